Source: an optimization exercise on an open RTL-to-GDS flow (aim: small area and a short achievable clock period). Production flows keep margins and buffers that such runs may drop. At most, simulation tests tie the RTL to the original design; equivalence was not proved. Runs are listed by start time; runs that overlapped did not see each other's results, and the first one shown may already differ from the original design. Not every run is shown, and edits may drop behaviour that the tests do not exercise. For runs 1, 16 and 20, only the layout was checked, not whether the RTL still works.

$ cat flow/config.mk
export PLATFORM = sky130hd
export DESIGN_NAME = intt4point
export DESIGN_NICKNAME = intt4point
export VERILOG_FILES = /design/flow/design.v
export SDC_FILE = /design/flow/constraint.sdc
export NUM_CORES = 4
export LEC_CHECK = 0
export CAP_MARGIN = 20
export CORE_MARGIN = 2
export CORE_UTILIZATION = 40
export SLEW_MARGIN = 20
$ cat flow/constraint.sdc
create_clock -name core_clock -period 95.0 [get_ports {clk}]
set_input_delay 19.0000 -clock core_clock [delete_from_list [all_inputs] [get_ports {clk}]]
set_output_delay 19.0000 -clock core_clock [all_outputs]
set_load 0.01 [all_outputs]
$ cat flow/design.v
module intt4point(
    input clk, rst,
    input [15:0] in0, in1, in2, in3,
    output reg [15:0] out0, out1, out2, out3
);
    wire [15:0] q_val = 16'd7681;
    wire [15:0] phim1 = 16'd1213;
    wire [15:0] phim2 = 16'd4298;
    wire [15:0] phim3 = 16'd5756;
    wire [15:0] temp0, temp1, temp2, temp3;
    wire [15:0] y0, y1, y2, y3;
    gsbf u0(.in_up(in0), .in_down(in2), .twf(phim1), .q(q_val), .out_up(temp0), .out_down(temp1)); 
    gsbf u1(.in_up(in1), .in_down(in3), .twf(phim3), .q(q_val), .out_up(temp2), .out_down(temp3)); 
    gsbf u2(.in_up(temp0), .in_down(temp2), .twf(phim2), .q(q_val), .out_up(y0), .out_down(y2));
    gsbf u3(.in_up(temp1), .in_down(temp3), .twf(phim2), .q(q_val), .out_up(y1), .out_down(y3));
    wire [15:0] n_inv = 16'd5761;
    wire [15:0] z0, z1, z2, z3;
    modmul s0(.a(y0), .b(n_inv), .q(q_val), .y(z0));
    modmul s1(.a(y1), .b(n_inv), .q(q_val), .y(z1));
    modmul s2(.a(y2), .b(n_inv), .q(q_val), .y(z2));
    modmul s3(.a(y3), .b(n_inv), .q(q_val), .y(z3));
    always @(posedge clk) begin
      if (rst) begin
        out0 <= 0;
        out1 <= 0;
        out2 <= 0;
        out3 <= 0;
      end else begin
        out0 <= z0;  
        out1 <= z1;
        out2 <= z2;
        out3 <= z3;
      end
    end
endmodule
module gsbf(
  input [15:0] in_up, in_down, twf, q,
  output [15:0] out_up, out_down
);
  wire [15:0] temp;
  modadd ma(.a(in_up), .b(in_down), .q(q), .y(out_up));
  modsub ms(.a(in_up), .b(in_down), .q(q), .y(temp));
  modmul mm(.a(temp), .b(twf), .q(q), .y(out_down));
endmodule
module modadd(
    input [15:0] a, b, q,
    output [15:0] y
);
    wire [16:0] sum;
    assign sum = a + b;
    assign y = (sum >= q) ? sum - q : sum;
endmodule
module modsub(
    input [15:0] a, b, q,
    output [15:0] y
);
    wire [16:0] qplusa;
    assign qplusa = q + a;
    assign y = (a >= b) ? (a - b) : (qplusa - b);
endmodule
module modmul(
    input [15:0] a, b, q,
    output [15:0] y
);
    wire [31:0] result;
    assign result = a * b;
    assign y = result % q;
endmodule
$ cat flow/run.sh
#!/bin/bash
# synth_recipe.tcl (not shown) runs the flow's synth.tcl, then flattens the netlist and writes it again
# the make line also repeats each setting of config.mk as NAME=value (left out here)
make -C /OpenROAD-flow-scripts/flow DESIGN_CONFIG=/design/flow/config.mk WORK_HOME=/design/flow/orfs CLKGATE_MAP_FILE= SYNTH_SCRIPT=/design/flow/synth_recipe.tcl finish
==> results.sh, run 1 <==
export IMPL_run_status="complete, no violations"
export IMPL_die_span_y_um=511
export IMPL_drt_first_iter_violations=7350
export IMPL_cts_made_buffers=9
export IMPL_cts_root_buf="sky130_fd_sc_hd__clkbuf_16"
export IMPL_setup_worst_path_class="primary input to flop"
export IMPL_grt_met2_usage_pct=38.5
export IMPL_detailed_place_hpwl_um=265000
export IMPL_final_cell_area_sq_um=122000
export IMPL_ys_top_cells_by_count="sky130_fd_sc_hd__nor2_1, sky130_fd_sc_hd__inv_1, sky130_fd_sc_hd__xnor2_1"
export IMPL_syn_avg_cell_area_sq_um=7.55
export IMPL_crit_path_max_fanout=9
export IMPL_grt_busiest_layer="met2"
export IMPL_maximum_number_of_pins_on_one_net_before_global_route_repair=65
export IMPL_io_buffer_count=129
export IMPL_worst_path_max_delay_cell="sky130_fd_sc_hd__or4_4"
export IMPL_cell_mode_on_critical_path="sky130_fd_sc_hd__buf_4"
export IMPL_cts_clk_slew_worst_paths_ns=0.11
export IMPL_syn_cell_area_sq_um=103000
export IMPL_fp_dieW_um=511
export IMPL_slew_limit_headroom_pct=19.9
export IMPL_yosys_most_used_dff="sky130_fd_sc_hd__dfxtp_1"
export IMPL_synth_sequential_area_ratio_pct=1.25
export IMPL_grt_antenna_before_repair=3
export IMPL_grtUsageMet3_pct=1.34
export IMPL_tritoncts="yes"
export IMPL_detail_route_wirelength_um=319000
export IMPL_post_place_cell_area_sq_um=114000
export IMPL_cts_sink_cnt=64
export IMPL_tightestPinTransition_ns=1.19
export IMPL_final_setup_viol_count=0
export IMPL_worstPathBufferInverterCount=52
export IMPL_post_synth_top_area_fraction_pct=11.3
export IMPL_critical_path_top_delay_family="compound AO/OA/AOI/OAI gates"
export IMPL_dr_total_vias=105000
export IMPL_drc_errors=0
export IMPL_fp_dieArea_sq_um=261000
export IMPL_first_global_vias=97000
export IMPL_timing_critical_path_required_ns=95.23
export IMPL_arrival_ns=92.92
export IMPL_detail_route_first_pass_iterations=6
export IMPL_critical_path_max_stage_delay_ns=0.63
export IMPL_cap_viol_max_count=0
export IMPL_groute_layer_met1_usage_pct=32.0
export IMPL_start_kind="primary input"
export IMPL_floorplan_io_pins=130
export IMPL_clock_tree_htree_level_count=3
export IMPL_layout_cells_sized_above_1_pct=25.1
export IMPL_synthesis_instances=13600
export IMPL_grt_usage_pct=22.7
export IMPL_floorplan_rows=186
export IMPL_yosysMostFrequentCell="sky130_fd_sc_hd__nor2_1"
export IMPL_syn2layout_area_growth_pct=18.8
export IMPL_fillers=25400
export IMPL_final_period_minus_worst_setup_slack_ns=92.69
export IMPL_design_core_area_sq_um=256000
export IMPL_post_route_worst_setup_slack_ns=2.31
export IMPL_max_clock_freq_ghz=0.0108
export IMPL_place_worst_setup_slack_ns=-1.26
export IMPL_post_route_period_util_pct=97.6
export IMPL_route_detailed_vias_per_inst=5.75
export IMPL_slew_violations=0
export IMPL_synthesis_yosys_warnings=1
export IMPL_min_delay_path_class="primary input to flop"
export IMPL_initial_utilization_pct=40.1
export IMPL_end_kind="flop"
export IMPL_grt_first_pass_wirelength_um=509000
export IMPL_ys_top_cells_by_area="sky130_fd_sc_hd__ha_1, sky130_fd_sc_hd__xnor2_1, sky130_fd_sc_hd__fa_1"
export IMPL_synth_cell_type_count=237
export IMPL_num_nets_final=16200
export IMPL_synth_edff_count=0
export IMPL_wirelength_per_cell_um=17.5
export IMPL_grt_remaining_overflow=0
export IMPL_ctsLongestPathBuffers=2
export IMPL_yosys_register_bits=64
export IMPL_synth_largest_area_cell="sky130_fd_sc_hd__ha_1"
export IMPL_cts_hold_fix_buffers=0
export IMPL_async_reset_ff_share_pct=0
export IMPL_ant_nets=0
export IMPL_final_hold_viol_count=0
export IMPL_gpl_final_weighted_congestion=0.950
-- final timing paths --
path	start	end	depth (start not counted)
max	in1[2]	out3[15]	352
min	rst	out3[1]	3
-- flip-flops by register name, summed over array words and instances, names as in the netlist --
signal and count:
out3 16, out0 16, out2 16, out1 16
-- timing repair --
action                                  in CTS  in global routing
cloned                                       0                 10
endpoints found under the setup margin      16                 32
pin swaps                                   24                506
gates resized for setup                     55                950
setup buffers                               22                314
-- per-stage QoR --
stage	setup TNS, ns	std cells	hold WS, ns	utilization, %
after floorplan	0	13600	19.22	-
after global placement	-8.78	17800	19.67	44.5
after detailed placement	-19.11	17800	19.68	44.5
after CTS	0	17900	19.23	44.8
after global routing	-18.90	18200	19.29	47.7
final	0	18200	19.23	47.7
-- layer usage --
layer	part of all wire [%]	vias to the layer above	wire [um]
li1	-	51700	-
met1	47	49900	151000
met2	47	2650	150000
met3	4.2	353	13200
met4	1.6	0	4990
met5	0	-	0
-- logic make-up after synthesis --
group / after synthesis / synth area share (%)
simple gates: 5148 / 27.4
buf+inv: 1604 / 7.66
compound gates: 3580 / 27.5
fa+ha+maj: 1339 / 18.9
flops: 64 / 1.25
xor+xnor: 1646 / 14.8
mux: 239 / 2.55
-- cell usage in the layout, fill, tap and decap left out, types with 115 or more instances in the layout --
cell / instances
sky130_fd_sc_hd__a21oi_2: 128
sky130_fd_sc_hd__o21ai_0: 435
sky130_fd_sc_hd__xnor2_1: 1030
sky130_fd_sc_hd__fa_1: 362
sky130_fd_sc_hd__nand3_1: 385
sky130_fd_sc_hd__and3_1: 115
sky130_fd_sc_hd__ha_1: 889
sky130_fd_sc_hd__inv_1: 1210
sky130_fd_sc_hd__nor3_1: 410
sky130_fd_sc_hd__nor2_1: 1258
sky130_fd_sc_hd__and2_1: 121
sky130_fd_sc_hd__o21ai_1: 127
sky130_fd_sc_hd__mux2i_1: 129
sky130_fd_sc_hd__or2_2: 122
sky130_fd_sc_hd__o21bai_1: 122
sky130_fd_sc_hd__o211ai_1: 136
sky130_fd_sc_hd__nand4_1: 160
sky130_fd_sc_hd__nand2_1: 956
sky130_fd_sc_hd__a21oi_1: 570
sky130_fd_sc_hd__o21a_1: 116
sky130_fd_sc_hd__xor2_1: 427
sky130_fd_sc_hd__buf_4: 1318
sky130_fd_sc_hd__nand2b_1: 147
sky130_fd_sc_hd__a31oi_1: 142
-- cell type report --
type / count / area [sq um] / area share, %
Timing Repair Buffer: 1520 / 12200 / 10.0
Clock buffer: 11 / 253 / 0.207
Sequential cell: 64 / 1280 / 1.05
Antenna cell: 1 / 2.50 / 0.00205
Multi-Input combinational cell: 12000 / 99400 / 81.4
Inverter: 1242 / 4710 / 3.85
Clock inverter: 4 / 53.8 / 0.0440
Tap cell: 3384 / 4230 / 3.47
-- worst min-delay path, stage by stage --
cell	delay, ns
sky130_fd_sc_hd__buf_2	0.09
sky130_fd_sc_hd__buf_4	0.34
sky130_fd_sc_hd__nor2b_1	0.18
Power of run 1 is not shown: default switching activity piles up to over one toggle a cycle in this logic, so the estimate is an artifact.
==> inputs of run 2 (changes only) <==
==> flow/design.v (replaced) <==
module intt4point(
    input clk, rst,
    input [15:0] in0, in1, in2, in3,
    output reg [15:0] out0, out1, out2, out3
);
  wire s1 = in0[0] ^ in2[0];
  wire c2 = in0[0] & in2[0];
  wire s3 = in0[1] ^ in2[1] ^ c2;
  wire c4 = (in0[1] & in2[1]) | (in0[1] & c2) | (in2[1] & c2);
  wire s5 = in0[2] ^ in2[2] ^ c4;
  wire c6 = (in0[2] & in2[2]) | (in0[2] & c4) | (in2[2] & c4);
  wire s7 = in0[3] ^ in2[3] ^ c6;
  wire c8 = (in0[3] & in2[3]) | (in0[3] & c6) | (in2[3] & c6);
  wire s9 = in0[4] ^ in2[4] ^ c8;
  wire c10 = (in0[4] & in2[4]) | (in0[4] & c8) | (in2[4] & c8);
  wire s11 = in0[5] ^ in2[5] ^ c10;
  wire c12 = (in0[5] & in2[5]) | (in0[5] & c10) | (in2[5] & c10);
  wire s13 = in0[6] ^ in2[6] ^ c12;
  wire c14 = (in0[6] & in2[6]) | (in0[6] & c12) | (in2[6] & c12);
  wire s15 = in0[7] ^ in2[7] ^ c14;
  wire c16 = (in0[7] & in2[7]) | (in0[7] & c14) | (in2[7] & c14);
  wire s17 = in0[8] ^ in2[8] ^ c16;
  wire c18 = (in0[8] & in2[8]) | (in0[8] & c16) | (in2[8] & c16);
  wire s19 = in0[9] ^ in2[9] ^ c18;
  wire c20 = (in0[9] & in2[9]) | (in0[9] & c18) | (in2[9] & c18);
  wire s21 = in0[10] ^ in2[10] ^ c20;
  wire c22 = (in0[10] & in2[10]) | (in0[10] & c20) | (in2[10] & c20);
  wire s23 = in0[11] ^ in2[11] ^ c22;
  wire c24 = (in0[11] & in2[11]) | (in0[11] & c22) | (in2[11] & c22);
  wire s25 = in0[12] ^ in2[12] ^ c24;
  wire c26 = (in0[12] & in2[12]) | (in0[12] & c24) | (in2[12] & c24);
  wire s27 = in1[0] ^ in3[0];
  wire c28 = in1[0] & in3[0];
  wire s29 = in1[1] ^ in3[1] ^ c28;
  wire c30 = (in1[1] & in3[1]) | (in1[1] & c28) | (in3[1] & c28);
  wire s31 = in1[2] ^ in3[2] ^ c30;
  wire c32 = (in1[2] & in3[2]) | (in1[2] & c30) | (in3[2] & c30);
  wire s33 = in1[3] ^ in3[3] ^ c32;
  wire c34 = (in1[3] & in3[3]) | (in1[3] & c32) | (in3[3] & c32);
  wire s35 = in1[4] ^ in3[4] ^ c34;
  wire c36 = (in1[4] & in3[4]) | (in1[4] & c34) | (in3[4] & c34);
  wire s37 = in1[5] ^ in3[5] ^ c36;
  wire c38 = (in1[5] & in3[5]) | (in1[5] & c36) | (in3[5] & c36);
  wire s39 = in1[6] ^ in3[6] ^ c38;
  wire c40 = (in1[6] & in3[6]) | (in1[6] & c38) | (in3[6] & c38);
  wire s41 = in1[7] ^ in3[7] ^ c40;
  wire c42 = (in1[7] & in3[7]) | (in1[7] & c40) | (in3[7] & c40);
  wire s43 = in1[8] ^ in3[8] ^ c42;
  wire c44 = (in1[8] & in3[8]) | (in1[8] & c42) | (in3[8] & c42);
  wire s45 = in1[9] ^ in3[9] ^ c44;
  wire c46 = (in1[9] & in3[9]) | (in1[9] & c44) | (in3[9] & c44);
  wire s47 = in1[10] ^ in3[10] ^ c46;
  wire c48 = (in1[10] & in3[10]) | (in1[10] & c46) | (in3[10] & c46);
  wire s49 = in1[11] ^ in3[11] ^ c48;
  wire c50 = (in1[11] & in3[11]) | (in1[11] & c48) | (in3[11] & c48);
  wire s51 = in1[12] ^ in3[12] ^ c50;
  wire c52 = (in1[12] & in3[12]) | (in1[12] & c50) | (in3[12] & c50);
  wire n53 = ~in2[0];
  wire n54 = ~in2[1];
  wire n55 = ~in2[2];
  wire n56 = ~in2[3];
  wire n57 = ~in2[4];
  wire n58 = ~in2[5];
  wire n59 = ~in2[6];
  wire n60 = ~in2[7];
  wire n61 = ~in2[8];
  wire n62 = ~in2[9];
  wire n63 = ~in2[10];
  wire n64 = ~in2[11];
  wire n65 = ~in2[12];
  wire s66 = in0[0] ^ n53 ^ 1'b1;
  wire c67 = (in0[0] & n53) | (in0[0] & 1'b1) | (n53 & 1'b1);
  wire s68 = in0[1] ^ n54 ^ c67;
  wire c69 = (in0[1] & n54) | (in0[1] & c67) | (n54 & c67);
  wire s70 = in0[2] ^ n55 ^ c69;
  wire c71 = (in0[2] & n55) | (in0[2] & c69) | (n55 & c69);
  wire s72 = in0[3] ^ n56 ^ c71;
  wire c73 = (in0[3] & n56) | (in0[3] & c71) | (n56 & c71);
  wire s74 = in0[4] ^ n57 ^ c73;
  wire c75 = (in0[4] & n57) | (in0[4] & c73) | (n57 & c73);
  wire s76 = in0[5] ^ n58 ^ c75;
  wire c77 = (in0[5] & n58) | (in0[5] & c75) | (n58 & c75);
  wire s78 = in0[6] ^ n59 ^ c77;
  wire c79 = (in0[6] & n59) | (in0[6] & c77) | (n59 & c77);
  wire s80 = in0[7] ^ n60 ^ c79;
  wire c81 = (in0[7] & n60) | (in0[7] & c79) | (n60 & c79);
  wire s82 = in0[8] ^ n61 ^ c81;
  wire c83 = (in0[8] & n61) | (in0[8] & c81) | (n61 & c81);
  wire s84 = in0[9] ^ n62 ^ c83;
  wire c85 = (in0[9] & n62) | (in0[9] & c83) | (n62 & c83);
  wire s86 = in0[10] ^ n63 ^ c85;
  wire c87 = (in0[10] & n63) | (in0[10] & c85) | (n63 & c85);
  wire s88 = in0[11] ^ n64 ^ c87;
  wire c89 = (in0[11] & n64) | (in0[11] & c87) | (n64 & c87);
  wire s90 = in0[12] ^ n65 ^ c89;
  wire c91 = (in0[12] & n65) | (in0[12] & c89) | (n65 & c89);
  wire n92 = ~c91;
  wire n93 = ~in3[0];
  wire n94 = ~in3[1];
  wire n95 = ~in3[2];
  wire n96 = ~in3[3];
  wire n97 = ~in3[4];
  wire n98 = ~in3[5];
  wire n99 = ~in3[6];
  wire n100 = ~in3[7];
  wire n101 = ~in3[8];
  wire n102 = ~in3[9];
  wire n103 = ~in3[10];
  wire n104 = ~in3[11];
  wire n105 = ~in3[12];
  wire s106 = in1[0] ^ n93 ^ 1'b1;
  wire c107 = (in1[0] & n93) | (in1[0] & 1'b1) | (n93 & 1'b1);
  wire s108 = in1[1] ^ n94 ^ c107;
  wire c109 = (in1[1] & n94) | (in1[1] & c107) | (n94 & c107);
  wire s110 = in1[2] ^ n95 ^ c109;
  wire c111 = (in1[2] & n95) | (in1[2] & c109) | (n95 & c109);
  wire s112 = in1[3] ^ n96 ^ c111;
  wire c113 = (in1[3] & n96) | (in1[3] & c111) | (n96 & c111);
  wire s114 = in1[4] ^ n97 ^ c113;
  wire c115 = (in1[4] & n97) | (in1[4] & c113) | (n97 & c113);
  wire s116 = in1[5] ^ n98 ^ c115;
  wire c117 = (in1[5] & n98) | (in1[5] & c115) | (n98 & c115);
  wire s118 = in1[6] ^ n99 ^ c117;
  wire c119 = (in1[6] & n99) | (in1[6] & c117) | (n99 & c117);
  wire s120 = in1[7] ^ n100 ^ c119;
  wire c121 = (in1[7] & n100) | (in1[7] & c119) | (n100 & c119);
  wire s122 = in1[8] ^ n101 ^ c121;
  wire c123 = (in1[8] & n101) | (in1[8] & c121) | (n101 & c121);
  wire s124 = in1[9] ^ n102 ^ c123;
  wire c125 = (in1[9] & n102) | (in1[9] & c123) | (n102 & c123);
  wire s126 = in1[10] ^ n103 ^ c125;
  wire c127 = (in1[10] & n103) | (in1[10] & c125) | (n103 & c125);
  wire s128 = in1[11] ^ n104 ^ c127;
  wire c129 = (in1[11] & n104) | (in1[11] & c127) | (n104 & c127);
  wire s130 = in1[12] ^ n105 ^ c129;
  wire c131 = (in1[12] & n105) | (in1[12] & c129) | (n105 & c129);
  wire n132 = ~c131;
  wire n133 = ~s27;
  wire n134 = ~s29;
  wire n135 = ~s31;
  wire n136 = ~s33;
  wire n137 = ~s35;
  wire n138 = ~s37;
  wire n139 = ~s39;
  wire n140 = ~s41;
  wire n141 = ~s43;
  wire n142 = ~s45;
  wire n143 = ~s47;
  wire n144 = ~s49;
  wire n145 = ~s51;
  wire n146 = ~c52;
  wire s147 = s1 ^ n133 ^ 1'b1;
  wire c148 = (s1 & n133) | (s1 & 1'b1) | (n133 & 1'b1);
  wire s149 = s3 ^ n134 ^ c148;
  wire c150 = (s3 & n134) | (s3 & c148) | (n134 & c148);
  wire s151 = s5 ^ n135 ^ c150;
  wire c152 = (s5 & n135) | (s5 & c150) | (n135 & c150);
  wire s153 = s7 ^ n136 ^ c152;
  wire c154 = (s7 & n136) | (s7 & c152) | (n136 & c152);
  wire s155 = s9 ^ n137 ^ c154;
  wire c156 = (s9 & n137) | (s9 & c154) | (n137 & c154);
  wire s157 = s11 ^ n138 ^ c156;
  wire c158 = (s11 & n138) | (s11 & c156) | (n138 & c156);
  wire s159 = s13 ^ n139 ^ c158;
  wire c160 = (s13 & n139) | (s13 & c158) | (n139 & c158);
  wire s161 = s15 ^ n140 ^ c160;
  wire c162 = (s15 & n140) | (s15 & c160) | (n140 & c160);
  wire s163 = s17 ^ n141 ^ c162;
  wire c164 = (s17 & n141) | (s17 & c162) | (n141 & c162);
  wire s165 = s19 ^ n142 ^ c164;
  wire c166 = (s19 & n142) | (s19 & c164) | (n142 & c164);
  wire s167 = s21 ^ n143 ^ c166;
  wire c168 = (s21 & n143) | (s21 & c166) | (n143 & c166);
  wire s169 = s23 ^ n144 ^ c168;
  wire c170 = (s23 & n144) | (s23 & c168) | (n144 & c168);
  wire s171 = s25 ^ n145 ^ c170;
  wire c172 = (s25 & n145) | (s25 & c170) | (n145 & c170);
  wire s173 = c26 ^ n146 ^ c172;
  wire c174 = (c26 & n146) | (c26 & c172) | (n146 & c172);
  wire n175 = ~c174;
  wire n176 = ~s1;
  wire n177 = ~s3;
  wire n178 = ~s27;
  wire n179 = ~s29;
  wire s180 = 1'b1 ^ s5 ^ s31;
  wire c181 = (1'b1 & s5) | (1'b1 & s31) | (s5 & s31);
  wire s182 = 1'b1 ^ s7 ^ s33;
  wire c183 = (1'b1 & s7) | (1'b1 & s33) | (s7 & s33);
  wire s184 = 1'b1 ^ s9 ^ s35;
  wire c185 = (1'b1 & s9) | (1'b1 & s35) | (s9 & s35);
  wire s186 = 1'b1 ^ s11 ^ s37;
  wire c187 = (1'b1 & s11) | (1'b1 & s37) | (s11 & s37);
  wire s188 = 1'b1 ^ s13 ^ s39;
  wire c189 = (1'b1 & s13) | (1'b1 & s39) | (s13 & s39);
  wire s190 = 1'b1 ^ s15 ^ s41;
  wire c191 = (1'b1 & s15) | (1'b1 & s41) | (s15 & s41);
  wire s192 = 1'b1 ^ s17 ^ s43;
  wire c193 = (1'b1 & s17) | (1'b1 & s43) | (s17 & s43);
  wire s194 = 1'b1 ^ s1 ^ s27;
  wire c195 = (1'b1 & s1) | (1'b1 & s27) | (s1 & s27);
  wire s196 = s194 ^ s19 ^ s45;
  wire c197 = (s194 & s19) | (s194 & s45) | (s19 & s45);
  wire s198 = 1'b1 ^ s3 ^ s29;
  wire c199 = (1'b1 & s3) | (1'b1 & s29) | (s3 & s29);
  wire s200 = c195 ^ s198 ^ s21;
  wire c201 = (c195 & s198) | (c195 & s21) | (s198 & s21);
  wire s202 = s47 ^ c197 ^ s200;
  wire c203 = (s47 & c197) | (s47 & s200) | (c197 & s200);
  wire s204 = 1'b1 ^ c199 ^ s23;
  wire c205 = (1'b1 & c199) | (1'b1 & s23) | (c199 & s23);
  wire s206 = s49 ^ c201 ^ c203;
  wire c207 = (s49 & c201) | (s49 & c203) | (c201 & c203);
  wire s208 = s25 ^ s51 ^ c205;
  wire c209 = (s25 & s51) | (s25 & c205) | (s51 & c205);
  wire s210 = 1'b1 ^ n176 ^ n178;
  wire c211 = (1'b1 & n176) | (1'b1 & n178) | (n176 & n178);
  wire s212 = s210 ^ c26 ^ c52;
  wire c213 = (s210 & c26) | (s210 & c52) | (c26 & c52);
  wire s214 = n177 ^ n179 ^ c211;
  wire c215 = (n177 & n179) | (n177 & c211) | (n179 & c211);
  wire n216 = ~c215;
  wire s217 = s214 ^ c213;
  wire c218 = s214 & c213;
  wire n219 = ~c218;
  wire s220 = n216 ^ s180 ^ n219;
  wire c221 = (n216 & s180) | (n216 & n219) | (s180 & n219);
  wire s222 = c181 ^ s182 ^ c221;
  wire c223 = (c181 & s182) | (c181 & c221) | (s182 & c221);
  wire s224 = c183 ^ s184 ^ c223;
  wire c225 = (c183 & s184) | (c183 & c223) | (s184 & c223);
  wire s226 = c185 ^ s186 ^ c225;
  wire c227 = (c185 & s186) | (c185 & c225) | (s186 & c225);
  wire s228 = c187 ^ s188 ^ c227;
  wire c229 = (c187 & s188) | (c187 & c227) | (s188 & c227);
  wire s230 = c189 ^ s190 ^ c229;
  wire c231 = (c189 & s190) | (c189 & c229) | (s190 & c229);
  wire s232 = c191 ^ s192 ^ c231;
  wire c233 = (c191 & s192) | (c191 & c231) | (s192 & c231);
  wire s234 = c193 ^ s196 ^ c233;
  wire c235 = (c193 & s196) | (c193 & c233) | (s196 & c233);
  wire s236 = c215 ^ s204 ^ s206;
  wire c237 = (c215 & s204) | (c215 & s206) | (s204 & s206);
  wire s238 = c207 ^ s208 ^ c237;
  wire c239 = (c207 & s208) | (c207 & c237) | (s208 & c237);
  wire s240 = c209 ^ s212 ^ c239;
  wire c241 = (c209 & s212) | (c209 & c239) | (s212 & c239);
  wire s242 = s217 ^ c241;
  wire c243 = s217 & c241;
  wire n244 = ~c243;
  wire s245 = c218 ^ s236 ^ c243;
  wire c246 = (c218 & s236) | (c218 & c243) | (s236 & c243);
  wire s247 = s220 ^ n244;
  wire c248 = s220 & n244;
  wire s249 = s222 ^ 1'b0 ^ c248;
  wire c250 = (s222 & 1'b0) | (s222 & c248) | (1'b0 & c248);
  wire s251 = s224 ^ 1'b0 ^ c250;
  wire c252 = (s224 & 1'b0) | (s224 & c250) | (1'b0 & c250);
  wire s253 = s226 ^ 1'b0 ^ c252;
  wire c254 = (s226 & 1'b0) | (s226 & c252) | (1'b0 & c252);
  wire s255 = s228 ^ 1'b0 ^ c254;
  wire c256 = (s228 & 1'b0) | (s228 & c254) | (1'b0 & c254);
  wire s257 = s230 ^ 1'b0 ^ c256;
  wire c258 = (s230 & 1'b0) | (s230 & c256) | (1'b0 & c256);
  wire s259 = s232 ^ 1'b0 ^ c258;
  wire c260 = (s232 & 1'b0) | (s232 & c258) | (1'b0 & c258);
  wire s261 = s234 ^ 1'b0 ^ c260;
  wire c262 = (s234 & 1'b0) | (s234 & c260) | (1'b0 & c260);
  wire s263 = s202 ^ c235 ^ c262;
  wire c264 = (s202 & c235) | (s202 & c262) | (c235 & c262);
  wire s265 = s245 ^ 1'b0 ^ c264;
  wire c266 = (s245 & 1'b0) | (s245 & c264) | (1'b0 & c264);
  wire s267 = s238 ^ c246 ^ c266;
  wire c268 = (s238 & c246) | (s238 & c266) | (c246 & c266);
  wire s269 = s240 ^ 1'b0 ^ c268;
  wire c270 = (s240 & 1'b0) | (s240 & c268) | (1'b0 & c268);
  wire s271 = s242 ^ 1'b0 ^ c270;
  wire c272 = (s242 & 1'b0) | (s242 & c270) | (1'b0 & c270);
  wire [13:0] v0 = {c272, s271, s269, s267, s265, s263, s261, s259, s257, s255, s253, s251, s249, s247};
  wire [14:0] v0m = {1'b0, v0} - 15'd7681;
  wire [12:0] z0 = v0m[14] ? v0[12:0] : v0m[12:0];
  wire n273 = ~s66;
  wire n274 = ~s66;
  wire n275 = ~s66;
  wire n276 = ~s66;
  wire n277 = ~s68;
  wire n278 = ~s68;
  wire n279 = ~s68;
  wire n280 = ~s68;
  wire n281 = ~s70;
  wire n282 = ~s70;
  wire n283 = ~s72;
  wire n284 = ~s72;
  wire n285 = ~s74;
  wire n286 = ~s74;
  wire n287 = ~s76;
  wire n288 = ~s76;
  wire n289 = ~s78;
  wire n290 = ~s78;
  wire n291 = ~s80;
  wire n292 = ~s80;
  wire n293 = ~s80;
  wire n294 = ~s82;
  wire n295 = ~s82;
  wire n296 = ~s82;
  wire n297 = ~s84;
  wire n298 = ~s84;
  wire n299 = ~s84;
  wire n300 = ~s86;
  wire n301 = ~s86;
  wire n302 = ~s86;
  wire n303 = ~s88;
  wire n304 = ~s88;
  wire n305 = ~s88;
  wire n306 = ~s88;
  wire n307 = ~s90;
  wire n308 = ~s90;
  wire n309 = ~s90;
  wire n310 = ~s90;
  wire n311 = ~s106;
  wire n312 = ~s106;
  wire n313 = ~s106;
  wire n314 = ~s108;
  wire n315 = ~s108;
  wire n316 = ~s108;
  wire n317 = ~s110;
  wire n318 = ~s110;
  wire n319 = ~s110;
  wire n320 = ~s112;
  wire n321 = ~s112;
  wire n322 = ~s112;
  wire n323 = ~s114;
  wire n324 = ~s114;
  wire n325 = ~s116;
  wire n326 = ~s116;
  wire n327 = ~s118;
  wire n328 = ~s118;
  wire n329 = ~s120;
  wire n330 = ~s120;
  wire n331 = ~s122;
  wire n332 = ~s122;
  wire n333 = ~s124;
  wire n334 = ~s124;
  wire n335 = ~s126;
  wire n336 = ~s126;
  wire n337 = ~s128;
  wire n338 = ~s128;
  wire n339 = ~s130;
  wire n340 = ~s130;
  wire n341 = ~n132;
  wire s342 = 1'b1 ^ n273 ^ n311;
  wire c343 = (1'b1 & n273) | (1'b1 & n311) | (n273 & n311);
  wire s344 = s342 ^ s70 ^ n317;
  wire c345 = (s342 & s70) | (s342 & n317) | (s70 & n317);
  wire s346 = n320 ^ s344 ^ s114;
  wire c347 = (n320 & s344) | (n320 & s114) | (s344 & s114);
  wire s348 = n287 ^ s346 ^ n291;
  wire c349 = (n287 & s346) | (n287 & n291) | (s346 & n291);
  wire s350 = s348 ^ n303 ^ n341;
  wire c351 = (s348 & n303) | (s348 & n341) | (n303 & n341);
  wire s352 = n277 ^ n314 ^ c343;
  wire c353 = (n277 & n314) | (n277 & c343) | (n314 & c343);
  wire s354 = s352 ^ c345 ^ s72;
  wire c355 = (s352 & c345) | (s352 & s72) | (c345 & s72);
  wire s356 = s354 ^ s116 ^ c347;
  wire c357 = (s354 & s116) | (s354 & c347) | (s116 & c347);
  wire s358 = n289 ^ s356 ^ n294;
  wire c359 = (n289 & s356) | (n289 & n294) | (s356 & n294);
  wire s360 = c349 ^ s358 ^ n307;
  wire c361 = (c349 & s358) | (c349 & n307) | (s358 & n307);
  wire s362 = 1'b1 ^ n281 ^ n318;
  wire c363 = (1'b1 & n281) | (1'b1 & n318) | (n281 & n318);
  wire s364 = c353 ^ s362 ^ s74;
  wire c365 = (c353 & s362) | (c353 & s74) | (s362 & s74);
  wire s366 = n323 ^ c355 ^ s364;
  wire c367 = (n323 & c355) | (n323 & s364) | (c355 & s364);
  wire s368 = s118 ^ c357 ^ s366;
  wire c369 = (s118 & c357) | (s118 & s366) | (c357 & s366);
  wire s370 = n292 ^ s368 ^ n297;
  wire c371 = (n292 & s368) | (n292 & n297) | (s368 & n297);
  wire s372 = c359 ^ s370 ^ n92;
  wire c373 = (c359 & s370) | (c359 & n92) | (s370 & n92);
  wire s374 = 1'b1 ^ c363 ^ n283;
  wire c375 = (1'b1 & c363) | (1'b1 & n283) | (c363 & n283);
  wire s376 = n321 ^ s374 ^ s76;
  wire c377 = (n321 & s374) | (n321 & s76) | (s374 & s76);
  wire s378 = n325 ^ c365 ^ c367;
  wire c379 = (n325 & c365) | (n325 & c367) | (c365 & c367);
  wire s380 = s376 ^ s120 ^ c369;
  wire c381 = (s376 & s120) | (s376 & c369) | (s120 & c369);
  wire s382 = s378 ^ n295 ^ s380;
  wire c383 = (s378 & n295) | (s378 & s380) | (n295 & s380);
  wire s384 = s382 ^ n300 ^ c371;
  wire c385 = (s382 & n300) | (s382 & c371) | (n300 & c371);
  wire s386 = n274 ^ n285 ^ n324;
  wire c387 = (n274 & n285) | (n274 & n324) | (n285 & n324);
  wire s388 = c375 ^ s386 ^ s78;
  wire c389 = (c375 & s386) | (c375 & s78) | (s386 & s78);
  wire s390 = n327 ^ c377 ^ c379;
  wire c391 = (n327 & c377) | (n327 & c379) | (c377 & c379);
  wire s392 = s388 ^ s122 ^ c381;
  wire c393 = (s388 & s122) | (s388 & c381) | (s122 & c381);
  wire s394 = s390 ^ n298 ^ s392;
  wire c395 = (s390 & n298) | (s390 & s392) | (n298 & s392);
  wire s396 = c383 ^ s394 ^ n304;
  wire c397 = (c383 & s394) | (c383 & n304) | (s394 & n304);
  wire s398 = s106 ^ n278 ^ n288;
  wire c399 = (s106 & n278) | (s106 & n288) | (n278 & n288);
  wire s400 = n326 ^ c387 ^ s398;
  wire c401 = (n326 & c387) | (n326 & s398) | (c387 & s398);
  wire s402 = s80 ^ n329 ^ c389;
  wire c403 = (s80 & n329) | (s80 & c389) | (n329 & c389);
  wire s404 = s400 ^ c391 ^ s402;
  wire c405 = (s400 & c391) | (s400 & s402) | (c391 & s402);
  wire s406 = s124 ^ c393 ^ s404;
  wire c407 = (s124 & c393) | (s124 & s404) | (c393 & s404);
  wire s408 = n301 ^ c395 ^ s406;
  wire c409 = (n301 & c395) | (n301 & s406) | (c395 & s406);
  wire s410 = s408 ^ n308 ^ c397;
  wire c411 = (s408 & n308) | (s408 & c397) | (n308 & c397);
  wire s412 = n275 ^ s108 ^ n282;
  wire c413 = (n275 & s108) | (n275 & n282) | (s108 & n282);
  wire s414 = s412 ^ n290 ^ n328;
  wire c415 = (s412 & n290) | (s412 & n328) | (n290 & n328);
  wire s416 = c399 ^ c401 ^ s414;
  wire c417 = (c399 & c401) | (c399 & s414) | (c401 & s414);
  wire s418 = s82 ^ n331 ^ c403;
  wire c419 = (s82 & n331) | (s82 & c403) | (n331 & c403);
  wire s420 = s416 ^ s418 ^ c405;
  wire c421 = (s416 & s418) | (s416 & c405) | (s418 & c405);
  wire s422 = s126 ^ c407 ^ s420;
  wire c423 = (s126 & c407) | (s126 & s420) | (c407 & s420);
  wire s424 = n305 ^ c409 ^ s422;
  wire c425 = (n305 & c409) | (n305 & s422) | (c409 & s422);
  wire s426 = n92 ^ s424 ^ c411;
  wire c427 = (n92 & s424) | (n92 & c411) | (s424 & c411);
  wire s428 = 1'b1 ^ n312 ^ n279;
  wire c429 = (1'b1 & n312) | (1'b1 & n279) | (n312 & n279);
  wire s430 = s110 ^ s428 ^ c413;
  wire c431 = (s110 & s428) | (s110 & c413) | (s428 & c413);
  wire s432 = n284 ^ s430 ^ n293;
  wire c433 = (n284 & s430) | (n284 & n293) | (s430 & n293);
  wire s434 = n330 ^ c415 ^ c417;
  wire c435 = (n330 & c415) | (n330 & c417) | (c415 & c417);
  wire s436 = s432 ^ s84 ^ n333;
  wire c437 = (s432 & s84) | (s432 & n333) | (s84 & n333);
  wire s438 = c419 ^ s434 ^ s436;
  wire c439 = (c419 & s434) | (c419 & s436) | (s434 & s436);
  wire s440 = c421 ^ s128 ^ s438;
  wire c441 = (c421 & s128) | (c421 & s438) | (s128 & s438);
  wire s442 = c423 ^ n309 ^ s440;
  wire c443 = (c423 & n309) | (c423 & s440) | (n309 & s440);
  wire s444 = c425 ^ s442 ^ c427;
  wire c445 = (c425 & s442) | (c425 & c427) | (s442 & c427);
  wire s446 = 1'b1 ^ n315 ^ s70;
  wire c447 = (1'b1 & n315) | (1'b1 & s70) | (n315 & s70);
  wire s448 = c429 ^ n322 ^ s446;
  wire c449 = (c429 & n322) | (c429 & s446) | (n322 & s446);
  wire s450 = c431 ^ n286 ^ s448;
  wire c451 = (c431 & n286) | (c431 & s448) | (n286 & s448);
  wire s452 = s450 ^ n296 ^ n332;
  wire c453 = (s450 & n296) | (s450 & n332) | (n296 & n332);
  wire s454 = c433 ^ s452 ^ c435;
  wire c455 = (c433 & s452) | (c433 & c435) | (s452 & c435);
  wire s456 = s86 ^ n335 ^ c437;
  wire c457 = (s86 & n335) | (s86 & c437) | (n335 & c437);
  wire s458 = s454 ^ c439 ^ s456;
  wire c459 = (s454 & c439) | (s454 & s456) | (c439 & s456);
  wire s460 = n92 ^ s130 ^ c441;
  wire c461 = (n92 & s130) | (n92 & c441) | (s130 & c441);
  wire s462 = s458 ^ c443 ^ s460;
  wire c463 = (s458 & c443) | (s458 & s460) | (c443 & s460);
  wire s464 = 1'b1 ^ s66 ^ n313;
  wire c465 = (1'b1 & s66) | (1'b1 & n313) | (s66 & n313);
  wire s466 = s464 ^ c447 ^ s72;
  wire c467 = (s464 & c447) | (s464 & s72) | (c447 & s72);
  wire s468 = c449 ^ s466 ^ c451;
  wire c469 = (c449 & s466) | (c449 & c451) | (s466 & c451);
  wire s470 = s468 ^ s80 ^ n299;
  wire c471 = (s468 & s80) | (s468 & n299) | (s80 & n299);
  wire s472 = n334 ^ c453 ^ s470;
  wire c473 = (n334 & c453) | (n334 & s470) | (c453 & s470);
  wire s474 = c455 ^ n337 ^ c457;
  wire c475 = (c455 & n337) | (c455 & c457) | (n337 & c457);
  wire s476 = s472 ^ c459 ^ s474;
  wire c477 = (s472 & c459) | (s472 & s474) | (c459 & s474);
  wire s478 = c461 ^ s476 ^ c463;
  wire c479 = (c461 & s476) | (c461 & c463) | (s476 & c463);
  wire s480 = 1'b1 ^ s68 ^ n316;
  wire c481 = (1'b1 & s68) | (1'b1 & n316) | (s68 & n316);
  wire s482 = c465 ^ s70 ^ s480;
  wire c483 = (c465 & s70) | (c465 & s480) | (s70 & s480);
  wire s484 = s482 ^ s74 ^ c467;
  wire c485 = (s482 & s74) | (s482 & c467) | (s74 & c467);
  wire s486 = s484 ^ c469 ^ s82;
  wire c487 = (s484 & c469) | (s484 & s82) | (c469 & s82);
  wire s488 = s486 ^ n302 ^ n336;
  wire c489 = (s486 & n302) | (s486 & n336) | (n302 & n336);
  wire s490 = c471 ^ n306 ^ s488;
  wire c491 = (c471 & n306) | (c471 & s488) | (n306 & s488);
  wire s492 = c473 ^ n339 ^ c475;
  wire c493 = (c473 & n339) | (c473 & c475) | (n339 & c475);
  wire s494 = s490 ^ c477 ^ s492;
  wire c495 = (s490 & c477) | (s490 & s492) | (c477 & s492);
  wire s496 = 1'b1 ^ n276 ^ s106;
  wire c497 = (1'b1 & n276) | (1'b1 & s106) | (n276 & s106);
  wire s498 = s496 ^ n319 ^ c481;
  wire c499 = (s496 & n319) | (s496 & c481) | (n319 & c481);
  wire s500 = s72 ^ s498 ^ c483;
  wire c501 = (s72 & s498) | (s72 & c483) | (s498 & c483);
  wire s502 = s500 ^ s76 ^ c485;
  wire c503 = (s500 & s76) | (s500 & c485) | (s76 & c485);
  wire s504 = s502 ^ s84 ^ c487;
  wire c505 = (s502 & s84) | (s502 & c487) | (s84 & c487);
  wire s506 = s504 ^ n338 ^ c489;
  wire c507 = (s504 & n338) | (s504 & c489) | (n338 & c489);
  wire s508 = n132 ^ n310 ^ c491;
  wire c509 = (n132 & n310) | (n132 & c491) | (n310 & c491);
  wire s510 = s506 ^ c493 ^ s508;
  wire c511 = (s506 & c493) | (s506 & s508) | (c493 & s508);
  wire s512 = n280 ^ s108 ^ c497;
  wire c513 = (n280 & s108) | (n280 & c497) | (s108 & c497);
  wire n514 = ~c513;
  wire s515 = s512 ^ c499 ^ s112;
  wire c516 = (s512 & c499) | (s512 & s112) | (c499 & s112);
  wire n517 = ~c516;
  wire s518 = s74 ^ c501 ^ s515;
  wire c519 = (s74 & c501) | (s74 & s515) | (c501 & s515);
  wire n520 = ~c519;
  wire s521 = s518 ^ s78 ^ c503;
  wire c522 = (s518 & s78) | (s518 & c503) | (s78 & c503);
  wire n523 = ~c522;
  wire s524 = s521 ^ s86 ^ c505;
  wire c525 = (s521 & s86) | (s521 & c505) | (s86 & c505);
  wire n526 = ~c525;
  wire s527 = s524 ^ n92 ^ n340;
  wire c528 = (s524 & n92) | (s524 & n340) | (n92 & n340);
  wire n529 = ~c528;
  wire s530 = c507 ^ c509 ^ s527;
  wire c531 = (c507 & c509) | (c507 & s527) | (c509 & s527);
  wire n532 = ~c531;
  wire s533 = c511 ^ s530;
  wire c534 = c511 & s530;
  wire n535 = ~c534;
  wire s536 = n514 ^ n517 ^ n520;
  wire c537 = (n514 & n517) | (n514 & n520) | (n517 & n520);
  wire s538 = s536 ^ n523 ^ n526;
  wire c539 = (s536 & n523) | (s536 & n526) | (n523 & n526);
  wire s540 = s538 ^ s350 ^ n529;
  wire c541 = (s538 & s350) | (s538 & n529) | (s350 & n529);
  wire s542 = n532 ^ s540 ^ n535;
  wire c543 = (n532 & s540) | (n532 & n535) | (s540 & n535);
  wire s544 = c537 ^ c539 ^ c351;
  wire c545 = (c537 & c539) | (c537 & c351) | (c539 & c351);
  wire s546 = s360 ^ c541 ^ s544;
  wire c547 = (s360 & c541) | (s360 & s544) | (c541 & s544);
  wire s548 = c361 ^ s372 ^ c545;
  wire c549 = (c361 & s372) | (c361 & c545) | (s372 & c545);
  wire s550 = s384 ^ c373 ^ c549;
  wire c551 = (s384 & c373) | (s384 & c549) | (c373 & c549);
  wire s552 = c385 ^ s396 ^ c551;
  wire c553 = (c385 & s396) | (c385 & c551) | (s396 & c551);
  wire s554 = c513 ^ c516 ^ c519;
  wire c555 = (c513 & c516) | (c513 & c519) | (c516 & c519);
  wire s556 = s554 ^ c522 ^ c525;
  wire c557 = (s554 & c522) | (s554 & c525) | (c522 & c525);
  wire s558 = s556 ^ c528 ^ c531;
  wire c559 = (s556 & c528) | (s556 & c531) | (c528 & c531);
  wire s560 = c534 ^ s558 ^ s478;
  wire c561 = (c534 & s558) | (c534 & s478) | (s558 & s478);
  wire s562 = c555 ^ c557 ^ s494;
  wire c563 = (c555 & c557) | (c555 & s494) | (c557 & s494);
  wire s564 = c559 ^ c479 ^ s562;
  wire c565 = (c559 & c479) | (c559 & s562) | (c479 & s562);
  wire s566 = c495 ^ s510 ^ c563;
  wire c567 = (c495 & s510) | (c495 & c563) | (s510 & c563);
  wire s568 = s533 ^ c567;
  wire c569 = s533 & c567;
  wire n570 = ~c569;
  wire s571 = s542 ^ n570;
  wire c572 = s542 & n570;
  wire s573 = c543 ^ s546 ^ c572;
  wire c574 = (c543 & s546) | (c543 & c572) | (s546 & c572);
  wire s575 = c547 ^ s548 ^ c574;
  wire c576 = (c547 & s548) | (c547 & c574) | (s548 & c574);
  wire s577 = s550 ^ 1'b0 ^ c576;
  wire c578 = (s550 & 1'b0) | (s550 & c576) | (1'b0 & c576);
  wire s579 = s552 ^ 1'b0 ^ c578;
  wire c580 = (s552 & 1'b0) | (s552 & c578) | (1'b0 & c578);
  wire s581 = s410 ^ c553 ^ c580;
  wire c582 = (s410 & c553) | (s410 & c580) | (c553 & c580);
  wire s583 = s426 ^ 1'b0 ^ c582;
  wire c584 = (s426 & 1'b0) | (s426 & c582) | (1'b0 & c582);
  wire s585 = s444 ^ 1'b0 ^ c584;
  wire c586 = (s444 & 1'b0) | (s444 & c584) | (1'b0 & c584);
  wire s587 = c445 ^ s462 ^ c586;
  wire c588 = (c445 & s462) | (c445 & c586) | (s462 & c586);
  wire s589 = s560 ^ c569 ^ c588;
  wire c590 = (s560 & c569) | (s560 & c588) | (c569 & c588);
  wire s591 = c561 ^ s564 ^ c590;
  wire c592 = (c561 & s564) | (c561 & c590) | (s564 & c590);
  wire s593 = c565 ^ s566 ^ c592;
  wire c594 = (c565 & s566) | (c565 & c592) | (s566 & c592);
  wire s595 = s568 ^ 1'b0 ^ c594;
  wire c596 = (s568 & 1'b0) | (s568 & c594) | (1'b0 & c594);
  wire [13:0] v1 = {c596, s595, s593, s591, s589, s587, s585, s583, s581, s579, s577, s575, s573, s571};
  wire [14:0] v1m = {1'b0, v1} - 15'd7681;
  wire [12:0] z1 = v1m[14] ? v1[12:0] : v1m[12:0];
  wire n597 = ~s147;
  wire n598 = ~s147;
  wire n599 = ~s149;
  wire n600 = ~s151;
  wire n601 = ~s153;
  wire n602 = ~s153;
  wire n603 = ~s155;
  wire n604 = ~s155;
  wire n605 = ~s157;
  wire n606 = ~s157;
  wire n607 = ~s159;
  wire n608 = ~s159;
  wire n609 = ~s159;
  wire n610 = ~s161;
  wire n611 = ~s161;
  wire n612 = ~s161;
  wire n613 = ~s163;
  wire n614 = ~s163;
  wire n615 = ~s163;
  wire n616 = ~s165;
  wire n617 = ~s165;
  wire n618 = ~s165;
  wire n619 = ~s167;
  wire n620 = ~s167;
  wire n621 = ~s169;
  wire n622 = ~s169;
  wire n623 = ~s171;
  wire n624 = ~s171;
  wire n625 = ~s173;
  wire n626 = ~s173;
  wire n627 = ~n175;
  wire s628 = s149 ^ n601 ^ n607;
  wire c629 = (s149 & n601) | (s149 & n607) | (n601 & n607);
  wire s630 = s628 ^ s167 ^ n623;
  wire c631 = (s628 & s167) | (s628 & n623) | (s167 & n623);
  wire s632 = s147 ^ s151 ^ n603;
  wire c633 = (s147 & s151) | (s147 & n603) | (s151 & n603);
  wire s634 = s632 ^ n610 ^ c629;
  wire c635 = (s632 & n610) | (s632 & c629) | (n610 & c629);
  wire s636 = s634 ^ s169 ^ n625;
  wire c637 = (s634 & s169) | (s634 & n625) | (s169 & n625);
  wire s638 = 1'b1 ^ s149 ^ s153;
  wire c639 = (1'b1 & s149) | (1'b1 & s153) | (s149 & s153);
  wire s640 = s638 ^ n605 ^ c633;
  wire c641 = (s638 & n605) | (s638 & c633) | (n605 & c633);
  wire s642 = s640 ^ n613 ^ c635;
  wire c643 = (s640 & n613) | (s640 & c635) | (n613 & c635);
  wire s644 = s642 ^ s171 ^ n175;
  wire c645 = (s642 & s171) | (s642 & n175) | (s171 & n175);
  wire s646 = 1'b1 ^ s151 ^ s155;
  wire c647 = (1'b1 & s151) | (1'b1 & s155) | (s151 & s155);
  wire s648 = c639 ^ s646 ^ n608;
  wire c649 = (c639 & s646) | (c639 & n608) | (s646 & n608);
  wire s650 = c641 ^ s648 ^ n616;
  wire c651 = (c641 & s648) | (c641 & n616) | (s648 & n616);
  wire s652 = c643 ^ s650 ^ s173;
  wire c653 = (c643 & s650) | (c643 & s173) | (s650 & s173);
  wire s654 = 1'b1 ^ n597 ^ s153;
  wire c655 = (1'b1 & n597) | (1'b1 & s153) | (n597 & s153);
  wire s656 = s654 ^ s157 ^ c647;
  wire c657 = (s654 & s157) | (s654 & c647) | (s157 & c647);
  wire s658 = s656 ^ n611 ^ c649;
  wire c659 = (s656 & n611) | (s656 & c649) | (n611 & c649);
  wire s660 = s658 ^ n619 ^ c651;
  wire c661 = (s658 & n619) | (s658 & c651) | (n619 & c651);
  wire s662 = s660 ^ n627 ^ c653;
  wire c663 = (s660 & n627) | (s660 & c653) | (n627 & c653);
  wire s664 = 1'b1 ^ n599 ^ s155;
  wire c665 = (1'b1 & n599) | (1'b1 & s155) | (n599 & s155);
  wire s666 = c655 ^ s664 ^ s159;
  wire c667 = (c655 & s664) | (c655 & s159) | (s664 & s159);
  wire s668 = c657 ^ s666 ^ n614;
  wire c669 = (c657 & s666) | (c657 & n614) | (s666 & n614);
  wire s670 = c659 ^ s668 ^ n621;
  wire c671 = (c659 & s668) | (c659 & n621) | (s668 & n621);
  wire s672 = c661 ^ s670 ^ c663;
  wire c673 = (c661 & s670) | (c661 & c663) | (s670 & c663);
  wire s674 = 1'b1 ^ s147 ^ n600;
  wire c675 = (1'b1 & s147) | (1'b1 & n600) | (s147 & n600);
  wire s676 = s674 ^ s157 ^ c665;
  wire c677 = (s674 & s157) | (s674 & c665) | (s157 & c665);
  wire s678 = s676 ^ s161 ^ c667;
  wire c679 = (s676 & s161) | (s676 & c667) | (s161 & c667);
  wire s680 = s678 ^ n617 ^ c669;
  wire c681 = (s678 & n617) | (s678 & c669) | (n617 & c669);
  wire s682 = s680 ^ n624 ^ c671;
  wire c683 = (s680 & n624) | (s680 & c671) | (n624 & c671);
  wire s684 = 1'b1 ^ s149 ^ n602;
  wire c685 = (1'b1 & s149) | (1'b1 & n602) | (s149 & n602);
  wire s686 = c675 ^ s684 ^ s159;
  wire c687 = (c675 & s684) | (c675 & s159) | (s684 & s159);
  wire s688 = c677 ^ s686 ^ s163;
  wire c689 = (c677 & s686) | (c677 & s163) | (s686 & s163);
  wire s690 = c679 ^ s688 ^ n620;
  wire c691 = (c679 & s688) | (c679 & n620) | (s688 & n620);
  wire s692 = c681 ^ s690 ^ n626;
  wire c693 = (c681 & s690) | (c681 & n626) | (s690 & n626);
  wire s694 = s147 ^ s151 ^ n604;
  wire c695 = (s147 & s151) | (s147 & n604) | (s151 & n604);
  wire s696 = c685 ^ s694 ^ s161;
  wire c697 = (c685 & s694) | (c685 & s161) | (s694 & s161);
  wire s698 = c687 ^ s696 ^ s165;
  wire c699 = (c687 & s696) | (c687 & s165) | (s696 & s165);
  wire s700 = c689 ^ s698 ^ n622;
  wire c701 = (c689 & s698) | (c689 & n622) | (s698 & n622);
  wire s702 = c691 ^ s700 ^ n175;
  wire c703 = (c691 & s700) | (c691 & n175) | (s700 & n175);
  wire s704 = 1'b1 ^ n606 ^ c695;
  wire c705 = (1'b1 & n606) | (1'b1 & c695) | (n606 & c695);
  wire s706 = n609 ^ s704 ^ s163;
  wire c707 = (n609 & s704) | (n609 & s163) | (s704 & s163);
  wire s708 = c697 ^ s706 ^ c699;
  wire c709 = (c697 & s706) | (c697 & c699) | (s706 & c699);
  wire s710 = s708 ^ c701 ^ c703;
  wire c711 = (s708 & c701) | (s708 & c703) | (c701 & c703);
  wire s712 = 1'b1 ^ s147 ^ s153;
  wire c713 = (1'b1 & s147) | (1'b1 & s153) | (s147 & s153);
  wire s714 = s712 ^ c705 ^ n612;
  wire c715 = (s712 & c705) | (s712 & n612) | (c705 & n612);
  wire s716 = s714 ^ s165 ^ c707;
  wire c717 = (s714 & s165) | (s714 & c707) | (s165 & c707);
  wire s718 = s716 ^ c709 ^ c711;
  wire c719 = (s716 & c709) | (s716 & c711) | (c709 & c711);
  wire s720 = s149 ^ s155 ^ c713;
  wire c721 = (s149 & s155) | (s149 & c713) | (s155 & c713);
  wire s722 = s720 ^ n615 ^ c715;
  wire c723 = (s720 & n615) | (s720 & c715) | (n615 & c715);
  wire s724 = s722 ^ s167 ^ c717;
  wire c725 = (s722 & s167) | (s722 & c717) | (s167 & c717);
  wire s726 = n598 ^ s151 ^ s157;
  wire c727 = (n598 & s151) | (n598 & s157) | (s151 & s157);
  wire n728 = ~c727;
  wire s729 = c721 ^ s726 ^ n618;
  wire c730 = (c721 & s726) | (c721 & n618) | (s726 & n618);
  wire n731 = ~c730;
  wire s732 = c723 ^ s729 ^ s169;
  wire c733 = (c723 & s729) | (c723 & s169) | (s729 & s169);
  wire n734 = ~c733;
  wire s735 = c725 ^ s732;
  wire c736 = c725 & s732;
  wire n737 = ~c736;
  wire s738 = n728 ^ n731 ^ n734;
  wire c739 = (n728 & n731) | (n728 & n734) | (n731 & n734);
  wire s740 = n737 ^ s630 ^ s738;
  wire c741 = (n737 & s630) | (n737 & s738) | (s630 & s738);
  wire s742 = c631 ^ c739 ^ s636;
  wire c743 = (c631 & c739) | (c631 & s636) | (c739 & s636);
  wire s744 = c637 ^ s644 ^ c743;
  wire c745 = (c637 & s644) | (c637 & c743) | (s644 & c743);
  wire s746 = c645 ^ s652 ^ c745;
  wire c747 = (c645 & s652) | (c645 & c745) | (s652 & c745);
  wire s748 = c727 ^ c730 ^ c733;
  wire c749 = (c727 & c730) | (c727 & c733) | (c730 & c733);
  wire s750 = c736 ^ s748 ^ s710;
  wire c751 = (c736 & s748) | (c736 & s710) | (s748 & s710);
  wire s752 = c749 ^ s718 ^ c751;
  wire c753 = (c749 & s718) | (c749 & c751) | (s718 & c751);
  wire s754 = s724 ^ c719 ^ c753;
  wire c755 = (s724 & c719) | (s724 & c753) | (c719 & c753);
  wire s756 = s735 ^ c755;
  wire c757 = s735 & c755;
  wire n758 = ~c757;
  wire s759 = s740 ^ n758;
  wire c760 = s740 & n758;
  wire s761 = c741 ^ s742 ^ c760;
  wire c762 = (c741 & s742) | (c741 & c760) | (s742 & c760);
  wire s763 = s744 ^ 1'b0 ^ c762;
  wire c764 = (s744 & 1'b0) | (s744 & c762) | (1'b0 & c762);
  wire s765 = s746 ^ 1'b0 ^ c764;
  wire c766 = (s746 & 1'b0) | (s746 & c764) | (1'b0 & c764);
  wire s767 = s662 ^ c747 ^ c766;
  wire c768 = (s662 & c747) | (s662 & c766) | (c747 & c766);
  wire s769 = s672 ^ 1'b0 ^ c768;
  wire c770 = (s672 & 1'b0) | (s672 & c768) | (1'b0 & c768);
  wire s771 = c673 ^ s682 ^ c770;
  wire c772 = (c673 & s682) | (c673 & c770) | (s682 & c770);
  wire s773 = c683 ^ s692 ^ c772;
  wire c774 = (c683 & s692) | (c683 & c772) | (s692 & c772);
  wire s775 = c693 ^ s702 ^ c774;
  wire c776 = (c693 & s702) | (c693 & c774) | (s702 & c774);
  wire s777 = s750 ^ c757 ^ c776;
  wire c778 = (s750 & c757) | (s750 & c776) | (c757 & c776);
  wire s779 = s752 ^ 1'b0 ^ c778;
  wire c780 = (s752 & 1'b0) | (s752 & c778) | (1'b0 & c778);
  wire s781 = s754 ^ 1'b0 ^ c780;
  wire c782 = (s754 & 1'b0) | (s754 & c780) | (1'b0 & c780);
  wire s783 = s756 ^ 1'b0 ^ c782;
  wire c784 = (s756 & 1'b0) | (s756 & c782) | (1'b0 & c782);
  wire [13:0] v2 = {c784, s783, s781, s779, s777, s775, s773, s771, s769, s767, s765, s763, s761, s759};
  wire [14:0] v2m = {1'b0, v2} - 15'd7681;
  wire [12:0] z2 = v2m[14] ? v2[12:0] : v2m[12:0];
  wire n785 = ~s66;
  wire n786 = ~s66;
  wire n787 = ~s66;
  wire n788 = ~s68;
  wire n789 = ~s68;
  wire n790 = ~s68;
  wire n791 = ~s70;
  wire n792 = ~s70;
  wire n793 = ~s70;
  wire n794 = ~s72;
  wire n795 = ~s72;
  wire n796 = ~s72;
  wire n797 = ~s74;
  wire n798 = ~s74;
  wire n799 = ~s76;
  wire n800 = ~s76;
  wire n801 = ~s78;
  wire n802 = ~s78;
  wire n803 = ~s80;
  wire n804 = ~s80;
  wire n805 = ~s82;
  wire n806 = ~s82;
  wire n807 = ~s84;
  wire n808 = ~s84;
  wire n809 = ~s86;
  wire n810 = ~s86;
  wire n811 = ~s88;
  wire n812 = ~s88;
  wire n813 = ~s90;
  wire n814 = ~s90;
  wire n815 = ~n92;
  wire n816 = ~s106;
  wire n817 = ~s106;
  wire n818 = ~s106;
  wire n819 = ~s106;
  wire n820 = ~s108;
  wire n821 = ~s108;
  wire n822 = ~s108;
  wire n823 = ~s108;
  wire n824 = ~s110;
  wire n825 = ~s110;
  wire n826 = ~s112;
  wire n827 = ~s112;
  wire n828 = ~s114;
  wire n829 = ~s114;
  wire n830 = ~s116;
  wire n831 = ~s116;
  wire n832 = ~s118;
  wire n833 = ~s118;
  wire n834 = ~s120;
  wire n835 = ~s120;
  wire n836 = ~s120;
  wire n837 = ~s122;
  wire n838 = ~s122;
  wire n839 = ~s122;
  wire n840 = ~s124;
  wire n841 = ~s124;
  wire n842 = ~s124;
  wire n843 = ~s126;
  wire n844 = ~s126;
  wire n845 = ~s126;
  wire n846 = ~s128;
  wire n847 = ~s128;
  wire n848 = ~s128;
  wire n849 = ~s128;
  wire n850 = ~s130;
  wire n851 = ~s130;
  wire n852 = ~s130;
  wire n853 = ~s130;
  wire s854 = 1'b1 ^ n785 ^ n816;
  wire c855 = (1'b1 & n785) | (1'b1 & n816) | (n785 & n816);
  wire s856 = s854 ^ n791 ^ s110;
  wire c857 = (s854 & n791) | (s854 & s110) | (n791 & s110);
  wire s858 = n794 ^ s856 ^ s74;
  wire c859 = (n794 & s856) | (n794 & s74) | (s856 & s74);
  wire s860 = n830 ^ s858 ^ n834;
  wire c861 = (n830 & s858) | (n830 & n834) | (s858 & n834);
  wire s862 = s860 ^ n846 ^ n815;
  wire c863 = (s860 & n846) | (s860 & n815) | (n846 & n815);
  wire s864 = n788 ^ n820 ^ c855;
  wire c865 = (n788 & n820) | (n788 & c855) | (n820 & c855);
  wire s866 = s864 ^ c857 ^ s112;
  wire c867 = (s864 & c857) | (s864 & s112) | (c857 & s112);
  wire s868 = s866 ^ s76 ^ c859;
  wire c869 = (s866 & s76) | (s866 & c859) | (s76 & c859);
  wire s870 = n832 ^ s868 ^ n837;
  wire c871 = (n832 & s868) | (n832 & n837) | (s868 & n837);
  wire s872 = c861 ^ s870 ^ n850;
  wire c873 = (c861 & s870) | (c861 & n850) | (s870 & n850);
  wire s874 = 1'b1 ^ n792 ^ n824;
  wire c875 = (1'b1 & n792) | (1'b1 & n824) | (n792 & n824);
  wire s876 = c865 ^ s874 ^ n797;
  wire c877 = (c865 & s874) | (c865 & n797) | (s874 & n797);
  wire s878 = s114 ^ c867 ^ s876;
  wire c879 = (s114 & c867) | (s114 & s876) | (c867 & s876);
  wire s880 = s78 ^ c869 ^ s878;
  wire c881 = (s78 & c869) | (s78 & s878) | (c869 & s878);
  wire s882 = n835 ^ s880 ^ n840;
  wire c883 = (n835 & s880) | (n835 & n840) | (s880 & n840);
  wire s884 = c871 ^ s882 ^ n132;
  wire c885 = (c871 & s882) | (c871 & n132) | (s882 & n132);
  wire s886 = 1'b1 ^ c875 ^ n795;
  wire c887 = (1'b1 & c875) | (1'b1 & n795) | (c875 & n795);
  wire s888 = n826 ^ s886 ^ n799;
  wire c889 = (n826 & s886) | (n826 & n799) | (s886 & n799);
  wire s890 = s116 ^ c877 ^ c879;
  wire c891 = (s116 & c877) | (s116 & c879) | (c877 & c879);
  wire s892 = s888 ^ s80 ^ c881;
  wire c893 = (s888 & s80) | (s888 & c881) | (s80 & c881);
  wire s894 = s890 ^ n838 ^ s892;
  wire c895 = (s890 & n838) | (s890 & s892) | (n838 & s892);
  wire s896 = s894 ^ n843 ^ c883;
  wire c897 = (s894 & n843) | (s894 & c883) | (n843 & c883);
  wire s898 = n817 ^ n798 ^ n828;
  wire c899 = (n817 & n798) | (n817 & n828) | (n798 & n828);
  wire s900 = c887 ^ s898 ^ n801;
  wire c901 = (c887 & s898) | (c887 & n801) | (s898 & n801);
  wire s902 = s118 ^ c889 ^ c891;
  wire c903 = (s118 & c889) | (s118 & c891) | (c889 & c891);
  wire s904 = s900 ^ s82 ^ c893;
  wire c905 = (s900 & s82) | (s900 & c893) | (s82 & c893);
  wire s906 = s902 ^ n841 ^ s904;
  wire c907 = (s902 & n841) | (s902 & s904) | (n841 & s904);
  wire s908 = c895 ^ s906 ^ n847;
  wire c909 = (c895 & s906) | (c895 & n847) | (s906 & n847);
  wire s910 = s66 ^ n821 ^ n800;
  wire c911 = (s66 & n821) | (s66 & n800) | (n821 & n800);
  wire s912 = n831 ^ c899 ^ s910;
  wire c913 = (n831 & c899) | (n831 & s910) | (c899 & s910);
  wire s914 = n803 ^ s120 ^ c901;
  wire c915 = (n803 & s120) | (n803 & c901) | (s120 & c901);
  wire s916 = s912 ^ c903 ^ s914;
  wire c917 = (s912 & c903) | (s912 & s914) | (c903 & s914);
  wire s918 = s84 ^ c905 ^ s916;
  wire c919 = (s84 & c905) | (s84 & s916) | (c905 & s916);
  wire s920 = n844 ^ c907 ^ s918;
  wire c921 = (n844 & c907) | (n844 & s918) | (c907 & s918);
  wire s922 = s920 ^ n851 ^ c909;
  wire c923 = (s920 & n851) | (s920 & c909) | (n851 & c909);
  wire s924 = n818 ^ s68 ^ n825;
  wire c925 = (n818 & s68) | (n818 & n825) | (s68 & n825);
  wire s926 = s924 ^ n802 ^ n833;
  wire c927 = (s924 & n802) | (s924 & n833) | (n802 & n833);
  wire s928 = c911 ^ c913 ^ s926;
  wire c929 = (c911 & c913) | (c911 & s926) | (c913 & s926);
  wire s930 = n805 ^ s122 ^ c915;
  wire c931 = (n805 & s122) | (n805 & c915) | (s122 & c915);
  wire s932 = s928 ^ s930 ^ c917;
  wire c933 = (s928 & s930) | (s928 & c917) | (s930 & c917);
  wire s934 = s86 ^ c919 ^ s932;
  wire c935 = (s86 & c919) | (s86 & s932) | (c919 & s932);
  wire s936 = n848 ^ c921 ^ s934;
  wire c937 = (n848 & c921) | (n848 & s934) | (c921 & s934);
  wire s938 = n132 ^ s936 ^ c923;
  wire c939 = (n132 & s936) | (n132 & c923) | (s936 & c923);
  wire s940 = 1'b1 ^ n786 ^ n822;
  wire c941 = (1'b1 & n786) | (1'b1 & n822) | (n786 & n822);
  wire s942 = s70 ^ s940 ^ c925;
  wire c943 = (s70 & s940) | (s70 & c925) | (s940 & c925);
  wire s944 = n827 ^ s942 ^ n804;
  wire c945 = (n827 & s942) | (n827 & n804) | (s942 & n804);
  wire s946 = n836 ^ c927 ^ c929;
  wire c947 = (n836 & c927) | (n836 & c929) | (c927 & c929);
  wire s948 = s944 ^ n807 ^ s124;
  wire c949 = (s944 & n807) | (s944 & s124) | (n807 & s124);
  wire s950 = c931 ^ s946 ^ s948;
  wire c951 = (c931 & s946) | (c931 & s948) | (s946 & s948);
  wire s952 = c933 ^ s88 ^ s950;
  wire c953 = (c933 & s88) | (c933 & s950) | (s88 & s950);
  wire s954 = c935 ^ n852 ^ s952;
  wire c955 = (c935 & n852) | (c935 & s952) | (n852 & s952);
  wire s956 = c937 ^ s954 ^ c939;
  wire c957 = (c937 & s954) | (c937 & c939) | (s954 & c939);
  wire s958 = 1'b1 ^ n789 ^ s110;
  wire c959 = (1'b1 & n789) | (1'b1 & s110) | (n789 & s110);
  wire s960 = c941 ^ n796 ^ s958;
  wire c961 = (c941 & n796) | (c941 & s958) | (n796 & s958);
  wire s962 = c943 ^ n829 ^ s960;
  wire c963 = (c943 & n829) | (c943 & s960) | (n829 & s960);
  wire s964 = s962 ^ n806 ^ n839;
  wire c965 = (s962 & n806) | (s962 & n839) | (n806 & n839);
  wire s966 = c945 ^ s964 ^ c947;
  wire c967 = (c945 & s964) | (c945 & c947) | (s964 & c947);
  wire s968 = n809 ^ s126 ^ c949;
  wire c969 = (n809 & s126) | (n809 & c949) | (s126 & c949);
  wire s970 = s966 ^ c951 ^ s968;
  wire c971 = (s966 & c951) | (s966 & s968) | (c951 & s968);
  wire s972 = n132 ^ s90 ^ c953;
  wire c973 = (n132 & s90) | (n132 & c953) | (s90 & c953);
  wire s974 = s970 ^ c955 ^ s972;
  wire c975 = (s970 & c955) | (s970 & s972) | (c955 & s972);
  wire s976 = 1'b1 ^ n787 ^ s106;
  wire c977 = (1'b1 & n787) | (1'b1 & s106) | (n787 & s106);
  wire s978 = s976 ^ c959 ^ s112;
  wire c979 = (s976 & c959) | (s976 & s112) | (c959 & s112);
  wire s980 = c961 ^ s978 ^ c963;
  wire c981 = (c961 & s978) | (c961 & c963) | (s978 & c963);
  wire s982 = s980 ^ s120 ^ n808;
  wire c983 = (s980 & s120) | (s980 & n808) | (s120 & n808);
  wire s984 = n842 ^ c965 ^ s982;
  wire c985 = (n842 & c965) | (n842 & s982) | (c965 & s982);
  wire s986 = c967 ^ n811 ^ c969;
  wire c987 = (c967 & n811) | (c967 & c969) | (n811 & c969);
  wire s988 = s984 ^ c971 ^ s986;
  wire c989 = (s984 & c971) | (s984 & s986) | (c971 & s986);
  wire s990 = c973 ^ s988 ^ c975;
  wire c991 = (c973 & s988) | (c973 & c975) | (s988 & c975);
  wire s992 = 1'b1 ^ n790 ^ s108;
  wire c993 = (1'b1 & n790) | (1'b1 & s108) | (n790 & s108);
  wire s994 = c977 ^ s110 ^ s992;
  wire c995 = (c977 & s110) | (c977 & s992) | (s110 & s992);
  wire s996 = s994 ^ s114 ^ c979;
  wire c997 = (s994 & s114) | (s994 & c979) | (s114 & c979);
  wire s998 = s996 ^ c981 ^ s122;
  wire c999 = (s996 & c981) | (s996 & s122) | (c981 & s122);
  wire s1000 = s998 ^ n810 ^ n845;
  wire c1001 = (s998 & n810) | (s998 & n845) | (n810 & n845);
  wire s1002 = c983 ^ n849 ^ s1000;
  wire c1003 = (c983 & n849) | (c983 & s1000) | (n849 & s1000);
  wire s1004 = c985 ^ n813 ^ c987;
  wire c1005 = (c985 & n813) | (c985 & c987) | (n813 & c987);
  wire s1006 = s1002 ^ c989 ^ s1004;
  wire c1007 = (s1002 & c989) | (s1002 & s1004) | (c989 & s1004);
  wire s1008 = 1'b1 ^ s66 ^ n819;
  wire c1009 = (1'b1 & s66) | (1'b1 & n819) | (s66 & n819);
  wire s1010 = s1008 ^ n793 ^ c993;
  wire c1011 = (s1008 & n793) | (s1008 & c993) | (n793 & c993);
  wire s1012 = s112 ^ s1010 ^ c995;
  wire c1013 = (s112 & s1010) | (s112 & c995) | (s1010 & c995);
  wire s1014 = s1012 ^ s116 ^ c997;
  wire c1015 = (s1012 & s116) | (s1012 & c997) | (s116 & c997);
  wire s1016 = s1014 ^ s124 ^ c999;
  wire c1017 = (s1014 & s124) | (s1014 & c999) | (s124 & c999);
  wire s1018 = s1016 ^ n812 ^ c1001;
  wire c1019 = (s1016 & n812) | (s1016 & c1001) | (n812 & c1001);
  wire s1020 = n92 ^ n853 ^ c1003;
  wire c1021 = (n92 & n853) | (n92 & c1003) | (n853 & c1003);
  wire s1022 = s1018 ^ c1005 ^ s1020;
  wire c1023 = (s1018 & c1005) | (s1018 & s1020) | (c1005 & s1020);
  wire s1024 = s68 ^ n823 ^ c1009;
  wire c1025 = (s68 & n823) | (s68 & c1009) | (n823 & c1009);
  wire n1026 = ~c1025;
  wire s1027 = s1024 ^ c1011 ^ s72;
  wire c1028 = (s1024 & c1011) | (s1024 & s72) | (c1011 & s72);
  wire n1029 = ~c1028;
  wire s1030 = s114 ^ c1013 ^ s1027;
  wire c1031 = (s114 & c1013) | (s114 & s1027) | (c1013 & s1027);
  wire n1032 = ~c1031;
  wire s1033 = s1030 ^ s118 ^ c1015;
  wire c1034 = (s1030 & s118) | (s1030 & c1015) | (s118 & c1015);
  wire n1035 = ~c1034;
  wire s1036 = s1033 ^ s126 ^ c1017;
  wire c1037 = (s1033 & s126) | (s1033 & c1017) | (s126 & c1017);
  wire n1038 = ~c1037;
  wire s1039 = s1036 ^ n132 ^ n814;
  wire c1040 = (s1036 & n132) | (s1036 & n814) | (n132 & n814);
  wire n1041 = ~c1040;
  wire s1042 = c1019 ^ c1021 ^ s1039;
  wire c1043 = (c1019 & c1021) | (c1019 & s1039) | (c1021 & s1039);
  wire n1044 = ~c1043;
  wire s1045 = c1023 ^ s1042;
  wire c1046 = c1023 & s1042;
  wire n1047 = ~c1046;
  wire s1048 = n1026 ^ n1029 ^ n1032;
  wire c1049 = (n1026 & n1029) | (n1026 & n1032) | (n1029 & n1032);
  wire s1050 = s1048 ^ n1035 ^ n1038;
  wire c1051 = (s1048 & n1035) | (s1048 & n1038) | (n1035 & n1038);
  wire s1052 = s1050 ^ s862 ^ n1041;
  wire c1053 = (s1050 & s862) | (s1050 & n1041) | (s862 & n1041);
  wire s1054 = n1044 ^ s1052 ^ n1047;
  wire c1055 = (n1044 & s1052) | (n1044 & n1047) | (s1052 & n1047);
  wire s1056 = c1049 ^ c1051 ^ c863;
  wire c1057 = (c1049 & c1051) | (c1049 & c863) | (c1051 & c863);
  wire s1058 = s872 ^ c1053 ^ s1056;
  wire c1059 = (s872 & c1053) | (s872 & s1056) | (c1053 & s1056);
  wire s1060 = c873 ^ s884 ^ c1057;
  wire c1061 = (c873 & s884) | (c873 & c1057) | (s884 & c1057);
  wire s1062 = s896 ^ c885 ^ c1061;
  wire c1063 = (s896 & c885) | (s896 & c1061) | (c885 & c1061);
  wire s1064 = c897 ^ s908 ^ c1063;
  wire c1065 = (c897 & s908) | (c897 & c1063) | (s908 & c1063);
  wire s1066 = c1025 ^ c1028 ^ c1031;
  wire c1067 = (c1025 & c1028) | (c1025 & c1031) | (c1028 & c1031);
  wire s1068 = s1066 ^ c1034 ^ c1037;
  wire c1069 = (s1066 & c1034) | (s1066 & c1037) | (c1034 & c1037);
  wire s1070 = s1068 ^ c1040 ^ c1043;
  wire c1071 = (s1068 & c1040) | (s1068 & c1043) | (c1040 & c1043);
  wire s1072 = c1046 ^ s1070 ^ s990;
  wire c1073 = (c1046 & s1070) | (c1046 & s990) | (s1070 & s990);
  wire s1074 = c1067 ^ c1069 ^ s1006;
  wire c1075 = (c1067 & c1069) | (c1067 & s1006) | (c1069 & s1006);
  wire s1076 = c1071 ^ c991 ^ s1074;
  wire c1077 = (c1071 & c991) | (c1071 & s1074) | (c991 & s1074);
  wire s1078 = c1007 ^ s1022 ^ c1075;
  wire c1079 = (c1007 & s1022) | (c1007 & c1075) | (s1022 & c1075);
  wire s1080 = s1045 ^ c1079;
  wire c1081 = s1045 & c1079;
  wire n1082 = ~c1081;
  wire s1083 = s1054 ^ n1082;
  wire c1084 = s1054 & n1082;
  wire s1085 = c1055 ^ s1058 ^ c1084;
  wire c1086 = (c1055 & s1058) | (c1055 & c1084) | (s1058 & c1084);
  wire s1087 = c1059 ^ s1060 ^ c1086;
  wire c1088 = (c1059 & s1060) | (c1059 & c1086) | (s1060 & c1086);
  wire s1089 = s1062 ^ 1'b0 ^ c1088;
  wire c1090 = (s1062 & 1'b0) | (s1062 & c1088) | (1'b0 & c1088);
  wire s1091 = s1064 ^ 1'b0 ^ c1090;
  wire c1092 = (s1064 & 1'b0) | (s1064 & c1090) | (1'b0 & c1090);
  wire s1093 = s922 ^ c1065 ^ c1092;
  wire c1094 = (s922 & c1065) | (s922 & c1092) | (c1065 & c1092);
  wire s1095 = s938 ^ 1'b0 ^ c1094;
  wire c1096 = (s938 & 1'b0) | (s938 & c1094) | (1'b0 & c1094);
  wire s1097 = s956 ^ 1'b0 ^ c1096;
  wire c1098 = (s956 & 1'b0) | (s956 & c1096) | (1'b0 & c1096);
  wire s1099 = c957 ^ s974 ^ c1098;
  wire c1100 = (c957 & s974) | (c957 & c1098) | (s974 & c1098);
  wire s1101 = s1072 ^ c1081 ^ c1100;
  wire c1102 = (s1072 & c1081) | (s1072 & c1100) | (c1081 & c1100);
  wire s1103 = c1073 ^ s1076 ^ c1102;
  wire c1104 = (c1073 & s1076) | (c1073 & c1102) | (s1076 & c1102);
  wire s1105 = c1077 ^ s1078 ^ c1104;
  wire c1106 = (c1077 & s1078) | (c1077 & c1104) | (s1078 & c1104);
  wire s1107 = s1080 ^ 1'b0 ^ c1106;
  wire c1108 = (s1080 & 1'b0) | (s1080 & c1106) | (1'b0 & c1106);
  wire [13:0] v3 = {c1108, s1107, s1105, s1103, s1101, s1099, s1097, s1095, s1093, s1091, s1089, s1087, s1085, s1083};
  wire [14:0] v3m = {1'b0, v3} - 15'd7681;
  wire [12:0] z3 = v3m[14] ? v3[12:0] : v3m[12:0];
  always @(posedge clk) begin
    if (rst) begin
      out0 <= 16'd0;
      out1 <= 16'd0;
      out2 <= 16'd0;
      out3 <= 16'd0;
    end else begin
      out0 <= {3'b000, z0};
      out1 <= {3'b000, z1};
      out2 <= {3'b000, z2};
      out3 <= {3'b000, z3};
    end
  end
endmodule
==> run 2 against run 1 <==
Core utilization is 1.8 points lower. Critical path depth is 306 lower. Setup slack better by 60 ns. Die area is 87% lower. Worst hold slack better by 0.14 ns. Highest routed layer unchanged. Synthesized area is 88% lower. Synthesized cell count is 91% lower. Critical path type unchanged.
==> results.sh, run 2 <==
export IMPL_timing_critical_path_required_ns=95.18
export IMPL_ant_nets=0
export IMPL_grt_remaining_overflow=0
export IMPL_slew_limit_headroom_pct=48.0
export IMPL_seqCellArea_sq_um=1040
export IMPL_clock_tree_htree_level_count=2
export IMPL_layout_cells_most_common="sky130_fd_sc_hd__inv_1"
export IMPL_cts_sink_cnt=52
export IMPL_drc_errors=0
export IMPL_tritoncts="yes"
export IMPL_antenna_cells_inserted=0
export IMPL_multi_input_comb_area_sq_um=9770
export IMPL_min_delay_path_class="primary input to flop"
export IMPL_first_global_vias=8413
export IMPL_detail_route_wirelength_um=27500
export IMPL_cts_clk_slew_worst_paths_ns=0.06
export IMPL_final_hold_viol_count=0
export IMPL_fp_dieW_um=181
export IMPL_async_reset_ff_share_pct=0
export IMPL_fp_dieArea_sq_um=32700
export IMPL_run_status="complete, no violations"
export IMPL_synth_cell_type_count=60
export IMPL_num_nets_final=1789
export IMPL_final_cell_mix="sky130_fd_sc_hd__inv_1, sky130_fd_sc_hd__fa_1, sky130_fd_sc_hd__clkdlybuf4s50_1"
export IMPL_initial_utilization_pct=40.8
export IMPL_cts_resized_gates=0
export IMPL_gpl_final_weighted_congestion=0.910
export IMPL_synth_edff_count=0
export IMPL_post_synth_top_area_fraction_pct=54.4
export IMPL_wirelength_per_cell_um=16.2
export IMPL_synthesis_yosys_warnings=1
export IMPL_ctsLongestPathBuffers=2
export IMPL_end_kind="flop"
export IMPL_floorplan_io_pins=130
export IMPL_grt_first_pass_wirelength_um=45300
export IMPL_final_setup_viol_count=0
export IMPL_ys_top_cells_by_count="sky130_fd_sc_hd__inv_1, sky130_fd_sc_hd__fa_1, sky130_fd_sc_hd__ha_1"
export IMPL_drt_first_iter_violations=421
export IMPL_final_period_minus_worst_setup_slack_ns=32.55
export IMPL_route_detailed_vias_per_inst=4.61
export IMPL_floorplan_rows=64
export IMPL_syn2layout_area_growth_pct=12.5
export IMPL_cts_made_buffers=5
export IMPL_io_buffer_count=105
export IMPL_cts_hold_fix_buffers=0
export IMPL_yosys_register_bits=52
export IMPL_crit_path_max_fanout=11
export IMPL_syn_avg_cell_area_sq_um=10.3
export IMPL_start_kind="primary input"
export IMPL_syn_cell_area_sq_um=12500
export IMPL_detailed_place_hpwl_um=25500
export IMPL_yosys_most_used_dff="sky130_fd_sc_hd__dfxtp_1"
export IMPL_detail_route_first_pass_iterations=4
export IMPL_ys_top_cells_by_area="sky130_fd_sc_hd__fa_1, sky130_fd_sc_hd__inv_1, sky130_fd_sc_hd__dfxtp_1"
export IMPL_dr_total_vias=7845
export IMPL_post_cts_setup_buffer_count=0
export IMPL_post_route_period_util_pct=34.3
export IMPL_arrival_ns=32.72
export IMPL_maximum_number_of_pins_on_one_net_before_global_route_repair=83
export IMPL_die_span_y_um=181
export IMPL_tns_ns=0
export IMPL_grt_setup_unrepaired="false"
export IMPL_critical_path_max_stage_delay_ns=0.66
export IMPL_cts_root_buf="sky130_fd_sc_hd__clkbuf_16"
export IMPL_layout_cells_sized_above_1_pct=3.52
export IMPL_synthesis_instances=1213
export IMPL_synth_sequential_area_ratio_pct=8.32
export IMPL_synth_largest_area_cell="sky130_fd_sc_hd__fa_1"
export IMPL_worst_path_max_delay_cell="sky130_fd_sc_hd__fa_1"
export IMPL_yosysMostFrequentCell="sky130_fd_sc_hd__inv_1"
export IMPL_setup_worst_path_class="primary input to flop"
export IMPL_fillers=2954
export IMPL_slew_violations=0
export IMPL_tightestPinTransition_ns=0.780
export IMPL_grt_usage_pct=17.5
export IMPL_cap_viol_max_count=0
export IMPL_cell_mode_on_critical_path="sky130_fd_sc_hd__fa_1"
export IMPL_grt_antenna_before_repair=0
export IMPL_design_core_area_sq_um=30700
export IMPL_max_clock_freq_ghz=0.0307
-- run 2: layout make-up --
type,instances,area share (%)
flip-flops and latches,52,7.39
multi-input cells,722,69.4
well taps,396,3.52
repair buffers,106,7.48
clock buffers,8,1.04
inverters,419,11.2
-- run 2: logic make-up after synthesis --
group	after synthesis	share of synthesized area, %
compound gates	91	4.84
simple gates	151	6.57
buf+inv	450	13.9
fa+ha+maj	421	62.4
other cells	1	0.0300
mux	32	2.86
xor+xnor	15	1.05
flops	52	8.32
-- run 2: per-stage QoR --
step,setup WS [ns],hold WS (ns),cell area (sq um),utilization [%],cells
finish,62.46,19.37,14100,45.9,1703
detailed placement,62.03,19.69,13900,45.4,1695
global placement,62.19,19.68,13900,45.4,1695
CTS,62.37,19.38,14100,45.9,1703
global route,61.71,19.43,14100,45.9,1703
floorplan,63.48,19.30,12600,-,1224
-- run 2: worst paths after layout --
kind                   start       end  depth (start not counted)
worst max-delay path  in0[0]   out3[5]                         46
worst min-delay path     rst  out1[12]                          3
-- run 2: routing by layer --
layer	part of all wire (%)	GRT usage (%)
met1	50	26.3
met2	45	27.8
met3	4.3	1.89
met4	1.2	3.16
met5	0	0
-- run 2: worst max-delay path, delay by kind of cell --
kind / cells / cell delay (ns)
adders and majority gates: 31 / 11.18
buffers and inverters: 11 / 1.22
AOI/OAI and AO/OA: 2 / 0.64
muxes: 1 / 0.39
and+or+nand+nor: 1 / 0.29
Power of run 2 is left out for the same reason.
==> inputs of run 3 (changes only) <==
==> flow/design.v (replaced) <==
module intt4point(
    input clk, rst,
    input [15:0] in0, in1, in2, in3,
    output [15:0] out0, out1, out2, out3
);
  wire s1 = in0[0] ^ in2[0];
  wire c2 = in0[0] & in2[0];
  wire s3 = in0[1] ^ in2[1] ^ c2;
  wire c4 = (in0[1] & in2[1]) | (in0[1] & c2) | (in2[1] & c2);
  wire s5 = in0[2] ^ in2[2] ^ c4;
  wire c6 = (in0[2] & in2[2]) | (in0[2] & c4) | (in2[2] & c4);
  wire s7 = in0[3] ^ in2[3] ^ c6;
  wire c8 = (in0[3] & in2[3]) | (in0[3] & c6) | (in2[3] & c6);
  wire s9 = in0[4] ^ in2[4] ^ c8;
  wire c10 = (in0[4] & in2[4]) | (in0[4] & c8) | (in2[4] & c8);
  wire s11 = in0[5] ^ in2[5] ^ c10;
  wire c12 = (in0[5] & in2[5]) | (in0[5] & c10) | (in2[5] & c10);
  wire s13 = in0[6] ^ in2[6] ^ c12;
  wire c14 = (in0[6] & in2[6]) | (in0[6] & c12) | (in2[6] & c12);
  wire s15 = in0[7] ^ in2[7] ^ c14;
  wire c16 = (in0[7] & in2[7]) | (in0[7] & c14) | (in2[7] & c14);
  wire s17 = in0[8] ^ in2[8] ^ c16;
  wire c18 = (in0[8] & in2[8]) | (in0[8] & c16) | (in2[8] & c16);
  wire s19 = in0[9] ^ in2[9] ^ c18;
  wire c20 = (in0[9] & in2[9]) | (in0[9] & c18) | (in2[9] & c18);
  wire s21 = in0[10] ^ in2[10] ^ c20;
  wire c22 = (in0[10] & in2[10]) | (in0[10] & c20) | (in2[10] & c20);
  wire s23 = in0[11] ^ in2[11] ^ c22;
  wire c24 = (in0[11] & in2[11]) | (in0[11] & c22) | (in2[11] & c22);
  wire s25 = in0[12] ^ in2[12] ^ c24;
  wire c26 = (in0[12] & in2[12]) | (in0[12] & c24) | (in2[12] & c24);
  wire s27 = in1[0] ^ in3[0];
  wire c28 = in1[0] & in3[0];
  wire s29 = in1[1] ^ in3[1] ^ c28;
  wire c30 = (in1[1] & in3[1]) | (in1[1] & c28) | (in3[1] & c28);
  wire s31 = in1[2] ^ in3[2] ^ c30;
  wire c32 = (in1[2] & in3[2]) | (in1[2] & c30) | (in3[2] & c30);
  wire s33 = in1[3] ^ in3[3] ^ c32;
  wire c34 = (in1[3] & in3[3]) | (in1[3] & c32) | (in3[3] & c32);
  wire s35 = in1[4] ^ in3[4] ^ c34;
  wire c36 = (in1[4] & in3[4]) | (in1[4] & c34) | (in3[4] & c34);
  wire s37 = in1[5] ^ in3[5] ^ c36;
  wire c38 = (in1[5] & in3[5]) | (in1[5] & c36) | (in3[5] & c36);
  wire s39 = in1[6] ^ in3[6] ^ c38;
  wire c40 = (in1[6] & in3[6]) | (in1[6] & c38) | (in3[6] & c38);
  wire s41 = in1[7] ^ in3[7] ^ c40;
  wire c42 = (in1[7] & in3[7]) | (in1[7] & c40) | (in3[7] & c40);
  wire s43 = in1[8] ^ in3[8] ^ c42;
  wire c44 = (in1[8] & in3[8]) | (in1[8] & c42) | (in3[8] & c42);
  wire s45 = in1[9] ^ in3[9] ^ c44;
  wire c46 = (in1[9] & in3[9]) | (in1[9] & c44) | (in3[9] & c44);
  wire s47 = in1[10] ^ in3[10] ^ c46;
  wire c48 = (in1[10] & in3[10]) | (in1[10] & c46) | (in3[10] & c46);
  wire s49 = in1[11] ^ in3[11] ^ c48;
  wire c50 = (in1[11] & in3[11]) | (in1[11] & c48) | (in3[11] & c48);
  wire s51 = in1[12] ^ in3[12] ^ c50;
  wire c52 = (in1[12] & in3[12]) | (in1[12] & c50) | (in3[12] & c50);
  wire n53 = ~in2[0];
  wire n54 = ~in2[1];
  wire n55 = ~in2[2];
  wire n56 = ~in2[3];
  wire n57 = ~in2[4];
  wire n58 = ~in2[5];
  wire n59 = ~in2[6];
  wire n60 = ~in2[7];
  wire n61 = ~in2[8];
  wire n62 = ~in2[9];
  wire n63 = ~in2[10];
  wire n64 = ~in2[11];
  wire n65 = ~in2[12];
  wire s66 = in0[0] ^ n53 ^ 1'b1;
  wire c67 = (in0[0] & n53) | (in0[0] & 1'b1) | (n53 & 1'b1);
  wire s68 = in0[1] ^ n54 ^ c67;
  wire c69 = (in0[1] & n54) | (in0[1] & c67) | (n54 & c67);
  wire s70 = in0[2] ^ n55 ^ c69;
  wire c71 = (in0[2] & n55) | (in0[2] & c69) | (n55 & c69);
  wire s72 = in0[3] ^ n56 ^ c71;
  wire c73 = (in0[3] & n56) | (in0[3] & c71) | (n56 & c71);
  wire s74 = in0[4] ^ n57 ^ c73;
  wire c75 = (in0[4] & n57) | (in0[4] & c73) | (n57 & c73);
  wire s76 = in0[5] ^ n58 ^ c75;
  wire c77 = (in0[5] & n58) | (in0[5] & c75) | (n58 & c75);
  wire s78 = in0[6] ^ n59 ^ c77;
  wire c79 = (in0[6] & n59) | (in0[6] & c77) | (n59 & c77);
  wire s80 = in0[7] ^ n60 ^ c79;
  wire c81 = (in0[7] & n60) | (in0[7] & c79) | (n60 & c79);
  wire s82 = in0[8] ^ n61 ^ c81;
  wire c83 = (in0[8] & n61) | (in0[8] & c81) | (n61 & c81);
  wire s84 = in0[9] ^ n62 ^ c83;
  wire c85 = (in0[9] & n62) | (in0[9] & c83) | (n62 & c83);
  wire s86 = in0[10] ^ n63 ^ c85;
  wire c87 = (in0[10] & n63) | (in0[10] & c85) | (n63 & c85);
  wire s88 = in0[11] ^ n64 ^ c87;
  wire c89 = (in0[11] & n64) | (in0[11] & c87) | (n64 & c87);
  wire s90 = in0[12] ^ n65 ^ c89;
  wire c91 = (in0[12] & n65) | (in0[12] & c89) | (n65 & c89);
  wire n92 = ~c91;
  wire n93 = ~in3[0];
  wire n94 = ~in3[1];
  wire n95 = ~in3[2];
  wire n96 = ~in3[3];
  wire n97 = ~in3[4];
  wire n98 = ~in3[5];
  wire n99 = ~in3[6];
  wire n100 = ~in3[7];
  wire n101 = ~in3[8];
  wire n102 = ~in3[9];
  wire n103 = ~in3[10];
  wire n104 = ~in3[11];
  wire n105 = ~in3[12];
  wire s106 = in1[0] ^ n93 ^ 1'b1;
  wire c107 = (in1[0] & n93) | (in1[0] & 1'b1) | (n93 & 1'b1);
  wire s108 = in1[1] ^ n94 ^ c107;
  wire c109 = (in1[1] & n94) | (in1[1] & c107) | (n94 & c107);
  wire s110 = in1[2] ^ n95 ^ c109;
  wire c111 = (in1[2] & n95) | (in1[2] & c109) | (n95 & c109);
  wire s112 = in1[3] ^ n96 ^ c111;
  wire c113 = (in1[3] & n96) | (in1[3] & c111) | (n96 & c111);
  wire s114 = in1[4] ^ n97 ^ c113;
  wire c115 = (in1[4] & n97) | (in1[4] & c113) | (n97 & c113);
  wire s116 = in1[5] ^ n98 ^ c115;
  wire c117 = (in1[5] & n98) | (in1[5] & c115) | (n98 & c115);
  wire s118 = in1[6] ^ n99 ^ c117;
  wire c119 = (in1[6] & n99) | (in1[6] & c117) | (n99 & c117);
  wire s120 = in1[7] ^ n100 ^ c119;
  wire c121 = (in1[7] & n100) | (in1[7] & c119) | (n100 & c119);
  wire s122 = in1[8] ^ n101 ^ c121;
  wire c123 = (in1[8] & n101) | (in1[8] & c121) | (n101 & c121);
  wire s124 = in1[9] ^ n102 ^ c123;
  wire c125 = (in1[9] & n102) | (in1[9] & c123) | (n102 & c123);
  wire s126 = in1[10] ^ n103 ^ c125;
  wire c127 = (in1[10] & n103) | (in1[10] & c125) | (n103 & c125);
  wire s128 = in1[11] ^ n104 ^ c127;
  wire c129 = (in1[11] & n104) | (in1[11] & c127) | (n104 & c127);
  wire s130 = in1[12] ^ n105 ^ c129;
  wire c131 = (in1[12] & n105) | (in1[12] & c129) | (n105 & c129);
  wire n132 = ~c131;
  wire n133 = ~s27;
  wire n134 = ~s29;
  wire n135 = ~s31;
  wire n136 = ~s33;
  wire n137 = ~s35;
  wire n138 = ~s37;
  wire n139 = ~s39;
  wire n140 = ~s41;
  wire n141 = ~s43;
  wire n142 = ~s45;
  wire n143 = ~s47;
  wire n144 = ~s49;
  wire n145 = ~s51;
  wire n146 = ~c52;
  wire s147 = s1 ^ n133 ^ 1'b1;
  wire c148 = (s1 & n133) | (s1 & 1'b1) | (n133 & 1'b1);
  wire s149 = s3 ^ n134 ^ c148;
  wire c150 = (s3 & n134) | (s3 & c148) | (n134 & c148);
  wire s151 = s5 ^ n135 ^ c150;
  wire c152 = (s5 & n135) | (s5 & c150) | (n135 & c150);
  wire s153 = s7 ^ n136 ^ c152;
  wire c154 = (s7 & n136) | (s7 & c152) | (n136 & c152);
  wire s155 = s9 ^ n137 ^ c154;
  wire c156 = (s9 & n137) | (s9 & c154) | (n137 & c154);
  wire s157 = s11 ^ n138 ^ c156;
  wire c158 = (s11 & n138) | (s11 & c156) | (n138 & c156);
  wire s159 = s13 ^ n139 ^ c158;
  wire c160 = (s13 & n139) | (s13 & c158) | (n139 & c158);
  wire s161 = s15 ^ n140 ^ c160;
  wire c162 = (s15 & n140) | (s15 & c160) | (n140 & c160);
  wire s163 = s17 ^ n141 ^ c162;
  wire c164 = (s17 & n141) | (s17 & c162) | (n141 & c162);
  wire s165 = s19 ^ n142 ^ c164;
  wire c166 = (s19 & n142) | (s19 & c164) | (n142 & c164);
  wire s167 = s21 ^ n143 ^ c166;
  wire c168 = (s21 & n143) | (s21 & c166) | (n143 & c166);
  wire s169 = s23 ^ n144 ^ c168;
  wire c170 = (s23 & n144) | (s23 & c168) | (n144 & c168);
  wire s171 = s25 ^ n145 ^ c170;
  wire c172 = (s25 & n145) | (s25 & c170) | (n145 & c170);
  wire s173 = c26 ^ n146 ^ c172;
  wire c174 = (c26 & n146) | (c26 & c172) | (n146 & c172);
  wire n175 = ~c174;
  wire s176 = s1 ^ s27;
  wire c177 = s1 & s27;
  wire s178 = s3 ^ s29 ^ c177;
  wire c179 = (s3 & s29) | (s3 & c177) | (s29 & c177);
  wire s180 = s5 ^ s31 ^ c179;
  wire c181 = (s5 & s31) | (s5 & c179) | (s31 & c179);
  wire s182 = s7 ^ s33 ^ c181;
  wire c183 = (s7 & s33) | (s7 & c181) | (s33 & c181);
  wire s184 = s9 ^ s35 ^ c183;
  wire c185 = (s9 & s35) | (s9 & c183) | (s35 & c183);
  wire s186 = s11 ^ s37 ^ c185;
  wire c187 = (s11 & s37) | (s11 & c185) | (s37 & c185);
  wire s188 = s13 ^ s39 ^ c187;
  wire c189 = (s13 & s39) | (s13 & c187) | (s39 & c187);
  wire s190 = s15 ^ s41 ^ c189;
  wire c191 = (s15 & s41) | (s15 & c189) | (s41 & c189);
  wire s192 = s17 ^ s43 ^ c191;
  wire c193 = (s17 & s43) | (s17 & c191) | (s43 & c191);
  wire s194 = s19 ^ s45 ^ c193;
  wire c195 = (s19 & s45) | (s19 & c193) | (s45 & c193);
  wire s196 = s21 ^ s47 ^ c195;
  wire c197 = (s21 & s47) | (s21 & c195) | (s47 & c195);
  wire s198 = s23 ^ s49 ^ c197;
  wire c199 = (s23 & s49) | (s23 & c197) | (s49 & c197);
  wire s200 = s25 ^ s51 ^ c199;
  wire c201 = (s25 & s51) | (s25 & c199) | (s51 & c199);
  wire s202 = c26 ^ c52 ^ c201;
  wire c203 = (c26 & c52) | (c26 & c201) | (c52 & c201);
  wire [13:0] ra_d = {n92, s90, s88, s86, s84, s82, s80, s78, s76, s74, s72, s70, s68, s66};
  reg [13:0] ra;
  wire [13:0] rb_d = {n132, s130, s128, s126, s124, s122, s120, s118, s116, s114, s112, s110, s108, s106};
  reg [13:0] rb;
  wire [14:0] rs_d = {c203, s202, s200, s198, s196, s194, s192, s190, s188, s186, s184, s182, s180, s178, s176};
  reg [14:0] rs;
  wire [14:0] rd_d = {n175, s173, s171, s169, s167, s165, s163, s161, s159, s157, s155, s153, s151, s149, s147};
  reg [14:0] rd;
  wire s204 = rs[0] ^ rs[9] ^ 1'b1;
  wire c205 = (rs[0] & rs[9]) | (rs[0] & 1'b1) | (rs[9] & 1'b1);
  wire s206 = rs[1] ^ rs[10] ^ 1'b1;
  wire c207 = (rs[1] & rs[10]) | (rs[1] & 1'b1) | (rs[10] & 1'b1);
  wire n208 = ~rs[1];
  wire s209 = n208 ^ rs[14];
  wire c210 = n208 & rs[14];
  wire n211 = ~c210;
  wire s212 = rs[2] ^ 1'b1 ^ n211;
  wire c213 = (rs[2] & 1'b1) | (rs[2] & n211) | (1'b1 & n211);
  wire s214 = rs[3] ^ 1'b1 ^ c213;
  wire c215 = (rs[3] & 1'b1) | (rs[3] & c213) | (1'b1 & c213);
  wire s216 = rs[4] ^ 1'b1 ^ c215;
  wire c217 = (rs[4] & 1'b1) | (rs[4] & c215) | (1'b1 & c215);
  wire s218 = rs[5] ^ 1'b1 ^ c217;
  wire c219 = (rs[5] & 1'b1) | (rs[5] & c217) | (1'b1 & c217);
  wire s220 = rs[6] ^ 1'b1 ^ c219;
  wire c221 = (rs[6] & 1'b1) | (rs[6] & c219) | (1'b1 & c219);
  wire s222 = rs[7] ^ 1'b1 ^ c221;
  wire c223 = (rs[7] & 1'b1) | (rs[7] & c221) | (1'b1 & c221);
  wire s224 = rs[8] ^ 1'b1 ^ c223;
  wire c225 = (rs[8] & 1'b1) | (rs[8] & c223) | (1'b1 & c223);
  wire s226 = rs[11] ^ c210 ^ c207;
  wire c227 = (rs[11] & c210) | (rs[11] & c207) | (c210 & c207);
  wire s228 = rs[12] ^ 1'b1 ^ c227;
  wire c229 = (rs[12] & 1'b1) | (rs[12] & c227) | (1'b1 & c227);
  wire n230 = ~rs[0];
  wire s231 = n230 ^ rs[13] ^ c229;
  wire c232 = (n230 & rs[13]) | (n230 & c229) | (rs[13] & c229);
  wire s233 = s209 ^ c232;
  wire c234 = s209 & c232;
  wire n235 = ~c234;
  wire [13:0] v0 = {1'b0, s233, s231, s228, s226, c205, s204, s224, s222, s220, s218, s216, s214, s212} + {1'b0, 1'b0, 1'b0, 1'b0, c234, s206, c225, 1'b0, 1'b0, 1'b0, 1'b0, 1'b0, 1'b0, n235};
  wire [14:0] v0m = {1'b0, v0} - 15'd7681;
  wire [12:0] z0 = v0m[14] ? v0[12:0] : v0m[12:0];
  wire n236 = ~ra[2];
  wire s237 = ra[0] ^ n236 ^ ra[5];
  wire c238 = (ra[0] & n236) | (ra[0] & ra[5]) | (n236 & ra[5]);
  wire s239 = ra[7] ^ ra[11] ^ rb[0];
  wire c240 = (ra[7] & ra[11]) | (ra[7] & rb[0]) | (ra[11] & rb[0]);
  wire n241 = ~rb[4];
  wire s242 = rb[2] ^ rb[3] ^ n241;
  wire c243 = (rb[2] & rb[3]) | (rb[2] & n241) | (rb[3] & n241);
  wire n244 = ~1'b1;
  wire s245 = rb[13] ^ n244 ^ s237;
  wire c246 = (rb[13] & n244) | (rb[13] & s237) | (n244 & s237);
  wire s247 = s239 ^ s242 ^ s245;
  wire c248 = (s239 & s242) | (s239 & s245) | (s242 & s245);
  wire n249 = ~ra[3];
  wire s250 = ra[1] ^ n249 ^ ra[6];
  wire c251 = (ra[1] & n249) | (ra[1] & ra[6]) | (n249 & ra[6]);
  wire s252 = ra[8] ^ ra[12] ^ rb[1];
  wire c253 = (ra[8] & ra[12]) | (ra[8] & rb[1]) | (ra[12] & rb[1]);
  wire n254 = ~rb[5];
  wire s255 = n254 ^ c238 ^ c240;
  wire c256 = (n254 & c238) | (n254 & c240) | (c238 & c240);
  wire s257 = c243 ^ s250 ^ s252;
  wire c258 = (c243 & s250) | (c243 & s252) | (s250 & s252);
  wire s259 = c246 ^ s255 ^ s257;
  wire c260 = (c246 & s255) | (c246 & s257) | (s255 & s257);
  wire n261 = ~ra[4];
  wire s262 = ra[2] ^ n261 ^ ra[7];
  wire c263 = (ra[2] & n261) | (ra[2] & ra[7]) | (n261 & ra[7]);
  wire n264 = ~ra[13];
  wire s265 = ra[9] ^ n264 ^ rb[2];
  wire c266 = (ra[9] & n264) | (ra[9] & rb[2]) | (n264 & rb[2]);
  wire s267 = n241 ^ rb[6] ^ 1'b1;
  wire c268 = (n241 & rb[6]) | (n241 & 1'b1) | (rb[6] & 1'b1);
  wire s269 = c251 ^ c253 ^ s262;
  wire c270 = (c251 & c253) | (c251 & s262) | (c253 & s262);
  wire n271 = ~s267;
  wire s272 = s265 ^ n271 ^ c256;
  wire c273 = (s265 & n271) | (s265 & c256) | (n271 & c256);
  wire s274 = c258 ^ s269 ^ s272;
  wire c275 = (c258 & s269) | (c258 & s272) | (s269 & s272);
  wire n276 = ~ra[5];
  wire s277 = ra[3] ^ n276 ^ ra[8];
  wire c278 = (ra[3] & n276) | (ra[3] & ra[8]) | (n276 & ra[8]);
  wire s279 = ra[10] ^ rb[3] ^ rb[5];
  wire c280 = (ra[10] & rb[3]) | (ra[10] & rb[5]) | (rb[3] & rb[5]);
  wire n281 = ~c263;
  wire s282 = rb[7] ^ 1'b1 ^ n281;
  wire c283 = (rb[7] & 1'b1) | (rb[7] & n281) | (1'b1 & n281);
  wire n284 = ~c268;
  wire s285 = c266 ^ n284 ^ s277;
  wire c286 = (c266 & n284) | (c266 & s277) | (n284 & s277);
  wire n287 = ~s282;
  wire s288 = s279 ^ c270 ^ n287;
  wire c289 = (s279 & c270) | (s279 & n287) | (c270 & n287);
  wire s290 = s285 ^ c273 ^ s288;
  wire c291 = (s285 & c273) | (s285 & s288) | (c273 & s288);
  wire n292 = ~ra[6];
  wire s293 = ra[0] ^ ra[4] ^ n292;
  wire c294 = (ra[0] & ra[4]) | (ra[0] & n292) | (ra[4] & n292);
  wire s295 = ra[9] ^ ra[11] ^ rb[4];
  wire c296 = (ra[9] & ra[11]) | (ra[9] & rb[4]) | (ra[11] & rb[4]);
  wire n297 = ~rb[8];
  wire s298 = rb[6] ^ n297 ^ c278;
  wire c299 = (rb[6] & n297) | (rb[6] & c278) | (n297 & c278);
  wire s300 = c280 ^ s293 ^ s295;
  wire c301 = (c280 & s293) | (c280 & s295) | (s293 & s295);
  wire n302 = ~c283;
  wire s303 = n302 ^ c286 ^ s298;
  wire c304 = (n302 & c286) | (n302 & s298) | (c286 & s298);
  wire s305 = s300 ^ c289 ^ s303;
  wire c306 = (s300 & c289) | (s300 & s303) | (c289 & s303);
  wire n307 = ~ra[7];
  wire s308 = ra[1] ^ ra[5] ^ n307;
  wire c309 = (ra[1] & ra[5]) | (ra[1] & n307) | (ra[5] & n307);
  wire n310 = ~rb[0];
  wire s311 = ra[10] ^ ra[12] ^ n310;
  wire c312 = (ra[10] & ra[12]) | (ra[10] & n310) | (ra[12] & n310);
  wire n313 = ~rb[9];
  wire s314 = rb[5] ^ rb[7] ^ n313;
  wire c315 = (rb[5] & rb[7]) | (rb[5] & n313) | (rb[7] & n313);
  wire s316 = c294 ^ c296 ^ s308;
  wire c317 = (c294 & c296) | (c294 & s308) | (c296 & s308);
  wire s318 = s311 ^ s314 ^ c299;
  wire c319 = (s311 & s314) | (s311 & c299) | (s314 & c299);
  wire s320 = c301 ^ s316 ^ c304;
  wire c321 = (c301 & s316) | (c301 & c304) | (s316 & c304);
  wire s322 = s318 ^ s320 ^ c306;
  wire c323 = (s318 & s320) | (s318 & c306) | (s320 & c306);
  wire s324 = ra[0] ^ ra[2] ^ ra[6];
  wire c325 = (ra[0] & ra[2]) | (ra[0] & ra[6]) | (ra[2] & ra[6]);
  wire n326 = ~ra[11];
  wire s327 = ra[8] ^ n326 ^ ra[13];
  wire c328 = (ra[8] & n326) | (ra[8] & ra[13]) | (n326 & ra[13]);
  wire n329 = ~rb[1];
  wire s330 = n329 ^ rb[6] ^ rb[8];
  wire c331 = (n329 & rb[6]) | (n329 & rb[8]) | (rb[6] & rb[8]);
  wire n332 = ~rb[10];
  wire s333 = n332 ^ c309 ^ c312;
  wire c334 = (n332 & c309) | (n332 & c312) | (c309 & c312);
  wire n335 = ~s327;
  wire s336 = c315 ^ s324 ^ n335;
  wire c337 = (c315 & s324) | (c315 & n335) | (s324 & n335);
  wire s338 = s330 ^ c317 ^ s333;
  wire c339 = (s330 & c317) | (s330 & s333) | (c317 & s333);
  wire s340 = s336 ^ c319 ^ s338;
  wire c341 = (s336 & c319) | (s336 & s338) | (c319 & s338);
  wire s342 = c321 ^ s340 ^ c323;
  wire c343 = (c321 & s340) | (c321 & c323) | (s340 & c323);
  wire s344 = ra[1] ^ ra[3] ^ ra[7];
  wire c345 = (ra[1] & ra[3]) | (ra[1] & ra[7]) | (ra[3] & ra[7]);
  wire n346 = ~ra[9];
  wire s347 = n346 ^ ra[12] ^ rb[0];
  wire c348 = (n346 & ra[12]) | (n346 & rb[0]) | (ra[12] & rb[0]);
  wire n349 = ~rb[2];
  wire s350 = n349 ^ rb[7] ^ rb[9];
  wire c351 = (n349 & rb[7]) | (n349 & rb[9]) | (rb[7] & rb[9]);
  wire n352 = ~c325;
  wire s353 = rb[11] ^ 1'b1 ^ n352;
  wire c354 = (rb[11] & 1'b1) | (rb[11] & n352) | (1'b1 & n352);
  wire n355 = ~c328;
  wire s356 = n355 ^ c331 ^ s344;
  wire c357 = (n355 & c331) | (n355 & s344) | (c331 & s344);
  wire s358 = s347 ^ s350 ^ c334;
  wire c359 = (s347 & s350) | (s347 & c334) | (s350 & c334);
  wire n360 = ~s353;
  wire s361 = c337 ^ n360 ^ s356;
  wire c362 = (c337 & n360) | (c337 & s356) | (n360 & s356);
  wire s363 = c339 ^ s358 ^ s361;
  wire c364 = (c339 & s358) | (c339 & s361) | (s358 & s361);
  wire s365 = c341 ^ s363 ^ c343;
  wire c366 = (c341 & s363) | (c341 & c343) | (s363 & c343);
  wire s367 = n236 ^ ra[4] ^ ra[8];
  wire c368 = (n236 & ra[4]) | (n236 & ra[8]) | (ra[4] & ra[8]);
  wire s369 = ra[10] ^ ra[13] ^ n329;
  wire c370 = (ra[10] & ra[13]) | (ra[10] & n329) | (ra[13] & n329);
  wire s371 = rb[3] ^ rb[8] ^ rb[10];
  wire c372 = (rb[3] & rb[8]) | (rb[3] & rb[10]) | (rb[8] & rb[10]);
  wire n373 = ~c345;
  wire s374 = rb[12] ^ 1'b1 ^ n373;
  wire c375 = (rb[12] & 1'b1) | (rb[12] & n373) | (1'b1 & n373);
  wire s376 = c348 ^ c351 ^ s367;
  wire c377 = (c348 & c351) | (c348 & s367) | (c351 & s367);
  wire n378 = ~s371;
  wire s379 = s369 ^ n378 ^ c354;
  wire c380 = (s369 & n378) | (s369 & c354) | (n378 & c354);
  wire n381 = ~s374;
  wire s382 = c357 ^ n381 ^ s376;
  wire c383 = (c357 & n381) | (c357 & s376) | (n381 & s376);
  wire n384 = ~s379;
  wire s385 = c359 ^ n384 ^ c362;
  wire c386 = (c359 & n384) | (c359 & c362) | (n384 & c362);
  wire s387 = s382 ^ c364 ^ s385;
  wire c388 = (s382 & c364) | (s382 & s385) | (c364 & s385);
  wire s389 = ra[0] ^ ra[3] ^ ra[7];
  wire c390 = (ra[0] & ra[3]) | (ra[0] & ra[7]) | (ra[3] & ra[7]);
  wire s391 = ra[9] ^ rb[0] ^ rb[9];
  wire c392 = (ra[9] & rb[0]) | (ra[9] & rb[9]) | (rb[0] & rb[9]);
  wire s393 = rb[11] ^ n244 ^ c368;
  wire c394 = (rb[11] & n244) | (rb[11] & c368) | (n244 & c368);
  wire n395 = ~c372;
  wire s396 = c370 ^ n395 ^ s389;
  wire c397 = (c370 & n395) | (c370 & s389) | (n395 & s389);
  wire n398 = ~c375;
  wire s399 = s391 ^ n398 ^ c377;
  wire c400 = (s391 & n398) | (s391 & c377) | (n398 & c377);
  wire n401 = ~s393;
  wire s402 = n401 ^ s396 ^ c380;
  wire c403 = (n401 & s396) | (n401 & c380) | (s396 & c380);
  wire n404 = ~s402;
  wire s405 = c383 ^ s399 ^ n404;
  wire c406 = (c383 & s399) | (c383 & n404) | (s399 & n404);
  wire s407 = c386 ^ s405 ^ c388;
  wire c408 = (c386 & s405) | (c386 & c388) | (s405 & c388);
  wire s409 = ra[1] ^ ra[2] ^ ra[4];
  wire c410 = (ra[1] & ra[2]) | (ra[1] & ra[4]) | (ra[2] & ra[4]);
  wire n411 = ~ra[8];
  wire s412 = n411 ^ ra[10] ^ ra[11];
  wire c413 = (n411 & ra[10]) | (n411 & ra[11]) | (ra[10] & ra[11]);
  wire s414 = rb[1] ^ rb[10] ^ rb[12];
  wire c415 = (rb[1] & rb[10]) | (rb[1] & rb[12]) | (rb[10] & rb[12]);
  wire n416 = ~c392;
  wire s417 = 1'b1 ^ c390 ^ n416;
  wire c418 = (1'b1 & c390) | (1'b1 & n416) | (c390 & n416);
  wire n419 = ~s409;
  wire s420 = n419 ^ s412 ^ s414;
  wire c421 = (n419 & s412) | (n419 & s414) | (s412 & s414);
  wire n422 = ~c394;
  wire s423 = n422 ^ c397 ^ s417;
  wire c424 = (n422 & c397) | (n422 & s417) | (c397 & s417);
  wire n425 = ~s423;
  wire s426 = s420 ^ c400 ^ n425;
  wire c427 = (s420 & c400) | (s420 & n425) | (c400 & n425);
  wire n428 = ~c403;
  wire s429 = n428 ^ s426 ^ c406;
  wire c430 = (n428 & s426) | (n428 & c406) | (s426 & c406);
  wire n431 = ~ra[0];
  wire s432 = n431 ^ ra[3] ^ ra[5];
  wire c433 = (n431 & ra[3]) | (n431 & ra[5]) | (ra[3] & ra[5]);
  wire n434 = ~ra[12];
  wire s435 = ra[9] ^ n434 ^ rb[0];
  wire c436 = (ra[9] & n434) | (ra[9] & rb[0]) | (n434 & rb[0]);
  wire n437 = ~rb[13];
  wire s438 = rb[2] ^ rb[11] ^ n437;
  wire c439 = (rb[2] & rb[11]) | (rb[2] & n437) | (rb[11] & n437);
  wire n440 = ~c413;
  wire s441 = 1'b1 ^ c410 ^ n440;
  wire c442 = (1'b1 & c410) | (1'b1 & n440) | (c410 & n440);
  wire n443 = ~c415;
  wire s444 = n443 ^ s432 ^ s435;
  wire c445 = (n443 & s432) | (n443 & s435) | (s432 & s435);
  wire n446 = ~c418;
  wire s447 = s438 ^ n446 ^ c421;
  wire c448 = (s438 & n446) | (s438 & c421) | (n446 & c421);
  wire s449 = s441 ^ s444 ^ c424;
  wire c450 = (s441 & s444) | (s441 & c424) | (s444 & c424);
  wire n451 = ~s449;
  wire s452 = s447 ^ n451 ^ c427;
  wire c453 = (s447 & n451) | (s447 & c427) | (n451 & c427);
  wire n454 = ~ra[1];
  wire s455 = n454 ^ ra[4] ^ ra[6];
  wire c456 = (n454 & ra[4]) | (n454 & ra[6]) | (ra[4] & ra[6]);
  wire s457 = ra[10] ^ ra[13] ^ rb[1];
  wire c458 = (ra[10] & ra[13]) | (ra[10] & rb[1]) | (ra[13] & rb[1]);
  wire n459 = ~rb[12];
  wire s460 = rb[3] ^ n459 ^ c433;
  wire c461 = (rb[3] & n459) | (rb[3] & c433) | (n459 & c433);
  wire n462 = ~c439;
  wire s463 = c436 ^ n462 ^ s455;
  wire c464 = (c436 & n462) | (c436 & s455) | (n462 & s455);
  wire s465 = s457 ^ c442 ^ c445;
  wire c466 = (s457 & c442) | (s457 & c445) | (c442 & c445);
  wire n467 = ~c448;
  wire s468 = s460 ^ s463 ^ n467;
  wire c469 = (s460 & s463) | (s460 & n467) | (s463 & n467);
  wire s470 = s465 ^ c450 ^ s468;
  wire c471 = (s465 & c450) | (s465 & s468) | (c450 & s468);
  wire n472 = ~c453;
  wire s473 = n472 ^ s470;
  wire c474 = n472 & s470;
  wire s475 = c456 ^ c458 ^ c461;
  wire c476 = (c456 & c458) | (c456 & c461) | (c458 & c461);
  wire s477 = c464 ^ c466 ^ s475;
  wire c478 = (c464 & c466) | (c464 & s475) | (c466 & s475);
  wire s479 = s247 ^ c469 ^ s477;
  wire c480 = (s247 & c469) | (s247 & s477) | (c469 & s477);
  wire s481 = c471 ^ s479 ^ c474;
  wire c482 = (c471 & s479) | (c471 & c474) | (s479 & c474);
  wire s483 = c476 ^ c248 ^ s259;
  wire c484 = (c476 & c248) | (c476 & s259) | (c248 & s259);
  wire s485 = c478 ^ s483 ^ c480;
  wire c486 = (c478 & s483) | (c478 & c480) | (s483 & c480);
  wire s487 = c260 ^ s274 ^ c484;
  wire c488 = (c260 & s274) | (c260 & c484) | (s274 & c484);
  wire s489 = c275 ^ s290 ^ c488;
  wire c490 = (c275 & s290) | (c275 & c488) | (s290 & c488);
  wire s491 = c291 ^ s305 ^ c490;
  wire c492 = (c291 & s305) | (c291 & c490) | (s305 & c490);
  wire s493 = c456 ^ c458 ^ c461;
  wire c494 = (c456 & c458) | (c456 & c461) | (c458 & c461);
  wire s495 = c464 ^ c466 ^ s493;
  wire c496 = (c464 & c466) | (c464 & s493) | (c466 & s493);
  wire s497 = c469 ^ s495 ^ c471;
  wire c498 = (c469 & s495) | (c469 & c471) | (s495 & c471);
  wire n499 = ~s407;
  wire s500 = c474 ^ s497 ^ n499;
  wire c501 = (c474 & s497) | (c474 & n499) | (s497 & n499);
  wire s502 = c494 ^ c496 ^ c498;
  wire c503 = (c494 & c496) | (c494 & c498) | (c496 & c498);
  wire n504 = ~s502;
  wire s505 = s429 ^ c408 ^ n504;
  wire c506 = (s429 & c408) | (s429 & n504) | (c408 & n504);
  wire n507 = ~c503;
  wire s508 = s452 ^ c430 ^ n507;
  wire c509 = (s452 & c430) | (s452 & n507) | (c430 & n507);
  wire n510 = ~c509;
  wire s511 = s473 ^ n510;
  wire c512 = s473 & n510;
  wire n513 = ~s481;
  wire n514 = ~c512;
  wire n515 = ~c482;
  wire n516 = ~s485;
  wire n517 = ~c486;
  wire n518 = ~s487;
  wire n519 = ~s489;
  wire n520 = ~s491;
  wire n521 = ~s322;
  wire n522 = ~c492;
  wire n523 = ~s342;
  wire n524 = ~s365;
  wire n525 = ~c366;
  wire n526 = ~s387;
  wire n527 = ~s505;
  wire n528 = ~c506;
  wire n529 = ~s508;
  wire [13:0] v1 = {1'b0, s511, n528, c501, s500, n525, n524, n523, n521, n520, n519, n517, n515, n513} + {1'b0, 1'b0, n529, n527, c512, n526, 1'b0, 1'b0, n522, 1'b0, 1'b0, n518, n516, n514};
  wire [14:0] v1m = {1'b0, v1} - 15'd7681;
  wire [12:0] z1 = v1m[14] ? v1[12:0] : v1m[12:0];
  wire n530 = ~rd[1];
  wire s531 = n530 ^ rd[3] ^ rd[6];
  wire c532 = (n530 & rd[3]) | (n530 & rd[6]) | (rd[3] & rd[6]);
  wire n533 = ~rd[10];
  wire s534 = n533 ^ rd[12] ^ s531;
  wire c535 = (n533 & rd[12]) | (n533 & s531) | (rd[12] & s531);
  wire n536 = ~rd[4];
  wire s537 = rd[0] ^ rd[2] ^ n536;
  wire c538 = (rd[0] & rd[2]) | (rd[0] & n536) | (rd[2] & n536);
  wire n539 = ~rd[11];
  wire s540 = rd[7] ^ n539 ^ rd[13];
  wire c541 = (rd[7] & n539) | (rd[7] & rd[13]) | (n539 & rd[13]);
  wire n542 = ~s537;
  wire s543 = c532 ^ n542 ^ s540;
  wire c544 = (c532 & n542) | (c532 & s540) | (n542 & s540);
  wire n545 = ~rd[5];
  wire s546 = rd[1] ^ rd[3] ^ n545;
  wire c547 = (rd[1] & rd[3]) | (rd[1] & n545) | (rd[3] & n545);
  wire n548 = ~rd[8];
  wire s549 = n548 ^ rd[12] ^ rd[14];
  wire c550 = (n548 & rd[12]) | (n548 & rd[14]) | (rd[12] & rd[14]);
  wire n551 = ~c541;
  wire s552 = 1'b1 ^ c538 ^ n551;
  wire c553 = (1'b1 & c538) | (1'b1 & n551) | (c538 & n551);
  wire n554 = ~c544;
  wire s555 = s546 ^ s549 ^ n554;
  wire c556 = (s546 & s549) | (s546 & n554) | (s549 & n554);
  wire n557 = ~rd[6];
  wire s558 = rd[2] ^ rd[4] ^ n557;
  wire c559 = (rd[2] & rd[4]) | (rd[2] & n557) | (rd[4] & n557);
  wire n560 = ~rd[9];
  wire s561 = n560 ^ rd[13] ^ 1'b1;
  wire c562 = (n560 & rd[13]) | (n560 & 1'b1) | (rd[13] & 1'b1);
  wire s563 = c547 ^ c550 ^ s558;
  wire c564 = (c547 & c550) | (c547 & s558) | (c550 & s558);
  wire s565 = s561 ^ c553 ^ s563;
  wire c566 = (s561 & c553) | (s561 & s563) | (c553 & s563);
  wire n567 = ~rd[0];
  wire s568 = n567 ^ rd[3] ^ rd[5];
  wire c569 = (n567 & rd[3]) | (n567 & rd[5]) | (rd[3] & rd[5]);
  wire s570 = rd[7] ^ rd[10] ^ rd[14];
  wire c571 = (rd[7] & rd[10]) | (rd[7] & rd[14]) | (rd[10] & rd[14]);
  wire s572 = 1'b1 ^ c559 ^ c562;
  wire c573 = (1'b1 & c559) | (1'b1 & c562) | (c559 & c562);
  wire n574 = ~s570;
  wire s575 = s568 ^ n574 ^ c564;
  wire c576 = (s568 & n574) | (s568 & c564) | (n574 & c564);
  wire s577 = s572 ^ c566 ^ s575;
  wire c578 = (s572 & c566) | (s572 & s575) | (c566 & s575);
  wire s579 = n530 ^ rd[4] ^ rd[6];
  wire c580 = (n530 & rd[4]) | (n530 & rd[6]) | (rd[4] & rd[6]);
  wire n581 = ~1'b1;
  wire s582 = rd[8] ^ rd[11] ^ n581;
  wire c583 = (rd[8] & rd[11]) | (rd[8] & n581) | (rd[11] & n581);
  wire n584 = ~c571;
  wire s585 = c569 ^ n584 ^ s579;
  wire c586 = (c569 & n584) | (c569 & s579) | (n584 & s579);
  wire n587 = ~s582;
  wire s588 = n587 ^ c573 ^ s585;
  wire c589 = (n587 & c573) | (n587 & s585) | (c573 & s585);
  wire s590 = c576 ^ s588 ^ c578;
  wire c591 = (c576 & s588) | (c576 & c578) | (s588 & c578);
  wire n592 = ~rd[2];
  wire s593 = rd[0] ^ n592 ^ rd[5];
  wire c594 = (rd[0] & n592) | (rd[0] & rd[5]) | (n592 & rd[5]);
  wire n595 = ~rd[7];
  wire s596 = n595 ^ rd[9] ^ rd[12];
  wire c597 = (n595 & rd[9]) | (n595 & rd[12]) | (rd[9] & rd[12]);
  wire n598 = ~c583;
  wire s599 = 1'b1 ^ c580 ^ n598;
  wire c600 = (1'b1 & c580) | (1'b1 & n598) | (c580 & n598);
  wire n601 = ~s596;
  wire s602 = s593 ^ n601 ^ c586;
  wire c603 = (s593 & n601) | (s593 & c586) | (n601 & c586);
  wire s604 = s599 ^ c589 ^ s602;
  wire c605 = (s599 & c589) | (s599 & s602) | (c589 & s602);
  wire n606 = ~rd[3];
  wire s607 = rd[1] ^ n606 ^ rd[6];
  wire c608 = (rd[1] & n606) | (rd[1] & rd[6]) | (n606 & rd[6]);
  wire s609 = n548 ^ rd[10] ^ rd[13];
  wire c610 = (n548 & rd[10]) | (n548 & rd[13]) | (rd[10] & rd[13]);
  wire n611 = ~c597;
  wire s612 = 1'b1 ^ c594 ^ n611;
  wire c613 = (1'b1 & c594) | (1'b1 & n611) | (c594 & n611);
  wire n614 = ~s609;
  wire s615 = s607 ^ n614 ^ c600;
  wire c616 = (s607 & n614) | (s607 & c600) | (n614 & c600);
  wire s617 = s612 ^ c603 ^ s615;
  wire c618 = (s612 & c603) | (s612 & s615) | (c603 & s615);
  wire s619 = rd[0] ^ rd[2] ^ n536;
  wire c620 = (rd[0] & rd[2]) | (rd[0] & n536) | (rd[2] & n536);
  wire s621 = rd[7] ^ rd[9] ^ n539;
  wire c622 = (rd[7] & rd[9]) | (rd[7] & n539) | (rd[9] & n539);
  wire n623 = ~c610;
  wire s624 = rd[14] ^ c608 ^ n623;
  wire c625 = (rd[14] & c608) | (rd[14] & n623) | (c608 & n623);
  wire s626 = s619 ^ s621 ^ c613;
  wire c627 = (s619 & s621) | (s619 & c613) | (s621 & c613);
  wire s628 = s624 ^ c616 ^ s626;
  wire c629 = (s624 & c616) | (s624 & s626) | (c616 & s626);
  wire s630 = rd[5] ^ rd[6] ^ n548;
  wire c631 = (rd[5] & rd[6]) | (rd[5] & n548) | (rd[6] & n548);
  wire s632 = 1'b1 ^ c620 ^ c622;
  wire c633 = (1'b1 & c620) | (1'b1 & c622) | (c620 & c622);
  wire n634 = ~s630;
  wire s635 = n634 ^ c625 ^ s632;
  wire c636 = (n634 & c625) | (n634 & s632) | (c625 & s632);
  wire s637 = c627 ^ s635 ^ c629;
  wire c638 = (c627 & s635) | (c627 & c629) | (s635 & c629);
  wire s639 = rd[0] ^ rd[3] ^ n595;
  wire c640 = (rd[0] & rd[3]) | (rd[0] & n595) | (rd[3] & n595);
  wire n641 = ~c631;
  wire s642 = rd[9] ^ 1'b1 ^ n641;
  wire c643 = (rd[9] & 1'b1) | (rd[9] & n641) | (1'b1 & n641);
  wire s644 = s639 ^ c633 ^ s642;
  wire c645 = (s639 & c633) | (s639 & s642) | (c633 & s642);
  wire s646 = c636 ^ s644 ^ c638;
  wire c647 = (c636 & s644) | (c636 & c638) | (s644 & c638);
  wire s648 = rd[1] ^ rd[4] ^ n548;
  wire c649 = (rd[1] & rd[4]) | (rd[1] & n548) | (rd[4] & n548);
  wire s650 = rd[10] ^ c640 ^ s648;
  wire c651 = (rd[10] & c640) | (rd[10] & s648) | (c640 & s648);
  wire s652 = c643 ^ s650 ^ c645;
  wire c653 = (c643 & s650) | (c643 & c645) | (s650 & c645);
  wire s654 = n567 ^ rd[2] ^ rd[5];
  wire c655 = (n567 & rd[2]) | (n567 & rd[5]) | (rd[2] & rd[5]);
  wire s656 = n560 ^ rd[11] ^ c649;
  wire c657 = (n560 & rd[11]) | (n560 & c649) | (rd[11] & c649);
  wire s658 = s654 ^ c651 ^ s656;
  wire c659 = (s654 & c651) | (s654 & s656) | (c651 & s656);
  wire s660 = s658 ^ c653;
  wire c661 = s658 & c653;
  wire s662 = c655 ^ c657 ^ s534;
  wire c663 = (c655 & c657) | (c655 & s534) | (c657 & s534);
  wire s664 = c659 ^ s662 ^ c661;
  wire c665 = (c659 & s662) | (c659 & c661) | (s662 & c661);
  wire s666 = c535 ^ s543 ^ c663;
  wire c667 = (c535 & s543) | (c535 & c663) | (s543 & c663);
  wire n668 = ~c667;
  wire s669 = s552 ^ s555 ^ n668;
  wire c670 = (s552 & s555) | (s552 & n668) | (s555 & n668);
  wire s671 = c556 ^ s565 ^ c670;
  wire c672 = (c556 & s565) | (c556 & c670) | (s565 & c670);
  wire s673 = c655 ^ c657 ^ c659;
  wire c674 = (c655 & c657) | (c655 & c659) | (c657 & c659);
  wire s675 = s673 ^ c661 ^ s637;
  wire c676 = (s673 & c661) | (s673 & s637) | (c661 & s637);
  wire s677 = c674 ^ s646 ^ c676;
  wire c678 = (c674 & s646) | (c674 & c676) | (s646 & c676);
  wire s679 = s652 ^ c647 ^ c678;
  wire c680 = (s652 & c647) | (s652 & c678) | (c647 & c678);
  wire s681 = s660 ^ c680;
  wire c682 = s660 & c680;
  wire n683 = ~s664;
  wire n684 = ~c682;
  wire n685 = ~c665;
  wire n686 = ~s666;
  wire [13:0] v2 = {1'b0, s681, s679, s677, s675, c618, c605, c591, s590, s577, s671, s669, n685, n683} + {1'b0, 1'b0, 1'b0, 1'b0, c682, s628, s617, s604, 1'b0, c672, 1'b0, 1'b0, n686, n684};
  wire [14:0] v2m = {1'b0, v2} - 15'd7681;
  wire [12:0] z2 = v2m[14] ? v2[12:0] : v2m[12:0];
  wire s687 = ra[0] ^ ra[2] ^ ra[3];
  wire c688 = (ra[0] & ra[2]) | (ra[0] & ra[3]) | (ra[2] & ra[3]);
  wire n689 = ~ra[4];
  wire s690 = n689 ^ ra[13] ^ rb[0];
  wire c691 = (n689 & ra[13]) | (n689 & rb[0]) | (ra[13] & rb[0]);
  wire n692 = ~rb[2];
  wire s693 = n692 ^ rb[5] ^ rb[7];
  wire c694 = (n692 & rb[5]) | (n692 & rb[7]) | (rb[5] & rb[7]);
  wire n695 = ~1'b1;
  wire s696 = rb[11] ^ n695 ^ s687;
  wire c697 = (rb[11] & n695) | (rb[11] & s687) | (n695 & s687);
  wire s698 = s690 ^ s693 ^ s696;
  wire c699 = (s690 & s693) | (s690 & s696) | (s693 & s696);
  wire n700 = ~ra[5];
  wire s701 = ra[1] ^ n700 ^ rb[1];
  wire c702 = (ra[1] & n700) | (ra[1] & rb[1]) | (n700 & rb[1]);
  wire n703 = ~rb[3];
  wire s704 = n703 ^ rb[6] ^ rb[8];
  wire c705 = (n703 & rb[6]) | (n703 & rb[8]) | (rb[6] & rb[8]);
  wire s706 = rb[12] ^ c688 ^ c691;
  wire c707 = (rb[12] & c688) | (rb[12] & c691) | (c688 & c691);
  wire s708 = c694 ^ s701 ^ s704;
  wire c709 = (c694 & s701) | (c694 & s704) | (s701 & s704);
  wire s710 = c697 ^ s706 ^ s708;
  wire c711 = (c697 & s706) | (c697 & s708) | (s706 & s708);
  wire n712 = ~ra[6];
  wire s713 = ra[2] ^ ra[4] ^ n712;
  wire c714 = (ra[2] & ra[4]) | (ra[2] & n712) | (ra[4] & n712);
  wire n715 = ~rb[4];
  wire s716 = rb[2] ^ n715 ^ rb[7];
  wire c717 = (rb[2] & n715) | (rb[2] & rb[7]) | (n715 & rb[7]);
  wire n718 = ~rb[9];
  wire s719 = n718 ^ rb[13] ^ 1'b1;
  wire c720 = (n718 & rb[13]) | (n718 & 1'b1) | (rb[13] & 1'b1);
  wire s721 = c702 ^ c705 ^ s713;
  wire c722 = (c702 & c705) | (c702 & s713) | (c705 & s713);
  wire n723 = ~s719;
  wire s724 = s716 ^ n723 ^ c707;
  wire c725 = (s716 & n723) | (s716 & c707) | (n723 & c707);
  wire s726 = c709 ^ s721 ^ s724;
  wire c727 = (c709 & s721) | (c709 & s724) | (s721 & s724);
  wire n728 = ~ra[7];
  wire s729 = ra[3] ^ ra[5] ^ n728;
  wire c730 = (ra[3] & ra[5]) | (ra[3] & n728) | (ra[5] & n728);
  wire n731 = ~rb[5];
  wire s732 = rb[3] ^ n731 ^ rb[8];
  wire c733 = (rb[3] & n731) | (rb[3] & rb[8]) | (n731 & rb[8]);
  wire s734 = rb[10] ^ n695 ^ c714;
  wire c735 = (rb[10] & n695) | (rb[10] & c714) | (n695 & c714);
  wire n736 = ~c720;
  wire s737 = c717 ^ n736 ^ s729;
  wire c738 = (c717 & n736) | (c717 & s729) | (n736 & s729);
  wire s739 = s732 ^ c722 ^ s734;
  wire c740 = (s732 & c722) | (s732 & s734) | (c722 & s734);
  wire s741 = s737 ^ c725 ^ s739;
  wire c742 = (s737 & c725) | (s737 & s739) | (c725 & s739);
  wire n743 = ~ra[8];
  wire s744 = ra[4] ^ ra[6] ^ n743;
  wire c745 = (ra[4] & ra[6]) | (ra[4] & n743) | (ra[6] & n743);
  wire n746 = ~rb[6];
  wire s747 = rb[0] ^ rb[4] ^ n746;
  wire c748 = (rb[0] & rb[4]) | (rb[0] & n746) | (rb[4] & n746);
  wire s749 = rb[9] ^ rb[11] ^ c730;
  wire c750 = (rb[9] & rb[11]) | (rb[9] & c730) | (rb[11] & c730);
  wire s751 = c733 ^ s744 ^ s747;
  wire c752 = (c733 & s744) | (c733 & s747) | (s744 & s747);
  wire s753 = c735 ^ c738 ^ s749;
  wire c754 = (c735 & c738) | (c735 & s749) | (c738 & s749);
  wire s755 = s751 ^ c740 ^ s753;
  wire c756 = (s751 & c740) | (s751 & s753) | (c740 & s753);
  wire n757 = ~ra[0];
  wire s758 = n757 ^ ra[5] ^ ra[7];
  wire c759 = (n757 & ra[5]) | (n757 & ra[7]) | (ra[5] & ra[7]);
  wire n760 = ~ra[9];
  wire s761 = n760 ^ rb[1] ^ rb[5];
  wire c762 = (n760 & rb[1]) | (n760 & rb[5]) | (rb[1] & rb[5]);
  wire n763 = ~rb[7];
  wire s764 = n763 ^ rb[10] ^ rb[12];
  wire c765 = (n763 & rb[10]) | (n763 & rb[12]) | (rb[10] & rb[12]);
  wire s766 = c745 ^ c748 ^ s758;
  wire c767 = (c745 & c748) | (c745 & s758) | (c748 & s758);
  wire s768 = s761 ^ s764 ^ c750;
  wire c769 = (s761 & s764) | (s761 & c750) | (s764 & c750);
  wire s770 = c752 ^ s766 ^ c754;
  wire c771 = (c752 & s766) | (c752 & c754) | (s766 & c754);
  wire s772 = s768 ^ s770 ^ c756;
  wire c773 = (s768 & s770) | (s768 & c756) | (s770 & c756);
  wire n774 = ~ra[1];
  wire s775 = n774 ^ ra[6] ^ ra[8];
  wire c776 = (n774 & ra[6]) | (n774 & ra[8]) | (ra[6] & ra[8]);
  wire n777 = ~ra[10];
  wire s778 = n777 ^ rb[0] ^ rb[2];
  wire c779 = (n777 & rb[0]) | (n777 & rb[2]) | (rb[0] & rb[2]);
  wire n780 = ~rb[8];
  wire s781 = rb[6] ^ n780 ^ rb[11];
  wire c782 = (rb[6] & n780) | (rb[6] & rb[11]) | (n780 & rb[11]);
  wire n783 = ~rb[13];
  wire s784 = n783 ^ c759 ^ c762;
  wire c785 = (n783 & c759) | (n783 & c762) | (c759 & c762);
  wire s786 = c765 ^ s775 ^ s778;
  wire c787 = (c765 & s775) | (c765 & s778) | (s775 & s778);
  wire s788 = s781 ^ c767 ^ s784;
  wire c789 = (s781 & c767) | (s781 & s784) | (c767 & s784);
  wire s790 = s786 ^ c769 ^ s788;
  wire c791 = (s786 & c769) | (s786 & s788) | (c769 & s788);
  wire s792 = c771 ^ s790 ^ c773;
  wire c793 = (c771 & s790) | (c771 & c773) | (s790 & c773);
  wire n794 = ~ra[2];
  wire s795 = ra[0] ^ n794 ^ ra[7];
  wire c796 = (ra[0] & n794) | (ra[0] & ra[7]) | (n794 & ra[7]);
  wire n797 = ~ra[11];
  wire s798 = ra[9] ^ n797 ^ rb[1];
  wire c799 = (ra[9] & n797) | (ra[9] & rb[1]) | (n797 & rb[1]);
  wire s800 = rb[3] ^ rb[7] ^ n718;
  wire c801 = (rb[3] & rb[7]) | (rb[3] & n718) | (rb[7] & n718);
  wire s802 = rb[12] ^ n695 ^ c776;
  wire c803 = (rb[12] & n695) | (rb[12] & c776) | (n695 & c776);
  wire s804 = c779 ^ c782 ^ s795;
  wire c805 = (c779 & c782) | (c779 & s795) | (c782 & s795);
  wire s806 = s798 ^ s800 ^ c785;
  wire c807 = (s798 & s800) | (s798 & c785) | (s800 & c785);
  wire s808 = c787 ^ s802 ^ s804;
  wire c809 = (c787 & s802) | (c787 & s804) | (s802 & s804);
  wire s810 = c789 ^ s806 ^ s808;
  wire c811 = (c789 & s806) | (c789 & s808) | (s806 & s808);
  wire s812 = c791 ^ s810 ^ c793;
  wire c813 = (c791 & s810) | (c791 & c793) | (s810 & c793);
  wire s814 = ra[1] ^ ra[3] ^ ra[8];
  wire c815 = (ra[1] & ra[3]) | (ra[1] & ra[8]) | (ra[3] & ra[8]);
  wire s816 = n777 ^ ra[12] ^ rb[2];
  wire c817 = (n777 & ra[12]) | (n777 & rb[2]) | (ra[12] & rb[2]);
  wire n818 = ~rb[10];
  wire s819 = rb[4] ^ rb[8] ^ n818;
  wire c820 = (rb[4] & rb[8]) | (rb[4] & n818) | (rb[8] & n818);
  wire n821 = ~c796;
  wire s822 = rb[13] ^ 1'b1 ^ n821;
  wire c823 = (rb[13] & 1'b1) | (rb[13] & n821) | (1'b1 & n821);
  wire s824 = c799 ^ c801 ^ s814;
  wire c825 = (c799 & c801) | (c799 & s814) | (c801 & s814);
  wire n826 = ~s816;
  wire s827 = n826 ^ s819 ^ c803;
  wire c828 = (n826 & s819) | (n826 & c803) | (s819 & c803);
  wire n829 = ~s822;
  wire s830 = c805 ^ n829 ^ s824;
  wire c831 = (c805 & n829) | (c805 & s824) | (n829 & s824);
  wire s832 = c807 ^ s827 ^ c809;
  wire c833 = (c807 & s827) | (c807 & c809) | (s827 & c809);
  wire s834 = s830 ^ c811 ^ s832;
  wire c835 = (s830 & c811) | (s830 & s832) | (c811 & s832);
  wire s836 = ra[0] ^ ra[9] ^ ra[11];
  wire c837 = (ra[0] & ra[9]) | (ra[0] & ra[11]) | (ra[9] & ra[11]);
  wire s838 = rb[0] ^ rb[3] ^ rb[7];
  wire c839 = (rb[0] & rb[3]) | (rb[0] & rb[7]) | (rb[3] & rb[7]);
  wire s840 = rb[9] ^ n695 ^ c815;
  wire c841 = (rb[9] & n695) | (rb[9] & c815) | (n695 & c815);
  wire n842 = ~c817;
  wire s843 = n842 ^ c820 ^ s836;
  wire c844 = (n842 & c820) | (n842 & s836) | (c820 & s836);
  wire n845 = ~c825;
  wire s846 = s838 ^ c823 ^ n845;
  wire c847 = (s838 & c823) | (s838 & n845) | (c823 & n845);
  wire s848 = s840 ^ s843 ^ c828;
  wire c849 = (s840 & s843) | (s840 & c828) | (s843 & c828);
  wire n850 = ~s846;
  wire s851 = c831 ^ n850 ^ s848;
  wire c852 = (c831 & n850) | (c831 & s848) | (n850 & s848);
  wire s853 = c833 ^ s851 ^ c835;
  wire c854 = (c833 & s851) | (c833 & c835) | (s851 & c835);
  wire s855 = ra[1] ^ ra[10] ^ ra[12];
  wire c856 = (ra[1] & ra[10]) | (ra[1] & ra[12]) | (ra[10] & ra[12]);
  wire s857 = rb[1] ^ rb[2] ^ rb[4];
  wire c858 = (rb[1] & rb[2]) | (rb[1] & rb[4]) | (rb[2] & rb[4]);
  wire s859 = n780 ^ rb[10] ^ rb[11];
  wire c860 = (n780 & rb[10]) | (n780 & rb[11]) | (rb[10] & rb[11]);
  wire n861 = ~c837;
  wire s862 = 1'b1 ^ n861 ^ c839;
  wire c863 = (1'b1 & n861) | (1'b1 & c839) | (n861 & c839);
  wire n864 = ~s857;
  wire s865 = s855 ^ n864 ^ s859;
  wire c866 = (s855 & n864) | (s855 & s859) | (n864 & s859);
  wire n867 = ~s862;
  wire s868 = c841 ^ c844 ^ n867;
  wire c869 = (c841 & c844) | (c841 & n867) | (c844 & n867);
  wire n870 = ~c847;
  wire s871 = s865 ^ n870 ^ s868;
  wire c872 = (s865 & n870) | (s865 & s868) | (n870 & s868);
  wire s873 = c849 ^ s871 ^ c852;
  wire c874 = (c849 & s871) | (c849 & c852) | (s871 & c852);
  wire s875 = n757 ^ ra[2] ^ ra[11];
  wire c876 = (n757 & ra[2]) | (n757 & ra[11]) | (ra[2] & ra[11]);
  wire n877 = ~rb[0];
  wire s878 = ra[13] ^ n877 ^ rb[3];
  wire c879 = (ra[13] & n877) | (ra[13] & rb[3]) | (n877 & rb[3]);
  wire n880 = ~rb[12];
  wire s881 = rb[5] ^ rb[9] ^ n880;
  wire c882 = (rb[5] & rb[9]) | (rb[5] & n880) | (rb[9] & n880);
  wire n883 = ~c856;
  wire s884 = 1'b1 ^ n883 ^ c858;
  wire c885 = (1'b1 & n883) | (1'b1 & c858) | (n883 & c858);
  wire n886 = ~s878;
  wire s887 = c860 ^ s875 ^ n886;
  wire c888 = (c860 & s875) | (c860 & n886) | (s875 & n886);
  wire n889 = ~c866;
  wire s890 = s881 ^ c863 ^ n889;
  wire c891 = (s881 & c863) | (s881 & n889) | (c863 & n889);
  wire n892 = ~s884;
  wire s893 = n892 ^ s887 ^ c869;
  wire c894 = (n892 & s887) | (n892 & c869) | (s887 & c869);
  wire n895 = ~s890;
  wire s896 = n895 ^ s893 ^ c872;
  wire c897 = (n895 & s893) | (n895 & c872) | (s893 & c872);
  wire n898 = ~ra[12];
  wire s899 = ra[1] ^ ra[3] ^ n898;
  wire c900 = (ra[1] & ra[3]) | (ra[1] & n898) | (ra[3] & n898);
  wire n901 = ~rb[1];
  wire s902 = n901 ^ rb[4] ^ rb[6];
  wire c903 = (n901 & rb[4]) | (n901 & rb[6]) | (rb[4] & rb[6]);
  wire n904 = ~c876;
  wire s905 = rb[10] ^ rb[13] ^ n904;
  wire c906 = (rb[10] & rb[13]) | (rb[10] & n904) | (rb[13] & n904);
  wire s907 = c879 ^ c882 ^ s899;
  wire c908 = (c879 & c882) | (c879 & s899) | (c882 & s899);
  wire n909 = ~c888;
  wire s910 = s902 ^ c885 ^ n909;
  wire c911 = (s902 & c885) | (s902 & n909) | (c885 & n909);
  wire s912 = s905 ^ s907 ^ c891;
  wire c913 = (s905 & s907) | (s905 & c891) | (s907 & c891);
  wire n914 = ~c894;
  wire s915 = s910 ^ n914 ^ s912;
  wire c916 = (s910 & n914) | (s910 & s912) | (n914 & s912);
  wire n917 = ~c897;
  wire s918 = n917 ^ s915;
  wire c919 = n917 & s915;
  wire s920 = c900 ^ c903 ^ c906;
  wire c921 = (c900 & c903) | (c900 & c906) | (c903 & c906);
  wire s922 = c908 ^ c911 ^ s920;
  wire c923 = (c908 & c911) | (c908 & s920) | (c911 & s920);
  wire s924 = s698 ^ c913 ^ s922;
  wire c925 = (s698 & c913) | (s698 & s922) | (c913 & s922);
  wire s926 = c916 ^ s924 ^ c919;
  wire c927 = (c916 & s924) | (c916 & c919) | (s924 & c919);
  wire s928 = c921 ^ c699 ^ s710;
  wire c929 = (c921 & c699) | (c921 & s710) | (c699 & s710);
  wire s930 = c923 ^ s928 ^ c925;
  wire c931 = (c923 & s928) | (c923 & c925) | (s928 & c925);
  wire s932 = c711 ^ s726 ^ c929;
  wire c933 = (c711 & s726) | (c711 & c929) | (s726 & c929);
  wire s934 = c727 ^ s741 ^ c933;
  wire c935 = (c727 & s741) | (c727 & c933) | (s741 & c933);
  wire s936 = c742 ^ s755 ^ c935;
  wire c937 = (c742 & s755) | (c742 & c935) | (s755 & c935);
  wire s938 = c900 ^ c903 ^ c906;
  wire c939 = (c900 & c903) | (c900 & c906) | (c903 & c906);
  wire s940 = c908 ^ c911 ^ s938;
  wire c941 = (c908 & c911) | (c908 & s938) | (c911 & s938);
  wire s942 = c913 ^ s940 ^ c916;
  wire c943 = (c913 & s940) | (c913 & c916) | (s940 & c916);
  wire n944 = ~s853;
  wire s945 = c919 ^ s942 ^ n944;
  wire c946 = (c919 & s942) | (c919 & n944) | (s942 & n944);
  wire s947 = c939 ^ c941 ^ c943;
  wire c948 = (c939 & c941) | (c939 & c943) | (c941 & c943);
  wire n949 = ~s947;
  wire s950 = s873 ^ c854 ^ n949;
  wire c951 = (s873 & c854) | (s873 & n949) | (c854 & n949);
  wire n952 = ~c948;
  wire s953 = s896 ^ c874 ^ n952;
  wire c954 = (s896 & c874) | (s896 & n952) | (c874 & n952);
  wire n955 = ~c954;
  wire s956 = s918 ^ n955;
  wire c957 = s918 & n955;
  wire n958 = ~s926;
  wire n959 = ~c957;
  wire n960 = ~c927;
  wire n961 = ~s930;
  wire n962 = ~c931;
  wire n963 = ~s932;
  wire n964 = ~s934;
  wire n965 = ~s936;
  wire n966 = ~s772;
  wire n967 = ~c937;
  wire n968 = ~s792;
  wire n969 = ~s812;
  wire n970 = ~c813;
  wire n971 = ~s834;
  wire n972 = ~s950;
  wire n973 = ~c951;
  wire n974 = ~s953;
  wire [13:0] v3 = {1'b0, s956, n973, c946, s945, n970, n969, n968, n966, n965, n964, n962, n960, n958} + {1'b0, 1'b0, n974, n972, c957, n971, 1'b0, 1'b0, n967, 1'b0, 1'b0, n963, n961, n959};
  wire [14:0] v3m = {1'b0, v3} - 15'd7681;
  wire [12:0] z3 = v3m[14] ? v3[12:0] : v3m[12:0];
  always @(posedge clk) begin
    if (rst) begin
      ra <= 14'd0;
      rb <= 14'd0;
      rs <= 15'd0;
      rd <= 15'd0;
    end else begin
      ra <= ra_d;
      rb <= rb_d;
      rs <= rs_d;
      rd <= rd_d;
    end
  end
  assign out0 = {3'b000, z0};
  assign out1 = {3'b000, z1};
  assign out2 = {3'b000, z2};
  assign out3 = {3'b000, z3};
endmodule
==> run 3 against run 2 <==
Still clean. Worst hold slack lost 0.031 ns. Die area grew 6.7%. Non-clock buffer count shrank 1. Cell area grew 7.5%. Core utilization grew 0.36 points. Global-route usage grew 0.63 points. Via count grew 17%. First-iteration DRC count shrank 14%. Fmax grew 17%. Wire length grew 9.3%. Count of clock-buffer cells in the layout grew 5.
==> results.sh, run 3 <==
export IMPL_cts_resized_gates=0
export IMPL_tightestPinTransition_ns=1.06
export IMPL_arrival_ns=8.90
export IMPL_synth_sequential_area_ratio_pct=8.54
export IMPL_critical_path_max_stage_delay_ns=0.84
export IMPL_whs_endpoint="rd[14]"
export IMPL_ys_top_cells_by_count="sky130_fd_sc_hd__inv_1, sky130_fd_sc_hd__fa_1, sky130_fd_sc_hd__nor2_1"
export IMPL_run_status="complete, no violations"
export IMPL_ant_nets=0
export IMPL_synth_top_family_by_area="adder cells"
export IMPL_route_detailed_vias_per_inst=4.71
export IMPL_maximum_number_of_pins_on_one_net_before_global_route_repair=60
export IMPL_number_of_instances_on_the_worst_hold_path=2
export IMPL_top_register="rd"
export IMPL_die_span_y_um=187
export IMPL_num_nets_final=1961
export IMPL_cts_sink_cnt=57
export IMPL_slew_violations=0
export IMPL_grtUsageMet3_pct=3.35
export IMPL_yosysMostFrequentCell="sky130_fd_sc_hd__inv_1"
export IMPL_grt_setup_unrepaired="false"
export IMPL_layout_cells_sized_above_1_pct=2.93
export IMPL_antenna_cells_inserted=0
export IMPL_design_core_area_sq_um=32700
export IMPL_worst_hold_startpoint="rst"
export IMPL_yosys_register_bits=57
export IMPL_yosys_area_share_adder_pct=54.3
export IMPL_cts_clk_slew_worst_paths_ns=0.05
export IMPL_end_kind="output port"
export IMPL_start_kind="flop"
export IMPL_grt_met2_usage_pct=31.4
export IMPL_grt_usage_pct=18.2
export IMPL_critical_path_top_delay_family="adder cells"
export IMPL_grt_remaining_overflow=0
export IMPL_cts_made_buffers=9
export IMPL_setup_worst_path_class="flop to output port"
export IMPL_final_period_minus_worst_setup_slack_ns=27.90
export IMPL_groute_layer_met1_usage_pct=24.1
export IMPL_max_ffs_per_register=15
export IMPL_dr_total_vias=9164
export IMPL_gpl_final_weighted_congestion=0.896
export IMPL_detailed_place_hpwl_um=26400
export IMPL_clock_tree_htree_level_count=3
export IMPL_tritoncts="yes"
export IMPL_drt_first_iter_violations=364
export IMPL_post_synth_top_area_fraction_pct=45.7
export IMPL_fp_dieW_um=187
export IMPL_final_hold_viol_count=0
export IMPL_synth_xor_area_share_pct=5.90
export IMPL_synth_cell_type_count=86
export IMPL_synthesis_yosys_warnings=1
export IMPL_cap_viol_max_count=0
export IMPL_min_delay_path_class="primary input to flop"
export IMPL_max_clock_freq_ghz=0.0358
export IMPL_io_buffer_count=105
export IMPL_wirelength_per_cell_um=15.5
export IMPL_synth_largest_area_cell="sky130_fd_sc_hd__fa_1"
export IMPL_detail_route_wirelength_um=30100
export IMPL_final_cell_mix="sky130_fd_sc_hd__inv_1, sky130_fd_sc_hd__fa_1, sky130_fd_sc_hd__clkdlybuf4s50_1"
export IMPL_cts_hold_fix_buffers=0
export IMPL_grt_busiest_layer="met2"
export IMPL_cell_mode_on_critical_path="sky130_fd_sc_hd__fa_1"
export IMPL_layout_cells_most_common="sky130_fd_sc_hd__inv_1"
export IMPL_post_synthesis_compound_gate_area_fraction_pct=7.64
export IMPL_slew_limit_headroom_pct=29.2
export IMPL_syn2layout_area_growth_pct=13.2
export IMPL_worstPathBufferInverterCount=8
export IMPL_cts_root_buf="sky130_fd_sc_hd__clkbuf_16"
export IMPL_synth_edff_count=0
export IMPL_grt_antenna_before_repair=0
export IMPL_grt_first_pass_wirelength_um=50200
export IMPL_synth_simple_area_share_pct=9.63
export IMPL_first_global_vias=9943
export IMPL_final_setup_viol_count=0
export IMPL_synthesis_instances=1397
export IMPL_detail_route_first_pass_iterations=5
export IMPL_fp_dieArea_sq_um=34900
export IMPL_crit_path_max_fanout=14
export IMPL_tns_ns=0
export IMPL_syn_avg_cell_area_sq_um=9.57
export IMPL_yosys_most_used_dff="sky130_fd_sc_hd__dfxtp_1"
export IMPL_initial_utilization_pct=40.9
export IMPL_post_route_period_util_pct=29.4
export IMPL_muxShareOfSynthArea_pct=0.814
export IMPL_async_reset_ff_share_pct=0
export IMPL_timing_critical_path_required_ns=76.00
export IMPL_floorplan_io_pins=130
export IMPL_post_cts_setup_buffer_count=0
export IMPL_ctsLongestPathBuffers=2
export IMPL_ys_top_cells_by_area="sky130_fd_sc_hd__fa_1, sky130_fd_sc_hd__inv_1, sky130_fd_sc_hd__dfxtp_1"
export IMPL_syn_cell_area_sq_um=13400
export IMPL_worst_path_max_delay_cell="sky130_fd_sc_hd__dfxtp_1"
export IMPL_floorplan_rows=66
export IMPL_drc_errors=0
==> run 3: changes by cell type after synthesis, sizes merged, moves of 26 or more <==
cell / delta
xnor2: +40
xor2: +35
fa: -35
nor2: +50
nand2: +31
mux2: -26
==> run 3: cell type report <==
cell class,instances,area [sq um]
clock buffers,13,270
clock inverters,2,12.5
fillers,3196,17600
inverters,426,1600
multi-input cells,900,10500
flip-flops and latches,57,1140
well taps,442,553
repair buffers,105,1050
==> run 3: worst max-delay path by stage <==
stage	from	to	slack (ns)	cells past startpoint
6_report	ra[1]	out3[11]	67.10	28
4_1_cts	ra[1]	out3[11]	67.05	28
3_5_place_dp	ra[0]	out3[11]	67.43	28
3_3_place_gp	ra[1]	out3[11]	67.53	28
2_1_floorplan	ra[1]	out3[5]	69.26	28
5_1_grt	ra[1]	out3[7]	66.55	28
==> run 3: per-layer routing <==
metal  share of wire, %  wire, um  vias up
li1                   -         -     4376
met1                 45     13500     4610
met2                 50     14900      151
met3                4.2      1250       27
met4                1.4       412        0
met5                  0         0        -
==> run 3: kinds of logic after synthesis <==
kind of cell,count (synthesis)
AOI/OAI and AO/OA,136
xor gates and xnor gates,90
adders and majority gates,397
buffers and inverters,451
DFF,57
muxes,10
other,1
and+or+nand+nor,255
==> run 3: per-stage QoR <==
| step | hold WS, ns | cells | cell area (sq um) | worst slack [ns] | util [%] |
|---|---|---|---|---|---|
| after detailed placement | 19.69 | 1930 | 14800 | 67.43 | 45.4 |
| after global routing | 19.39 | 1945 | 15100 | 66.55 | 46.3 |
| final | 19.34 | 1945 | 15100 | 67.10 | 46.3 |
| after floorplan | 19.20 | 1408 | 13400 | 69.26 | - |
| after global placement | 19.69 | 1930 | 14800 | 67.53 | 45.4 |
| after CTS | 19.35 | 1945 | 15100 | 67.05 | 46.3 |
Power of run 3 is left out for the same reason.
==> inputs of run 4 (changes only) <==
==> flow/flow/run.sh (new file) <==
#!/bin/bash
# Standard ORFS layout, with one extra step between synthesis and floorplan:
# flow/fixinv.py removes inverters between full adders by flipping the
# polarity of self-dual full-adder cells (registers and ports untouched).
set -euo pipefail
cd "$(dirname "$0")/.."
R=orfs/results/${FLOW_PLATFORM:-sky130hd}/intt4point/base
bash standard.sh synth > synth.log 2>&1
cp $R/1_2_yosys.v 1_2_yosys.orig.v
python3 flow/fixinv.py 1_2_yosys.orig.v $R/1_2_yosys.v > fixinv.log 2>&1
rm -f $R/1_synth.odb $R/1_synth.sdc
bash standard.sh > layout.log 2>&1
==> flow/flow/fixinv.py (new file) <==
#!/usr/bin/env python3
"""Remove inverters between full adders by flipping full-adder polarity.

A full adder is self-dual: FA(~a, ~b, ~c) = (~sum, ~cout). This pass
collapses inverter chains, chooses for every sky130 fa cell whether it
computes the true or the complemented function, and re-inserts only the
inverters the chosen polarities need. Registers, ports and all other cells
are left as they are. usage: fixinv.py IN.v OUT.v
"""
import re, sys
from collections import defaultdict

OUTPINS = {'X', 'Y', 'Q', 'Q_N', 'SUM', 'COUT', 'HI', 'LO'}
src = open(sys.argv[1]).read()
inst_re = re.compile(r'^  (sky130_fd_sc_hd__\w+) (\S+(?: )?) \(\n(.*?)\n  \);\n', re.S | re.M)
pin_re = re.compile(r'\.(\w+)\((.*?)\)(?:,)?$')

cells = []
first = None; last = None
for m in inst_re.finditer(src):
    if first is None: first = m.start()
    last = m.end()
    pins = []
    for line in m.group(3).split('\n'):
        pm = pin_re.match(line.strip())
        if not pm: raise SystemExit('cannot parse pin line: ' + line)
        pins.append([pm.group(1), pm.group(2)])
    cells.append({'type': m.group(1), 'name': m.group(2), 'pins': pins})
head = src[:first]; tail = src[last:]
if inst_re.sub('', src[first:last]).strip():
    raise SystemExit('unparsed text between instances')

ports = set()
for m in re.finditer(r'^\s*(input|output)\s+(?:\[(\d+):(\d+)\]\s+)?(\w+);', head, re.M):
    if m.group(2):
        for i in range(int(m.group(3)), int(m.group(2)) + 1): ports.add(f'{m.group(4)}[{i}]')
    else:
        ports.add(m.group(4))

def is_inv(c):
    return re.match(r'sky130_fd_sc_hd__(clk)?inv_\d+$', c['type']) is not None

driver = {}
for c in cells:
    for p, n in c['pins']:
        if p in OUTPINS: driver[n] = (c, p)

removable = []
for c in cells:
    if is_inv(c):
        pd = dict(c['pins'])
        if pd['Y'] not in ports and pd['A'] != 'clk':
            c['rm'] = True; removable.append(c)

def root(n):
    par = 0
    while n in driver and driver[n][0].get('rm'):
        n = dict(driver[n][0]['pins'])['A']; par ^= 1
    return n, par

fa = [c for c in cells if c['type'].startswith('sky130_fd_sc_hd__fa_')]
for c in fa:
    c['flip'] = 0
    c['can'] = all(n not in ports for p, n in c['pins'] if p in OUTPINS)

# loads: (cell, pin index, root, parity)
loads = defaultdict(list)
for c in cells:
    if c.get('rm'): continue
    for i, (p, n) in enumerate(c['pins']):
        if p in OUTPINS: continue
        r, par = root(n)
        loads[r].append((c, i, par))
# roots whose logical value is required at a port through a removed inverter chain cannot happen
# (inverters driving ports are kept).

def rootflip(r):
    d = driver.get(r)
    return d[0].get('flip', 0) if d else 0

def need(r):
    f = rootflip(r)
    return any((par ^ f ^ c.get('flip', 0)) for c, i, par in loads[r])

fa_roots = defaultdict(set)   # fa cell -> roots it touches
for r, ls in loads.items():
    for c, i, par in ls:
        if c in fa: fa_roots[id(c)].add(r)
for c in fa:
    for p, n in c['pins']:
        if p in OUTPINS: fa_roots[id(c)].add(n)

before = sum(1 for r in loads if need(r))
import random, math
rng = random.Random(1)
flippable = [c for c in fa if c['can']]
def total(): return sum(1 for r in loads if need(r))
def greedy():
    improved = True
    while improved:
        improved = False
        for c in flippable:
            rs = fa_roots[id(c)]
            old = sum(1 for r in rs if need(r))
            c['flip'] ^= 1
            new = sum(1 for r in rs if need(r))
            if new < old: improved = True
            else: c['flip'] ^= 1
greedy()
cur = total(); best = cur; bestf = [c['flip'] for c in flippable]
T = 2.0
steps = 400000 if flippable else 0
for it in range(steps):
    c = rng.choice(flippable)
    rs = fa_roots[id(c)]
    old = sum(1 for r in rs if need(r))
    c['flip'] ^= 1
    new = sum(1 for r in rs if need(r))
    dlt = new - old
    if dlt <= 0 or rng.random() < math.exp(-dlt / T):
        cur += dlt
        if cur < best:
            best = cur; bestf = [x['flip'] for x in flippable]
    else:
        c['flip'] ^= 1
    T = max(0.05, 2.0 * (1 - it / steps))
for c, f in zip(flippable, bestf): c['flip'] = f
greedy()
after = total()

newwires = []; newcells = []
invnet = {}
k = 0
for r, ls in loads.items():
    f = rootflip(r)
    for c, i, par in ls:
        if par ^ f ^ c.get('flip', 0):
            if r not in invnet:
                k += 1
                nn = f'_fixinv_n{k}_'
                invnet[r] = nn; newwires.append(nn)
                newcells.append({'type': 'sky130_fd_sc_hd__inv_1', 'name': f'_fixinv_c{k}_',
                                 'pins': [['A', r], ['Y', nn]]})
            c['pins'][i][1] = invnet[r]
        else:
            c['pins'][i][1] = r

def emit(c):
    body = ',\n'.join(f'    .{p}({n})' for p, n in c['pins'])
    return f'  {c["type"]} {c["name"]} (\n{body}\n  );\n'

out = head.rstrip('\n') + '\n' + ''.join(f'  wire {w};\n' for w in newwires)
out += ''.join(emit(c) for c in cells if not c.get('rm')) + ''.join(emit(c) for c in newcells) + tail
open(sys.argv[2], 'w').write(out)
print(f'fixinv: {len(removable)} inverters removed, {len(newcells)} added; '
      f'{sum(c["flip"] for c in fa)} of {len(fa)} full adders flipped; roots needing inverter {before} -> {after}',
      file=sys.stderr)
==> flow/standard.sh (new file) <==
#!/bin/bash
# synth_recipe.tcl (not shown) runs the flow's synth.tcl, then flattens the netlist and writes it again
# the make line also repeats each setting of config.mk as NAME=value (left out here)
make -C /OpenROAD-flow-scripts/flow DESIGN_CONFIG=/design/flow/config.mk WORK_HOME=/design/flow/orfs CLKGATE_MAP_FILE= SYNTH_SCRIPT=/design/flow/synth_recipe.tcl "${@:-finish}"
removed: flow/run.sh
==> run 4 against run 3 <==
Wire length is 4.3% lower. Global-route usage is 0.50 points higher. Critical path type unchanged. Worst hold slack better by 0.011 ns. Non-clock buffer count stayed put. Setup slack worse by 0.47 ns. Via count is 7.8% lower. Still clean on timing, DRC and antenna. Synthesized area is 6.2% lower. Flip-flop and latch count stayed put. First-iteration DRC count is 9.9% higher. Sequential share of layout area is 0.43 points higher.
==> results.sh, run 4 <==
export IMPL_timing_critical_path_required_ns=76.00
export IMPL_multi_input_comb_area_sq_um=10500
export IMPL_critical_path_startpoint="rb[1]"
export IMPL_tightestPinTransition_ns=1.06
export IMPL_final_hold_viol_count=0
export IMPL_seqCellArea_sq_um=1140
export IMPL_layout_cells_most_common="sky130_fd_sc_hd__fa_1"
export IMPL_floorplan_io_pins=130
export IMPL_gpl_final_weighted_congestion=0.892
export IMPL_cell_mode_on_critical_path="sky130_fd_sc_hd__fa_1"
export IMPL_grt_setup_unrepaired="false"
export IMPL_cts_resized_gates=0
export IMPL_run_status="complete, no violations"
export IMPL_route_detailed_vias_per_inst=5.03
export IMPL_cts_sink_cnt=57
export IMPL_slew_limit_headroom_pct=29.3
export IMPL_antenna_cells_inserted=0
export IMPL_grt_antenna_before_repair=0
export IMPL_post_route_period_util_pct=29.9
export IMPL_wirelength_per_cell_um=17.1
export IMPL_io_buffer_count=105
export IMPL_worstPathBufferInverterCount=5
export IMPL_cts_hold_fix_buffers=0
export IMPL_syn_avg_cell_area_sq_um=10.6
export IMPL_fp_dieW_um=181
export IMPL_synthesis_yosys_warnings=1
export IMPL_setup_worst_path_class="flop to output port"
export IMPL_cts_clk_slew_worst_paths_ns=0.05
export IMPL_worst_hold_startpoint="rst"
export IMPL_min_delay_path_class="primary input to flop"
export IMPL_critical_path_top_delay_family="adder cells"
export IMPL_critical_path_max_stage_delay_ns=0.80
export IMPL_crit_path_max_fanout=14
export IMPL_num_nets_final=1742
export IMPL_ctsLongestPathBuffers=2
export IMPL_post_cts_setup_buffer_count=0
export IMPL_cap_viol_max_count=0
export IMPL_cts_root_buf="sky130_fd_sc_hd__clkbuf_16"
export IMPL_syn2layout_area_growth_pct=14.1
export IMPL_grt_remaining_overflow=0
export IMPL_first_global_vias=9378
export IMPL_grt_first_pass_wirelength_um=48000
export IMPL_worst_path_max_delay_cell="sky130_fd_sc_hd__o31ai_2"
export IMPL_syn_cell_area_sq_um=12500
export IMPL_max_ffs_per_register=15
export IMPL_slew_violations=0
export IMPL_initial_utilization_pct=40.8
export IMPL_floorplan_rows=64
export IMPL_dr_total_vias=8451
export IMPL_die_span_y_um=181
export IMPL_final_cell_mix="sky130_fd_sc_hd__fa_1, sky130_fd_sc_hd__inv_1, sky130_fd_sc_hd__clkdlybuf4s50_1"
export IMPL_clock_tree_htree_level_count=3
export IMPL_detail_route_wirelength_um=28800
export IMPL_max_clock_freq_ghz=0.0352
export IMPL_final_period_minus_worst_setup_slack_ns=28.37
export IMPL_tns_ns=0
export IMPL_maximum_number_of_pins_on_one_net_before_global_route_repair=60
export IMPL_fillers=2896
export IMPL_fp_dieArea_sq_um=32800
export IMPL_layout_cells_sized_above_1_pct=3.50
export IMPL_start_kind="flop"
export IMPL_design_core_area_sq_um=30700
export IMPL_arrival_ns=9.37
export IMPL_tritoncts="yes"
export IMPL_drc_errors=0
export IMPL_drt_first_iter_violations=400
export IMPL_grt_usage_pct=18.7
export IMPL_final_setup_viol_count=0
export IMPL_top_register="rd"
export IMPL_detail_route_first_pass_iterations=7
export IMPL_end_kind="output port"
export IMPL_cts_made_buffers=9
export IMPL_synthesis_instances=1178
export IMPL_ant_nets=0
export IMPL_detailed_place_hpwl_um=25800
==> run 4: per-stage QoR <==
step | cell area (sq um) | utilization (%) | setup slack, ns | hold WS (ns) | instances
floorplan | 12600 | - | 68.75 | 19.20 | 1189
global placement | 14000 | 45.4 | 67.08 | 19.69 | 1665
detailed placement | 14000 | 45.4 | 66.90 | 19.69 | 1665
CTS | 14300 | 46.5 | 66.57 | 19.36 | 1681
global route | 14300 | 46.5 | 66.17 | 19.41 | 1681
finish | 14300 | 46.5 | 66.63 | 19.35 | 1681
==> run 4: path summary, 6_finish.rpt <==
path	slack [ns]	cells past startpoint	endpoint
max	66.63	25	out3[11]
min	19.35	2	rs[9]
==> run 4: per-layer routing <==
| layer | share of wire, % | track usage (%) | wire (um) | up-vias |
|---|---|---|---|---|
| met4 | 1.1 | 3.58 | 306 | 0 |
| met2 | 51 | 33.6 | 14800 | 190 |
| met3 | 3.9 | 1.73 | 1130 | 22 |
| met5 | 0 | 0 | 0 | - |
| met1 | 44 | 24.8 | 12500 | 4298 |
| li1 | - | - | - | 3941 |
==> run 4: cell type report <==
type / instances / area share, %
multi-input cells: 900 / 73.4
repair buffers: 105 / 7.31
clock inverters: 6 / 0.735
flip-flops and latches: 57 / 7.97
well taps: 396 / 3.46
clock buffers: 10 / 1.67
inverters: 207 / 5.43
Power of run 4 is left out for the same reason.
==> inputs of run 5 (changes only) <==
--- a/flow/config.mk
+++ b/flow/config.mk
@@ -10,2 +10,2 @@
 export CORE_UTILIZATION = 40
-export SLEW_MARGIN = 20
+export SLEW_MARGIN = 90
==> run 5 against run 4 <==
Still clean. Count of clock-buffer cells in the layout shrank 1. Die area stayed put. Non-clock buffer count grew 814. Fmax shrank 63%. Worst hold slack worse by 0.48 ns. Synthesized cell count stayed put. First-iteration DRC count rose to 3.2 times the previous value. Sequential share of layout area shrank 3.0 points. Cell area up 79%. Synthesized area unchanged. Critical endpoint is now out3[0].
==> results.sh, run 5 <==
export IMPL_run_status="complete, no violations"
export IMPL_multi_input_comb_area_sq_um=14600
export IMPL_gpl_final_weighted_congestion=0.892
export IMPL_cts_made_buffers=9
export IMPL_layout_cells_most_common="sky130_fd_sc_hd__clkdlybuf4s50_1"
export IMPL_maximum_number_of_pins_on_one_net_before_global_route_repair=13
export IMPL_cts_hold_fix_buffers=0
export IMPL_fp_dieArea_sq_um=32800
export IMPL_topRoutingLayerUsed="met5"
export IMPL_tritoncts="yes"
export IMPL_grt_remaining_overflow=0
export IMPL_clock_tree_htree_level_count=3
export IMPL_min_delay_path_class="primary input to flop"
export IMPL_final_period_minus_worst_setup_slack_ns=77.08
export IMPL_seqCellArea_sq_um=1280
export IMPL_crit_path_max_fanout=4
export IMPL_route_detailed_vias_per_inst=5.90
export IMPL_first_global_vias=14100
export IMPL_synthesis_instances=1178
export IMPL_detail_route_wirelength_um=73100
export IMPL_grt_first_pass_wirelength_um=77700
export IMPL_drt_first_iter_violations=1278
export IMPL_worst_hold_startpoint="rst"
export IMPL_io_buffer_count=105
export IMPL_grt_setup_unrepaired="false"
export IMPL_ctsLongestPathBuffers=2
export IMPL_initial_utilization_pct=40.8
export IMPL_drc_errors=0
export IMPL_top_register="rd"
export IMPL_ant_nets=0
export IMPL_cts_root_buf="sky130_fd_sc_hd__clkbuf_16"
export IMPL_tns_ns=0
export IMPL_grt_antenna_before_repair=6
export IMPL_max_ffs_per_register=15
export IMPL_syn2layout_area_growth_pct=104
export IMPL_grt_usage_pct=31.3
export IMPL_post_route_period_util_pct=81.1
export IMPL_num_nets_final=2556
export IMPL_design_core_area_sq_um=30700
export IMPL_floorplan_rows=64
export IMPL_layout_cells_sized_above_1_pct=41.5
export IMPL_critical_path_top_delay_family="buffers and inverters"
export IMPL_final_setup_viol_count=0
export IMPL_final_hold_viol_count=0
export IMPL_dr_total_vias=14700
export IMPL_fillers=1263
export IMPL_synthesis_yosys_warnings=1
export IMPL_m1WireLength_um=21700
export IMPL_end_kind="output port"
export IMPL_slew_violations=0
export IMPL_cts_sink_cnt=57
export IMPL_whs_endpoint="rs[6]"
export IMPL_detailed_place_hpwl_um=42000
export IMPL_number_of_instances_on_the_worst_hold_path=2
export IMPL_cp_num_cells=127
export IMPL_worst_path_max_delay_cell="sky130_fd_sc_hd__clkdlybuf4s50_1"
export IMPL_syn_cell_area_sq_um=12500
export IMPL_arrival_ns=58.08
export IMPL_setup_worst_path_class="flop to output port"
export IMPL_post_cts_setup_buffer_count=0
export IMPL_cts_resized_gates=0
export IMPL_timing_critical_path_required_ns=76.00
export IMPL_met3WireLength_um=7370
export IMPL_fp_dieW_um=181
export IMPL_cell_mode_on_critical_path="sky130_fd_sc_hd__clkdlybuf4s50_1"
export IMPL_max_clock_freq_ghz=0.0130
export IMPL_floorplan_io_pins=130
export IMPL_start_kind="flop"
export IMPL_detail_route_first_pass_iterations=6
export IMPL_critical_path_max_stage_delay_ns=0.69
export IMPL_die_span_y_um=181
export IMPL_routed_wl_met2_um=34600
export IMPL_worstPathBufferInverterCount=110
export IMPL_cap_viol_max_count=0
export IMPL_final_cell_mix="sky130_fd_sc_hd__clkdlybuf4s50_1, sky130_fd_sc_hd__fa_1, sky130_fd_sc_hd__inv_1"
export IMPL_syn_avg_cell_area_sq_um=10.6
export IMPL_wirelength_per_cell_um=29.3
export IMPL_cts_clk_slew_worst_paths_ns=0.07
[run 5: worst max-delay path by stage]
| stage | start | endpoint | slack, ns |
|---|---|---|---|
| floorplan | rb[1] | out3[5] | 68.75 |
| global placement | rb[1] | out3[11] | 67.08 |
| detailed placement | ra[1] | out3[0] | 32.19 |
| CTS | ra[1] | out3[0] | 31.61 |
| global route | rb[10] | out3[0] | 17.11 |
| finish | rb[10] | out3[0] | 17.92 |
[run 5: metal layers]
| metal | vias up | global-route usage [%] |
|---|---|---|
| met1 | 7169 | 32.7 |
| met3 | 709 | 5.44 |
| met4 | 4 | 18.6 |
| met5 | - | 0 |
| met2 | 1290 | 58.7 |
| li1 | 5573 | - |
[run 5: per-stage QoR]
stage | std cells | hold WS (ns) | worst slack (ns) | utilization, % | area [sq um]
floorplan | 1189 | 19.20 | 68.75 | - | 12600
global placement | 1665 | 19.69 | 67.08 | 45.4 | 14000
detailed placement | 2208 | 19.22 | 32.19 | 71.1 | 21900
CTS | 2224 | 18.87 | 31.61 | 72.2 | 22200
global route | 2497 | 18.87 | 17.11 | 83.1 | 25600
finish | 2500 | 18.87 | 17.92 | 83.1 | 25600
[run 5: area by class of cell]
type	count	area share (%)
multi-input cells	900	56.9
repair buffers	919	31.3
flip-flops and latches	57	5.02
inverters	207	3.42
well taps	396	1.94
clock buffers	9	0.881
clock inverters	7	0.426
diodes	5	0.0489
Power of run 5 is left out for the same reason.
==> inputs of run 6 (changes only) <==
--- a/flow/config.mk
+++ b/flow/config.mk
@@ -10,2 +10,2 @@
 export CORE_UTILIZATION = 40
-export SLEW_MARGIN = 90
+export SLEW_MARGIN = 60
==> run 6 against run 5 <==
Still clean. First-iteration DRC count shrank 66%. Wire length fell by 61%. Worst hold slack better by 0.19 ns. Flip-flop and latch count unchanged. Critical path depth down 101. Fmax grew to 2.8 times the previous value. Core utilization down 37 points. Via count decreased by 43%. Cell area down 44%. Synthesized area unchanged. Die area unchanged. Critical path type unchanged.
==> results.sh, run 6 <==
export IMPL_die_span_y_um=181
export IMPL_final_setup_viol_count=0
export IMPL_fillers=2886
export IMPL_detail_route_first_pass_iterations=4
export IMPL_critical_path_top_delay_family="adder cells"
export IMPL_wirelength_per_cell_um=17.1
export IMPL_seqCellArea_sq_um=1150
export IMPL_synthesis_instances=1178
export IMPL_syn_cell_area_sq_um=12500
export IMPL_grt_antenna_before_repair=0
export IMPL_tns_ns=0
export IMPL_detailed_place_hpwl_um=25800
export IMPL_cts_resized_gates=0
export IMPL_route_detailed_vias_per_inst=5.02
export IMPL_clock_tree_htree_level_count=3
export IMPL_syn2layout_area_growth_pct=14.1
export IMPL_cap_viol_max_count=0
export IMPL_slew_limit_headroom_pct=61.9
export IMPL_grt_busiest_layer="met2"
export IMPL_drc_errors=0
export IMPL_floorplan_io_pins=130
export IMPL_ant_nets=0
export IMPL_grt_setup_unrepaired="false"
export IMPL_fp_dieArea_sq_um=32800
export IMPL_gpl_final_weighted_congestion=0.892
export IMPL_setup_worst_path_class="flop to output port"
export IMPL_post_cts_setup_buffer_count=0
export IMPL_fp_dieW_um=181
export IMPL_grt_usage_pct=18.6
export IMPL_final_hold_viol_count=0
export IMPL_max_clock_freq_ghz=0.0357
export IMPL_maximum_number_of_pins_on_one_net_before_global_route_repair=60
export IMPL_final_cell_mix="sky130_fd_sc_hd__fa_1, sky130_fd_sc_hd__inv_1, sky130_fd_sc_hd__clkdlybuf4s50_1"
export IMPL_worst_path_max_delay_cell="sky130_fd_sc_hd__dfxtp_1"
export IMPL_grt_remaining_overflow=0
export IMPL_ctsLongestPathBuffers=2
export IMPL_run_status="complete, no violations"
export IMPL_start_kind="flop"
export IMPL_cts_hold_fix_buffers=0
export IMPL_worstPathBufferInverterCount=6
export IMPL_io_buffer_count=105
export IMPL_grt_met2_usage_pct=33.2
export IMPL_post_route_period_util_pct=29.5
export IMPL_syn_avg_cell_area_sq_um=10.6
export IMPL_initial_utilization_pct=40.8
export IMPL_top_register="rd"
export IMPL_first_global_vias=9377
export IMPL_drt_first_iter_violations=434
export IMPL_cts_made_buffers=9
export IMPL_tightestPinTransition_ns=0.570
export IMPL_antenna_cells_inserted=0
export IMPL_detail_route_wirelength_um=28800
export IMPL_num_nets_final=1744
export IMPL_final_period_minus_worst_setup_slack_ns=27.99
export IMPL_design_core_area_sq_um=30700
export IMPL_cell_mode_on_critical_path="sky130_fd_sc_hd__fa_1"
export IMPL_crit_path_max_fanout=10
export IMPL_cts_clk_slew_worst_paths_ns=0.05
export IMPL_slew_violations=0
export IMPL_floorplan_rows=64
export IMPL_cts_root_buf="sky130_fd_sc_hd__clkbuf_16"
export IMPL_critical_path_max_stage_delay_ns=0.67
export IMPL_arrival_ns=8.99
export IMPL_grtUsageMet3_pct=2.02
export IMPL_grt_first_pass_wirelength_um=47900
export IMPL_groute_layer_met1_usage_pct=24.9
export IMPL_timing_critical_path_required_ns=76.00
export IMPL_tritoncts="yes"
export IMPL_layout_cells_sized_above_1_pct=4.43
export IMPL_dr_total_vias=8457
export IMPL_max_ffs_per_register=15
export IMPL_cts_sink_cnt=57
export IMPL_min_delay_path_class="primary input to flop"
export IMPL_end_kind="output port"
export IMPL_synthesis_yosys_warnings=1
export IMPL_layout_cells_most_common="sky130_fd_sc_hd__fa_1"
export IMPL_multi_input_comb_area_sq_um=10500
==> run 6: cell type report <==
cell class,count,share of cell area (%)
clock buffer,13,1.82
clock inverter,3,0.105
inverter,207,5.43
multi-input combinational,900,73.7
sequential,57,8.04
tap,396,3.46
timing repair buffer,107,7.44
==> run 6: metrics by stage <==
stage	setup WS [ns]	instance area [sq um]	util (%)	instances	hold slack, ns
floorplan	68.75	12600	-	1189	19.20
global placement	67.08	14000	45.4	1665	19.69
detailed placement	67.21	14000	45.5	1665	19.39
CTS	66.88	14300	46.4	1681	19.06
global route	66.60	14300	46.5	1683	19.08
finish	67.01	14300	46.5	1683	19.06
==> run 6: worst paths after layout <==
check             startpoint  endpoint  slack, ns  cells after the start
hold / removal           rst     rs[9]      19.06                      2
setup / recovery       rb[1]   out3[7]      67.01                     26
==> run 6: per-layer routing <==
layer  part of all wire, %  vias to the layer above
met1                    44                     4332
li1                      -                     3937
met5                     0                        -
met4                   1.3                        0
met3                   3.2                       29
met2                    51                      159
Power of run 6 is left out for the same reason.
==> inputs of run 7 (changes only) <==
--- a/flow/flow/run.sh
+++ b/flow/flow/run.sh
@@ -4,3 +4,6 @@
 # polarity of self-dual full-adder cells (registers and ports untouched).
+# Port buffers are plain sky130 buf_2 cells instead of the delay buffer that
+# buffer_ports picks by default; every input and output still gets its buffer.
 set -euo pipefail
+export BUFFER_PORTS_ARGS="-buffer_cell sky130_fd_sc_hd__buf_2"
 cd "$(dirname "$0")/.."
--- a/flow/config.mk
+++ b/flow/config.mk
@@ -9,3 +9,3 @@
 export CORE_MARGIN = 2
-export CORE_UTILIZATION = 40
-export SLEW_MARGIN = 60
+export CORE_UTILIZATION = 60
+export SLEW_MARGIN = 20
==> run 7 against run 6 <==
Highest routed layer unchanged. Cell count decreased by 7.6%. Synthesized area unchanged. Count of clock-buffer cells in the layout decreased by 4. Die area decreased by 33%. Critical endpoint is now out3[11]. Critical path depth decreased by 1.
==> results.sh, run 7 <==
export IMPL_io_buffer_count=105
export IMPL_tightestPinTransition_ns=1.02
export IMPL_gpl_final_weighted_congestion=0.929
export IMPL_run_status="complete, no violations"
export IMPL_fillers=1705
export IMPL_grt_first_pass_wirelength_um=45100
export IMPL_seqCellArea_sq_um=1140
export IMPL_synthesis_instances=1178
export IMPL_syn_cell_area_sq_um=12500
export IMPL_cts_root_buf="sky130_fd_sc_hd__clkbuf_16"
export IMPL_cts_made_buffers=9
export IMPL_floorplan_rows=52
export IMPL_route_detailed_vias_per_inst=5.44
export IMPL_cell_mode_on_critical_path="sky130_fd_sc_hd__fa_1"
export IMPL_initial_utilization_pct=61.6
export IMPL_max_clock_freq_ghz=0.0361
export IMPL_num_nets_final=1742
export IMPL_maximum_number_of_pins_on_one_net_before_global_route_repair=60
export IMPL_ant_nets=0
export IMPL_final_hold_viol_count=0
export IMPL_start_kind="flop"
export IMPL_critical_path_top_delay_family="adder cells"
export IMPL_number_of_instances_on_the_worst_hold_path=3
export IMPL_post_cts_setup_buffer_count=0
export IMPL_min_delay_path_class="primary input to flop"
export IMPL_worst_hold_startpoint="in3[0]"
export IMPL_cell_count_after_placement=1539
export IMPL_crit_path_max_fanout=14
export IMPL_syn2layout_area_growth_pct=8.58
export IMPL_worst_path_max_delay_cell="sky130_fd_sc_hd__o31ai_2"
export IMPL_fp_dieArea_sq_um=22100
export IMPL_grt_setup_unrepaired="false"
export IMPL_ctsLongestPathBuffers=2
export IMPL_end_kind="output port"
export IMPL_grt_usage_pct=26.5
export IMPL_arrival_ns=8.69
export IMPL_worstPathBufferInverterCount=5
export IMPL_setup_worst_path_class="flop to output port"
export IMPL_slew_violations=0
export IMPL_detailed_place_hpwl_um=23900
export IMPL_wirelength_per_cell_um=17.2
export IMPL_cap_viol_max_count=0
export IMPL_antenna_cells_inserted=0
export IMPL_cts_resized_gates=0
export IMPL_floorplan_io_pins=130
export IMPL_synthesis_yosys_warnings=1
export IMPL_syn_avg_cell_area_sq_um=10.6
export IMPL_post_route_worst_setup_slack_ns=67.31
export IMPL_design_core_area_sq_um=20400
export IMPL_tritoncts="yes"
export IMPL_detail_route_wirelength_um=26800
export IMPL_drt_first_iter_violations=385
export IMPL_final_setup_viol_count=0
export IMPL_grt_remaining_overflow=0
export IMPL_timing_critical_path_required_ns=76.00
export IMPL_grt_antenna_before_repair=0
export IMPL_detail_route_first_pass_iterations=5
export IMPL_cts_sink_cnt=57
export IMPL_final_core_util_pct=66.9
export IMPL_tns_ns=0
export IMPL_max_ffs_per_register=15
export IMPL_fp_dieW_um=149
export IMPL_final_period_minus_worst_setup_slack_ns=27.69
export IMPL_post_route_period_util_pct=29.1
export IMPL_whs_endpoint="rb[0]"
export IMPL_critical_path_max_stage_delay_ns=0.74
export IMPL_place_worst_setup_slack_ns=67.62
export IMPL_final_cell_mix="sky130_fd_sc_hd__fa_1, sky130_fd_sc_hd__inv_1, sky130_fd_sc_hd__buf_2"
export IMPL_cts_clk_slew_worst_paths_ns=0.05
export IMPL_layout_cells_sized_above_1_pct=11.6
export IMPL_clock_tree_htree_level_count=3
export IMPL_cts_hold_fix_buffers=0
export IMPL_dr_total_vias=8457
export IMPL_drc_errors=0
export IMPL_slew_limit_headroom_pct=31.9
export IMPL_die_span_y_um=149
export IMPL_multi_input_comb_area_sq_um=10500
export IMPL_layout_cells_most_common="sky130_fd_sc_hd__fa_1"
export IMPL_first_global_vias=9120
export IMPL_final_cells=1555
export IMPL_top_register="rd"
==> run 7: layer usage <==
layer | vias up | share of wire (%) | GRT usage, % | wire length [um]
met5 | - | 0 | 0 | 0
met2 | 194 | 50 | 45.3 | 13400
met3 | 36 | 4.6 | 3.44 | 1250
met4 | 0 | 1.7 | 5.57 | 464
li1 | 3955 | - | - | -
met1 | 4272 | 44 | 36.8 | 11700
==> run 7: cell type report <==
type,count,area share [%]
inverter,207,5.71
clock inverter,7,0.754
multi-input combinational,900,77.2
clock buffer,9,1.65
sequential,57,8.38
timing repair buffer,105,3.86
tap,270,2.48
==> run 7: how the worst max path moves through the flow <==
stage / from / cells past startpoint / end
after CTS: rb[1] / 25 / out3[11]
after detailed placement: rb[1] / 25 / out3[11]
after global placement: rb[1] / 25 / out3[11]
final: rb[1] / 25 / out3[11]
after floorplan: rb[1] / 25 / out3[5]
after global routing: rb[1] / 25 / out3[11]
==> run 7: per-stage QoR <==
step                instance area [sq um]  hold WS [ns]
floorplan                           12600         19.20
global placement                    13300         19.37
detailed placement                  13300         19.37
CTS                                 13600         19.03
global route                        13600         19.05
finish                              13600         19.04
==> run 7: tightest hold or removal path, stage by stage <==
cell                     delay [ns]
sky130_fd_sc_hd__buf_2         0.09
sky130_fd_sc_hd__ha_1          0.16
sky130_fd_sc_hd__nor2_1        0.05
Power of run 7 is left out for the same reason.
==> inputs of run 8 (changes only) <==
--- a/flow/config.mk
+++ b/flow/config.mk
@@ -10,2 +10,4 @@
 export CORE_UTILIZATION = 60
+export CTS_BUF_LIST = sky130_fd_sc_hd__clkbuf_4
+export CTS_CLUSTER_SIZE = 30
 export SLEW_MARGIN = 20
==> run 8 against run 7 <==
Still clean. Global-route usage is essentially flat. Die area is the same. Worst hold slack lost 0.10 ns. Synthesized cell count is the same. Cell area shrank 1.2%. Sequential share of layout area grew 0.098 points. First-iteration DRC count shrank 12%. Count of clock-buffer cells in the layout is the same. Setup slack lost 0.11 ns. Non-clock buffer count is the same. Critical path depth is the same. Critical path type unchanged. Highest routed layer unchanged.
==> results.sh, run 8 <==
export IMPL_dr_total_vias=8427
export IMPL_layout_cells_most_common="sky130_fd_sc_hd__fa_1"
export IMPL_start_kind="flop"
export IMPL_cts_root_buf="sky130_fd_sc_hd__clkbuf_4"
export IMPL_die_span_y_um=149
export IMPL_maximum_number_of_pins_on_one_net_before_global_route_repair=60
export IMPL_wirelength_per_cell_um=17.2
export IMPL_whs_endpoint="ra[9]"
export IMPL_fp_dieW_um=149
export IMPL_grt_remaining_overflow=0
export IMPL_synthesis_instances=1178
export IMPL_final_cells=1555
export IMPL_cts_resized_gates=0
export IMPL_gpl_final_weighted_congestion=0.929
export IMPL_top_register="rd"
export IMPL_post_route_period_util_pct=29.3
export IMPL_timing_critical_path_required_ns=76.00
export IMPL_final_core_util_pct=66.1
export IMPL_grt_first_pass_wirelength_um=45100
export IMPL_floorplan_rows=52
export IMPL_worst_hold_startpoint="in2[9]"
export IMPL_io_buffer_count=105
export IMPL_fp_dieArea_sq_um=22100
export IMPL_post_cts_setup_buffer_count=0
export IMPL_clock_tree_htree_level_count=3
export IMPL_synthesis_yosys_warnings=1
export IMPL_drc_errors=0
export IMPL_grt_antenna_before_repair=0
export IMPL_arrival_ns=8.80
export IMPL_final_cell_mix="sky130_fd_sc_hd__fa_1, sky130_fd_sc_hd__inv_1, sky130_fd_sc_hd__buf_2"
export IMPL_end_kind="output port"
export IMPL_syn2layout_area_growth_pct=7.32
export IMPL_layout_cells_sized_above_1_pct=11.6
export IMPL_detail_route_first_pass_iterations=5
export IMPL_detail_route_wirelength_um=26700
export IMPL_floorplan_io_pins=130
export IMPL_cap_viol_max_count=0
export IMPL_cts_sink_cnt=57
export IMPL_run_status="complete, no violations"
export IMPL_cts_clk_slew_worst_paths_ns=0.11
export IMPL_final_hold_viol_count=0
export IMPL_final_setup_viol_count=0
export IMPL_first_global_vias=9123
export IMPL_syn_avg_cell_area_sq_um=10.6
export IMPL_num_nets_final=1742
export IMPL_final_period_minus_worst_setup_slack_ns=27.80
export IMPL_min_delay_path_class="primary input to flop"
export IMPL_grt_setup_unrepaired="false"
export IMPL_ctsLongestPathBuffers=2
export IMPL_cts_hold_fix_buffers=0
export IMPL_max_clock_freq_ghz=0.0360
export IMPL_initial_utilization_pct=61.6
export IMPL_tightestPinTransition_ns=1.04
export IMPL_tns_ns=0
export IMPL_grt_usage_pct=26.5
export IMPL_detailed_place_hpwl_um=23900
export IMPL_slew_limit_headroom_pct=31.0
export IMPL_route_detailed_vias_per_inst=5.42
export IMPL_max_ffs_per_register=15
export IMPL_tritoncts="yes"
export IMPL_cts_made_buffers=9
export IMPL_slew_violations=0
export IMPL_antenna_cells_inserted=0
export IMPL_setup_worst_path_class="flop to output port"
export IMPL_crit_path_max_fanout=14
export IMPL_syn_cell_area_sq_um=12500
export IMPL_drt_first_iter_violations=338
export IMPL_ant_nets=0
export IMPL_number_of_instances_on_the_worst_hold_path=3
export IMPL_cell_count_after_placement=1539
export IMPL_design_core_area_sq_um=20400
-- run 8: layer usage --
metal	part of all wire, %	vias to the layer above	wire length (um)	global-route usage, %
li1	-	3948	-	-
met1	44	4250	11700	36.8
met2	50	194	13400	45.2
met3	4.8	35	1290	3.62
met4	1.7	0	445	5.86
met5	0	-	0	0
-- run 8: worst max-delay path, stage by stage (launching register included) --
cell,delay (ns)
sky130_fd_sc_hd__dfxtp_1,0.66
sky130_fd_sc_hd__inv_1,0.31
sky130_fd_sc_hd__fa_1,0.62
sky130_fd_sc_hd__fa_1,0.17
sky130_fd_sc_hd__inv_1,0.05
sky130_fd_sc_hd__fa_1,0.44
sky130_fd_sc_hd__fa_1,0.51
sky130_fd_sc_hd__fa_1,0.51
sky130_fd_sc_hd__fa_1,0.47
sky130_fd_sc_hd__fa_1,0.46
sky130_fd_sc_hd__fa_1,0.43
sky130_fd_sc_hd__ha_1,0.24
sky130_fd_sc_hd__inv_1,0.06
sky130_fd_sc_hd__ha_1,0.19
sky130_fd_sc_hd__inv_1,0.08
sky130_fd_sc_hd__fa_1,0.44
sky130_fd_sc_hd__nand2b_1,0.20
sky130_fd_sc_hd__a211o_1,0.38
sky130_fd_sc_hd__a22oi_2,0.18
sky130_fd_sc_hd__xor2_1,0.32
sky130_fd_sc_hd__nand3_1,0.14
sky130_fd_sc_hd__o31ai_2,0.74
sky130_fd_sc_hd__a21boi_1,0.31
sky130_fd_sc_hd__and3_1,0.20
sky130_fd_sc_hd__xor2_1,0.14
sky130_fd_sc_hd__buf_2,0.14
-- run 8: how the worst max path moves through the flow --
stage,from,endpoint,slack [ns],cells past startpoint
after floorplan,rb[1],out3[5],68.75,25
after global placement,rb[1],out3[11],67.64,25
after detailed placement,rb[1],out3[11],67.62,25
after CTS,rb[1],out3[11],67.15,25
after global routing,rb[1],out3[11],66.67,25
final,rb[1],out3[11],67.20,25
-- run 8: stage by stage --
stage                     area [sq um]  worst slack (ns)  hold slack, ns
after floorplan                  12600             68.75           19.20
after global placement           13300             67.64           19.37
after detailed placement         13300             67.62           19.37
after CTS                        13500             67.15           18.91
after global routing             13500             66.67           18.93
final                            13500             67.20           18.93
-- run 8: final cells by class --
type / instances / area (sq um)
multi-input combinational: 900 / 10500
fill: 1728 / 6910
sequential: 57 / 1140
inverter: 207 / 777
timing repair buffer: 105 / 526
tap: 270 / 338
clock inverter: 7 / 103
clock buffer: 9 / 67.6
Power of run 8 is left out for the same reason.
==> inputs of run 9 (changes only) <==
--- a/flow/config.mk
+++ b/flow/config.mk
@@ -10,4 +10,2 @@
 export CORE_UTILIZATION = 60
-export CTS_BUF_LIST = sky130_fd_sc_hd__clkbuf_4
-export CTS_CLUSTER_SIZE = 30
-export SLEW_MARGIN = 20
+export SLEW_MARGIN = 60
==> run 9 against run 8 <==
First-iteration DRC count grew 16%. Synthesized area is the same. Setup slack gained 0.38 ns. Die area is the same. Non-clock buffer count grew 2. Critical path type unchanged. Highest routed layer unchanged.
==> results.sh, run 9 <==
export IMPL_run_status="complete, no violations"
export IMPL_drt_first_iter_violations=393
export IMPL_design_core_area_sq_um=20400
export IMPL_ctsLongestPathBuffers=2
export IMPL_floorplan_io_pins=130
export IMPL_ant_nets=0
export IMPL_post_place_cell_area_sq_um=13300
export IMPL_syn2layout_area_growth_pct=9.01
export IMPL_antenna_cells_inserted=0
export IMPL_grt_remaining_overflow=0
export IMPL_setup_worst_path_class="flop to output port"
export IMPL_cap_viol_max_count=0
export IMPL_initial_utilization_pct=61.6
export IMPL_slew_violations=0
export IMPL_final_hold_viol_count=0
export IMPL_gpl_final_weighted_congestion=0.929
export IMPL_end_kind="output port"
export IMPL_post_route_period_util_pct=28.9
export IMPL_post_cts_setup_buffer_count=0
export IMPL_grt_first_pass_wirelength_um=45400
export IMPL_floorplan_rows=52
export IMPL_dr_total_vias=8489
export IMPL_synthesis_yosys_warnings=1
export IMPL_synthesis_instances=1178
export IMPL_syn_cell_area_sq_um=12500
export IMPL_cts_clk_slew_worst_paths_ns=0.05
export IMPL_tightestPinTransition_ns=0.544
export IMPL_timing_critical_path_required_ns=76.00
export IMPL_grt_antenna_before_repair=0
export IMPL_cp_num_cells=26
export IMPL_grt_usage_pct=26.7
export IMPL_die_span_y_um=149
export IMPL_maximum_number_of_pins_on_one_net_before_global_route_repair=60
export IMPL_tritoncts="yes"
export IMPL_min_delay_path_class="primary input to flop"
export IMPL_final_cell_area_sq_um=13700
export IMPL_detailed_place_hpwl_um=24000
export IMPL_worstPathBufferInverterCount=6
export IMPL_syn_avg_cell_area_sq_um=10.6
export IMPL_wirelength_per_cell_um=17.3
export IMPL_start_kind="flop"
export IMPL_layout_cells_most_common="sky130_fd_sc_hd__fa_1"
export IMPL_route_detailed_vias_per_inst=5.45
export IMPL_top_register="rd"
export IMPL_arrival_ns=8.42
export IMPL_io_buffer_count=105
export IMPL_crit_path_max_fanout=10
export IMPL_cts_hold_fix_buffers=0
export IMPL_critical_path_top_delay_family="adder cells"
export IMPL_detail_route_wirelength_um=26900
export IMPL_max_ffs_per_register=15
export IMPL_critical_path_startpoint="rb[1]"
export IMPL_cts_root_buf="sky130_fd_sc_hd__clkbuf_16"
export IMPL_layout_cells_sized_above_1_pct=12.5
export IMPL_cell_mode_on_critical_path="sky130_fd_sc_hd__fa_1"
export IMPL_fp_dieArea_sq_um=22100
export IMPL_fillers=1652
export IMPL_tns_ns=0
export IMPL_worst_hold_startpoint="in3[0]"
export IMPL_final_period_minus_worst_setup_slack_ns=27.42
export IMPL_first_global_vias=9154
export IMPL_cts_resized_gates=0
export IMPL_slew_limit_headroom_pct=63.4
export IMPL_final_core_util_pct=67.1
export IMPL_grt_setup_unrepaired="false"
export IMPL_cts_made_buffers=9
export IMPL_final_setup_viol_count=0
export IMPL_max_clock_freq_ghz=0.0365
export IMPL_critical_path_max_stage_delay_ns=0.64
export IMPL_final_cell_mix="sky130_fd_sc_hd__fa_1, sky130_fd_sc_hd__inv_1, sky130_fd_sc_hd__buf_2"
export IMPL_fp_dieW_um=149
export IMPL_drc_errors=0
export IMPL_clock_tree_htree_level_count=3
export IMPL_num_nets_final=1744
export IMPL_cts_sink_cnt=57
export IMPL_worst_path_max_delay_cell="sky130_fd_sc_hd__dfxtp_1"
export IMPL_number_of_instances_on_the_worst_hold_path=3
export IMPL_detail_route_first_pass_iterations=5
run 9: through the flow:
step           hold slack (ns)  setup slack [ns]  cells
6_report                 19.02             67.58   1557
5_1_grt                  19.04             67.15   1557
4_1_cts                  19.01             67.47   1555
3_5_place_dp             19.35             67.84   1539
3_3_place_gp             19.37             67.64   1539
2_1_floorplan            19.20             68.75   1189
run 9: worst min-delay path: stages:
cell and delay (ns):
sky130_fd_sc_hd__buf_2 0.10, sky130_fd_sc_hd__ha_1 0.15, sky130_fd_sc_hd__nor2_1 0.05
run 9: worst paths after layout:
path  endpoint  slack, ns
max    out3[7]      67.58
min      rb[0]      19.02
run 9: layout make-up:
cell class | instances | area, sq um | share of cell area, %
Clock buffer | 9 | 225 | 1.65
Inverter | 207 | 777 | 5.68
Clock inverter | 7 | 101 | 0.741
Timing Repair Buffer | 107 | 544 | 3.98
Sequential cell | 57 | 1150 | 8.43
Multi-Input combinational cell | 900 | 10500 | 77.0
Tap cell | 270 | 338 | 2.47
run 9: layer usage:
| layer | share of wire [%] | global-route usage [%] | vias up |
|---|---|---|---|
| li1 | - | - | 3953 |
| met1 | 43 | 36.3 | 4268 |
| met2 | 50 | 45.4 | 226 |
| met3 | 5.6 | 4.29 | 42 |
| met4 | 1.7 | 6.24 | 0 |
| met5 | 0 | 0 | - |
Power of run 9 is left out for the same reason.
==> inputs of run 10 (changes only) <==
--- a/flow/config.mk
+++ b/flow/config.mk
@@ -10,2 +10,3 @@
 export CORE_UTILIZATION = 60
+export CTS_BUF_LIST = sky130_fd_sc_hd__clkbuf_8
 export SLEW_MARGIN = 60
==> run 10 against run 9 <==
Global-route usage rose by 0.12 points. Fmax fell by 0.10%. Still clean. First-iteration DRC count rose by 5.9%. Cell area fell by 0.74%. Critical endpoint unchanged. Non-clock buffer count did not move. Count of clock-buffer cells in the layout did not move. Critical path depth did not move. Setup slack got worse by 0.028 ns. Via count fell by 0.46%. Flip-flop and latch count did not move. Synthesized area did not move.
==> results.sh, run 10 <==
export IMPL_die_span_y_um=149
export IMPL_detailed_place_hpwl_um=24000
export IMPL_whs_endpoint="rb[0]"
export IMPL_final_cell_mix="sky130_fd_sc_hd__fa_1, sky130_fd_sc_hd__inv_1, sky130_fd_sc_hd__buf_2"
export IMPL_layout_cells_sized_above_1_pct=12.5
export IMPL_cts_made_buffers=9
export IMPL_tns_ns=0
export IMPL_worstPathBufferInverterCount=6
export IMPL_number_of_instances_on_the_worst_hold_path=3
export IMPL_top_register="rd"
export IMPL_first_global_vias=9137
export IMPL_setup_worst_path_class="flop to output port"
export IMPL_detail_route_first_pass_iterations=5
export IMPL_grt_first_pass_wirelength_um=45500
export IMPL_drc_errors=0
export IMPL_final_setup_viol_count=0
export IMPL_layout_cells_most_common="sky130_fd_sc_hd__fa_1"
export IMPL_end_kind="output port"
export IMPL_maximum_number_of_pins_on_one_net_before_global_route_repair=60
export IMPL_final_cell_area_sq_um=13600
export IMPL_grt_remaining_overflow=0
export IMPL_io_buffer_count=105
export IMPL_wirelength_per_cell_um=17.3
export IMPL_syn_cell_area_sq_um=12500
export IMPL_initial_utilization_pct=61.6
export IMPL_timing_critical_path_required_ns=76.00
export IMPL_run_status="complete, no violations"
export IMPL_synthesis_instances=1178
export IMPL_route_detailed_vias_per_inst=5.43
export IMPL_critical_path_max_stage_delay_ns=0.64
export IMPL_fp_dieArea_sq_um=22100
export IMPL_crit_path_max_fanout=10
export IMPL_max_clock_freq_ghz=0.0364
export IMPL_hold_slack_ns=18.99
export IMPL_arrival_ns=8.45
export IMPL_slew_violations=0
export IMPL_dr_total_vias=8450
export IMPL_tritoncts="yes"
export IMPL_synthesis_yosys_warnings=1
export IMPL_design_core_area_sq_um=20400
export IMPL_critical_path_top_delay_family="adder cells"
export IMPL_cts_clk_slew_worst_paths_ns=0.07
export IMPL_syn_avg_cell_area_sq_um=10.6
export IMPL_floorplan_io_pins=130
export IMPL_fp_dieW_um=149
export IMPL_tightestPinTransition_ns=0.539
export IMPL_start_kind="flop"
export IMPL_max_ffs_per_register=15
export IMPL_final_hold_viol_count=0
export IMPL_clock_tree_htree_level_count=3
export IMPL_min_delay_path_class="primary input to flop"
export IMPL_post_place_cell_area_sq_um=13300
export IMPL_cell_mode_on_critical_path="sky130_fd_sc_hd__fa_1"
export IMPL_slew_limit_headroom_pct=63.8
export IMPL_final_period_minus_worst_setup_slack_ns=27.45
export IMPL_cts_root_buf="sky130_fd_sc_hd__clkbuf_8"
export IMPL_grt_usage_pct=26.8
export IMPL_worst_path_max_delay_cell="sky130_fd_sc_hd__dfxtp_1"
export IMPL_gpl_final_weighted_congestion=0.929
export IMPL_final_cells=1557
export IMPL_floorplan_rows=52
export IMPL_drt_first_iter_violations=416
export IMPL_syn2layout_area_growth_pct=8.20
export IMPL_cap_viol_max_count=0
export IMPL_post_cts_setup_buffer_count=0
export IMPL_post_route_period_util_pct=28.9
export IMPL_cts_resized_gates=0
export IMPL_num_nets_final=1744
export IMPL_grt_setup_unrepaired="false"
export IMPL_grt_antenna_before_repair=0
export IMPL_cts_sink_cnt=57
export IMPL_ant_nets=0
export IMPL_cell_count_after_placement=1539
export IMPL_detail_route_wirelength_um=26900
export IMPL_cts_hold_fix_buffers=0
export IMPL_antenna_cells_inserted=0
export IMPL_worst_hold_startpoint="in3[0]"
export IMPL_ctsLongestPathBuffers=2
-- run 10: metrics by stage --
step,utilization [%],setup slack (ns)
final,66.6,67.55
after CTS,66.5,67.43
after global routing,66.6,67.11
after floorplan,-,68.75
after detailed placement,65.4,67.84
after global placement,65.2,67.64
-- run 10: worst max-delay path by stage --
stage                      from  slack, ns  endpoint  cells after the start
final                     rb[1]      67.55   out3[7]                     26
after global routing      rb[1]      67.11   out3[7]                     26
after CTS                 rb[1]      67.43  out3[11]                     25
after detailed placement  rb[1]      67.84  out3[11]                     25
after global placement    rb[1]      67.64  out3[11]                     25
after floorplan           rb[1]      68.75   out3[5]                     25
-- run 10: final cells by class --
class                           count  area [sq um]
Inverter                          207           777
Sequential cell                    57          1150
Tap cell                          270           338
Clock inverter                      7           101
Clock buffer                        9           124
Multi-Input combinational cell    900         10500
Fill cell                        1668          6800
Timing Repair Buffer              107           544
-- run 10: routing by layer --
metal	global-route usage [%]	vias up	wire, um
li1	-	3951	-
met1	36.5	4266	11600
met2	45.5	192	13400
met3	4.54	41	1430
met4	6.00	0	473
met5	0	-	0
Power of run 10 is left out for the same reason.
==> inputs of run 11 (changes only) <==
--- a/flow/flow/fixinv.py
+++ b/flow/flow/fixinv.py
@@ -76,2 +76,13 @@
 
+ha_in = {}   # id(ha) -> {'A': (root, par), 'B': (root, par)}
+for c in cells:
+    if c.get('rm') or not c['type'].startswith('sky130_fd_sc_hd__ha_'): continue
+    d = {}
+    for p, n in c['pins']:
+        if p in ('A', 'B'): d[p] = root(n)
+    ha_in[id(c)] = d
+partner = defaultdict(set)
+for d in ha_in.values():
+    partner[d['A'][0]].add(d['B'][0]); partner[d['B'][0]].add(d['A'][0])
+
 def rootflip(r):
@@ -80,5 +91,14 @@
 
+def is_ha(c): return c['type'].startswith('sky130_fd_sc_hd__ha_')
+def pinneed(c, i, par, r):
+    """1 if this load pin needs the complement of root r's physical net."""
+    n = par ^ rootflip(r) ^ c.get('flip', 0)
+    if n and is_ha(c):
+        pa = ha_in[id(c)]
+        other = pa['B'] if c['pins'][i][0] == 'A' else pa['A']
+        if other[1] ^ rootflip(other[0]):
+            return 0     # both inputs complemented: becomes xor2 + nor2
+    return n
 def need(r):
-    f = rootflip(r)
-    return any((par ^ f ^ c.get('flip', 0)) for c, i, par in loads[r])
+    return any(pinneed(c, i, par, r) for c, i, par in loads[r])
 
@@ -91,2 +111,6 @@
         if p in OUTPINS: fa_roots[id(c)].add(n)
+for c in fa:
+    extra_r = set()
+    for r in fa_roots[id(c)]: extra_r |= partner.get(r, set())
+    fa_roots[id(c)] |= extra_r
 
@@ -133,2 +157,8 @@
 k = 0
+nconv = 0
+for c in cells:
+    if c.get('rm') or not is_ha(c): continue
+    d = ha_in[id(c)]
+    if (d['A'][1] ^ rootflip(d['A'][0])) and (d['B'][1] ^ rootflip(d['B'][0])):
+        c['conv'] = True; nconv += 1
 for r, ls in loads.items():
@@ -136,2 +166,5 @@
     for c, i, par in ls:
+        if c.get('conv'):
+            c['pins'][i][1] = r
+            continue
         if par ^ f ^ c.get('flip', 0):
@@ -148,2 +181,6 @@
 def emit(c):
+    if c.get('conv'):
+        d = dict(c['pins'])
+        return (f'  sky130_fd_sc_hd__xor2_1 {c["name"]}_x (\n    .A({d["A"]}),\n    .B({d["B"]}),\n    .X({d["SUM"]})\n  );\n'
+                f'  sky130_fd_sc_hd__nor2_1 {c["name"]}_n (\n    .A({d["A"]}),\n    .B({d["B"]}),\n    .Y({d["COUT"]})\n  );\n')
     body = ',\n'.join(f'    .{p}({n})' for p, n in c['pins'])
@@ -155,3 +192,3 @@
 print(f'fixinv: {len(removable)} inverters removed, {len(newcells)} added; '
-      f'{sum(c["flip"] for c in fa)} of {len(fa)} full adders flipped; roots needing inverter {before} -> {after}',
+      f'{sum(c["flip"] for c in fa)} of {len(fa)} full adders flipped; {nconv} half adders to xor2+nor2; roots needing inverter {before} -> {after}',
       file=sys.stderr)
==> run 11 against run 10 <==
Flip-flop and latch count is the same. Fmax up 0.62%. Critical path depth shrank 1. Setup slack better by 0.17 ns. Worst hold slack better by 0.025 ns. Sequential share of layout area grew 0.14 points. Non-clock buffer count stayed put. Critical path type unchanged. Largest cell class unchanged.
==> results.sh, run 11 <==
export IMPL_grt_usage_pct=27.4
export IMPL_seqCellArea_sq_um=1150
export IMPL_arrival_ns=8.28
export IMPL_final_period_minus_worst_setup_slack_ns=27.28
export IMPL_final_hold_viol_count=0
export IMPL_num_nets_final=1698
export IMPL_place_worst_setup_slack_ns=67.97
export IMPL_slew_limit_headroom_pct=64.0
export IMPL_timing_critical_path_required_ns=76.00
export IMPL_run_status="complete, no violations"
export IMPL_grt_remaining_overflow=0
export IMPL_syn_avg_cell_area_sq_um=10.7
export IMPL_tns_ns=0
export IMPL_design_core_area_sq_um=20200
export IMPL_ant_nets=0
export IMPL_cts_hold_fix_buffers=0
export IMPL_start_kind="flop"
export IMPL_layout_cells_sized_above_1_pct=12.8
export IMPL_cts_made_buffers=9
export IMPL_cts_sink_cnt=57
export IMPL_grt_antenna_before_repair=0
export IMPL_post_route_period_util_pct=28.7
export IMPL_crit_path_max_fanout=8
export IMPL_detail_route_wirelength_um=27500
export IMPL_gpl_final_weighted_congestion=0.976
export IMPL_slew_violations=0
export IMPL_cap_viol_max_count=0
export IMPL_top_register="rd"
export IMPL_synthesis_instances=1160
export IMPL_route_detailed_vias_per_inst=5.50
export IMPL_multi_input_comb_area_sq_um=10500
export IMPL_end_kind="output port"
export IMPL_cts_clk_slew_worst_paths_ns=0.07
export IMPL_floorplan_rows=52
export IMPL_first_global_vias=9134
export IMPL_drt_first_iter_violations=396
export IMPL_max_clock_freq_ghz=0.0367
export IMPL_grt_first_pass_wirelength_um=46400
export IMPL_drc_errors=0
export IMPL_syn_cell_area_sq_um=12400
export IMPL_detail_route_first_pass_iterations=5
export IMPL_clock_tree_htree_level_count=3
export IMPL_ctsLongestPathBuffers=2
export IMPL_post_cts_setup_buffer_count=0
export IMPL_cts_resized_gates=0
export IMPL_final_core_util_pct=66.0
export IMPL_tightestPinTransition_ns=0.539
export IMPL_die_span_y_um=148
export IMPL_floorplan_io_pins=130
export IMPL_fp_dieArea_sq_um=21800
export IMPL_layout_cells_most_common="sky130_fd_sc_hd__fa_1"
export IMPL_setup_worst_path_class="flop to output port"
export IMPL_antenna_cells_inserted=0
export IMPL_maximum_number_of_pins_on_one_net_before_global_route_repair=60
export IMPL_final_cell_mix="sky130_fd_sc_hd__fa_1, sky130_fd_sc_hd__inv_1, sky130_fd_sc_hd__nor2_1"
export IMPL_synthesis_yosys_warnings=1
export IMPL_dr_total_vias=8458
export IMPL_min_delay_path_class="primary input to flop"
export IMPL_final_setup_viol_count=0
export IMPL_post_route_worst_setup_slack_ns=67.72
export IMPL_tritoncts="yes"
export IMPL_wirelength_per_cell_um=17.9
export IMPL_fillers=1691
export IMPL_io_buffer_count=105
export IMPL_max_ffs_per_register=15
export IMPL_syn2layout_area_growth_pct=7.99
export IMPL_initial_utilization_pct=61.1
export IMPL_detailed_place_hpwl_um=24400
export IMPL_fp_dieW_um=148
export IMPL_grt_setup_unrepaired="false"
export IMPL_cts_root_buf="sky130_fd_sc_hd__clkbuf_8"
-- run 11: layout make-up --
type | instances | share of cell area (%)
Clock buffer | 9 | 0.928
Clock inverter | 7 | 0.431
Inverter | 161 | 4.53
Multi-Input combinational cell | 928 | 78.9
Sequential cell | 57 | 8.64
Tap cell | 270 | 2.53
Timing Repair Buffer | 107 | 4.06
-- run 11: final timing paths --
| check | startpoint | end | slack [ns] | cells after the start |
|---|---|---|---|---|
| hold / removal | in3[3] | rb[3] | 19.01 | 3 |
| setup / recovery | rb[2] | out3[7] | 67.72 | 25 |
-- run 11: routing by layer --
metal  vias to the layer above  GRT usage, %  wire length, um
li1                       3910             -                -
met1                      4278          38.0            11800
met2                       232          47.1            14000
met3                        38          3.80             1290
met4                         0          4.90              462
met5                         -             0                0
-- run 11: critical path: stages, from the launching register on --
cell and delay (ns):
sky130_fd_sc_hd__dfxtp_1 0.60, sky130_fd_sc_hd__inv_1 0.36, sky130_fd_sc_hd__fa_1 0.57, sky130_fd_sc_hd__fa_1 0.45, sky130_fd_sc_hd__fa_1 0.46, sky130_fd_sc_hd__fa_1 0.53
sky130_fd_sc_hd__fa_1 0.49, sky130_fd_sc_hd__fa_1 0.47, sky130_fd_sc_hd__fa_1 0.46, sky130_fd_sc_hd__fa_1 0.42, sky130_fd_sc_hd__inv_1 0.07, sky130_fd_sc_hd__ha_1 0.25
sky130_fd_sc_hd__nor2_1 0.11, sky130_fd_sc_hd__inv_1 0.09, sky130_fd_sc_hd__fa_1 0.19, sky130_fd_sc_hd__nand2b_1 0.17, sky130_fd_sc_hd__a21oi_1 0.11, sky130_fd_sc_hd__o211a_1 0.25
sky130_fd_sc_hd__o211ai_1 0.38, sky130_fd_sc_hd__a21oi_1 0.18, sky130_fd_sc_hd__o31ai_4 0.37, sky130_fd_sc_hd__buf_2 0.27, sky130_fd_sc_hd__a21oi_1 0.08, sky130_fd_sc_hd__a311o_1 0.33
sky130_fd_sc_hd__xnor2_1 0.13, sky130_fd_sc_hd__buf_2 0.14
-- run 11: metrics by stage --
step	hold WS (ns)	area [sq um]	std cells
final	19.01	13400	1539
after global routing	19.02	13400	1539
after CTS	19.00	13300	1537
after detailed placement	19.37	13200	1521
after global placement	19.38	13100	1521
after floorplan	19.22	12400	1171
Power of run 11 is left out for the same reason.
==> inputs of run 12 (changes only) <==
==> flow/design.v (replaced) <==
module intt4point(
    input clk, rst,
    input [15:0] in0, in1, in2, in3,
    output [15:0] out0, out1, out2, out3
);
  wire s1 = in0[0] ^ in2[0];
  wire c2 = in0[0] & in2[0];
  wire s3 = in0[1] ^ in2[1] ^ c2;
  wire c4 = (in0[1] & in2[1]) | (in0[1] & c2) | (in2[1] & c2);
  wire s5 = in0[2] ^ in2[2] ^ c4;
  wire c6 = (in0[2] & in2[2]) | (in0[2] & c4) | (in2[2] & c4);
  wire s7 = in0[3] ^ in2[3] ^ c6;
  wire c8 = (in0[3] & in2[3]) | (in0[3] & c6) | (in2[3] & c6);
  wire s9 = in0[4] ^ in2[4] ^ c8;
  wire c10 = (in0[4] & in2[4]) | (in0[4] & c8) | (in2[4] & c8);
  wire s11 = in0[5] ^ in2[5] ^ c10;
  wire c12 = (in0[5] & in2[5]) | (in0[5] & c10) | (in2[5] & c10);
  wire s13 = in0[6] ^ in2[6] ^ c12;
  wire c14 = (in0[6] & in2[6]) | (in0[6] & c12) | (in2[6] & c12);
  wire s15 = in0[7] ^ in2[7] ^ c14;
  wire c16 = (in0[7] & in2[7]) | (in0[7] & c14) | (in2[7] & c14);
  wire s17 = in0[8] ^ in2[8] ^ c16;
  wire c18 = (in0[8] & in2[8]) | (in0[8] & c16) | (in2[8] & c16);
  wire s19 = in0[9] ^ in2[9] ^ c18;
  wire c20 = (in0[9] & in2[9]) | (in0[9] & c18) | (in2[9] & c18);
  wire s21 = in0[10] ^ in2[10] ^ c20;
  wire c22 = (in0[10] & in2[10]) | (in0[10] & c20) | (in2[10] & c20);
  wire s23 = in0[11] ^ in2[11] ^ c22;
  wire c24 = (in0[11] & in2[11]) | (in0[11] & c22) | (in2[11] & c22);
  wire s25 = in0[12] ^ in2[12] ^ c24;
  wire c26 = (in0[12] & in2[12]) | (in0[12] & c24) | (in2[12] & c24);
  wire s27 = in1[0] ^ in3[0];
  wire c28 = in1[0] & in3[0];
  wire s29 = in1[1] ^ in3[1] ^ c28;
  wire c30 = (in1[1] & in3[1]) | (in1[1] & c28) | (in3[1] & c28);
  wire s31 = in1[2] ^ in3[2] ^ c30;
  wire c32 = (in1[2] & in3[2]) | (in1[2] & c30) | (in3[2] & c30);
  wire s33 = in1[3] ^ in3[3] ^ c32;
  wire c34 = (in1[3] & in3[3]) | (in1[3] & c32) | (in3[3] & c32);
  wire s35 = in1[4] ^ in3[4] ^ c34;
  wire c36 = (in1[4] & in3[4]) | (in1[4] & c34) | (in3[4] & c34);
  wire s37 = in1[5] ^ in3[5] ^ c36;
  wire c38 = (in1[5] & in3[5]) | (in1[5] & c36) | (in3[5] & c36);
  wire s39 = in1[6] ^ in3[6] ^ c38;
  wire c40 = (in1[6] & in3[6]) | (in1[6] & c38) | (in3[6] & c38);
  wire s41 = in1[7] ^ in3[7] ^ c40;
  wire c42 = (in1[7] & in3[7]) | (in1[7] & c40) | (in3[7] & c40);
  wire s43 = in1[8] ^ in3[8] ^ c42;
  wire c44 = (in1[8] & in3[8]) | (in1[8] & c42) | (in3[8] & c42);
  wire s45 = in1[9] ^ in3[9] ^ c44;
  wire c46 = (in1[9] & in3[9]) | (in1[9] & c44) | (in3[9] & c44);
  wire s47 = in1[10] ^ in3[10] ^ c46;
  wire c48 = (in1[10] & in3[10]) | (in1[10] & c46) | (in3[10] & c46);
  wire s49 = in1[11] ^ in3[11] ^ c48;
  wire c50 = (in1[11] & in3[11]) | (in1[11] & c48) | (in3[11] & c48);
  wire s51 = in1[12] ^ in3[12] ^ c50;
  wire c52 = (in1[12] & in3[12]) | (in1[12] & c50) | (in3[12] & c50);
  wire n53 = ~in2[0];
  wire n54 = ~in2[1];
  wire n55 = ~in2[2];
  wire n56 = ~in2[3];
  wire n57 = ~in2[4];
  wire n58 = ~in2[5];
  wire n59 = ~in2[6];
  wire n60 = ~in2[7];
  wire n61 = ~in2[8];
  wire n62 = ~in2[9];
  wire n63 = ~in2[10];
  wire n64 = ~in2[11];
  wire n65 = ~in2[12];
  wire s66 = in0[0] ^ n53 ^ 1'b1;
  wire c67 = (in0[0] & n53) | (in0[0] & 1'b1) | (n53 & 1'b1);
  wire s68 = in0[1] ^ n54 ^ c67;
  wire c69 = (in0[1] & n54) | (in0[1] & c67) | (n54 & c67);
  wire s70 = in0[2] ^ n55 ^ c69;
  wire c71 = (in0[2] & n55) | (in0[2] & c69) | (n55 & c69);
  wire s72 = in0[3] ^ n56 ^ c71;
  wire c73 = (in0[3] & n56) | (in0[3] & c71) | (n56 & c71);
  wire s74 = in0[4] ^ n57 ^ c73;
  wire c75 = (in0[4] & n57) | (in0[4] & c73) | (n57 & c73);
  wire s76 = in0[5] ^ n58 ^ c75;
  wire c77 = (in0[5] & n58) | (in0[5] & c75) | (n58 & c75);
  wire s78 = in0[6] ^ n59 ^ c77;
  wire c79 = (in0[6] & n59) | (in0[6] & c77) | (n59 & c77);
  wire s80 = in0[7] ^ n60 ^ c79;
  wire c81 = (in0[7] & n60) | (in0[7] & c79) | (n60 & c79);
  wire s82 = in0[8] ^ n61 ^ c81;
  wire c83 = (in0[8] & n61) | (in0[8] & c81) | (n61 & c81);
  wire s84 = in0[9] ^ n62 ^ c83;
  wire c85 = (in0[9] & n62) | (in0[9] & c83) | (n62 & c83);
  wire s86 = in0[10] ^ n63 ^ c85;
  wire c87 = (in0[10] & n63) | (in0[10] & c85) | (n63 & c85);
  wire s88 = in0[11] ^ n64 ^ c87;
  wire c89 = (in0[11] & n64) | (in0[11] & c87) | (n64 & c87);
  wire s90 = in0[12] ^ n65 ^ c89;
  wire c91 = (in0[12] & n65) | (in0[12] & c89) | (n65 & c89);
  wire n92 = ~c91;
  wire n93 = ~in3[0];
  wire n94 = ~in3[1];
  wire n95 = ~in3[2];
  wire n96 = ~in3[3];
  wire n97 = ~in3[4];
  wire n98 = ~in3[5];
  wire n99 = ~in3[6];
  wire n100 = ~in3[7];
  wire n101 = ~in3[8];
  wire n102 = ~in3[9];
  wire n103 = ~in3[10];
  wire n104 = ~in3[11];
  wire n105 = ~in3[12];
  wire s106 = in1[0] ^ n93 ^ 1'b1;
  wire c107 = (in1[0] & n93) | (in1[0] & 1'b1) | (n93 & 1'b1);
  wire s108 = in1[1] ^ n94 ^ c107;
  wire c109 = (in1[1] & n94) | (in1[1] & c107) | (n94 & c107);
  wire s110 = in1[2] ^ n95 ^ c109;
  wire c111 = (in1[2] & n95) | (in1[2] & c109) | (n95 & c109);
  wire s112 = in1[3] ^ n96 ^ c111;
  wire c113 = (in1[3] & n96) | (in1[3] & c111) | (n96 & c111);
  wire s114 = in1[4] ^ n97 ^ c113;
  wire c115 = (in1[4] & n97) | (in1[4] & c113) | (n97 & c113);
  wire s116 = in1[5] ^ n98 ^ c115;
  wire c117 = (in1[5] & n98) | (in1[5] & c115) | (n98 & c115);
  wire s118 = in1[6] ^ n99 ^ c117;
  wire c119 = (in1[6] & n99) | (in1[6] & c117) | (n99 & c117);
  wire s120 = in1[7] ^ n100 ^ c119;
  wire c121 = (in1[7] & n100) | (in1[7] & c119) | (n100 & c119);
  wire s122 = in1[8] ^ n101 ^ c121;
  wire c123 = (in1[8] & n101) | (in1[8] & c121) | (n101 & c121);
  wire s124 = in1[9] ^ n102 ^ c123;
  wire c125 = (in1[9] & n102) | (in1[9] & c123) | (n102 & c123);
  wire s126 = in1[10] ^ n103 ^ c125;
  wire c127 = (in1[10] & n103) | (in1[10] & c125) | (n103 & c125);
  wire s128 = in1[11] ^ n104 ^ c127;
  wire c129 = (in1[11] & n104) | (in1[11] & c127) | (n104 & c127);
  wire s130 = in1[12] ^ n105 ^ c129;
  wire c131 = (in1[12] & n105) | (in1[12] & c129) | (n105 & c129);
  wire n132 = ~c131;
  wire n133 = ~s27;
  wire n134 = ~s29;
  wire n135 = ~s31;
  wire n136 = ~s33;
  wire n137 = ~s35;
  wire n138 = ~s37;
  wire n139 = ~s39;
  wire n140 = ~s41;
  wire n141 = ~s43;
  wire n142 = ~s45;
  wire n143 = ~s47;
  wire n144 = ~s49;
  wire n145 = ~s51;
  wire n146 = ~c52;
  wire s147 = s1 ^ n133 ^ 1'b1;
  wire c148 = (s1 & n133) | (s1 & 1'b1) | (n133 & 1'b1);
  wire s149 = s3 ^ n134 ^ c148;
  wire c150 = (s3 & n134) | (s3 & c148) | (n134 & c148);
  wire s151 = s5 ^ n135 ^ c150;
  wire c152 = (s5 & n135) | (s5 & c150) | (n135 & c150);
  wire s153 = s7 ^ n136 ^ c152;
  wire c154 = (s7 & n136) | (s7 & c152) | (n136 & c152);
  wire s155 = s9 ^ n137 ^ c154;
  wire c156 = (s9 & n137) | (s9 & c154) | (n137 & c154);
  wire s157 = s11 ^ n138 ^ c156;
  wire c158 = (s11 & n138) | (s11 & c156) | (n138 & c156);
  wire s159 = s13 ^ n139 ^ c158;
  wire c160 = (s13 & n139) | (s13 & c158) | (n139 & c158);
  wire s161 = s15 ^ n140 ^ c160;
  wire c162 = (s15 & n140) | (s15 & c160) | (n140 & c160);
  wire s163 = s17 ^ n141 ^ c162;
  wire c164 = (s17 & n141) | (s17 & c162) | (n141 & c162);
  wire s165 = s19 ^ n142 ^ c164;
  wire c166 = (s19 & n142) | (s19 & c164) | (n142 & c164);
  wire s167 = s21 ^ n143 ^ c166;
  wire c168 = (s21 & n143) | (s21 & c166) | (n143 & c166);
  wire s169 = s23 ^ n144 ^ c168;
  wire c170 = (s23 & n144) | (s23 & c168) | (n144 & c168);
  wire s171 = s25 ^ n145 ^ c170;
  wire c172 = (s25 & n145) | (s25 & c170) | (n145 & c170);
  wire s173 = c26 ^ n146 ^ c172;
  wire c174 = (c26 & n146) | (c26 & c172) | (n146 & c172);
  wire n175 = ~c174;
  wire s176 = s1 ^ s27;
  wire c177 = s1 & s27;
  wire s178 = s3 ^ s29 ^ c177;
  wire c179 = (s3 & s29) | (s3 & c177) | (s29 & c177);
  wire s180 = s5 ^ s31 ^ c179;
  wire c181 = (s5 & s31) | (s5 & c179) | (s31 & c179);
  wire s182 = s7 ^ s33 ^ c181;
  wire c183 = (s7 & s33) | (s7 & c181) | (s33 & c181);
  wire s184 = s9 ^ s35 ^ c183;
  wire c185 = (s9 & s35) | (s9 & c183) | (s35 & c183);
  wire s186 = s11 ^ s37 ^ c185;
  wire c187 = (s11 & s37) | (s11 & c185) | (s37 & c185);
  wire s188 = s13 ^ s39 ^ c187;
  wire c189 = (s13 & s39) | (s13 & c187) | (s39 & c187);
  wire s190 = s15 ^ s41 ^ c189;
  wire c191 = (s15 & s41) | (s15 & c189) | (s41 & c189);
  wire s192 = s17 ^ s43 ^ c191;
  wire c193 = (s17 & s43) | (s17 & c191) | (s43 & c191);
  wire s194 = s19 ^ s45 ^ c193;
  wire c195 = (s19 & s45) | (s19 & c193) | (s45 & c193);
  wire s196 = s21 ^ s47 ^ c195;
  wire c197 = (s21 & s47) | (s21 & c195) | (s47 & c195);
  wire s198 = s23 ^ s49 ^ c197;
  wire c199 = (s23 & s49) | (s23 & c197) | (s49 & c197);
  wire s200 = s25 ^ s51 ^ c199;
  wire c201 = (s25 & s51) | (s25 & c199) | (s51 & c199);
  wire s202 = c26 ^ c52 ^ c201;
  wire c203 = (c26 & c52) | (c26 & c201) | (c52 & c201);
  wire [13:0] ra_d = {n92, s90, s88, s86, s84, s82, s80, s78, s76, s74, s72, s70, s68, s66};
  reg [13:0] ra;
  wire [13:0] rb_d = {n132, s130, s128, s126, s124, s122, s120, s118, s116, s114, s112, s110, s108, s106};
  reg [13:0] rb;
  wire [14:0] rs_d = {c203, s202, s200, s198, s196, s194, s192, s190, s188, s186, s184, s182, s180, s178, s176};
  reg [14:0] rs;
  wire [14:0] rd_d = {n175, s173, s171, s169, s167, s165, s163, s161, s159, s157, s155, s153, s151, s149, s147};
  reg [14:0] rd;
  wire s204 = rs[0] ^ rs[9] ^ 1'b1;
  wire c205 = (rs[0] & rs[9]) | (rs[0] & 1'b1) | (rs[9] & 1'b1);
  wire s206 = rs[1] ^ rs[10] ^ 1'b1;
  wire c207 = (rs[1] & rs[10]) | (rs[1] & 1'b1) | (rs[10] & 1'b1);
  wire n208 = ~rs[1];
  wire s209 = n208 ^ rs[14];
  wire c210 = n208 & rs[14];
  wire n211 = ~c210;
  wire s212 = rs[2] ^ 1'b1 ^ n211;
  wire c213 = (rs[2] & 1'b1) | (rs[2] & n211) | (1'b1 & n211);
  wire s214 = rs[3] ^ 1'b1 ^ c213;
  wire c215 = (rs[3] & 1'b1) | (rs[3] & c213) | (1'b1 & c213);
  wire s216 = rs[4] ^ 1'b1 ^ c215;
  wire c217 = (rs[4] & 1'b1) | (rs[4] & c215) | (1'b1 & c215);
  wire s218 = rs[5] ^ 1'b1 ^ c217;
  wire c219 = (rs[5] & 1'b1) | (rs[5] & c217) | (1'b1 & c217);
  wire s220 = rs[6] ^ 1'b1 ^ c219;
  wire c221 = (rs[6] & 1'b1) | (rs[6] & c219) | (1'b1 & c219);
  wire s222 = rs[7] ^ 1'b1 ^ c221;
  wire c223 = (rs[7] & 1'b1) | (rs[7] & c221) | (1'b1 & c221);
  wire s224 = rs[8] ^ 1'b1 ^ c223;
  wire c225 = (rs[8] & 1'b1) | (rs[8] & c223) | (1'b1 & c223);
  wire s226 = rs[11] ^ c210 ^ c207;
  wire c227 = (rs[11] & c210) | (rs[11] & c207) | (c210 & c207);
  wire s228 = rs[12] ^ 1'b1 ^ c227;
  wire c229 = (rs[12] & 1'b1) | (rs[12] & c227) | (1'b1 & c227);
  wire n230 = ~rs[0];
  wire s231 = n230 ^ rs[13] ^ c229;
  wire c232 = (n230 & rs[13]) | (n230 & c229) | (rs[13] & c229);
  wire s233 = s209 ^ c232;
  wire c234 = s209 & c232;
  wire n235 = ~c234;
  wire s236 = s212 ^ n235;
  wire c237 = s212 & n235;
  wire s238 = s214 ^ 1'b0 ^ c237;
  wire c239 = (s214 & 1'b0) | (s214 & c237) | (1'b0 & c237);
  wire s240 = s216 ^ 1'b0 ^ c239;
  wire c241 = (s216 & 1'b0) | (s216 & c239) | (1'b0 & c239);
  wire s242 = s218 ^ 1'b0 ^ c241;
  wire c243 = (s218 & 1'b0) | (s218 & c241) | (1'b0 & c241);
  wire s244 = s220 ^ 1'b0 ^ c243;
  wire c245 = (s220 & 1'b0) | (s220 & c243) | (1'b0 & c243);
  wire s246 = s222 ^ 1'b0 ^ c245;
  wire c247 = (s222 & 1'b0) | (s222 & c245) | (1'b0 & c245);
  wire s248 = s224 ^ 1'b0 ^ c247;
  wire c249 = (s224 & 1'b0) | (s224 & c247) | (1'b0 & c247);
  wire s250 = s204 ^ c225 ^ c249;
  wire c251 = (s204 & c225) | (s204 & c249) | (c225 & c249);
  wire s252 = c205 ^ s206 ^ c251;
  wire c253 = (c205 & s206) | (c205 & c251) | (s206 & c251);
  wire s254 = s226 ^ c234 ^ c253;
  wire c255 = (s226 & c234) | (s226 & c253) | (c234 & c253);
  wire s256 = s228 ^ 1'b0 ^ c255;
  wire c257 = (s228 & 1'b0) | (s228 & c255) | (1'b0 & c255);
  wire s258 = s231 ^ 1'b0 ^ c257;
  wire c259 = (s231 & 1'b0) | (s231 & c257) | (1'b0 & c257);
  wire s260 = s233 ^ 1'b0 ^ c259;
  wire c261 = (s233 & 1'b0) | (s233 & c259) | (1'b0 & c259);
  wire [13:0] v0 = {c261, s260, s258, s256, s254, s252, s250, s248, s246, s244, s242, s240, s238, s236};
  wire [14:0] v0m = {1'b0, v0} - 15'd7681;
  wire [12:0] z0 = v0m[14] ? v0[12:0] : v0m[12:0];
  wire n262 = ~ra[2];
  wire s263 = ra[0] ^ n262 ^ ra[5];
  wire c264 = (ra[0] & n262) | (ra[0] & ra[5]) | (n262 & ra[5]);
  wire s265 = ra[7] ^ ra[11] ^ rb[0];
  wire c266 = (ra[7] & ra[11]) | (ra[7] & rb[0]) | (ra[11] & rb[0]);
  wire n267 = ~rb[4];
  wire s268 = rb[2] ^ rb[3] ^ n267;
  wire c269 = (rb[2] & rb[3]) | (rb[2] & n267) | (rb[3] & n267);
  wire n270 = ~1'b1;
  wire s271 = rb[13] ^ n270 ^ s263;
  wire c272 = (rb[13] & n270) | (rb[13] & s263) | (n270 & s263);
  wire s273 = s265 ^ s268 ^ s271;
  wire c274 = (s265 & s268) | (s265 & s271) | (s268 & s271);
  wire n275 = ~ra[3];
  wire s276 = ra[1] ^ n275 ^ ra[6];
  wire c277 = (ra[1] & n275) | (ra[1] & ra[6]) | (n275 & ra[6]);
  wire s278 = ra[8] ^ ra[12] ^ rb[1];
  wire c279 = (ra[8] & ra[12]) | (ra[8] & rb[1]) | (ra[12] & rb[1]);
  wire n280 = ~rb[5];
  wire s281 = n280 ^ c264 ^ c266;
  wire c282 = (n280 & c264) | (n280 & c266) | (c264 & c266);
  wire s283 = c269 ^ s276 ^ s278;
  wire c284 = (c269 & s276) | (c269 & s278) | (s276 & s278);
  wire s285 = c272 ^ s281 ^ s283;
  wire c286 = (c272 & s281) | (c272 & s283) | (s281 & s283);
  wire n287 = ~ra[4];
  wire s288 = ra[2] ^ n287 ^ ra[7];
  wire c289 = (ra[2] & n287) | (ra[2] & ra[7]) | (n287 & ra[7]);
  wire n290 = ~ra[13];
  wire s291 = ra[9] ^ n290 ^ rb[2];
  wire c292 = (ra[9] & n290) | (ra[9] & rb[2]) | (n290 & rb[2]);
  wire s293 = n267 ^ rb[6] ^ 1'b1;
  wire c294 = (n267 & rb[6]) | (n267 & 1'b1) | (rb[6] & 1'b1);
  wire s295 = c277 ^ c279 ^ s288;
  wire c296 = (c277 & c279) | (c277 & s288) | (c279 & s288);
  wire n297 = ~s293;
  wire s298 = s291 ^ n297 ^ c282;
  wire c299 = (s291 & n297) | (s291 & c282) | (n297 & c282);
  wire s300 = c284 ^ s295 ^ s298;
  wire c301 = (c284 & s295) | (c284 & s298) | (s295 & s298);
  wire n302 = ~ra[5];
  wire s303 = ra[3] ^ n302 ^ ra[8];
  wire c304 = (ra[3] & n302) | (ra[3] & ra[8]) | (n302 & ra[8]);
  wire s305 = ra[10] ^ rb[3] ^ rb[5];
  wire c306 = (ra[10] & rb[3]) | (ra[10] & rb[5]) | (rb[3] & rb[5]);
  wire n307 = ~c289;
  wire s308 = rb[7] ^ 1'b1 ^ n307;
  wire c309 = (rb[7] & 1'b1) | (rb[7] & n307) | (1'b1 & n307);
  wire n310 = ~c294;
  wire s311 = c292 ^ n310 ^ s303;
  wire c312 = (c292 & n310) | (c292 & s303) | (n310 & s303);
  wire n313 = ~s308;
  wire s314 = s305 ^ c296 ^ n313;
  wire c315 = (s305 & c296) | (s305 & n313) | (c296 & n313);
  wire s316 = s311 ^ c299 ^ s314;
  wire c317 = (s311 & c299) | (s311 & s314) | (c299 & s314);
  wire n318 = ~ra[6];
  wire s319 = ra[0] ^ ra[4] ^ n318;
  wire c320 = (ra[0] & ra[4]) | (ra[0] & n318) | (ra[4] & n318);
  wire s321 = ra[9] ^ ra[11] ^ rb[4];
  wire c322 = (ra[9] & ra[11]) | (ra[9] & rb[4]) | (ra[11] & rb[4]);
  wire n323 = ~rb[8];
  wire s324 = rb[6] ^ n323 ^ c304;
  wire c325 = (rb[6] & n323) | (rb[6] & c304) | (n323 & c304);
  wire s326 = c306 ^ s319 ^ s321;
  wire c327 = (c306 & s319) | (c306 & s321) | (s319 & s321);
  wire n328 = ~c309;
  wire s329 = n328 ^ c312 ^ s324;
  wire c330 = (n328 & c312) | (n328 & s324) | (c312 & s324);
  wire s331 = s326 ^ c315 ^ s329;
  wire c332 = (s326 & c315) | (s326 & s329) | (c315 & s329);
  wire n333 = ~ra[7];
  wire s334 = ra[1] ^ ra[5] ^ n333;
  wire c335 = (ra[1] & ra[5]) | (ra[1] & n333) | (ra[5] & n333);
  wire n336 = ~rb[0];
  wire s337 = ra[10] ^ ra[12] ^ n336;
  wire c338 = (ra[10] & ra[12]) | (ra[10] & n336) | (ra[12] & n336);
  wire n339 = ~rb[9];
  wire s340 = rb[5] ^ rb[7] ^ n339;
  wire c341 = (rb[5] & rb[7]) | (rb[5] & n339) | (rb[7] & n339);
  wire s342 = c320 ^ c322 ^ s334;
  wire c343 = (c320 & c322) | (c320 & s334) | (c322 & s334);
  wire s344 = s337 ^ s340 ^ c325;
  wire c345 = (s337 & s340) | (s337 & c325) | (s340 & c325);
  wire s346 = c327 ^ s342 ^ c330;
  wire c347 = (c327 & s342) | (c327 & c330) | (s342 & c330);
  wire s348 = s344 ^ s346 ^ c332;
  wire c349 = (s344 & s346) | (s344 & c332) | (s346 & c332);
  wire s350 = ra[0] ^ ra[2] ^ ra[6];
  wire c351 = (ra[0] & ra[2]) | (ra[0] & ra[6]) | (ra[2] & ra[6]);
  wire n352 = ~ra[11];
  wire s353 = ra[8] ^ n352 ^ ra[13];
  wire c354 = (ra[8] & n352) | (ra[8] & ra[13]) | (n352 & ra[13]);
  wire n355 = ~rb[1];
  wire s356 = n355 ^ rb[6] ^ rb[8];
  wire c357 = (n355 & rb[6]) | (n355 & rb[8]) | (rb[6] & rb[8]);
  wire n358 = ~rb[10];
  wire s359 = n358 ^ c335 ^ c338;
  wire c360 = (n358 & c335) | (n358 & c338) | (c335 & c338);
  wire n361 = ~s353;
  wire s362 = c341 ^ s350 ^ n361;
  wire c363 = (c341 & s350) | (c341 & n361) | (s350 & n361);
  wire s364 = s356 ^ c343 ^ s359;
  wire c365 = (s356 & c343) | (s356 & s359) | (c343 & s359);
  wire s366 = s362 ^ c345 ^ s364;
  wire c367 = (s362 & c345) | (s362 & s364) | (c345 & s364);
  wire s368 = c347 ^ s366 ^ c349;
  wire c369 = (c347 & s366) | (c347 & c349) | (s366 & c349);
  wire s370 = ra[1] ^ ra[3] ^ ra[7];
  wire c371 = (ra[1] & ra[3]) | (ra[1] & ra[7]) | (ra[3] & ra[7]);
  wire n372 = ~ra[9];
  wire s373 = n372 ^ ra[12] ^ rb[0];
  wire c374 = (n372 & ra[12]) | (n372 & rb[0]) | (ra[12] & rb[0]);
  wire n375 = ~rb[2];
  wire s376 = n375 ^ rb[7] ^ rb[9];
  wire c377 = (n375 & rb[7]) | (n375 & rb[9]) | (rb[7] & rb[9]);
  wire n378 = ~c351;
  wire s379 = rb[11] ^ 1'b1 ^ n378;
  wire c380 = (rb[11] & 1'b1) | (rb[11] & n378) | (1'b1 & n378);
  wire n381 = ~c354;
  wire s382 = n381 ^ c357 ^ s370;
  wire c383 = (n381 & c357) | (n381 & s370) | (c357 & s370);
  wire s384 = s373 ^ s376 ^ c360;
  wire c385 = (s373 & s376) | (s373 & c360) | (s376 & c360);
  wire n386 = ~s379;
  wire s387 = c363 ^ n386 ^ s382;
  wire c388 = (c363 & n386) | (c363 & s382) | (n386 & s382);
  wire s389 = c365 ^ s384 ^ s387;
  wire c390 = (c365 & s384) | (c365 & s387) | (s384 & s387);
  wire s391 = c367 ^ s389 ^ c369;
  wire c392 = (c367 & s389) | (c367 & c369) | (s389 & c369);
  wire s393 = n262 ^ ra[4] ^ ra[8];
  wire c394 = (n262 & ra[4]) | (n262 & ra[8]) | (ra[4] & ra[8]);
  wire s395 = ra[10] ^ ra[13] ^ n355;
  wire c396 = (ra[10] & ra[13]) | (ra[10] & n355) | (ra[13] & n355);
  wire s397 = rb[3] ^ rb[8] ^ rb[10];
  wire c398 = (rb[3] & rb[8]) | (rb[3] & rb[10]) | (rb[8] & rb[10]);
  wire n399 = ~c371;
  wire s400 = rb[12] ^ 1'b1 ^ n399;
  wire c401 = (rb[12] & 1'b1) | (rb[12] & n399) | (1'b1 & n399);
  wire s402 = c374 ^ c377 ^ s393;
  wire c403 = (c374 & c377) | (c374 & s393) | (c377 & s393);
  wire n404 = ~s397;
  wire s405 = s395 ^ n404 ^ c380;
  wire c406 = (s395 & n404) | (s395 & c380) | (n404 & c380);
  wire n407 = ~s400;
  wire s408 = c383 ^ n407 ^ s402;
  wire c409 = (c383 & n407) | (c383 & s402) | (n407 & s402);
  wire n410 = ~s405;
  wire s411 = c385 ^ n410 ^ c388;
  wire c412 = (c385 & n410) | (c385 & c388) | (n410 & c388);
  wire s413 = s408 ^ c390 ^ s411;
  wire c414 = (s408 & c390) | (s408 & s411) | (c390 & s411);
  wire s415 = ra[0] ^ ra[3] ^ ra[7];
  wire c416 = (ra[0] & ra[3]) | (ra[0] & ra[7]) | (ra[3] & ra[7]);
  wire s417 = ra[9] ^ rb[0] ^ rb[9];
  wire c418 = (ra[9] & rb[0]) | (ra[9] & rb[9]) | (rb[0] & rb[9]);
  wire s419 = rb[11] ^ n270 ^ c394;
  wire c420 = (rb[11] & n270) | (rb[11] & c394) | (n270 & c394);
  wire n421 = ~c398;
  wire s422 = c396 ^ n421 ^ s415;
  wire c423 = (c396 & n421) | (c396 & s415) | (n421 & s415);
  wire n424 = ~c401;
  wire s425 = s417 ^ n424 ^ c403;
  wire c426 = (s417 & n424) | (s417 & c403) | (n424 & c403);
  wire n427 = ~s419;
  wire s428 = n427 ^ s422 ^ c406;
  wire c429 = (n427 & s422) | (n427 & c406) | (s422 & c406);
  wire n430 = ~s428;
  wire s431 = c409 ^ s425 ^ n430;
  wire c432 = (c409 & s425) | (c409 & n430) | (s425 & n430);
  wire s433 = c412 ^ s431 ^ c414;
  wire c434 = (c412 & s431) | (c412 & c414) | (s431 & c414);
  wire s435 = ra[1] ^ ra[2] ^ ra[4];
  wire c436 = (ra[1] & ra[2]) | (ra[1] & ra[4]) | (ra[2] & ra[4]);
  wire n437 = ~ra[8];
  wire s438 = n437 ^ ra[10] ^ ra[11];
  wire c439 = (n437 & ra[10]) | (n437 & ra[11]) | (ra[10] & ra[11]);
  wire s440 = rb[1] ^ rb[10] ^ rb[12];
  wire c441 = (rb[1] & rb[10]) | (rb[1] & rb[12]) | (rb[10] & rb[12]);
  wire n442 = ~c418;
  wire s443 = 1'b1 ^ c416 ^ n442;
  wire c444 = (1'b1 & c416) | (1'b1 & n442) | (c416 & n442);
  wire n445 = ~s435;
  wire s446 = n445 ^ s438 ^ s440;
  wire c447 = (n445 & s438) | (n445 & s440) | (s438 & s440);
  wire n448 = ~c420;
  wire s449 = n448 ^ c423 ^ s443;
  wire c450 = (n448 & c423) | (n448 & s443) | (c423 & s443);
  wire n451 = ~s449;
  wire s452 = s446 ^ c426 ^ n451;
  wire c453 = (s446 & c426) | (s446 & n451) | (c426 & n451);
  wire n454 = ~c429;
  wire s455 = n454 ^ s452 ^ c432;
  wire c456 = (n454 & s452) | (n454 & c432) | (s452 & c432);
  wire n457 = ~ra[0];
  wire s458 = n457 ^ ra[3] ^ ra[5];
  wire c459 = (n457 & ra[3]) | (n457 & ra[5]) | (ra[3] & ra[5]);
  wire n460 = ~ra[12];
  wire s461 = ra[9] ^ n460 ^ rb[0];
  wire c462 = (ra[9] & n460) | (ra[9] & rb[0]) | (n460 & rb[0]);
  wire n463 = ~rb[13];
  wire s464 = rb[2] ^ rb[11] ^ n463;
  wire c465 = (rb[2] & rb[11]) | (rb[2] & n463) | (rb[11] & n463);
  wire n466 = ~c439;
  wire s467 = 1'b1 ^ c436 ^ n466;
  wire c468 = (1'b1 & c436) | (1'b1 & n466) | (c436 & n466);
  wire n469 = ~c441;
  wire s470 = n469 ^ s458 ^ s461;
  wire c471 = (n469 & s458) | (n469 & s461) | (s458 & s461);
  wire n472 = ~c444;
  wire s473 = s464 ^ n472 ^ c447;
  wire c474 = (s464 & n472) | (s464 & c447) | (n472 & c447);
  wire s475 = s467 ^ s470 ^ c450;
  wire c476 = (s467 & s470) | (s467 & c450) | (s470 & c450);
  wire n477 = ~s475;
  wire s478 = s473 ^ n477 ^ c453;
  wire c479 = (s473 & n477) | (s473 & c453) | (n477 & c453);
  wire n480 = ~ra[1];
  wire s481 = n480 ^ ra[4] ^ ra[6];
  wire c482 = (n480 & ra[4]) | (n480 & ra[6]) | (ra[4] & ra[6]);
  wire s483 = ra[10] ^ ra[13] ^ rb[1];
  wire c484 = (ra[10] & ra[13]) | (ra[10] & rb[1]) | (ra[13] & rb[1]);
  wire n485 = ~rb[12];
  wire s486 = rb[3] ^ n485 ^ c459;
  wire c487 = (rb[3] & n485) | (rb[3] & c459) | (n485 & c459);
  wire n488 = ~c465;
  wire s489 = c462 ^ n488 ^ s481;
  wire c490 = (c462 & n488) | (c462 & s481) | (n488 & s481);
  wire s491 = s483 ^ c468 ^ c471;
  wire c492 = (s483 & c468) | (s483 & c471) | (c468 & c471);
  wire n493 = ~c474;
  wire s494 = s486 ^ s489 ^ n493;
  wire c495 = (s486 & s489) | (s486 & n493) | (s489 & n493);
  wire s496 = s491 ^ c476 ^ s494;
  wire c497 = (s491 & c476) | (s491 & s494) | (c476 & s494);
  wire n498 = ~c479;
  wire s499 = n498 ^ s496;
  wire c500 = n498 & s496;
  wire s501 = c482 ^ c484 ^ c487;
  wire c502 = (c482 & c484) | (c482 & c487) | (c484 & c487);
  wire s503 = c490 ^ c492 ^ s501;
  wire c504 = (c490 & c492) | (c490 & s501) | (c492 & s501);
  wire s505 = s273 ^ c495 ^ s503;
  wire c506 = (s273 & c495) | (s273 & s503) | (c495 & s503);
  wire s507 = c497 ^ s505 ^ c500;
  wire c508 = (c497 & s505) | (c497 & c500) | (s505 & c500);
  wire s509 = c502 ^ c274 ^ s285;
  wire c510 = (c502 & c274) | (c502 & s285) | (c274 & s285);
  wire s511 = c504 ^ s509 ^ c506;
  wire c512 = (c504 & s509) | (c504 & c506) | (s509 & c506);
  wire s513 = c286 ^ s300 ^ c510;
  wire c514 = (c286 & s300) | (c286 & c510) | (s300 & c510);
  wire s515 = c301 ^ s316 ^ c514;
  wire c516 = (c301 & s316) | (c301 & c514) | (s316 & c514);
  wire s517 = c317 ^ s331 ^ c516;
  wire c518 = (c317 & s331) | (c317 & c516) | (s331 & c516);
  wire s519 = c482 ^ c484 ^ c487;
  wire c520 = (c482 & c484) | (c482 & c487) | (c484 & c487);
  wire s521 = c490 ^ c492 ^ s519;
  wire c522 = (c490 & c492) | (c490 & s519) | (c492 & s519);
  wire s523 = c495 ^ s521 ^ c497;
  wire c524 = (c495 & s521) | (c495 & c497) | (s521 & c497);
  wire n525 = ~s433;
  wire s526 = c500 ^ s523 ^ n525;
  wire c527 = (c500 & s523) | (c500 & n525) | (s523 & n525);
  wire s528 = c520 ^ c522 ^ c524;
  wire c529 = (c520 & c522) | (c520 & c524) | (c522 & c524);
  wire n530 = ~s528;
  wire s531 = s455 ^ c434 ^ n530;
  wire c532 = (s455 & c434) | (s455 & n530) | (c434 & n530);
  wire n533 = ~c529;
  wire s534 = s478 ^ c456 ^ n533;
  wire c535 = (s478 & c456) | (s478 & n533) | (c456 & n533);
  wire n536 = ~c535;
  wire s537 = s499 ^ n536;
  wire c538 = s499 & n536;
  wire n539 = ~s507;
  wire n540 = ~c538;
  wire n541 = ~c508;
  wire n542 = ~s511;
  wire n543 = ~c512;
  wire n544 = ~s513;
  wire n545 = ~s515;
  wire n546 = ~s517;
  wire n547 = ~s348;
  wire n548 = ~c518;
  wire n549 = ~s368;
  wire n550 = ~s391;
  wire n551 = ~c392;
  wire n552 = ~s413;
  wire n553 = ~s531;
  wire n554 = ~c532;
  wire n555 = ~s534;
  wire [13:0] v1 = {1'b0, s537, n554, c527, s526, n551, n550, n549, n547, n546, n545, n543, n541, n539} + {1'b0, 1'b0, n555, n553, c538, n552, 1'b0, 1'b0, n548, 1'b0, 1'b0, n544, n542, n540};
  wire [14:0] v1m = {1'b0, v1} - 15'd7681;
  wire [12:0] z1 = v1m[14] ? v1[12:0] : v1m[12:0];
  wire n556 = ~rd[1];
  wire s557 = n556 ^ rd[3] ^ rd[6];
  wire c558 = (n556 & rd[3]) | (n556 & rd[6]) | (rd[3] & rd[6]);
  wire n559 = ~rd[10];
  wire s560 = n559 ^ rd[12] ^ s557;
  wire c561 = (n559 & rd[12]) | (n559 & s557) | (rd[12] & s557);
  wire n562 = ~rd[4];
  wire s563 = rd[0] ^ rd[2] ^ n562;
  wire c564 = (rd[0] & rd[2]) | (rd[0] & n562) | (rd[2] & n562);
  wire n565 = ~rd[11];
  wire s566 = rd[7] ^ n565 ^ rd[13];
  wire c567 = (rd[7] & n565) | (rd[7] & rd[13]) | (n565 & rd[13]);
  wire n568 = ~s563;
  wire s569 = c558 ^ n568 ^ s566;
  wire c570 = (c558 & n568) | (c558 & s566) | (n568 & s566);
  wire n571 = ~rd[5];
  wire s572 = rd[1] ^ rd[3] ^ n571;
  wire c573 = (rd[1] & rd[3]) | (rd[1] & n571) | (rd[3] & n571);
  wire n574 = ~rd[8];
  wire s575 = n574 ^ rd[12] ^ rd[14];
  wire c576 = (n574 & rd[12]) | (n574 & rd[14]) | (rd[12] & rd[14]);
  wire n577 = ~c567;
  wire s578 = 1'b1 ^ c564 ^ n577;
  wire c579 = (1'b1 & c564) | (1'b1 & n577) | (c564 & n577);
  wire n580 = ~c570;
  wire s581 = s572 ^ s575 ^ n580;
  wire c582 = (s572 & s575) | (s572 & n580) | (s575 & n580);
  wire n583 = ~rd[6];
  wire s584 = rd[2] ^ rd[4] ^ n583;
  wire c585 = (rd[2] & rd[4]) | (rd[2] & n583) | (rd[4] & n583);
  wire n586 = ~rd[9];
  wire s587 = n586 ^ rd[13] ^ 1'b1;
  wire c588 = (n586 & rd[13]) | (n586 & 1'b1) | (rd[13] & 1'b1);
  wire s589 = c573 ^ c576 ^ s584;
  wire c590 = (c573 & c576) | (c573 & s584) | (c576 & s584);
  wire s591 = s587 ^ c579 ^ s589;
  wire c592 = (s587 & c579) | (s587 & s589) | (c579 & s589);
  wire n593 = ~rd[0];
  wire s594 = n593 ^ rd[3] ^ rd[5];
  wire c595 = (n593 & rd[3]) | (n593 & rd[5]) | (rd[3] & rd[5]);
  wire s596 = rd[7] ^ rd[10] ^ rd[14];
  wire c597 = (rd[7] & rd[10]) | (rd[7] & rd[14]) | (rd[10] & rd[14]);
  wire s598 = 1'b1 ^ c585 ^ c588;
  wire c599 = (1'b1 & c585) | (1'b1 & c588) | (c585 & c588);
  wire n600 = ~s596;
  wire s601 = s594 ^ n600 ^ c590;
  wire c602 = (s594 & n600) | (s594 & c590) | (n600 & c590);
  wire s603 = s598 ^ c592 ^ s601;
  wire c604 = (s598 & c592) | (s598 & s601) | (c592 & s601);
  wire s605 = n556 ^ rd[4] ^ rd[6];
  wire c606 = (n556 & rd[4]) | (n556 & rd[6]) | (rd[4] & rd[6]);
  wire n607 = ~1'b1;
  wire s608 = rd[8] ^ rd[11] ^ n607;
  wire c609 = (rd[8] & rd[11]) | (rd[8] & n607) | (rd[11] & n607);
  wire n610 = ~c597;
  wire s611 = c595 ^ n610 ^ s605;
  wire c612 = (c595 & n610) | (c595 & s605) | (n610 & s605);
  wire n613 = ~s608;
  wire s614 = n613 ^ c599 ^ s611;
  wire c615 = (n613 & c599) | (n613 & s611) | (c599 & s611);
  wire s616 = c602 ^ s614 ^ c604;
  wire c617 = (c602 & s614) | (c602 & c604) | (s614 & c604);
  wire n618 = ~rd[2];
  wire s619 = rd[0] ^ n618 ^ rd[5];
  wire c620 = (rd[0] & n618) | (rd[0] & rd[5]) | (n618 & rd[5]);
  wire n621 = ~rd[7];
  wire s622 = n621 ^ rd[9] ^ rd[12];
  wire c623 = (n621 & rd[9]) | (n621 & rd[12]) | (rd[9] & rd[12]);
  wire n624 = ~c609;
  wire s625 = 1'b1 ^ c606 ^ n624;
  wire c626 = (1'b1 & c606) | (1'b1 & n624) | (c606 & n624);
  wire n627 = ~s622;
  wire s628 = s619 ^ n627 ^ c612;
  wire c629 = (s619 & n627) | (s619 & c612) | (n627 & c612);
  wire s630 = s625 ^ c615 ^ s628;
  wire c631 = (s625 & c615) | (s625 & s628) | (c615 & s628);
  wire n632 = ~rd[3];
  wire s633 = rd[1] ^ n632 ^ rd[6];
  wire c634 = (rd[1] & n632) | (rd[1] & rd[6]) | (n632 & rd[6]);
  wire s635 = n574 ^ rd[10] ^ rd[13];
  wire c636 = (n574 & rd[10]) | (n574 & rd[13]) | (rd[10] & rd[13]);
  wire n637 = ~c623;
  wire s638 = 1'b1 ^ c620 ^ n637;
  wire c639 = (1'b1 & c620) | (1'b1 & n637) | (c620 & n637);
  wire n640 = ~s635;
  wire s641 = s633 ^ n640 ^ c626;
  wire c642 = (s633 & n640) | (s633 & c626) | (n640 & c626);
  wire s643 = s638 ^ c629 ^ s641;
  wire c644 = (s638 & c629) | (s638 & s641) | (c629 & s641);
  wire s645 = rd[0] ^ rd[2] ^ n562;
  wire c646 = (rd[0] & rd[2]) | (rd[0] & n562) | (rd[2] & n562);
  wire s647 = rd[7] ^ rd[9] ^ n565;
  wire c648 = (rd[7] & rd[9]) | (rd[7] & n565) | (rd[9] & n565);
  wire n649 = ~c636;
  wire s650 = rd[14] ^ c634 ^ n649;
  wire c651 = (rd[14] & c634) | (rd[14] & n649) | (c634 & n649);
  wire s652 = s645 ^ s647 ^ c639;
  wire c653 = (s645 & s647) | (s645 & c639) | (s647 & c639);
  wire s654 = s650 ^ c642 ^ s652;
  wire c655 = (s650 & c642) | (s650 & s652) | (c642 & s652);
  wire s656 = rd[5] ^ rd[6] ^ n574;
  wire c657 = (rd[5] & rd[6]) | (rd[5] & n574) | (rd[6] & n574);
  wire s658 = 1'b1 ^ c646 ^ c648;
  wire c659 = (1'b1 & c646) | (1'b1 & c648) | (c646 & c648);
  wire n660 = ~s656;
  wire s661 = n660 ^ c651 ^ s658;
  wire c662 = (n660 & c651) | (n660 & s658) | (c651 & s658);
  wire s663 = c653 ^ s661 ^ c655;
  wire c664 = (c653 & s661) | (c653 & c655) | (s661 & c655);
  wire s665 = rd[0] ^ rd[3] ^ n621;
  wire c666 = (rd[0] & rd[3]) | (rd[0] & n621) | (rd[3] & n621);
  wire n667 = ~c657;
  wire s668 = rd[9] ^ 1'b1 ^ n667;
  wire c669 = (rd[9] & 1'b1) | (rd[9] & n667) | (1'b1 & n667);
  wire s670 = s665 ^ c659 ^ s668;
  wire c671 = (s665 & c659) | (s665 & s668) | (c659 & s668);
  wire s672 = c662 ^ s670 ^ c664;
  wire c673 = (c662 & s670) | (c662 & c664) | (s670 & c664);
  wire s674 = rd[1] ^ rd[4] ^ n574;
  wire c675 = (rd[1] & rd[4]) | (rd[1] & n574) | (rd[4] & n574);
  wire s676 = rd[10] ^ c666 ^ s674;
  wire c677 = (rd[10] & c666) | (rd[10] & s674) | (c666 & s674);
  wire s678 = c669 ^ s676 ^ c671;
  wire c679 = (c669 & s676) | (c669 & c671) | (s676 & c671);
  wire s680 = n593 ^ rd[2] ^ rd[5];
  wire c681 = (n593 & rd[2]) | (n593 & rd[5]) | (rd[2] & rd[5]);
  wire s682 = n586 ^ rd[11] ^ c675;
  wire c683 = (n586 & rd[11]) | (n586 & c675) | (rd[11] & c675);
  wire s684 = s680 ^ c677 ^ s682;
  wire c685 = (s680 & c677) | (s680 & s682) | (c677 & s682);
  wire s686 = s684 ^ c679;
  wire c687 = s684 & c679;
  wire s688 = c681 ^ c683 ^ s560;
  wire c689 = (c681 & c683) | (c681 & s560) | (c683 & s560);
  wire s690 = c685 ^ s688 ^ c687;
  wire c691 = (c685 & s688) | (c685 & c687) | (s688 & c687);
  wire s692 = c561 ^ s569 ^ c689;
  wire c693 = (c561 & s569) | (c561 & c689) | (s569 & c689);
  wire n694 = ~c693;
  wire s695 = s578 ^ s581 ^ n694;
  wire c696 = (s578 & s581) | (s578 & n694) | (s581 & n694);
  wire s697 = c582 ^ s591 ^ c696;
  wire c698 = (c582 & s591) | (c582 & c696) | (s591 & c696);
  wire s699 = c681 ^ c683 ^ c685;
  wire c700 = (c681 & c683) | (c681 & c685) | (c683 & c685);
  wire s701 = s699 ^ c687 ^ s663;
  wire c702 = (s699 & c687) | (s699 & s663) | (c687 & s663);
  wire s703 = c700 ^ s672 ^ c702;
  wire c704 = (c700 & s672) | (c700 & c702) | (s672 & c702);
  wire s705 = s678 ^ c673 ^ c704;
  wire c706 = (s678 & c673) | (s678 & c704) | (c673 & c704);
  wire s707 = s686 ^ c706;
  wire c708 = s686 & c706;
  wire n709 = ~s690;
  wire n710 = ~c708;
  wire n711 = ~c691;
  wire n712 = ~s692;
  wire [13:0] v2 = {1'b0, s707, s705, s703, s701, c644, c631, c617, s616, s603, s697, s695, n711, n709} + {1'b0, 1'b0, 1'b0, 1'b0, c708, s654, s643, s630, 1'b0, c698, 1'b0, 1'b0, n712, n710};
  wire [14:0] v2m = {1'b0, v2} - 15'd7681;
  wire [12:0] z2 = v2m[14] ? v2[12:0] : v2m[12:0];
  wire s713 = ra[0] ^ ra[2] ^ ra[3];
  wire c714 = (ra[0] & ra[2]) | (ra[0] & ra[3]) | (ra[2] & ra[3]);
  wire n715 = ~ra[4];
  wire s716 = n715 ^ ra[13] ^ rb[0];
  wire c717 = (n715 & ra[13]) | (n715 & rb[0]) | (ra[13] & rb[0]);
  wire n718 = ~rb[2];
  wire s719 = n718 ^ rb[5] ^ rb[7];
  wire c720 = (n718 & rb[5]) | (n718 & rb[7]) | (rb[5] & rb[7]);
  wire n721 = ~1'b1;
  wire s722 = rb[11] ^ n721 ^ s713;
  wire c723 = (rb[11] & n721) | (rb[11] & s713) | (n721 & s713);
  wire s724 = s716 ^ s719 ^ s722;
  wire c725 = (s716 & s719) | (s716 & s722) | (s719 & s722);
  wire n726 = ~ra[5];
  wire s727 = ra[1] ^ n726 ^ rb[1];
  wire c728 = (ra[1] & n726) | (ra[1] & rb[1]) | (n726 & rb[1]);
  wire n729 = ~rb[3];
  wire s730 = n729 ^ rb[6] ^ rb[8];
  wire c731 = (n729 & rb[6]) | (n729 & rb[8]) | (rb[6] & rb[8]);
  wire s732 = rb[12] ^ c714 ^ c717;
  wire c733 = (rb[12] & c714) | (rb[12] & c717) | (c714 & c717);
  wire s734 = c720 ^ s727 ^ s730;
  wire c735 = (c720 & s727) | (c720 & s730) | (s727 & s730);
  wire s736 = c723 ^ s732 ^ s734;
  wire c737 = (c723 & s732) | (c723 & s734) | (s732 & s734);
  wire n738 = ~ra[6];
  wire s739 = ra[2] ^ ra[4] ^ n738;
  wire c740 = (ra[2] & ra[4]) | (ra[2] & n738) | (ra[4] & n738);
  wire n741 = ~rb[4];
  wire s742 = rb[2] ^ n741 ^ rb[7];
  wire c743 = (rb[2] & n741) | (rb[2] & rb[7]) | (n741 & rb[7]);
  wire n744 = ~rb[9];
  wire s745 = n744 ^ rb[13] ^ 1'b1;
  wire c746 = (n744 & rb[13]) | (n744 & 1'b1) | (rb[13] & 1'b1);
  wire s747 = c728 ^ c731 ^ s739;
  wire c748 = (c728 & c731) | (c728 & s739) | (c731 & s739);
  wire n749 = ~s745;
  wire s750 = s742 ^ n749 ^ c733;
  wire c751 = (s742 & n749) | (s742 & c733) | (n749 & c733);
  wire s752 = c735 ^ s747 ^ s750;
  wire c753 = (c735 & s747) | (c735 & s750) | (s747 & s750);
  wire n754 = ~ra[7];
  wire s755 = ra[3] ^ ra[5] ^ n754;
  wire c756 = (ra[3] & ra[5]) | (ra[3] & n754) | (ra[5] & n754);
  wire n757 = ~rb[5];
  wire s758 = rb[3] ^ n757 ^ rb[8];
  wire c759 = (rb[3] & n757) | (rb[3] & rb[8]) | (n757 & rb[8]);
  wire s760 = rb[10] ^ n721 ^ c740;
  wire c761 = (rb[10] & n721) | (rb[10] & c740) | (n721 & c740);
  wire n762 = ~c746;
  wire s763 = c743 ^ n762 ^ s755;
  wire c764 = (c743 & n762) | (c743 & s755) | (n762 & s755);
  wire s765 = s758 ^ c748 ^ s760;
  wire c766 = (s758 & c748) | (s758 & s760) | (c748 & s760);
  wire s767 = s763 ^ c751 ^ s765;
  wire c768 = (s763 & c751) | (s763 & s765) | (c751 & s765);
  wire n769 = ~ra[8];
  wire s770 = ra[4] ^ ra[6] ^ n769;
  wire c771 = (ra[4] & ra[6]) | (ra[4] & n769) | (ra[6] & n769);
  wire n772 = ~rb[6];
  wire s773 = rb[0] ^ rb[4] ^ n772;
  wire c774 = (rb[0] & rb[4]) | (rb[0] & n772) | (rb[4] & n772);
  wire s775 = rb[9] ^ rb[11] ^ c756;
  wire c776 = (rb[9] & rb[11]) | (rb[9] & c756) | (rb[11] & c756);
  wire s777 = c759 ^ s770 ^ s773;
  wire c778 = (c759 & s770) | (c759 & s773) | (s770 & s773);
  wire s779 = c761 ^ c764 ^ s775;
  wire c780 = (c761 & c764) | (c761 & s775) | (c764 & s775);
  wire s781 = s777 ^ c766 ^ s779;
  wire c782 = (s777 & c766) | (s777 & s779) | (c766 & s779);
  wire n783 = ~ra[0];
  wire s784 = n783 ^ ra[5] ^ ra[7];
  wire c785 = (n783 & ra[5]) | (n783 & ra[7]) | (ra[5] & ra[7]);
  wire n786 = ~ra[9];
  wire s787 = n786 ^ rb[1] ^ rb[5];
  wire c788 = (n786 & rb[1]) | (n786 & rb[5]) | (rb[1] & rb[5]);
  wire n789 = ~rb[7];
  wire s790 = n789 ^ rb[10] ^ rb[12];
  wire c791 = (n789 & rb[10]) | (n789 & rb[12]) | (rb[10] & rb[12]);
  wire s792 = c771 ^ c774 ^ s784;
  wire c793 = (c771 & c774) | (c771 & s784) | (c774 & s784);
  wire s794 = s787 ^ s790 ^ c776;
  wire c795 = (s787 & s790) | (s787 & c776) | (s790 & c776);
  wire s796 = c778 ^ s792 ^ c780;
  wire c797 = (c778 & s792) | (c778 & c780) | (s792 & c780);
  wire s798 = s794 ^ s796 ^ c782;
  wire c799 = (s794 & s796) | (s794 & c782) | (s796 & c782);
  wire n800 = ~ra[1];
  wire s801 = n800 ^ ra[6] ^ ra[8];
  wire c802 = (n800 & ra[6]) | (n800 & ra[8]) | (ra[6] & ra[8]);
  wire n803 = ~ra[10];
  wire s804 = n803 ^ rb[0] ^ rb[2];
  wire c805 = (n803 & rb[0]) | (n803 & rb[2]) | (rb[0] & rb[2]);
  wire n806 = ~rb[8];
  wire s807 = rb[6] ^ n806 ^ rb[11];
  wire c808 = (rb[6] & n806) | (rb[6] & rb[11]) | (n806 & rb[11]);
  wire n809 = ~rb[13];
  wire s810 = n809 ^ c785 ^ c788;
  wire c811 = (n809 & c785) | (n809 & c788) | (c785 & c788);
  wire s812 = c791 ^ s801 ^ s804;
  wire c813 = (c791 & s801) | (c791 & s804) | (s801 & s804);
  wire s814 = s807 ^ c793 ^ s810;
  wire c815 = (s807 & c793) | (s807 & s810) | (c793 & s810);
  wire s816 = s812 ^ c795 ^ s814;
  wire c817 = (s812 & c795) | (s812 & s814) | (c795 & s814);
  wire s818 = c797 ^ s816 ^ c799;
  wire c819 = (c797 & s816) | (c797 & c799) | (s816 & c799);
  wire n820 = ~ra[2];
  wire s821 = ra[0] ^ n820 ^ ra[7];
  wire c822 = (ra[0] & n820) | (ra[0] & ra[7]) | (n820 & ra[7]);
  wire n823 = ~ra[11];
  wire s824 = ra[9] ^ n823 ^ rb[1];
  wire c825 = (ra[9] & n823) | (ra[9] & rb[1]) | (n823 & rb[1]);
  wire s826 = rb[3] ^ rb[7] ^ n744;
  wire c827 = (rb[3] & rb[7]) | (rb[3] & n744) | (rb[7] & n744);
  wire s828 = rb[12] ^ n721 ^ c802;
  wire c829 = (rb[12] & n721) | (rb[12] & c802) | (n721 & c802);
  wire s830 = c805 ^ c808 ^ s821;
  wire c831 = (c805 & c808) | (c805 & s821) | (c808 & s821);
  wire s832 = s824 ^ s826 ^ c811;
  wire c833 = (s824 & s826) | (s824 & c811) | (s826 & c811);
  wire s834 = c813 ^ s828 ^ s830;
  wire c835 = (c813 & s828) | (c813 & s830) | (s828 & s830);
  wire s836 = c815 ^ s832 ^ s834;
  wire c837 = (c815 & s832) | (c815 & s834) | (s832 & s834);
  wire s838 = c817 ^ s836 ^ c819;
  wire c839 = (c817 & s836) | (c817 & c819) | (s836 & c819);
  wire s840 = ra[1] ^ ra[3] ^ ra[8];
  wire c841 = (ra[1] & ra[3]) | (ra[1] & ra[8]) | (ra[3] & ra[8]);
  wire s842 = n803 ^ ra[12] ^ rb[2];
  wire c843 = (n803 & ra[12]) | (n803 & rb[2]) | (ra[12] & rb[2]);
  wire n844 = ~rb[10];
  wire s845 = rb[4] ^ rb[8] ^ n844;
  wire c846 = (rb[4] & rb[8]) | (rb[4] & n844) | (rb[8] & n844);
  wire n847 = ~c822;
  wire s848 = rb[13] ^ 1'b1 ^ n847;
  wire c849 = (rb[13] & 1'b1) | (rb[13] & n847) | (1'b1 & n847);
  wire s850 = c825 ^ c827 ^ s840;
  wire c851 = (c825 & c827) | (c825 & s840) | (c827 & s840);
  wire n852 = ~s842;
  wire s853 = n852 ^ s845 ^ c829;
  wire c854 = (n852 & s845) | (n852 & c829) | (s845 & c829);
  wire n855 = ~s848;
  wire s856 = c831 ^ n855 ^ s850;
  wire c857 = (c831 & n855) | (c831 & s850) | (n855 & s850);
  wire s858 = c833 ^ s853 ^ c835;
  wire c859 = (c833 & s853) | (c833 & c835) | (s853 & c835);
  wire s860 = s856 ^ c837 ^ s858;
  wire c861 = (s856 & c837) | (s856 & s858) | (c837 & s858);
  wire s862 = ra[0] ^ ra[9] ^ ra[11];
  wire c863 = (ra[0] & ra[9]) | (ra[0] & ra[11]) | (ra[9] & ra[11]);
  wire s864 = rb[0] ^ rb[3] ^ rb[7];
  wire c865 = (rb[0] & rb[3]) | (rb[0] & rb[7]) | (rb[3] & rb[7]);
  wire s866 = rb[9] ^ n721 ^ c841;
  wire c867 = (rb[9] & n721) | (rb[9] & c841) | (n721 & c841);
  wire n868 = ~c843;
  wire s869 = n868 ^ c846 ^ s862;
  wire c870 = (n868 & c846) | (n868 & s862) | (c846 & s862);
  wire n871 = ~c851;
  wire s872 = s864 ^ c849 ^ n871;
  wire c873 = (s864 & c849) | (s864 & n871) | (c849 & n871);
  wire s874 = s866 ^ s869 ^ c854;
  wire c875 = (s866 & s869) | (s866 & c854) | (s869 & c854);
  wire n876 = ~s872;
  wire s877 = c857 ^ n876 ^ s874;
  wire c878 = (c857 & n876) | (c857 & s874) | (n876 & s874);
  wire s879 = c859 ^ s877 ^ c861;
  wire c880 = (c859 & s877) | (c859 & c861) | (s877 & c861);
  wire s881 = ra[1] ^ ra[10] ^ ra[12];
  wire c882 = (ra[1] & ra[10]) | (ra[1] & ra[12]) | (ra[10] & ra[12]);
  wire s883 = rb[1] ^ rb[2] ^ rb[4];
  wire c884 = (rb[1] & rb[2]) | (rb[1] & rb[4]) | (rb[2] & rb[4]);
  wire s885 = n806 ^ rb[10] ^ rb[11];
  wire c886 = (n806 & rb[10]) | (n806 & rb[11]) | (rb[10] & rb[11]);
  wire n887 = ~c863;
  wire s888 = 1'b1 ^ n887 ^ c865;
  wire c889 = (1'b1 & n887) | (1'b1 & c865) | (n887 & c865);
  wire n890 = ~s883;
  wire s891 = s881 ^ n890 ^ s885;
  wire c892 = (s881 & n890) | (s881 & s885) | (n890 & s885);
  wire n893 = ~s888;
  wire s894 = c867 ^ c870 ^ n893;
  wire c895 = (c867 & c870) | (c867 & n893) | (c870 & n893);
  wire n896 = ~c873;
  wire s897 = s891 ^ n896 ^ s894;
  wire c898 = (s891 & n896) | (s891 & s894) | (n896 & s894);
  wire s899 = c875 ^ s897 ^ c878;
  wire c900 = (c875 & s897) | (c875 & c878) | (s897 & c878);
  wire s901 = n783 ^ ra[2] ^ ra[11];
  wire c902 = (n783 & ra[2]) | (n783 & ra[11]) | (ra[2] & ra[11]);
  wire n903 = ~rb[0];
  wire s904 = ra[13] ^ n903 ^ rb[3];
  wire c905 = (ra[13] & n903) | (ra[13] & rb[3]) | (n903 & rb[3]);
  wire n906 = ~rb[12];
  wire s907 = rb[5] ^ rb[9] ^ n906;
  wire c908 = (rb[5] & rb[9]) | (rb[5] & n906) | (rb[9] & n906);
  wire n909 = ~c882;
  wire s910 = 1'b1 ^ n909 ^ c884;
  wire c911 = (1'b1 & n909) | (1'b1 & c884) | (n909 & c884);
  wire n912 = ~s904;
  wire s913 = c886 ^ s901 ^ n912;
  wire c914 = (c886 & s901) | (c886 & n912) | (s901 & n912);
  wire n915 = ~c892;
  wire s916 = s907 ^ c889 ^ n915;
  wire c917 = (s907 & c889) | (s907 & n915) | (c889 & n915);
  wire n918 = ~s910;
  wire s919 = n918 ^ s913 ^ c895;
  wire c920 = (n918 & s913) | (n918 & c895) | (s913 & c895);
  wire n921 = ~s916;
  wire s922 = n921 ^ s919 ^ c898;
  wire c923 = (n921 & s919) | (n921 & c898) | (s919 & c898);
  wire n924 = ~ra[12];
  wire s925 = ra[1] ^ ra[3] ^ n924;
  wire c926 = (ra[1] & ra[3]) | (ra[1] & n924) | (ra[3] & n924);
  wire n927 = ~rb[1];
  wire s928 = n927 ^ rb[4] ^ rb[6];
  wire c929 = (n927 & rb[4]) | (n927 & rb[6]) | (rb[4] & rb[6]);
  wire n930 = ~c902;
  wire s931 = rb[10] ^ rb[13] ^ n930;
  wire c932 = (rb[10] & rb[13]) | (rb[10] & n930) | (rb[13] & n930);
  wire s933 = c905 ^ c908 ^ s925;
  wire c934 = (c905 & c908) | (c905 & s925) | (c908 & s925);
  wire n935 = ~c914;
  wire s936 = s928 ^ c911 ^ n935;
  wire c937 = (s928 & c911) | (s928 & n935) | (c911 & n935);
  wire s938 = s931 ^ s933 ^ c917;
  wire c939 = (s931 & s933) | (s931 & c917) | (s933 & c917);
  wire n940 = ~c920;
  wire s941 = s936 ^ n940 ^ s938;
  wire c942 = (s936 & n940) | (s936 & s938) | (n940 & s938);
  wire n943 = ~c923;
  wire s944 = n943 ^ s941;
  wire c945 = n943 & s941;
  wire s946 = c926 ^ c929 ^ c932;
  wire c947 = (c926 & c929) | (c926 & c932) | (c929 & c932);
  wire s948 = c934 ^ c937 ^ s946;
  wire c949 = (c934 & c937) | (c934 & s946) | (c937 & s946);
  wire s950 = s724 ^ c939 ^ s948;
  wire c951 = (s724 & c939) | (s724 & s948) | (c939 & s948);
  wire s952 = c942 ^ s950 ^ c945;
  wire c953 = (c942 & s950) | (c942 & c945) | (s950 & c945);
  wire s954 = c947 ^ c725 ^ s736;
  wire c955 = (c947 & c725) | (c947 & s736) | (c725 & s736);
  wire s956 = c949 ^ s954 ^ c951;
  wire c957 = (c949 & s954) | (c949 & c951) | (s954 & c951);
  wire s958 = c737 ^ s752 ^ c955;
  wire c959 = (c737 & s752) | (c737 & c955) | (s752 & c955);
  wire s960 = c753 ^ s767 ^ c959;
  wire c961 = (c753 & s767) | (c753 & c959) | (s767 & c959);
  wire s962 = c768 ^ s781 ^ c961;
  wire c963 = (c768 & s781) | (c768 & c961) | (s781 & c961);
  wire s964 = c926 ^ c929 ^ c932;
  wire c965 = (c926 & c929) | (c926 & c932) | (c929 & c932);
  wire s966 = c934 ^ c937 ^ s964;
  wire c967 = (c934 & c937) | (c934 & s964) | (c937 & s964);
  wire s968 = c939 ^ s966 ^ c942;
  wire c969 = (c939 & s966) | (c939 & c942) | (s966 & c942);
  wire n970 = ~s879;
  wire s971 = c945 ^ s968 ^ n970;
  wire c972 = (c945 & s968) | (c945 & n970) | (s968 & n970);
  wire s973 = c965 ^ c967 ^ c969;
  wire c974 = (c965 & c967) | (c965 & c969) | (c967 & c969);
  wire n975 = ~s973;
  wire s976 = s899 ^ c880 ^ n975;
  wire c977 = (s899 & c880) | (s899 & n975) | (c880 & n975);
  wire n978 = ~c974;
  wire s979 = s922 ^ c900 ^ n978;
  wire c980 = (s922 & c900) | (s922 & n978) | (c900 & n978);
  wire n981 = ~c980;
  wire s982 = s944 ^ n981;
  wire c983 = s944 & n981;
  wire n984 = ~s952;
  wire n985 = ~c983;
  wire n986 = ~c953;
  wire n987 = ~s956;
  wire n988 = ~c957;
  wire n989 = ~s958;
  wire n990 = ~s960;
  wire n991 = ~s962;
  wire n992 = ~s798;
  wire n993 = ~c963;
  wire n994 = ~s818;
  wire n995 = ~s838;
  wire n996 = ~c839;
  wire n997 = ~s860;
  wire n998 = ~s976;
  wire n999 = ~c977;
  wire n1000 = ~s979;
  wire [13:0] v3 = {1'b0, s982, n999, c972, s971, n996, n995, n994, n992, n991, n990, n988, n986, n984} + {1'b0, 1'b0, n1000, n998, c983, n997, 1'b0, 1'b0, n993, 1'b0, 1'b0, n989, n987, n985};
  wire [14:0] v3m = {1'b0, v3} - 15'd7681;
  wire [12:0] z3 = v3m[14] ? v3[12:0] : v3m[12:0];
  always @(posedge clk) begin
    if (rst) begin
      ra <= 14'd0;
      rb <= 14'd0;
      rs <= 15'd0;
      rd <= 15'd0;
    end else begin
      ra <= ra_d;
      rb <= rb_d;
      rs <= rs_d;
      rd <= rd_d;
    end
  end
  assign out0 = {3'b000, z0};
  assign out1 = {3'b000, z1};
  assign out2 = {3'b000, z2};
  assign out3 = {3'b000, z3};
endmodule
==> run 12 against run 11 <==
Wire length decreased by 4.2%. Non-clock buffer count is 2 lower. Global-route usage fell by 0.92 points. Cell area down 2.1%. Core utilization is 0.75 points higher. Count of clock-buffer cells in the layout rose by 1. Via count down 6.1%. Cell count fell by 3.1%. Fmax grew 0.38%. Setup slack improved by 0.10 ns. Critical path type unchanged. Highest routed layer unchanged.
==> results.sh, run 12 <==
export IMPL_crit_path_max_fanout=7
export IMPL_min_delay_path_class="primary input to flop"
export IMPL_cap_viol_max_count=0
export IMPL_detail_route_first_pass_iterations=4
export IMPL_cts_resized_gates=0
export IMPL_num_nets_final=1665
export IMPL_tns_ns=0
export IMPL_grt_remaining_overflow=0
export IMPL_floorplan_io_pins=130
export IMPL_synthesis_instances=1116
export IMPL_layout_cells_sized_above_1_pct=11.7
export IMPL_critical_path_max_stage_delay_ns=0.62
export IMPL_floorplan_rows=51
export IMPL_worst_path_max_delay_cell="sky130_fd_sc_hd__dfxtp_1"
export IMPL_cts_root_buf="sky130_fd_sc_hd__clkbuf_8"
export IMPL_syn_cell_area_sq_um=12100
export IMPL_tightestPinTransition_ns=0.554
export IMPL_worstPathBufferInverterCount=4
export IMPL_setup_worst_path_class="flop to output port"
export IMPL_grt_first_pass_wirelength_um=44000
export IMPL_top_register="rd"
export IMPL_synthesis_yosys_warnings=1
export IMPL_final_cell_mix="sky130_fd_sc_hd__fa_1, sky130_fd_sc_hd__inv_1, sky130_fd_sc_hd__nor2_1"
export IMPL_final_setup_viol_count=0
export IMPL_start_kind="flop"
export IMPL_run_status="complete, no violations"
export IMPL_cell_mode_on_critical_path="sky130_fd_sc_hd__fa_1"
export IMPL_cts_hold_fix_buffers=0
export IMPL_post_route_period_util_pct=28.6
export IMPL_fp_dieArea_sq_um=21300
export IMPL_wirelength_per_cell_um=17.7
export IMPL_final_hold_viol_count=0
export IMPL_first_global_vias=8733
export IMPL_fp_dieW_um=146
export IMPL_io_buffer_count=105
export IMPL_grt_setup_unrepaired="false"
export IMPL_detail_route_wirelength_um=26400
export IMPL_cts_clk_slew_worst_paths_ns=0.06
export IMPL_post_cts_setup_buffer_count=0
export IMPL_antenna_cells_inserted=0
export IMPL_design_core_area_sq_um=19600
export IMPL_drc_errors=0
export IMPL_cts_made_buffers=9
export IMPL_dr_total_vias=7939
export IMPL_maximum_number_of_pins_on_one_net_before_global_route_repair=58
export IMPL_end_kind="output port"
export IMPL_critical_path_top_delay_family="adder cells"
export IMPL_slew_limit_headroom_pct=63.0
export IMPL_layout_cells_most_common="sky130_fd_sc_hd__fa_1"
export IMPL_syn_avg_cell_area_sq_um=10.8
export IMPL_max_ffs_per_register=15
export IMPL_cts_sink_cnt=57
export IMPL_tritoncts="yes"
export IMPL_gpl_final_weighted_congestion=0.913
export IMPL_arrival_ns=8.18
export IMPL_slew_violations=0
export IMPL_die_span_y_um=146
export IMPL_syn2layout_area_growth_pct=8.16
export IMPL_grt_antenna_before_repair=0
export IMPL_ant_nets=0
export IMPL_clock_tree_htree_level_count=3
export IMPL_final_period_minus_worst_setup_slack_ns=27.18
export IMPL_grt_usage_pct=26.5
export IMPL_route_detailed_vias_per_inst=5.32
export IMPL_detailed_place_hpwl_um=23700
export IMPL_timing_critical_path_required_ns=76.00
export IMPL_ctsLongestPathBuffers=2
export IMPL_drt_first_iter_violations=351
export IMPL_max_clock_freq_ghz=0.0368
export IMPL_initial_utilization_pct=61.7
## run 12: worst paths after layout
path | start | end | depth (start not counted)
max | rb[8] | out3[7] | 25
min | in2[5] | ra[5] | 3
## run 12: final cells by class
type / instances / area (sq um)
fillers: 1659 / 6520
clock buffers: 10 / 138
multi-input cells: 876 / 10200
clock inverters: 5 / 56.3
flip-flops and latches: 57 / 1150
well taps: 265 / 332
repair buffers: 105 / 532
inverters: 173 / 649
## run 12: metrics by stage
stage	cells	hold WS (ns)	worst slack [ns]	util, %	instance area (sq um)
5_1_grt	1491	19.02	67.28	66.7	13100
6_report	1491	19.02	67.82	66.7	13100
3_3_place_gp	1476	19.37	67.98	65.6	12900
4_1_cts	1491	19.01	67.76	66.7	13100
3_5_place_dp	1476	19.37	68.13	65.7	12900
2_1_floorplan	1127	19.22	68.86	-	12100
## run 12: tightest hold or removal path: stages
cell and delay, ns:
sky130_fd_sc_hd__buf_2 0.11, sky130_fd_sc_hd__fa_1 0.16, sky130_fd_sc_hd__nor2_1 0.04
## run 12: metal layers
layer  global-route usage (%)  share of wire (%)
met1                     34.8                 42
met2                     47.3                 52
met3                     4.14                4.6
met4                     4.46                1.6
met5                        0                  0
Power of run 12 is left out for the same reason.
==> inputs of run 13 (changes only) <==
--- a/flow/flow/run.sh
+++ b/flow/flow/run.sh
@@ -4,6 +4,6 @@
 # polarity of self-dual full-adder cells (registers and ports untouched).
-# Port buffers are plain sky130 buf_2 cells instead of the delay buffer that
+# Port buffers are plain sky130 buf_1 cells instead of the delay buffer that
 # buffer_ports picks by default; every input and output still gets its buffer.
 set -euo pipefail
-export BUFFER_PORTS_ARGS="-buffer_cell sky130_fd_sc_hd__buf_2"
+export BUFFER_PORTS_ARGS="-buffer_cell sky130_fd_sc_hd__buf_1"
 cd "$(dirname "$0")/.."
--- a/flow/config.mk
+++ b/flow/config.mk
@@ -9,3 +9,3 @@
 export CORE_MARGIN = 2
-export CORE_UTILIZATION = 60
+export CORE_UTILIZATION = 75
 export CTS_BUF_LIST = sky130_fd_sc_hd__clkbuf_8
==> run 13 against run 12 <==
Fmax fell by 0.31%. Non-clock buffer count did not move. Critical path depth did not move. Global-route usage rose by 8.8 points. First-iteration DRC count rose by 56%. Core utilization rose by 15 points. Die area fell by 19%. Cell count fell by 3.2%. Flip-flop and latch count did not move. Sequential share of layout area rose by 0.10 points. Count of clock-buffer cells in the layout fell by 1. Via count rose by 4.5%.
==> results.sh, run 13 <==
export IMPL_run_status="complete, no violations"
export IMPL_fillers=1005
export IMPL_post_cts_setup_buffer_count=0
export IMPL_gpl_final_weighted_congestion=1.00
export IMPL_synthesis_instances=1116
export IMPL_tightestPinTransition_ns=0.605
export IMPL_layout_cells_sized_above_1_pct=3.34
export IMPL_cts_hold_fix_buffers=0
export IMPL_ctsLongestPathBuffers=2
export IMPL_grt_usage_pct=35.2
export IMPL_setup_worst_path_class="flop to output port"
export IMPL_initial_utilization_pct=76.4
export IMPL_grt_setup_unrepaired="false"
export IMPL_cts_root_buf="sky130_fd_sc_hd__clkbuf_8"
export IMPL_detailed_place_hpwl_um=24400
export IMPL_grt_antenna_before_repair=0
export IMPL_num_nets_final=1665
export IMPL_hold_slack_ns=19.00
export IMPL_floorplan_io_pins=130
export IMPL_final_cell_mix="sky130_fd_sc_hd__fa_1, sky130_fd_sc_hd__inv_1, sky130_fd_sc_hd__nor2_1"
export IMPL_wirelength_per_cell_um=19.4
export IMPL_max_clock_freq_ghz=0.0367
export IMPL_detail_route_wirelength_um=28000
export IMPL_arrival_ns=8.26
export IMPL_synthesis_yosys_warnings=1
export IMPL_antenna_cells_inserted=0
export IMPL_cts_made_buffers=9
export IMPL_final_setup_viol_count=0
export IMPL_layout_cells_most_common="sky130_fd_sc_hd__fa_1"
export IMPL_seqCellArea_sq_um=1150
export IMPL_tns_ns=0
export IMPL_multi_input_comb_area_sq_um=10200
export IMPL_grt_remaining_overflow=0
export IMPL_tritoncts="yes"
export IMPL_fp_dieArea_sq_um=17200
export IMPL_cts_sink_cnt=57
export IMPL_post_route_period_util_pct=28.7
export IMPL_io_buffer_count=105
export IMPL_drc_errors=0
export IMPL_clock_tree_htree_level_count=3
export IMPL_floorplan_rows=46
export IMPL_timing_critical_path_required_ns=76.00
export IMPL_syn_cell_area_sq_um=12100
export IMPL_grt_first_pass_wirelength_um=44200
export IMPL_end_kind="output port"
export IMPL_detail_route_first_pass_iterations=5
export IMPL_start_kind="flop"
export IMPL_route_detailed_vias_per_inst=5.75
export IMPL_syn2layout_area_growth_pct=6.89
export IMPL_syn_avg_cell_area_sq_um=10.8
export IMPL_slew_limit_headroom_pct=59.6
export IMPL_slew_violations=0
export IMPL_post_place_cell_area_sq_um=12700
export IMPL_first_global_vias=8718
export IMPL_final_hold_viol_count=0
export IMPL_cts_clk_slew_worst_paths_ns=0.08
export IMPL_fp_dieW_um=131
export IMPL_final_cell_area_sq_um=12900
export IMPL_design_core_area_sq_um=15800
export IMPL_die_span_y_um=131
export IMPL_maximum_number_of_pins_on_one_net_before_global_route_repair=58
export IMPL_min_delay_path_class="primary input to flop"
export IMPL_ant_nets=0
export IMPL_crit_path_max_fanout=7
export IMPL_cap_viol_max_count=0
export IMPL_final_period_minus_worst_setup_slack_ns=27.26
export IMPL_drt_first_iter_violations=546
export IMPL_max_ffs_per_register=15
export IMPL_top_register="rd"
export IMPL_cts_resized_gates=0
export IMPL_dr_total_vias=8299
[run 13: final timing paths]
| check | start | to | slack (ns) | depth (start not counted) |
|---|---|---|---|---|
| min | rst | rs[1] | 19.00 | 2 |
| max | rb[2] | out3[7] | 67.74 | 25 |
[run 13: worst max-delay path, stage by stage (launching register included)]
cell and delay [ns]:
sky130_fd_sc_hd__dfxtp_1 0.63, sky130_fd_sc_hd__inv_1 0.33, sky130_fd_sc_hd__fa_1 0.56, sky130_fd_sc_hd__fa_1 0.44, sky130_fd_sc_hd__fa_1 0.46, sky130_fd_sc_hd__fa_1 0.52
sky130_fd_sc_hd__fa_1 0.51, sky130_fd_sc_hd__fa_1 0.48, sky130_fd_sc_hd__fa_1 0.46, sky130_fd_sc_hd__fa_1 0.44, sky130_fd_sc_hd__inv_1 0.07, sky130_fd_sc_hd__ha_1 0.20
sky130_fd_sc_hd__nor2_1 0.12, sky130_fd_sc_hd__inv_1 0.10, sky130_fd_sc_hd__fa_1 0.22, sky130_fd_sc_hd__and2b_1 0.22, sky130_fd_sc_hd__o2111ai_2 0.33, sky130_fd_sc_hd__a21oi_1 0.14
sky130_fd_sc_hd__xnor2_1 0.20, sky130_fd_sc_hd__a41o_1 0.31, sky130_fd_sc_hd__o31ai_4 0.38, sky130_fd_sc_hd__nand2_4 0.12, sky130_fd_sc_hd__a21oi_2 0.14, sky130_fd_sc_hd__mux2i_1 0.23
sky130_fd_sc_hd__xor2_1 0.16, sky130_fd_sc_hd__buf_1 0.16
[run 13: cell type report]
cell class	count	share of cell area (%)
Clock buffer	9	0.959
Sequential cell	57	8.88
Multi-Input combinational cell	876	79.1
Inverter	173	5.03
Clock inverter	7	0.794
Tap cell	216	2.09
Timing Repair Buffer	105	3.11
[run 13: per-stage QoR]
stage / cells / utilization, % / setup WS, ns
2_1_floorplan: 1127 / - / 68.86
3_3_place_gp: 1427 / 80.0 / 67.81
3_5_place_dp: 1427 / 80.1 / 68.11
4_1_cts: 1443 / 81.5 / 67.74
5_1_grt: 1443 / 81.6 / 67.29
6_report: 1443 / 81.6 / 67.74
[run 13: routing by layer]
metal  part of all wire (%)  GRT usage, %  vias up
met5                      0             0        -
li1                       -             -     3692
met4                    4.1          12.6        0
met1                     40          47.0     4132
met3                    7.8          7.86       93
met2                     48          58.0      382
Power of run 13 is left out for the same reason.
==> inputs of run 14 (changes only) <==
--- a/flow/flow/run.sh
+++ b/flow/flow/run.sh
@@ -3,3 +3,4 @@
 # flow/fixinv.py removes inverters between full adders by flipping the
-# polarity of self-dual full-adder cells (registers and ports untouched).
+# polarity of self-dual full-adder cells (registers and ports untouched)
+# and gives the latest-arriving input of each full adder its fastest pin.
 # Port buffers are plain sky130 buf_1 cells instead of the delay buffer that
--- a/flow/flow/fixinv.py
+++ b/flow/flow/fixinv.py
@@ -180,2 +180,50 @@
 
+# Full-adder inputs are interchangeable: give the latest-arriving net the CIN
+# pin (the fastest one) and the earliest the A pin (the slowest), using a
+# rough unit-delay estimate of arrival times.
+def swap_fa_pins(allcells):
+    drv = {}
+    for c in allcells:
+        for p, n in c['pins']:
+            if p in OUTPINS: drv[n] = c
+    arr = {}
+    busy = set()
+    def cell_in(c):
+        return [n for p, n in c['pins'] if p not in OUTPINS and p != 'CLK']
+    def arrival(n):
+        if n in arr: return arr[n]
+        c = drv.get(n)
+        if c is None: arr[n] = 0.0; return 0.0
+        t = c['type']
+        if 'dfxtp' in t: arr[n] = 0.5; return 0.5
+        if id(c) in busy: return 0.0
+        busy.add(id(c))
+        ins = [arrival(x) for x in cell_in(c)]
+        busy.discard(id(c))
+        m = max(ins) if ins else 0.0
+        if '__fa_' in t:
+            pd = dict(c['pins']); pin = [p for p, x in c['pins'] if x == n][0]
+            ta, tb, tc = arrival(pd['A']), arrival(pd['B']), arrival(pd['CIN'])
+            if pin == 'COUT': d = max(ta + 0.40, tb + 0.37, tc + 0.34)
+            else: d = max(ta + 0.50, tb + 0.47, tc + 0.45)
+        elif '__ha_' in t: d = m + 0.25
+        elif 'inv' in t: d = m + 0.08
+        else: d = m + 0.2
+        arr[n] = d
+        return d
+    import sys
+    sys.setrecursionlimit(100000)
+    nsw = 0
+    order = sorted([c for c in allcells if '__fa_' in c['type']], key=lambda c: max(arrival(n) for p, n in c['pins'] if p in ('A','B','CIN')))
+    for c in order:
+        idx = {p: i for i, (p, n) in enumerate(c['pins'])}
+        ins = sorted([c['pins'][idx[p]][1] for p in ('A', 'B', 'CIN')], key=arrival)
+        old = [c['pins'][idx[p]][1] for p in ('A', 'B', 'CIN')]
+        if old != ins:
+            nsw += 1
+            for p, n in zip(('A', 'B', 'CIN'), ins): c['pins'][idx[p]][1] = n
+            for p, n in c['pins']:
+                if p in OUTPINS: arr.pop(n, None)
+    return nsw
+
 def emit(c):
@@ -188,2 +236,3 @@
 
+nswap = swap_fa_pins([c for c in cells if not c.get('rm')] + newcells)
 out = head.rstrip('\n') + '\n' + ''.join(f'  wire {w};\n' for w in newwires)
@@ -192,3 +241,3 @@
 print(f'fixinv: {len(removable)} inverters removed, {len(newcells)} added; '
-      f'{sum(c["flip"] for c in fa)} of {len(fa)} full adders flipped; {nconv} half adders to xor2+nor2; roots needing inverter {before} -> {after}',
+      f'{nswap} full adders with inputs reordered; {sum(c["flip"] for c in fa)} of {len(fa)} full adders flipped; {nconv} half adders to xor2+nor2; roots needing inverter {before} -> {after}',
       file=sys.stderr)
==> run 14 against run 13 <==
First-iteration DRC count shrank 25%. Sequential share of layout area hardly changed. Die area unchanged. Non-clock buffer count unchanged. Synthesized area did not move.
==> results.sh, run 14 <==
export IMPL_slew_limit_headroom_pct=62.6
export IMPL_ctsLongestPathBuffers=2
export IMPL_dr_total_vias=8304
export IMPL_seqCellArea_sq_um=1150
export IMPL_worstPathBufferInverterCount=4
export IMPL_tightestPinTransition_ns=0.560
export IMPL_post_route_worst_setup_slack_ns=68.08
export IMPL_gpl_final_weighted_congestion=0.967
export IMPL_grt_setup_unrepaired="false"
export IMPL_grt_usage_pct=33.5
export IMPL_post_route_period_util_pct=28.3
export IMPL_setup_worst_path_class="flop to output port"
export IMPL_grt_antenna_before_repair=0
export IMPL_final_hold_viol_count=0
export IMPL_start_kind="flop"
export IMPL_floorplan_io_pins=130
export IMPL_critical_path_max_stage_delay_ns=0.65
export IMPL_layout_cells_sized_above_1_pct=3.42
export IMPL_min_delay_path_class="primary input to flop"
export IMPL_timing_critical_path_required_ns=76.00
export IMPL_cell_mode_on_critical_path="sky130_fd_sc_hd__fa_1"
export IMPL_antenna_cells_inserted=0
export IMPL_detail_route_first_pass_iterations=5
export IMPL_post_cts_setup_buffer_count=0
export IMPL_arrival_ns=7.92
export IMPL_final_setup_viol_count=0
export IMPL_cts_sink_cnt=57
export IMPL_slew_violations=0
export IMPL_max_ffs_per_register=15
export IMPL_syn_avg_cell_area_sq_um=10.8
export IMPL_fillers=1029
export IMPL_fp_dieArea_sq_um=17200
export IMPL_place_worst_setup_slack_ns=68.51
export IMPL_end_kind="output port"
export IMPL_max_clock_freq_ghz=0.0372
export IMPL_detail_route_wirelength_um=26500
export IMPL_cts_hold_fix_buffers=0
export IMPL_design_core_area_sq_um=15800
export IMPL_cap_viol_max_count=0
export IMPL_crit_path_max_fanout=7
export IMPL_tritoncts="yes"
export IMPL_ant_nets=0
export IMPL_detailed_place_hpwl_um=23300
export IMPL_initial_utilization_pct=76.4
export IMPL_critical_path_top_delay_family="adder cells"
export IMPL_cts_root_buf="sky130_fd_sc_hd__clkbuf_8"
export IMPL_layout_cells_most_common="sky130_fd_sc_hd__fa_1"
export IMPL_die_span_y_um=131
export IMPL_clock_tree_htree_level_count=3
export IMPL_final_cell_mix="sky130_fd_sc_hd__fa_1, sky130_fd_sc_hd__inv_1, sky130_fd_sc_hd__nor2_1"
export IMPL_drt_first_iter_violations=412
export IMPL_tns_ns=0
export IMPL_worst_path_max_delay_cell="sky130_fd_sc_hd__dfxtp_1"
export IMPL_route_detailed_vias_per_inst=5.75
export IMPL_first_global_vias=8898
export IMPL_synthesis_instances=1116
export IMPL_cts_resized_gates=0
export IMPL_grt_first_pass_wirelength_um=42700
export IMPL_floorplan_rows=46
export IMPL_cts_made_buffers=9
export IMPL_grt_remaining_overflow=0
export IMPL_syn2layout_area_growth_pct=6.76
export IMPL_top_register="rd"
export IMPL_io_buffer_count=105
export IMPL_maximum_number_of_pins_on_one_net_before_global_route_repair=58
export IMPL_final_period_minus_worst_setup_slack_ns=26.92
export IMPL_syn_cell_area_sq_um=12100
export IMPL_multi_input_comb_area_sq_um=10200
export IMPL_synthesis_yosys_warnings=1
export IMPL_run_status="complete, no violations"
export IMPL_cts_clk_slew_worst_paths_ns=0.06
export IMPL_drc_errors=0
export IMPL_wirelength_per_cell_um=18.4
export IMPL_fp_dieW_um=131
export IMPL_num_nets_final=1665
-- run 14: cell type report --
class                      count  area share (%)
clock buffer                   9           0.960
sequential                    57            8.92
tap                          216            2.09
timing repair buffer         105            3.13
clock inverter                 7           0.669
inverter                     173            5.03
multi-input combinational    876            79.2
-- run 14: layer usage --
| metal | share of wire (%) | vias to the layer above | global-route usage (%) |
|---|---|---|---|
| met5 | 0 | - | 0 |
| li1 | - | 3684 | - |
| met2 | 51 | 320 | 57.2 |
| met4 | 2.8 | 0 | 9.64 |
| met1 | 40 | 4233 | 44.1 |
| met3 | 6.9 | 67 | 6.64 |
-- run 14: worst min-delay path: stages --
cell and delay, ns:
sky130_fd_sc_hd__buf_1 0.10, sky130_fd_sc_hd__inv_1 0.08, sky130_fd_sc_hd__fa_1 0.16, sky130_fd_sc_hd__nor2_1 0.04
-- run 14: through the flow --
step           instances  utilization [%]  area (sq um)  hold WS, ns
2_1_floorplan       1127                -         12100        19.23
3_3_place_gp        1427             80.0         12700        19.43
3_5_place_dp        1427             80.1         12700        19.43
4_1_cts             1443             81.5         12900        19.06
5_1_grt             1443             81.5         12900        19.10
6_report            1443             81.5         12900        19.07
-- run 14: path summary, 6_finish.rpt --
path | start | to | slack, ns | depth (start not counted)
worst max-delay path | rb[2] | out3[7] | 68.08 | 25
worst min-delay path | in1[1] | rb[1] | 19.07 | 4
Power of run 14 is left out for the same reason.
==> inputs of run 15 (changes only) <==
--- a/flow/config.mk
+++ b/flow/config.mk
@@ -7,2 +7,3 @@
 export LEC_CHECK = 0
+export ABC_AREA = 1
 export CAP_MARGIN = 20
==> run 15 against run 14 <==
Via count rose by 13%. Synthesized cell count rose by 21%. Setup slack got worse by 0.084 ns. Cell count rose by 16%. Synthesized area rose by 3.4%. First-iteration DRC count rose by 40%. Flip-flop and latch count did not move.
==> results.sh, run 15 <==
export IMPL_floorplan_rows=47
export IMPL_cts_hold_fix_buffers=0
export IMPL_critical_path_max_stage_delay_ns=0.65
export IMPL_grt_antenna_before_repair=0
export IMPL_crit_path_max_fanout=24
export IMPL_gpl_final_weighted_congestion=0.968
export IMPL_grt_usage_pct=37.0
export IMPL_layout_cells_sized_above_1_pct=3.44
export IMPL_clock_tree_htree_level_count=3
export IMPL_cts_root_buf="sky130_fd_sc_hd__clkbuf_8"
export IMPL_tns_ns=0
export IMPL_detail_route_wirelength_um=30000
export IMPL_final_setup_viol_count=0
export IMPL_final_hold_viol_count=0
export IMPL_top_register="rd"
export IMPL_max_clock_freq_ghz=0.0370
export IMPL_fp_dieArea_sq_um=17700
export IMPL_grt_first_pass_wirelength_um=50000
export IMPL_fillers=1059
export IMPL_timing_critical_path_required_ns=76.00
export IMPL_drt_first_iter_violations=577
export IMPL_min_delay_path_class="primary input to flop"
export IMPL_tritoncts="yes"
export IMPL_ant_nets=0
export IMPL_max_ffs_per_register=15
export IMPL_synthesis_yosys_warnings=1
export IMPL_setup_worst_path_class="flop to output port"
export IMPL_synthesis_instances=1345
export IMPL_route_detailed_vias_per_inst=5.63
export IMPL_ctsLongestPathBuffers=2
export IMPL_io_buffer_count=105
export IMPL_post_cts_setup_buffer_count=0
export IMPL_syn_cell_area_sq_um=12500
export IMPL_final_period_minus_worst_setup_slack_ns=27.00
export IMPL_hold_slack_ns=19.07
export IMPL_cts_made_buffers=9
export IMPL_floorplan_io_pins=130
export IMPL_worst_path_max_delay_cell="sky130_fd_sc_hd__dfxtp_1"
export IMPL_slew_limit_headroom_pct=64.2
export IMPL_design_core_area_sq_um=16400
export IMPL_final_cell_mix="sky130_fd_sc_hd__fa_1, sky130_fd_sc_hd__inv_1, sky130_fd_sc_hd__nand2_1"
export IMPL_initial_utilization_pct=76.2
export IMPL_grt_remaining_overflow=0
export IMPL_cell_mode_on_critical_path="sky130_fd_sc_hd__fa_1"
export IMPL_drc_errors=0
export IMPL_arrival_ns=8.00
export IMPL_tightestPinTransition_ns=0.537
export IMPL_post_route_period_util_pct=28.4
export IMPL_layout_cells_most_common="sky130_fd_sc_hd__fa_1"
export IMPL_seqCellArea_sq_um=1150
export IMPL_cts_sink_cnt=57
export IMPL_slew_violations=0
export IMPL_run_status="complete, no violations"
export IMPL_cts_resized_gates=0
export IMPL_maximum_number_of_pins_on_one_net_before_global_route_repair=42
export IMPL_cts_clk_slew_worst_paths_ns=0.07
export IMPL_end_kind="output port"
export IMPL_fp_dieW_um=133
export IMPL_detailed_place_hpwl_um=26000
export IMPL_die_span_y_um=133
export IMPL_grt_setup_unrepaired="false"
export IMPL_syn_avg_cell_area_sq_um=9.29
export IMPL_num_nets_final=1891
export IMPL_multi_input_comb_area_sq_um=10300
export IMPL_cap_viol_max_count=0
export IMPL_first_global_vias=10100
export IMPL_start_kind="flop"
export IMPL_antenna_cells_inserted=0
export IMPL_syn2layout_area_growth_pct=6.76
export IMPL_detail_route_first_pass_iterations=5
export IMPL_dr_total_vias=9406
export IMPL_wirelength_per_cell_um=17.9
run 15: path summary, 6_finish.rpt:
check / startpoint / to / slack (ns) / cells past startpoint
setup / recovery: rb[3] / out3[9] / 68.00 / 30
hold / removal: in2[10] / ra[10] / 19.07 / 3
run 15: final cells by class:
cell class	instances	area share, %
clock buffer	11	1.13
multi-input combinational	1013	76.9
timing repair buffer	105	2.98
inverter	261	7.34
clock inverter	5	0.938
sequential	57	8.65
tap	220	2.06
run 15: metal layers:
layer  vias to the layer above  global-route usage (%)  share of wire (%)
met4                         0                    14.2                4.3
met1                      4639                    47.1                 37
met3                        96                    6.32                7.3
li1                       4246                       -                  -
met2                       425                    63.9                 51
met5                         -                       0                  0
run 15: worst max-delay path: cells and delay by family (launching register included):
kind,cells,cell delay [ns]
buf+inv,5,0.73
fa+ha+maj,11,4.33
xor+xnor,1,0.34
simple gates,12,1.35
flops,1,0.65
compound gates,1,0.25
run 15: metrics by stage:
| stage | std cells | worst slack [ns] | area, sq um | util, % |
|---|---|---|---|---|
| final | 1672 | 68.00 | 13300 | 81.3 |
| after CTS | 1672 | 67.99 | 13300 | 81.2 |
| after global placement | 1656 | 68.63 | 13000 | 79.5 |
| after global routing | 1672 | 67.54 | 13300 | 81.3 |
| after detailed placement | 1656 | 68.39 | 13000 | 79.5 |
| after floorplan | 1356 | 69.46 | 12500 | - |
Power of run 15 is left out for the same reason.
==> inputs of run 16 (changes only) <==
==> flow/design.v (replaced) <==
module intt4point(
    input clk, rst,
    input [15:0] in0, in1, in2, in3,
    output [15:0] out0, out1, out2, out3
);
  wire s1 = in0[0] ^ in2[0];
  wire c2 = in0[0] & in2[0];
  wire s3 = in0[1] ^ in2[1] ^ c2;
  wire c4 = (in0[1] & in2[1]) | (in0[1] & c2) | (in2[1] & c2);
  wire s5 = in0[2] ^ in2[2] ^ c4;
  wire c6 = (in0[2] & in2[2]) | (in0[2] & c4) | (in2[2] & c4);
  wire s7 = in0[3] ^ in2[3] ^ c6;
  wire c8 = (in0[3] & in2[3]) | (in0[3] & c6) | (in2[3] & c6);
  wire s9 = in0[4] ^ in2[4] ^ c8;
  wire c10 = (in0[4] & in2[4]) | (in0[4] & c8) | (in2[4] & c8);
  wire s11 = in0[5] ^ in2[5] ^ c10;
  wire c12 = (in0[5] & in2[5]) | (in0[5] & c10) | (in2[5] & c10);
  wire s13 = in0[6] ^ in2[6] ^ c12;
  wire c14 = (in0[6] & in2[6]) | (in0[6] & c12) | (in2[6] & c12);
  wire s15 = in0[7] ^ in2[7] ^ c14;
  wire c16 = (in0[7] & in2[7]) | (in0[7] & c14) | (in2[7] & c14);
  wire s17 = in0[8] ^ in2[8] ^ c16;
  wire c18 = (in0[8] & in2[8]) | (in0[8] & c16) | (in2[8] & c16);
  wire s19 = in0[9] ^ in2[9] ^ c18;
  wire c20 = (in0[9] & in2[9]) | (in0[9] & c18) | (in2[9] & c18);
  wire s21 = in0[10] ^ in2[10] ^ c20;
  wire c22 = (in0[10] & in2[10]) | (in0[10] & c20) | (in2[10] & c20);
  wire s23 = in0[11] ^ in2[11] ^ c22;
  wire c24 = (in0[11] & in2[11]) | (in0[11] & c22) | (in2[11] & c22);
  wire s25 = in0[12] ^ in2[12] ^ c24;
  wire c26 = (in0[12] & in2[12]) | (in0[12] & c24) | (in2[12] & c24);
  wire s27 = in1[0] ^ in3[0];
  wire c28 = in1[0] & in3[0];
  wire s29 = in1[1] ^ in3[1] ^ c28;
  wire c30 = (in1[1] & in3[1]) | (in1[1] & c28) | (in3[1] & c28);
  wire s31 = in1[2] ^ in3[2] ^ c30;
  wire c32 = (in1[2] & in3[2]) | (in1[2] & c30) | (in3[2] & c30);
  wire s33 = in1[3] ^ in3[3] ^ c32;
  wire c34 = (in1[3] & in3[3]) | (in1[3] & c32) | (in3[3] & c32);
  wire s35 = in1[4] ^ in3[4] ^ c34;
  wire c36 = (in1[4] & in3[4]) | (in1[4] & c34) | (in3[4] & c34);
  wire s37 = in1[5] ^ in3[5] ^ c36;
  wire c38 = (in1[5] & in3[5]) | (in1[5] & c36) | (in3[5] & c36);
  wire s39 = in1[6] ^ in3[6] ^ c38;
  wire c40 = (in1[6] & in3[6]) | (in1[6] & c38) | (in3[6] & c38);
  wire s41 = in1[7] ^ in3[7] ^ c40;
  wire c42 = (in1[7] & in3[7]) | (in1[7] & c40) | (in3[7] & c40);
  wire s43 = in1[8] ^ in3[8] ^ c42;
  wire c44 = (in1[8] & in3[8]) | (in1[8] & c42) | (in3[8] & c42);
  wire s45 = in1[9] ^ in3[9] ^ c44;
  wire c46 = (in1[9] & in3[9]) | (in1[9] & c44) | (in3[9] & c44);
  wire s47 = in1[10] ^ in3[10] ^ c46;
  wire c48 = (in1[10] & in3[10]) | (in1[10] & c46) | (in3[10] & c46);
  wire s49 = in1[11] ^ in3[11] ^ c48;
  wire c50 = (in1[11] & in3[11]) | (in1[11] & c48) | (in3[11] & c48);
  wire s51 = in1[12] ^ in3[12] ^ c50;
  wire c52 = (in1[12] & in3[12]) | (in1[12] & c50) | (in3[12] & c50);
  wire n53 = ~in2[0];
  wire n54 = ~in2[1];
  wire n55 = ~in2[2];
  wire n56 = ~in2[3];
  wire n57 = ~in2[4];
  wire n58 = ~in2[5];
  wire n59 = ~in2[6];
  wire n60 = ~in2[7];
  wire n61 = ~in2[8];
  wire n62 = ~in2[9];
  wire n63 = ~in2[10];
  wire n64 = ~in2[11];
  wire n65 = ~in2[12];
  wire s66 = in0[0] ^ n53 ^ 1'b1;
  wire c67 = (in0[0] & n53) | (in0[0] & 1'b1) | (n53 & 1'b1);
  wire s68 = in0[1] ^ n54 ^ c67;
  wire c69 = (in0[1] & n54) | (in0[1] & c67) | (n54 & c67);
  wire s70 = in0[2] ^ n55 ^ c69;
  wire c71 = (in0[2] & n55) | (in0[2] & c69) | (n55 & c69);
  wire s72 = in0[3] ^ n56 ^ c71;
  wire c73 = (in0[3] & n56) | (in0[3] & c71) | (n56 & c71);
  wire s74 = in0[4] ^ n57 ^ c73;
  wire c75 = (in0[4] & n57) | (in0[4] & c73) | (n57 & c73);
  wire s76 = in0[5] ^ n58 ^ c75;
  wire c77 = (in0[5] & n58) | (in0[5] & c75) | (n58 & c75);
  wire s78 = in0[6] ^ n59 ^ c77;
  wire c79 = (in0[6] & n59) | (in0[6] & c77) | (n59 & c77);
  wire s80 = in0[7] ^ n60 ^ c79;
  wire c81 = (in0[7] & n60) | (in0[7] & c79) | (n60 & c79);
  wire s82 = in0[8] ^ n61 ^ c81;
  wire c83 = (in0[8] & n61) | (in0[8] & c81) | (n61 & c81);
  wire s84 = in0[9] ^ n62 ^ c83;
  wire c85 = (in0[9] & n62) | (in0[9] & c83) | (n62 & c83);
  wire s86 = in0[10] ^ n63 ^ c85;
  wire c87 = (in0[10] & n63) | (in0[10] & c85) | (n63 & c85);
  wire s88 = in0[11] ^ n64 ^ c87;
  wire c89 = (in0[11] & n64) | (in0[11] & c87) | (n64 & c87);
  wire s90 = in0[12] ^ n65 ^ c89;
  wire c91 = (in0[12] & n65) | (in0[12] & c89) | (n65 & c89);
  wire n92 = ~c91;
  wire n93 = ~in3[0];
  wire n94 = ~in3[1];
  wire n95 = ~in3[2];
  wire n96 = ~in3[3];
  wire n97 = ~in3[4];
  wire n98 = ~in3[5];
  wire n99 = ~in3[6];
  wire n100 = ~in3[7];
  wire n101 = ~in3[8];
  wire n102 = ~in3[9];
  wire n103 = ~in3[10];
  wire n104 = ~in3[11];
  wire n105 = ~in3[12];
  wire s106 = in1[0] ^ n93 ^ 1'b1;
  wire c107 = (in1[0] & n93) | (in1[0] & 1'b1) | (n93 & 1'b1);
  wire s108 = in1[1] ^ n94 ^ c107;
  wire c109 = (in1[1] & n94) | (in1[1] & c107) | (n94 & c107);
  wire s110 = in1[2] ^ n95 ^ c109;
  wire c111 = (in1[2] & n95) | (in1[2] & c109) | (n95 & c109);
  wire s112 = in1[3] ^ n96 ^ c111;
  wire c113 = (in1[3] & n96) | (in1[3] & c111) | (n96 & c111);
  wire s114 = in1[4] ^ n97 ^ c113;
  wire c115 = (in1[4] & n97) | (in1[4] & c113) | (n97 & c113);
  wire s116 = in1[5] ^ n98 ^ c115;
  wire c117 = (in1[5] & n98) | (in1[5] & c115) | (n98 & c115);
  wire s118 = in1[6] ^ n99 ^ c117;
  wire c119 = (in1[6] & n99) | (in1[6] & c117) | (n99 & c117);
  wire s120 = in1[7] ^ n100 ^ c119;
  wire c121 = (in1[7] & n100) | (in1[7] & c119) | (n100 & c119);
  wire s122 = in1[8] ^ n101 ^ c121;
  wire c123 = (in1[8] & n101) | (in1[8] & c121) | (n101 & c121);
  wire s124 = in1[9] ^ n102 ^ c123;
  wire c125 = (in1[9] & n102) | (in1[9] & c123) | (n102 & c123);
  wire s126 = in1[10] ^ n103 ^ c125;
  wire c127 = (in1[10] & n103) | (in1[10] & c125) | (n103 & c125);
  wire s128 = in1[11] ^ n104 ^ c127;
  wire c129 = (in1[11] & n104) | (in1[11] & c127) | (n104 & c127);
  wire s130 = in1[12] ^ n105 ^ c129;
  wire c131 = (in1[12] & n105) | (in1[12] & c129) | (n105 & c129);
  wire n132 = ~c131;
  wire n133 = ~s27;
  wire n134 = ~s29;
  wire n135 = ~s31;
  wire n136 = ~s33;
  wire n137 = ~s35;
  wire n138 = ~s37;
  wire n139 = ~s39;
  wire n140 = ~s41;
  wire n141 = ~s43;
  wire n142 = ~s45;
  wire n143 = ~s47;
  wire n144 = ~s49;
  wire n145 = ~s51;
  wire n146 = ~c52;
  wire s147 = s1 ^ n133 ^ 1'b1;
  wire c148 = (s1 & n133) | (s1 & 1'b1) | (n133 & 1'b1);
  wire s149 = s3 ^ n134 ^ c148;
  wire c150 = (s3 & n134) | (s3 & c148) | (n134 & c148);
  wire s151 = s5 ^ n135 ^ c150;
  wire c152 = (s5 & n135) | (s5 & c150) | (n135 & c150);
  wire s153 = s7 ^ n136 ^ c152;
  wire c154 = (s7 & n136) | (s7 & c152) | (n136 & c152);
  wire s155 = s9 ^ n137 ^ c154;
  wire c156 = (s9 & n137) | (s9 & c154) | (n137 & c154);
  wire s157 = s11 ^ n138 ^ c156;
  wire c158 = (s11 & n138) | (s11 & c156) | (n138 & c156);
  wire s159 = s13 ^ n139 ^ c158;
  wire c160 = (s13 & n139) | (s13 & c158) | (n139 & c158);
  wire s161 = s15 ^ n140 ^ c160;
  wire c162 = (s15 & n140) | (s15 & c160) | (n140 & c160);
  wire s163 = s17 ^ n141 ^ c162;
  wire c164 = (s17 & n141) | (s17 & c162) | (n141 & c162);
  wire s165 = s19 ^ n142 ^ c164;
  wire c166 = (s19 & n142) | (s19 & c164) | (n142 & c164);
  wire s167 = s21 ^ n143 ^ c166;
  wire c168 = (s21 & n143) | (s21 & c166) | (n143 & c166);
  wire s169 = s23 ^ n144 ^ c168;
  wire c170 = (s23 & n144) | (s23 & c168) | (n144 & c168);
  wire s171 = s25 ^ n145 ^ c170;
  wire c172 = (s25 & n145) | (s25 & c170) | (n145 & c170);
  wire s173 = c26 ^ n146 ^ c172;
  wire c174 = (c26 & n146) | (c26 & c172) | (n146 & c172);
  wire n175 = ~c174;
  wire s176 = s1 ^ s27;
  wire c177 = s1 & s27;
  wire s178 = s3 ^ s29 ^ c177;
  wire c179 = (s3 & s29) | (s3 & c177) | (s29 & c177);
  wire s180 = s5 ^ s31 ^ c179;
  wire c181 = (s5 & s31) | (s5 & c179) | (s31 & c179);
  wire s182 = s7 ^ s33 ^ c181;
  wire c183 = (s7 & s33) | (s7 & c181) | (s33 & c181);
  wire s184 = s9 ^ s35 ^ c183;
  wire c185 = (s9 & s35) | (s9 & c183) | (s35 & c183);
  wire s186 = s11 ^ s37 ^ c185;
  wire c187 = (s11 & s37) | (s11 & c185) | (s37 & c185);
  wire s188 = s13 ^ s39 ^ c187;
  wire c189 = (s13 & s39) | (s13 & c187) | (s39 & c187);
  wire s190 = s15 ^ s41 ^ c189;
  wire c191 = (s15 & s41) | (s15 & c189) | (s41 & c189);
  wire s192 = s17 ^ s43 ^ c191;
  wire c193 = (s17 & s43) | (s17 & c191) | (s43 & c191);
  wire s194 = s19 ^ s45 ^ c193;
  wire c195 = (s19 & s45) | (s19 & c193) | (s45 & c193);
  wire s196 = s21 ^ s47 ^ c195;
  wire c197 = (s21 & s47) | (s21 & c195) | (s47 & c195);
  wire s198 = s23 ^ s49 ^ c197;
  wire c199 = (s23 & s49) | (s23 & c197) | (s49 & c197);
  wire s200 = s25 ^ s51 ^ c199;
  wire c201 = (s25 & s51) | (s25 & c199) | (s51 & c199);
  wire s202 = c26 ^ c52 ^ c201;
  wire c203 = (c26 & c52) | (c26 & c201) | (c52 & c201);
  wire [13:0] ra_d = {n92, s90, s88, s86, s84, s82, s80, s78, s76, s74, s72, s70, s68, s66};
  reg [13:0] ra;
  wire [13:0] rb_d = {n132, s130, s128, s126, s124, s122, s120, s118, s116, s114, s112, s110, s108, s106};
  reg [13:0] rb;
  wire [14:0] rs_d = {c203, s202, s200, s198, s196, s194, s192, s190, s188, s186, s184, s182, s180, s178, s176};
  reg [14:0] rs;
  wire [14:0] rd_d = {n175, s173, s171, s169, s167, s165, s163, s161, s159, s157, s155, s153, s151, s149, s147};
  reg [14:0] rd;
  wire s204 = rs[0] ^ rs[9] ^ 1'b1;
  wire c205 = (rs[0] & rs[9]) | (rs[0] & 1'b1) | (rs[9] & 1'b1);
  wire s206 = rs[1] ^ rs[10] ^ 1'b1;
  wire c207 = (rs[1] & rs[10]) | (rs[1] & 1'b1) | (rs[10] & 1'b1);
  wire n208 = ~rs[1];
  wire s209 = n208 ^ rs[14];
  wire c210 = n208 & rs[14];
  wire n211 = ~c210;
  wire s212 = rs[2] ^ 1'b1 ^ n211;
  wire c213 = (rs[2] & 1'b1) | (rs[2] & n211) | (1'b1 & n211);
  wire s214 = rs[11] ^ c210 ^ c207;
  wire c215 = (rs[11] & c210) | (rs[11] & c207) | (c210 & c207);
  wire s216 = rs[3] ^ 1'b1 ^ c213;
  wire c217 = (rs[3] & 1'b1) | (rs[3] & c213) | (1'b1 & c213);
  wire s218 = rs[12] ^ 1'b1 ^ c215;
  wire c219 = (rs[12] & 1'b1) | (rs[12] & c215) | (1'b1 & c215);
  wire s220 = rs[4] ^ 1'b1 ^ c217;
  wire c221 = (rs[4] & 1'b1) | (rs[4] & c217) | (1'b1 & c217);
  wire n222 = ~rs[0];
  wire s223 = n222 ^ rs[13] ^ c219;
  wire c224 = (n222 & rs[13]) | (n222 & c219) | (rs[13] & c219);
  wire s225 = rs[5] ^ 1'b1 ^ c221;
  wire c226 = (rs[5] & 1'b1) | (rs[5] & c221) | (1'b1 & c221);
  wire s227 = rs[6] ^ 1'b1 ^ c226;
  wire c228 = (rs[6] & 1'b1) | (rs[6] & c226) | (1'b1 & c226);
  wire s229 = s209 ^ c224;
  wire c230 = s209 & c224;
  wire s231 = rs[7] ^ 1'b1 ^ c228;
  wire c232 = (rs[7] & 1'b1) | (rs[7] & c228) | (1'b1 & c228);
  wire s233 = rs[8] ^ 1'b1 ^ c232;
  wire c234 = (rs[8] & 1'b1) | (rs[8] & c232) | (1'b1 & c232);
  wire n235 = ~c230;
  wire s236 = s212 ^ n235;
  wire c237 = s212 & n235;
  wire s238 = s216 ^ 1'b0 ^ c237;
  wire c239 = (s216 & 1'b0) | (s216 & c237) | (1'b0 & c237);
  wire s240 = s220 ^ 1'b0 ^ c239;
  wire c241 = (s220 & 1'b0) | (s220 & c239) | (1'b0 & c239);
  wire s242 = s225 ^ 1'b0 ^ c241;
  wire c243 = (s225 & 1'b0) | (s225 & c241) | (1'b0 & c241);
  wire s244 = s227 ^ 1'b0 ^ c243;
  wire c245 = (s227 & 1'b0) | (s227 & c243) | (1'b0 & c243);
  wire s246 = s231 ^ 1'b0 ^ c245;
  wire c247 = (s231 & 1'b0) | (s231 & c245) | (1'b0 & c245);
  wire s248 = s233 ^ 1'b0 ^ c247;
  wire c249 = (s233 & 1'b0) | (s233 & c247) | (1'b0 & c247);
  wire s250 = s204 ^ c234 ^ c249;
  wire c251 = (s204 & c234) | (s204 & c249) | (c234 & c249);
  wire s252 = c205 ^ s206 ^ c251;
  wire c253 = (c205 & s206) | (c205 & c251) | (s206 & c251);
  wire s254 = s214 ^ c230 ^ c253;
  wire c255 = (s214 & c230) | (s214 & c253) | (c230 & c253);
  wire s256 = s218 ^ 1'b0 ^ c255;
  wire c257 = (s218 & 1'b0) | (s218 & c255) | (1'b0 & c255);
  wire s258 = s223 ^ 1'b0 ^ c257;
  wire c259 = (s223 & 1'b0) | (s223 & c257) | (1'b0 & c257);
  wire s260 = s229 ^ 1'b0 ^ c259;
  wire c261 = (s229 & 1'b0) | (s229 & c259) | (1'b0 & c259);
  wire [13:0] v0 = {c261, s260, s258, s256, s254, s252, s250, s248, s246, s244, s242, s240, s238, s236};
  wire [14:0] v0m = {1'b0, v0} - 15'd7681;
  wire [12:0] z0 = v0m[14] ? v0[12:0] : v0m[12:0];
  wire n262 = ~ra[2];
  wire s263 = ra[0] ^ n262 ^ ra[5];
  wire c264 = (ra[0] & n262) | (ra[0] & ra[5]) | (n262 & ra[5]);
  wire s265 = ra[7] ^ ra[11] ^ rb[0];
  wire c266 = (ra[7] & ra[11]) | (ra[7] & rb[0]) | (ra[11] & rb[0]);
  wire n267 = ~rb[4];
  wire s268 = rb[2] ^ rb[3] ^ n267;
  wire c269 = (rb[2] & rb[3]) | (rb[2] & n267) | (rb[3] & n267);
  wire n270 = ~ra[3];
  wire s271 = ra[1] ^ n270 ^ ra[6];
  wire c272 = (ra[1] & n270) | (ra[1] & ra[6]) | (n270 & ra[6]);
  wire s273 = ra[8] ^ ra[12] ^ rb[1];
  wire c274 = (ra[8] & ra[12]) | (ra[8] & rb[1]) | (ra[12] & rb[1]);
  wire n275 = ~ra[4];
  wire s276 = ra[2] ^ n275 ^ ra[7];
  wire c277 = (ra[2] & n275) | (ra[2] & ra[7]) | (n275 & ra[7]);
  wire n278 = ~ra[13];
  wire s279 = ra[9] ^ n278 ^ rb[2];
  wire c280 = (ra[9] & n278) | (ra[9] & rb[2]) | (n278 & rb[2]);
  wire s281 = n267 ^ rb[6] ^ 1'b1;
  wire c282 = (n267 & rb[6]) | (n267 & 1'b1) | (rb[6] & 1'b1);
  wire n283 = ~ra[5];
  wire s284 = ra[3] ^ n283 ^ ra[8];
  wire c285 = (ra[3] & n283) | (ra[3] & ra[8]) | (n283 & ra[8]);
  wire s286 = ra[10] ^ rb[3] ^ rb[5];
  wire c287 = (ra[10] & rb[3]) | (ra[10] & rb[5]) | (rb[3] & rb[5]);
  wire n288 = ~ra[6];
  wire s289 = ra[0] ^ ra[4] ^ n288;
  wire c290 = (ra[0] & ra[4]) | (ra[0] & n288) | (ra[4] & n288);
  wire s291 = ra[9] ^ ra[11] ^ rb[4];
  wire c292 = (ra[9] & ra[11]) | (ra[9] & rb[4]) | (ra[11] & rb[4]);
  wire n293 = ~ra[7];
  wire s294 = ra[1] ^ ra[5] ^ n293;
  wire c295 = (ra[1] & ra[5]) | (ra[1] & n293) | (ra[5] & n293);
  wire n296 = ~rb[0];
  wire s297 = ra[10] ^ ra[12] ^ n296;
  wire c298 = (ra[10] & ra[12]) | (ra[10] & n296) | (ra[12] & n296);
  wire n299 = ~rb[9];
  wire s300 = rb[5] ^ rb[7] ^ n299;
  wire c301 = (rb[5] & rb[7]) | (rb[5] & n299) | (rb[7] & n299);
  wire s302 = ra[0] ^ ra[2] ^ ra[6];
  wire c303 = (ra[0] & ra[2]) | (ra[0] & ra[6]) | (ra[2] & ra[6]);
  wire n304 = ~ra[11];
  wire s305 = ra[8] ^ n304 ^ ra[13];
  wire c306 = (ra[8] & n304) | (ra[8] & ra[13]) | (n304 & ra[13]);
  wire n307 = ~rb[1];
  wire s308 = n307 ^ rb[6] ^ rb[8];
  wire c309 = (n307 & rb[6]) | (n307 & rb[8]) | (rb[6] & rb[8]);
  wire s310 = ra[1] ^ ra[3] ^ ra[7];
  wire c311 = (ra[1] & ra[3]) | (ra[1] & ra[7]) | (ra[3] & ra[7]);
  wire n312 = ~ra[9];
  wire s313 = n312 ^ ra[12] ^ rb[0];
  wire c314 = (n312 & ra[12]) | (n312 & rb[0]) | (ra[12] & rb[0]);
  wire n315 = ~rb[2];
  wire s316 = n315 ^ rb[7] ^ rb[9];
  wire c317 = (n315 & rb[7]) | (n315 & rb[9]) | (rb[7] & rb[9]);
  wire s318 = n262 ^ ra[4] ^ ra[8];
  wire c319 = (n262 & ra[4]) | (n262 & ra[8]) | (ra[4] & ra[8]);
  wire s320 = ra[10] ^ ra[13] ^ n307;
  wire c321 = (ra[10] & ra[13]) | (ra[10] & n307) | (ra[13] & n307);
  wire s322 = rb[3] ^ rb[8] ^ rb[10];
  wire c323 = (rb[3] & rb[8]) | (rb[3] & rb[10]) | (rb[8] & rb[10]);
  wire s324 = ra[0] ^ ra[3] ^ ra[7];
  wire c325 = (ra[0] & ra[3]) | (ra[0] & ra[7]) | (ra[3] & ra[7]);
  wire s326 = ra[9] ^ rb[0] ^ rb[9];
  wire c327 = (ra[9] & rb[0]) | (ra[9] & rb[9]) | (rb[0] & rb[9]);
  wire s328 = ra[1] ^ ra[2] ^ ra[4];
  wire c329 = (ra[1] & ra[2]) | (ra[1] & ra[4]) | (ra[2] & ra[4]);
  wire n330 = ~ra[8];
  wire s331 = n330 ^ ra[10] ^ ra[11];
  wire c332 = (n330 & ra[10]) | (n330 & ra[11]) | (ra[10] & ra[11]);
  wire s333 = rb[1] ^ rb[10] ^ rb[12];
  wire c334 = (rb[1] & rb[10]) | (rb[1] & rb[12]) | (rb[10] & rb[12]);
  wire n335 = ~ra[0];
  wire s336 = n335 ^ ra[3] ^ ra[5];
  wire c337 = (n335 & ra[3]) | (n335 & ra[5]) | (ra[3] & ra[5]);
  wire n338 = ~ra[12];
  wire s339 = ra[9] ^ n338 ^ rb[0];
  wire c340 = (ra[9] & n338) | (ra[9] & rb[0]) | (n338 & rb[0]);
  wire n341 = ~rb[13];
  wire s342 = rb[2] ^ rb[11] ^ n341;
  wire c343 = (rb[2] & rb[11]) | (rb[2] & n341) | (rb[11] & n341);
  wire n344 = ~ra[1];
  wire s345 = n344 ^ ra[4] ^ ra[6];
  wire c346 = (n344 & ra[4]) | (n344 & ra[6]) | (ra[4] & ra[6]);
  wire s347 = ra[10] ^ ra[13] ^ rb[1];
  wire c348 = (ra[10] & ra[13]) | (ra[10] & rb[1]) | (ra[13] & rb[1]);
  wire n349 = ~1'b1;
  wire s350 = rb[13] ^ n349 ^ c346;
  wire c351 = (rb[13] & n349) | (rb[13] & c346) | (n349 & c346);
  wire n352 = ~rb[5];
  wire s353 = n352 ^ c264 ^ c266;
  wire c354 = (n352 & c264) | (n352 & c266) | (c264 & c266);
  wire n355 = ~c277;
  wire s356 = rb[7] ^ 1'b1 ^ n355;
  wire c357 = (rb[7] & 1'b1) | (rb[7] & n355) | (1'b1 & n355);
  wire n358 = ~rb[8];
  wire s359 = rb[6] ^ n358 ^ c285;
  wire c360 = (rb[6] & n358) | (rb[6] & c285) | (n358 & c285);
  wire n361 = ~rb[10];
  wire s362 = n361 ^ c295 ^ c298;
  wire c363 = (n361 & c295) | (n361 & c298) | (c295 & c298);
  wire n364 = ~c303;
  wire s365 = rb[11] ^ 1'b1 ^ n364;
  wire c366 = (rb[11] & 1'b1) | (rb[11] & n364) | (1'b1 & n364);
  wire n367 = ~c311;
  wire s368 = rb[12] ^ 1'b1 ^ n367;
  wire c369 = (rb[12] & 1'b1) | (rb[12] & n367) | (1'b1 & n367);
  wire s370 = rb[11] ^ n349 ^ c319;
  wire c371 = (rb[11] & n349) | (rb[11] & c319) | (n349 & c319);
  wire n372 = ~c323;
  wire s373 = c321 ^ n372 ^ c346;
  wire c374 = (c321 & n372) | (c321 & c346) | (n372 & c346);
  wire n375 = ~c327;
  wire s376 = 1'b1 ^ c325 ^ n375;
  wire c377 = (1'b1 & c325) | (1'b1 & n375) | (c325 & n375);
  wire n378 = ~c332;
  wire s379 = 1'b1 ^ c329 ^ n378;
  wire c380 = (1'b1 & c329) | (1'b1 & n378) | (c329 & n378);
  wire n381 = ~rb[12];
  wire s382 = rb[3] ^ n381 ^ c337;
  wire c383 = (rb[3] & n381) | (rb[3] & c337) | (n381 & c337);
  wire s384 = c348 ^ s263 ^ s265;
  wire c385 = (c348 & s263) | (c348 & s265) | (s263 & s265);
  wire s386 = c269 ^ s271 ^ s273;
  wire c387 = (c269 & s271) | (c269 & s273) | (s271 & s273);
  wire s388 = c272 ^ c274 ^ s276;
  wire c389 = (c272 & c274) | (c272 & s276) | (c274 & s276);
  wire n390 = ~c282;
  wire s391 = c280 ^ n390 ^ s284;
  wire c392 = (c280 & n390) | (c280 & s284) | (n390 & s284);
  wire s393 = c287 ^ s289 ^ s291;
  wire c394 = (c287 & s289) | (c287 & s291) | (s289 & s291);
  wire s395 = c290 ^ c292 ^ s294;
  wire c396 = (c290 & c292) | (c290 & s294) | (c292 & s294);
  wire n397 = ~s305;
  wire s398 = c301 ^ s302 ^ n397;
  wire c399 = (c301 & s302) | (c301 & n397) | (s302 & n397);
  wire n400 = ~c306;
  wire s401 = n400 ^ c309 ^ s310;
  wire c402 = (n400 & c309) | (n400 & s310) | (c309 & s310);
  wire s403 = c314 ^ c317 ^ s318;
  wire c404 = (c314 & c317) | (c314 & s318) | (c317 & s318);
  wire n405 = ~s326;
  wire s406 = c348 ^ s324 ^ n405;
  wire c407 = (c348 & s324) | (c348 & n405) | (s324 & n405);
  wire n408 = ~s328;
  wire s409 = n408 ^ s331 ^ s333;
  wire c410 = (n408 & s331) | (n408 & s333) | (s331 & s333);
  wire n411 = ~c334;
  wire s412 = n411 ^ s336 ^ s339;
  wire c413 = (n411 & s336) | (n411 & s339) | (s336 & s339);
  wire n414 = ~c343;
  wire s415 = c340 ^ n414 ^ s345;
  wire c416 = (c340 & n414) | (c340 & s345) | (n414 & s345);
  wire n417 = ~s281;
  wire s418 = s279 ^ n417 ^ c354;
  wire c419 = (s279 & n417) | (s279 & c354) | (n417 & c354);
  wire s420 = s297 ^ s300 ^ c360;
  wire c421 = (s297 & s300) | (s297 & c360) | (s300 & c360);
  wire s422 = s313 ^ s316 ^ c363;
  wire c423 = (s313 & s316) | (s313 & c363) | (s316 & c363);
  wire n424 = ~s322;
  wire s425 = s320 ^ n424 ^ c366;
  wire c426 = (s320 & n424) | (s320 & c366) | (n424 & c366);
  wire s427 = s268 ^ c383 ^ s350;
  wire c428 = (s268 & c383) | (s268 & s350) | (c383 & s350);
  wire s429 = c351 ^ s353 ^ c385;
  wire c430 = (c351 & s353) | (c351 & c385) | (s353 & c385);
  wire n431 = ~s356;
  wire s432 = s286 ^ n431 ^ c389;
  wire c433 = (s286 & n431) | (s286 & c389) | (n431 & c389);
  wire n434 = ~c357;
  wire s435 = n434 ^ s359 ^ c392;
  wire c436 = (n434 & s359) | (n434 & c392) | (s359 & c392);
  wire s437 = s308 ^ s362 ^ c396;
  wire c438 = (s308 & s362) | (s308 & c396) | (s362 & c396);
  wire n439 = ~s370;
  wire s440 = c369 ^ c383 ^ n439;
  wire c441 = (c369 & c383) | (c369 & n439) | (c383 & n439);
  wire n442 = ~c404;
  wire s443 = s373 ^ n442 ^ c416;
  wire c444 = (s373 & n442) | (s373 & c416) | (n442 & c416);
  wire n445 = ~c371;
  wire s446 = n445 ^ c374 ^ s376;
  wire c447 = (n445 & c374) | (n445 & s376) | (c374 & s376);
  wire n448 = ~s342;
  wire s449 = n448 ^ c377 ^ s379;
  wire c450 = (n448 & c377) | (n448 & s379) | (c377 & s379);
  wire s451 = s347 ^ c380 ^ s382;
  wire c452 = (s347 & c380) | (s347 & s382) | (c380 & s382);
  wire n453 = ~s365;
  wire s454 = n453 ^ c399 ^ s401;
  wire c455 = (n453 & c399) | (n453 & s401) | (c399 & s401);
  wire n456 = ~s368;
  wire s457 = n456 ^ c402 ^ s403;
  wire c458 = (n456 & c402) | (n456 & s403) | (c402 & s403);
  wire s459 = c416 ^ s384 ^ c452;
  wire c460 = (c416 & s384) | (c416 & c452) | (s384 & c452);
  wire s461 = c387 ^ s388 ^ s418;
  wire c462 = (c387 & s388) | (c387 & s418) | (s388 & s418);
  wire s463 = c394 ^ s395 ^ s420;
  wire c464 = (c394 & s395) | (c394 & s420) | (s395 & s420);
  wire s465 = s406 ^ c426 ^ c452;
  wire c466 = (s406 & c426) | (s406 & c452) | (c426 & c452);
  wire n467 = ~s409;
  wire s468 = c407 ^ n467 ^ c441;
  wire c469 = (c407 & n467) | (c407 & c441) | (n467 & c441);
  wire n470 = ~c410;
  wire s471 = n470 ^ s412 ^ c447;
  wire c472 = (n470 & s412) | (n470 & c447) | (s412 & c447);
  wire s473 = c413 ^ s415 ^ c450;
  wire c474 = (c413 & s415) | (c413 & c450) | (s415 & c450);
  wire s475 = s386 ^ c428 ^ s429;
  wire c476 = (s386 & c428) | (s386 & s429) | (c428 & s429);
  wire s477 = s391 ^ c419 ^ s432;
  wire c478 = (s391 & c419) | (s391 & s432) | (c419 & s432);
  wire s479 = s393 ^ c433 ^ s435;
  wire c480 = (s393 & c433) | (s393 & s435) | (c433 & s435);
  wire s481 = s398 ^ c421 ^ s437;
  wire c482 = (s398 & c421) | (s398 & s437) | (c421 & s437);
  wire n483 = ~s425;
  wire s484 = c423 ^ n483 ^ c455;
  wire c485 = (c423 & n483) | (c423 & c455) | (n483 & c455);
  wire n486 = ~c458;
  wire s487 = s440 ^ s443 ^ n486;
  wire c488 = (s440 & s443) | (s440 & n486) | (s443 & n486);
  wire s489 = s422 ^ c438 ^ s454;
  wire c490 = (s422 & c438) | (s422 & s454) | (c438 & s454);
  wire s491 = c444 ^ s446 ^ c466;
  wire c492 = (c444 & s446) | (c444 & c466) | (s446 & c466);
  wire s493 = s427 ^ c474 ^ s459;
  wire c494 = (s427 & c474) | (s427 & s459) | (c474 & s459);
  wire s495 = s449 ^ c469 ^ s471;
  wire c496 = (s449 & c469) | (s449 & s471) | (c469 & s471);
  wire s497 = s451 ^ c472 ^ s473;
  wire c498 = (s451 & c472) | (s451 & s473) | (c472 & s473);
  wire s499 = c430 ^ s461 ^ c476;
  wire c500 = (c430 & s461) | (c430 & c476) | (s461 & c476);
  wire s501 = c436 ^ s463 ^ c480;
  wire c502 = (c436 & s463) | (c436 & c480) | (s463 & c480);
  wire n503 = ~c485;
  wire s504 = c474 ^ s465 ^ n503;
  wire c505 = (c474 & s465) | (c474 & n503) | (s465 & n503);
  wire s506 = s457 ^ s484 ^ c490;
  wire c507 = (s457 & s484) | (s457 & c490) | (s484 & c490);
  wire s508 = c460 ^ s475 ^ c494;
  wire c509 = (c460 & s475) | (c460 & c494) | (s475 & c494);
  wire s510 = c462 ^ s477 ^ c500;
  wire c511 = (c462 & s477) | (c462 & c500) | (s477 & c500);
  wire s512 = c464 ^ s481 ^ c502;
  wire c513 = (c464 & s481) | (c464 & c502) | (s481 & c502);
  wire s514 = s468 ^ c488 ^ s491;
  wire c515 = (s468 & c488) | (s468 & s491) | (c488 & s491);
  wire n516 = ~c507;
  wire s517 = s487 ^ c498 ^ n516;
  wire c518 = (s487 & c498) | (s487 & n516) | (c498 & n516);
  wire s519 = c496 ^ s497;
  wire c520 = c496 & s497;
  wire s521 = c498 ^ s493 ^ c520;
  wire c522 = (c498 & s493) | (c498 & c520) | (s493 & c520);
  wire s523 = c478 ^ s479 ^ c511;
  wire c524 = (c478 & s479) | (c478 & c511) | (s479 & c511);
  wire s525 = c482 ^ s489 ^ c513;
  wire c526 = (c482 & s489) | (c482 & c513) | (s489 & c513);
  wire s527 = c492 ^ s495 ^ c515;
  wire c528 = (c492 & s495) | (c492 & c515) | (s495 & c515);
  wire s529 = c505 ^ c518 ^ s514;
  wire c530 = (c505 & c518) | (c505 & s514) | (c518 & s514);
  wire s531 = s504 ^ c520 ^ s517;
  wire c532 = (s504 & c520) | (s504 & s517) | (c520 & s517);
  wire s533 = s519 ^ c528;
  wire c534 = s519 & c528;
  wire n535 = ~s521;
  wire n536 = ~c534;
  wire n537 = ~s508;
  wire n538 = ~c522;
  wire n539 = ~s499;
  wire n540 = ~c509;
  wire n541 = ~s510;
  wire n542 = ~s523;
  wire n543 = ~s501;
  wire n544 = ~c524;
  wire n545 = ~s512;
  wire n546 = ~s525;
  wire n547 = ~s506;
  wire n548 = ~c526;
  wire [13:0] v1 = {1'b0, s533, s527, s529, s531, n547, n546, n545, n543, n542, n541, n539, n537, n535} + {1'b0, 1'b0, c530, c532, c534, n548, 1'b0, 1'b0, n544, 1'b0, 1'b0, n540, n538, n536};
  wire [14:0] v1m = {1'b0, v1} - 15'd7681;
  wire [12:0] z1 = v1m[14] ? v1[12:0] : v1m[12:0];
  wire n549 = ~rd[1];
  wire s550 = n549 ^ rd[3] ^ rd[6];
  wire c551 = (n549 & rd[3]) | (n549 & rd[6]) | (rd[3] & rd[6]);
  wire n552 = ~rd[4];
  wire s553 = rd[0] ^ rd[2] ^ n552;
  wire c554 = (rd[0] & rd[2]) | (rd[0] & n552) | (rd[2] & n552);
  wire n555 = ~rd[11];
  wire s556 = rd[7] ^ n555 ^ rd[13];
  wire c557 = (rd[7] & n555) | (rd[7] & rd[13]) | (n555 & rd[13]);
  wire n558 = ~rd[5];
  wire s559 = rd[1] ^ rd[3] ^ n558;
  wire c560 = (rd[1] & rd[3]) | (rd[1] & n558) | (rd[3] & n558);
  wire n561 = ~rd[8];
  wire s562 = n561 ^ rd[12] ^ rd[14];
  wire c563 = (n561 & rd[12]) | (n561 & rd[14]) | (rd[12] & rd[14]);
  wire n564 = ~rd[6];
  wire s565 = rd[2] ^ rd[4] ^ n564;
  wire c566 = (rd[2] & rd[4]) | (rd[2] & n564) | (rd[4] & n564);
  wire n567 = ~rd[9];
  wire s568 = n567 ^ rd[13] ^ 1'b1;
  wire c569 = (n567 & rd[13]) | (n567 & 1'b1) | (rd[13] & 1'b1);
  wire n570 = ~rd[0];
  wire s571 = n570 ^ rd[3] ^ rd[5];
  wire c572 = (n570 & rd[3]) | (n570 & rd[5]) | (rd[3] & rd[5]);
  wire s573 = rd[7] ^ rd[10] ^ rd[14];
  wire c574 = (rd[7] & rd[10]) | (rd[7] & rd[14]) | (rd[10] & rd[14]);
  wire s575 = n549 ^ rd[4] ^ rd[6];
  wire c576 = (n549 & rd[4]) | (n549 & rd[6]) | (rd[4] & rd[6]);
  wire n577 = ~1'b1;
  wire s578 = rd[8] ^ rd[11] ^ n577;
  wire c579 = (rd[8] & rd[11]) | (rd[8] & n577) | (rd[11] & n577);
  wire n580 = ~rd[2];
  wire s581 = rd[0] ^ n580 ^ rd[5];
  wire c582 = (rd[0] & n580) | (rd[0] & rd[5]) | (n580 & rd[5]);
  wire n583 = ~rd[7];
  wire s584 = n583 ^ rd[9] ^ rd[12];
  wire c585 = (n583 & rd[9]) | (n583 & rd[12]) | (rd[9] & rd[12]);
  wire n586 = ~rd[3];
  wire s587 = rd[1] ^ n586 ^ rd[6];
  wire c588 = (rd[1] & n586) | (rd[1] & rd[6]) | (n586 & rd[6]);
  wire s589 = n561 ^ rd[10] ^ rd[13];
  wire c590 = (n561 & rd[10]) | (n561 & rd[13]) | (rd[10] & rd[13]);
  wire s591 = rd[0] ^ rd[2] ^ n552;
  wire c592 = (rd[0] & rd[2]) | (rd[0] & n552) | (rd[2] & n552);
  wire s593 = rd[7] ^ rd[9] ^ n555;
  wire c594 = (rd[7] & rd[9]) | (rd[7] & n555) | (rd[9] & n555);
  wire s595 = rd[5] ^ rd[6] ^ n561;
  wire c596 = (rd[5] & rd[6]) | (rd[5] & n561) | (rd[6] & n561);
  wire s597 = rd[0] ^ rd[3] ^ n583;
  wire c598 = (rd[0] & rd[3]) | (rd[0] & n583) | (rd[3] & n583);
  wire s599 = rd[1] ^ rd[4] ^ n561;
  wire c600 = (rd[1] & rd[4]) | (rd[1] & n561) | (rd[4] & n561);
  wire s601 = n570 ^ rd[2] ^ rd[5];
  wire c602 = (n570 & rd[2]) | (n570 & rd[5]) | (rd[2] & rd[5]);
  wire n603 = ~rd[10];
  wire s604 = n603 ^ rd[12] ^ c602;
  wire c605 = (n603 & rd[12]) | (n603 & c602) | (rd[12] & c602);
  wire n606 = ~c557;
  wire s607 = 1'b1 ^ c554 ^ n606;
  wire c608 = (1'b1 & c554) | (1'b1 & n606) | (c554 & n606);
  wire s609 = 1'b1 ^ c566 ^ c569;
  wire c610 = (1'b1 & c566) | (1'b1 & c569) | (c566 & c569);
  wire n611 = ~c579;
  wire s612 = 1'b1 ^ c576 ^ n611;
  wire c613 = (1'b1 & c576) | (1'b1 & n611) | (c576 & n611);
  wire n614 = ~c585;
  wire s615 = 1'b1 ^ c582 ^ n614;
  wire c616 = (1'b1 & c582) | (1'b1 & n614) | (c582 & n614);
  wire n617 = ~c590;
  wire s618 = rd[14] ^ c588 ^ n617;
  wire c619 = (rd[14] & c588) | (rd[14] & n617) | (c588 & n617);
  wire s620 = 1'b1 ^ c592 ^ c594;
  wire c621 = (1'b1 & c592) | (1'b1 & c594) | (c592 & c594);
  wire n622 = ~c596;
  wire s623 = rd[9] ^ 1'b1 ^ n622;
  wire c624 = (rd[9] & 1'b1) | (rd[9] & n622) | (1'b1 & n622);
  wire s625 = n567 ^ rd[11] ^ c600;
  wire c626 = (n567 & rd[11]) | (n567 & c600) | (rd[11] & c600);
  wire n627 = ~s553;
  wire s628 = c551 ^ n627 ^ s556;
  wire c629 = (c551 & n627) | (c551 & s556) | (n627 & s556);
  wire s630 = c560 ^ c563 ^ s565;
  wire c631 = (c560 & c563) | (c560 & s565) | (c563 & s565);
  wire n632 = ~c574;
  wire s633 = c572 ^ n632 ^ s575;
  wire c634 = (c572 & n632) | (c572 & s575) | (n632 & s575);
  wire s635 = rd[10] ^ c598 ^ s599;
  wire c636 = (rd[10] & c598) | (rd[10] & s599) | (c598 & s599);
  wire n637 = ~s589;
  wire s638 = s587 ^ n637 ^ c613;
  wire c639 = (s587 & n637) | (s587 & c613) | (n637 & c613);
  wire s640 = s591 ^ s593 ^ c616;
  wire c641 = (s591 & s593) | (s591 & c616) | (s593 & c616);
  wire n642 = ~s595;
  wire s643 = c602 ^ n642 ^ c619;
  wire c644 = (c602 & n642) | (c602 & c619) | (n642 & c619);
  wire s645 = s550 ^ c626 ^ s604;
  wire c646 = (s550 & c626) | (s550 & s604) | (c626 & s604);
  wire s647 = s559 ^ s562 ^ s607;
  wire c648 = (s559 & s562) | (s559 & s607) | (s562 & s607);
  wire n649 = ~s573;
  wire s650 = s571 ^ n649 ^ s609;
  wire c651 = (s571 & n649) | (s571 & s609) | (n649 & s609);
  wire n652 = ~s584;
  wire s653 = s581 ^ n652 ^ s612;
  wire c654 = (s581 & n652) | (s581 & s612) | (n652 & s612);
  wire s655 = s597 ^ c621 ^ s623;
  wire c656 = (s597 & c621) | (s597 & s623) | (c621 & s623);
  wire s657 = s601 ^ s625 ^ c636;
  wire c658 = (s601 & s625) | (s601 & c636) | (s625 & c636);
  wire s659 = s568 ^ c608 ^ s630;
  wire c660 = (s568 & c608) | (s568 & s630) | (c608 & s630);
  wire n661 = ~s578;
  wire s662 = n661 ^ c610 ^ s633;
  wire c663 = (n661 & c610) | (n661 & s633) | (c610 & s633);
  wire s664 = c626 ^ s620 ^ c641;
  wire c665 = (c626 & s620) | (c626 & c641) | (s620 & c641);
  wire s666 = c605 ^ s628 ^ c646;
  wire c667 = (c605 & s628) | (c605 & c646) | (s628 & c646);
  wire s668 = s615 ^ s638 ^ c654;
  wire c669 = (s615 & s638) | (s615 & c654) | (s638 & c654);
  wire s670 = s618 ^ c639 ^ s640;
  wire c671 = (s618 & c639) | (s618 & s640) | (c639 & s640);
  wire s672 = c624 ^ s635 ^ c656;
  wire c673 = (c624 & s635) | (c624 & c656) | (s635 & c656);
  wire s674 = c631 ^ s650 ^ c660;
  wire c675 = (c631 & s650) | (c631 & c660) | (s650 & c660);
  wire s676 = c634 ^ s653 ^ c663;
  wire c677 = (c634 & s653) | (c634 & c663) | (s653 & c663);
  wire s678 = c644 ^ s655 ^ c665;
  wire c679 = (c644 & s655) | (c644 & c665) | (s655 & c665);
  wire n680 = ~s647;
  wire s681 = c629 ^ n680 ^ c667;
  wire c682 = (c629 & n680) | (c629 & c667) | (n680 & c667);
  wire s683 = s643 ^ c658 ^ c671;
  wire c684 = (s643 & c658) | (s643 & c671) | (c658 & c671);
  wire s685 = c651 ^ s662 ^ c675;
  wire c686 = (c651 & s662) | (c651 & c675) | (s662 & c675);
  wire s687 = s657 ^ c673;
  wire c688 = s657 & c673;
  wire s689 = c658 ^ s645 ^ c688;
  wire c690 = (c658 & s645) | (c658 & c688) | (s645 & c688);
  wire n691 = ~c682;
  wire s692 = c648 ^ s659 ^ n691;
  wire c693 = (c648 & s659) | (c648 & n691) | (s659 & n691);
  wire s694 = s664 ^ c688 ^ s683;
  wire c695 = (s664 & c688) | (s664 & s683) | (c688 & s683);
  wire s696 = c684 ^ s678 ^ c695;
  wire c697 = (c684 & s678) | (c684 & c695) | (s678 & c695);
  wire s698 = s672 ^ c679 ^ c697;
  wire c699 = (s672 & c679) | (s672 & c697) | (c679 & c697);
  wire s700 = s687 ^ c699;
  wire c701 = s687 & c699;
  wire n702 = ~s689;
  wire n703 = ~c701;
  wire n704 = ~s666;
  wire n705 = ~c690;
  wire n706 = ~s681;
  wire [13:0] v2 = {1'b0, s700, s698, s696, s694, c669, s668, s676, s685, s674, s692, n706, n704, n702} + {1'b0, 1'b0, 1'b0, 1'b0, c701, s670, c677, c686, 1'b0, c693, 1'b0, 1'b0, n705, n703};
  wire [14:0] v2m = {1'b0, v2} - 15'd7681;
  wire [12:0] z2 = v2m[14] ? v2[12:0] : v2m[12:0];
  wire s707 = ra[0] ^ ra[2] ^ ra[3];
  wire c708 = (ra[0] & ra[2]) | (ra[0] & ra[3]) | (ra[2] & ra[3]);
  wire n709 = ~ra[4];
  wire s710 = n709 ^ ra[13] ^ rb[0];
  wire c711 = (n709 & ra[13]) | (n709 & rb[0]) | (ra[13] & rb[0]);
  wire n712 = ~rb[2];
  wire s713 = n712 ^ rb[5] ^ rb[7];
  wire c714 = (n712 & rb[5]) | (n712 & rb[7]) | (rb[5] & rb[7]);
  wire n715 = ~ra[5];
  wire s716 = ra[1] ^ n715 ^ rb[1];
  wire c717 = (ra[1] & n715) | (ra[1] & rb[1]) | (n715 & rb[1]);
  wire n718 = ~rb[3];
  wire s719 = n718 ^ rb[6] ^ rb[8];
  wire c720 = (n718 & rb[6]) | (n718 & rb[8]) | (rb[6] & rb[8]);
  wire n721 = ~ra[6];
  wire s722 = ra[2] ^ ra[4] ^ n721;
  wire c723 = (ra[2] & ra[4]) | (ra[2] & n721) | (ra[4] & n721);
  wire n724 = ~rb[4];
  wire s725 = rb[2] ^ n724 ^ rb[7];
  wire c726 = (rb[2] & n724) | (rb[2] & rb[7]) | (n724 & rb[7]);
  wire n727 = ~rb[9];
  wire s728 = n727 ^ rb[13] ^ 1'b1;
  wire c729 = (n727 & rb[13]) | (n727 & 1'b1) | (rb[13] & 1'b1);
  wire n730 = ~ra[7];
  wire s731 = ra[3] ^ ra[5] ^ n730;
  wire c732 = (ra[3] & ra[5]) | (ra[3] & n730) | (ra[5] & n730);
  wire n733 = ~rb[5];
  wire s734 = rb[3] ^ n733 ^ rb[8];
  wire c735 = (rb[3] & n733) | (rb[3] & rb[8]) | (n733 & rb[8]);
  wire n736 = ~ra[8];
  wire s737 = ra[4] ^ ra[6] ^ n736;
  wire c738 = (ra[4] & ra[6]) | (ra[4] & n736) | (ra[6] & n736);
  wire n739 = ~rb[6];
  wire s740 = rb[0] ^ rb[4] ^ n739;
  wire c741 = (rb[0] & rb[4]) | (rb[0] & n739) | (rb[4] & n739);
  wire n742 = ~ra[0];
  wire s743 = n742 ^ ra[5] ^ ra[7];
  wire c744 = (n742 & ra[5]) | (n742 & ra[7]) | (ra[5] & ra[7]);
  wire n745 = ~ra[9];
  wire s746 = n745 ^ rb[1] ^ rb[5];
  wire c747 = (n745 & rb[1]) | (n745 & rb[5]) | (rb[1] & rb[5]);
  wire n748 = ~rb[7];
  wire s749 = n748 ^ rb[10] ^ rb[12];
  wire c750 = (n748 & rb[10]) | (n748 & rb[12]) | (rb[10] & rb[12]);
  wire n751 = ~ra[1];
  wire s752 = n751 ^ ra[6] ^ ra[8];
  wire c753 = (n751 & ra[6]) | (n751 & ra[8]) | (ra[6] & ra[8]);
  wire n754 = ~ra[10];
  wire s755 = n754 ^ rb[0] ^ rb[2];
  wire c756 = (n754 & rb[0]) | (n754 & rb[2]) | (rb[0] & rb[2]);
  wire n757 = ~rb[8];
  wire s758 = rb[6] ^ n757 ^ rb[11];
  wire c759 = (rb[6] & n757) | (rb[6] & rb[11]) | (n757 & rb[11]);
  wire n760 = ~ra[2];
  wire s761 = ra[0] ^ n760 ^ ra[7];
  wire c762 = (ra[0] & n760) | (ra[0] & ra[7]) | (n760 & ra[7]);
  wire n763 = ~ra[11];
  wire s764 = ra[9] ^ n763 ^ rb[1];
  wire c765 = (ra[9] & n763) | (ra[9] & rb[1]) | (n763 & rb[1]);
  wire s766 = rb[3] ^ rb[7] ^ n727;
  wire c767 = (rb[3] & rb[7]) | (rb[3] & n727) | (rb[7] & n727);
  wire s768 = ra[1] ^ ra[3] ^ ra[8];
  wire c769 = (ra[1] & ra[3]) | (ra[1] & ra[8]) | (ra[3] & ra[8]);
  wire s770 = n754 ^ ra[12] ^ rb[2];
  wire c771 = (n754 & ra[12]) | (n754 & rb[2]) | (ra[12] & rb[2]);
  wire n772 = ~rb[10];
  wire s773 = rb[4] ^ rb[8] ^ n772;
  wire c774 = (rb[4] & rb[8]) | (rb[4] & n772) | (rb[8] & n772);
  wire s775 = ra[0] ^ ra[9] ^ ra[11];
  wire c776 = (ra[0] & ra[9]) | (ra[0] & ra[11]) | (ra[9] & ra[11]);
  wire s777 = rb[0] ^ rb[3] ^ rb[7];
  wire c778 = (rb[0] & rb[3]) | (rb[0] & rb[7]) | (rb[3] & rb[7]);
  wire s779 = ra[1] ^ ra[10] ^ ra[12];
  wire c780 = (ra[1] & ra[10]) | (ra[1] & ra[12]) | (ra[10] & ra[12]);
  wire s781 = rb[1] ^ rb[2] ^ rb[4];
  wire c782 = (rb[1] & rb[2]) | (rb[1] & rb[4]) | (rb[2] & rb[4]);
  wire s783 = n757 ^ rb[10] ^ rb[11];
  wire c784 = (n757 & rb[10]) | (n757 & rb[11]) | (rb[10] & rb[11]);
  wire s785 = n742 ^ ra[2] ^ ra[11];
  wire c786 = (n742 & ra[2]) | (n742 & ra[11]) | (ra[2] & ra[11]);
  wire n787 = ~rb[0];
  wire s788 = ra[13] ^ n787 ^ rb[3];
  wire c789 = (ra[13] & n787) | (ra[13] & rb[3]) | (n787 & rb[3]);
  wire n790 = ~rb[12];
  wire s791 = rb[5] ^ rb[9] ^ n790;
  wire c792 = (rb[5] & rb[9]) | (rb[5] & n790) | (rb[9] & n790);
  wire n793 = ~ra[12];
  wire s794 = ra[1] ^ ra[3] ^ n793;
  wire c795 = (ra[1] & ra[3]) | (ra[1] & n793) | (ra[3] & n793);
  wire n796 = ~rb[1];
  wire s797 = n796 ^ rb[4] ^ rb[6];
  wire c798 = (n796 & rb[4]) | (n796 & rb[6]) | (rb[4] & rb[6]);
  wire n799 = ~1'b1;
  wire s800 = rb[11] ^ n799 ^ c795;
  wire c801 = (rb[11] & n799) | (rb[11] & c795) | (n799 & c795);
  wire s802 = rb[12] ^ c708 ^ c711;
  wire c803 = (rb[12] & c708) | (rb[12] & c711) | (c708 & c711);
  wire s804 = rb[10] ^ n799 ^ c723;
  wire c805 = (rb[10] & n799) | (rb[10] & c723) | (n799 & c723);
  wire s806 = rb[9] ^ rb[11] ^ c732;
  wire c807 = (rb[9] & rb[11]) | (rb[9] & c732) | (rb[11] & c732);
  wire n808 = ~rb[13];
  wire s809 = n808 ^ c744 ^ c747;
  wire c810 = (n808 & c744) | (n808 & c747) | (c744 & c747);
  wire s811 = rb[12] ^ n799 ^ c753;
  wire c812 = (rb[12] & n799) | (rb[12] & c753) | (n799 & c753);
  wire n813 = ~c762;
  wire s814 = rb[13] ^ 1'b1 ^ n813;
  wire c815 = (rb[13] & 1'b1) | (rb[13] & n813) | (1'b1 & n813);
  wire s816 = rb[9] ^ n799 ^ c769;
  wire c817 = (rb[9] & n799) | (rb[9] & c769) | (n799 & c769);
  wire n818 = ~c774;
  wire s819 = c771 ^ n818 ^ c795;
  wire c820 = (c771 & n818) | (c771 & c795) | (n818 & c795);
  wire n821 = ~c776;
  wire s822 = 1'b1 ^ n821 ^ c778;
  wire c823 = (1'b1 & n821) | (1'b1 & c778) | (n821 & c778);
  wire n824 = ~c780;
  wire s825 = 1'b1 ^ n824 ^ c782;
  wire c826 = (1'b1 & n824) | (1'b1 & c782) | (n824 & c782);
  wire n827 = ~c786;
  wire s828 = rb[10] ^ rb[13] ^ n827;
  wire c829 = (rb[10] & rb[13]) | (rb[10] & n827) | (rb[13] & n827);
  wire s830 = c798 ^ s707 ^ s710;
  wire c831 = (c798 & s707) | (c798 & s710) | (s707 & s710);
  wire s832 = c714 ^ s716 ^ s719;
  wire c833 = (c714 & s716) | (c714 & s719) | (s716 & s719);
  wire s834 = c717 ^ c720 ^ s722;
  wire c835 = (c717 & c720) | (c717 & s722) | (c720 & s722);
  wire n836 = ~c729;
  wire s837 = c726 ^ n836 ^ s731;
  wire c838 = (c726 & n836) | (c726 & s731) | (n836 & s731);
  wire s839 = c735 ^ s737 ^ s740;
  wire c840 = (c735 & s737) | (c735 & s740) | (s737 & s740);
  wire s841 = c738 ^ c741 ^ s743;
  wire c842 = (c738 & c741) | (c738 & s743) | (c741 & s743);
  wire s843 = c750 ^ s752 ^ s755;
  wire c844 = (c750 & s752) | (c750 & s755) | (s752 & s755);
  wire s845 = c756 ^ c759 ^ s761;
  wire c846 = (c756 & c759) | (c756 & s761) | (c759 & s761);
  wire s847 = c765 ^ c767 ^ s768;
  wire c848 = (c765 & c767) | (c765 & s768) | (c767 & s768);
  wire n849 = ~s775;
  wire s850 = c798 ^ n849 ^ s777;
  wire c851 = (c798 & n849) | (c798 & s777) | (n849 & s777);
  wire n852 = ~s781;
  wire s853 = s779 ^ n852 ^ s783;
  wire c854 = (s779 & n852) | (s779 & s783) | (n852 & s783);
  wire n855 = ~s788;
  wire s856 = c784 ^ s785 ^ n855;
  wire c857 = (c784 & s785) | (c784 & n855) | (s785 & n855);
  wire s858 = c789 ^ c792 ^ s794;
  wire c859 = (c789 & c792) | (c789 & s794) | (c792 & s794);
  wire n860 = ~s728;
  wire s861 = s725 ^ n860 ^ c803;
  wire c862 = (s725 & n860) | (s725 & c803) | (n860 & c803);
  wire s863 = s746 ^ s749 ^ c807;
  wire c864 = (s746 & s749) | (s746 & c807) | (s749 & c807);
  wire s865 = s764 ^ s766 ^ c810;
  wire c866 = (s764 & s766) | (s764 & c810) | (s766 & c810);
  wire n867 = ~s770;
  wire s868 = n867 ^ s773 ^ c812;
  wire c869 = (n867 & s773) | (n867 & c812) | (s773 & c812);
  wire s870 = s713 ^ c829 ^ s800;
  wire c871 = (s713 & c829) | (s713 & s800) | (c829 & s800);
  wire s872 = c801 ^ s802 ^ c831;
  wire c873 = (c801 & s802) | (c801 & c831) | (s802 & c831);
  wire s874 = s734 ^ s804 ^ c835;
  wire c875 = (s734 & s804) | (s734 & c835) | (s804 & c835);
  wire s876 = c805 ^ s806 ^ c838;
  wire c877 = (c805 & s806) | (c805 & c838) | (s806 & c838);
  wire s878 = s758 ^ s809 ^ c842;
  wire c879 = (s758 & s809) | (s758 & c842) | (s809 & c842);
  wire n880 = ~s816;
  wire s881 = c815 ^ c829 ^ n880;
  wire c882 = (c815 & c829) | (c815 & n880) | (c829 & n880);
  wire n883 = ~c848;
  wire s884 = s819 ^ n883 ^ c859;
  wire c885 = (s819 & n883) | (s819 & c859) | (n883 & c859);
  wire n886 = ~c817;
  wire s887 = n886 ^ c820 ^ s822;
  wire c888 = (n886 & c820) | (n886 & s822) | (c820 & s822);
  wire s889 = s791 ^ c823 ^ s825;
  wire c890 = (s791 & c823) | (s791 & s825) | (c823 & s825);
  wire s891 = s797 ^ c826 ^ s828;
  wire c892 = (s797 & c826) | (s797 & s828) | (c826 & s828);
  wire s893 = s811 ^ c844 ^ s845;
  wire c894 = (s811 & c844) | (s811 & s845) | (c844 & s845);
  wire n895 = ~s814;
  wire s896 = n895 ^ c846 ^ s847;
  wire c897 = (n895 & c846) | (n895 & s847) | (c846 & s847);
  wire s898 = c859 ^ s830 ^ c892;
  wire c899 = (c859 & s830) | (c859 & c892) | (s830 & c892);
  wire s900 = c833 ^ s834 ^ s861;
  wire c901 = (c833 & s834) | (c833 & s861) | (s834 & s861);
  wire s902 = c840 ^ s841 ^ s863;
  wire c903 = (c840 & s841) | (c840 & s863) | (s841 & s863);
  wire n904 = ~c869;
  wire s905 = s850 ^ n904 ^ c892;
  wire c906 = (s850 & n904) | (s850 & c892) | (n904 & c892);
  wire n907 = ~s853;
  wire s908 = c851 ^ n907 ^ c882;
  wire c909 = (c851 & n907) | (c851 & c882) | (n907 & c882);
  wire n910 = ~c888;
  wire s911 = c854 ^ s856 ^ n910;
  wire c912 = (c854 & s856) | (c854 & n910) | (s856 & n910);
  wire n913 = ~c857;
  wire s914 = n913 ^ s858 ^ c890;
  wire c915 = (n913 & s858) | (n913 & c890) | (s858 & c890);
  wire s916 = s832 ^ c871 ^ s872;
  wire c917 = (s832 & c871) | (s832 & s872) | (c871 & s872);
  wire s918 = s837 ^ c862 ^ s874;
  wire c919 = (s837 & c862) | (s837 & s874) | (c862 & s874);
  wire s920 = s839 ^ c875 ^ s876;
  wire c921 = (s839 & c875) | (s839 & s876) | (c875 & s876);
  wire s922 = s843 ^ c864 ^ s878;
  wire c923 = (s843 & c864) | (s843 & s878) | (c864 & s878);
  wire s924 = c866 ^ s868 ^ c894;
  wire c925 = (c866 & s868) | (c866 & c894) | (s868 & c894);
  wire n926 = ~c897;
  wire s927 = s881 ^ s884 ^ n926;
  wire c928 = (s881 & s884) | (s881 & n926) | (s884 & n926);
  wire s929 = s865 ^ c879 ^ s893;
  wire c930 = (s865 & c879) | (s865 & s893) | (c879 & s893);
  wire s931 = c885 ^ s887 ^ c906;
  wire c932 = (c885 & s887) | (c885 & c906) | (s887 & c906);
  wire s933 = s870 ^ c915 ^ s898;
  wire c934 = (s870 & c915) | (s870 & s898) | (c915 & s898);
  wire n935 = ~s911;
  wire s936 = s889 ^ c909 ^ n935;
  wire c937 = (s889 & c909) | (s889 & n935) | (c909 & n935);
  wire n938 = ~c912;
  wire s939 = s891 ^ n938 ^ s914;
  wire c940 = (s891 & n938) | (s891 & s914) | (n938 & s914);
  wire s941 = c873 ^ s900 ^ c917;
  wire c942 = (c873 & s900) | (c873 & c917) | (s900 & c917);
  wire s943 = c877 ^ s902 ^ c921;
  wire c944 = (c877 & s902) | (c877 & c921) | (s902 & c921);
  wire n945 = ~c925;
  wire s946 = c915 ^ s905 ^ n945;
  wire c947 = (c915 & s905) | (c915 & n945) | (s905 & n945);
  wire s948 = s896 ^ s924 ^ c930;
  wire c949 = (s896 & s924) | (s896 & c930) | (s924 & c930);
  wire s950 = c899 ^ s916 ^ c934;
  wire c951 = (c899 & s916) | (c899 & c934) | (s916 & c934);
  wire s952 = c901 ^ s918 ^ c942;
  wire c953 = (c901 & s918) | (c901 & c942) | (s918 & c942);
  wire s954 = c903 ^ s922 ^ c944;
  wire c955 = (c903 & s922) | (c903 & c944) | (s922 & c944);
  wire s956 = s908 ^ c928 ^ s931;
  wire c957 = (s908 & c928) | (s908 & s931) | (c928 & s931);
  wire n958 = ~c949;
  wire s959 = s927 ^ c940 ^ n958;
  wire c960 = (s927 & c940) | (s927 & n958) | (c940 & n958);
  wire s961 = c937 ^ s939;
  wire c962 = c937 & s939;
  wire s963 = c940 ^ s933 ^ c962;
  wire c964 = (c940 & s933) | (c940 & c962) | (s933 & c962);
  wire s965 = c919 ^ s920 ^ c953;
  wire c966 = (c919 & s920) | (c919 & c953) | (s920 & c953);
  wire s967 = c923 ^ s929 ^ c955;
  wire c968 = (c923 & s929) | (c923 & c955) | (s929 & c955);
  wire s969 = c932 ^ s936 ^ c957;
  wire c970 = (c932 & s936) | (c932 & c957) | (s936 & c957);
  wire s971 = c947 ^ c960 ^ s956;
  wire c972 = (c947 & c960) | (c947 & s956) | (c960 & s956);
  wire s973 = s946 ^ c962 ^ s959;
  wire c974 = (s946 & c962) | (s946 & s959) | (c962 & s959);
  wire s975 = s961 ^ c970;
  wire c976 = s961 & c970;
  wire n977 = ~s963;
  wire n978 = ~c976;
  wire n979 = ~s950;
  wire n980 = ~c964;
  wire n981 = ~s941;
  wire n982 = ~c951;
  wire n983 = ~s952;
  wire n984 = ~s965;
  wire n985 = ~s943;
  wire n986 = ~c966;
  wire n987 = ~s954;
  wire n988 = ~s967;
  wire n989 = ~s948;
  wire n990 = ~c968;
  wire [13:0] v3 = {1'b0, s975, s969, s971, s973, n989, n988, n987, n985, n984, n983, n981, n979, n977} + {1'b0, 1'b0, c972, c974, c976, n990, 1'b0, 1'b0, n986, 1'b0, 1'b0, n982, n980, n978};
  wire [14:0] v3m = {1'b0, v3} - 15'd7681;
  wire [12:0] z3 = v3m[14] ? v3[12:0] : v3m[12:0];
  always @(posedge clk) begin
    if (rst) begin
      ra <= 14'd0;
      rb <= 14'd0;
      rs <= 15'd0;
      rd <= 15'd0;
    end else begin
      ra <= ra_d;
      rb <= rb_d;
      rs <= rs_d;
      rd <= rd_d;
    end
  end
  assign out0 = {3'b000, z0};
  assign out1 = {3'b000, z1};
  assign out2 = {3'b000, z2};
  assign out3 = {3'b000, z3};
endmodule
--- a/flow/flow/fixinv.py
+++ b/flow/flow/fixinv.py
@@ -92,2 +92,5 @@
 def is_ha(c): return c['type'].startswith('sky130_fd_sc_hd__ha_')
+XTOG = {'sky130_fd_sc_hd__xor2_1': 'sky130_fd_sc_hd__xnor2_1', 'sky130_fd_sc_hd__xnor2_1': 'sky130_fd_sc_hd__xor2_1',
+        'sky130_fd_sc_hd__xor2_2': 'sky130_fd_sc_hd__xnor2_2', 'sky130_fd_sc_hd__xnor2_2': 'sky130_fd_sc_hd__xor2_2'}
+def is_x(c): return c['type'] in XTOG
 def pinneed(c, i, par, r):
@@ -95,2 +98,4 @@
     n = par ^ rootflip(r) ^ c.get('flip', 0)
+    if n and is_x(c):
+        return 0         # an xor/xnor input of the other polarity: swap xor2 <-> xnor2
     if n and is_ha(c):
@@ -167,2 +172,7 @@
         if c.get('conv'):
+            c['pins'][i][1] = r
+            continue
+        if is_x(c):
+            if par ^ f ^ c.get('flip', 0):
+                c['xtog'] = c.get('xtog', 0) ^ 1
             c['pins'][i][1] = r
@@ -229,2 +239,5 @@
 def emit(c):
+    if c.get('xtog'):
+        c = dict(c); c['type'] = XTOG[c['type']]
+        c['pins'] = [[{'X': 'Y', 'Y': 'X'}.get(p, p), n] for p, n in c['pins']]
     if c.get('conv'):
--- a/flow/config.mk
+++ b/flow/config.mk
@@ -7,3 +7,2 @@
 export LEC_CHECK = 0
-export ABC_AREA = 1
 export CAP_MARGIN = 20
==> run 16 against run 15 <==
Still clean. Flip-flop and latch count unchanged. Synthesized area decreased by 2.2%. Sequential share of layout area increased by 0.21 points. Count of clock-buffer cells in the layout increased by 1. Setup slack improved by 0.27 ns. Cell count decreased by 13%. Core utilization increased by 0.63 points. Via count decreased by 9.8%. Synthesized cell count decreased by 16%. Non-clock buffer count unchanged.
==> results.sh, run 16 <==
export IMPL_detail_route_wirelength_um=28600
export IMPL_grt_remaining_overflow=0
export IMPL_top_register="rd"
export IMPL_detailed_place_hpwl_um=25000
export IMPL_crit_path_max_fanout=5
export IMPL_cts_hold_fix_buffers=0
export IMPL_floorplan_io_pins=130
export IMPL_design_core_area_sq_um=15900
export IMPL_worst_hold_startpoint="in1[3]"
export IMPL_post_place_cell_area_sq_um=12800
export IMPL_synthesis_instances=1131
export IMPL_layout_cells_sized_above_1_pct=3.96
export IMPL_cts_root_buf="sky130_fd_sc_hd__clkbuf_8"
export IMPL_drc_errors=0
export IMPL_synthesis_yosys_warnings=1
export IMPL_ant_nets=0
export IMPL_run_status="complete, no violations"
export IMPL_min_delay_path_class="primary input to flop"
export IMPL_arrival_ns=7.73
export IMPL_whs_endpoint="rb[3]"
export IMPL_cts_sink_cnt=57
export IMPL_detail_route_first_pass_iterations=5
export IMPL_post_cts_setup_buffer_count=0
export IMPL_cts_clk_slew_worst_paths_ns=0.07
export IMPL_final_cell_mix="sky130_fd_sc_hd__fa_1, sky130_fd_sc_hd__inv_1, sky130_fd_sc_hd__nor2_1"
export IMPL_maximum_number_of_pins_on_one_net_before_global_route_repair=61
export IMPL_start_kind="flop"
export IMPL_io_buffer_count=105
export IMPL_fp_dieW_um=132
export IMPL_tightestPinTransition_ns=0.572
export IMPL_grt_antenna_before_repair=4
export IMPL_floorplan_rows=46
export IMPL_max_clock_freq_ghz=0.0374
export IMPL_layout_cells_most_common="sky130_fd_sc_hd__fa_1"
export IMPL_first_global_vias=9390
export IMPL_drt_first_iter_violations=585
export IMPL_wirelength_per_cell_um=19.6
export IMPL_cts_made_buffers=9
export IMPL_syn_cell_area_sq_um=12200
export IMPL_grt_first_pass_wirelength_um=47000
export IMPL_number_of_instances_on_the_worst_hold_path=4
export IMPL_max_ffs_per_register=15
export IMPL_num_nets_final=1684
export IMPL_final_setup_viol_count=0
export IMPL_slew_violations=0
export IMPL_slew_limit_headroom_pct=61.8
export IMPL_grt_setup_unrepaired="false"
export IMPL_route_detailed_vias_per_inst=5.83
export IMPL_tns_ns=0
export IMPL_cts_resized_gates=0
export IMPL_end_kind="output port"
export IMPL_syn_avg_cell_area_sq_um=10.8
export IMPL_setup_worst_path_class="flop to output port"
export IMPL_timing_critical_path_required_ns=76.00
export IMPL_final_period_minus_worst_setup_slack_ns=26.73
export IMPL_die_span_y_um=132
export IMPL_fp_dieArea_sq_um=17300
export IMPL_fillers=1005
export IMPL_cell_count_after_placement=1439
export IMPL_ctsLongestPathBuffers=2
export IMPL_final_cells=1456
export IMPL_dr_total_vias=8482
export IMPL_initial_utilization_pct=76.9
export IMPL_tritoncts="yes"
export IMPL_cap_viol_max_count=0
export IMPL_clock_tree_htree_level_count=3
export IMPL_final_hold_viol_count=0
export IMPL_post_route_period_util_pct=28.1
export IMPL_hold_slack_ns=19.08
export IMPL_gpl_final_weighted_congestion=0.950
export IMPL_grt_usage_pct=35.3
export IMPL_syn2layout_area_growth_pct=6.56
export IMPL_final_cell_area_sq_um=13000
-- run 16: through the flow --
step	setup WS [ns]	utilization, %
2_1_floorplan	69.53	-
3_3_place_gp	68.51	80.4
3_5_place_dp	68.74	80.6
4_1_cts	68.35	81.7
5_1_grt	67.94	81.9
6_report	68.27	81.9
-- run 16: cell type report --
class	count	area, sq um	share of cell area (%)
multi-input cells	897	10400	79.8
flip-flops and latches	57	1150	8.85
inverters	164	616	4.73
repair buffers	105	404	3.11
well taps	216	270	2.08
clock buffers	12	165	1.27
clock inverters	3	16.3	0.125
diodes	2	5.00	0.0385
-- run 16: worst max-delay path by stage --
| stage | startpoint | to | slack, ns | cells after the start |
|---|---|---|---|---|
| finish | ra[3] | out1[8] | 68.27 | 23 |
| global route | ra[3] | out1[11] | 67.94 | 23 |
| CTS | ra[3] | out1[8] | 68.35 | 23 |
| detailed placement | ra[3] | out1[8] | 68.74 | 23 |
| global placement | ra[0] | out3[8] | 68.51 | 23 |
| floorplan | ra[0] | out3[7] | 69.53 | 23 |
-- run 16: routing by layer --
layer	global-route usage, %	part of all wire (%)
met3	5.98	6.3
met5	0	0.10
met1	44.4	38
met2	62.2	52
met4	12.3	3.8
-- run 16: critical path, cell delays in order, from the launching register on --
cell and delay (ns):
sky130_fd_sc_hd__dfxtp_1 0.60, sky130_fd_sc_hd__inv_1 0.32, sky130_fd_sc_hd__fa_1 0.47, sky130_fd_sc_hd__fa_1 0.47, sky130_fd_sc_hd__fa_1 0.49, sky130_fd_sc_hd__fa_1 0.42, sky130_fd_sc_hd__fa_1 0.48, sky130_fd_sc_hd__fa_1 0.40
sky130_fd_sc_hd__fa_1 0.36, sky130_fd_sc_hd__inv_1 0.06, sky130_fd_sc_hd__ha_1 0.23, sky130_fd_sc_hd__inv_1 0.07, sky130_fd_sc_hd__ha_1 0.23, sky130_fd_sc_hd__fa_1 0.44, sky130_fd_sc_hd__a21o_1 0.24, sky130_fd_sc_hd__a311o_1 0.39
sky130_fd_sc_hd__a31o_1 0.23, sky130_fd_sc_hd__a21oi_1 0.23, sky130_fd_sc_hd__xnor2_1 0.17, sky130_fd_sc_hd__o2111ai_1 0.21, sky130_fd_sc_hd__a21oi_1 0.29, sky130_fd_sc_hd__nor3b_1 0.27, sky130_fd_sc_hd__xnor2_1 0.15, sky130_fd_sc_hd__buf_1 0.17
Power of run 16 is left out for the same reason.
==> inputs of run 17 (changes only) <==
==> flow/design.v: back to that of run 12 <==
==> run 17 against run 16 <==
First-iteration DRC count down 18%. Flip-flop and latch count unchanged. Cell count down 1.3%. Critical path depth up 2. Worst hold slack worse by 0.0058 ns. Synthesized cell count down 1.9%. Count of clock-buffer cells in the layout down 2. Cell area down 0.94%. Critical endpoint is now out3[7].
==> results.sh, run 17 <==
export IMPL_cts_made_buffers=9
export IMPL_grt_setup_unrepaired="false"
export IMPL_min_delay_path_class="primary input to flop"
export IMPL_synthesis_yosys_warnings=1
export IMPL_syn_avg_cell_area_sq_um=10.9
export IMPL_floorplan_rows=46
export IMPL_die_span_y_um=131
export IMPL_cts_clk_slew_worst_paths_ns=0.06
export IMPL_clock_tree_htree_level_count=3
export IMPL_design_core_area_sq_um=15800
export IMPL_tightestPinTransition_ns=0.586
export IMPL_floorplan_io_pins=130
export IMPL_fp_dieW_um=131
export IMPL_cts_sink_cnt=57
export IMPL_grt_antenna_before_repair=0
export IMPL_dr_total_vias=8290
export IMPL_start_kind="flop"
export IMPL_final_hold_viol_count=0
export IMPL_m1WireLength_um=10400
export IMPL_fp_dieArea_sq_um=17100
export IMPL_final_cell_mix="sky130_fd_sc_hd__fa_1, sky130_fd_sc_hd__inv_1, sky130_fd_sc_hd__nor2_1"
export IMPL_detail_route_first_pass_iterations=5
export IMPL_io_buffer_count=105
export IMPL_arrival_ns=7.85
export IMPL_slew_limit_headroom_pct=60.9
export IMPL_routed_wl_met2_um=13900
export IMPL_post_route_period_util_pct=28.3
export IMPL_gpl_final_weighted_congestion=0.968
export IMPL_drt_first_iter_violations=480
export IMPL_met3WireLength_um=1810
export IMPL_final_period_minus_worst_setup_slack_ns=26.85
export IMPL_end_kind="output port"
export IMPL_layout_cells_sized_above_1_pct=3.52
export IMPL_ctsLongestPathBuffers=2
export IMPL_tritoncts="yes"
export IMPL_top_register="rd"
export IMPL_worst_hold_startpoint="in0[1]"
export IMPL_wirelength_per_cell_um=18.6
export IMPL_layout_cells_most_common="sky130_fd_sc_hd__fa_1"
export IMPL_setup_worst_path_class="flop to output port"
export IMPL_route_detailed_vias_per_inst=5.77
export IMPL_grt_usage_pct=33.5
export IMPL_syn2layout_area_growth_pct=6.91
export IMPL_crit_path_max_fanout=7
export IMPL_ant_nets=0
export IMPL_first_global_vias=8761
export IMPL_topRoutingLayerUsed="met4"
export IMPL_tns_ns=0
export IMPL_grt_remaining_overflow=0
export IMPL_final_setup_viol_count=0
export IMPL_maximum_number_of_pins_on_one_net_before_global_route_repair=58
export IMPL_detailed_place_hpwl_um=23400
export IMPL_run_status="complete, no violations"
export IMPL_timing_critical_path_required_ns=76.00
export IMPL_initial_utilization_pct=76.2
export IMPL_drc_errors=0
export IMPL_syn_cell_area_sq_um=12100
export IMPL_synthesis_instances=1110
export IMPL_detail_route_wirelength_um=26700
export IMPL_grt_first_pass_wirelength_um=42700
export IMPL_max_ffs_per_register=15
export IMPL_antenna_cells_inserted=0
export IMPL_max_clock_freq_ghz=0.0372
export IMPL_slew_violations=0
export IMPL_num_nets_final=1657
export IMPL_cts_hold_fix_buffers=0
export IMPL_cts_root_buf="sky130_fd_sc_hd__clkbuf_8"
export IMPL_post_cts_setup_buffer_count=0
export IMPL_cap_viol_max_count=0
export IMPL_number_of_instances_on_the_worst_hold_path=4
export IMPL_whs_endpoint="ra[1]"
export IMPL_cts_resized_gates=0
run 17: worst max-delay path by stage:
stage | from | end | slack [ns] | cells past startpoint
detailed placement | ra[3] | out1[5] | 68.50 | 25
global placement | ra[1] | out1[5] | 68.20 | 23
finish | rb[2] | out3[7] | 68.15 | 25
floorplan | rb[1] | out3[7] | 69.39 | 24
global route | ra[2] | out1[5] | 67.69 | 23
CTS | ra[3] | out1[5] | 68.11 | 23
run 17: final cells by class:
cell class / instances / area [sq um]
multi-input combinational: 878 / 10200
fill: 981 / 2940
sequential: 57 / 1150
inverter: 165 / 619
timing repair buffer: 105 / 404
tap: 216 / 270
clock buffer: 10 / 138
clock inverter: 6 / 82.6
run 17: through the flow:
step	setup slack, ns	hold slack [ns]	instance area, sq um	cells	util, %
after floorplan	69.39	19.23	12100	1121	-
final	68.15	19.07	12900	1437	81.5
after global placement	68.20	19.43	12600	1421	79.8
after global routing	67.69	19.11	12900	1437	81.5
after CTS	68.11	19.07	12900	1437	81.4
after detailed placement	68.50	19.43	12700	1421	80.0
run 17: critical path: stages, from the launching register on:
cell,delay [ns]
sky130_fd_sc_hd__dfxtp_1,0.69
sky130_fd_sc_hd__inv_1,0.32
sky130_fd_sc_hd__fa_1,0.55
sky130_fd_sc_hd__fa_1,0.39
sky130_fd_sc_hd__fa_1,0.41
sky130_fd_sc_hd__fa_1,0.46
sky130_fd_sc_hd__fa_1,0.44
sky130_fd_sc_hd__fa_1,0.40
sky130_fd_sc_hd__fa_1,0.39
sky130_fd_sc_hd__fa_1,0.37
sky130_fd_sc_hd__inv_1,0.08
sky130_fd_sc_hd__ha_1,0.23
sky130_fd_sc_hd__nor2_1,0.13
sky130_fd_sc_hd__inv_1,0.08
sky130_fd_sc_hd__fa_1,0.20
sky130_fd_sc_hd__and2b_1,0.22
sky130_fd_sc_hd__o2111ai_2,0.32
sky130_fd_sc_hd__a21oi_1,0.14
sky130_fd_sc_hd__xnor2_1,0.20
sky130_fd_sc_hd__a41o_1,0.31
sky130_fd_sc_hd__o31ai_4,0.40
sky130_fd_sc_hd__nand2_4,0.11
sky130_fd_sc_hd__a21oi_2,0.14
sky130_fd_sc_hd__mux2i_1,0.22
sky130_fd_sc_hd__xnor2_1,0.13
sky130_fd_sc_hd__buf_1,0.17
run 17: metal layers:
metal  GRT usage [%]  vias up
met5               0        -
met3            7.45       64
met1            42.6     4246
met2            58.6      301
met4            9.51        0
li1                -     3679
Power of run 17 is left out for the same reason.
## Run 18: large edit since run 17, in outline
flow/design.v: 1043 -> 1271 lines; modules unchanged: 0
  intt4point: edited, 1043 -> 1271 lines, shown in part
==> module intt4point, changes in run 18, first 54 of 1131 lines <==
@@ -571,454 +571,682 @@
   wire n555 = ~s534;
-  wire [13:0] v1 = {1'b0, s537, n554, c527, s526, n551, n550, n549, n547, n546, n545, n543, n541, n539} + {1'b0, 1'b0, n555, n553, c538, n552, 1'b0, 1'b0, n548, 1'b0, 1'b0, n544, n542, n540};
+  wire g556 = n539 & n540;
+  wire g557 = n541 & n542;
+  wire g558 = n543 & n544;
+  wire g559 = n545 & 1'b0;
+  wire g560 = n546 & 1'b0;
+  wire g561 = n547 & n548;
+  wire g562 = n549 & 1'b0;
+  wire g563 = n550 & 1'b0;
+  wire g564 = n551 & n552;
+  wire g565 = s526 & c538;
+  wire g566 = c527 & n553;
+  wire g567 = n554 & n555;
+  wire g568 = s537 & 1'b0;
+  wire p569 = n539 ^ n540;
+  wire p570 = n541 ^ n542;
+  wire p571 = n543 ^ n544;
+  wire p572 = n545 ^ 1'b0;
+  wire p573 = n546 ^ 1'b0;
+  wire p574 = n547 ^ n548;
+  wire p575 = n549 ^ 1'b0;
+  wire p576 = n550 ^ 1'b0;
+  wire p577 = n551 ^ n552;
+  wire p578 = s526 ^ c538;
+  wire p579 = c527 ^ n553;
+  wire p580 = n554 ^ n555;
+  wire p581 = s537 ^ 1'b0;
+  wire g582 = g557 | (p570 & g556);
+  wire p583 = p570 & p569;
+  wire g584 = g559 | (p572 & g558);
+  wire p585 = p572 & p571;
+  wire g586 = g561 | (p574 & g560);
+  wire p587 = p574 & p573;
+  wire g588 = g563 | (p576 & g562);
+  wire p589 = p576 & p575;
+  wire g590 = g565 | (p578 & g564);
+  wire p591 = p578 & p577;
+  wire g592 = g567 | (p580 & g566);
+  wire p593 = p580 & p579;
+  wire g594 = g584 | (p585 & g582);
+  wire p595 = p585 & p583;
+  wire g596 = g588 | (p589 & g586);
+  wire p597 = p589 & p587;
+  wire g598 = g592 | (p593 & g590);
+  wire p599 = p593 & p591;
+  wire g600 = g596 | (p597 & g594);
+  wire p601 = p597 & p595;
+  wire g602 = g598 | (p599 & g600);
+  wire p603 = p599 & p601;
+  wire g604 = g586 | (p587 & g594);
+  wire p605 = p587 & p595;
+  wire g606 = g590 | (p591 & g600);
==> run 18 against run 17 <==
Highest routed layer unchanged. Global-route usage rose by 0.12 points. Die area is 4.4% lower. Flip-flop and latch count stayed put. First-iteration DRC count fell by 25%. Cell count fell by 13%. Sequential share of layout area rose by 0.46 points. Worst hold slack worse by 0.0085 ns. Via count decreased by 14%. Synthesized cell count decreased by 14%.
==> results.sh, run 18 <==
export IMPL_design_core_area_sq_um=15100
export IMPL_fp_dieArea_sq_um=16400
export IMPL_fillers=971
export IMPL_post_cts_setup_buffer_count=0
export IMPL_worst_path_max_delay_cell="sky130_fd_sc_hd__dfxtp_1"
export IMPL_critical_path_top_delay_family="adder cells"
export IMPL_cts_sink_cnt=57
export IMPL_grt_antenna_before_repair=0
export IMPL_grt_met2_usage_pct=56.9
export IMPL_timing_critical_path_required_ns=76.00
export IMPL_syn2layout_area_growth_pct=6.40
export IMPL_syn_avg_cell_area_sq_um=12.1
export IMPL_grt_setup_unrepaired="false"
export IMPL_tightestPinTransition_ns=0.548
export IMPL_detailed_place_hpwl_um=21800
export IMPL_initial_utilization_pct=76.3
export IMPL_clock_tree_htree_level_count=3
export IMPL_dr_total_vias=7146
export IMPL_post_route_period_util_pct=28.6
export IMPL_arrival_ns=8.14
export IMPL_number_of_instances_on_the_worst_hold_path=4
export IMPL_run_status="complete, no violations"
export IMPL_worst_hold_startpoint="in0[11]"
export IMPL_crit_path_max_fanout=10
export IMPL_ctsLongestPathBuffers=2
export IMPL_max_clock_freq_ghz=0.0368
export IMPL_critical_path_cell_chain="inv_1 > fa_1 > fa_1 > fa_1 > fa_1 > fa_1 > fa_1 > fa_1 > fa_1 > inv_1 > ha_1 > inv_1 > ha_1 > fa_1 > a21oi_1 > o31a_1 > o31ai_1 > fa_1 > xor2_1 > a41oi_2 > a31oi_4 > nor3b_2 > xor2_1 > buf_1"
export IMPL_seqCellArea_sq_um=1150
export IMPL_groute_layer_met1_usage_pct=43.1
export IMPL_cts_resized_gates=0
export IMPL_wirelength_per_cell_um=19.7
export IMPL_start_kind="flop"
export IMPL_cell_count_after_placement=1237
export IMPL_worstPathBufferInverterCount=4
export IMPL_multi_input_comb_area_sq_um=9720
export IMPL_drc_errors=0
export IMPL_io_buffer_count=105
export IMPL_grt_usage_pct=33.7
export IMPL_cap_viol_max_count=0
export IMPL_synthesis_yosys_warnings=1
export IMPL_cts_root_buf="sky130_fd_sc_hd__clkbuf_8"
export IMPL_final_cell_mix="sky130_fd_sc_hd__fa_1, sky130_fd_sc_hd__inv_1, sky130_fd_sc_hd__buf_1"
export IMPL_gpl_final_weighted_congestion=0.999
export IMPL_first_global_vias=8205
export IMPL_maximum_number_of_pins_on_one_net_before_global_route_repair=58
export IMPL_end_kind="output port"
export IMPL_syn_cell_area_sq_um=11500
export IMPL_top_register="rd"
export IMPL_cts_made_buffers=9
export IMPL_critical_path_startpoint="ra[2]"
export IMPL_slew_limit_headroom_pct=63.4
export IMPL_slew_violations=0
export IMPL_route_detailed_vias_per_inst=5.70
export IMPL_layout_cells_sized_above_1_pct=3.94
export IMPL_tritoncts="yes"
export IMPL_grt_busiest_layer="met2"
export IMPL_layout_cells_most_common="sky130_fd_sc_hd__fa_1"
export IMPL_cp_num_cells=24
export IMPL_tns_ns=0
export IMPL_min_delay_path_class="primary input to flop"
export IMPL_grt_remaining_overflow=0
export IMPL_drt_first_iter_violations=358
export IMPL_max_ffs_per_register=15
export IMPL_setup_worst_path_class="flop to output port"
export IMPL_floorplan_rows=45
export IMPL_grtUsageMet3_pct=8.01
export IMPL_final_hold_viol_count=0
export IMPL_cell_mode_on_critical_path="sky130_fd_sc_hd__fa_1"
export IMPL_detail_route_wirelength_um=24700
export IMPL_final_period_minus_worst_setup_slack_ns=27.14
export IMPL_synthesis_instances=952
export IMPL_cts_clk_slew_worst_paths_ns=0.07
export IMPL_die_span_y_um=128
export IMPL_grt_first_pass_wirelength_um=40700
export IMPL_final_cells=1253
export IMPL_detail_route_first_pass_iterations=4
export IMPL_cp_endpoint="out1[4]"
export IMPL_antenna_cells_inserted=0
export IMPL_final_setup_viol_count=0
export IMPL_fp_dieW_um=128
export IMPL_ant_nets=0
export IMPL_cts_hold_fix_buffers=0
export IMPL_num_nets_final=1528
export IMPL_critical_path_max_stage_delay_ns=0.63
export IMPL_floorplan_io_pins=130
-- run 18: cell types whose count changed in the layout (fill, tap and decap cells not counted), moves of 7 or more --
cell / delta
sky130_fd_sc_hd__nor2_1: -34
sky130_fd_sc_hd__o21ai_1: -7
sky130_fd_sc_hd__fa_1: +31
sky130_fd_sc_hd__xor2_1: -23
sky130_fd_sc_hd__a21o_1: -7
sky130_fd_sc_hd__mux2i_1: -10
sky130_fd_sc_hd__inv_1: -14
sky130_fd_sc_hd__xnor2_1: -15
sky130_fd_sc_hd__o21ai_0: -10
sky130_fd_sc_hd__nand2_1: -17
sky130_fd_sc_hd__a21oi_1: -14
-- run 18: final cells by class --
class	instances	area share [%]
inverter	152	4.66
timing repair buffer	105	3.30
clock inverter	7	0.388
clock buffer	9	1.01
multi-input combinational	735	79.3
tap	188	1.92
sequential	57	9.39
-- run 18: worst min path at each step --
stage	end	slack (ns)
after floorplan	ra[10]	19.23
after detailed placement	ra[11]	19.43
after global placement	ra[12]	19.43
final	ra[11]	19.06
after global routing	ra[10]	19.08
after CTS	ra[11]	19.06
-- run 18: through the flow --
| step | area (sq um) | utilization, % | hold slack [ns] | setup slack (ns) |
|---|---|---|---|---|
| finish | 12300 | 81.2 | 19.06 | 67.86 |
| global route | 12300 | 81.2 | 19.08 | 67.50 |
| CTS | 12200 | 81.2 | 19.06 | 67.78 |
| detailed placement | 12100 | 80.0 | 19.43 | 68.18 |
| global placement | 12100 | 79.9 | 19.43 | 68.17 |
| floorplan | 11600 | - | 19.23 | 69.05 |
-- run 18: routing by layer --
metal	vias to the layer above	share of wire (%)
met5	-	0
met4	0	4.4
met3	96	7.3
met2	339	51
met1	3623	38
li1	3088	-
Power of run 18 is left out for the same reason.
==> inputs of run 19 (changes only) <==
--- a/flow/config.mk
+++ b/flow/config.mk
@@ -11,2 +11,2 @@
 export CTS_BUF_LIST = sky130_fd_sc_hd__clkbuf_8
-export SLEW_MARGIN = 60
+export SLEW_MARGIN = 70
==> run 19 against run 18 <==
Still clean. Core utilization grew 1.3 points. Cell count is essentially flat. Synthesized area is the same. Count of clock-buffer cells in the layout is the same. Wire length grew 2.0%.
==> results.sh, run 19 <==
export IMPL_max_ffs_per_register=15
export IMPL_clock_tree_htree_level_count=3
export IMPL_ant_nets=0
export IMPL_grt_first_pass_wirelength_um=41300
export IMPL_fp_dieArea_sq_um=16400
export IMPL_detailed_place_hpwl_um=21600
export IMPL_floorplan_io_pins=130
export IMPL_min_delay_path_class="primary input to flop"
export IMPL_synthesis_instances=952
export IMPL_hold_slack_ns=19.04
export IMPL_layout_cells_most_common="sky130_fd_sc_hd__fa_1"
export IMPL_die_span_y_um=128
export IMPL_antenna_cells_inserted=0
export IMPL_setup_worst_path_class="flop to output port"
export IMPL_post_route_period_util_pct=28.5
export IMPL_syn_avg_cell_area_sq_um=12.1
export IMPL_maximum_number_of_pins_on_one_net_before_global_route_repair=58
export IMPL_initial_utilization_pct=76.3
export IMPL_final_core_util_pct=82.5
export IMPL_synthesis_yosys_warnings=1
export IMPL_cap_viol_max_count=0
export IMPL_wirelength_per_cell_um=20.1
export IMPL_syn_cell_area_sq_um=11500
export IMPL_ctsLongestPathBuffers=2
export IMPL_cp_endpoint="out1[4]"
export IMPL_layout_cells_sized_above_1_pct=6.47
export IMPL_grt_setup_unrepaired="false"
export IMPL_io_buffer_count=105
export IMPL_grt_usage_pct=34.4
export IMPL_start_kind="flop"
export IMPL_cts_sink_cnt=57
export IMPL_fillers=900
export IMPL_final_setup_viol_count=0
export IMPL_cts_clk_slew_worst_paths_ns=0.07
export IMPL_place_worst_setup_slack_ns=68.31
export IMPL_run_status="complete, no violations"
export IMPL_top_register="rd"
export IMPL_timing_critical_path_required_ns=76.00
export IMPL_drc_errors=0
export IMPL_grt_antenna_before_repair=0
export IMPL_syn2layout_area_growth_pct=8.08
export IMPL_end_kind="output port"
export IMPL_route_detailed_vias_per_inst=5.76
export IMPL_final_hold_viol_count=0
export IMPL_first_global_vias=8214
export IMPL_drt_first_iter_violations=359
export IMPL_cts_root_buf="sky130_fd_sc_hd__clkbuf_8"
export IMPL_crit_path_max_fanout=10
export IMPL_final_cell_mix="sky130_fd_sc_hd__fa_1, sky130_fd_sc_hd__inv_1, sky130_fd_sc_hd__buf_1"
export IMPL_cts_hold_fix_buffers=0
export IMPL_detail_route_first_pass_iterations=5
export IMPL_num_nets_final=1529
export IMPL_critical_path_startpoint="ra[3]"
export IMPL_tns_ns=0
export IMPL_fp_dieW_um=128
export IMPL_post_route_worst_setup_slack_ns=67.91
export IMPL_arrival_ns=8.09
export IMPL_gpl_final_weighted_congestion=0.999
export IMPL_max_clock_freq_ghz=0.0369
export IMPL_tritoncts="yes"
export IMPL_detail_route_wirelength_um=25200
export IMPL_cts_resized_gates=0
export IMPL_final_period_minus_worst_setup_slack_ns=27.09
export IMPL_cts_made_buffers=9
export IMPL_slew_violations=0
export IMPL_post_cts_setup_buffer_count=0
export IMPL_floorplan_rows=45
export IMPL_design_core_area_sq_um=15100
export IMPL_grt_remaining_overflow=0
export IMPL_dr_total_vias=7228
==> run 19: routing by layer <==
metal  share of wire (%)  vias up  track usage [%]  wire (um)
li1                    -     3092                -          -
met1                  37     3719             43.6       9410
met2                  52      324             59.5      13100
met3                 6.7       93             7.22       1690
met4                 4.1        0             12.5       1030
met5                   0        -                0          0
==> run 19: layout make-up <==
type | instances | area, sq um | area share, %
clock buffers | 9 | 124 | 0.995
clock inverters | 7 | 125 | 1.01
inverters | 152 | 571 | 4.58
multi-input cells | 735 | 9820 | 78.9
flip-flops and latches | 57 | 1170 | 9.37
well taps | 188 | 235 | 1.89
repair buffers | 106 | 409 | 3.29
==> run 19: through the flow <==
| step | instances | instance area (sq um) |
|---|---|---|
| 2_1_floorplan | 963 | 11600 |
| 3_5_place_dp | 1237 | 12100 |
| 3_3_place_gp | 1237 | 12100 |
| 4_1_cts | 1253 | 12400 |
| 6_report | 1254 | 12400 |
| 5_1_grt | 1254 | 12400 |
==> run 19: worst min path at each step <==
stage,slack [ns],start,depth (start not counted),endpoint
after floorplan,19.23,in2[10],2,ra[10]
after global placement,19.43,in0[12],4,ra[12]
after detailed placement,19.42,in0[11],4,ra[11]
after CTS,19.04,in0[11],4,ra[11]
after global routing,19.06,in0[12],4,ra[12]
final,19.04,in0[11],4,ra[11]
==> run 19: critical path: stages, from the launching register on <==
cell                      delay, ns
sky130_fd_sc_hd__dfxtp_1       0.59
sky130_fd_sc_hd__inv_1         0.30
sky130_fd_sc_hd__fa_1          0.53
sky130_fd_sc_hd__fa_1          0.40
sky130_fd_sc_hd__fa_1          0.42
sky130_fd_sc_hd__fa_1          0.43
sky130_fd_sc_hd__fa_1          0.49
sky130_fd_sc_hd__fa_1          0.42
sky130_fd_sc_hd__fa_1          0.39
sky130_fd_sc_hd__fa_1          0.37
sky130_fd_sc_hd__inv_1         0.06
sky130_fd_sc_hd__ha_1          0.20
sky130_fd_sc_hd__inv_1         0.06
sky130_fd_sc_hd__ha_1          0.20
sky130_fd_sc_hd__fa_1          0.40
sky130_fd_sc_hd__a21oi_1       0.23
sky130_fd_sc_hd__o31a_1        0.31
sky130_fd_sc_hd__o31ai_2       0.12
sky130_fd_sc_hd__fa_1          0.39
sky130_fd_sc_hd__xor2_1        0.31
sky130_fd_sc_hd__a41oi_2       0.21
sky130_fd_sc_hd__a31oi_4       0.32
sky130_fd_sc_hd__nor3b_2       0.24
sky130_fd_sc_hd__xor2_1        0.15
sky130_fd_sc_hd__buf_1         0.16
Power of run 19 is left out for the same reason.
==> inputs of run 20 (changes only) <==
--- a/flow/design.v
+++ b/flow/design.v
@@ -275,3 +275,5 @@
   wire [13:0] v0 = {c261, s260, s258, s256, s254, s252, s250, s248, s246, s244, s242, s240, s238, s236};
-  wire [14:0] v0m = {1'b0, v0} - 15'd7681;
+  wire v0ge = v0[13] | (&v0[12:9] & |v0[8:0]);
+  wire [12:0] v0s = v0[12:0] - 13'd7681;
+  wire [14:0] v0m = {~v0ge, 1'b0, v0s};
   wire [12:0] z0 = v0m[14] ? v0[12:0] : v0m[12:0];
@@ -648,3 +650,5 @@
   wire [13:0] v1 = {g618, s631, s630, s629, s628, s627, s626, s625, s624, s623, s622, s621, s620, p569};
-  wire [14:0] v1m = {1'b0, v1} - 15'd7681;
+  wire v1ge = v1[13] | (&v1[12:9] & |v1[8:0]);
+  wire [12:0] v1s = v1[12:0] - 13'd7681;
+  wire [14:0] v1m = {~v1ge, 1'b0, v1s};
   wire [12:0] z1 = v1m[14] ? v1[12:0] : v1m[12:0];
@@ -884,3 +888,5 @@
   wire [13:0] v2 = {g851, s864, s863, s862, s861, s860, s859, s858, s857, s856, s855, s854, s853, p802};
-  wire [14:0] v2m = {1'b0, v2} - 15'd7681;
+  wire v2ge = v2[13] | (&v2[12:9] & |v2[8:0]);
+  wire [12:0] v2s = v2[12:0] - 13'd7681;
+  wire [14:0] v2m = {~v2ge, 1'b0, v2s};
   wire [12:0] z2 = v2m[14] ? v2[12:0] : v2m[12:0];
@@ -1251,3 +1257,5 @@
   wire [13:0] v3 = {g1215, s1228, s1227, s1226, s1225, s1224, s1223, s1222, s1221, s1220, s1219, s1218, s1217, p1166};
-  wire [14:0] v3m = {1'b0, v3} - 15'd7681;
+  wire v3ge = v3[13] | (&v3[12:9] & |v3[8:0]);
+  wire [12:0] v3s = v3[12:0] - 13'd7681;
+  wire [14:0] v3m = {~v3ge, 1'b0, v3s};
   wire [12:0] z3 = v3m[14] ? v3[12:0] : v3m[12:0];
--- a/flow/config.mk
+++ b/flow/config.mk
@@ -11,2 +11,2 @@
 export CTS_BUF_LIST = sky130_fd_sc_hd__clkbuf_8
-export SLEW_MARGIN = 70
+export SLEW_MARGIN = 60
==> run 20 against run 19 <==
First-iteration DRC count down 13%. Synthesized cell count increased by 0.84%. Die area about the same. Setup slack worse by 0.059 ns. Count of clock-buffer cells in the layout is the same. Global-route usage fell by 0.63 points. Critical path type unchanged. Via count down 0.24%. Highest routed layer unchanged. Largest cell class unchanged.
==> results.sh, run 20 <==
export IMPL_seqCellArea_sq_um=1150
export IMPL_final_cell_mix="sky130_fd_sc_hd__fa_1, sky130_fd_sc_hd__inv_1, sky130_fd_sc_hd__buf_1"
export IMPL_grt_remaining_overflow=0
export IMPL_tns_ns=0
export IMPL_tightestPinTransition_ns=0.556
export IMPL_grt_setup_unrepaired="false"
export IMPL_max_clock_freq_ghz=0.0368
export IMPL_fp_dieArea_sq_um=16400
export IMPL_cts_hold_fix_buffers=0
export IMPL_num_nets_final=1537
export IMPL_cts_clk_slew_worst_paths_ns=0.07
export IMPL_cts_sink_cnt=57
export IMPL_final_cells=1261
export IMPL_cell_count_after_placement=1244
export IMPL_detailed_place_hpwl_um=21800
export IMPL_final_hold_viol_count=0
export IMPL_cts_root_buf="sky130_fd_sc_hd__clkbuf_8"
export IMPL_top_register="rd"
export IMPL_critical_path_top_delay_family="adder cells"
export IMPL_multi_input_comb_area_sq_um=9700
export IMPL_ctsLongestPathBuffers=2
export IMPL_end_kind="output port"
export IMPL_syn_avg_cell_area_sq_um=12.0
export IMPL_max_ffs_per_register=15
export IMPL_grt_usage_pct=33.7
export IMPL_start_kind="flop"
export IMPL_critical_path_max_stage_delay_ns=0.56
export IMPL_cts_resized_gates=0
export IMPL_slew_violations=0
export IMPL_worstPathBufferInverterCount=4
export IMPL_floorplan_io_pins=130
export IMPL_critical_path_cell_chain="inv_1 > fa_1 > fa_1 > fa_1 > fa_1 > fa_1 > fa_1 > fa_1 > fa_1 > inv_1 > ha_1 > inv_1 > ha_1 > fa_1 > a21oi_1 > o41a_1 > o31ai_1 > fa_1 > xor2_1 > a41oi_1 > a21oi_2 > o2111ai_1 > xnor2_1 > buf_1"
export IMPL_syn2layout_area_growth_pct=7.26
export IMPL_number_of_instances_on_the_worst_hold_path=2
export IMPL_crit_path_max_fanout=11
export IMPL_fillers=889
export IMPL_grt_first_pass_wirelength_um=41000
export IMPL_slew_limit_headroom_pct=62.9
export IMPL_min_delay_path_class="primary input to flop"
export IMPL_first_global_vias=8158
export IMPL_cap_viol_max_count=0
export IMPL_cts_made_buffers=9
export IMPL_cp_num_cells=24
export IMPL_initial_utilization_pct=76.3
export IMPL_layout_cells_most_common="sky130_fd_sc_hd__fa_1"
export IMPL_dr_total_vias=7211
export IMPL_detail_route_wirelength_um=24500
export IMPL_layout_cells_sized_above_1_pct=4.01
export IMPL_grt_antenna_before_repair=1
export IMPL_arrival_ns=8.15
export IMPL_final_setup_viol_count=0
export IMPL_drt_first_iter_violations=311
export IMPL_gpl_final_weighted_congestion=0.967
export IMPL_detail_route_first_pass_iterations=4
export IMPL_route_detailed_vias_per_inst=5.72
export IMPL_timing_critical_path_required_ns=76.00
export IMPL_final_period_minus_worst_setup_slack_ns=27.15
export IMPL_ant_nets=0
export IMPL_floorplan_rows=45
export IMPL_cell_mode_on_critical_path="sky130_fd_sc_hd__fa_1"
export IMPL_maximum_number_of_pins_on_one_net_before_global_route_repair=58
export IMPL_design_core_area_sq_um=15100
export IMPL_io_buffer_count=105
export IMPL_clock_tree_htree_level_count=3
export IMPL_synthesis_instances=960
export IMPL_die_span_y_um=128
export IMPL_drc_errors=0
export IMPL_worst_path_max_delay_cell="sky130_fd_sc_hd__dfxtp_1"
export IMPL_fp_dieW_um=128
export IMPL_post_cts_setup_buffer_count=0
export IMPL_post_route_period_util_pct=28.6
export IMPL_place_worst_setup_slack_ns=68.21
export IMPL_setup_worst_path_class="flop to output port"
export IMPL_run_status="complete, no violations"
export IMPL_post_route_worst_setup_slack_ns=67.85
export IMPL_synthesis_yosys_warnings=1
export IMPL_hold_slack_ns=19.06
export IMPL_tritoncts="yes"
export IMPL_wirelength_per_cell_um=19.4
export IMPL_syn_cell_area_sq_um=11500
## run 20: metal layers
layer | wire length (um) | vias up | track usage (%)
met2 | 12400 | 314 | 57.3
li1 | - | 3122 | -
met4 | 847 | 0 | 11.1
met5 | 0 | - | 0
met1 | 9300 | 3694 | 43.5
met3 | 1950 | 81 | 8.35
## run 20: final timing paths
path              slack [ns]  startpoint        to
setup / recovery       67.85       rb[2]  out3[11]
hold / removal         19.06         rst    ra[10]
## run 20: final cells by class
class | instances | area share [%]
multi-input combinational | 730 | 78.5
sequential | 57 | 9.33
inverter | 164 | 4.98
timing repair buffer | 105 | 3.27
tap | 188 | 1.90
clock inverter | 7 | 1.01
clock buffer | 9 | 1.00
antenna | 1 | 0.0203
## run 20: metrics by stage
step	util [%]	area, sq um
2_1_floorplan	-	11600
3_3_place_gp	80.0	12100
3_5_place_dp	80.1	12100
4_1_cts	81.8	12300
5_1_grt	81.9	12400
6_report	81.9	12400
Power of run 20 is left out for the same reason.
==> inputs of run 21 (changes only) <==
--- a/flow/design.v
+++ b/flow/design.v
@@ -275,5 +275,3 @@
   wire [13:0] v0 = {c261, s260, s258, s256, s254, s252, s250, s248, s246, s244, s242, s240, s238, s236};
-  wire v0ge = v0[13] | (&v0[12:9] & |v0[8:0]);
-  wire [12:0] v0s = v0[12:0] - 13'd7681;
-  wire [14:0] v0m = {~v0ge, 1'b0, v0s};
+  wire [14:0] v0m = {1'b0, v0} - 15'd7681;
   wire [12:0] z0 = v0m[14] ? v0[12:0] : v0m[12:0];
@@ -650,5 +648,3 @@
   wire [13:0] v1 = {g618, s631, s630, s629, s628, s627, s626, s625, s624, s623, s622, s621, s620, p569};
-  wire v1ge = v1[13] | (&v1[12:9] & |v1[8:0]);
-  wire [12:0] v1s = v1[12:0] - 13'd7681;
-  wire [14:0] v1m = {~v1ge, 1'b0, v1s};
+  wire [14:0] v1m = {1'b0, v1} - 15'd7681;
   wire [12:0] z1 = v1m[14] ? v1[12:0] : v1m[12:0];
@@ -888,5 +884,3 @@
   wire [13:0] v2 = {g851, s864, s863, s862, s861, s860, s859, s858, s857, s856, s855, s854, s853, p802};
-  wire v2ge = v2[13] | (&v2[12:9] & |v2[8:0]);
-  wire [12:0] v2s = v2[12:0] - 13'd7681;
-  wire [14:0] v2m = {~v2ge, 1'b0, v2s};
+  wire [14:0] v2m = {1'b0, v2} - 15'd7681;
   wire [12:0] z2 = v2m[14] ? v2[12:0] : v2m[12:0];
@@ -1257,5 +1251,3 @@
   wire [13:0] v3 = {g1215, s1228, s1227, s1226, s1225, s1224, s1223, s1222, s1221, s1220, s1219, s1218, s1217, p1166};
-  wire v3ge = v3[13] | (&v3[12:9] & |v3[8:0]);
-  wire [12:0] v3s = v3[12:0] - 13'd7681;
-  wire [14:0] v3m = {~v3ge, 1'b0, v3s};
+  wire [14:0] v3m = {1'b0, v3} - 15'd7681;
   wire [12:0] z3 = v3m[14] ? v3[12:0] : v3m[12:0];
--- a/flow/config.mk
+++ b/flow/config.mk
@@ -11,2 +11,4 @@
 export CTS_BUF_LIST = sky130_fd_sc_hd__clkbuf_8
+export CTS_CLUSTER_DIAMETER = 100
+export CTS_CLUSTER_SIZE = 30
 export SLEW_MARGIN = 60
==> run 21 against run 20 <==
Largest cell class unchanged. Worst hold slack barely moved. Critical endpoint is now out1[4]. Cell count fell by 0.63%. Count of clock-buffer cells in the layout did not move. Wire length rose by 0.80%. Setup slack improved by 0.0084 ns. Fmax barely moved. Global-route usage fell by 0.078 points. Critical path type unchanged.
==> results.sh, run 21 <==
export IMPL_synthesis_instances=952
export IMPL_detailed_place_hpwl_um=21800
export IMPL_antenna_cells_inserted=0
export IMPL_final_core_util_pct=81.2
export IMPL_grt_first_pass_wirelength_um=40700
export IMPL_start_kind="flop"
export IMPL_tightestPinTransition_ns=0.548
export IMPL_ctsLongestPathBuffers=2
export IMPL_gpl_final_weighted_congestion=0.999
export IMPL_min_delay_path_class="primary input to flop"
export IMPL_die_span_y_um=128
export IMPL_final_hold_viol_count=0
export IMPL_setup_worst_path_class="flop to output port"
export IMPL_final_cell_mix="sky130_fd_sc_hd__fa_1, sky130_fd_sc_hd__inv_1, sky130_fd_sc_hd__buf_1"
export IMPL_detail_route_first_pass_iterations=4
export IMPL_fillers=971
export IMPL_dr_total_vias=7146
export IMPL_first_global_vias=8205
export IMPL_design_core_area_sq_um=15100
export IMPL_floorplan_io_pins=130
export IMPL_grt_setup_unrepaired="false"
export IMPL_seqCellArea_sq_um=1150
export IMPL_final_period_minus_worst_setup_slack_ns=27.14
export IMPL_ant_nets=0
export IMPL_cts_made_buffers=9
export IMPL_synthesis_yosys_warnings=1
export IMPL_floorplan_rows=45
export IMPL_grt_usage_pct=33.7
export IMPL_cts_clk_slew_worst_paths_ns=0.07
export IMPL_num_nets_final=1528
export IMPL_initial_utilization_pct=76.3
export IMPL_layout_cells_sized_above_1_pct=3.94
export IMPL_grt_remaining_overflow=0
export IMPL_cts_resized_gates=0
export IMPL_fp_dieArea_sq_um=16400
export IMPL_route_detailed_vias_per_inst=5.70
export IMPL_slew_limit_headroom_pct=63.4
export IMPL_syn_cell_area_sq_um=11500
export IMPL_run_status="complete, no violations"
export IMPL_slew_violations=0
export IMPL_multi_input_comb_area_sq_um=9720
export IMPL_grt_antenna_before_repair=0
export IMPL_tritoncts="yes"
export IMPL_layout_cells_most_common="sky130_fd_sc_hd__fa_1"
export IMPL_timing_critical_path_required_ns=76.00
export IMPL_io_buffer_count=105
export IMPL_clock_tree_htree_level_count=3
export IMPL_tns_ns=0
export IMPL_wirelength_per_cell_um=19.7
export IMPL_max_ffs_per_register=15
export IMPL_syn2layout_area_growth_pct=6.40
export IMPL_max_clock_freq_ghz=0.0368
export IMPL_maximum_number_of_pins_on_one_net_before_global_route_repair=58
export IMPL_syn_avg_cell_area_sq_um=12.1
export IMPL_post_route_period_util_pct=28.6
export IMPL_crit_path_max_fanout=10
export IMPL_detail_route_wirelength_um=24700
export IMPL_post_cts_setup_buffer_count=0
export IMPL_drt_first_iter_violations=358
export IMPL_fp_dieW_um=128
export IMPL_drc_errors=0
export IMPL_cts_sink_cnt=57
export IMPL_arrival_ns=8.14
export IMPL_cts_hold_fix_buffers=0
export IMPL_final_setup_viol_count=0
export IMPL_cap_viol_max_count=0
export IMPL_end_kind="output port"
export IMPL_top_register="rd"
export IMPL_cts_root_buf="sky130_fd_sc_hd__clkbuf_8"
## run 21: changes by cell type in the layout (fill, tap and decap cells not counted), moves of 3 or more
cell	before	now
sky130_fd_sc_hd__nor3b_1	4	1
sky130_fd_sc_hd__bufinv_16	3	0
sky130_fd_sc_hd__nor2_1	88	84
sky130_fd_sc_hd__clkinv_2	0	3
sky130_fd_sc_hd__nand4_1	11	6
sky130_fd_sc_hd__o2111ai_1	3	0
sky130_fd_sc_hd__nand2b_1	2	5
sky130_fd_sc_hd__nand2_1	21	29
sky130_fd_sc_hd__inv_1	164	152
sky130_fd_sc_hd__a31oi_1	3	0
sky130_fd_sc_hd__xnor2_1	30	35
sky130_fd_sc_hd__nor4_1	5	2
## run 21: layer usage
| layer | vias to the layer above | wire [um] | GRT usage (%) |
|---|---|---|---|
| met4 | 0 | 1090 | 12.5 |
| met1 | 3623 | 9280 | 43.1 |
| met5 | - | 0 | 0 |
| li1 | 3088 | - | - |
| met3 | 96 | 1800 | 8.01 |
| met2 | 339 | 12500 | 56.9 |
## run 21: cell type report
class,instances,share of cell area [%]
clock buffer,9,1.01
multi-input combinational,735,79.3
clock inverter,7,0.388
tap,188,1.92
sequential,57,9.39
timing repair buffer,105,3.30
inverter,152,4.66
## run 21: metrics by stage
step / hold WS (ns) / setup WS, ns / cells / cell area, sq um
after global routing: 19.08 / 67.50 / 1253 / 12300
after CTS: 19.06 / 67.78 / 1253 / 12200
final: 19.06 / 67.86 / 1253 / 12300
after global placement: 19.43 / 68.17 / 1237 / 12100
after detailed placement: 19.43 / 68.18 / 1237 / 12100
after floorplan: 19.23 / 69.05 / 963 / 11600
## run 21: path summary, 6_finish.rpt
path | slack, ns | end | from | cells past startpoint
min | 19.06 | ra[11] | in0[11] | 4
max | 67.86 | out1[4] | ra[2] | 24
## run 21: critical path, stage by stage, from the launching register on
cell                      delay (ns)
sky130_fd_sc_hd__dfxtp_1        0.63
sky130_fd_sc_hd__inv_1          0.36
sky130_fd_sc_hd__fa_1           0.56
sky130_fd_sc_hd__fa_1           0.40
sky130_fd_sc_hd__fa_1           0.40
sky130_fd_sc_hd__fa_1           0.46
sky130_fd_sc_hd__fa_1           0.47
sky130_fd_sc_hd__fa_1           0.42
sky130_fd_sc_hd__fa_1           0.39
sky130_fd_sc_hd__fa_1           0.37
sky130_fd_sc_hd__inv_1          0.06
sky130_fd_sc_hd__ha_1           0.19
sky130_fd_sc_hd__inv_1          0.06
sky130_fd_sc_hd__ha_1           0.20
sky130_fd_sc_hd__fa_1           0.40
sky130_fd_sc_hd__a21oi_1        0.23
sky130_fd_sc_hd__o31a_1         0.27
sky130_fd_sc_hd__o31ai_1        0.14
sky130_fd_sc_hd__fa_1           0.39
sky130_fd_sc_hd__xor2_1         0.31
sky130_fd_sc_hd__a41oi_2        0.21
sky130_fd_sc_hd__a31oi_4        0.32
sky130_fd_sc_hd__nor3b_2        0.24
sky130_fd_sc_hd__xor2_1         0.15
sky130_fd_sc_hd__buf_1          0.16
Power of run 21 is left out for the same reason.
==> inputs of run 22 (changes only) <==
--- a/flow/config.mk
+++ b/flow/config.mk
@@ -9,6 +9,4 @@
 export CORE_MARGIN = 2
-export CORE_UTILIZATION = 75
+export CORE_UTILIZATION = 85
 export CTS_BUF_LIST = sky130_fd_sc_hd__clkbuf_8
-export CTS_CLUSTER_DIAMETER = 100
-export CTS_CLUSTER_SIZE = 30
 export SLEW_MARGIN = 60
==> run 22 against run 21 <==
Still clean. Wire length rose by 61%. Cell area rose by 0.69%. First-iteration DRC count rose to 3.9 times the previous value. Worst hold slack got worse by 0.072 ns. Flip-flop and latch count did not move. Sequential share of layout area barely moved. Critical path depth did not move. Cell count fell by 0.96%. Synthesized cell count did not move.
==> results.sh, run 22 <==
export IMPL_run_status="complete, no violations"
export IMPL_initial_utilization_pct=87.0
export IMPL_cell_count_after_placement=1225
export IMPL_slew_limit_headroom_pct=56.1
export IMPL_setup_worst_path_class="flop to output port"
export IMPL_post_cts_setup_buffer_count=0
export IMPL_syn2layout_area_growth_pct=7.14
export IMPL_drt_first_iter_violations=1390
export IMPL_critical_path_max_stage_delay_ns=0.68
export IMPL_met3WireLength_um=5710
export IMPL_arrival_ns=8.89
export IMPL_dr_total_vias=9155
export IMPL_detail_route_wirelength_um=39700
export IMPL_max_ffs_per_register=15
export IMPL_num_nets_final=1528
export IMPL_worstPathBufferInverterCount=4
export IMPL_post_route_worst_setup_slack_ns=67.11
export IMPL_final_hold_viol_count=0
export IMPL_critical_path_cell_chain="inv_1 > fa_1 > fa_1 > fa_1 > fa_1 > fa_1 > fa_1 > fa_1 > fa_1 > inv_1 > ha_1 > inv_1 > ha_1 > fa_1 > a21oi_1 > o31a_1 > o31ai_1 > fa_1 > xor2_1 > a41oi_1 > a21oi_2 > nand3_1 > xnor2_1 > buf_1"
export IMPL_layout_cells_most_common="sky130_fd_sc_hd__fa_1"
export IMPL_critical_path_top_delay_family="adder cells"
export IMPL_grt_antenna_before_repair=0
export IMPL_gpl_final_weighted_congestion=0.976
export IMPL_top_register="rd"
export IMPL_cts_hold_fix_buffers=0
export IMPL_synthesis_yosys_warnings=1
export IMPL_topRoutingLayerUsed="met4"
export IMPL_clock_tree_htree_level_count=3
export IMPL_syn_avg_cell_area_sq_um=12.1
export IMPL_die_span_y_um=120
export IMPL_detail_route_first_pass_iterations=7
export IMPL_route_detailed_vias_per_inst=7.38
export IMPL_maximum_number_of_pins_on_one_net_before_global_route_repair=58
export IMPL_final_setup_viol_count=0
export IMPL_floorplan_io_pins=130
export IMPL_grt_first_pass_wirelength_um=55600
export IMPL_io_buffer_count=105
export IMPL_crit_path_max_fanout=7
export IMPL_final_cells=1241
export IMPL_timing_critical_path_required_ns=76.00
export IMPL_worst_path_max_delay_cell="sky130_fd_sc_hd__dfxtp_1"
export IMPL_cts_made_buffers=9
export IMPL_tritoncts="yes"
export IMPL_design_core_area_sq_um=13200
export IMPL_wirelength_per_cell_um=32.0
export IMPL_cts_resized_gates=0
export IMPL_final_cell_mix="sky130_fd_sc_hd__fa_1, sky130_fd_sc_hd__inv_1, sky130_fd_sc_hd__buf_1"
export IMPL_slew_violations=0
export IMPL_cts_clk_slew_worst_paths_ns=0.09
export IMPL_syn_cell_area_sq_um=11500
export IMPL_post_route_period_util_pct=29.4
export IMPL_detailed_place_hpwl_um=24700
export IMPL_fp_dieArea_sq_um=14500
export IMPL_ctsLongestPathBuffers=2
export IMPL_antenna_cells_inserted=0
export IMPL_cts_sink_cnt=57
export IMPL_final_period_minus_worst_setup_slack_ns=27.89
export IMPL_place_worst_setup_slack_ns=68.10
export IMPL_grt_setup_unrepaired="false"
export IMPL_floorplan_rows=42
export IMPL_tightestPinTransition_ns=0.658
export IMPL_min_delay_path_class="primary input to flop"
export IMPL_drc_errors=0
export IMPL_fillers=367
export IMPL_first_global_vias=10100
export IMPL_grt_remaining_overflow=0
export IMPL_fp_dieW_um=120
export IMPL_hold_slack_ns=18.99
export IMPL_max_clock_freq_ghz=0.0359
export IMPL_tns_ns=0
export IMPL_synthesis_instances=952
export IMPL_routed_wl_met2_um=17600
export IMPL_grt_usage_pct=53.7
export IMPL_cts_root_buf="sky130_fd_sc_hd__clkbuf_8"
export IMPL_start_kind="flop"
export IMPL_ant_nets=0
export IMPL_m1WireLength_um=11100
export IMPL_cap_viol_max_count=0
export IMPL_end_kind="output port"
export IMPL_layout_cells_sized_above_1_pct=4.60
export IMPL_cell_mode_on_critical_path="sky130_fd_sc_hd__fa_1"
[run 22: metal layers]
layer,global-route usage [%],vias to the layer above
li1,-,3093
met1,59.4,4321
met2,85.1,1224
met3,18.9,517
met4,41.5,0
met5,0,-
[run 22: worst paths after layout]
check              from      end  slack (ns)  depth (start not counted)
setup / recovery  rb[8]  out3[7]       67.11                         24
hold / removal      rst   rb[12]       18.99                          2
[run 22: cell type report]
class                           count  area [sq um]  area share (%)
Clock buffer                        9           124            1.00
Tap cell                          176           220            1.78
Clock inverter                      7           125            1.01
Inverter                          152           571            4.62
Sequential cell                    57          1150            9.36
Multi-Input combinational cell    735          9740            79.0
Timing Repair Buffer              105           402            3.26
[run 22: metrics by stage]
step	util, %	cell area (sq um)
2_1_floorplan	-	11600
3_3_place_gp	91.0	12000
3_5_place_dp	91.0	12100
4_1_cts	92.9	12300
5_1_grt	93.2	12300
6_report	93.2	12300
Power of run 22 is left out for the same reason.
==> inputs of run 23 (changes only) <==
--- a/flow/flow/run.sh
+++ b/flow/flow/run.sh
@@ -4,3 +4,4 @@
 # polarity of self-dual full-adder cells (registers and ports untouched)
-# and gives the latest-arriving input of each full adder its fastest pin.
+# and gives the latest-arriving input of each full adder its fastest pin;
+# flip-flops and inverters driving four or more pins get the x2 drive.
 # Port buffers are plain sky130 buf_1 cells instead of the delay buffer that
--- a/flow/flow/fixinv.py
+++ b/flow/flow/fixinv.py
@@ -250,2 +250,16 @@
 nswap = swap_fa_pins([c for c in cells if not c.get('rm')] + newcells)
+# Upsize flip-flops and inverters that drive many pins (drive strength only;
+# the cell types stay the same).
+UPF = int(__import__('os').environ.get('FIXINV_UPSIZE', '4'))
+fan = defaultdict(int)
+for c in [c for c in cells if not c.get('rm')] + newcells:
+    for p, n in c['pins']:
+        if p not in OUTPINS: fan[n] += 1
+nup = 0
+if UPF > 0:
+    for c in [c for c in cells if not c.get('rm')] + newcells:
+        if c['type'] in ('sky130_fd_sc_hd__dfxtp_1', 'sky130_fd_sc_hd__inv_1'):
+            outn = [n for p, n in c['pins'] if p in OUTPINS][0]
+            if fan[outn] >= UPF:
+                c['type'] = c['type'][:-1] + '2'; nup += 1
 out = head.rstrip('\n') + '\n' + ''.join(f'  wire {w};\n' for w in newwires)
@@ -254,3 +268,3 @@
 print(f'fixinv: {len(removable)} inverters removed, {len(newcells)} added; '
-      f'{nswap} full adders with inputs reordered; {sum(c["flip"] for c in fa)} of {len(fa)} full adders flipped; {nconv} half adders to xor2+nor2; roots needing inverter {before} -> {after}',
+      f'{nswap} full adders with inputs reordered; {nup} cells upsized; {sum(c["flip"] for c in fa)} of {len(fa)} full adders flipped; {nconv} half adders to xor2+nor2; roots needing inverter {before} -> {after}',
       file=sys.stderr)
--- a/flow/config.mk
+++ b/flow/config.mk
@@ -9,3 +9,3 @@
 export CORE_MARGIN = 2
-export CORE_UTILIZATION = 85
+export CORE_UTILIZATION = 75
 export CTS_BUF_LIST = sky130_fd_sc_hd__clkbuf_8
==> run 23 against run 22 <==
Wire length fell by 38%. Die area increased by 13%. First-iteration DRC count shrank 74%. Count of clock-buffer cells in the layout is the same. Worst hold slack improved by 0.076 ns. Flip-flop and latch count stayed put. Synthesized area is 0.35% higher. Core utilization shrank 12 points. Critical path depth is the same. Via count fell by 23%. Critical path type unchanged.
==> results.sh, run 23 <==
export IMPL_cell_mode_on_critical_path="sky130_fd_sc_hd__fa_1"
export IMPL_antenna_cells_inserted=0
export IMPL_cap_viol_max_count=0
export IMPL_route_detailed_vias_per_inst=5.64
export IMPL_cts_clk_slew_worst_paths_ns=0.07
export IMPL_drc_errors=0
export IMPL_initial_utilization_pct=76.3
export IMPL_drt_first_iter_violations=367
export IMPL_cts_hold_fix_buffers=0
export IMPL_dr_total_vias=7066
export IMPL_io_buffer_count=105
export IMPL_top_register="rd"
export IMPL_layout_cells_most_common="sky130_fd_sc_hd__fa_1"
export IMPL_grt_setup_unrepaired="false"
export IMPL_post_cts_setup_buffer_count=0
export IMPL_start_kind="flop"
export IMPL_final_hold_viol_count=0
export IMPL_layout_cells_sized_above_1_pct=7.70
export IMPL_cts_root_buf="sky130_fd_sc_hd__clkbuf_8"
export IMPL_arrival_ns=7.85
export IMPL_grt_remaining_overflow=0
export IMPL_final_period_minus_worst_setup_slack_ns=26.85
export IMPL_detailed_place_hpwl_um=21700
export IMPL_fp_dieW_um=128
export IMPL_critical_path_top_delay_family="adder cells"
export IMPL_fp_dieArea_sq_um=16400
export IMPL_die_span_y_um=128
export IMPL_first_global_vias=7977
export IMPL_synthesis_yosys_warnings=1
export IMPL_run_status="complete, no violations"
export IMPL_cts_sink_cnt=57
export IMPL_grt_first_pass_wirelength_um=40100
export IMPL_post_route_worst_setup_slack_ns=68.15
export IMPL_final_cell_mix="sky130_fd_sc_hd__fa_1, sky130_fd_sc_hd__inv_1, sky130_fd_sc_hd__buf_1"
export IMPL_detail_route_wirelength_um=24500
export IMPL_syn2layout_area_growth_pct=6.56
export IMPL_slew_violations=0
export IMPL_floorplan_rows=45
export IMPL_timing_critical_path_required_ns=76.00
export IMPL_setup_worst_path_class="flop to output port"
export IMPL_cts_resized_gates=0
export IMPL_min_delay_path_class="primary input to flop"
export IMPL_final_setup_viol_count=0
export IMPL_place_worst_setup_slack_ns=68.49
export IMPL_cts_made_buffers=9
export IMPL_clock_tree_htree_level_count=3
export IMPL_ant_nets=0
export IMPL_tns_ns=0
export IMPL_crit_path_max_fanout=10
export IMPL_critical_path_max_stage_delay_ns=0.54
export IMPL_maximum_number_of_pins_on_one_net_before_global_route_repair=58
export IMPL_floorplan_io_pins=130
export IMPL_tritoncts="yes"
export IMPL_cell_count_after_placement=1237
export IMPL_worstPathBufferInverterCount=4
export IMPL_post_route_period_util_pct=28.3
export IMPL_max_clock_freq_ghz=0.0372
export IMPL_end_kind="output port"
export IMPL_worst_path_max_delay_cell="sky130_fd_sc_hd__dfxtp_2"
export IMPL_max_ffs_per_register=15
export IMPL_syn_avg_cell_area_sq_um=12.1
export IMPL_critical_path_cell_chain="inv_2 > fa_1 > fa_1 > fa_1 > fa_1 > fa_1 > fa_1 > fa_1 > fa_1 > inv_1 > ha_1 > inv_1 > ha_1 > fa_1 > a21oi_1 > o31a_1 > o31ai_1 > fa_1 > xor2_1 > a41oi_2 > a31oi_4 > nor3b_2 > xor2_1 > buf_1"
export IMPL_ctsLongestPathBuffers=2
export IMPL_synthesis_instances=952
export IMPL_design_core_area_sq_um=15100
export IMPL_detail_route_first_pass_iterations=4
export IMPL_gpl_final_weighted_congestion=1.01
export IMPL_final_cells=1253
export IMPL_num_nets_final=1528
export IMPL_grt_antenna_before_repair=0
export IMPL_wirelength_per_cell_um=19.5
export IMPL_syn_cell_area_sq_um=11600
export IMPL_grt_usage_pct=33.1
run 23: area by class of cell:
type / instances / area (sq um)
Tap cell: 188 / 235
Clock buffer: 9 / 124
Clock inverter: 7 / 70.1
Fill cell: 920 / 2830
Sequential cell: 57 / 1180
Inverter: 152 / 571
Multi-Input combinational cell: 735 / 9730
Timing Repair Buffer: 105 / 404
run 23: through the flow:
step	instance area [sq um]	hold slack (ns)	util, %
2_1_floorplan	11600	19.22	-
3_3_place_gp	12100	19.42	79.9
3_5_place_dp	12100	19.42	80.0
4_1_cts	12300	19.06	81.2
5_1_grt	12300	19.09	81.3
6_report	12300	19.07	81.3
run 23: final timing paths:
kind	start	end	slack [ns]	depth (start not counted)
worst min-delay path	in0[11]	ra[11]	19.07	4
worst max-delay path	ra[1]	out1[4]	68.15	24
run 23: per-layer routing:
| metal | track usage (%) | part of all wire [%] | vias up |
|---|---|---|---|
| li1 | - | - | 3096 |
| met1 | 43.1 | 38 | 3603 |
| met2 | 56.4 | 51 | 301 |
| met3 | 8.18 | 7.6 | 66 |
| met4 | 9.70 | 3.2 | 0 |
| met5 | 0 | 0 | - |
run 23: worst min-delay path, cell delays in order:
cell                     delay, ns
sky130_fd_sc_hd__buf_1        0.10
sky130_fd_sc_hd__inv_1        0.08
sky130_fd_sc_hd__fa_1         0.15
sky130_fd_sc_hd__nor2_1       0.04
Power of run 23 is left out for the same reason.
==> inputs of run 24 (changes only) <==
--- a/flow/config.mk
+++ b/flow/config.mk
@@ -9,4 +9,4 @@
 export CORE_MARGIN = 2
-export CORE_UTILIZATION = 75
-export CTS_BUF_LIST = sky130_fd_sc_hd__clkbuf_8
+export CORE_UTILIZATION = 80
+export CTS_BUF_LIST = sky130_fd_sc_hd__clkbuf_16
 export SLEW_MARGIN = 60
==> run 24 against run 23 <==
Core utilization up 7.3 points. Count of clock-buffer cells in the layout did not move. Cell area rose by 0.67%. Critical path depth is the same. Sequential share of layout area shrank 0.064 points. Cell count decreased by 0.64%. Flip-flop and latch count unchanged. Die area fell by 6.1%. Setup slack got worse by 0.34 ns. Non-clock buffer count did not move. Critical endpoint is now out3[6]. Largest cell class unchanged.
==> results.sh, run 24 <==
export IMPL_cts_resized_gates=0
export IMPL_syn_avg_cell_area_sq_um=12.1
export IMPL_worst_path_max_delay_cell="sky130_fd_sc_hd__fa_1"
export IMPL_slew_violations=0
export IMPL_die_span_y_um=124
export IMPL_layout_cells_most_common="sky130_fd_sc_hd__fa_1"
export IMPL_min_delay_path_class="primary input to flop"
export IMPL_tightestPinTransition_ns=0.548
export IMPL_drc_errors=0
export IMPL_cts_sink_cnt=57
export IMPL_run_status="complete, no violations"
export IMPL_critical_path_top_delay_family="adder cells"
export IMPL_arrival_ns=8.19
export IMPL_drt_first_iter_violations=537
export IMPL_final_period_minus_worst_setup_slack_ns=27.19
export IMPL_end_kind="output port"
export IMPL_ctsLongestPathBuffers=2
export IMPL_grt_antenna_before_repair=0
export IMPL_ant_nets=0
export IMPL_max_ffs_per_register=15
export IMPL_grt_first_pass_wirelength_um=46400
export IMPL_grt_setup_unrepaired="false"
export IMPL_num_nets_final=1528
export IMPL_synthesis_yosys_warnings=1
export IMPL_cts_made_buffers=9
export IMPL_post_cts_setup_buffer_count=0
export IMPL_clock_tree_htree_level_count=3
export IMPL_antenna_cells_inserted=0
export IMPL_post_route_period_util_pct=28.6
export IMPL_detail_route_first_pass_iterations=5
export IMPL_timing_critical_path_required_ns=76.00
export IMPL_setup_worst_path_class="flop to output port"
export IMPL_cap_viol_max_count=0
export IMPL_first_global_vias=8995
export IMPL_top_register="rd"
export IMPL_max_clock_freq_ghz=0.0368
export IMPL_final_hold_viol_count=0
export IMPL_post_place_cell_area_sq_um=12100
export IMPL_cts_root_buf="sky130_fd_sc_hd__clkbuf_16"
export IMPL_syn_cell_area_sq_um=11600
export IMPL_tns_ns=0
export IMPL_critical_path_max_stage_delay_ns=0.55
export IMPL_design_core_area_sq_um=14000
export IMPL_grt_remaining_overflow=0
export IMPL_synthesis_instances=952
export IMPL_maximum_number_of_pins_on_one_net_before_global_route_repair=58
export IMPL_worstPathBufferInverterCount=4
export IMPL_wirelength_per_cell_um=24.1
export IMPL_start_kind="flop"
export IMPL_detail_route_wirelength_um=30000
export IMPL_initial_utilization_pct=82.6
export IMPL_route_detailed_vias_per_inst=6.34
export IMPL_slew_limit_headroom_pct=63.2
export IMPL_layout_cells_sized_above_1_pct=7.42
export IMPL_final_cell_mix="sky130_fd_sc_hd__fa_1, sky130_fd_sc_hd__inv_1, sky130_fd_sc_hd__buf_1"
export IMPL_gpl_final_weighted_congestion=1.01
export IMPL_grt_usage_pct=42.6
export IMPL_critical_path_cell_chain="inv_1 > fa_1 > fa_1 > fa_1 > fa_1 > fa_1 > fa_1 > fa_1 > fa_1 > inv_1 > ha_1 > inv_1 > ha_1 > fa_1 > a21oi_1 > o31a_1 > o31ai_1 > fa_1 > xor2_1 > a41oi_1 > a211oi_2 > nand2_1 > xnor2_1 > buf_1"
export IMPL_final_setup_viol_count=0
export IMPL_floorplan_io_pins=130
export IMPL_detailed_place_hpwl_um=23500
export IMPL_crit_path_max_fanout=8
export IMPL_cts_clk_slew_worst_paths_ns=0.05
export IMPL_dr_total_vias=7893
export IMPL_final_cell_area_sq_um=12400
export IMPL_syn2layout_area_growth_pct=7.28
export IMPL_fp_dieArea_sq_um=15400
export IMPL_io_buffer_count=105
export IMPL_cts_hold_fix_buffers=0
export IMPL_floorplan_rows=43
export IMPL_fp_dieW_um=124
export IMPL_tritoncts="yes"
export IMPL_cell_mode_on_critical_path="sky130_fd_sc_hd__fa_1"
## run 24: cell types whose count changed in the layout (fill, tap and decap cells not counted)
cell / delta
sky130_fd_sc_hd__clkbuf_8: -9
sky130_fd_sc_hd__inv_6: -1
sky130_fd_sc_hd__xnor2_1: +1
sky130_fd_sc_hd__clkbuf_16: +9
sky130_fd_sc_hd__inv_1: +1
sky130_fd_sc_hd__clkinv_2: -2
sky130_fd_sc_hd__nor4_1: -1
sky130_fd_sc_hd__clkinv_1: +2
sky130_fd_sc_hd__xnor2_2: -1
sky130_fd_sc_hd__nor4_2: +1
## run 24: routing by layer
layer	vias up	GRT usage (%)	wire (um)	part of all wire [%]
met1	3970	47.6	9810	33
met4	0	26.4	2240	7.5
met5	-	0	0	0
li1	3104	-	-	-
met3	224	12.6	2890	9.6
met2	595	71.9	15100	50
## run 24: final timing paths
check    start       to  cells after the start
max      rb[1]  out3[6]                     24
min    in0[12]   ra[12]                      4
## run 24: layout make-up
class	count	area [sq um]
multi-input cells	735	9730
well taps	180	225
clock inverters	7	62.6
repair buffers	105	404
fillers	593	1590
flip-flops and latches	57	1180
inverters	152	571
clock buffers	9	225
## run 24: stage by stage
stage               util (%)  instances  setup WS (ns)  hold WS [ns]
global route            88.6       1245          67.59         19.13
global placement        86.4       1229          68.59         19.42
CTS                     88.6       1245          67.92         19.10
detailed placement      86.5       1229          68.43         19.43
floorplan                  -        963          69.29         19.22
finish                  88.6       1245          67.81         19.10
Power of run 24 is left out for the same reason.
==> inputs of run 25 (changes only) <==
--- a/flow/config.mk
+++ b/flow/config.mk
@@ -9,4 +9,4 @@
 export CORE_MARGIN = 2
-export CORE_UTILIZATION = 80
-export CTS_BUF_LIST = sky130_fd_sc_hd__clkbuf_16
-export SLEW_MARGIN = 60
+export CORE_UTILIZATION = 70
+export CTS_BUF_LIST = sky130_fd_sc_hd__clkbuf_8
+export SLEW_MARGIN = 50
==> run 25 against run 24 <==
Cell area about the same. Fmax increased by 1.3%. Synthesized cell count did not move. Non-clock buffer count unchanged. Critical endpoint is now out3[5]. Largest cell class unchanged.
==> results.sh, run 25 <==
export IMPL_run_status="complete, no violations"
export IMPL_tns_ns=0
export IMPL_timing_critical_path_required_ns=76.00
export IMPL_cts_sink_cnt=57
export IMPL_ctsLongestPathBuffers=2
export IMPL_tritoncts="yes"
export IMPL_synthesis_yosys_warnings=1
export IMPL_fp_dieArea_sq_um=17600
export IMPL_max_clock_freq_ghz=0.0372
export IMPL_critical_path_top_delay_family="adder cells"
export IMPL_final_period_minus_worst_setup_slack_ns=26.85
export IMPL_final_cell_mix="sky130_fd_sc_hd__fa_1, sky130_fd_sc_hd__inv_1, sky130_fd_sc_hd__buf_1"
export IMPL_critical_path_max_stage_delay_ns=0.55
export IMPL_layout_cells_sized_above_1_pct=7.61
export IMPL_route_detailed_vias_per_inst=5.53
export IMPL_cts_hold_fix_buffers=0
export IMPL_io_buffer_count=105
export IMPL_drt_first_iter_violations=352
export IMPL_cell_count_after_placement=1265
export IMPL_antenna_cells_inserted=0
export IMPL_grt_remaining_overflow=0
export IMPL_slew_violations=0
export IMPL_cts_resized_gates=0
export IMPL_crit_path_max_fanout=8
export IMPL_end_kind="output port"
export IMPL_synthesis_instances=952
export IMPL_die_span_y_um=132
export IMPL_final_core_util_pct=77.4
export IMPL_cts_clk_slew_worst_paths_ns=0.07
export IMPL_wirelength_per_cell_um=18.7
export IMPL_floorplan_rows=46
export IMPL_final_hold_viol_count=0
export IMPL_grt_antenna_before_repair=0
export IMPL_min_delay_path_class="primary input to flop"
export IMPL_setup_worst_path_class="flop to output port"
export IMPL_grt_setup_unrepaired="false"
export IMPL_cts_root_buf="sky130_fd_sc_hd__clkbuf_8"
export IMPL_final_cells=1281
export IMPL_cp_endpoint="out3[5]"
export IMPL_critical_path_cell_chain="inv_1 > fa_1 > fa_1 > fa_1 > fa_1 > fa_1 > fa_1 > fa_1 > fa_1 > inv_1 > ha_1 > inv_1 > ha_1 > fa_1 > a21oi_1 > o31a_1 > o31ai_1 > fa_1 > xor2_1 > a41oi_1 > a21oi_2 > nand3b_1 > xnor2_1 > buf_1"
export IMPL_initial_utilization_pct=72.2
export IMPL_post_place_cell_area_sq_um=12100
export IMPL_grt_first_pass_wirelength_um=40200
export IMPL_maximum_number_of_pins_on_one_net_before_global_route_repair=58
export IMPL_syn_cell_area_sq_um=11600
export IMPL_cap_viol_max_count=0
export IMPL_syn_avg_cell_area_sq_um=12.1
export IMPL_final_setup_viol_count=0
export IMPL_critical_path_startpoint="rb[1]"
export IMPL_ant_nets=0
export IMPL_layout_cells_most_common="sky130_fd_sc_hd__fa_1"
export IMPL_post_route_period_util_pct=28.3
export IMPL_max_ffs_per_register=15
export IMPL_syn2layout_area_growth_pct=7.22
export IMPL_design_core_area_sq_um=16000
export IMPL_detail_route_wirelength_um=23900
export IMPL_worstPathBufferInverterCount=4
export IMPL_floorplan_io_pins=130
export IMPL_num_nets_final=1528
export IMPL_drc_errors=0
export IMPL_gpl_final_weighted_congestion=0.975
export IMPL_cp_num_cells=24
export IMPL_final_cell_area_sq_um=12400
export IMPL_detailed_place_hpwl_um=21200
export IMPL_tightestPinTransition_ns=0.611
export IMPL_post_cts_setup_buffer_count=0
export IMPL_arrival_ns=7.85
export IMPL_dr_total_vias=7079
export IMPL_start_kind="flop"
export IMPL_cell_mode_on_critical_path="sky130_fd_sc_hd__fa_1"
export IMPL_fillers=1123
export IMPL_worst_path_max_delay_cell="sky130_fd_sc_hd__dfxtp_2"
export IMPL_clock_tree_htree_level_count=3
export IMPL_top_register="rd"
export IMPL_fp_dieW_um=132
export IMPL_first_global_vias=8156
export IMPL_detail_route_first_pass_iterations=4
export IMPL_slew_limit_headroom_pct=59.3
export IMPL_cts_made_buffers=9
export IMPL_grt_usage_pct=30.2
run 25: how the worst min path moves through the flow:
stage                     endpoint     from  cells after the start
after floorplan             ra[10]  in2[10]                      2
after global placement      ra[11]  in0[11]                      4
after detailed placement    ra[12]  in0[12]                      4
after CTS                   ra[12]  in0[12]                      4
after global routing        ra[10]  in0[10]                      4
final                       ra[12]  in0[12]                      4
run 25: per-layer routing:
layer	part of all wire [%]	up-vias	GRT usage, %
li1	-	3083	-
met1	39	3676	39.7
met2	51	260	52.0
met3	6.7	60	5.67
met4	2.6	0	9.14
met5	0	-	0
run 25: layout make-up:
class / count / area, sq um / area share [%]
multi-input cells: 735 / 9720 / 78.5
clock inverters: 7 / 125 / 1.01
flip-flops and latches: 57 / 1180 / 9.53
repair buffers: 105 / 398 / 3.21
inverters: 152 / 571 / 4.61
clock buffers: 9 / 124 / 1.00
well taps: 216 / 270 / 2.18
run 25: per-stage QoR:
stage	hold slack (ns)	worst slack (ns)
2_1_floorplan	19.22	69.29
3_3_place_gp	19.42	68.60
3_5_place_dp	19.43	68.47
4_1_cts	19.07	68.11
5_1_grt	19.08	67.71
6_report	19.08	68.15
Power of run 25 is left out for the same reason.

static timing again, ports no longer ideal:
In the flow no input, the clock included, has a driving cell. The finished layouts below were timed again as built, in two steps.
Step 1: set_driving_cell puts a clkbuf_16 on clk and a buf_2 on each other input, an assumption about the parent block.
Step 2 also shifts input and output timing later by t, the mid clock arrival at the registers, as if the neighbouring blocks saw the same clock.
Slacks: ideal ports / drivers / drivers and shift; pairs: ideal ports / drivers.
run | shift t [ns] | slack for setup (ns) | clock arrival spread, ns
run 1 | 0.462 | 2.312 / 2.353 / 1.891 | 0.049 / 0.049
run 2 | 0.332 | 62.455 / 62.477 / 62.146 | 0.007 / 0.007
run 3 | 0.365 | 67.095 / 67.055 / 67.420 | 0.008 / 0.009
run 4 | 0.356 | 66.630 / 66.592 / 66.948 | 0.005 / 0.006
run 5 | 0.388 | 17.919 / 17.874 / 18.262 | 0.020 / 0.020
run 6 | 0.359 | 67.012 / 66.971 / 67.330 | 0.006 / 0.006
run 7 | 0.357 | 67.309 / 67.274 / 67.631 | 0.009 / 0.010
run 8 | 0.453 | 67.196 / 67.163 / 67.615 | 0.024 / 0.025
run 9 | 0.366 | 67.575 / 67.538 / 67.904 | 0.010 / 0.010
run 10 | 0.387 | 67.547 / 67.515 / 67.902 | 0.014 / 0.014
run 11 | 0.363 | 67.716 / 67.685 / 68.048 | 0.008 / 0.008
run 12 | 0.361 | 67.819 / 67.787 / 68.149 | 0.010 / 0.009
run 13 | 0.373 | 67.735 / 67.704 / 68.077 | 0.013 / 0.012
run 14 | 0.371 | 68.085 / 68.055 / 68.426 | 0.012 / 0.012
run 15 | 0.374 | 68.001 / 67.972 / 68.347 | 0.010 / 0.009
run 16 | 0.364 | 68.271 / 68.240 / 68.604 | 0.006 / 0.006
run 17 | 0.371 | 68.153 / 68.116 / 68.487 | 0.006 / 0.006
run 18 | 0.373 | 67.856 / 67.827 / 68.200 | 0.008 / 0.008
run 19 | 0.393 | 67.907 / 67.877 / 68.270 | 0.010 / 0.010
run 20 | 0.379 | 67.848 / 67.815 / 68.194 | 0.008 / 0.008
run 21 | 0.373 | 67.856 / 67.827 / 68.200 | 0.008 / 0.008
run 22 | 0.403 | 67.107 / 67.077 / 67.481 | 0.015 / 0.015
run 23 | 0.366 | 68.150 / 68.120 / 68.486 | 0.008 / 0.007
run 24 | 0.364 | 67.805 / 67.768 / 68.132 | 0.006 / 0.006
run 25 | 0.367 | 68.149 / 68.119 / 68.487 | 0.015 / 0.015
After both steps setup and hold are still met in every run listed. The setup slack of run 1, which loses most, moves by +0.041 ns with the drivers and by -0.421 ns with both steps.
